This design comes from an exercise in tuning for small area and a short achievable clock period on the open sky130 flow, not from production work.
Where RTL was checked, it was by simulation tests only, not by an equivalence proof against the original.
The runs stand in the order in which they began. Some may have run side by side, so a run need not build on the results above it, and the first need not be the original design.
The series may have gaps, and a smaller design here may also do less where the tests do not look.
Function not checked in runs 5 to 10, 19 to 27, 41 to 48, 53, 54, 56 to 58 and 61: the RTL went through the layout flow alone.
No activity file was given, so power comes from the tool's default toggle rates.

[run.sh]
#!/bin/bash
# synth_recipe.tcl (not shown) runs the flow's synth.tcl, then flattens the netlist and writes it again
# the make line also repeats each setting of config.mk as NAME=value (left out here)
make -C /OpenROAD-flow-scripts/flow DESIGN_CONFIG=/design/flow/config.mk WORK_HOME=/design/flow/orfs CLKGATE_MAP_FILE= SYNTH_SCRIPT=/design/flow/synth_recipe.tcl finish
[config.mk]
export PLATFORM = sky130hd
export DESIGN_NAME = fpu16_top
export DESIGN_NICKNAME = fpu16_top
export VERILOG_FILES = /design/flow/design.v
export SDC_FILE = /design/flow/constraint.sdc
export NUM_CORES = 4
export LEC_CHECK = 0
export CAP_MARGIN = 20
export CORE_MARGIN = 2
export CORE_UTILIZATION = 40
export SLEW_MARGIN = 20
[constraint.sdc]
create_clock -name core_clock -period 8.0 [get_ports {aclk}]
set_input_delay 1.6000 -clock core_clock [delete_from_list [all_inputs] [get_ports {aclk}]]
set_output_delay 1.6000 -clock core_clock [all_outputs]
set_load 0.01 [all_outputs]
[design.v]
module fpu_add_pipe(
    input aclk,
    input [15:0] s_axis_a_tdata,                
    input [15:0] s_axis_b_tdata,                
    input s_axis_a_tvalid,
    input s_axis_b_tvalid,
    output reg [15:0] m_axis_result_tdata,               
    output  m_axis_result_tvalid
    );
    reg [1:0] error_num;
    reg is_ready_out;
    reg [14:0] sum_raw_1;
    reg sum_raw_zero_1;
    reg [4:0] l_e_1;
    reg [4:0] l_e_0_1;
    reg [10:0] l_m_1; 
    reg l_s_1;
    reg is_valid_ain_1, is_valid_bin_1;
    reg [15:0] opa_1, opb_1;
    reg s_zero_1;
    reg [1:0] ls_zero_1;
    reg pos_add_neg_inf_1;
    reg guard_2;
    reg round_bit_2;
    reg sticky_2;
    reg [14:0] sum_raw_2;
    reg sum_raw_zero_2;
    reg [4:0] sum_e_0_2;
    reg [3:0] shift_m_2;
    reg e_subnormal_2;
    reg normalize_flag_2;
    reg [4:0] l_e_0_2;
    reg l_s_2;
    reg [4:0] l_e_2;
    reg [10:0] l_m_2; 
    reg is_valid_ain_2, is_valid_bin_2;
    reg [15:0] opa_2, opb_2;
    reg s_zero_2;
    reg [1:0] ls_zero_2;
    reg pos_add_neg_inf_2;
    reg guard_3;
    reg round_bit_3;
    reg sticky_3;
    reg [10:0] sum_normalize_3;
    reg [4:0] sum_e_3;
    reg l_s_3;
    reg [4:0] l_e_0_3;
    reg [10:0] l_m_3; 
    reg sum_raw_zero_3;
    reg is_valid_ain_3, is_valid_bin_3;
    reg [15:0] opa_3, opb_3;
    reg s_zero_3;
    reg [1:0] ls_zero_3;
    reg pos_add_neg_inf_3;
    wire opa_s;
    wire opb_s;
    wire [4:0] opa_e;
    wire [4:0] opb_e;
    wire [4:0] opa_e_s;
    wire [4:0] opb_e_s;
    wire [10:0] opa_m;
    wire [10:0] opb_m;
    wire subnormal_a;
    wire subnormal_b;
    wire is_valid_ain_0;
    wire is_valid_bin_0;
    wire [15:0] opa_0;
    wire [15:0] opb_0;
    assign opa_s = s_axis_a_tdata[15];
    assign opb_s = s_axis_b_tdata[15];
    assign subnormal_a = ~(|opa_e);
    assign subnormal_b = ~(|opb_e);
    assign opa_e = s_axis_a_tdata[14:10];
    assign opb_e = s_axis_b_tdata[14:10];
    assign opa_e_s = subnormal_a ? opa_e + 1 : opa_e;
    assign opb_e_s = subnormal_b ? opb_e + 1 : opb_e;
    assign opa_m = subnormal_a ? {1'b0, s_axis_a_tdata[9:0]} : {1'b1, s_axis_a_tdata[9:0]};
    assign opb_m = subnormal_b ? {1'b0, s_axis_b_tdata[9:0]} : {1'b1, s_axis_b_tdata[9:0]};
    assign is_valid_ain_0 = s_axis_a_tvalid;
    assign is_valid_bin_0 = s_axis_b_tvalid;
    assign opa_0 = s_axis_a_tdata;
    assign opb_0 = s_axis_b_tdata;
    wire opa_lt_opb = (opa_e > opb_e) ? 1 : ((opa_e == opb_e) && (s_axis_a_tdata[9:0] > s_axis_b_tdata[9:0])) ? 1 : 0;
    wire l_s = opa_lt_opb ? opa_s : opb_s;
    wire s_s = opa_lt_opb ? opb_s : opa_s;
    wire l_subnormal = opa_lt_opb ? subnormal_a : subnormal_b;
    wire s_subnormal = opa_lt_opb ? subnormal_b : subnormal_a;
    wire [4:0] l_e_0 = opa_lt_opb ? opa_e : opb_e;
    wire [4:0] s_e_0 = opa_lt_opb ? opb_e : opa_e;
    wire [4:0] l_e = opa_lt_opb ? opa_e_s : opb_e_s;
    wire [4:0] s_e = opa_lt_opb ? opb_e_s : opa_e_s;
    wire [10:0] l_m = opa_lt_opb ? opa_m : opb_m;
    wire [10:0] s_m = opa_lt_opb ? opb_m : opa_m;
    wire s_zero = s_subnormal && ~(|s_m[9:0]);
    wire [1:0] ls_zero = { l_s && s_s, (l_subnormal && ~(|l_m[9:0])) && s_zero };
    wire pos_add_neg_inf = (l_s ^ s_s) && (&s_e) && (~(|s_axis_a_tdata[9:0])&&~(|s_axis_b_tdata[9:0])); 
    wire [4:0] diff = l_e - s_e;
    wire [3:0] diff_e = diff > 4'd14 ? 4'd14 : diff;
    wire [13:0] s_m_shift_0 = {s_m, 3'b0};
    reg sticky;
    always@(*)begin
        case(diff_e)
        00: sticky = 1'b0;
        01: sticky = s_m_shift_0[0];
        02: sticky = |s_m_shift_0[01:0];
        03: sticky = |s_m_shift_0[02:0];
        04: sticky = |s_m_shift_0[03:0];
        05: sticky = |s_m_shift_0[04:0];
        06: sticky = |s_m_shift_0[05:0];
        07: sticky = |s_m_shift_0[06:0];
        08: sticky = |s_m_shift_0[07:0];
        09: sticky = |s_m_shift_0[08:0];
        10: sticky = |s_m_shift_0[09:0];
        11: sticky = |s_m_shift_0[10:0];
        12: sticky = |s_m_shift_0[11:0];
        13: sticky = |s_m_shift_0[12:0];
        default: sticky = |s_m_shift_0[13:0];
        endcase
    end
    wire [13:0] s_m_shift_1 = s_m_shift_0 >> diff_e;
    wire [13:0] s_m_shift = {s_m_shift_1[13:1], s_m_shift_1[0] | sticky};
    wire sub_add_flag = s_s ^ l_s;
    wire [13:0] l_m_longer = {l_m, 3'b0};
    wire [14:0] sum_raw = sub_add_flag ? l_m_longer - s_m_shift : l_m_longer + s_m_shift;
    wire sum_raw_zero = ~(|sum_raw);
    wire normalize_flag = sum_raw_1[14];
    wire [5:0] e_right_shift = l_e_1 + 1;   
    wire [4:0] sum_e_right = e_right_shift[5] ? 5'b11111 : e_right_shift[4:0];
    wire [4:0] sum_e_0 = normalize_flag ? sum_e_right : l_e_1; 
    wire [10:0] sum_for_normalize = normalize_flag ? sum_raw_1[13:4] : sum_raw_1[12:3];
    wire [3:0] shift_m_0;
    LZC_for_fadd_new U0_shift_module(sum_raw_1[13:3], shift_m_0);
    wire guard_0 = normalize_flag ? sum_raw_1[3] : sum_raw_1[2];
    wire round_bit_0 = normalize_flag ? sum_raw_1[2] : sum_raw_1[1];
    wire sticky_n_0 = normalize_flag ? (sum_raw_1[1] | sum_raw_1[0]) : sum_raw_1[0];
    wire e_subnormal = (sum_e_0 <= shift_m_0 && ~normalize_flag) || (sum_e_0==1 && l_e_0_1==0);
    wire [3:0] shift_m = (sum_e_0 == 1 || normalize_flag) ? 0 : 
                        e_subnormal ? l_e_1 - 1 : shift_m_0;
    wire guard;
    wire round_bit;
    Rounding_bit_gen U0_rounding_module(shift_m, guard_0, round_bit_0, guard, round_bit);
    wire [14:0] sum_normalize_00 = sum_raw_2 << shift_m_2;
    wire [10:0] sum_normalize_0 = normalize_flag_2 ? sum_raw_2[13:4] : sum_normalize_00[12:3];
    wire [4:0] sum_e = (e_subnormal_2 && ~sum_normalize_00[13])? sum_e_0_2 - shift_m_2 - 1 : sum_e_0_2 - shift_m_2;
    wire [10:0] sum_m = (guard_3 && (round_bit_3 | sticky_3 | sum_normalize_3[0])) ? sum_normalize_3 + 1 :
                                                                                sum_normalize_3;
    wire [4:0] sum_e_f = sum_m[10] ? sum_e_3 + 1 : sum_e_3;
    reg [15:0] sum_f;
    reg [15:0] sum_ff;
    reg [4:0] sum_e_ff;
    reg pos_add_neg_inf_ff;
    reg vld_ff;
    always@(posedge aclk)begin
        sum_f <= pos_add_neg_inf_3 ? 16'hfe00 :
            ls_zero_3[0] ? {ls_zero_3[1], 15'b0} : 16'hffff;
        sum_ff <= s_zero_3 | (&l_e_0_3) ? {l_s_3, l_e_0_3, l_m_3[9:0]} : 
            sum_raw_zero_3 ? 16'b0 :
            &sum_e_f ? {l_s_3, sum_e_f, 10'b0} : {l_s_3, sum_e_f, sum_m[9:0]};     
        sum_e_ff <= sum_e_f;   
        pos_add_neg_inf_ff <= pos_add_neg_inf_3;
        vld_ff <= is_valid_ain_3 & is_valid_bin_3;
    end
    reg [15:0] sum_fff;
    reg [15:0] sum_e_fff;
    reg pos_add_neg_inf_fff;
    reg vld_fff;
    always@(posedge aclk)begin
        sum_fff <= &sum_f ? sum_ff : sum_f;
        sum_e_fff <= sum_e_ff;
        pos_add_neg_inf_fff <= pos_add_neg_inf_ff;
        vld_fff <= vld_ff;
    end
    always@(posedge aclk)begin
        m_axis_result_tdata <= sum_fff;
        is_ready_out <= vld_fff;
        error_num <= (&(sum_fff[14:10]) && |(sum_fff[9:0])) | pos_add_neg_inf_fff ? 1:(&(sum_fff[14:10]) && ~(|sum_fff[9:0])) ? 2:0;
    end
    assign m_axis_result_tvalid = ~(|error_num) && is_ready_out;
    always@(posedge aclk)begin
        l_e_1 <= l_e;
        l_e_0_1 <= l_e_0;
        l_m_1 <= l_m;
        l_s_1 <= l_s;
        sum_raw_1 <= sum_raw;
        sum_raw_zero_1 <= sum_raw_zero;
        is_valid_ain_1 <= is_valid_ain_0;
        is_valid_bin_1 <= is_valid_bin_0;
        opa_1 <= opa_0;
        opb_1 <= opb_0;
        s_zero_1 <= s_zero;
        ls_zero_1 <= ls_zero;
        pos_add_neg_inf_1 <= pos_add_neg_inf;
    end
    always@(posedge aclk)begin
        sum_raw_2 <= sum_raw_1;
        sum_raw_zero_2 <= sum_raw_zero_1;
        sum_e_0_2 <= sum_e_0;
        guard_2 <= guard;
        round_bit_2 <= round_bit;
        sticky_2 <= sticky_n_0;
        shift_m_2 <= shift_m;
        e_subnormal_2 <= e_subnormal;
        normalize_flag_2 <= normalize_flag;
        l_e_0_2 <= l_e_0_1;
        l_s_2 <= l_s_1;
        l_e_2 <= l_e_1;
        l_m_2 <= l_m_1;
        is_valid_ain_2 <= is_valid_ain_1;
        is_valid_bin_2 <= is_valid_bin_1;
        opa_2 <= opa_1;
        opb_2 <= opb_1;
        s_zero_2 <= s_zero_1;
        ls_zero_2 <= ls_zero_1;
        pos_add_neg_inf_2 <= pos_add_neg_inf_1;             
    end
    always@(posedge aclk)begin
        guard_3 <= guard_2;
        round_bit_3 <= round_bit_2;
        sticky_3 <= sticky_2;
        sum_normalize_3 <= sum_normalize_0;
        sum_raw_zero_3 <= sum_raw_zero_2;
        sum_e_3 <= sum_e;
        l_s_3 <= l_s_2;
        l_e_0_3 <= l_e_0_2;
        l_m_3 <= l_m_2;
        is_valid_ain_3 <= is_valid_ain_2;
        is_valid_bin_3 <= is_valid_bin_2;
        opa_3 <= opa_2;
        opb_3 <= opb_2;
        s_zero_3 <= s_zero_2;
        ls_zero_3 <= ls_zero_2;
        pos_add_neg_inf_3 <= pos_add_neg_inf_2;        
    end
endmodule
module LZC_for_fadd_new(
    input wire [10:0] op,
    output wire [3:0] shift_cnt
    );
    assign shift_cnt =
    op[10] ? 0 :
    op[9] ? 1 :
    op[8] ? 2 :
    op[7] ? 3 :
    op[6] ? 4 :
    op[5] ? 5 :
    op[4] ? 6 :
    op[3] ? 7 :
    op[2] ? 8 :
    op[1] ? 9 :
    op[0] ? 10:
    11;
endmodule
module Rounding_bit_gen(
    input wire [3:0] shift_m,
    input wire guard_i,
    input wire round_bit_i,
    output wire guard_o,
    output wire round_bit_o
    );
    reg guard;
    reg round_bit;
    always@(*)begin
        case(shift_m)
        0: begin 
            guard = guard_i; 
            round_bit = round_bit_i;
        end
        1: begin
            guard = round_bit_i;
            round_bit = 0;
        end
        default: begin
            guard = 0;
            round_bit = 0;
        end
        endcase
    end
    assign guard_o = guard;
    assign round_bit_o = round_bit;
endmodule
module fpu_sub_pipe(
    input aclk,
    input [15:0] s_axis_a_tdata,                
    input [15:0] s_axis_b_tdata,                
    input s_axis_a_tvalid,
    input s_axis_b_tvalid,
    output reg [15:0] m_axis_result_tdata,               
    output  m_axis_result_tvalid
    );
    reg is_ready_out;
    reg [1:0] error_num;
    reg [14:0] sum_raw_1;
    reg sum_raw_zero_1;
    reg [4:0] l_e_1;
    reg [4:0] l_e_0_1;
    reg [10:0] l_m_1; 
    reg f_s_1;
    reg l_s_1;
    reg is_valid_ain_1, is_valid_bin_1;
    reg [15:0] opa_1, opb_1;
    reg s_zero_1;
    reg [1:0] ls_zero_1;
    reg pos_add_neg_inf_1;
    reg guard_2;
    reg round_bit_2;
    reg sticky_2;
    reg [14:0] sum_raw_2;
    reg sum_raw_zero_2;
    reg [4:0] sum_e_0_2;
    reg [3:0] shift_m_2;
    reg e_subnormal_2;
    reg normalize_flag_2;
    reg [4:0] l_e_0_2;
    reg f_s_2;
    reg l_s_2;
    reg [4:0] l_e_2;
    reg [10:0] l_m_2; 
    reg is_valid_ain_2, is_valid_bin_2;
    reg [15:0] opa_2, opb_2;
    reg s_zero_2;
    reg [1:0] ls_zero_2;
    reg pos_add_neg_inf_2;
    reg guard_3;
    reg round_bit_3;
    reg sticky_3;
    reg [10:0] sum_normalize_3;
    reg [4:0] sum_e_3;
    reg f_s_3;
    reg l_s_3;
    reg [4:0] l_e_0_3;
    reg [10:0] l_m_3; 
    reg sum_raw_zero_3;
    reg is_valid_ain_3, is_valid_bin_3;
    reg [15:0] opa_3, opb_3;
    reg s_zero_3;
    reg [1:0] ls_zero_3;
    reg pos_add_neg_inf_3;
    wire opa_s;
    wire opb_s;
    wire [4:0] opa_e;
    wire [4:0] opb_e;
    wire [4:0] opa_e_s;
    wire [4:0] opb_e_s;
    wire [10:0] opa_m;
    wire [10:0] opb_m;
    wire subnormal_a;
    wire subnormal_b;
    wire is_valid_ain_0;
    wire is_valid_bin_0;
    wire [15:0] opa_0;
    wire [15:0] opb_0;
    assign opa_s = s_axis_a_tdata[15];
    assign opb_s = s_axis_b_tdata[15];
    assign subnormal_a = ~(|opa_e);
    assign subnormal_b = ~(|opb_e);
    assign opa_e = s_axis_a_tdata[14:10];
    assign opb_e = s_axis_b_tdata[14:10];
    assign opa_e_s = subnormal_a ? opa_e + 1 : opa_e;
    assign opb_e_s = subnormal_b ? opb_e + 1 : opb_e;
    assign opa_m = subnormal_a ? {1'b0, s_axis_a_tdata[9:0]} : {1'b1, s_axis_a_tdata[9:0]};
    assign opb_m = subnormal_b ? {1'b0, s_axis_b_tdata[9:0]} : {1'b1, s_axis_b_tdata[9:0]};
    assign is_valid_ain_0 = s_axis_a_tvalid;
    assign is_valid_bin_0 = s_axis_b_tvalid;
    assign opa_0 = s_axis_a_tdata;
    assign opb_0 = s_axis_b_tdata;
    wire opa_lt_opb = (opa_e > opb_e) ? 1 : ((opa_e == opb_e) && (s_axis_a_tdata[9:0] > s_axis_b_tdata[9:0])) ? 1 : 0;
    wire f_s = ((opa_lt_opb && ~opa_s) || (~opa_lt_opb && opb_s)) ? 0 : 1; 
    wire l_s = opa_lt_opb ? opa_s : opb_s;
    wire s_s = opa_lt_opb ? opb_s : opa_s;
    wire l_subnormal = opa_lt_opb ? subnormal_a : subnormal_b;
    wire s_subnormal = opa_lt_opb ? subnormal_b : subnormal_a;
    wire [4:0] l_e_0 = opa_lt_opb ? opa_e : opb_e;
    wire [4:0] s_e_0 = opa_lt_opb ? opb_e : opa_e;
    wire [4:0] l_e = opa_lt_opb ? opa_e_s : opb_e_s;
    wire [4:0] s_e = opa_lt_opb ? opb_e_s : opa_e_s;
    wire [10:0] l_m = opa_lt_opb ? opa_m : opb_m;
    wire [10:0] s_m = opa_lt_opb ? opb_m : opa_m;
    wire s_zero = s_subnormal && ~(|s_m[9:0]);
    wire [1:0] ls_zero = { l_s && s_s, (l_subnormal && ~(|l_m[9:0])) && s_zero };
    wire pos_add_neg_inf = (l_s ^ s_s) && (&s_e) && (~(|s_axis_a_tdata[9:0])&&~(|s_axis_b_tdata[9:0])); 
    wire [4:0] diff = l_e - s_e;
    wire [3:0] diff_e = diff > 4'd14 ? 4'd14 : diff;
    wire [13:0] s_m_shift_0 = {s_m, 3'b0};
    reg sticky;
    always@(*)begin
        case(diff_e)
        00: sticky = 1'b0;
        01: sticky = s_m_shift_0[0];
        02: sticky = |s_m_shift_0[01:0];
        03: sticky = |s_m_shift_0[02:0];
        04: sticky = |s_m_shift_0[03:0];
        05: sticky = |s_m_shift_0[04:0];
        06: sticky = |s_m_shift_0[05:0];
        07: sticky = |s_m_shift_0[06:0];
        08: sticky = |s_m_shift_0[07:0];
        09: sticky = |s_m_shift_0[08:0];
        10: sticky = |s_m_shift_0[09:0];
        11: sticky = |s_m_shift_0[10:0];
        12: sticky = |s_m_shift_0[11:0];
        13: sticky = |s_m_shift_0[12:0];
        default: sticky = |s_m_shift_0[13:0];
        endcase
    end
    wire [13:0] s_m_shift_1 = s_m_shift_0 >> diff_e;
    wire [13:0] s_m_shift = {s_m_shift_1[13:1], s_m_shift_1[0] | sticky};
    wire sub_add_flag = s_s ^ l_s;
    wire [13:0] l_m_longer = {l_m, 3'b0};
    wire [14:0] sum_raw = sub_add_flag ? l_m_longer + s_m_shift : l_m_longer - s_m_shift;
    wire sum_raw_zero = ~(|sum_raw);
    wire normalize_flag = sum_raw_1[14];
    wire [5:0] e_right_shift = l_e_1 + 1;   
    wire [4:0] sum_e_right = e_right_shift[5] ? 5'b11111 : e_right_shift[4:0];
    wire [4:0] sum_e_0 = normalize_flag ? sum_e_right : l_e_1; 
    wire [10:0] sum_for_normalize = normalize_flag ? sum_raw_1[13:4] : sum_raw_1[12:3];
    wire [3:0] shift_m_0;
    LZC_for_fadd_new U0_shift_module(sum_raw_1[13:3], shift_m_0);
    wire guard_0 = normalize_flag ? sum_raw_1[3] : sum_raw_1[2];
    wire round_bit_0 = normalize_flag ? sum_raw_1[2] : sum_raw_1[1];
    wire sticky_n_0 = normalize_flag ? (sum_raw_1[1] | sum_raw_1[0]) : sum_raw_1[0];
    wire e_subnormal = (sum_e_0 <= shift_m_0 && ~normalize_flag) || (sum_e_0==1 && l_e_0_1==0);
    wire [3:0] shift_m = (sum_e_0 == 1 || normalize_flag) ? 0 : 
                        e_subnormal ? l_e_1 - 1 : shift_m_0;
    wire guard;
    wire round_bit;
    Rounding_bit_gen U0_rounding_module(shift_m, guard_0, round_bit_0, guard, round_bit);
    wire [14:0] sum_normalize_00 = sum_raw_2 << shift_m_2;
    wire [10:0] sum_normalize_0 = normalize_flag_2 ? sum_raw_2[13:4] : sum_normalize_00[12:3];
    wire [4:0] sum_e = (e_subnormal_2 && ~sum_normalize_00[13])? sum_e_0_2 - shift_m_2 - 1 : sum_e_0_2 - shift_m_2;
    wire [10:0] sum_m = (guard_3 && (round_bit_3 | sticky_3 | sum_normalize_3[0])) ? sum_normalize_3 + 1 :
                                                                                sum_normalize_3;
    wire [4:0] sum_e_f = sum_m[10] ? sum_e_3 + 1 : sum_e_3;
    reg [15:0] sum_f;
    reg [15:0] sum_ff;
    reg [4:0] sum_e_ff;
    reg pos_add_neg_inf_ff;
    reg vld_ff;
    always@(posedge aclk)begin
        sum_f <= pos_add_neg_inf_3 ? 16'hfe00 :
            ls_zero_3[0] ? {ls_zero_3[1], 15'b0} : 16'hffff;
        sum_ff <= s_zero_3 | (&l_e_0_3) ? {f_s_3, l_e_0_3, l_m_3[9:0]} : 
            sum_raw_zero_3 ? 16'b0 :
            &sum_e_f ? {f_s_3, sum_e_f, 10'b0} : {f_s_3, sum_e_f, sum_m[9:0]};     
        sum_e_ff <= sum_e_f;   
        pos_add_neg_inf_ff <= pos_add_neg_inf_3;
        vld_ff <= is_valid_ain_3 & is_valid_bin_3;
    end
    reg [15:0] sum_fff;
    reg [15:0] sum_e_fff;
    reg pos_add_neg_inf_fff;
    reg vld_fff;
    always@(posedge aclk)begin
        sum_fff <= &sum_f ? sum_ff : sum_f;
        sum_e_fff <= sum_e_ff;
        pos_add_neg_inf_fff <= pos_add_neg_inf_ff;
        vld_fff <= vld_ff;
    end
    always@(posedge aclk)begin
        m_axis_result_tdata <= sum_fff;
        is_ready_out <= vld_fff;
        error_num <= (&(sum_fff[14:10]) && |(sum_fff[9:0])) | pos_add_neg_inf_fff ? 1:(&(sum_fff[14:10]) && ~(|sum_fff[9:0])) ? 2:0;
    end
    assign m_axis_result_tvalid = ~(|error_num) && is_ready_out;
    always@(posedge aclk)begin
        l_e_1 <= l_e;
        l_e_0_1 <= l_e_0;
        l_m_1 <= l_m;
        l_s_1 <= l_s;
        f_s_1 <= f_s;
        sum_raw_1 <= sum_raw;
        sum_raw_zero_1 <= sum_raw_zero;
        is_valid_ain_1 <= is_valid_ain_0;
        is_valid_bin_1 <= is_valid_bin_0;
        opa_1 <= opa_0;
        opb_1 <= opb_0;
        s_zero_1 <= s_zero;
        ls_zero_1 <= ls_zero;
        pos_add_neg_inf_1 <= pos_add_neg_inf;
    end
    always@(posedge aclk)begin
        sum_raw_2 <= sum_raw_1;
        sum_raw_zero_2 <= sum_raw_zero_1;
        sum_e_0_2 <= sum_e_0;
        guard_2 <= guard;
        round_bit_2 <= round_bit;
        sticky_2 <= sticky_n_0;
        shift_m_2 <= shift_m;
        e_subnormal_2 <= e_subnormal;
        normalize_flag_2 <= normalize_flag;
        l_e_0_2 <= l_e_0_1;
        l_s_2 <= l_s_1;
        f_s_2 <= f_s_1;
        l_e_2 <= l_e_1;
        l_m_2 <= l_m_1;
        is_valid_ain_2 <= is_valid_ain_1;
        is_valid_bin_2 <= is_valid_bin_1;
        opa_2 <= opa_1;
        opb_2 <= opb_1;
        s_zero_2 <= s_zero_1;
        ls_zero_2 <= ls_zero_1;
        pos_add_neg_inf_2 <= pos_add_neg_inf_1;             
    end
    always@(posedge aclk)begin
        guard_3 <= guard_2;
        round_bit_3 <= round_bit_2;
        sticky_3 <= sticky_2;
        sum_normalize_3 <= sum_normalize_0;
        sum_raw_zero_3 <= sum_raw_zero_2;
        sum_e_3 <= sum_e;
        l_s_3 <= l_s_2;
        f_s_3 <= f_s_2;
        l_e_0_3 <= l_e_0_2;
        l_m_3 <= l_m_2;
        is_valid_ain_3 <= is_valid_ain_2;
        is_valid_bin_3 <= is_valid_bin_2;
        opa_3 <= opa_2;
        opb_3 <= opb_2;
        s_zero_3 <= s_zero_2;
        ls_zero_3 <= ls_zero_2;
        pos_add_neg_inf_3 <= pos_add_neg_inf_2;        
    end
endmodule
module fpu_mul_pipe(
    input aclk,
    input [15:0] s_axis_a_tdata,   
    input [15:0] s_axis_b_tdata,   
    input s_axis_a_tvalid,
    input s_axis_b_tvalid,
    output reg [15:0] m_axis_result_tdata,  
    output m_axis_result_tvalid
    );
    reg is_ready_out;
    reg [1:0] error_num;
    reg [6:0] opa_e_s_1, opb_e_s_1;
    reg [10:0] opa_m_s_1, opb_m_s_1;
    reg opa_s_1, opb_s_1;
    reg is_valid_ain_1, is_valid_bin_1;
    reg zero_mul_1;
    reg [1:0] nan_mul_1;
    reg [15:0] opa_1, opb_1;
    reg [6:0] mul_e_2;
    reg mul_s_2;
    reg [21:0] mul_m_raw_2;
    reg is_valid_ain_2, is_valid_bin_2;
    reg zero_mul_2;
    reg [1:0] nan_mul_2;    
    reg [15:0] opa_2, opb_2;
    reg [6:0] mul_e_test_3;
    reg [21:0] mul_m_raw_3;
    reg [21:0] mul_normalize_test_3;
    reg [6:0] mul_e_3;
    reg mul_s_3;
    reg is_valid_ain_3, is_valid_bin_3;
    reg zero_mul_3;
    reg [1:0] nan_mul_3;    
    reg [15:0] opa_3, opb_3;
    reg [11:0] mul_normalize_4;
    reg sticky_4;
    reg ovf_4;
    reg mul_s_4;
    reg round_up_or_not_4;
    reg [6:0] mul_e_test_f_4;
    reg is_valid_ain_4, is_valid_bin_4;
    reg zero_mul_4;
    reg [1:0] nan_mul_4;    
    reg [15:0] opa_4, opb_4;
    wire ovf;
    wire opa_s, opb_s;
    wire [4:0] opa_e, opb_e;
    wire [6:0] opa_e_n, opb_e_n;
    wire [6:0] opa_e_s, opb_e_s;
    wire [10:0] opa_m, opb_m;
    wire [10:0] opa_m_s, opb_m_s;
    wire subnormal_a, subnormal_b;
    wire nan_a, nan_b;
    wire is_valid_ain_0, is_valid_bin_0;
    wire [15:0] opa_0, opb_0;
    assign opa_s = s_axis_a_tdata[15];
    assign opb_s = s_axis_b_tdata[15];
    assign subnormal_a = ~(|opa_e);
    assign subnormal_b = ~(|opb_e);
    assign opa_e = s_axis_a_tdata[14:10];
    assign opb_e = s_axis_b_tdata[14:10];
    assign opa_e_n = opa_e - 7'd15;
    assign opb_e_n = opb_e - 7'd15;
    assign nan_a = &opa_e;
    assign nan_b = &opb_e;
    assign opa_m = subnormal_a ? {1'b0, s_axis_a_tdata[9:0]} : {1'b1, s_axis_a_tdata[9:0]};
    assign opb_m = subnormal_b ? {1'b0, s_axis_b_tdata[9:0]} : {1'b1, s_axis_b_tdata[9:0]};
    assign is_valid_ain_0 = s_axis_a_tvalid;
    assign is_valid_bin_0 = s_axis_b_tvalid;
    assign opa_0 = s_axis_a_tdata;
    assign opb_0 = s_axis_b_tdata;
    wire [3:0] shift_a;
    wire [3:0] shift_b;
    LZC_for_fmul_pipe U1_shift_module(opa_m, shift_a);
    LZC_for_fmul_pipe U2_shift_module(opb_m, shift_b);
    assign opa_m_s = subnormal_a ? opa_m << shift_a : opa_m;
    assign opb_m_s = subnormal_b ? opb_m << shift_b : opb_m;
    assign opa_e_s = subnormal_a ? opa_e_n + 1 - shift_a : opa_e_n;
    assign opb_e_s = subnormal_b ? opb_e_n + 1 - shift_b : opb_e_n;
    wire zero_mul = (~(|opa_e) && ~(|s_axis_a_tdata[9:0])) | (~(|opb_e) && ~(|s_axis_b_tdata[9:0]));
    wire [1:0] nan_mul = {nan_a, nan_b};
    wire [6:0] mul_e = opb_e_s + opa_e_s + 1;
    wire mul_s = opa_s ^ opb_s;
    wire [21:0] mul_m_raw = opa_m_s * opb_m_s;
    wire normalize_flag = mul_m_raw_2[21];
    wire [3:0] shift_m_0;
    LZC_for_fmul_pipe U0_shift_module(mul_m_raw_2[21:11], shift_m_0);
    wire [4:0] shift_m_test = normalize_flag ? 0 : shift_m_0;
    wire [21:0] mul_normalize_test = mul_m_raw_2 << shift_m_test;
    wire [6:0] mul_e_test = mul_e_2 - shift_m_test;
    wire right_normalize_flag = $signed(mul_e_test_3) < -14;
    wire [6:0] right_shift = right_normalize_flag ? -14 - mul_e_test_3 : 0;
    reg [6:0] right_sft_ff;
    reg [6:0] mul_e_test_33;
    reg [21:0] mul_normalize_test_33;
    reg [21:0] mul_m_raw_33;
    reg [6:0] mul_e_33;
    reg [1:0] nan_mul_33;
    reg mul_s_33;
    reg is_valid_ain_33, is_valid_bin_33;
    reg zero_mul_33;
    reg [15:0] opa_33, opb_33;
    always@(posedge aclk) begin
        right_sft_ff <= right_shift;
        mul_e_test_33 <= mul_e_test_3;
        mul_normalize_test_33 <= mul_normalize_test_3;
        mul_m_raw_33 <= mul_m_raw_3;
        mul_e_33 <= mul_e_3;
        nan_mul_33 <= nan_mul_3;
        mul_s_33 <= mul_s_3;
        is_valid_ain_33 <= is_valid_ain_3;
        is_valid_bin_33 <= is_valid_bin_3;
        zero_mul_33 <= zero_mul_3;
        opa_33 <= opa_3;
        opb_33 <= opb_3; 
    end
    wire [6:0] mul_e_test_f = mul_e_test_33 + right_sft_ff;
    wire [21:0] mul_normalize_test_right = mul_normalize_test_33 >> right_sft_ff;
    wire or_result;
    assign or_result = |mul_normalize_test_33[9:0];
    reg sticky;
    always@(*)begin
        case(right_sft_ff)
        7'd00: sticky = or_result;
        01: sticky = mul_normalize_test_33[10] | or_result;
        02: sticky = |mul_normalize_test_33[11:10] | or_result;
        03: sticky = |mul_normalize_test_33[12:10] | or_result;
        04: sticky = |mul_normalize_test_33[13:10] | or_result;
        05: sticky = |mul_normalize_test_33[14:10] | or_result;
        06: sticky = |mul_normalize_test_33[15:10] | or_result;
        07: sticky = |mul_normalize_test_33[16:10] | or_result;
        08: sticky = |mul_normalize_test_33[17:10] | or_result;
        09: sticky = |mul_normalize_test_33[18:10] | or_result;
        10: sticky = |mul_normalize_test_33[19:10] | or_result;
        11: sticky = |mul_normalize_test_33[20:10] | or_result;
        default: sticky = |mul_normalize_test_33[21:10] | or_result;
        endcase
    end
    reg [6:0] right_sft_fff;
    reg [6:0] mul_e_test_ff;
    reg [21:0]  mul_normalize_test_right_f;
    reg [21:0] mul_m_raw_333;
    reg [6:0] mul_e_333;
    reg [1:0] nan_mul_333;
    reg sticky_333;
    reg mul_s_333;
    reg is_valid_ain_333, is_valid_bin_333;
    reg zero_mul_333;
    reg [15:0] opa_333, opb_333;
    always@(posedge aclk)begin
        right_sft_fff <= right_sft_ff;
        mul_e_test_ff <= mul_e_test_f;
        mul_normalize_test_right_f <= mul_normalize_test_right;
        mul_m_raw_333 <= mul_m_raw_33;
        sticky_333 <= sticky;
        mul_e_333 <= mul_e_33;
        nan_mul_333 <= nan_mul_33;
        mul_s_333 <= mul_s_33;
        is_valid_ain_333 <= is_valid_ain_33;
        is_valid_bin_333 <= is_valid_bin_33;
        zero_mul_333 <= zero_mul_33;
        opa_333 <= opa_33;
        opb_333 <= opb_33; 
    end
    wire ovf_1 = (mul_m_raw_333[21] && (& (mul_e_333 + 15))) || (|nan_mul_333) ? 1 : 0;
    wire [10:0] round_bits = mul_normalize_test_right_f[10:0];
    wire last_mantissa = mul_normalize_test_right_f[11];
    wire [9:0] round_bits_nos = round_bits[9:0];
    reg round_up_or_not;
    always@(*)begin
        if(round_bits[10] == 1 && ((|round_bits_nos) | sticky_333))begin
            round_up_or_not = 1;
        end
        else if(round_bits[10] == 1 && (~(|round_bits_nos))) begin
            round_up_or_not = last_mantissa ? 1:0;
        end
        else begin
            round_up_or_not = 0;
        end        
    end
    wire [11:0] mul_normalize = ovf_1 ? 11'b0 :
                mul_normalize_test_right_f[21:11] + round_up_or_not; 
    always@(posedge aclk)begin
        ovf_4 <= ovf_1;
        mul_normalize_4 <= mul_normalize;
        mul_s_4 <= mul_s_333;
        mul_e_test_f_4 <= mul_e_test_ff;
        is_valid_ain_4 <= is_valid_ain_333;
        is_valid_bin_4 <= is_valid_bin_333;
        zero_mul_4 <= zero_mul_333;
        nan_mul_4 <= nan_mul_333;  
        opa_4 <= opa_333;
        opb_4 <= opb_333;     
    end
    wire [6:0] mul_e_f = mul_normalize_4[11] ? mul_e_test_f_4 + 1: mul_e_test_f_4;
    wire [6:0] mul_e_ff = mul_e_f + 15;
    wire ovf_f = $signed(mul_e_ff) > 30;
    wire [6:0] mul_e_fff = $signed(mul_e_ff[4:0]) == 1 && ~mul_normalize_4[10] ? 6'd0 :
                            mul_e_ff;
    wire [15:0] mul_r = {mul_s_4, mul_e_fff[4:0], mul_normalize_4[9:0]};
    reg [6:0] mul_e_fff1;
    reg ovf_f1;
    reg [15:0] mul_r_f;
    reg mul_s_5;
    reg is_valid_ain_5, is_valid_bin_5;
    reg zero_mul_5;
    reg [1:0] nan_mul_5;    
    reg [15:0] opa_5, opb_5;
    always@(posedge aclk)begin
        mul_e_fff1 <= mul_e_fff;
        ovf_f1 <= ovf_f | ovf_4;
        mul_r_f <= mul_r;
        is_valid_ain_5 <= is_valid_ain_4;
        is_valid_bin_5 <= is_valid_bin_4;
        zero_mul_5 <= zero_mul_4;
        nan_mul_5 <= nan_mul_4;  
        mul_s_5 <= mul_s_4;
        opa_5 <= opa_4;
        opb_5 <= opb_4;  
    end
    wire [15:0] mul_f;
    assign mul_f = nan_mul_5[1] ? {mul_s_5, opa_5[14:0]} :
                nan_mul_5[0] && ~nan_mul_5[1] ? {mul_s_5, opb_5[14:0]} : 
                zero_mul_5 ? {mul_s_5, 15'b0} : 
                ovf_f1 && ~(|nan_mul_5) ? {mul_s_5, 5'b11111, 10'b0} : 
                mul_r_f;
    always@(posedge aclk)begin
        m_axis_result_tdata <= mul_f;
        error_num <= (ovf_f1 && |(mul_f[9:0])) ? 1 : 
                    (ovf_f1 && ~(|mul_f[9:0])) ? 2 : 0;
        is_ready_out <= is_valid_ain_5 & is_valid_bin_5;
    end
    assign m_axis_result_tvalid = ~(|error_num) && is_ready_out;
    always@(posedge aclk)begin
        mul_e_2 <= mul_e;
        mul_s_2 <= mul_s;
        mul_m_raw_2 <= mul_m_raw;
        is_valid_ain_2 <= is_valid_ain_0;
        is_valid_bin_2 <= is_valid_bin_0;
        zero_mul_2 <= zero_mul;
        nan_mul_2 <= nan_mul;
        opa_2 <= opa_0;
        opb_2 <= opb_0;
    end
    always @(posedge aclk) begin
        mul_s_3 <= mul_s_2;
        mul_e_test_3 <= mul_e_test;
        mul_m_raw_3 <= mul_m_raw_2;
        mul_normalize_test_3 <= mul_normalize_test;
        mul_e_3 <= mul_e_2;
        is_valid_ain_3 <= is_valid_ain_2;
        is_valid_bin_3 <= is_valid_bin_2;
        zero_mul_3 <= zero_mul_2;
        nan_mul_3 <= nan_mul_2;  
        opa_3 <= opa_2;
        opb_3 <= opb_2;         
    end
endmodule
module LZC_for_fmul_pipe(
    input wire [10:0] op,
    output wire [3:0] shift_cnt
    );
    assign shift_cnt =
    op[10] ? 0 :
    op[9] ? 1 :
    op[8] ? 2 :
    op[7] ? 3 :
    op[6] ? 4 :
    op[5] ? 5 :
    op[4] ? 6 :
    op[3] ? 7 :
    op[2] ? 8 :
    op[1] ? 9 :
    op[0] ? 10:
    11;
endmodule
module fpu_comp_large(
    input aclk,
    input [15:0] s_axis_a_tdata,                
    input [15:0] s_axis_b_tdata,                
    input s_axis_a_tvalid,
    input s_axis_b_tvalid,
    output [7:0] m_axis_result_tdata,               
    output reg m_axis_result_tvalid
    );
    wire opa_s;
    wire opb_s;
    wire [4:0] opa_e;
    wire [4:0] opb_e;
    wire [4:0] opa_e_s;
    wire [4:0] opb_e_s;
    wire [10:0] opa_m;
    wire [10:0] opb_m;
    wire [15:0] opa_0;
    wire [15:0] opb_0;
    reg [15:0] opa_1;
    reg [15:0] opb_1;
    wire is_valid_ain_0, is_valid_bin_0;
    reg is_valid_ain_1, is_valid_bin_1;
    reg is_ready_out;
    reg [1:0] error_num;
    assign opa_s = s_axis_a_tdata[15];
    assign opb_s = s_axis_b_tdata[15];
    assign opa_e = s_axis_a_tdata[14:10];
    assign opb_e = s_axis_b_tdata[14:10];
    assign opa_m = s_axis_a_tdata[9:0];
    assign opb_m = s_axis_b_tdata[9:0];
    assign opa_0 = s_axis_a_tdata;
    assign opb_0 = s_axis_b_tdata;
    assign is_valid_ain_0 = s_axis_a_tvalid;
    assign is_valid_bin_0 = s_axis_b_tvalid;
    wire a_e_b = ~(| (s_axis_a_tdata ^ s_axis_b_tdata));
    wire s_a_g_b = (~opa_s) & opb_s;
    wire s_a_e_b = ~(opa_s ^ opb_s);
    wire e_a_g_b = (opa_e > opb_e);
    wire e_a_l_b = (opa_e < opb_e);
    wire e_a_e_b = (opa_e == opb_e);
    wire m_a_g_b = (opa_m > opb_m);
    wire m_a_l_b = (opa_m < opb_m);
    reg con1;
    reg con2;
    reg con3;
    reg con4;
    reg con5;
    reg con6;
    always@(posedge aclk)begin
        con1 <= a_e_b;
        con2 <= ~a_e_b & s_a_g_b;
        con3 <= ~a_e_b & s_a_e_b & (~opa_s) & e_a_g_b;
        con4 <= ~a_e_b & s_a_e_b & (~opa_s) & e_a_e_b & m_a_g_b;
        con5 <= ~a_e_b & s_a_e_b & opa_s & e_a_l_b;
        con6 <= ~a_e_b & s_a_e_b & opa_s & e_a_e_b & m_a_l_b;     
        opa_1 <= opa_0;
        opb_1 <= opb_0;   
        is_valid_ain_1 <= is_valid_ain_0;
        is_valid_bin_1 <= is_valid_bin_0;
    end
    assign m_axis_result_tdata = (con1 | con2 | con3 | con4 | con5 | con6) ? 8'b00000001 : 8'b00000000;
    always@(*)begin
        m_axis_result_tvalid = is_valid_ain_1 & is_valid_bin_1;
        is_ready_out = m_axis_result_tvalid;
    end
endmodule
module fpu16_top(
    input         aclk,
    input  [15:0] a,
    input  [15:0] b,
    input         a_valid,
    input         b_valid,
    output [15:0] add_result,
    output        add_valid,
    output [15:0] sub_result,
    output        sub_valid,
    output [15:0] mul_result,
    output        mul_valid,
    output [7:0]  cmp_result,
    output        cmp_valid
    );
    fpu_add_pipe u_add(
        .aclk(aclk),
        .s_axis_a_tdata(a), .s_axis_b_tdata(b),
        .s_axis_a_tvalid(a_valid), .s_axis_b_tvalid(b_valid),
        .m_axis_result_tdata(add_result), .m_axis_result_tvalid(add_valid));
    fpu_sub_pipe u_sub(
        .aclk(aclk),
        .s_axis_a_tdata(a), .s_axis_b_tdata(b),
        .s_axis_a_tvalid(a_valid), .s_axis_b_tvalid(b_valid),
        .m_axis_result_tdata(sub_result), .m_axis_result_tvalid(sub_valid));
    fpu_mul_pipe u_mul(
        .aclk(aclk),
        .s_axis_a_tdata(a), .s_axis_b_tdata(b),
        .s_axis_a_tvalid(a_valid), .s_axis_b_tvalid(b_valid),
        .m_axis_result_tdata(mul_result), .m_axis_result_tvalid(mul_valid));
    fpu_comp_large u_cmp(
        .aclk(aclk),
        .s_axis_a_tdata(a), .s_axis_b_tdata(b),
        .s_axis_a_tvalid(a_valid), .s_axis_b_tvalid(b_valid),
        .m_axis_result_tdata(cmp_result), .m_axis_result_tvalid(cmp_valid));
endmodule
==> metrics.cfg, run 1 <==
[run_status]
status = complete, no violations

[worst_hold_path]
holdCritStartpoint = u_mul.opb_33[7]
hold_class = flip-flop to flip-flop
min_to = u_mul.opb_333[7]
whs_path_depth = 0

[critical_path]
rr_startpoint = u_sub.l_e_1[0]
cp_slowest_cell = fa_1
r2r_slack_ns = 4.08
r2r_cells = 17
start_kind = primary input
cp_max_fo = 5
arrival_ns = 8.39
end_kind = flip-flop
r2r-end = u_add.round_bit_2
worstPathRequired_ns = 8.53
cpPeakStageDelay_ns = 0.49
cp_common_cell = fa_1
crit_type = primary input to flip-flop

[sta]
fin_crit_sh_pct = 98.2
final_max_slew_viol_count = 0
hold_viol_final = 0
worst_clock_skew_ns = 0.0294
setup_tns_ns = 0
setup_viol = 0
rsz0062_at_grt = yes
slew_headroom_pct = 25.0
timing.final.crit_period_ns = 7.86
setup_ws_ns = 0.144
fmax_mhz = 127
worst_pin_slew_ns = 1.11

[clocking]
clk_path_buf_depth = 3
cts_tree = yes
cts_max_level = 3
cts_hold_repair.buffers = 0
clock-sinks = 703
clock_latency_ns = 0.61
cts_buffers = 70
clockRootBuffer = clkbuf_16
clkTransAtPathRegs_ns = 0.06

[cells_and_area]
instances_no_fill = 4878
fill_cells = 7074
drive_gt1_share_pct = 23.3
syn2layout_area_growth_pct = 29.0
final_area_sq_mm = 0.0403
nets = 4080

[placement]
place_ws_ns = -1.05
port_buffers = 87
dp_hpwl_microns = 61800
gp_congestion = 0.923
place_area_sq_mm = 0.0365
placed_cells = 4691

[logic_synthesis]
ys.flop_type = dfxtp_1
syn-mean-instance-area_sq_um = 9.54
synth_edf_count = 0
syn_area_sq_mm = 0.0312
synth_cell_types = 97
synthArstFlopShare_pct = 0
ys_seq_elements = 703
synth.yosys.seq_area_share_pct = 45.1
netlist_instances = 3271
synth_warnings = 5

[die]
pin_count = 95
die_w_microns = 283
die_y_microns = 283
rows = 102
dieArea_sq_mm = 0.0803
core_area_sq_mm = 0.0773
start_util_pct = 40.4

[grt]
antenna_found_initial = 10
grtUsageTotal_pct = 19.4
grt_start_max_net_pins = 42
grt_pass1_wl_microns = 126000
grt_pass1_vias = 22800
grt_overflow_total = 0

[power_and_ir_drop]
vdd_drop_max_uv = 263
p_sw_share_pct = 36.1
clock_power_share_pct = 21.0
p_seq_share_pct = 33.0
internal-power_mw = 10.4
p_leak_nw = 17.8
powerDensity_mw_per_mm2 = 404
p_comb_share_pct = 45.9
power_switching_mw = 5.87

[detailed_routing]
vias = 24400
ant_nets = 0
vias_per_cell = 5.00
first_iter_violations = 1818
wirelength_microns = 80000
route.detailed.drc = 0
dr.pass1.iters = 5
wl_per_cell_microns = 16.4

[job]
maxCapViolations = 0

## critical path: cells and delay by family
kind / cells / cell delay, ns
multiplexers: 1 / 0.14
XOR/XNOR: 1 / 0.16
AND/OR/NAND/NOR: 5 / 0.56
buffers and inverters: 9 / 0.84
AO/OA/AOI/OAI: 11 / 2.36
adder cells (fa/ha/maj): 7 / 2.71
## layout make-up
cell class | instances | area (sq um) | area share (%)
clock inverter | 30 | 418 | 1.04
antenna | 3 | 7.51 | 0.0186
clock buffer | 97 | 2080 | 5.15
multi-input combinational | 2170 | 16700 | 41.5
timing repair buffer | 573 | 4700 | 11.7
inverter | 262 | 1010 | 2.50
sequential | 703 | 14100 | 34.9
tap | 1040 | 1300 | 3.23
## what timing repair did
item | 4_1_cts | 5_1_grt
resized for setup | 50 | 186
gates cloned | 0 | 1
pin swaps | 22 | 93
endpoints found under the setup margin | 11 | 13
setup buffers | 12 | 45
## worst max-delay path by stage
stage	startpoint	end	slack, ns	cells after the start
after floorplan	b[6]	u_sub.sum_raw_zero_1	-0.03	39
after global placement	b[11]	u_add.sum_raw_zero_1	-0.98	36
after detailed placement	a[10]	u_mul.mul_m_raw_2[21]	-1.05	35
after CTS	a[3]	u_mul.mul_m_raw_2[20]	0.005	34
after global routing	b[10]	u_mul.mul_m_raw_2[21]	-0.16	40
final	b[10]	u_mul.mul_m_raw_2[21]	0.14	34
## metrics by stage
stage | utilization [%] | power, mW | hold WS [ns]
2_1_floorplan | - | 9.83 | 0.310
3_3_place_gp | 47.2 | 12.5 | 0.310
3_5_place_dp | 47.2 | 12.6 | 0.312
4_1_cts | 50.8 | 16.2 | 0.300
5_1_grt | 52.1 | 17.5 | 0.305
6_report | 52.1 | 16.3 | 0.301
## routing by layer
layer / GRT usage [%] / routed length [microns] / vias to the layer above
li1: - / - / 12300
met1: 28.9 / 39700 / 11400
met2: 29.6 / 34400 / 626
met3: 2.59 / 4300 / 122
met4: 5.05 / 1600 / 10
met5: 0 / 52 / -
## layout by cell type, fill, tap and decap left out, types with 59 or more instances in the layout
master and n:
o21ai_0 140, mux2i_1 80, inv_1 237, nand2_1 278, nor2_1 287, buf_4 456, a21oi_1 152, dfxtp_1 702
xnor2_1 66, nor3_1 59, fa_1 86, ha_1 155, clkbuf_16 73
## flip-flops by register name, indices dropped and copies added, names as in the netlist, 22 cells and up
| name | flops |
|---|---|
| u_mul.mul_normalize_test_33 | 22 |
| u_mul.mul_normalize_test_3 | 22 |
| u_mul.mul_m_raw_2 | 22 |
| u_mul.mul_normalize_test_right_f | 22 |
## logic make-up (layout without fill, tap and decap cells)
kind of cell               count (synthesis)  after routing  synth area share [%]
AOI/OAI and AO/OA                        683            683                  14.6
xor gates and xnor gates                 118            118                  3.36
adders and majority gates                265            265                  12.8
buffers and inverters                    404            962                  4.98
DFF                                      703            703                  45.1
muxes                                    140            140                  4.95
other                                      1             10                0.0120
and+or+nand+nor                          957            957                  14.3
## cell usage after synthesis (11+ instances only)
library cell / n / area [sq um]
o21ai_0: 152 / 761
nor2b_1: 35 / 219
nand4_1: 16 / 100
nor3_1: 62 / 310
o22ai_1: 14 / 87.6
a22o_1: 13 / 114
a21o_1: 33 / 248
clkbuf_1: 117 / 439
and2_1: 34 / 213
o211ai_1: 19 / 143
fa_1: 89 / 1780
a31oi_1: 22 / 138
o21bai_1: 13 / 97.6
xnor2_1: 66 / 578
a31o_2: 23 / 201
or3_1: 21 / 131
and3_1: 26 / 163
nand2_1: 291 / 1090
a21oi_1: 173 / 866
or2_2: 11 / 68.8
dfxtp_1: 703 / 14100
o21a_1: 26 / 195
o31ai_1: 14 / 105
inv_1: 255 / 957
nor4_1: 35 / 219
buf_1: 13 / 48.8
a41oi_1: 13 / 114
ha_1: 176 / 2200
nand2b_1: 33 / 206
nor2_1: 296 / 1110
mux2i_1: 98 / 981
nand3_1: 50 / 250
xor2_1: 51 / 447
mux2_2: 33 / 372
a211oi_1: 43 / 323
## power by group through the flow
stage	registers, mW	logic [mW]	clock network (mW)
5_1_grt	5.51	8.33	3.64
3_3_place_gp	5.42	7.10	0
4_1_cts	5.36	7.29	3.50
2_1_floorplan	5.13	4.70	0
3_5_place_dp	5.43	7.14	0
6_report	5.38	7.48	3.43
==> run 2, diff against run 1 <==
==> design.v (replaced) <==
module fpu_addsub_core(
    input  [15:0] a,
    input  [15:0] b,
    output [15:0] add_res,
    output [15:0] sub_res
    );
    wire sa = a[15], sb = b[15];
    wire a_gt = a[14:0] > b[14:0];
    wire [14:0] l = a_gt ? a[14:0] : b[14:0];
    wire [14:0] s = a_gt ? b[14:0] : a[14:0];
    wire l_s = a_gt ? sa : sb;
    wire s_s = a_gt ? sb : sa;
    wire l_sub = ~(|l[14:10]);
    wire s_sub = ~(|s[14:10]);
    wire [4:0] l_e = {l[14:11], l[10] | l_sub};
    wire [4:0] s_e = {s[14:11], s[10] | s_sub};
    wire [10:0] l_m = {~l_sub, l[9:0]};
    wire [10:0] s_m = {~s_sub, s[9:0]};
    wire s_zero = s_sub & ~(|s[9:0]);
    wire l_zero = l_sub & ~(|l[9:0]);
    wire l_inf = &l[14:10];
    wire eff_sub = sa ^ sb;
    wire pani = eff_sub & (&s[14:10]) & ~(|a[9:0]) & ~(|b[9:0]);
    wire [4:0] diff = l_e - s_e;
    wire [3:0] d = diff > 5'd14 ? 4'd14 : diff[3:0];
    wire [13:0] s_ext = {s_m, 3'b0};
    wire [13:0] s_shr = s_ext >> d;
    wire [13:0] lost = s_ext & ~(14'h3fff << d);
    wire [13:0] s_al = {s_shr[13:1], s_shr[0] | (|lost)};
    wire [13:0] l_ext = {l_m, 3'b0};
    wire [14:0] ps = {1'b0, l_ext} + {1'b0, s_al};
    wire p_nf = ps[14];
    wire [9:0] p_fr = p_nf ? ps[13:4] : ps[12:3];
    wire p_g = p_nf ? ps[3] : ps[2];
    wire p_r = p_nf ? ps[2] : ps[1];
    wire p_st = p_nf ? (ps[1] | ps[0]) : ps[0];
    wire [4:0] p_e = p_nf ? l_e + 5'd1 : (ps[13] ? l_e : 5'd0);
    wire p_inc = p_g & (p_r | p_st | p_fr[0]);
    wire [10:0] p_m = {1'b0, p_fr} + p_inc;
    wire [4:0] p_ef = p_e + p_m[10];
    wire [14:0] p_res = (&p_ef) ? {5'b11111, 10'b0} : {p_ef, p_m[9:0]};
    wire p_zero = ~(|ps);
    wire [14:0] ms = {1'b0, l_ext} - {1'b0, s_al};
    wire [10:0] mt = ms[13:3];
    wire [3:0] lzc =
        mt[10] ? 4'd0 : mt[9] ? 4'd1 : mt[8] ? 4'd2 : mt[7] ? 4'd3 :
        mt[6] ? 4'd4 : mt[5] ? 4'd5 : mt[4] ? 4'd6 : mt[3] ? 4'd7 :
        mt[2] ? 4'd8 : mt[1] ? 4'd9 : mt[0] ? 4'd10 : 4'd11;
    wire [4:0] lem1 = l_e - 5'd1;
    wire m_esub = ({1'b0, lzc} >= l_e) | (l_e == 5'd1 && l[14:10] == 5'd0);
    wire [3:0] sh = (l_e == 5'd1) ? 4'd0 : ({1'b0, lzc} >= l_e) ? lem1[3:0] : lzc;
    wire [14:0] mn = ms << sh;
    wire [9:0] m_fr = mn[12:3];
    wire m_g = (sh == 4'd0) ? ms[2] : (sh == 4'd1) ? ms[1] : 1'b0;
    wire m_r = (sh == 4'd0) ? ms[1] : 1'b0;
    wire m_st = ms[0];
    wire [4:0] m_e = (m_esub & ~mn[13]) ? 5'd0 : l_e - {1'b0, sh};
    wire m_inc = m_g & (m_r | m_st | m_fr[0]);
    wire [10:0] m_m = {1'b0, m_fr} + m_inc;
    wire [4:0] m_ef = m_e + m_m[10];
    wire [14:0] m_res = (&m_ef) ? {5'b11111, 10'b0} : {m_ef, m_m[9:0]};
    wire m_zero = ~(|ms);
    wire f_s = a_gt ? sa : ~sb;
    wire both_zero = l_zero & s_zero;
    wire pass_l = s_zero | l_inf;
    wire [14:0] add_mag = eff_sub ? m_res : p_res;
    wire [14:0] sub_mag = eff_sub ? p_res : m_res;
    wire add_z = eff_sub ? m_zero : p_zero;
    wire sub_z = eff_sub ? p_zero : m_zero;
    assign add_res = pani ? 16'hfe00 : both_zero ? {l_s & s_s, 15'b0} :
                     pass_l ? {l_s, l} : add_z ? 16'b0 : {l_s, add_mag};
    assign sub_res = pani ? 16'hfe00 : both_zero ? {l_s & s_s, 15'b0} :
                     pass_l ? {f_s, l} : sub_z ? 16'b0 : {f_s, sub_mag};
endmodule
module fpu_mul_core(
    input  [15:0] a,
    input  [15:0] b,
    output [15:0] res,
    output        err
    );
    wire sa = a[15], sb = b[15];
    wire [4:0] ea = a[14:10], eb = b[14:10];
    wire sub_a = ~(|ea), sub_b = ~(|eb);
    wire nan_a = &ea, nan_b = &eb;
    wire [10:0] ma = {~sub_a, a[9:0]};
    wire [10:0] mb = {~sub_b, b[9:0]};
    wire [3:0] lza, lzb;
    lzc11 u_lza(ma, lza);
    lzc11 u_lzb(mb, lzb);
    wire [10:0] ma_s = sub_a ? ma << lza : ma;
    wire [10:0] mb_s = sub_b ? mb << lzb : mb;
    wire [6:0] ea_s = sub_a ? 7'd114 - {3'b0, lza} : {2'b0, ea} - 7'd15;
    wire [6:0] eb_s = sub_b ? 7'd114 - {3'b0, lzb} : {2'b0, eb} - 7'd15;
    wire zero = (sub_a & ~(|a[9:0])) | (sub_b & ~(|b[9:0]));
    wire s = sa ^ sb;
    wire [6:0] mul_e = ea_s + eb_s + 7'd1;
    wire [21:0] P = ma_s * mb_s;
    wire nf = P[21];
    wire [3:0] lzp;
    lzc11 u_lzp(P[21:11], lzp);
    wire [3:0] sht = nf ? 4'd0 : lzp;
    wire [21:0] norm = P << sht;
    wire [6:0] e_t = mul_e - {3'b0, sht};
    wire rnf = $signed(e_t) < -14;
    wire [6:0] rs = rnf ? 7'd114 - e_t : 7'd0;
    wire [6:0] e_tf = e_t + rs;
    wire [21:0] normr = norm >> rs;
    wire [7:0] rs10 = {1'b0, rs} + 8'd10;
    wire sticky = |(norm & ~({22{1'b1}} << rs10));
    wire ovf_1 = nan_a | nan_b;
    wire ru = normr[10] & ((|normr[9:0]) | sticky | normr[11]);
    wire [11:0] mant = ovf_1 ? 12'b0 : {1'b0, normr[21:11]} + ru;
    wire [6:0] e_f = mant[11] ? e_tf + 7'd1 : e_tf;
    wire [6:0] e_ff = e_f + 7'd15;
    wire ovf_f = $signed(e_ff) > 30;
    wire [4:0] e_fff = (e_ff[4:0] == 5'd1 && ~mant[10]) ? 5'd0 : e_ff[4:0];
    wire ovf = ovf_f | ovf_1;
    assign res = nan_a ? {s, a[14:0]} : nan_b ? {s, b[14:0]} : zero ? {s, 15'b0} :
                 ovf ? {s, 5'b11111, 10'b0} : {s, e_fff, mant[9:0]};
    assign err = ovf;
endmodule
module lzc11(
    input  [10:0] op,
    output [3:0]  cnt
    );
    assign cnt =
        op[10] ? 4'd0 : op[9] ? 4'd1 : op[8] ? 4'd2 : op[7] ? 4'd3 :
        op[6] ? 4'd4 : op[5] ? 4'd5 : op[4] ? 4'd6 : op[3] ? 4'd7 :
        op[2] ? 4'd8 : op[1] ? 4'd9 : op[0] ? 4'd10 : 4'd11;
endmodule
module fpu_cmp_core(
    input  [15:0] a,
    input  [15:0] b,
    output        ge
    );
    wire mag_ge = a[14:0] >= b[14:0];
    wire mag_le = a[14:0] <= b[14:0];
    assign ge = (a[15] ^ b[15]) ? ~a[15] : (a[15] ? mag_le : mag_ge);
endmodule
module fpu16_top(
    input         aclk,
    input  [15:0] a,
    input  [15:0] b,
    input         a_valid,
    input         b_valid,
    output [15:0] add_result,
    output        add_valid,
    output [15:0] sub_result,
    output        sub_valid,
    output [15:0] mul_result,
    output        mul_valid,
    output [7:0]  cmp_result,
    output        cmp_valid
    );
    reg [15:0] a0, a1, a2, a3, a4, a5;
    reg [15:0] b0, b1, b2, b3, b4, b5;
    reg v0, v1, v2, v3, v4, v5;
    always @(posedge aclk) begin
        a0 <= a;  b0 <= b;  v0 <= a_valid & b_valid;
        a1 <= a0; b1 <= b0; v1 <= v0;
        a2 <= a1; b2 <= b1; v2 <= v1;
        a3 <= a2; b3 <= b2; v3 <= v2;
        a4 <= a3; b4 <= b3; v4 <= v3;
        a5 <= a4; b5 <= b4; v5 <= v4;
    end
    wire ge;
    fpu_cmp_core u_cmp(.a(a0), .b(b0), .ge(ge));
    assign cmp_result = {7'b0, ge};
    assign cmp_valid = v0;
    wire [15:0] add_c, sub_c;
    fpu_addsub_core u_as(.a(a4), .b(b4), .add_res(add_c), .sub_res(sub_c));
    reg [15:0] add_q, sub_q;
    reg add_vq, sub_vq;
    always @(posedge aclk) begin
        add_q <= add_c;
        sub_q <= sub_c;
        add_vq <= v4 & ~(&add_c[14:10]);
        sub_vq <= v4 & ~(&sub_c[14:10]);
    end
    assign add_result = add_q;
    assign add_valid = add_vq;
    assign sub_result = sub_q;
    assign sub_valid = sub_vq;
    wire [15:0] mul_c;
    wire mul_err;
    fpu_mul_core u_mul(.a(a5), .b(b5), .res(mul_c), .err(mul_err));
    reg [15:0] mul_q;
    reg mul_vq;
    always @(posedge aclk) begin
        mul_q <= mul_c;
        mul_vq <= v5 & ~mul_err;
    end
    assign mul_result = mul_q;
    assign mul_valid = mul_vq;
endmodule
==> metrics.cfg, run 2 <==
[run_status]
status = complete, but fails checks
so.violations = setup timing

[detailed_routing]
route.detailed.drc = 0  ; unchanged
ant_nets = 0  ; unchanged
vias = 25900  ; +6.1%
first_iter_violations = 2037  ; +12%

[logic_synthesis]
synth_most_common_cell = nor2_1
synth_edf_count = 0  ; unchanged
synth-simple-area-share_pct = 21.3  ; +7.0 points
synth_compound_area_share_pct = 22.8  ; +8.2 points
synthTopCellsByArea = dfxtp_1, ha_1, fa_1
netlist_instances = 2774  ; -15%
synth_xor_area_share_pct = 4.44  ; +1.1 points
synth_top_family_by_area = compound AO/OA/AOI/OAI gates
synth.yosys.seq_area_share_pct = 22.8  ; -22 points
syn-mean-instance-area_sq_um = 7.88  ; -17%
ys_seq_elements = 249  ; -65%
yosysTopAreaCell = dfxtp_1
synth_top_area_share_pct = 22.8  ; -22 points
synthMuxAreaShare_pct = 4.56  ; -0.39 points
synth_warnings = 1  ; -4
synthArstFlopShare_pct = 0  ; unchanged
syn_area_sq_mm = 0.0219  ; -30%
synth_commonest_cells = nor2_1, nand2_1, inv_1

[cells_and_area]
syn2layout_area_growth_pct = 61.2
nets = 4184  ; +2.5%
layout_common_cells = buf_4, nand2_1, nor2_1
multi_input_area_sq_mm = 0.0178  ; +6.7%
ff_latch_area_sq_mm = 0.00501  ; -64%
final_area_sq_mm = 0.0352  ; -13%
instances_no_fill = 4616  ; -5.4%
drive_gt1_share_pct = 41.8  ; +19 points
layout_commonest_cell = buf_4
final_core_util_pct = 65.3  ; +13 points

[sta]
setup_viol = 50  ; +50
hold_viol_final = 0  ; unchanged
worst_clock_skew_ns = 0.0276  ; -0.00177 ns
rsz0062_at_grt = yes
final_max_slew_viol_count = 0  ; unchanged
setup_ws_ns = -5.58  ; -5.72 ns
fin_crit_sh_pct = 170  ; +72 points

[clocking]
clk_path_buf_depth = 3  ; unchanged
clock-sinks = 249  ; -65%
clock_latency_ns = 0.56  ; -0.05 ns
cts_hold_repair.buffers = 0  ; unchanged
clockRootBuffer = clkbuf_16
cts_max_level = 1  ; -2
clkTransAtPathRegs_ns = 0.07  ; about the same
cts_tree = yes

[critical_path]
cp_slowest_cell = fa_1
crit_type = flip-flop to flip-flop
cpPeakStageDelay_ns = 0.52  ; +0.03 ns
worstPathRequired_ns = 8.47  ; -0.06 ns
arrival_ns = 14.05  ; +5.66 ns
start_kind = flip-flop

[grt]
antenna_found_initial = 0  ; -10
grt_pass1_wl_microns = 138000  ; +9.6%
grt_overflow_total = 0  ; unchanged
grt_pass1_vias = 25800  ; +13%

[die]
pin_count = 95  ; unchanged
die_y_microns = 238  ; -16%
rows = 85  ; -17%
start_util_pct = 40.5  ; +0.17 points
core_area_sq_mm = 0.0539  ; -30%
dieArea_sq_mm = 0.0565  ; -30%

[placement]
place_area_sq_mm = 0.0313  ; -14%
dp_hpwl_microns = 71000  ; +15%
place_ws_ns = -5.91  ; -4.86 ns
placed_cells = 4415  ; -5.9%
port_buffers = 87  ; unchanged
gp_congestion = 1.01  ; +9.0%

-- run 2: changes by cell type after synthesis, sizes merged, moves of 21 or more --
cell	before	now
nor2	301	275
nand2	291	270
clkbuf	117	95
dfxtp	703	249
nand3	50	91
o21ai	162	136
-- run 2: cell families after synthesis --
kind of cell / after synthesis
flops: 249
mux: 95
buf+inv: 383
simple gates: 967
other cells: 1
compound gates: 720
fa+ha+maj: 249
xor+xnor: 110
-- run 2: routing by layer --
layer	up-vias	part of all wire, %	global-route usage (%)
met5	-	0	0
met4	0	5.4	14.5
met3	323	5.5	3.32
met2	1079	49	55.5
met1	12300	40	36.1
li1	12100	-	-
-- run 2: timing repair --
| action | CTS | global route |
|---|---|---|
| buffers inserted | 111 | 56 |
| setup endpoints to repair | 50 | 50 |
| pin swaps | 110 | 123 |
| gates resized for setup | 177 | 194 |
| gates cloned | 3 | 1 |
-- run 2: path summary, 6_finish.rpt --
kind,to,depth (start not counted),startpoint,slack (ns)
worst max-delay path,mul_q[8],64,a5[10],-5.58
worst min-delay path,b2[13],0,b1[13],0.32
worst max register to register,mul_q[8],64,a5[10],-5.58
worst min register to register,b2[13],0,b1[13],0.32
-- run 2: critical path: cells and delay by family, from the launching register on --
kind                     cells  cell delay (ns)
multiplexers                 2             0.52
flip-flops                   1             0.33
AO/OA/AOI/OAI               22             4.80
adder cells (fa/ha/maj)     10             3.64
XOR/XNOR                     2             0.33
AND/OR/NAND/NOR             12             2.10
buffers and inverters       16             1.76
-- run 2: cell type report --
class / instances / area share (%)
antenna: 1 / 0.00710
sequential: 249 / 14.2
multi-input combinational: 2150 / 50.6
inverter: 257 / 2.77
clock inverter: 12 / 0.515
clock buffer: 31 / 1.92
tap: 696 / 2.47
timing repair buffer: 1220 / 27.5
Power of run 2 is left out: the tool's default activity adds up to more than one toggle a clock period on the data nets, which glitch-free logic cannot reach.
==> run 3, diff against run 2 <==
==> design.v (replaced) <==
module fpu_as_s1(
    input  [15:0] a,
    input  [15:0] b,
    output [14:0] l,        
    output [13:0] s_al,     
    output        l_s,      
    output        eff_sub,  
    output        f_s,      
    output        pani,     
    output        both_zero,
    output        pass_l    
    );
    wire sa = a[15], sb = b[15];
    wire a_gt = a[14:0] > b[14:0];
    assign l = a_gt ? a[14:0] : b[14:0];
    wire [14:0] s = a_gt ? b[14:0] : a[14:0];
    assign l_s = a_gt ? sa : sb;
    assign f_s = a_gt ? sa : ~sb;
    assign eff_sub = sa ^ sb;
    wire l_sub = ~(|l[14:10]);
    wire s_sub = ~(|s[14:10]);
    wire [4:0] l_e = {l[14:11], l[10] | l_sub};
    wire [4:0] s_e = {s[14:11], s[10] | s_sub};
    wire [10:0] s_m = {~s_sub, s[9:0]};
    wire s_zero = s_sub & ~(|s[9:0]);
    wire l_zero = l_sub & ~(|l[9:0]);
    assign both_zero = l_zero & s_zero;
    assign pass_l = s_zero | (&l[14:10]);
    assign pani = eff_sub & (&s[14:10]) & ~(|a[9:0]) & ~(|b[9:0]);
    wire [4:0] diff = l_e - s_e;
    wire [3:0] d = diff > 5'd14 ? 4'd14 : diff[3:0];
    wire [13:0] s_ext = {s_m, 3'b0};
    wire [13:0] s_shr = s_ext >> d;
    wire [13:0] lost = s_ext & ~(14'h3fff << d);
    assign s_al = {s_shr[13:1], s_shr[0] | (|lost)};
endmodule
module fpu_as_s2(
    input  [14:0] l,
    input  [13:0] s_al,
    input         l_s,
    input         eff_sub,
    input         f_s,
    input         pani,
    input         both_zero,
    input         pass_l,
    output [15:0] add_res,
    output [15:0] sub_res
    );
    wire l_sub = ~(|l[14:10]);
    wire [4:0] l_e = {l[14:11], l[10] | l_sub};
    wire [13:0] l_ext = {~l_sub, l[9:0], 3'b0};
    wire [14:0] ps = {1'b0, l_ext} + {1'b0, s_al};
    wire p_nf = ps[14];
    wire [9:0] p_fr = p_nf ? ps[13:4] : ps[12:3];
    wire p_g = p_nf ? ps[3] : ps[2];
    wire p_r = p_nf ? ps[2] : ps[1];
    wire p_st = p_nf ? (ps[1] | ps[0]) : ps[0];
    wire [4:0] p_e = p_nf ? l_e + 5'd1 : (ps[13] ? l_e : 5'd0);
    wire p_inc = p_g & (p_r | p_st | p_fr[0]);
    wire [10:0] p_m = {1'b0, p_fr} + p_inc;
    wire [4:0] p_ef = p_e + p_m[10];
    wire [14:0] p_res = (&p_ef) ? {5'b11111, 10'b0} : {p_ef, p_m[9:0]};
    wire p_zero = ~(|ps);
    wire [14:0] ms = {1'b0, l_ext} - {1'b0, s_al};
    wire [10:0] mt = ms[13:3];
    wire [3:0] lzc =
        mt[10] ? 4'd0 : mt[9] ? 4'd1 : mt[8] ? 4'd2 : mt[7] ? 4'd3 :
        mt[6] ? 4'd4 : mt[5] ? 4'd5 : mt[4] ? 4'd6 : mt[3] ? 4'd7 :
        mt[2] ? 4'd8 : mt[1] ? 4'd9 : mt[0] ? 4'd10 : 4'd11;
    wire [4:0] lem1 = l_e - 5'd1;
    wire m_esub = ({1'b0, lzc} >= l_e) | (l_e == 5'd1 && l[14:10] == 5'd0);
    wire [3:0] sh = (l_e == 5'd1) ? 4'd0 : ({1'b0, lzc} >= l_e) ? lem1[3:0] : lzc;
    wire [14:0] mn = ms << sh;
    wire [9:0] m_fr = mn[12:3];
    wire m_g = (sh == 4'd0) ? ms[2] : (sh == 4'd1) ? ms[1] : 1'b0;
    wire m_r = (sh == 4'd0) ? ms[1] : 1'b0;
    wire m_st = ms[0];
    wire [4:0] m_e = (m_esub & ~mn[13]) ? 5'd0 : l_e - {1'b0, sh};
    wire m_inc = m_g & (m_r | m_st | m_fr[0]);
    wire [10:0] m_m = {1'b0, m_fr} + m_inc;
    wire [4:0] m_ef = m_e + m_m[10];
    wire [14:0] m_res = (&m_ef) ? {5'b11111, 10'b0} : {m_ef, m_m[9:0]};
    wire m_zero = ~(|ms);
    wire [14:0] add_mag = eff_sub ? m_res : p_res;
    wire [14:0] sub_mag = eff_sub ? p_res : m_res;
    wire add_z = eff_sub ? m_zero : p_zero;
    wire sub_z = eff_sub ? p_zero : m_zero;
    wire zs = both_zero & l_s & ~eff_sub;
    assign add_res = pani ? 16'hfe00 : both_zero ? {zs, 15'b0} :
                     pass_l ? {l_s, l} : add_z ? 16'b0 : {l_s, add_mag};
    assign sub_res = pani ? 16'hfe00 : both_zero ? {zs, 15'b0} :
                     pass_l ? {f_s, l} : sub_z ? 16'b0 : {f_s, sub_mag};
endmodule
module fpu_mul_s1(
    input  [15:0] a,
    input  [15:0] b,
    output [21:0] q,       
    output [6:0]  t,       
    output [4:0]  tz,      
    output        s,
    output        nan,
    output        zero
    );
    wire [4:0] ea = a[14:10], eb = b[14:10];
    wire sub_a = ~(|ea), sub_b = ~(|eb);
    wire nan_a = &ea, nan_b = &eb;
    wire [10:0] ma = {~sub_a, a[9:0]};
    wire [10:0] mb = {~sub_b, b[9:0]};
    wire one_a = nan_b & ~nan_a;
    wire [10:0] ma1 = {ma[10] | one_a, ma[9:0] & {10{~one_a}}};
    wire [10:0] mb1 = {mb[10] | nan_a, mb[9:0] & {10{~nan_a}}};
    assign q = ma1 * mb1;
    assign t = {2'b0, ea[4:1], ea[0] | sub_a} + {2'b0, eb[4:1], eb[0] | sub_b} - 7'd15;
    wire [3:0] tza, tzb;
    tzc11 u_tza(ma1, tza);
    tzc11 u_tzb(mb1, tzb);
    assign tz = tza + tzb;
    assign s = a[15] ^ b[15];
    assign nan = nan_a | nan_b;
    assign zero = (sub_a & ~(|a[9:0])) | (sub_b & ~(|b[9:0]));
endmodule
module fpu_mul_s2(
    input  [21:0] q,
    input  [6:0]  t,
    input  [4:0]  tz,
    input         s,
    input         nan,
    input         zero,
    output [15:0] res,
    output        err
    );
    wire [3:0] lq =
        q[21] ? 4'd0 : q[20] ? 4'd1 : q[19] ? 4'd2 : q[18] ? 4'd3 :
        q[17] ? 4'd4 : q[16] ? 4'd5 : q[15] ? 4'd6 : q[14] ? 4'd7 :
        q[13] ? 4'd8 : q[12] ? 4'd9 : q[11] ? 4'd10 : 4'd11;
    wire normal = ~t[6] & (t[5:0] >= {2'b0, lq});
    wire [6:0] l = normal ? {3'b0, lq} : t;
    wire [32:0] qp = {q, 11'b0};
    wire [6:0] sh = 7'd11 - l;
    wire [32:0] z = qp >> sh[4:0];
    wire [11:0] win = z[21:10];
    wire [6:0] tzl = {2'b0, tz} + l;
    wire sticky = $signed(tzl) <= 9;
    wire inc = win[0] & (sticky | win[1]);
    wire [11:0] m = {1'b0, win[11:1]} + inc;
    wire [6:0] e = t + 7'd1 - {3'b0, lq};
    wire [6:0] ef = e + m[11];
    wire ovf = normal & ($signed(ef) > 30);
    wire [4:0] field = normal ? ef[4:0] : {4'b0, m[10]};
    assign res = nan ? {s, 5'b11111, m[9:0]} : zero ? {s, 15'b0} :
                 ovf ? {s, 5'b11111, 10'b0} : {s, field, m[9:0]};
    assign err = nan | (ovf & ~zero);
endmodule
module tzc11(
    input  [10:0] op,
    output [3:0]  cnt
    );
    assign cnt =
        op[0] ? 4'd0 : op[1] ? 4'd1 : op[2] ? 4'd2 : op[3] ? 4'd3 :
        op[4] ? 4'd4 : op[5] ? 4'd5 : op[6] ? 4'd6 : op[7] ? 4'd7 :
        op[8] ? 4'd8 : op[9] ? 4'd9 : 4'd10;
endmodule
module fpu_cmp_core(
    input  [15:0] a,
    input  [15:0] b,
    output        ge
    );
    wire mag_ge = a[14:0] >= b[14:0];
    wire mag_le = a[14:0] <= b[14:0];
    assign ge = (a[15] ^ b[15]) ? ~a[15] : (a[15] ? mag_le : mag_ge);
endmodule
module fpu16_top(
    input         aclk,
    input  [15:0] a,
    input  [15:0] b,
    input         a_valid,
    input         b_valid,
    output [15:0] add_result,
    output        add_valid,
    output [15:0] sub_result,
    output        sub_valid,
    output [15:0] mul_result,
    output        mul_valid,
    output [7:0]  cmp_result,
    output        cmp_valid
    );
    reg [15:0] a0, a1, a2, a3, a4;
    reg [15:0] b0, b1, b2, b3, b4;
    reg v0, v1, v2, v3, v4, v5;
    always @(posedge aclk) begin
        a0 <= a;  b0 <= b;  v0 <= a_valid & b_valid;
        a1 <= a0; b1 <= b0; v1 <= v0;
        a2 <= a1; b2 <= b1; v2 <= v1;
        a3 <= a2; b3 <= b2; v3 <= v2;
        a4 <= a3; b4 <= b3; v4 <= v3;
        v5 <= v4;
    end
    wire ge;
    fpu_cmp_core u_cmp(.a(a), .b(b), .ge(ge));
    reg cmp_q;
    always @(posedge aclk) cmp_q <= ge;
    assign cmp_result = {7'b0, cmp_q};
    assign cmp_valid = v0;
    wire [14:0] as_l;
    wire [13:0] as_sal;
    wire as_ls, as_es, as_fs, as_pani, as_bz, as_pl;
    fpu_as_s1 u_as1(.a(a3), .b(b3), .l(as_l), .s_al(as_sal), .l_s(as_ls),
        .eff_sub(as_es), .f_s(as_fs), .pani(as_pani), .both_zero(as_bz), .pass_l(as_pl));
    reg [14:0] as_l4;
    reg [13:0] as_sal4;
    reg as_ls4, as_es4, as_fs4, as_pani4, as_bz4, as_pl4;
    always @(posedge aclk) begin
        as_l4 <= as_l; as_sal4 <= as_sal; as_ls4 <= as_ls; as_es4 <= as_es;
        as_fs4 <= as_fs; as_pani4 <= as_pani; as_bz4 <= as_bz; as_pl4 <= as_pl;
    end
    wire [15:0] add_c, sub_c;
    fpu_as_s2 u_as2(.l(as_l4), .s_al(as_sal4), .l_s(as_ls4), .eff_sub(as_es4),
        .f_s(as_fs4), .pani(as_pani4), .both_zero(as_bz4), .pass_l(as_pl4),
        .add_res(add_c), .sub_res(sub_c));
    reg [15:0] add_q, sub_q;
    reg add_vq, sub_vq;
    always @(posedge aclk) begin
        add_q <= add_c;
        sub_q <= sub_c;
        add_vq <= v4 & ~(&add_c[14:10]);
        sub_vq <= v4 & ~(&sub_c[14:10]);
    end
    assign add_result = add_q;
    assign add_valid = add_vq;
    assign sub_result = sub_q;
    assign sub_valid = sub_vq;
    wire [21:0] m_q;
    wire [6:0] m_t;
    wire [4:0] m_tz;
    wire m_s, m_nan, m_zero;
    fpu_mul_s1 u_mul1(.a(a4), .b(b4), .q(m_q), .t(m_t), .tz(m_tz), .s(m_s),
        .nan(m_nan), .zero(m_zero));
    reg [21:0] m_q5;
    reg [6:0] m_t5;
    reg [4:0] m_tz5;
    reg m_s5, m_nan5, m_zero5;
    always @(posedge aclk) begin
        m_q5 <= m_q; m_t5 <= m_t; m_tz5 <= m_tz;
        m_s5 <= m_s; m_nan5 <= m_nan; m_zero5 <= m_zero;
    end
    wire [15:0] mul_c;
    wire mul_err;
    fpu_mul_s2 u_mul2(.q(m_q5), .t(m_t5), .tz(m_tz5), .s(m_s5), .nan(m_nan5),
        .zero(m_zero5), .res(mul_c), .err(mul_err));
    reg [15:0] mul_q;
    reg mul_vq;
    always @(posedge aclk) begin
        mul_q <= mul_c;
        mul_vq <= v5 & ~mul_err;
    end
    assign mul_result = mul_q;
    assign mul_valid = mul_vq;
endmodule
--- a/config.mk
+++ b/config.mk
@@ -8,4 +8,5 @@
 export CAP_MARGIN = 20
 export CORE_MARGIN = 2
 export CORE_UTILIZATION = 40
+export SETUP_SLACK_MARGIN = 4.5
 export SLEW_MARGIN = 20
==> metrics.cfg, run 3 <==
[placement]
gp_congestion = 0.940  ; -6.5%
place_ws_ns = 0.257  ; +6.17 ns
port_buffers = 87  ; unchanged
dp_hpwl_microns = 47000  ; -34%

[critical_path]
start_kind = flip-flop
cpPeakStageDelay_ns = 0.45  ; -0.07 ns
worstPathRequired_ns = 8.44  ; -0.03 ns
rr_startpoint = as_l4[7]
crit_type = flip-flop to flip-flop
critical-path-top-delay-family = simple AND/OR/NAND/NOR gates
path_buf_inv = 4  ; -12
startpoint = as_l4[7]
cp_max_fo = 9
cp_slowest_cell = ha_2
r2r_slack_ns = 1.19  ; +6.77 ns
crit_cells = 30  ; -53%
arrival_ns = 7.25  ; -6.80 ns
r2r_cells = 30  ; -53%
end_kind = flip-flop
r2r-end = sub_q[9]

[die]
die_w_microns = 228
core_area_sq_mm = 0.0499  ; -7.5%
die_y_microns = 228  ; -4.1%
pin_count = 95  ; unchanged
dieArea_sq_mm = 0.0520  ; -8.1%
start_util_pct = 40.2  ; -0.30 points

[detailed_routing]
route.detailed.drc = 0  ; unchanged
ant_nets = 0  ; unchanged
wl_per_cell_microns = 20.3
first_iter_violations = 1503  ; -26%
vias = 19500  ; -25%

[clocking]
clockRootBuffer = clkbuf_16
clkTransAtPathRegs_ns = 0.07  ; about the same
cts_max_level = 2  ; +1
cts_buffers = 34
clock_latency_ns = 0.56  ; about the same
cts_tree = yes
cts_hold_repair.buffers = 0  ; unchanged

[sta]
setup_viol = 0  ; -100%
fin_crit_sh_pct = 85.1  ; -85 points
worst_clock_skew_ns = 0.0214  ; -0.00621 ns
setup_ws_ns = 1.19  ; +6.77 ns
hold_viol_final = 0  ; unchanged
rsz0062_at_grt = yes
final_max_slew_viol_count = 0  ; unchanged

[power_and_ir_drop]
p_seq_share_pct = 16.5

[logic_synthesis]
synth_top_area_share_pct = 28.9  ; +6.1 points
synth_commonest_cells = dfxtp_1, nand2_1, inv_1
synth.yosys.seq_area_share_pct = 28.9  ; +6.1 points
syn-mean-instance-area_sq_um = 8.59  ; +9.1%
yosysTopAreaCell = dfxtp_1
netlist_instances = 2335  ; -16%
synth_edf_count = 0  ; unchanged
syn_area_sq_mm = 0.0201  ; -8.2%
ys_seq_elements = 290  ; +16%
synth_most_common_cell = dfxtp_1
synthTopCellsByArea = dfxtp_1, ha_1, fa_1
synthArstFlopShare_pct = 0  ; unchanged
synth_warnings = 1  ; unchanged

[cells_and_area]
layout_commonest_cell = dfxtp_1
antenna_cells = 0  ; -1
nets = 2960  ; -29%
drive_gt1_share_pct = 34.5  ; -7.3 points
layout_common_cells = dfxtp_1, buf_4, nand2_1

[grt]
antenna_found_initial = 1  ; +1
grt_overflow_total = 0  ; unchanged
grt_pass1_wl_microns = 105000  ; -24%
grt_pass1_vias = 19100  ; -26%

[worst_hold_path]
whs_path_depth = 0  ; unchanged
min_to = a3[11]

[run_status]
status = complete, no violations

run 3: changes by cell type in the layout (fill, tap and decap cells not counted), moves of 19 or more:
cell	previous run	this run
a21oi_1	131	86
buf_4	1087	222
buf_6	31	66
dfxtp_4	0	19
inv_1	220	165
mux2i_1	58	21
nand2_1	254	176
nand3_1	77	96
nor2_1	244	159
nor3_1	67	28
xnor2_1	63	38
run 3: cell type report:
| class | instances | area [sq um] |
|---|---|---|
| multi-input cells | 1755 | 16100 |
| fillers | 4259 | 21400 |
| inverters | 204 | 816 |
| clock inverters | 21 | 267 |
| repair buffers | 387 | 3520 |
| well taps | 672 | 841 |
| clock buffers | 40 | 913 |
| repair inverters | 2 | 17.5 |
| flip-flops and latches | 290 | 5920 |
run 3: per-layer routing:
layer	global-route usage, %	up-vias	share of wire [%]
li1	-	8970	-
met5	0	-	0
met4	11.1	0	4.4
met2	40.7	887	46
met1	32.6	9394	42
met3	4.14	227	6.7
run 3: repair_timing:
item	4_1_cts	5_1_grt
gates cloned	12	2
buffers inserted	216	60
setup endpoints to repair	85	94
gates resized for setup	435	218
pin swaps	178	131
run 3: kinds of logic after synthesis:
family                     synth area share, %
AOI/OAI and AO/OA                         18.9
xor gates and xnor gates                  3.40
adders and majority gates                 18.9
buffers and inverters                     6.31
DFF                                       28.9
muxes                                     3.36
other                                   0.0187
and+or+nand+nor                           20.2
run 3: metrics by stage:
step | hold slack [ns] | instances | utilization (%) | power (mW)
2_1_floorplan | 0.310 | 2341 | - | 6.16
3_3_place_gp | 0.310 | 3020 | 44.4 | 7.67
3_5_place_dp | 0.312 | 3020 | 44.4 | 7.71
4_1_cts | 0.317 | 3309 | 54.1 | 10.9
5_1_grt | 0.324 | 3371 | 57.0 | 12.5
6_report | 0.314 | 3371 | 57.0 | 11.8
==> run 4, diff against run 3 <==
--- a/config.mk
+++ b/config.mk
@@ -8,5 +8,4 @@
 export CAP_MARGIN = 20
 export CORE_MARGIN = 2
 export CORE_UTILIZATION = 40
-export SETUP_SLACK_MARGIN = 4.5
 export SLEW_MARGIN = 20
==> metrics.cfg, run 4 <==
[critical_path]
worstPathRequired_ns = 8.48  ; +0.04 ns
end_kind = flip-flop
cp_common_cell = ha_1
cp_slowest_cell = or4_4
cpPeakStageDelay_ns = 0.44  ; about the same
arrival_ns = 7.96  ; +0.71 ns
crit_type = flip-flop to flip-flop
cp_max_fo = 22  ; +13
start_kind = flip-flop

[placement]
place_ws_ns = -0.00340  ; -0.260 ns
gp_congestion = 0.938  ; -0.19%
dp_hpwl_microns = 46300  ; -1.4%
port_buffers = 87  ; unchanged
placed_cells = 3038  ; +0.60%

[sta]
worst_clock_skew_ns = 0.0284  ; +0.00694 ns
hold_viol_final = 0  ; unchanged
rsz0062_at_grt = no
fmax_mhz = 134
fin_crit_sh_pct = 93.6  ; +8.5 points
final_max_slew_viol_count = 0  ; unchanged
slew_headroom_pct = 27.8
setup_ws_ns = 0.514  ; -0.676 ns

[die]
core_area_sq_mm = 0.0499  ; unchanged
die_w_microns = 228  ; unchanged
pin_count = 95  ; unchanged
dieArea_sq_mm = 0.0520  ; unchanged
start_util_pct = 40.2  ; unchanged
die_y_microns = 228  ; unchanged

[detailed_routing]
wl_per_cell_microns = 18.7  ; -7.7%
vias = 17500  ; -10%
wl_met1_microns = 26900  ; -7.5%
top_layer_used = met4
ant_nets = 0  ; unchanged
first_iter_violations = 1288  ; -14%
wl_met3_microns = 3450  ; -25%
route.detailed.drc = 0  ; unchanged
wl_met2_microns = 26300  ; -17%

[logic_synthesis]
synth.yosys.seq_area_share_pct = 28.9  ; unchanged
synthTopCellsByArea = dfxtp_1, ha_1, fa_1
yosysTopAreaCell = dfxtp_1
ys_seq_elements = 290  ; unchanged
syn_area_sq_mm = 0.0201  ; unchanged
synth_top_area_share_pct = 28.9  ; unchanged
synth_warnings = 1  ; unchanged
syn-mean-instance-area_sq_um = 8.59  ; unchanged
synth_edf_count = 0  ; unchanged
synthArstFlopShare_pct = 0  ; unchanged
synth_commonest_cells = dfxtp_1, nand2_1, inv_1

[cells_and_area]
nets = 2687  ; -9.2%
antenna_cells = 0  ; unchanged
layout_common_cells = dfxtp_1, nand2_1, inv_1
instances_no_fill = 3098  ; -8.1%
final_core_util_pct = 45.6  ; -11 points
drive_gt1_share_pct = 8.78  ; -26 points
layout_commonest_cell = dfxtp_1

[clocking]
cts_max_level = 1  ; -1
clockRootBuffer = clkbuf_16
clkTransAtPathRegs_ns = 0.07  ; about the same
cts_buffers = 31  ; -8.8%
clock_latency_ns = 0.59  ; +0.03 ns
cts_tree = yes

[run_status]
status = complete, no violations

[grt]
use_met2_pct = 35.8  ; -4.9 points
grt_pass1_wl_microns = 92800  ; -11%
grt_overflow_total = 0  ; unchanged
grt_util_met1_pct = 30.8  ; -1.8 points
antenna_found_initial = 1  ; unchanged
busiest_layer = met2
grt_pass1_vias = 16900  ; -11%
grtUsageMet3_pct = 2.61  ; -1.5 points

[power_and_ir_drop]
total_power_mw = 8.93  ; -24%

## run 4: cell counts after synthesis
Identical to the previous run, type by type.
## run 4: path summary, 6_finish.rpt
check                              start       end  slack [ns]  cells past startpoint
worst max-delay path            as_l4[3]  sub_q[9]        0.51                     30
worst min-delay path              a2[15]    a3[15]        0.31                      0
worst max register to register  as_l4[3]  sub_q[9]        0.51                     30
worst min register to register    a2[15]    a3[15]        0.31                      0
## run 4: worst max-delay path, delay by kind of cell, from the launching register on
kind	cells	cell delay [ns]
AO/OA/AOI/OAI	11	2.61
AND/OR/NAND/NOR	11	2.32
adder cells (fa/ha/maj)	3	0.87
multiplexers	3	0.78
flip-flops	1	0.38
XOR/XNOR	1	0.21
buffers and inverters	1	0.19
## run 4: logic make-up (layout without fill, tap and decap cells)
kind of cell             count (synthesis)  count (layout)  share of synthesized area, %
multiplexers                            61              61                          3.36
adder cells (fa/ha/maj)                251             251                          18.9
other                                    1               7                        0.0187
AND/OR/NAND/NOR                        805             805                          20.2
AO/OA/AOI/OAI                          545             545                          18.9
flip-flops                             290             290                          28.9
buffers and inverters                  305             390                          6.31
XOR/XNOR                                77              77                          3.40
## run 4: cell type report
cell class              count  area (sq um)  share of cell area [%]
well taps                 672           841                    3.70
clock buffers              42           907                    3.99
inverters                 204           773                    3.40
clock inverters            16           163                   0.715
repair buffers            128          1180                    5.18
flip-flops and latches    290          5810                    25.5
multi-input cells        1746         13100                    57.5
## run 4: report_power, final
part	internal (mW)	switching, mW	total (mW)
logic	2.26	3.30	5.56
clock network	0.841	0.614	1.46
registers	1.74	0.176	1.92
## run 4: what timing repair did
action | 4_1_cts | 5_1_grt
resized for setup | 1 | 15
setup endpoints to repair | 1 | 25
setup buffers | 0 | 2
pin swaps | 0 | 1
gates cloned | 0 | 0
hold buffers | 0 | 0
==> run 5, diff against run 4 <==
==> design.v (replaced) <==
module mul11_cs(
    input  [10:0] x,
    input  [10:0] y,
    output [21:0] r0,
    output [21:0] r1
    );
    wire w1 = x[0] & y[9] ^ x[1] & y[8];
    wire w2 = x[0] & y[9] & x[1] & y[8];
    wire w3 = x[0] & y[10] ^ x[1] & y[9] ^ x[2] & y[8];
    wire w4 = (x[0] & y[10] & x[1] & y[9]) | (x[0] & y[10] & x[2] & y[8]) | (x[1] & y[9] & x[2] & y[8]);
    wire w5 = x[3] & y[7] ^ x[4] & y[6];
    wire w6 = x[3] & y[7] & x[4] & y[6];
    wire w7 = x[1] & y[10] ^ x[2] & y[9] ^ x[3] & y[8];
    wire w8 = (x[1] & y[10] & x[2] & y[9]) | (x[1] & y[10] & x[3] & y[8]) | (x[2] & y[9] & x[3] & y[8]);
    wire w9 = x[4] & y[7] ^ x[5] & y[6];
    wire w10 = x[4] & y[7] & x[5] & y[6];
    wire w11 = x[2] & y[10] ^ x[3] & y[9] ^ x[4] & y[8];
    wire w12 = (x[2] & y[10] & x[3] & y[9]) | (x[2] & y[10] & x[4] & y[8]) | (x[3] & y[9] & x[4] & y[8]);
    wire w13 = x[0] & y[6] ^ x[1] & y[5];
    wire w14 = x[0] & y[6] & x[1] & y[5];
    wire w15 = x[0] & y[7] ^ x[1] & y[6] ^ x[2] & y[5];
    wire w16 = (x[0] & y[7] & x[1] & y[6]) | (x[0] & y[7] & x[2] & y[5]) | (x[1] & y[6] & x[2] & y[5]);
    wire w17 = x[3] & y[4] ^ x[4] & y[3];
    wire w18 = x[3] & y[4] & x[4] & y[3];
    wire w19 = x[0] & y[8] ^ x[1] & y[7] ^ x[2] & y[6];
    wire w20 = (x[0] & y[8] & x[1] & y[7]) | (x[0] & y[8] & x[2] & y[6]) | (x[1] & y[7] & x[2] & y[6]);
    wire w21 = x[3] & y[5] ^ x[4] & y[4] ^ x[5] & y[3];
    wire w22 = (x[3] & y[5] & x[4] & y[4]) | (x[3] & y[5] & x[5] & y[3]) | (x[4] & y[4] & x[5] & y[3]);
    wire w23 = x[6] & y[2] ^ x[7] & y[1];
    wire w24 = x[6] & y[2] & x[7] & y[1];
    wire w25 = w1 ^ x[2] & y[7] ^ x[3] & y[6];
    wire w26 = (w1 & x[2] & y[7]) | (w1 & x[3] & y[6]) | (x[2] & y[7] & x[3] & y[6]);
    wire w27 = x[4] & y[5] ^ x[5] & y[4] ^ x[6] & y[3];
    wire w28 = (x[4] & y[5] & x[5] & y[4]) | (x[4] & y[5] & x[6] & y[3]) | (x[5] & y[4] & x[6] & y[3]);
    wire w29 = x[7] & y[2] ^ x[8] & y[1] ^ x[9] & y[0];
    wire w30 = (x[7] & y[2] & x[8] & y[1]) | (x[7] & y[2] & x[9] & y[0]) | (x[8] & y[1] & x[9] & y[0]);
    wire w31 = w2 ^ w3 ^ w5;
    wire w32 = (w2 & w3) | (w2 & w5) | (w3 & w5);
    wire w33 = x[5] & y[5] ^ x[6] & y[4] ^ x[7] & y[3];
    wire w34 = (x[5] & y[5] & x[6] & y[4]) | (x[5] & y[5] & x[7] & y[3]) | (x[6] & y[4] & x[7] & y[3]);
    wire w35 = x[8] & y[2] ^ x[9] & y[1] ^ x[10] & y[0];
    wire w36 = (x[8] & y[2] & x[9] & y[1]) | (x[8] & y[2] & x[10] & y[0]) | (x[9] & y[1] & x[10] & y[0]);
    wire w37 = w4 ^ w6 ^ w7;
    wire w38 = (w4 & w6) | (w4 & w7) | (w6 & w7);
    wire w39 = w9 ^ x[6] & y[5] ^ x[7] & y[4];
    wire w40 = (w9 & x[6] & y[5]) | (w9 & x[7] & y[4]) | (x[6] & y[5] & x[7] & y[4]);
    wire w41 = x[8] & y[3] ^ x[9] & y[2] ^ x[10] & y[1];
    wire w42 = (x[8] & y[3] & x[9] & y[2]) | (x[8] & y[3] & x[10] & y[1]) | (x[9] & y[2] & x[10] & y[1]);
    wire w43 = w8 ^ w10 ^ w11;
    wire w44 = (w8 & w10) | (w8 & w11) | (w10 & w11);
    wire w45 = x[5] & y[7] ^ x[6] & y[6] ^ x[7] & y[5];
    wire w46 = (x[5] & y[7] & x[6] & y[6]) | (x[5] & y[7] & x[7] & y[5]) | (x[6] & y[6] & x[7] & y[5]);
    wire w47 = x[8] & y[4] ^ x[9] & y[3] ^ x[10] & y[2];
    wire w48 = (x[8] & y[4] & x[9] & y[3]) | (x[8] & y[4] & x[10] & y[2]) | (x[9] & y[3] & x[10] & y[2]);
    wire w49 = w12 ^ x[3] & y[10] ^ x[4] & y[9];
    wire w50 = (w12 & x[3] & y[10]) | (w12 & x[4] & y[9]) | (x[3] & y[10] & x[4] & y[9]);
    wire w51 = x[5] & y[8] ^ x[6] & y[7] ^ x[7] & y[6];
    wire w52 = (x[5] & y[8] & x[6] & y[7]) | (x[5] & y[8] & x[7] & y[6]) | (x[6] & y[7] & x[7] & y[6]);
    wire w53 = x[8] & y[5] ^ x[9] & y[4] ^ x[10] & y[3];
    wire w54 = (x[8] & y[5] & x[9] & y[4]) | (x[8] & y[5] & x[10] & y[3]) | (x[9] & y[4] & x[10] & y[3]);
    wire w55 = x[4] & y[10] ^ x[5] & y[9] ^ x[6] & y[8];
    wire w56 = (x[4] & y[10] & x[5] & y[9]) | (x[4] & y[10] & x[6] & y[8]) | (x[5] & y[9] & x[6] & y[8]);
    wire w57 = x[7] & y[7] ^ x[8] & y[6] ^ x[9] & y[5];
    wire w58 = (x[7] & y[7] & x[8] & y[6]) | (x[7] & y[7] & x[9] & y[5]) | (x[8] & y[6] & x[9] & y[5]);
    wire w59 = x[5] & y[10] ^ x[6] & y[9] ^ x[7] & y[8];
    wire w60 = (x[5] & y[10] & x[6] & y[9]) | (x[5] & y[10] & x[7] & y[8]) | (x[6] & y[9] & x[7] & y[8]);
    wire w61 = x[0] & y[4] ^ x[1] & y[3];
    wire w62 = x[0] & y[4] & x[1] & y[3];
    wire w63 = x[0] & y[5] ^ x[1] & y[4] ^ x[2] & y[3];
    wire w64 = (x[0] & y[5] & x[1] & y[4]) | (x[0] & y[5] & x[2] & y[3]) | (x[1] & y[4] & x[2] & y[3]);
    wire w65 = x[3] & y[2] ^ x[4] & y[1];
    wire w66 = x[3] & y[2] & x[4] & y[1];
    wire w67 = w13 ^ x[2] & y[4] ^ x[3] & y[3];
    wire w68 = (w13 & x[2] & y[4]) | (w13 & x[3] & y[3]) | (x[2] & y[4] & x[3] & y[3]);
    wire w69 = x[4] & y[2] ^ x[5] & y[1] ^ x[6] & y[0];
    wire w70 = (x[4] & y[2] & x[5] & y[1]) | (x[4] & y[2] & x[6] & y[0]) | (x[5] & y[1] & x[6] & y[0]);
    wire w71 = w14 ^ w15 ^ w17;
    wire w72 = (w14 & w15) | (w14 & w17) | (w15 & w17);
    wire w73 = x[5] & y[2] ^ x[6] & y[1] ^ x[7] & y[0];
    wire w74 = (x[5] & y[2] & x[6] & y[1]) | (x[5] & y[2] & x[7] & y[0]) | (x[6] & y[1] & x[7] & y[0]);
    wire w75 = w16 ^ w18 ^ w19;
    wire w76 = (w16 & w18) | (w16 & w19) | (w18 & w19);
    wire w77 = w21 ^ w23 ^ x[8] & y[0];
    wire w78 = (w21 & w23) | (w21 & x[8] & y[0]) | (w23 & x[8] & y[0]);
    wire w79 = w20 ^ w22 ^ w24;
    wire w80 = (w20 & w22) | (w20 & w24) | (w22 & w24);
    wire w81 = w25 ^ w27 ^ w29;
    wire w82 = (w25 & w27) | (w25 & w29) | (w27 & w29);
    wire w83 = w26 ^ w28 ^ w30;
    wire w84 = (w26 & w28) | (w26 & w30) | (w28 & w30);
    wire w85 = w31 ^ w33 ^ w35;
    wire w86 = (w31 & w33) | (w31 & w35) | (w33 & w35);
    wire w87 = w32 ^ w34 ^ w36;
    wire w88 = (w32 & w34) | (w32 & w36) | (w34 & w36);
    wire w89 = w37 ^ w39 ^ w41;
    wire w90 = (w37 & w39) | (w37 & w41) | (w39 & w41);
    wire w91 = w38 ^ w40 ^ w42;
    wire w92 = (w38 & w40) | (w38 & w42) | (w40 & w42);
    wire w93 = w43 ^ w45 ^ w47;
    wire w94 = (w43 & w45) | (w43 & w47) | (w45 & w47);
    wire w95 = w44 ^ w46 ^ w48;
    wire w96 = (w44 & w46) | (w44 & w48) | (w46 & w48);
    wire w97 = w49 ^ w51 ^ w53;
    wire w98 = (w49 & w51) | (w49 & w53) | (w51 & w53);
    wire w99 = w50 ^ w52 ^ w54;
    wire w100 = (w50 & w52) | (w50 & w54) | (w52 & w54);
    wire w101 = w55 ^ w57 ^ x[10] & y[4];
    wire w102 = (w55 & w57) | (w55 & x[10] & y[4]) | (w57 & x[10] & y[4]);
    wire w103 = w56 ^ w58 ^ w59;
    wire w104 = (w56 & w58) | (w56 & w59) | (w58 & w59);
    wire w105 = x[8] & y[7] ^ x[9] & y[6] ^ x[10] & y[5];
    wire w106 = (x[8] & y[7] & x[9] & y[6]) | (x[8] & y[7] & x[10] & y[5]) | (x[9] & y[6] & x[10] & y[5]);
    wire w107 = w60 ^ x[6] & y[10] ^ x[7] & y[9];
    wire w108 = (w60 & x[6] & y[10]) | (w60 & x[7] & y[9]) | (x[6] & y[10] & x[7] & y[9]);
    wire w109 = x[8] & y[8] ^ x[9] & y[7] ^ x[10] & y[6];
    wire w110 = (x[8] & y[8] & x[9] & y[7]) | (x[8] & y[8] & x[10] & y[6]) | (x[9] & y[7] & x[10] & y[6]);
    wire w111 = x[7] & y[10] ^ x[8] & y[9] ^ x[9] & y[8];
    wire w112 = (x[7] & y[10] & x[8] & y[9]) | (x[7] & y[10] & x[9] & y[8]) | (x[8] & y[9] & x[9] & y[8]);
    wire w113 = x[0] & y[3] ^ x[1] & y[2];
    wire w114 = x[0] & y[3] & x[1] & y[2];
    wire w115 = w61 ^ x[2] & y[2] ^ x[3] & y[1];
    wire w116 = (w61 & x[2] & y[2]) | (w61 & x[3] & y[1]) | (x[2] & y[2] & x[3] & y[1]);
    wire w117 = w62 ^ w63 ^ w65;
    wire w118 = (w62 & w63) | (w62 & w65) | (w63 & w65);
    wire w119 = w64 ^ w66 ^ w67;
    wire w120 = (w64 & w66) | (w64 & w67) | (w66 & w67);
    wire w121 = w68 ^ w70 ^ w71;
    wire w122 = (w68 & w70) | (w68 & w71) | (w70 & w71);
    wire w123 = w72 ^ w74 ^ w75;
    wire w124 = (w72 & w74) | (w72 & w75) | (w74 & w75);
    wire w125 = w76 ^ w78 ^ w79;
    wire w126 = (w76 & w78) | (w76 & w79) | (w78 & w79);
    wire w127 = w80 ^ w82 ^ w83;
    wire w128 = (w80 & w82) | (w80 & w83) | (w82 & w83);
    wire w129 = w84 ^ w86 ^ w87;
    wire w130 = (w84 & w86) | (w84 & w87) | (w86 & w87);
    wire w131 = w88 ^ w90 ^ w91;
    wire w132 = (w88 & w90) | (w88 & w91) | (w90 & w91);
    wire w133 = w92 ^ w94 ^ w95;
    wire w134 = (w92 & w94) | (w92 & w95) | (w94 & w95);
    wire w135 = w96 ^ w98 ^ w99;
    wire w136 = (w96 & w98) | (w96 & w99) | (w98 & w99);
    wire w137 = w100 ^ w102 ^ w103;
    wire w138 = (w100 & w102) | (w100 & w103) | (w102 & w103);
    wire w139 = w104 ^ w106 ^ w107;
    wire w140 = (w104 & w106) | (w104 & w107) | (w106 & w107);
    wire w141 = w108 ^ w110 ^ w111;
    wire w142 = (w108 & w110) | (w108 & w111) | (w110 & w111);
    wire w143 = w112 ^ x[8] & y[10] ^ x[9] & y[9];
    wire w144 = (w112 & x[8] & y[10]) | (w112 & x[9] & y[9]) | (x[8] & y[10] & x[9] & y[9]);
    wire w145 = x[0] & y[2] ^ x[1] & y[1];
    wire w146 = x[0] & y[2] & x[1] & y[1];
    wire w147 = w113 ^ x[2] & y[1] ^ x[3] & y[0];
    wire w148 = (w113 & x[2] & y[1]) | (w113 & x[3] & y[0]) | (x[2] & y[1] & x[3] & y[0]);
    wire w149 = w114 ^ w115 ^ x[4] & y[0];
    wire w150 = (w114 & w115) | (w114 & x[4] & y[0]) | (w115 & x[4] & y[0]);
    wire w151 = w116 ^ w117 ^ x[5] & y[0];
    wire w152 = (w116 & w117) | (w116 & x[5] & y[0]) | (w117 & x[5] & y[0]);
    wire w153 = w118 ^ w119 ^ w69;
    wire w154 = (w118 & w119) | (w118 & w69) | (w119 & w69);
    wire w155 = w120 ^ w121 ^ w73;
    wire w156 = (w120 & w121) | (w120 & w73) | (w121 & w73);
    wire w157 = w122 ^ w123 ^ w77;
    wire w158 = (w122 & w123) | (w122 & w77) | (w123 & w77);
    wire w159 = w124 ^ w125 ^ w81;
    wire w160 = (w124 & w125) | (w124 & w81) | (w125 & w81);
    wire w161 = w126 ^ w127 ^ w85;
    wire w162 = (w126 & w127) | (w126 & w85) | (w127 & w85);
    wire w163 = w128 ^ w129 ^ w89;
    wire w164 = (w128 & w129) | (w128 & w89) | (w129 & w89);
    wire w165 = w130 ^ w131 ^ w93;
    wire w166 = (w130 & w131) | (w130 & w93) | (w131 & w93);
    wire w167 = w132 ^ w133 ^ w97;
    wire w168 = (w132 & w133) | (w132 & w97) | (w133 & w97);
    wire w169 = w134 ^ w135 ^ w101;
    wire w170 = (w134 & w135) | (w134 & w101) | (w135 & w101);
    wire w171 = w136 ^ w137 ^ w105;
    wire w172 = (w136 & w137) | (w136 & w105) | (w137 & w105);
    wire w173 = w138 ^ w139 ^ w109;
    wire w174 = (w138 & w139) | (w138 & w109) | (w139 & w109);
    wire w175 = w140 ^ w141 ^ x[10] & y[7];
    wire w176 = (w140 & w141) | (w140 & x[10] & y[7]) | (w141 & x[10] & y[7]);
    wire w177 = w142 ^ w143 ^ x[10] & y[8];
    wire w178 = (w142 & w143) | (w142 & x[10] & y[8]) | (w143 & x[10] & y[8]);
    wire w179 = w144 ^ x[9] & y[10] ^ x[10] & y[9];
    wire w180 = (w144 & x[9] & y[10]) | (w144 & x[10] & y[9]) | (x[9] & y[10] & x[10] & y[9]);
    assign r0 = {1'b0, w180, w178, w176, w174, w172, w170, w168, w166, w164, w162, w160, w158, w156, w154, w152, w150, w148, w146, w145, x[0] & y[1], x[0] & y[0]};
    assign r1 = {1'b0, x[10] & y[10], w179, w177, w175, w173, w171, w169, w167, w165, w163, w161, w159, w157, w155, w153, w151, w149, w147, x[2] & y[0], x[1] & y[0], 1'b0};
endmodule
module lzc12(
    input  [11:0] op,
    output [3:0]  cnt
    );
    assign cnt =
        op[11] ? 4'd0 : op[10] ? 4'd1 : op[9] ? 4'd2 : op[8] ? 4'd3 :
        op[7] ? 4'd4 : op[6] ? 4'd5 : op[5] ? 4'd6 : op[4] ? 4'd7 :
        op[3] ? 4'd8 : op[2] ? 4'd9 : op[1] ? 4'd10 : op[0] ? 4'd11 : 4'd12;
endmodule
module tzc11(
    input  [10:0] op,
    output [3:0]  cnt
    );
    assign cnt =
        op[0] ? 4'd0 : op[1] ? 4'd1 : op[2] ? 4'd2 : op[3] ? 4'd3 :
        op[4] ? 4'd4 : op[5] ? 4'd5 : op[6] ? 4'd6 : op[7] ? 4'd7 :
        op[8] ? 4'd8 : op[9] ? 4'd9 : op[10] ? 4'd10 : 4'd11;
endmodule
module fpu_cmp_core(
    input  [15:0] a,
    input  [15:0] b,
    output        ge
    );
    wire mag_ge = a[14:0] >= b[14:0];
    wire mag_le = a[14:0] <= b[14:0];
    assign ge = (a[15] ^ b[15]) ? ~a[15] : (a[15] ? mag_le : mag_ge);
endmodule
module fpu16_top(
    input         aclk,
    input  [15:0] a,
    input  [15:0] b,
    input         a_valid,
    input         b_valid,
    output [15:0] add_result,
    output        add_valid,
    output [15:0] sub_result,
    output        sub_valid,
    output [15:0] mul_result,
    output        mul_valid,
    output [7:0]  cmp_result,
    output        cmp_valid
    );
    reg v0, v1, v2, v3, v4, v5;
    always @(posedge aclk) begin
        v0 <= a_valid & b_valid;
        v1 <= v0; v2 <= v1; v3 <= v2; v4 <= v3; v5 <= v4;
    end
    reg [15:0] a0, b0;
    reg cmp_q;
    wire ge;
    fpu_cmp_core u_cmp(.a(a), .b(b), .ge(ge));
    always @(posedge aclk) begin
        a0 <= a;
        b0 <= b;
        cmp_q <= ge;
    end
    assign cmp_result = {7'b0, cmp_q};
    assign cmp_valid = v0;
    wire a_gt = a0[14:0] > b0[14:0];
    wire h_a0 = |a0[14:10];
    wire h_b0 = |b0[14:10];
    wire [4:0] ea1 = {a0[14:11], a0[10] | ~h_a0};
    wire [4:0] eb1 = {b0[14:11], b0[10] | ~h_b0};
    wire [4:0] dab = ea1 - eb1;
    wire [4:0] dba = eb1 - ea1;
    wire [3:0] dab_c = (dab > 5'd14) ? 4'd14 : dab[3:0];
    wire [3:0] dba_c = (dba > 5'd14) ? 4'd14 : dba[3:0];
    reg [14:0] l1, s1;
    reg ls1, es1, fs1, hl1, hs1;
    reg [3:0] d1;
    always @(posedge aclk) begin
        l1  <= a_gt ? a0[14:0] : b0[14:0];
        s1  <= a_gt ? b0[14:0] : a0[14:0];
        ls1 <= a_gt ? a0[15] : b0[15];
        es1 <= a0[15] ^ b0[15];
        fs1 <= a_gt ? a0[15] : ~b0[15];
        hl1 <= a_gt ? h_a0 : h_b0;
        hs1 <= a_gt ? h_b0 : h_a0;
        d1  <= a_gt ? dab_c : dba_c;
    end
    wire [13:0] s_ext = {hs1, s1[9:0], 3'b0};
    wire [13:0] s_shr = s_ext >> d1;
    wire [13:0] s_lost = s_ext & ~(14'h3fff << d1);
    reg [14:0] l2;
    reg [13:0] sal2;
    reg ls2, es2, fs2, hl2, pani2, bz2;
    always @(posedge aclk) begin
        l2    <= l1;
        sal2  <= {s_shr[13:1], s_shr[0] | (|s_lost)};
        ls2   <= ls1;
        es2   <= es1;
        fs2   <= fs1;
        hl2   <= hl1;
        pani2 <= es1 & (&s1[14:10]) & ~(|l1[9:0]) & ~(|s1[9:0]);
        bz2   <= ~hl1 & ~(|l1[9:0]);
    end
    wire linf2 = &l2[14:10];
    wire [13:0] sal_e = linf2 ? 14'b0 : sal2;
    wire [13:0] l_ext = {hl2, l2[9:0], 3'b0};
    reg [14:0] ps3;
    reg [13:0] ms3;
    reg [4:0] le3;
    reg linf3, ls3, es3, fs3, pani3, bz3;
    always @(posedge aclk) begin
        ps3   <= {1'b0, l_ext} + {1'b0, sal_e};
        ms3   <= l_ext - sal_e;
        le3   <= {l2[14:11], l2[10] | ~hl2};
        linf3 <= linf2;
        ls3   <= ls2;
        es3   <= es2;
        fs3   <= fs2;
        pani3 <= pani2;
        bz3   <= bz2;
    end
    wire p_nf = ps3[14];
    wire [9:0] p_fr = p_nf ? ps3[13:4] : ps3[12:3];
    wire p_g  = p_nf ? ps3[3] : ps3[2];
    wire p_r  = p_nf ? ps3[2] : ps3[1];
    wire p_st = p_nf ? (ps3[1] | ps3[0]) : ps3[0];
    wire [4:0] p_e = p_nf ? le3 + 5'd1 : (ps3[13] ? le3 : 5'd0);
    wire p_inc = p_g & (p_r | p_st | p_fr[0]);
    wire [10:0] m_force = (le3 >= 5'd12) ? 11'b0 : (11'b1 << (5'd11 - le3));
    wire [10:0] m_top = ms3[13:3] | m_force;
    wire [3:0] m_sh =
        m_top[10] ? 4'd0 : m_top[9] ? 4'd1 : m_top[8] ? 4'd2 : m_top[7] ? 4'd3 :
        m_top[6] ? 4'd4 : m_top[5] ? 4'd5 : m_top[4] ? 4'd6 : m_top[3] ? 4'd7 :
        m_top[2] ? 4'd8 : m_top[1] ? 4'd9 : m_top[0] ? 4'd10 : 4'd11;
    wire [13:0] m_n = ms3 << m_sh;
    wire [4:0] m_e = m_n[13] ? le3 - {1'b0, m_sh} : 5'd0;
    wire m_inc = (m_sh == 4'd0) ? ms3[2] & (ms3[1] | ms3[0] | ms3[3]) :
                 (m_sh == 4'd1) ? ms3[1] & (ms3[0] | ms3[2]) : 1'b0;
    reg [14:0] pv4, mv4;
    reg pinc4, minc4, mz4, linf4, ls4, es4, fs4, pani4, bz4;
    always @(posedge aclk) begin
        pv4   <= {p_e, p_fr};
        pinc4 <= p_inc;
        mv4   <= {m_e, m_n[12:3]};
        minc4 <= m_inc;
        mz4   <= ~(|ms3);
        linf4 <= linf3;
        ls4   <= ls3;
        es4   <= es3;
        fs4   <= fs3;
        pani4 <= pani3;
        bz4   <= bz3;
    end
    wire [14:0] p_rnd = pv4 + pinc4;
    wire [14:0] m_rnd = mv4 + minc4;
    wire [14:0] p_res = ((&p_rnd[14:10]) & ~linf4) ? 15'h7c00 : p_rnd;
    wire [14:0] m_res = ((&m_rnd[14:10]) & ~linf4) ? 15'h7c00 : m_rnd;
    wire [14:0] add_mag = es4 ? m_res : p_res;
    wire [14:0] sub_mag = es4 ? p_res : m_res;
    wire zs = bz4 & ls4 & ~es4;
    wire [15:0] add_c = pani4 ? 16'hfe00 : bz4 ? {zs, 15'b0} :
                        (es4 & mz4) ? 16'b0 : {ls4, add_mag};
    wire [15:0] sub_c = pani4 ? 16'hfe00 : bz4 ? {zs, 15'b0} :
                        (~es4 & mz4) ? 16'b0 : {fs4, sub_mag};
    reg [15:0] add_q, sub_q;
    reg add_vq, sub_vq;
    always @(posedge aclk) begin
        add_q  <= add_c;
        sub_q  <= sub_c;
        add_vq <= v4 & ~(&add_c[14:10]);
        sub_vq <= v4 & ~(&sub_c[14:10]);
    end
    assign add_result = add_q;
    assign add_valid = add_vq;
    assign sub_result = sub_q;
    assign sub_valid = sub_vq;
    wire [10:0] m_x = {hl1, l1[9:0]};
    wire [10:0] m_y = {hs1, s1[9:0]};
    wire [21:0] cs0, cs1;
    mul11_cs u_mul(.x(m_x), .y(m_y), .r0(cs0), .r1(cs1));
    wire [3:0] tz_x, tz_y;
    tzc11 u_tzx(m_x, tz_x);
    tzc11 u_tzy(m_y, tz_y);
    reg [21:0] cs0_2, cs1_2;
    reg [6:0] t2;
    reg [4:0] tz2;
    reg msg2, nan2, psel2, zero2;
    always @(posedge aclk) begin
        cs0_2 <= cs0;
        cs1_2 <= cs1;
        t2    <= {2'b0, l1[14:11], l1[10] | ~hl1} + {2'b0, s1[14:11], s1[10] | ~hs1} - 7'd15;
        tz2   <= tz_x + tz_y;
        msg2  <= es1;
        nan2  <= &l1[14:10];
        psel2 <= (&s1[14:10]) & (ls1 ^ fs1);
        zero2 <= ~hs1 & ~(|s1[9:0]);
    end
    wire [21:0] q_sum = cs0_2 + cs1_2;
    wire [9:0] payload = psel2 ? sal2[12:3] : l2[9:0];
    reg [21:0] q3;
    reg [6:0] t3;
    reg [4:0] tz3;
    reg msg3, nan3, zero3;
    always @(posedge aclk) begin
        q3    <= nan2 ? {2'b01, payload, 10'b0} : q_sum;
        t3    <= t2;
        tz3   <= tz2;
        msg3  <= msg2;
        nan3  <= nan2;
        zero3 <= zero2;
    end
    wire [3:0] lq;
    lzc12 u_lq(q3[21:10], lq);
    wire normal = ~t3[6] & (t3[5:0] >= {2'b0, lq});
    wire [6:0] tzq = {2'b0, tz3} + {3'b0, lq};
    wire [6:0] tzt = {2'b0, tz3} + t3;
    reg [21:0] q4;
    reg [6:0] l4, e4;
    reg normal4, st4, msg4, nan4, zero4;
    always @(posedge aclk) begin
        q4      <= q3;
        l4      <= normal ? {3'b0, lq} : t3;
        e4      <= t3 + 7'd1 - {3'b0, lq};
        normal4 <= normal;
        st4     <= normal ? (tzq <= 7'd9) : ($signed(tzt) <= 9);
        msg4    <= msg3;
        nan4    <= nan3;
        zero4   <= zero3;
    end
    wire [32:0] q_pad = {q4, 11'b0};
    wire [6:0] q_sh = 7'd11 - l4;
    wire [32:0] q_z = q_pad >> q_sh[4:0];
    wire [11:0] win = q_z[21:10];
    reg [10:0] mant5;
    reg [6:0] e5;
    reg inc5, normal5, msg5, nan5, zero5;
    always @(posedge aclk) begin
        mant5   <= win[11:1];
        inc5    <= win[0] & (st4 | win[1]);
        e5      <= e4;
        normal5 <= normal4;
        msg5    <= msg4;
        nan5    <= nan4;
        zero5   <= zero4;
    end
    wire [11:0] mr = {1'b0, mant5} + inc5;
    wire [6:0] ef = e5 + mr[11];
    wire ovf = normal5 & ($signed(ef) > 30);
    wire [4:0] field = normal5 ? ef[4:0] : {4'b0, mr[10]};
    wire [15:0] mul_c = nan5 ? {msg5, 5'b11111, mr[9:0]} : zero5 ? {msg5, 15'b0} :
                        ovf ? {msg5, 5'b11111, 10'b0} : {msg5, field, mr[9:0]};
    wire mul_err = nan5 | (ovf & ~zero5);
    reg [15:0] mul_q;
    reg mul_vq;
    always @(posedge aclk) begin
        mul_q  <= mul_c;
        mul_vq <= v5 & ~mul_err;
    end
    assign mul_result = mul_q;
    assign mul_valid = mul_vq;
endmodule
==> metrics.cfg, run 5 <==
[detailed_routing]
route.detailed.drc = 0  ; unchanged
first_iter_violations = 788  ; -39%
vias = 15600  ; -11%
wl_per_cell_microns = 15.8  ; -15%
ant_nets = 0  ; unchanged

[clocking]
cts_post_setup_buffers_inserted = 0  ; unchanged
cts_tree = yes
clockRootBuffer = clkbuf_16
clock_latency_ns = 0.59  ; about the same
cts_buffers = 42  ; +35%
clkTransAtPathRegs_ns = 0.06  ; about the same
ctsResizeCount = 0  ; -1
cts_hold_repair.buffers = 0  ; unchanged

[die]
die_w_microns = 232  ; +1.6%
core_area_sq_mm = 0.0513  ; +2.9%
die_y_microns = 232  ; +1.6%
dieArea_sq_mm = 0.0537  ; +3.3%
pin_count = 95  ; unchanged
start_util_pct = 40.4  ; +0.17 points

[cells_and_area]
syn2layout_area_growth_pct = 13.6
antenna_cells = 0  ; unchanged
layout_common_cells = dfxtp_1, nand2_1, nor2_1
drive_gt1_share_pct = 7.17  ; -1.6 points
nets = 2552  ; -5.0%
layout_commonest_cell = dfxtp_1

[sta]
setup_ws_ns = 4.26  ; +3.74 ns
worst_clock_skew_ns = 0.0312  ; +0.00287 ns
hold_viol_final = 0  ; unchanged
fmax_mhz = 267  ; +100%
slew_headroom_pct = 32.2  ; +4.5 points
final_max_slew_viol_count = 0  ; unchanged
rsz0062_at_grt = no

[critical_path]
arrival_ns = 4.18  ; -3.78 ns
worstSetupEndpoint = cs1_2[12]
cp_common_cell = fa_1
crit_type = flip-flop to flip-flop
r2r_cells = 7  ; -77%
cp_max_fo = 24  ; +9.1%
end_kind = flip-flop
cp_slowest_cell = dfxtp_1
worstPathRequired_ns = 8.44  ; -0.04 ns
r2r-end = cs1_2[12]
start_kind = flip-flop
r2r_slack_ns = 4.26  ; +3.74 ns
cpPeakStageDelay_ns = 0.90  ; +0.46 ns
rr_startpoint = s1[8]

[grt]
busiest_layer = met2
grtUsageMet3_pct = 2.30  ; -0.31 points
grt_pass1_vias = 15100  ; -11%
grt_pass1_wl_microns = 78100  ; -16%
antenna_found_initial = 0  ; -1
grt_util_met1_pct = 24.1  ; -6.7 points
grt_overflow_total = 0  ; unchanged

[worst_hold_path]
min_to = tz3[2]
whs_path_depth = 0  ; unchanged
holdCritStartpoint = tz2[2]

[logic_synthesis]
synth_edf_count = 0  ; unchanged
synth_commonest_cells = dfxtp_1, nand2_1, nor2_1
yosysTopAreaCell = dfxtp_1
syn_area_sq_mm = 0.0207  ; +3.3%
synth.yosys.seq_area_share_pct = 38.1  ; +9.2 points
synth_top_area_share_pct = 38.1  ; +9.2 points
synthArstFlopShare_pct = 0  ; unchanged
ys_seq_elements = 395  ; +36%
syn-mean-instance-area_sq_um = 9.05  ; +5.3%
synth_warnings = 1  ; unchanged

[placement]
port_buffers = 87  ; unchanged
gp_congestion = 0.844  ; -10%
place_ws_ns = 3.79  ; +3.79 ns
dp_hpwl_microns = 36800  ; -21%

[run_status]
status = complete, no violations

## run 5: power breakdown
part | leakage [nW] | switching, mW | internal, mW
combinational | 6.09 | 2.11 | 1.86
sequential | 3.31 | 0.579 | 2.69
clock | 0.715 | 0.813 | 1.22
## run 5: area by class of cell
cell class                      count  area (sq um)
Timing Repair Buffer               95           931
Fill cell                        4957         27800
Inverter                          176           661
Sequential cell                   395          7910
Clock buffer                       57          1190
Multi-Input combinational cell   1616         11700
Tap cell                          680           851
Clock inverter                     19           292
## run 5: cell families after synthesis
kind of cell,Yosys count,synth area share (%)
AND/OR/NAND/NOR,679,15.3
buffers and inverters,286,5.51
flip-flops,395,38.1
adder cells (fa/ha/maj),198,13.7
multiplexers,108,6.14
XOR/XNOR,168,7.10
AO/OA/AOI/OAI,456,14.1
other,1,0.0181
## run 5: per-layer routing
| metal | vias to the layer above | wire, microns |
|---|---|---|
| met4 | 0 | 1440 |
| met5 | - | 0 |
| met2 | 372 | 21700 |
| met1 | 7236 | 22700 |
| met3 | 89 | 2180 |
| li1 | 7864 | - |
## run 5: worst max-delay path: cells and delay by family (launching register included)
kind / cells / cell delay (ns)
and+or+nand+nor: 1 / 0.30
DFF: 1 / 0.90
adders and majority gates: 5 / 2.37
buffers and inverters: 1 / 0.05
## run 5: through the flow
stage / power [mW] / util, % / cells / hold WS (ns)
finish: 9.28 / 45.9 / 3038 / 0.317
global placement: 7.19 / 43.0 / 2962 / 0.310
CTS: 9.35 / 45.9 / 3038 / 0.308
global route: 10.0 / 45.9 / 3038 / 0.329
floorplan: 6.10 / - / 2297 / 0.310
detailed placement: 7.29 / 43.0 / 2962 / 0.312
==> run 6, diff against run 5 <==
--- a/config.mk
+++ b/config.mk
@@ -5,6 +5,7 @@
 export SDC_FILE = /design/flow/constraint.sdc
 export NUM_CORES = 4
 export LEC_CHECK = 0
+export ABC_AREA = 1
 export CAP_MARGIN = 20
 export CORE_MARGIN = 2
 export CORE_UTILIZATION = 40
==> metrics.cfg, run 6 <==
[logic_synthesis]
synth_top_area_share_pct = 39.2  ; +1.1 points
netlist_instances = 2579
yosysTopAreaCell = dfxtp_1
synth_commonest_cells = nand2_1, dfxtp_1, inv_1
synth-adder-area-share_pct = 13.8  ; +0.049 points
ys_seq_elements = 395  ; unchanged
syn_area_sq_mm = 0.0202  ; -2.8%
synthMuxAreaShare_pct = 0.149  ; -6.0 points
synthArstFlopShare_pct = 0  ; unchanged
synth_edf_count = 0  ; unchanged
syn-mean-instance-area_sq_um = 7.81  ; -14%
synth_top_family_by_area = simple AND/OR/NAND/NOR gates

[grt]
grt_pass1_vias = 16100  ; +6.8%
grt_overflow_total = 0  ; unchanged
antenna_found_initial = 0  ; unchanged
grt_pass1_wl_microns = 84000  ; +7.6%

[clocking]
clock_latency_ns = 0.56  ; -0.03 ns
ctsResizeCount = 0  ; unchanged
clkTransAtPathRegs_ns = 0.06  ; about the same
cts_max_level = 2
cts_post_setup_buffers_inserted = 0  ; unchanged
cts_hold_repair.buffers = 0  ; unchanged
cts_tree = yes
clockRootBuffer = clkbuf_16
cts_buffers = 43  ; +2.4%

[cells_and_area]
syn2layout_area_growth_pct = 15.0
drive_gt1_share_pct = 5.15  ; -2.0 points
antenna_cells = 0  ; unchanged
fill_cells = 4945  ; -0.24%
layout_commonest_cell = nand2_1
nets = 2872  ; +13%
layout_common_cells = nand2_1, dfxtp_1, inv_1

[critical_path]
worstPathRequired_ns = 8.44  ; about the same
arrival_ns = 4.14  ; -0.04 ns
worstSetupEndpoint = cs1_2[12]
cp_max_fo = 16  ; -33%
crit_type = flip-flop to flip-flop
r2r-end = cs1_2[12]
start_kind = flip-flop
r2r_slack_ns = 4.30  ; +0.04 ns

[detailed_routing]
route.detailed.drc = 0  ; unchanged
wl_per_cell_microns = 15.6  ; -1.7%
vias = 16700  ; +7.0%
wirelength_microns = 52200
ant_nets = 0  ; unchanged
first_iter_violations = 1122  ; +42%

[sta]
rsz0062_at_grt = no
hold_ws_ns = 0.322  ; +0.00569 ns
worst_clock_skew_ns = 0.0226  ; -0.00862 ns
fmax_mhz = 270  ; +1.1%
hold_viol_final = 0  ; unchanged
slew_headroom_pct = 34.6  ; +2.4 points
setup_ws_ns = 4.30  ; +0.0407 ns
setup_viol = 0

[power_and_ir_drop]
p_comb_share_pct = 40.5  ; -2.3 points
internal-power_mw = 5.48  ; -5.1%
p_seq_share_pct = 35.3  ; about the same
power_switching_mw = 3.51  ; +0.18%
clock_power_share_pct = 24.2  ; +2.3 points
p_sw_share_pct = 39.1  ; +1.3 points

[die]
core_area_sq_mm = 0.0500  ; -2.6%
dieArea_sq_mm = 0.0522  ; -2.8%
start_util_pct = 40.3  ; -0.084 points
die_w_microns = 228  ; -1.4%
pin_count = 95  ; unchanged
die_y_microns = 228  ; -1.4%

[placement]
port_buffers = 87  ; unchanged
place_ws_ns = 4.29  ; +0.503 ns
placed_cells = 3273  ; +10%
gp_congestion = 0.918  ; +8.8%

[run_status]
status = complete, no violations

-- run 6: changes by cell type after synthesis, moves of 47 or more --
cell / change
xnor2_1: -76
inv_1: +168
nand2_1: +324
nand3_1: +65
o21ai_0: +125
mux2i_1: -47
-- run 6: layout make-up --
| class | instances | area (sq um) | share of cell area [%] |
|---|---|---|---|
| Tap cell | 672 | 841 | 3.63 |
| Sequential cell | 395 | 7910 | 34.1 |
| Clock buffer | 51 | 1190 | 5.13 |
| Multi-Input combinational cell | 1752 | 10600 | 45.6 |
| Inverter | 360 | 1350 | 5.83 |
| Timing Repair Buffer | 94 | 923 | 3.98 |
| Clock inverter | 28 | 403 | 1.74 |
-- run 6: worst max-delay path, cell delays in order (launching register included) --
cell and delay, ns:
dfxtp_1 0.72, inv_1 0.24, o21ai_0 0.28, o21ai_0 0.15, xnor2_1 0.23, fa_1 0.49, fa_1 0.46, fa_1 0.51
inv_1 0.05, fa_1 0.45
-- run 6: how the worst min path moves through the flow --
stage / start / to / slack [ns] / cells past startpoint
after floorplan: bz2 / bz3 / 0.31 / 0
after global placement: v2 / v3 / 0.31 / 0
after detailed placement: e4[1] / e5[1] / 0.31 / 0
after CTS: es2 / es3 / 0.33 / 0
after global routing: t2[3] / t3[3] / 0.33 / 0
final: es2 / es3 / 0.32 / 0
-- run 6: power by group through the flow --
stage	combinational, mW	clock (mW)	sequential, mW
3_3_place_gp	3.57	0	3.20
3_5_place_dp	3.63	0	3.21
5_1_grt	4.17	2.32	3.25
2_1_floorplan	2.68	0	3.01
4_1_cts	3.66	2.24	3.17
6_report	3.64	2.18	3.17
-- run 6: routing by layer --
metal / track usage, % / part of all wire [%]
met5: 0 / 0
met4: 7.37 / 3.6
met3: 2.73 / 4.3
met2: 34.5 / 48
met1: 25.3 / 45
==> run 7, diff against run 6 <==
--- a/config.mk
+++ b/config.mk
@@ -9,4 +9,5 @@
 export CAP_MARGIN = 20
 export CORE_MARGIN = 2
 export CORE_UTILIZATION = 40
+export SETUP_SLACK_MARGIN = 4.9
 export SLEW_MARGIN = 20
==> metrics.cfg, run 7 <==
[grt]
grt_pass1_vias = 16500  ; +2.7%
busiest_layer = met2
grt_util_met1_pct = 25.4  ; +0.11 points
grt_overflow_total = 0  ; unchanged
grt_pass1_wl_microns = 86100  ; +2.4%
use_met2_pct = 34.7  ; +0.21 points
grtUsageMet3_pct = 3.27  ; +0.54 points

[critical_path]
path_cells = clkdlybuf4s50_1
critical-path-top-delay-family = buffers and inverters
start_kind = flip-flop
path_buf_inv = 1  ; -1
cp_max_fo = 1  ; -15
r2r_slack_ns = 4.98  ; +0.68 ns
cp_slowest_cell = clkdlybuf4s50_1
arrival_ns = 1.42  ; -2.72 ns
worstPathRequired_ns = 6.40  ; -2.04 ns
r2r-end = cs1_2[11]
crit_type = flip-flop to primary output

[power_and_ir_drop]
p_seq_share_pct = 35.6  ; +0.3 points
clock_power_share_pct = 21.5  ; -2.7 points
p_sw_share_pct = 40.0  ; +0.94 points
p_comb_share_pct = 42.8  ; +2.3 points
internal-power_mw = 5.35  ; -2.3%

[cells_and_area]
antenna_cells = 0  ; unchanged
syn2layout_area_growth_pct = 17.2
nets = 2902  ; +1.0%
layout_commonest_cell = nand2_1
fill_cells = 4972  ; +0.55%
layout_common_cells = nand2_1, dfxtp_1, inv_1
multi_input_area_sq_mm = 0.0109  ; +3.4%
drive_gt1_share_pct = 8.62  ; +3.5 points

[placement]
port_buffers = 87  ; unchanged
placed_cells = 3272  ; -0.031%
gp_congestion = 0.944  ; +2.8%

[detailed_routing]
top_layer_used = met4
wl_met3_microns = 2400  ; +8.0%
vias = 16800  ; +0.71%
wl_met2_microns = 25100  ; +1.2%
wl_per_cell_microns = 16.0  ; +2.9%
wl_met1_microns = 23700  ; +1.8%

[clocking]
cts_tree = yes
cts_hold_repair.buffers = 0  ; unchanged
clock_latency_ns = 0.57  ; about the same
cts_max_level = 2  ; unchanged
cts_buffers = 42  ; -2.3%
cts_post_setup_buffers_inserted = 10  ; +10
ctsResizeCount = 44  ; +44
clockRootBuffer = clkbuf_16

[logic_synthesis]
ys_seq_elements = 395  ; unchanged
synth_top_area_share_pct = 39.2  ; unchanged
syn-mean-instance-area_sq_um = 7.81  ; unchanged
netlist_instances = 2579  ; unchanged
synth_commonest_cells = nand2_1, dfxtp_1, inv_1
synthArstFlopShare_pct = 0  ; unchanged
synth_edf_count = 0  ; unchanged
syn_area_sq_mm = 0.0202  ; unchanged

[die]
start_util_pct = 40.3  ; unchanged
die_w_microns = 228  ; unchanged
pin_count = 95  ; unchanged
die_y_microns = 228  ; unchanged
core_area_sq_mm = 0.0500  ; unchanged

[sta]
setup_viol = 0  ; unchanged
fmax_mhz = 331  ; +23%
rsz0062_at_grt = yes
worst_clock_skew_ns = 0.0237  ; +0.00104 ns
worst_pin_slew_ns = 1.08
hold_viol_final = 0  ; unchanged
slew_headroom_pct = 27.5  ; -7.2 points

[worst_hold_path]
holdCritStartpoint = bz3
min_to = bz4

[run_status]
status = complete, no violations

## run 7: worst max-delay path by stage
stage          slack, ns  cells after the start       from             end
2_1_floorplan       4.91                     11        hs1       cs1_2[11]
3_3_place_gp        4.28                     13       b[2]           cmp_q
3_5_place_dp        4.26                     13       b[2]           cmp_q
4_1_cts             4.83                     10        hs1       cs1_2[11]
5_1_grt             4.83                     18     l2[14]         ps3[13]
6_report            4.98                      1  add_q[14]  add_result[14]
## run 7: cell families after synthesis
group           after synthesis  share of synthesized area, %
compound gates              518                          14.2
xor+xnor                    112                          4.87
fa+ha+maj                   191                          13.8
buf+inv                     438                          8.43
flops                       395                          39.2
mux                           3                         0.149
other cells                   1                        0.0186
simple gates                921                          19.3
## run 7: stage by stage
step / setup slack (ns) / hold WS, ns / utilization (%) / cell area [sq um] / total power, mW
final: 4.98 / 0.310 / 47.3 / 23600 / 8.92
after global routing: 4.83 / 0.307 / 47.3 / 23600 / 9.69
after CTS: 4.83 / 0.308 / 46.3 / 23100 / 8.85
after detailed placement: 4.26 / 0.312 / 43.2 / 21600 / 6.85
after global placement: 4.28 / 0.311 / 43.2 / 21600 / 6.77
after floorplan: 4.91 / 0.310 / - / 20200 / 5.69
## run 7: cell type report
class                      count  share of cell area (%)
multi-input combinational   1754                    46.2
sequential                   395                    33.8
inverter                     360                    5.78
clock buffer                  60                    5.12
timing repair buffer         123                    4.88
tap                          672                    3.56
clock inverter                10                   0.657
## run 7: power groups by stage
stage	combinational [mW]	clock [mW]	sequential, mW
finish	3.82	1.92	3.18
global route	4.37	2.05	3.26
CTS	3.71	1.97	3.17
detailed placement	3.64	0	3.21
global placement	3.57	0	3.20
floorplan	2.68	0	3.01
==> run 8, diff against run 7 <==
--- a/config.mk
+++ b/config.mk
@@ -9,5 +9,5 @@
 export CAP_MARGIN = 20
 export CORE_MARGIN = 2
 export CORE_UTILIZATION = 40
-export SETUP_SLACK_MARGIN = 4.9
+export SETUP_SLACK_MARGIN = 4.6
 export SLEW_MARGIN = 20
==> metrics.cfg, run 8 <==
[critical_path]
cp_slowest_cell = dfxtp_1
critical-path-top-delay-family = adder cells
path_buf_inv = 2  ; +1
crit_type = flip-flop to flip-flop
start_kind = flip-flop
r2r_slack_ns = 4.70  ; -0.28 ns
arrival_ns = 3.74  ; +2.32 ns
r2r-end = cs1_2[12]
cp_max_fo = 12  ; +11
worstPathRequired_ns = 8.44  ; +2.04 ns

[clocking]
cts_max_level = 2  ; unchanged
cts_tree = yes
clock_latency_ns = 0.56  ; about the same
cts_hold_repair.buffers = 0  ; unchanged
cts_buffers = 43  ; +2.4%
clockRootBuffer = clkbuf_16

[die]
core_area_sq_mm = 0.0500  ; unchanged
die_w_microns = 228  ; unchanged
pin_count = 95  ; unchanged
start_util_pct = 40.3  ; unchanged
die_y_microns = 228  ; unchanged

[cells_and_area]
final_core_util_pct = 46.7  ; -0.57 points
drive_gt1_share_pct = 6.48  ; -2.1 points
syn2layout_area_growth_pct = 15.8
layout_commonest_cell = nand2_1
antenna_cells = 0  ; unchanged
layout_common_cells = nand2_1, dfxtp_1, inv_1
nets = 2877  ; -0.86%
fill_cells = 4940  ; -0.64%

[logic_synthesis]
synth_commonest_cells = nand2_1, dfxtp_1, inv_1
ys_seq_elements = 395  ; unchanged
synthArstFlopShare_pct = 0  ; unchanged
netlist_instances = 2579  ; unchanged
syn_area_sq_mm = 0.0202  ; unchanged
syn-mean-instance-area_sq_um = 7.81  ; unchanged
synth_top_area_share_pct = 39.2  ; unchanged
synth_edf_count = 0  ; unchanged

[detailed_routing]
wl_per_cell_microns = 15.6  ; -2.6%
wl_met2_microns = 25100  ; about the same
wl_met1_microns = 23400  ; -1.3%
wl_met3_microns = 2050  ; -15%
vias = 16700  ; -0.70%
top_layer_used = met4

[grt]
grt_start_max_net_pins = 46
grt_pass1_wl_microns = 84100  ; -2.3%
busiest_layer = met2
grtUsageMet3_pct = 2.73  ; -0.54 points
grt_overflow_total = 0  ; unchanged
use_met2_pct = 34.6  ; -0.14 points
grt_util_met1_pct = 25.3  ; -0.12 points

[power_and_ir_drop]
total_power_mw = 9.05  ; +1.4%
powerSeq_mw = 3.18  ; about the same
p_comb_share_pct = 40.8  ; -2.0 points
p_sw_share_pct = 39.2  ; -0.83 points
p_comb_mw = 3.69  ; -3%
p_seq_share_pct = 35.1  ; -0.5 points
p_clk_mw = 2.18  ; +14%
internal-power_mw = 5.50  ; +2.8%

[sta]
setup_viol = 0  ; unchanged
fmax_mhz = 303  ; -8.6%
slew_headroom_pct = 32.9  ; +5.5 points
worst_pin_slew_ns = 1.00  ; -0.0733 ns
hold_viol_final = 0  ; unchanged
hold_ws_ns = 0.322  ; +0.0124 ns
rsz0062_at_grt = no

[run_status]
status = complete, no violations

[worst_hold_path]
holdCritStartpoint = es2
min_to = es3

[placement]
port_buffers = 87  ; unchanged
gp_congestion = 0.918  ; -2.8%

[job]
maxCapViolations = 0

-- run 8: repair_timing --
item	CTS	global route
resized for setup	7	40
buffers inserted	0	3
gates cloned	0	2
pin swaps	0	3
endpoints found under the setup margin	18	38
-- run 8: how the worst max path moves through the flow --
stage	depth (start not counted)	end	from
after floorplan	11	cs1_2[11]	hs1
after global placement	13	cmp_q	b[2]
after detailed placement	13	cmp_q	b[2]
after CTS	9	cs1_2[12]	l1[2]
after global routing	23	mv4[14]	le3[1]
final	8	cs1_2[12]	s1[2]
-- run 8: cell type report --
class                   count  area (sq um)  share of cell area (%)
inverters                 360          1350                    5.79
multi-input cells        1754         10700                    45.7
well taps                 672           841                    3.60
clock inverters            28           403                    1.73
repair buffers             97           946                    4.05
clock buffers              51          1190                    5.09
flip-flops and latches    395          7950                    34.1
-- run 8: cells by family after synthesis --
family | Yosys count | share of synthesized area [%]
adders and majority gates | 191 | 13.8
and+or+nand+nor | 921 | 19.3
xor gates and xnor gates | 112 | 4.87
other | 1 | 0.0186
AOI/OAI and AO/OA | 518 | 14.2
DFF | 395 | 39.2
buffers and inverters | 438 | 8.43
muxes | 3 | 0.149
-- run 8: worst register-to-register path: cells and delay by family (launching register included) --
| family | cells | cell delay [ns] |
|---|---|---|
| xor+xnor | 1 | 0.17 |
| simple gates | 1 | 0.11 |
| fa+ha+maj | 3 | 1.35 |
| flops | 1 | 0.75 |
| compound gates | 1 | 0.39 |
| buf+inv | 2 | 0.41 |
-- run 8: per-stage QoR --
step           worst slack [ns]  std cells  area [sq um]
2_1_floorplan              4.75       2585         20200
4_1_cts                    4.58       3352         23200
5_1_grt                    4.60       3357         23300
3_3_place_gp               4.30       3273         21600
6_report                   4.70       3357         23300
3_5_place_dp               4.29       3273         21600
==> run 9, diff against run 8 <==
--- a/design.v
+++ b/design.v
@@ -210,9 +210,38 @@
     input  [15:0] b,
     output        ge
     );
-    wire mag_ge = a[14:0] >= b[14:0];
-    wire mag_le = a[14:0] <= b[14:0];
-    assign ge = (a[15] ^ b[15]) ? ~a[15] : (a[15] ? mag_le : mag_ge);
+    wire gt, eq;
+    mag_cmp15 u_mag(.x(a[14:0]), .y(b[14:0]), .gt(gt), .eq(eq));
+    assign ge = (a[15] ^ b[15]) ? ~a[15] : (a[15] ? ~gt : (gt | eq));
+endmodule
+module mag_cmp15(
+    input  [14:0] x,
+    input  [14:0] y,
+    output        gt,
+    output        eq
+    );
+    wire [15:0] g0 = {1'b0, x & ~y};
+    wire [15:0] e0 = {1'b1, ~(x ^ y)};
+    wire [7:0] g1, e1;
+    wire [3:0] g2, e2;
+    wire [1:0] g3, e3;
+    genvar i;
+    generate
+        for (i = 0; i < 8; i = i + 1) begin : l1
+            assign g1[i] = g0[2*i+1] | (e0[2*i+1] & g0[2*i]);
+            assign e1[i] = e0[2*i+1] & e0[2*i];
+        end
+        for (i = 0; i < 4; i = i + 1) begin : l2
+            assign g2[i] = g1[2*i+1] | (e1[2*i+1] & g1[2*i]);
+            assign e2[i] = e1[2*i+1] & e1[2*i];
+        end
+        for (i = 0; i < 2; i = i + 1) begin : l3
+            assign g3[i] = g2[2*i+1] | (e2[2*i+1] & g2[2*i]);
+            assign e3[i] = e2[2*i+1] & e2[2*i];
+        end
+    endgenerate
+    assign gt = g3[1] | (e3[1] & g3[0]);
+    assign eq = e3[1] & e3[0];
 endmodule
 module fpu16_top(
     input         aclk,
@@ -245,7 +274,8 @@
     end
     assign cmp_result = {7'b0, cmp_q};
     assign cmp_valid = v0;
-    wire a_gt = a0[14:0] > b0[14:0];
+    wire a_gt, a_eq;
+    mag_cmp15 u_agt(.x(a0[14:0]), .y(b0[14:0]), .gt(a_gt), .eq(a_eq));
     wire h_a0 = |a0[14:10];
     wire h_b0 = |b0[14:10];
     wire [4:0] ea1 = {a0[14:11], a0[10] | ~h_a0};
--- a/config.mk
+++ b/config.mk
@@ -9,5 +9,7 @@
 export CAP_MARGIN = 20
 export CORE_MARGIN = 2
 export CORE_UTILIZATION = 40
-export SETUP_SLACK_MARGIN = 4.6
+export CTS_CLUSTER_DIAMETER = 100
+export CTS_CLUSTER_SIZE = 30
+export SETUP_SLACK_MARGIN = 5.0
 export SLEW_MARGIN = 20
==> metrics.cfg, run 9 <==
[run_status]
status = complete, no violations

[clocking]
cts_buffers = 18  ; -58%
clock_latency_ns = 0.56  ; about the same
clkTransAtPathRegs_ns = 0.10
cts_hold_repair.buffers = 0  ; unchanged
clockRootBuffer = clkbuf_16

[logic_synthesis]
synth_edf_count = 0  ; unchanged
synth_commonest_cells = nand2_1, dfxtp_1, inv_1
synthArstFlopShare_pct = 0  ; unchanged
synth_compound_area_share_pct = 14.0  ; -0.17 points
ys_seq_elements = 395  ; unchanged
synth_top_area_share_pct = 39.0  ; -0.27 points
synth-adder-area-share_pct = 13.8  ; -0.034 points
synth_xor_area_share_pct = 4.92  ; +0.052 points
syn-mean-instance-area_sq_um = 7.82  ; +0.12%
synth-simple-area-share_pct = 19.3  ; about the same
synth_top_family_by_area = simple AND/OR/NAND/NOR gates
syn_area_sq_mm = 0.0203  ; +0.70%
synthMuxAreaShare_pct = 0.148  ; -0.0010 points
netlist_instances = 2594  ; +0.58%

[sta]
hold_ws_ns = 0.324  ; +0.00137 ns
worst_pin_slew_ns = 0.829  ; -0.176 ns
rsz0062_at_grt = yes
fmax_mhz = 326  ; +7.7%
setup_viol = 0  ; unchanged
setup_ws_ns = 4.93  ; +0.236 ns
slew_headroom_pct = 44.7  ; +12 points
hold_viol_final = 0  ; unchanged

[cells_and_area]
final_core_util_pct = 46.9  ; +0.16 points
syn2layout_area_growth_pct = 15.6
instances_no_fill = 3387  ; +0.89%
final_area_sq_mm = 0.0235  ; +0.56%
layout_commonest_cell = nand2_1
drive_gt1_share_pct = 10.6  ; +4.1 points
nets = 2935  ; +2.0%
antenna_cells = 0  ; unchanged

[die]
die_y_microns = 229  ; +0.34%
core_area_sq_mm = 0.0501  ; +0.21%
start_util_pct = 40.5  ; +0.20 points
pin_count = 95  ; unchanged
die_w_microns = 229  ; +0.34%

[detailed_routing]
wl_per_cell_microns = 15.6  ; about the same
vias = 16800  ; +0.65%

[critical_path]
r2r_slack_ns = 4.93  ; +0.24 ns
cp_max_fo = 2  ; -10
r2r-end = mul_q[3]
crit_type = flip-flop to flip-flop
worstPathRequired_ns = 8.44  ; about the same
cp_slowest_cell = dfxtp_2
arrival_ns = 3.51  ; -0.23 ns
start_kind = flip-flop

[power_and_ir_drop]
p_sw_share_pct = 42.5  ; +3.3 points
p_seq_share_pct = 38.7  ; +3.6 points
powerSeq_mw = 3.17  ; about the same
total_power_mw = 8.19  ; -9.5%
internal-power_mw = 4.71  ; -14%
clock_power_share_pct = 13.5
p_comb_share_pct = 47.8  ; +7.0 points
p_comb_mw = 3.92  ; +6.2%
p_clk_mw = 1.11  ; -49%

[placement]
gp_congestion = 0.910  ; -0.84%
port_buffers = 87  ; unchanged
place_ws_ns = 4.34  ; +0.0530 ns
place_area_sq_mm = 0.0216  ; +0.24%
placed_cells = 3273  ; unchanged

[job]
maxCapViolations = 0  ; unchanged

[worst_hold_path]
holdCritStartpoint = t2[3]
min_to = t3[3]

[grt]
grt_pass1_wl_microns = 83800  ; -0.25%
grt_start_max_net_pins = 48  ; +4.3%
grt_overflow_total = 0  ; unchanged

==> run 9: cell types whose count changed after synthesis, moves of 5 or more <==
cell | before | now
a22o_1 | 1 | 6
nand2_1 | 557 | 533
a21oi_1 | 162 | 149
nor2_1 | 151 | 165
o21ai_0 | 225 | 246
o22ai_1 | 20 | 13
inv_2 | 15 | 6
o21ai_1 | 21 | 8
inv_1 | 342 | 360
nand3_1 | 119 | 114
nand4_1 | 17 | 25
==> run 9: cell type report <==
class | count | area [sq um]
clock buffer | 21 | 472
clock inverter | 6 | 103
fill | 4991 | 26600
inverter | 370 | 1410
multi-input combinational | 1748 | 11100
sequential | 395 | 7990
tap | 672 | 841
timing repair buffer | 175 | 1520
==> run 9: layer usage <==
layer	vias up	wire (microns)	global-route usage, %
li1	8560	-	-
met2	429	25000	34.4
met5	-	0	0
met4	0	1650	5.56
met3	86	2620	2.37
met1	7691	23500	25.1
==> run 9: worst max-delay path by stage <==
stage	startpoint	endpoint	slack, ns
finish	mant5[0]	mul_q[3]	4.93
global route	mant5[0]	mul_q[7]	4.79
CTS	le3[1]	mv4[14]	4.92
detailed placement	l1[0]	cs1_2[11]	4.34
global placement	l1[0]	cs1_2[11]	4.41
floorplan	l1[1]	cs1_2[11]	4.99
==> run 9: repair_timing <==
action | in CTS | in global routing
cloned | 2 | 0
setup endpoints to repair | 97 | 53
pin swaps | 26 | 51
buffers inserted | 55 | 30
gates resized for setup | 143 | 101
endpoints found under the hold margin | 0 | 0
==> run 9: critical path, delay by kind of cell (launching register included) <==
kind | cells | cell delay (ns)
DFF | 1 | 0.36
buffers and inverters | 19 | 2.13
adders and majority gates | 1 | 0.16
and+or+nand+nor | 4 | 0.31
==> run 10, diff against run 9 <==
==> flow/run.sh (new file) <==
#!/bin/bash
# The standard layout, with stronger port buffers and a tighter setup repair target.
set -euo pipefail
bash standard.sh SETUP_SLACK_MARGIN=5.3 "BUFFER_PORTS_ARGS=-buffer_cell sky130_fd_sc_hd__buf_4" finish > standard.log 2>&1
==> standard.sh (new file) <==
#!/bin/bash
# synth_recipe.tcl (not shown) runs the flow's synth.tcl, then flattens the netlist and writes it again
# the make line also repeats each setting of config.mk as NAME=value (left out here)
make -C /OpenROAD-flow-scripts/flow DESIGN_CONFIG=/design/flow/config.mk WORK_HOME=/design/flow/orfs CLKGATE_MAP_FILE= SYNTH_SCRIPT=/design/flow/synth_recipe.tcl "${@:-finish}"
--- a/config.mk
+++ b/config.mk
@@ -9,7 +9,4 @@
 export CAP_MARGIN = 20
 export CORE_MARGIN = 2
 export CORE_UTILIZATION = 40
-export CTS_CLUSTER_DIAMETER = 100
-export CTS_CLUSTER_SIZE = 30
-export SETUP_SLACK_MARGIN = 5.0
 export SLEW_MARGIN = 20
removed: run.sh
==> metrics.cfg, run 10 <==
[critical_path]
arrival_ns = 3.48  ; -0.03 ns
worstPathRequired_ns = 8.52  ; +0.08 ns
crit_type = flip-flop to flip-flop
start_kind = flip-flop
cp_max_fo = 4  ; +2
path_buf_inv = 3  ; -16
cp_slowest_cell = fa_2
critical-path-top-delay-family = adder cells

[detailed_routing]
top_layer_used = met4
wl_met1_microns = 24000  ; +2.4%
ant_nets = 0
vias = 17400  ; +3.9%
wl_met3_microns = 2840  ; +8.3%
wl_met2_microns = 26600  ; +6.3%
wl_per_cell_microns = 15.8  ; +1.7%

[grt]
grt_overflow_total = 0  ; unchanged
grt_pass1_wl_microns = 87000  ; +3.7%
grt_start_max_net_pins = 47  ; -2.1%

[cells_and_area]
multi_input_area_sq_mm = 0.0118  ; +5.9%
fill_cells = 4711  ; -5.6%
final_area_sq_mm = 0.0255  ; +8.8%
ff_latch_area_sq_mm = 0.00801  ; +0.27%
nets = 3016  ; +2.8%
layout_commonest_cell = nand2_1
final_core_util_pct = 51.0  ; +4.1 points
instances_no_fill = 3497  ; +3.2%
drive_gt1_share_pct = 21.8  ; +11 points
syn2layout_area_growth_pct = 25.8

[run_status]
status = complete, no violations

[logic_synthesis]
synth_commonest_cells = nand2_1, dfxtp_1, inv_1
netlist_instances = 2594  ; unchanged
synth_edf_count = 0  ; unchanged
synthArstFlopShare_pct = 0  ; unchanged
ys_seq_elements = 395  ; unchanged
syn_area_sq_mm = 0.0203  ; unchanged
ys.flop_type = dfxtp_1
syn-mean-instance-area_sq_um = 7.82  ; unchanged
synth_top_area_share_pct = 39.0  ; unchanged

[die]
dieArea_sq_mm = 0.0525
die_w_microns = 229  ; unchanged
core_area_sq_mm = 0.0501  ; unchanged
die_y_microns = 229  ; unchanged
start_util_pct = 40.5  ; unchanged
pin_count = 95  ; unchanged

[clocking]
cts_tree = yes
clk_path_buf_depth = 3
ctsResizeCount = 167  ; +17%
cts_buffers = 44  ; +26
clock-sinks = 395
clock_latency_ns = 0.58  ; +0.02 ns
clkTransAtPathRegs_ns = 0.06  ; -0.04 ns
clockRootBuffer = clkbuf_16
cts_hold_repair.buffers = 0  ; unchanged
cts_post_setup_buffers_inserted = 83  ; +51%

[sta]
fmax_mhz = 338  ; +3.5%
final_max_slew_viol_count = 0
setup_ws_ns = 5.04  ; +0.104 ns
rsz0062_at_grt = yes
fin_crit_sh_pct = 37.0
slew_headroom_pct = 41.1  ; -3.6 points
hold_viol_final = 0  ; unchanged
worst_pin_slew_ns = 0.876  ; +0.0470 ns
setup_viol = 0  ; unchanged

[placement]
port_buffers = 87  ; unchanged
place_area_sq_mm = 0.0215  ; -0.54%
gp_congestion = 0.937  ; +3.0%
dp_hpwl_microns = 40500
place_ws_ns = 4.58  ; +0.240 ns
placed_cells = 3276  ; +0.092%

[job]
maxCapViolations = 0  ; unchanged

[power_and_ir_drop]
vdd_drop_max_uv = 148

[run 10: layer usage]
metal  vias to the layer above  GRT usage (%)
li1                       8756              -
met1                      8027           25.8
met2                       499           35.0
met3                       139           2.86
met4                         0           7.91
met5                         -              0
[run 10: final cells by class]
type                    instances  share of cell area (%)
diodes                          1                 0.00980
clock buffers                  55                    4.76
clock inverters                26                    1.40
inverters                     370                    5.74
multi-input cells            1749                    46.2
flip-flops and latches        395                    31.4
well taps                     672                    3.29
repair buffers                226                    7.16
repair inverters                3                  0.0833
[run 10: path summary, 6_finish.rpt]
kind,from,to,slack (ns),depth (start not counted)
worst max-delay path,hs1,cs1_2[13],5.04,11
worst min-delay path,tz2[0],tz3[0],0.32,0
worst max register to register,hs1,cs1_2[13],5.04,11
worst min register to register,tz2[0],tz3[0],0.32,0
[run 10: metrics by stage]
| stage | total power [mW] | hold slack [ns] |
|---|---|---|
| 4_1_cts | 9.31 | 0.324 |
| 5_1_grt | 10.5 | 0.327 |
| 6_report | 9.70 | 0.323 |
| 2_1_floorplan | 5.80 | 0.310 |
| 3_3_place_gp | 6.81 | 0.310 |
| 3_5_place_dp | 6.87 | 0.312 |
[run 10: cells by family (layout without fill, tap and decap cells)]
kind of cell	Yosys count	after routing	synth area share, %
other	1	8	0.0185
buffers and inverters	459	680	8.85
flip-flops	395	395	39.0
AND/OR/NAND/NOR	918	920	19.3
multiplexers	3	3	0.148
adder cells (fa/ha/maj)	192	192	13.8
XOR/XNOR	114	114	4.92
AO/OA/AOI/OAI	512	513	14.0
[run 10: power by group]
group | total, mW | switching, mW | internal [mW]
combinational | 4.36 | 2.55 | 1.81
clock | 2.14 | 0.846 | 1.29
sequential | 3.20 | 0.519 | 2.68
total | 9.70 | 3.92 | 5.78
==> run 11, diff against run 10 <==
--- a/design.v
+++ b/design.v
@@ -302,7 +302,7 @@
     wire [13:0] s_lost = s_ext & ~(14'h3fff << d1);
     reg [14:0] l2;
     reg [13:0] sal2;
-    reg ls2, es2, fs2, hl2, pani2, bz2;
+    reg ls2, es2, fs2, hl2, linf2, pani2, bz2;
     always @(posedge aclk) begin
         l2    <= l1;
         sal2  <= {s_shr[13:1], s_shr[0] | (|s_lost)};
@@ -310,10 +310,10 @@
         es2   <= es1;
         fs2   <= fs1;
         hl2   <= hl1;
+        linf2 <= &l1[14:10];
         pani2 <= es1 & (&s1[14:10]) & ~(|l1[9:0]) & ~(|s1[9:0]);
         bz2   <= ~hl1 & ~(|l1[9:0]);
     end
-    wire linf2 = &l2[14:10];
     wire [13:0] sal_e = linf2 ? 14'b0 : sal2;
     wire [13:0] l_ext = {hl2, l2[9:0], 3'b0};
     reg [14:0] ps3;
@@ -443,22 +443,25 @@
     wire [6:0] q_sh = 7'd11 - l4;
     wire [32:0] q_z = q_pad >> q_sh[4:0];
     wire [11:0] win = q_z[21:10];
+    wire [6:0] e4p1 = e4 + 7'd1;
     reg [10:0] mant5;
-    reg [6:0] e5;
-    reg inc5, normal5, msg5, nan5, zero5;
+    reg [4:0] e5;
+    reg inc5, ovn5, ovc5, normal5, msg5, nan5, zero5;
     always @(posedge aclk) begin
         mant5   <= win[11:1];
         inc5    <= win[0] & (st4 | win[1]);
-        e5      <= e4;
+        e5      <= e4[4:0];
+        ovn5    <= normal4 & ($signed(e4) > 30);
+        ovc5    <= normal4 & ($signed(e4p1) > 30);
         normal5 <= normal4;
         msg5    <= msg4;
         nan5    <= nan4;
         zero5   <= zero4;
     end
     wire [11:0] mr = {1'b0, mant5} + inc5;
-    wire [6:0] ef = e5 + mr[11];
-    wire ovf = normal5 & ($signed(ef) > 30);
-    wire [4:0] field = normal5 ? ef[4:0] : {4'b0, mr[10]};
+    wire carry = inc5 & (&mant5);
+    wire ovf = carry ? ovc5 : ovn5;
+    wire [4:0] field = ~normal5 ? {4'b0, mr[10]} : carry ? e5 + 5'd1 : e5;
     wire [15:0] mul_c = nan5 ? {msg5, 5'b11111, mr[9:0]} : zero5 ? {msg5, 15'b0} :
                         ovf ? {msg5, 5'b11111, 10'b0} : {msg5, field, mr[9:0]};
     wire mul_err = nan5 | (ovf & ~zero5);
==> run.sh (new file) <==
#!/bin/bash
# synth_recipe.tcl (not shown) runs the flow's synth.tcl, then flattens the netlist and writes it again
# the make line also repeats each setting of config.mk as NAME=value (left out here)
make -C /OpenROAD-flow-scripts/flow DESIGN_CONFIG=/design/flow/config.mk WORK_HOME=/design/flow/orfs CLKGATE_MAP_FILE= SYNTH_SCRIPT=/design/flow/synth_recipe.tcl finish
--- a/config.mk
+++ b/config.mk
@@ -9,4 +9,5 @@
 export CAP_MARGIN = 20
 export CORE_MARGIN = 2
 export CORE_UTILIZATION = 40
+export SETUP_SLACK_MARGIN = 4.9
 export SLEW_MARGIN = 20
removed: flow/run.sh
removed: standard.sh
==> metrics.cfg, run 11 <==
[cells_and_area]
drive_gt1_share_pct = 7.04  ; -15 points
nets = 2940  ; -2.5%
antenna_cells = 0  ; -1
final_core_util_pct = 47.1  ; -3.9 points
layout_commonest_cell = nand2_1

[power_and_ir_drop]
vdd_drop_max_uv = 138  ; -6.8%
p_comb_mw = 3.76  ; -14%
p_sw_share_pct = 39.8  ; -0.58 points
clock_power_share_pct = 21.7  ; -0.3 points
internal-power_mw = 5.32  ; -8.0%
p_seq_share_pct = 35.7  ; +2.7 points
power-top-group = combinational logic
powerSeq_mw = 3.16  ; -1%
power_switching_mw = 3.52  ; -10%
total_power_mw = 8.84  ; -8.9%

[die]
dieArea_sq_mm = 0.0527  ; +0.33%
start_util_pct = 40.6  ; +0.052 points

[sta]
worst_pin_slew_ns = 0.895  ; +0.0197 ns
rsz0062_at_grt = yes
fmax_mhz = 325  ; -3.7%
final_max_slew_viol_count = 0  ; unchanged
slew_headroom_pct = 39.8  ; -1.3 points
setup_viol = 0  ; unchanged

[detailed_routing]
ant_nets = 0  ; unchanged
top_layer_used = met4
wl_per_cell_microns = 14.7  ; -7.0%
vias = 16800  ; -3.8%
wl_met1_microns = 21900  ; -8.9%

[logic_synthesis]
synthArstFlopShare_pct = 0  ; unchanged
syn-mean-instance-area_sq_um = 7.73  ; -1.2%
synth_edf_count = 0  ; unchanged
syn_area_sq_mm = 0.0204  ; +0.33%
synthMuxAreaShare_pct = 0.197  ; +0.049 points
synth_top_area_share_pct = 38.6  ; -0.33 points
synth_compound_area_share_pct = 13.8  ; -0.20 points
synth_top_family_by_area = simple AND/OR/NAND/NOR gates
ys.flop_type = dfxtp_1
synth-adder-area-share_pct = 13.8  ; +0.016 points
synth-simple-area-share_pct = 20.2  ; +0.86 points
netlist_instances = 2634  ; +1.5%

[critical_path]
worstPathRequired_ns = 8.42  ; -0.10 ns
r2r_slack_ns = 4.93  ; -0.11 ns
start_kind = flip-flop
cp_slowest_cell = fa_1
path_buf_inv = 2  ; -1
r2r-end = cs1_2[13]
arrival_ns = 3.50  ; +0.02 ns
crit_type = flip-flop to flip-flop

[grt]
grt_overflow_total = 0  ; unchanged
grt_pass1_wl_microns = 81600  ; -6.2%
grt_util_met1_pct = 23.3  ; -2.5 points
grtUsageMet3_pct = 2.59  ; -0.27 points
use_met2_pct = 33.4  ; -1.7 points
grt_start_max_net_pins = 49  ; +4.3%

[clocking]
clk_path_buf_depth = 3  ; unchanged
cts_tree = yes
cts_buffers = 42  ; -4.5%
cts_hold_repair.buffers = 0  ; unchanged
ctsResizeCount = 37  ; -78%
clock_latency_ns = 0.57  ; about the same
cts_post_setup_buffers_inserted = 10  ; -88%
clkTransAtPathRegs_ns = 0.06  ; about the same
clock-sinks = 393  ; -0.51%
clockRootBuffer = clkbuf_16

[worst_hold_path]
min_to = tz3[1]
holdCritStartpoint = tz2[1]
whs_path_depth = 0  ; unchanged

[job]
maxCapViolations = 0  ; unchanged

[run_status]
status = complete, no violations

[placement]
port_buffers = 87  ; unchanged
dp_hpwl_microns = 38600  ; -4.6%

[run 11: changes by cell type after synthesis, moves of 5 or more]
cell / before / now
xor2_1: 86 / 76
o21bai_1: 10 / 15
a21oi_1: 149 / 144
nand3_1: 114 / 121
nand2_1: 533 / 602
clkbuf_1: 66 / 72
nor2_1: 165 / 154
o211ai_1: 9 / 14
o21ai_0: 246 / 215
[run 11: cell families (layout without fill, tap and decap cells)]
| family | Yosys count | in the layout |
|---|---|---|
| flip-flops | 393 | 393 |
| multiplexers | 4 | 4 |
| adder cells (fa/ha/maj) | 193 | 193 |
| buffers and inverters | 460 | 560 |
| XOR/XNOR | 108 | 108 |
| AND/OR/NAND/NOR | 978 | 979 |
| AO/OA/AOI/OAI | 497 | 497 |
| other | 1 | 7 |
[run 11: final cells by class]
cell class              instances  area, sq um
flip-flops and latches        393         7930
repair buffers                116         1140
well taps                     672          841
inverters                     371         1410
clock buffers                  57         1200
fillers                      4936        26600
multi-input cells            1788        10900
clock inverters                16          179
[run 11: worst max-delay path by stage]
stage	depth (start not counted)	endpoint	slack (ns)	startpoint
6_report	9	cs1_2[13]	4.93	l1[2]
5_1_grt	23	mv4[14]	4.75	le3[0]
4_1_cts	11	cmp_q	4.90	b[1]
3_5_place_dp	11	cmp_q	4.26	b[1]
3_3_place_gp	11	cmp_q	4.27	b[1]
2_1_floorplan	10	cs1_2[11]	4.91	s1[6]
[run 11: through the flow]
step                std cells  setup slack [ns]  hold slack, ns  area, sq um
floorplan                2640              4.91           0.310        20400
global placement         3315              4.27           0.310        21700
detailed placement       3315              4.26           0.312        21700
CTS                      3398              4.90           0.325        23300
global route             3413              4.75           0.328        23600
finish                   3413              4.93           0.324        23600
==> run 12, diff against run 11 <==
--- a/config.mk
+++ b/config.mk
@@ -9,5 +9,6 @@
 export CAP_MARGIN = 20
 export CORE_MARGIN = 2
 export CORE_UTILIZATION = 40
+export CTS_BUF_LIST = sky130_fd_sc_hd__clkbuf_8
 export SETUP_SLACK_MARGIN = 4.9
 export SLEW_MARGIN = 20
==> metrics.cfg, run 12 <==
[run_status]
status = complete, no violations

[power_and_ir_drop]
p_comb_mw = 3.69  ; -2%
p_sw_share_pct = 40.1  ; +0.35 points
power-top-group = combinational logic
p_seq_share_pct = 35.7  ; about the same
powerSeq_mw = 3.15  ; about the same
clock_power_share_pct = 22.4  ; +0.7 points
power_switching_mw = 3.54  ; +0.69%
internal-power_mw = 5.28  ; -0.78%

[critical_path]
crit_type = flip-flop to flip-flop
start_kind = flip-flop
startpoint = l1[2]
crit_cells = 10  ; +1
cpPeakStageDelay_ns = 0.50
worstPathRequired_ns = 8.51  ; +0.09 ns
r2r-end = cs1_2[13]
r2r_cells = 10
cp_slowest_cell = fa_1
arrival_ns = 3.58  ; +0.08 ns
cp_common_cell = fa_1
path_buf_inv = 3  ; +1
worstSetupEndpoint = cs1_2[13]
r2r_slack_ns = 4.94  ; about the same

[grt]
grt_start_max_net_pins = 49  ; unchanged
grtUsageMet3_pct = 3.01  ; +0.42 points
grt_util_met1_pct = 23.2  ; -0.049 points
grt_pass1_wl_microns = 82000  ; +0.47%
use_met2_pct = 33.3  ; -0.085 points
grt_overflow_total = 0  ; unchanged

[clocking]
clock_latency_ns = 0.64  ; +0.07 ns
cts_tree = yes
clk_path_buf_depth = 3  ; unchanged
clkTransAtPathRegs_ns = 0.06  ; about the same
clock-sinks = 393  ; unchanged
cts_max_level = 3
clockRootBuffer = clkbuf_8

[placement]
placed_cells = 3315  ; unchanged
port_buffers = 87  ; unchanged
place_ws_ns = 4.26  ; unchanged
dp_hpwl_microns = 38600  ; unchanged

[cells_and_area]
layout_commonest_cell = nand2_1
fill_cells = 4961  ; +0.51%
drive_gt1_share_pct = 8.10  ; +1.1 points
nets = 2960  ; +0.68%
instances_no_fill = 3452  ; +1.1%

[logic_synthesis]
syn_area_sq_mm = 0.0204  ; unchanged
ys.flop_type = dfxtp_1
netlist_instances = 2634  ; unchanged
synth_top_area_share_pct = 38.6  ; unchanged
synth_cell_types = 63
synth_edf_count = 0  ; unchanged
synthArstFlopShare_pct = 0  ; unchanged
syn-mean-instance-area_sq_um = 7.73  ; unchanged

[sta]
setup_viol = 0  ; unchanged
worst_pin_slew_ns = 0.881  ; -0.0147 ns
slew_headroom_pct = 41.2  ; +1.5 points
setup_ws_ns = 4.94  ; +0.00914 ns
rsz0062_at_grt = yes
final_max_slew_viol_count = 0  ; unchanged
fmax_mhz = 326  ; +0.30%
hold_ws_ns = 0.313  ; -0.0104 ns

[die]
rows = 82
dieArea_sq_mm = 0.0527  ; unchanged
start_util_pct = 40.6  ; unchanged

[detailed_routing]
ant_nets = 0  ; unchanged
wl_met1_microns = 21900  ; +0.25%
vias = 16900  ; +0.97%
top_layer_used = met4
wl_per_cell_microns = 14.6  ; -1.1%
first_iter_violations = 746

[job]
maxCapViolations = 0  ; unchanged

## run 12: cell counts after synthesis
No cell type changed its count.
## run 12: final cells by class
| cell class | instances | area [sq um] | share of cell area [%] |
|---|---|---|---|
| Antenna cell | 1 | 2.50 | 0.0106 |
| Clock buffer | 79 | 1090 | 4.61 |
| Clock inverter | 36 | 393 | 1.66 |
| Inverter | 371 | 1400 | 5.94 |
| Multi-Input combinational cell | 1788 | 10900 | 46.2 |
| Sequential cell | 393 | 7920 | 33.6 |
| Tap cell | 672 | 841 | 3.56 |
| Timing Repair Buffer | 112 | 1050 | 4.46 |
## run 12: worst min path at each step
stage,from,end,cells past startpoint
finish,q3[9],q4[9],0
global route,q3[9],q4[9],0
detailed placement,v1,v2,0
global placement,bz3,bz4,0
CTS,q3[9],q4[9],0
floorplan,bz2,bz3,0
## run 12: cell families (layout without fill, tap and decap cells)
group | after synthesis | in the layout | synth area share (%)
xor+xnor | 108 | 108 | 4.65
mux | 4 | 4 | 0.197
flops | 393 | 393 | 38.6
other cells | 1 | 8 | 0.0184
simple gates | 978 | 979 | 20.2
fa+ha+maj | 193 | 193 | 13.8
buf+inv | 460 | 598 | 8.73
compound gates | 497 | 497 | 13.8
## run 12: per-stage QoR
stage / power [mW] / instance area, sq um
after floorplan: 5.71 / 20400
after global placement: 6.76 / 21700
after detailed placement: 6.83 / 21700
after CTS: 8.84 / 23300
after global routing: 9.61 / 23600
final: 8.82 / 23600
## run 12: timing repair
action | CTS | global route
resized for setup | 63 | 54
hold buffers | 0 | 0
pin swaps | 1 | 9
gates cloned | 0 | 1
endpoints found under the setup margin | 61 | 50
buffers inserted | 11 | 9
hold endpoints to repair | 0 | 0
==> run 13, diff against run 12 <==
--- a/design.v
+++ b/design.v
@@ -196,15 +196,6 @@
         op[7] ? 4'd4 : op[6] ? 4'd5 : op[5] ? 4'd6 : op[4] ? 4'd7 :
         op[3] ? 4'd8 : op[2] ? 4'd9 : op[1] ? 4'd10 : op[0] ? 4'd11 : 4'd12;
 endmodule
-module tzc11(
-    input  [10:0] op,
-    output [3:0]  cnt
-    );
-    assign cnt =
-        op[0] ? 4'd0 : op[1] ? 4'd1 : op[2] ? 4'd2 : op[3] ? 4'd3 :
-        op[4] ? 4'd4 : op[5] ? 4'd5 : op[6] ? 4'd6 : op[7] ? 4'd7 :
-        op[8] ? 4'd8 : op[9] ? 4'd9 : op[10] ? 4'd10 : 4'd11;
-endmodule
 module fpu_cmp_core(
     input  [15:0] a,
     input  [15:0] b,
@@ -390,18 +381,13 @@
     wire [10:0] m_y = {hs1, s1[9:0]};
     wire [21:0] cs0, cs1;
     mul11_cs u_mul(.x(m_x), .y(m_y), .r0(cs0), .r1(cs1));
-    wire [3:0] tz_x, tz_y;
-    tzc11 u_tzx(m_x, tz_x);
-    tzc11 u_tzy(m_y, tz_y);
     reg [21:0] cs0_2, cs1_2;
     reg [6:0] t2;
-    reg [4:0] tz2;
     reg msg2, nan2, psel2, zero2;
     always @(posedge aclk) begin
         cs0_2 <= cs0;
         cs1_2 <= cs1;
         t2    <= {2'b0, l1[14:11], l1[10] | ~hl1} + {2'b0, s1[14:11], s1[10] | ~hs1} - 7'd15;
-        tz2   <= tz_x + tz_y;
         msg2  <= es1;
         nan2  <= &l1[14:10];
         psel2 <= (&s1[14:10]) & (ls1 ^ fs1);
@@ -411,12 +397,10 @@
     wire [9:0] payload = psel2 ? sal2[12:3] : l2[9:0];
     reg [21:0] q3;
     reg [6:0] t3;
-    reg [4:0] tz3;
     reg msg3, nan3, zero3;
     always @(posedge aclk) begin
         q3    <= nan2 ? {2'b01, payload, 10'b0} : q_sum;
         t3    <= t2;
-        tz3   <= tz2;
         msg3  <= msg2;
         nan3  <= nan2;
         zero3 <= zero2;
@@ -424,17 +408,14 @@
     wire [3:0] lq;
     lzc12 u_lq(q3[21:10], lq);
     wire normal = ~t3[6] & (t3[5:0] >= {2'b0, lq});
-    wire [6:0] tzq = {2'b0, tz3} + {3'b0, lq};
-    wire [6:0] tzt = {2'b0, tz3} + t3;
     reg [21:0] q4;
     reg [6:0] l4, e4;
-    reg normal4, st4, msg4, nan4, zero4;
+    reg normal4, msg4, nan4, zero4;
     always @(posedge aclk) begin
         q4      <= q3;
         l4      <= normal ? {3'b0, lq} : t3;
         e4      <= t3 + 7'd1 - {3'b0, lq};
         normal4 <= normal;
-        st4     <= normal ? (tzq <= 7'd9) : ($signed(tzt) <= 9);
         msg4    <= msg3;
         nan4    <= nan3;
         zero4   <= zero3;
@@ -443,6 +424,8 @@
     wire [6:0] q_sh = 7'd11 - l4;
     wire [32:0] q_z = q_pad >> q_sh[4:0];
     wire [11:0] win = q_z[21:10];
+    wire [22:0] below = ~({23{1'b1}} << q_sh[4:0]);
+    wire st4 = |(q4 & below[22:1]);
     wire [6:0] e4p1 = e4 + 7'd1;
     reg [10:0] mant5;
     reg [4:0] e5;
--- a/config.mk
+++ b/config.mk
@@ -9,6 +9,5 @@
 export CAP_MARGIN = 20
 export CORE_MARGIN = 2
 export CORE_UTILIZATION = 40
-export CTS_BUF_LIST = sky130_fd_sc_hd__clkbuf_8
 export SETUP_SLACK_MARGIN = 4.9
 export SLEW_MARGIN = 20
==> metrics.cfg, run 13 <==
[run_status]
status = complete, no violations

[detailed_routing]
ant_nets = 0  ; unchanged
first_iter_violations = 1173  ; +57%
top_layer_used = met4
vias = 16200  ; -4.5%
wl_met1_microns = 21500  ; -1.8%
wl_per_cell_microns = 14.5  ; -0.51%

[sta]
rsz0062_at_grt = yes
hold_ws_ns = 0.321  ; +0.00766 ns
fmax_mhz = 330  ; +1.2%
setup_ws_ns = 4.97  ; +0.0377 ns
setup_viol = 0  ; unchanged
final_max_slew_viol_count = 0  ; unchanged
fin_crit_sh_pct = 37.8

[placement]
place_area_sq_mm = 0.0210  ; -3.4%
dp_hpwl_microns = 36900  ; -4.6%
placed_cells = 3201  ; -3.4%
place_ws_ns = 4.49  ; +0.237 ns
port_buffers = 87  ; unchanged

[cells_and_area]
drive_gt1_share_pct = 7.02  ; -1.1 points
nets = 2816  ; -4.9%
fill_cells = 4717  ; -4.9%
layout_commonest_cell = nand2_1
final_area_sq_mm = 0.0230  ; -2.7%
antenna_cells = 0  ; -1

[critical_path]
crit_type = flip-flop to primary output
r2r_slack_ns = 4.98  ; +0.04 ns
r2r_cells = 8  ; -2
cp_slowest_cell = clkdlybuf4s50_1
start_kind = flip-flop
crit_cells = 1  ; -9
cpPeakStageDelay_ns = 0.54  ; +0.04 ns
path_buf_inv = 1  ; -2
worstPathRequired_ns = 6.40  ; -2.11 ns
arrival_ns = 1.43  ; -2.15 ns

[logic_synthesis]
synth_xor_area_share_pct = 4.55  ; -0.10 points
synth_compound_area_share_pct = 14.4  ; +0.59 points
synthMuxAreaShare_pct = 0.357  ; +0.16 points
synth_cell_types = 63  ; unchanged
synth_edf_count = 0  ; unchanged
synth_top_family_by_area = simple AND/OR/NAND/NOR gates
synth-simple-area-share_pct = 19.8  ; -0.34 points
synth_top_area_share_pct = 38.9  ; +0.27 points
syn-mean-instance-area_sq_um = 7.76  ; +0.38%
netlist_instances = 2533  ; -3.8%
synth-adder-area-share_pct = 13.2  ; -0.57 points
syn_area_sq_mm = 0.0197  ; -3.5%
synthArstFlopShare_pct = 0  ; unchanged

[die]
start_util_pct = 40.3  ; -0.26 points
rows = 81  ; -1.2%
dieArea_sq_mm = 0.0509  ; -3.4%
pin_count = 95

[grt]
grt_overflow_total = 0  ; unchanged
grt_pass1_wl_microns = 77900  ; -5.0%
grt_start_max_net_pins = 34  ; -31%

[power_and_ir_drop]
total_power_mw = 9.10  ; +3.2%
p_seq_share_pct = 34.2  ; -1.5 points
internal-power_mw = 5.53  ; +4.7%
p_sw_share_pct = 39.3  ; -0.87 points
power_switching_mw = 3.58  ; +0.95%

[worst_hold_path]
whs_path_depth = 0  ; unchanged
min_to = t3[1]
holdCritStartpoint = t2[1]

[clocking]
cts_max_level = 2  ; -1
clk_path_buf_depth = 3  ; unchanged
cts_tree = yes
cts_hold_repair.buffers = 0  ; unchanged
clock-sinks = 382  ; -2.8%
clock_latency_ns = 0.56  ; -0.08 ns
clockRootBuffer = clkbuf_16

[job]
maxCapViolations = 0  ; unchanged

-- run 13: cell types whose count changed in the layout (fill, tap and decap cells not counted), sizes merged, moves of 9 or more --
cell	delta
clkinv	-9
nand2	-34
dfxtp	-11
inv	-32
clkdlybuf4s50	+34
a21oi	-17
ha	-12
clkbuf	-17
nor3	-11
nand3	+10
dlygate4sd2	-27
a211oi	+11
-- run 13: power groups by stage --
stage | Clock [mW] | Sequential (mW) | Combinational (mW)
3_3_place_gp | 0 | 3.15 | 3.67
4_1_cts | 2.24 | 3.12 | 3.75
5_1_grt | 2.31 | 3.19 | 4.38
2_1_floorplan | 0 | 2.96 | 2.72
3_5_place_dp | 0 | 3.16 | 3.71
6_report | 2.18 | 3.12 | 3.81
-- run 13: layer usage --
layer	GRT usage, %	vias up
met2	32.8	408
li1	-	8335
met4	7.39	0
met1	23.5	7333
met5	0	-
met3	2.81	85
-- run 13: repair_timing --
item / 4_1_cts / 5_1_grt
pin swaps: 3 / 1
setup endpoints to repair: 17 / 29
setup buffers: 3 / 16
gates resized for setup: 33 / 44
cloned: 0 / 2
-- run 13: final cells by class --
cell class | count | area [sq um] | share of cell area (%)
timing repair buffer | 110 | 1040 | 4.54
timing repair inverter | 1 | 5.00 | 0.0218
inverter | 349 | 1330 | 5.78
tap | 664 | 831 | 3.62
sequential | 382 | 7710 | 33.6
clock buffer | 61 | 1280 | 5.55
multi-input combinational | 1716 | 10500 | 45.5
clock inverter | 18 | 330 | 1.44
-- run 13: worst max-delay path by stage --
stage,from,end,slack [ns]
final,cmp_q,cmp_result[0],4.97
after global routing,le3[1],mv4[14],4.78
after CTS,s1[9],cs1_2[11],4.87
after detailed placement,b[1],cmp_q,4.49
after global placement,b[1],cmp_q,4.49
after floorplan,hs1,cs1_2[11],4.90
==> run 14, diff against run 13 <==
--- a/config.mk
+++ b/config.mk
@@ -9,5 +9,5 @@
 export CAP_MARGIN = 20
 export CORE_MARGIN = 2
 export CORE_UTILIZATION = 40
-export SETUP_SLACK_MARGIN = 4.9
+export SETUP_SLACK_MARGIN = 5.0
 export SLEW_MARGIN = 20
==> metrics.cfg, run 14 <==
[sta]
setup_viol = 0  ; unchanged
timing.final.crit_period_ns = 2.92
final_max_slew_viol_count = 0  ; unchanged
fmax_mhz = 342  ; +3.6%
rsz0062_at_grt = yes
fin_crit_sh_pct = 36.5  ; -1.3 points

[cells_and_area]
layout_commonest_cell = nand2_1
fill_cells = 4788  ; +1.5%
largest_class = multi-input gates
signal_buffers = 121  ; +10%
layout.nonclk_buf_share_pct = 4.64  ; +0.099 points
seq_cells = 382  ; unchanged
seq_share_pct = 33.4  ; -0.13 points
antenna_cells = 0  ; unchanged
multi_input_area_share_pct = 45.9  ; +0.37 points
nets = 2826  ; +0.36%
n_clock_buffer = 56  ; -8.2%
clock_area_share_pct = 6.70  ; -0.29 points
n_all_inverters = 350  ; unchanged
nMultiInputCombCells = 1716  ; unchanged
ff_latch_area_sq_mm = 0.00772  ; +0.18%
drive_gt1_share_pct = 8.55  ; +1.5 points
multi_input_area_sq_mm = 0.0106  ; +1.4%

[detailed_routing]
vias_per_cell = 4.95
ant_nets = 0  ; unchanged
top_layer_used = met4
first_iter_violations = 971  ; -17%
wl_met1_microns = 21400  ; -0.66%
wl_per_cell_microns = 14.6  ; +0.98%

[clocking]
clock-sinks = 382  ; unchanged
clk_path_buf_depth = 3  ; unchanged
cts_buffers = 42
cts_hold_repair.buffers = 0  ; unchanged
cts_max_level = 2  ; unchanged
clockRootBuffer = clkbuf_16
cts_tree = yes

[die]
start_util_pct = 40.3  ; unchanged
die_y_microns = 226
rows = 81  ; unchanged
dieArea_sq_mm = 0.0509  ; unchanged
n_tap_cell = 664  ; unchanged
pin_count = 95  ; unchanged

[critical_path]
arrival_ns = 3.40  ; +1.97 ns
crit_type = primary input to flip-flop
path_buf_inv = 3  ; +2
cp_slowest_cell = clkdlybuf4s50_1
start_kind = primary input
cpPeakStageDelay_ns = 0.47  ; -0.07 ns
worstPathRequired_ns = 8.48  ; +2.08 ns

[placement]
placed_cells = 3199  ; -0.062%
place_area_sq_mm = 0.0210  ; about the same
dp_hpwl_microns = 37200  ; +0.96%
port_buffers = 87  ; unchanged

[logic_synthesis]
synth_cell_types = 63  ; unchanged
synth_edf_count = 0  ; unchanged
ys_seq_elements = 382
syn-mean-instance-area_sq_um = 7.76  ; unchanged
synth_top_area_share_pct = 38.9  ; unchanged
syn_area_sq_mm = 0.0197  ; unchanged
synth_most_common_cell = nand2_1
synthArstFlopShare_pct = 0  ; unchanged
netlist_instances = 2533  ; unchanged

[power_and_ir_drop]
power_switching_mw = 3.60  ; +0.71%
p_seq_share_pct = 34.9  ; +0.7 points
internal-power_mw = 5.44  ; -1.6%
p_sw_share_pct = 39.8  ; +0.55 points
total_power_mw = 9.04  ; -0.67%

[grt]
grt_start_max_net_pins = 34  ; unchanged
grt_overflow_total = 0  ; unchanged
grt_pass1_wl_microns = 78600  ; +0.91%

[run_status]
status = complete, no violations

## run 14: cell counts after synthesis
No cell type changed its count.
## run 14: worst paths after layout
kind / depth (start not counted) / endpoint / slack (ns) / from
min reg2reg: 0 / es4 / 0.32 / es3
max reg2reg: 9 / cs1_2[15] / 5.11 / l1[4]
max: 11 / cmp_q / 5.08 / b[2]
min: 0 / es4 / 0.32 / es3
## run 14: power groups by stage
stage | Combinational (mW) | Clock, mW | Sequential (mW)
floorplan | 2.73 | 0 | 2.96
global placement | 3.64 | 0 | 3.19
detailed placement | 3.68 | 0 | 3.21
CTS | 3.67 | 2.18 | 3.15
global route | 4.33 | 2.25 | 3.23
finish | 3.76 | 2.13 | 3.16
## run 14: per-layer routing
layer	global-route usage [%]	vias to the layer above
met3	2.67	116
met5	0	-
li1	-	8357
met1	23.5	7454
met4	7.56	0
met2	33.5	444
## run 14: logic make-up after synthesis
logic type | share of synthesized area, %
buffers and inverters | 8.73
xor gates and xnor gates | 4.55
and+or+nand+nor | 19.8
other | 0.0191
muxes | 0.357
DFF | 38.9
adders and majority gates | 13.2
AOI/OAI and AO/OA | 14.4
## run 14: per-stage QoR
stage	utilization, %	hold WS, ns
final	47.4	0.323
after global routing	47.4	0.327
after CTS	46.5	0.316
after detailed placement	43.1	0.312
after global placement	43.1	0.310
after floorplan	-	0.310
## run 14: timing repair
| action | CTS | global route |
|---|---|---|
| setup endpoints to repair | 78 | 61 |
| setup buffers | 13 | 19 |
| resized for setup | 92 | 77 |
| cloned | 0 | 2 |
| pin swaps | 2 | 21 |
==> run 15, diff against run 14 <==
--- a/config.mk
+++ b/config.mk
@@ -9,5 +9,6 @@
 export CAP_MARGIN = 20
 export CORE_MARGIN = 2
 export CORE_UTILIZATION = 40
+export CTS_BUF_LIST = sky130_fd_sc_hd__clkbuf_4
 export SETUP_SLACK_MARGIN = 5.0
 export SLEW_MARGIN = 20
==> metrics.cfg, run 15 <==
[grt]
busiest_layer = met2
grt_util_met1_pct = 23.2  ; -0.29 points
grtUsageMet3_pct = 3.81  ; +1.1 points
grt_start_max_net_pins = 34  ; unchanged
use_met2_pct = 33.3  ; -0.17 points
grt_pass1_wl_microns = 79600  ; +1.3%
grt_overflow_total = 0  ; unchanged

[sta]
worst_clock_skew_ns = 0.0493
final_max_slew_viol_count = 0  ; unchanged
rsz0062_at_grt = yes
fmax_mhz = 346  ; +1.1%
setup_tns_ns = 0
hold_ws_ns = 0.311  ; -0.0116 ns
timing.final.crit_period_ns = 2.89  ; -0.0308 ns
worst_pin_slew_ns = 0.823
setup_viol = 0  ; unchanged
hold_viol_final = 0
fin_crit_sh_pct = 36.1  ; -0.39 points

[detailed_routing]
first_iter_violations = 976  ; +0.51%
wl_per_cell_microns = 14.2  ; -2.9%
ant_nets = 0  ; unchanged
top_layer_used = met4
wl_met1_microns = 21100  ; -1.3%
vias_per_cell = 4.90  ; -1.0%

[placement]
place_area_sq_mm = 0.0210  ; unchanged
port_buffers = 87  ; unchanged
placed_cells = 3199  ; unchanged
dp_hpwl_microns = 37200  ; unchanged

[logic_synthesis]
yosysTopAreaCell = dfxtp_1
synth_cell_types = 63  ; unchanged
synth_top_area_share_pct = 38.9  ; unchanged
ys.flop_type = dfxtp_1
syn-mean-instance-area_sq_um = 7.76  ; unchanged
netlist_instances = 2533  ; unchanged
synth_most_common_cell = nand2_1
synth_edf_count = 0  ; unchanged
ys_seq_elements = 382  ; unchanged
syn_area_sq_mm = 0.0197  ; unchanged
synthArstFlopShare_pct = 0  ; unchanged

[die]
start_util_pct = 40.3  ; unchanged
pin_count = 95  ; unchanged
dieArea_sq_mm = 0.0509  ; unchanged
rows = 81  ; unchanged
die_y_microns = 226  ; unchanged
core_area_sq_mm = 0.0487

[critical_path]
arrival_ns = 3.54  ; +0.14 ns
crit_type = flip-flop to flip-flop
start_kind = flip-flop
startpoint = s1[9]
cp_common_cell = fa_1
worstPathRequired_ns = 8.65  ; +0.17 ns
cpPeakStageDelay_ns = 0.50  ; +0.03 ns
cp_slowest_cell = fa_1
rr_startpoint = s1[9]

[cells_and_area]
nets = 2885  ; +2.1%
layout_common_cells = nand2_1, dfxtp_1, inv_1
layout_commonest_cell = nand2_1
drive_gt1_share_pct = 12.8  ; +4.3 points
final_core_util_pct = 46.2  ; -1.2 points

[clocking]
clockRootBuffer = clkbuf_4
cts_hold_repair.buffers = 0  ; unchanged
cts_tree = yes
cts_max_level = 3  ; +1
cts_buffers = 98  ; +130%
clock_latency_ns = 0.81
clock-sinks = 382  ; unchanged
clk_path_buf_depth = 3  ; unchanged

[power_and_ir_drop]
total_power_mw = 8.44  ; -6.7%
p_leak_nw = 10.9

[run_status]
status = complete, no violations

[worst_hold_path]
holdCritStartpoint = t2[1]

## run 15: cell counts after synthesis
No cell type changed its count.
## run 15: report_power, final
group / internal [mW] / switching (mW) / leakage, nW
sequential: 2.61 / 0.542 / 3.21
combinational: 1.45 / 2.28 / 6.93
clock: 0.802 / 0.754 / 0.715
## run 15: worst paths after layout
kind | to | slack (ns) | depth (start not counted)
worst max-delay path | cs1_2[13] | 5.11 | 9
worst min register to register | t3[1] | 0.31 | 0
worst max register to register | cs1_2[13] | 5.11 | 9
worst min-delay path | t3[1] | 0.31 | 0
## run 15: timing repair
action / CTS / global route
pin swaps: 2 / 15
endpoints found under the setup margin: 82 / 71
buffers inserted: 11 / 24
resized for setup: 235 / 74
cloned: 0 / 2
## run 15: logic make-up (layout without fill, tap and decap cells)
group,after synthesis,after routing,share of synthesized area (%)
xor gates and xnor gates,102,102,4.55
and+or+nand+nor,930,931,19.8
buffers and inverters,442,647,8.73
AOI/OAI and AO/OA,491,491,14.4
adders and majority gates,178,178,13.2
DFF,382,382,38.9
muxes,7,7,0.357
other,1,8,0.0191
## run 15: area by class of cell
| type | count | area (sq um) |
|---|---|---|
| fillers | 4930 | 26200 |
| multi-input cells | 1716 | 10500 |
| repair buffers | 124 | 912 |
| flip-flops and latches | 382 | 7730 |
| clock inverters | 34 | 153 |
| diodes | 1 | 2.50 |
| inverters | 349 | 1330 |
| well taps | 664 | 831 |
| repair inverters | 1 | 5.00 |
| clock buffers | 139 | 1040 |
## run 15: worst max-delay path, delay by kind of cell (launching register included)
kind                       cells  cell delay [ns]
xor gates and xnor gates       1             0.15
adders and majority gates      4             1.82
buffers and inverters          2             0.21
DFF                            1             0.39
and+or+nand+nor                2             0.18
==> run 16, diff against run 15 <==
--- a/config.mk
+++ b/config.mk
@@ -10,5 +10,6 @@
 export CORE_MARGIN = 2
 export CORE_UTILIZATION = 40
 export CTS_BUF_LIST = sky130_fd_sc_hd__clkbuf_4
+export CTS_CLUSTER_SIZE = 20
 export SETUP_SLACK_MARGIN = 5.0
 export SLEW_MARGIN = 20
==> metrics.cfg, run 16 <==
[logic_synthesis]
yosysTopAreaCell = dfxtp_1
synth_top_area_share_pct = 38.9  ; unchanged
ys_seq_elements = 382  ; unchanged
ys.flop_type = dfxtp_1
synth_compound_area_share_pct = 14.4  ; unchanged
syn-mean-instance-area_sq_um = 7.76  ; unchanged
syn_area_sq_mm = 0.0197  ; unchanged
netlist_instances = 2533  ; unchanged
synth_cell_types = 63  ; unchanged
synth-adder-area-share_pct = 13.2  ; unchanged
synth_edf_count = 0  ; unchanged
synth_top_family_by_area = simple AND/OR/NAND/NOR gates
synth_xor_area_share_pct = 4.55  ; unchanged
synthMuxAreaShare_pct = 0.357  ; unchanged
synth_most_common_cell = nand2_1
synth-simple-area-share_pct = 19.8  ; unchanged
synthArstFlopShare_pct = 0  ; unchanged

[clocking]
clk_path_buf_depth = 3  ; unchanged
cts_tree = yes
cts_max_level = 3  ; unchanged
clockRootBuffer = clkbuf_4
clock-sinks = 382  ; unchanged
cts_buffers = 98  ; unchanged
clock_latency_ns = 0.81  ; about the same

[power_and_ir_drop]
p_leak_nw = 10.9  ; unchanged

[sta]
hold_viol_final = 0  ; unchanged
fin_crit_sh_pct = 36.1  ; unchanged
rsz0062_at_grt = yes
final_max_slew_viol_count = 0  ; unchanged
slew_headroom_pct = 45.0
setup_viol = 0  ; unchanged
setup_tns_ns = 0  ; unchanged
timing.final.crit_period_ns = 2.89  ; unchanged
worst_pin_slew_ns = 0.823  ; unchanged
worst_clock_skew_ns = 0.0493  ; unchanged
fmax_mhz = 346  ; unchanged
hold_ws_ns = 0.311  ; unchanged

[critical_path]
worstPathRequired_ns = 8.65  ; about the same
crit_type = flip-flop to flip-flop
cp_slowest_cell = fa_1
start_kind = flip-flop
cpPeakStageDelay_ns = 0.50  ; about the same
path_buf_inv = 2  ; unchanged
arrival_ns = 3.54  ; about the same
cp_common_cell = fa_1

[cells_and_area]
multi_input_area_sq_mm = 0.0105  ; unchanged
layout_common_cells = nand2_1, dfxtp_1, inv_1
ff_latch_area_sq_mm = 0.00773  ; unchanged
syn2layout_area_growth_pct = 14.7
fill_cells = 4930  ; unchanged
final_core_util_pct = 46.2  ; unchanged
nets = 2885  ; unchanged
drive_gt1_share_pct = 12.8  ; unchanged
layout_commonest_cell = nand2_1

[die]
rows = 81  ; unchanged
die_y_microns = 226  ; unchanged
dieArea_sq_mm = 0.0509  ; unchanged
core_area_sq_mm = 0.0487  ; unchanged
start_util_pct = 40.3  ; unchanged
pin_count = 95  ; unchanged

[grt]
grt_pass1_wl_microns = 79600  ; unchanged
grt_overflow_total = 0  ; unchanged
grt_start_max_net_pins = 34  ; unchanged

[detailed_routing]
vias_per_cell = 4.90  ; unchanged
first_iter_violations = 976  ; unchanged
dr.pass1.iters = 5
ant_nets = 0  ; unchanged
wl_per_cell_microns = 14.2  ; unchanged

[placement]
port_buffers = 87  ; unchanged
dp_hpwl_microns = 37200  ; unchanged

[run_status]
status = complete, no violations

run 16: cell counts after synthesis:
No cell type changed its count.
run 16: layer usage:
| layer | up-vias | wire, microns | global-route usage (%) |
|---|---|---|---|
| met3 | 128 | 2470 | 3.81 |
| met4 | 0 | 1760 | 8.67 |
| li1 | 8543 | - | - |
| met2 | 470 | 23100 | 33.3 |
| met1 | 7564 | 21100 | 23.2 |
| met5 | - | 0 | 0 |
run 16: worst paths after layout:
kind              startpoint   endpoint  slack [ns]  cells after the start
setup reg to reg       s1[9]  cs1_2[13]        5.11                      9
hold reg to reg        t2[1]      t3[1]        0.31                      0
hold / removal         t2[1]      t3[1]        0.31                      0
setup / recovery       s1[9]  cs1_2[13]        5.11                      9
run 16: per-stage QoR:
stage	instances	total power, mW	cell area, sq um	setup WS [ns]
after global placement	3199	6.83	21000	4.50
after CTS	3383	8.44	22200	4.90
final	3410	8.44	22500	5.11
after floorplan	2539	5.69	19700	5.02
after detailed placement	3199	6.88	21000	4.41
after global routing	3410	9.26	22500	4.82
run 16: area by class of cell:
cell class / count / area share, %
inverters: 349 / 5.89
multi-input cells: 1716 / 46.8
repair buffers: 124 / 4.05
well taps: 664 / 3.69
clock inverters: 34 / 0.677
flip-flops and latches: 382 / 34.3
diodes: 1 / 0.0111
clock buffers: 139 / 4.63
repair inverters: 1 / 0.0222
run 16: power breakdown:
group          switching [mW]  leakage [nW]  total (mW)  internal, mW
Sequential              0.542          3.21        3.15          2.61
Combinational            2.28          6.93        3.73          1.45
Clock                   0.754         0.715        1.56         0.802
Total                    3.58          10.9        8.44          4.86
run 16: repair_timing:
action	4_1_cts	5_1_grt
endpoints found under the setup margin	82	71
setup buffers	11	24
gates cloned	0	2
resized for setup	235	74
endpoints found under the hold margin	0	0
pin swaps	2	15
hold buffers	0	0
==> run 17, diff against run 16 <==
--- a/config.mk
+++ b/config.mk
@@ -9,7 +9,6 @@
 export CAP_MARGIN = 20
 export CORE_MARGIN = 2
 export CORE_UTILIZATION = 40
-export CTS_BUF_LIST = sky130_fd_sc_hd__clkbuf_4
-export CTS_CLUSTER_SIZE = 20
+export CTS_BUF_LIST = sky130_fd_sc_hd__clkbuf_2 sky130_fd_sc_hd__clkbuf_4
 export SETUP_SLACK_MARGIN = 5.0
 export SLEW_MARGIN = 20
==> metrics.cfg, run 17 <==
[clocking]
clock_latency_ns = 0.81  ; about the same
cts_tree = yes
cts_buffers = 98  ; unchanged
clk_path_buf_depth = 3  ; unchanged
ctsResizeCount = 235  ; unchanged
clockRootBuffer = clkbuf_4
cts_post_setup_buffers_inserted = 11  ; unchanged
cts_hold_repair.buffers = 0  ; unchanged
clock-sinks = 382  ; unchanged

[cells_and_area]
nMultiInputCombCells = 1716  ; unchanged
antenna_cells = 1  ; unchanged
n_clock_buffer = 139  ; unchanged
drive_gt1_share_pct = 12.8  ; unchanged
signal_buffers = 124  ; unchanged
ff_latch_area_sq_mm = 0.00773  ; unchanged
multi_input_area_sq_mm = 0.0105  ; unchanged
seq_share_pct = 34.3  ; unchanged
layout.nonclk_buf_share_pct = 4.05  ; unchanged
n_all_inverters = 350  ; unchanged
nets = 2885  ; unchanged
layout_common_cells = nand2_1, dfxtp_1, inv_1
seq_cells = 382  ; unchanged
largest_class = multi-input gates
final_area_sq_mm = 0.0225  ; unchanged
clock_area_share_pct = 5.31  ; unchanged
fill_cells = 4930  ; unchanged
layout_commonest_cell = nand2_1
syn2layout_area_growth_pct = 14.7  ; unchanged
multi_input_area_share_pct = 46.8  ; unchanged

[logic_synthesis]
syn-mean-instance-area_sq_um = 7.76  ; unchanged
netlist_instances = 2533  ; unchanged
yosysTopAreaCell = dfxtp_1
synth_top_area_share_pct = 38.9  ; unchanged
synthArstFlopShare_pct = 0  ; unchanged
synth_most_common_cell = nand2_1
ys.flop_type = dfxtp_1
synth_commonest_cells = nand2_1, dfxtp_1, inv_1
synth_cell_types = 63  ; unchanged

[detailed_routing]
wl_per_cell_microns = 14.2  ; unchanged
dr.pass1.iters = 5  ; unchanged
ant_nets = 0  ; unchanged
first_iter_violations = 976  ; unchanged
vias_per_cell = 4.90  ; unchanged

[placement]
port_buffers = 87  ; unchanged
place_area_sq_mm = 0.0210  ; unchanged
place_ws_ns = 4.41  ; unchanged

[sta]
setup_viol = 0  ; unchanged
fmax_mhz = 346  ; unchanged
setup_tns_ns = 0  ; unchanged
setup_ws_ns = 5.11  ; unchanged
worst_clock_skew_ns = 0.0493  ; unchanged
timing.final.crit_period_ns = 2.89  ; unchanged
hold_viol_final = 0  ; unchanged
worst_pin_slew_ns = 0.823  ; unchanged
final_max_slew_viol_count = 0  ; unchanged
fin_crit_sh_pct = 36.1  ; unchanged

[grt]
grt_pass1_wl_microns = 79600  ; unchanged
grt_overflow_total = 0  ; unchanged
grt_start_max_net_pins = 34  ; unchanged

[critical_path]
crit_type = flip-flop to flip-flop
worstPathRequired_ns = 8.65  ; about the same
end_kind = flip-flop
arrival_ns = 3.54  ; about the same
start_kind = flip-flop

[die]
pin_count = 95  ; unchanged
core_area_sq_mm = 0.0487  ; unchanged
start_util_pct = 40.3  ; unchanged
dieArea_sq_mm = 0.0509  ; unchanged
die_y_microns = 226  ; unchanged

[power_and_ir_drop]
p_leak_nw = 10.9  ; unchanged

[run_status]
status = complete, no violations

-- run 17: cell counts after synthesis --
Identical to the previous run, type by type.
-- run 17: metal layers --
| metal | part of all wire (%) | global-route usage, % |
|---|---|---|
| met4 | 3.6 | 8.67 |
| met5 | 0 | 0 |
| met3 | 5.1 | 3.81 |
| met2 | 48 | 33.3 |
| met1 | 44 | 23.2 |
-- run 17: stage by stage --
step	util [%]	total power [mW]	hold WS, ns
3_5_place_dp	43.1	6.88	0.312
6_report	46.2	8.44	0.311
5_1_grt	46.2	9.26	0.310
4_1_cts	45.5	8.44	0.299
3_3_place_gp	43.1	6.83	0.310
2_1_floorplan	-	5.69	0.310
-- run 17: report_power, final --
part / total (mW) / internal [mW] / switching, mW
registers: 3.15 / 2.61 / 0.542
logic: 3.73 / 1.45 / 2.28
clock network: 1.56 / 0.802 / 0.754
total: 8.44 / 4.86 / 3.58
-- run 17: cell families after synthesis --
family	share of synthesized area, %
other cells	0.0191
mux	0.357
fa+ha+maj	13.2
compound gates	14.4
xor+xnor	4.55
simple gates	19.8
buf+inv	8.73
flops	38.9
-- run 17: worst paths after layout --
check        start         to  slack, ns  cells past startpoint
max          s1[9]  cs1_2[13]       5.11                      9
min          t2[1]      t3[1]       0.31                      0
max reg2reg  s1[9]  cs1_2[13]       5.11                      9
min reg2reg  t2[1]      t3[1]       0.31                      0
-- run 17: critical path: stages, from the launching register on --
cell	delay, ns
dfxtp_4	0.39
buf_4	0.16
nand3_1	0.09
nand2_1	0.09
xnor2_2	0.15
fa_1	0.50
fa_2	0.39
fa_1	0.50
inv_1	0.05
fa_1	0.43
==> run 18: too many edits to list; what changed since run 17 <==
design.v: 459 -> 481 lines; modules unchanged: 4
  mul11_cs: edited, 189 -> 211 lines, shown in part
==> module mul11_cs as of run 18, first 41 of 211 lines <==
module mul11_cs(
    input  [10:0] x,
    input  [10:0] y,
    output [21:0] r0,
    output [21:0] r1
    );
    wire neg0 = y[1];
    wire one0 = y[0] ^ 1'b0;
    wire two0 = (y[1] & ~y[0] & ~1'b0) | (~y[1] & y[0] & 1'b0);
    wire neg1 = y[3];
    wire one1 = y[2] ^ y[1];
    wire two1 = (y[3] & ~y[2] & ~y[1]) | (~y[3] & y[2] & y[1]);
    wire neg2 = y[5];
    wire one2 = y[4] ^ y[3];
    wire two2 = (y[5] & ~y[4] & ~y[3]) | (~y[5] & y[4] & y[3]);
    wire neg3 = y[7];
    wire one3 = y[6] ^ y[5];
    wire two3 = (y[7] & ~y[6] & ~y[5]) | (~y[7] & y[6] & y[5]);
    wire neg4 = y[9];
    wire one4 = y[8] ^ y[7];
    wire two4 = (y[9] & ~y[8] & ~y[7]) | (~y[9] & y[8] & y[7]);
    wire neg5 = 1'b0;
    wire one5 = y[10] ^ y[9];
    wire two5 = (1'b0 & ~y[10] & ~y[9]) | (~1'b0 & y[10] & y[9]);
    wire pp0_0 = ((one0 & x[0]) | (two0 & 1'b0)) ^ neg0;
    wire pp0_1 = ((one0 & x[1]) | (two0 & x[0])) ^ neg0;
    wire pp0_2 = ((one0 & x[2]) | (two0 & x[1])) ^ neg0;
    wire pp0_3 = ((one0 & x[3]) | (two0 & x[2])) ^ neg0;
    wire pp0_4 = ((one0 & x[4]) | (two0 & x[3])) ^ neg0;
    wire pp0_5 = ((one0 & x[5]) | (two0 & x[4])) ^ neg0;
    wire pp0_6 = ((one0 & x[6]) | (two0 & x[5])) ^ neg0;
    wire pp0_7 = ((one0 & x[7]) | (two0 & x[6])) ^ neg0;
    wire pp0_8 = ((one0 & x[8]) | (two0 & x[7])) ^ neg0;
    wire pp0_9 = ((one0 & x[9]) | (two0 & x[8])) ^ neg0;
    wire pp0_10 = ((one0 & x[10]) | (two0 & x[9])) ^ neg0;
    wire pp0_11 = ((one0 & 1'b0) | (two0 & x[10])) ^ neg0;
    wire pp1_0 = ((one1 & x[0]) | (two1 & 1'b0)) ^ neg1;
    wire pp1_1 = ((one1 & x[1]) | (two1 & x[0])) ^ neg1;
    wire pp1_2 = ((one1 & x[2]) | (two1 & x[1])) ^ neg1;
    wire pp1_3 = ((one1 & x[3]) | (two1 & x[2])) ^ neg1;
    wire pp1_4 = ((one1 & x[4]) | (two1 & x[3])) ^ neg1;
--- a/config.mk
+++ b/config.mk
@@ -9,6 +9,6 @@
 export CAP_MARGIN = 20
 export CORE_MARGIN = 2
 export CORE_UTILIZATION = 40
-export CTS_BUF_LIST = sky130_fd_sc_hd__clkbuf_2 sky130_fd_sc_hd__clkbuf_4
+export CTS_BUF_LIST = sky130_fd_sc_hd__clkbuf_4
 export SETUP_SLACK_MARGIN = 5.0
 export SLEW_MARGIN = 20
==> metrics.cfg, run 18 <==
[cells_and_area]
final_core_util_pct = 46.8  ; +0.54 points
final_area_sq_mm = 0.0223  ; -0.92%
syn2layout_area_growth_pct = 15.2
drive_gt1_share_pct = 14.0  ; +1.2 points
layout_commonest_cell = nand2_1

[sta]
worst_clock_skew_ns = 0.0544  ; +0.00509 ns
setup_ws_ns = 5.04  ; -0.0685 ns
final_max_slew_viol_count = 0  ; unchanged
timing.final.crit_period_ns = 2.96  ; +0.0685 ns
setup_tns_ns = 0  ; unchanged
fmax_mhz = 338  ; -2.3%
hold_viol_final = 0  ; unchanged
setup_viol = 0  ; unchanged
hold_ws_ns = 0.278  ; -0.0329 ns
fin_crit_sh_pct = 37.0  ; +0.86 points

[clocking]
clock_latency_ns = 0.84  ; +0.03 ns
cts_tree = yes
clock-sinks = 384  ; +0.52%
cts_max_level = 3
cts_hold_repair.buffers = 0  ; unchanged
clk_path_buf_depth = 3  ; unchanged
cts_buffers = 99  ; +1.0%
clockRootBuffer = clkbuf_4

[critical_path]
cpPeakStageDelay_ns = 0.52  ; +0.02 ns
crit_type = flip-flop to flip-flop
arrival_ns = 3.62  ; +0.08 ns
cp_common_cell = fa_1
r2r_slack_ns = 5.04  ; -0.07 ns
rr_startpoint = s1[9]
crit_cells = 8  ; -1
end_kind = flip-flop
critical-path-top-delay-family = adder cells
r2r-end = cs1_2[12]
path_buf_inv = 3  ; +1
cp_slowest_cell = fa_1
path_cells = ha_1, clkinv_1, o22ai_1, inv_1, fa_1, fa_1, inv_1, fa_1
worstSetupEndpoint = cs1_2[12]
start_kind = flip-flop
r2r_cells = 8  ; -1

[placement]
place_ws_ns = 3.97  ; -0.433 ns
port_buffers = 87  ; unchanged

[grt]
grt_pass1_wl_microns = 80900  ; +1.6%
grt_overflow_total = 0  ; unchanged

[power_and_ir_drop]
p_comb_mw = 4.22  ; +13%
power-top-group = combinational logic
p_comb_share_pct = 46.9  ; +2.7 points
p_leak_nw = 10.6  ; -2.7%
p_seq_share_pct = 34.3  ; -3.0 points
powerSeq_mw = 3.08  ; -2%
power_switching_mw = 3.85  ; +7.5%
p_sw_share_pct = 42.7  ; +0.30 points
total_power_mw = 9.00  ; +6.7%

[detailed_routing]
vias_per_cell = 4.98  ; +1.6%
wl_per_cell_microns = 15.5  ; +9.2%
ant_nets = 0  ; unchanged
dr.pass1.iters = 6  ; +1

[logic_synthesis]
synth_top_area_share_pct = 39.7  ; +0.75 points
synth_commonest_cells = nand2_1, dfxtp_1, inv_1
ys.flop_type = dfxtp_1
syn-mean-instance-area_sq_um = 8.14  ; +4.9%
yosysTopAreaCell = dfxtp_1
netlist_instances = 2382  ; -6.0%
synthTopCellsByArea = dfxtp_1, ha_1, nand2_1
synth_most_common_cell = nand2_1
synthArstFlopShare_pct = 0  ; unchanged
synth_cell_types = 70  ; +11%

[die]
core_area_sq_mm = 0.0477  ; -2.1%
dieArea_sq_mm = 0.0502  ; -1.4%
start_util_pct = 40.6  ; +0.28 points
die_y_microns = 224  ; -0.68%

[run_status]
status = complete, no violations

==> run 18: how the worst min path moves through the flow <==
stage,startpoint,endpoint,slack (ns),cells past startpoint
6_report,l2[14],le3[4],0.28,0
5_1_grt,l2[14],le3[4],0.28,0
2_1_floorplan,bz2,bz3,0.31,0
3_5_place_dp,fs2,fs3,0.31,0
4_1_cts,l2[14],le3[4],0.28,0
3_3_place_gp,msg5,mul_q[15],0.31,0
==> run 18: layer usage <==
metal	track usage, %	wire length [microns]	up-vias
li1	-	-	8170
met1	24.7	21800	7375
met2	34.0	24200	418
met3	3.92	2400	113
met4	8.43	1730	0
met5	0	0	-
==> run 18: what timing repair did <==
action                                  CTS  global route
endpoints found under the setup margin   92            39
cloned                                    1             0
setup buffers                            15            24
gates resized for setup                 259            32
pin swaps                                 3             7
==> run 18: cell type report <==
class | count | area (sq um) | area share (%)
clock inverters | 43 | 267 | 1.19
multi-input cells | 1570 | 10200 | 45.7
clock buffers | 136 | 1020 | 4.57
inverters | 351 | 1390 | 6.23
diodes | 1 | 2.50 | 0.0112
well taps | 615 | 769 | 3.45
flip-flops and latches | 384 | 7730 | 34.6
repair buffers | 130 | 938 | 4.20
==> run 18: logic make-up (layout without fill, tap and decap cells) <==
family,count (synthesis),count (layout),synth area share [%]
AND/OR/NAND/NOR,744,745,17.0
AO/OA/AOI/OAI,510,510,15.2
buffers and inverters,435,660,8.77
flip-flops,384,384,39.7
adder cells (fa/ha/maj),186,186,13.9
XOR/XNOR,117,117,5.29
multiplexers,5,5,0.258
other,1,8,0.0193
==> run 19, diff against run 18 <==
--- a/design.v
+++ b/design.v
@@ -291,15 +291,8 @@
     mag_cmp15 u_agt(.x(a0[14:0]), .y(b0[14:0]), .gt(a_gt), .eq(a_eq));
     wire h_a0 = |a0[14:10];
     wire h_b0 = |b0[14:10];
-    wire [4:0] ea1 = {a0[14:11], a0[10] | ~h_a0};
-    wire [4:0] eb1 = {b0[14:11], b0[10] | ~h_b0};
-    wire [4:0] dab = ea1 - eb1;
-    wire [4:0] dba = eb1 - ea1;
-    wire [3:0] dab_c = (dab > 5'd14) ? 4'd14 : dab[3:0];
-    wire [3:0] dba_c = (dba > 5'd14) ? 4'd14 : dba[3:0];
     reg [14:0] l1, s1;
     reg ls1, es1, fs1, hl1, hs1;
-    reg [3:0] d1;
     always @(posedge aclk) begin
         l1  <= a_gt ? a0[14:0] : b0[14:0];
         s1  <= a_gt ? b0[14:0] : a0[14:0];
@@ -308,8 +301,11 @@
         fs1 <= a_gt ? a0[15] : ~b0[15];
         hl1 <= a_gt ? h_a0 : h_b0;
         hs1 <= a_gt ? h_b0 : h_a0;
-        d1  <= a_gt ? dab_c : dba_c;
     end
+    wire [4:0] le1 = {l1[14:11], l1[10] | ~hl1};
+    wire [4:0] se1 = {s1[14:11], s1[10] | ~hs1};
+    wire [4:0] diff1 = le1 - se1;
+    wire [3:0] d1 = (diff1 > 5'd14) ? 4'd14 : diff1[3:0];
     wire [13:0] s_ext = {hs1, s1[9:0], 3'b0};
     wire [13:0] s_shr = s_ext >> d1;
     wire [13:0] s_lost = s_ext & ~(14'h3fff << d1);
@@ -409,7 +405,7 @@
     always @(posedge aclk) begin
         cs0_2 <= cs0;
         cs1_2 <= cs1;
-        t2    <= {2'b0, l1[14:11], l1[10] | ~hl1} + {2'b0, s1[14:11], s1[10] | ~hs1} - 7'd15;
+        t2    <= {2'b0, le1} + {2'b0, se1} - 7'd15;
         msg2  <= es1;
         nan2  <= &l1[14:10];
         psel2 <= (&s1[14:10]) & (ls1 ^ fs1);
==> metrics.cfg, run 19 <==
[run_status]
status = complete, no violations

[critical_path]
crit_type = flip-flop to flip-flop
cp_common_cell = fa_1
critical-path-top-delay-family = adder cells
path_cells = buf_12, nor2_4, nor2_4, inv_4, o22ai_2, xor2_1, fa_1, inv_1, fa_1, inv_1, fa_1
cp_slowest_cell = fa_1
crit_cells = 11  ; +3
rr_startpoint = s1[1]
start_kind = flip-flop
r2r_slack_ns = 5.09  ; +0.05 ns
path_buf_inv = 4  ; +1
r2r-end = cs1_2[11]
cpPeakStageDelay_ns = 0.52  ; about the same
arrival_ns = 3.60  ; -0.02 ns
r2r_cells = 11  ; +3
worstSetupEndpoint = cs1_2[11]

[sta]
final_max_slew_viol_count = 0  ; unchanged
hold_ws_ns = 0.324  ; +0.0459 ns
timing.final.crit_period_ns = 2.91  ; -0.0512 ns
setup_tns_ns = 0  ; unchanged
setup_viol = 0  ; unchanged
fmax_mhz = 344  ; +1.8%
worst_clock_skew_ns = 0.0439  ; -0.0105 ns
fin_crit_sh_pct = 36.3  ; -0.64 points
setup_ws_ns = 5.09  ; +0.0512 ns
hold_viol_final = 0  ; unchanged

[clocking]
cts_max_level = 3  ; unchanged
clk_path_buf_depth = 3  ; unchanged
clockRootBuffer = clkbuf_4
clock_latency_ns = 0.84  ; about the same
cts_hold_repair.buffers = 0  ; unchanged
cts_tree = yes
ctsResizeCount = 271  ; +4.6%
cts_buffers = 102  ; +3.0%
clock-sinks = 380  ; -1.0%

[logic_synthesis]
ys.flop_type = dfxtp_1
syn-mean-instance-area_sq_um = 8.10  ; -0.51%
synth_top_area_share_pct = 39.9  ; +0.22 points
synth_cell_types = 62  ; -11%
synthArstFlopShare_pct = 0  ; unchanged
synth_commonest_cells = nand2_1, dfxtp_1, inv_1
synthTopCellsByArea = dfxtp_1, ha_1, nand2_1
netlist_instances = 2356  ; -1.1%
yosysTopAreaCell = dfxtp_1
synth_most_common_cell = nand2_1

[die]
dieArea_sq_mm = 0.0494  ; -1.6%
die_y_microns = 222  ; -0.79%
die_w_microns = 222

[worst_hold_path]
min_to = le3[1]
whs_path_depth = 0  ; unchanged
holdCritStartpoint = l2[11]

[cells_and_area]
final_core_util_pct = 47.5  ; +0.74 points
drive_gt1_share_pct = 15.8  ; +1.8 points
syn2layout_area_growth_pct = 18.2
instances_no_fill = 3232
layout_commonest_cell = nand2_1

[grt]
grt_pass1_wl_microns = 78400  ; -3.1%
grt_overflow_total = 0  ; unchanged

[placement]
place_ws_ns = 4.02  ; +0.0416 ns
gp_congestion = 0.921
port_buffers = 87  ; unchanged

[power_and_ir_drop]
p_comb_share_pct = 47.9  ; +1.0 points
p_seq_share_pct = 32.5  ; -1.8 points
power_switching_mw = 4.14  ; +7.6%
clock_power_share_pct = 19.6
p_sw_share_pct = 43.2  ; +0.49 points
p_leak_nw = 10.6  ; +0.24%

[detailed_routing]
wl_per_cell_microns = 15.2  ; -2.1%
ant_nets = 0  ; unchanged
dr.pass1.iters = 5  ; -1
vias_per_cell = 4.95  ; -0.51%

run 19: worst register-to-register path, stage by stage, from the launching register on:
cell,delay [ns]
dfxtp_4,0.37
buf_12,0.16
nor2_4,0.25
nor2_4,0.09
inv_4,0.10
o22ai_2,0.08
xor2_1,0.19
fa_1,0.52
inv_1,0.05
fa_1,0.47
inv_1,0.05
fa_1,0.45
run 19: power groups by stage:
| stage | logic, mW | clock network [mW] | registers (mW) |
|---|---|---|---|
| global route | 5.22 | 2.04 | 3.19 |
| finish | 4.59 | 1.87 | 3.11 |
| CTS | 4.35 | 1.94 | 3.11 |
| detailed placement | 4.35 | 0 | 3.17 |
| global placement | 4.29 | 0 | 3.16 |
| floorplan | 3.14 | 0 | 3.00 |
run 19: metal layers:
metal	part of all wire [%]	vias to the layer above	track usage (%)
met4	3.1	0	7.69
met2	47	497	32.9
met3	5.6	121	4.19
met5	0	-	0
met1	44	7242	24.7
li1	-	8144	-
run 19: cell type report:
type / instances / area, sq um
Clock inverter: 39 / 353
Timing Repair Buffer: 141 / 1070
Fill cell: 4779 / 24900
Tap cell: 615 / 769
Multi-Input combinational cell: 1575 / 10300
Inverter: 334 / 1320
Antenna cell: 3 / 7.51
Clock buffer: 145 / 1090
Sequential cell: 380 / 7660
run 19: logic make-up (layout without fill, tap and decap cells):
group | Yosys count | after routing | share of synthesized area, %
adder cells (fa/ha/maj) | 183 | 183 | 13.9
buffers and inverters | 411 | 659 | 8.50
AO/OA/AOI/OAI | 511 | 512 | 15.1
multiplexers | 8 | 8 | 0.420
flip-flops | 380 | 380 | 39.9
other | 1 | 10 | 0.0197
XOR/XNOR | 117 | 117 | 5.37
AND/OR/NAND/NOR | 745 | 748 | 16.9
==> run 20, diff against run 19 <==
==> flow/run.sh (new file) <==
#!/bin/bash
# The standard layout, with buf_2 cells as the port buffers and a tighter setup repair target.
set -euo pipefail
bash standard.sh SETUP_SLACK_MARGIN=5.25 "BUFFER_PORTS_ARGS=-buffer_cell sky130_fd_sc_hd__buf_2" finish > standard.log 2>&1
==> standard.sh (new file) <==
#!/bin/bash
# synth_recipe.tcl (not shown) runs the flow's synth.tcl, then flattens the netlist and writes it again
# the make line also repeats each setting of config.mk as NAME=value (left out here)
make -C /OpenROAD-flow-scripts/flow DESIGN_CONFIG=/design/flow/config.mk WORK_HOME=/design/flow/orfs CLKGATE_MAP_FILE= SYNTH_SCRIPT=/design/flow/synth_recipe.tcl "${@:-finish}"
removed: run.sh
==> metrics.cfg, run 20 <==
[cells_and_area]
syn2layout_area_growth_pct = 25.8
signal_buffers = 217  ; +54%
layout.nonclk_buf_share_pct = 7.28  ; +2.5 points
ff_latch_area_sq_mm = 0.00769  ; +0.44%
n_clock_buffer = 136  ; -6.2%
fill_cells = 4553  ; -4.7%
layout_commonest_cell = nand2_1
reg.largest.list = cs0_2: 22 flops, q3: 22 flops, q4: 22 flops
nMultiInputCombCells = 1575  ; unchanged
drive_gt1_share_pct = 24.9  ; +9.1 points
seq_share_pct = 32.1  ; -1.9 points
multi_input_area_share_pct = 46.1  ; +0.51 points
largest_class = multi-input gates
clock_area_share_pct = 5.61  ; -0.79 points
seq_cells = 380  ; unchanged
n_all_inverters = 336  ; +0.60%
multi_input_area_sq_mm = 0.0111  ; +7.7%

[die]
die_y_microns = 222  ; unchanged
pin_count = 95
die_w_microns = 222  ; unchanged
n_tap_cell = 615  ; unchanged
dieArea_sq_mm = 0.0494  ; unchanged

[sta]
setup_viol = 0  ; unchanged
timing.final.crit_period_ns = 2.92  ; +0.00883 ns
worst_clock_skew_ns = 0.0834  ; +0.0395 ns
hold_viol_final = 0  ; unchanged
fin_crit_sh_pct = 36.5  ; +0.11 points
setup_tns_ns = 0  ; unchanged
setup_ws_ns = 5.08  ; -0.00883 ns
final_max_slew_viol_count = 0  ; unchanged
fmax_mhz = 343  ; -0.30%

[detailed_routing]
vias_per_cell = 4.98  ; +0.66%
ant_nets = 0  ; unchanged
wl_per_cell_microns = 15.2  ; -0.21%
dr.pass1.iters = 5  ; unchanged

[clocking]
clock-sinks = 380  ; unchanged
cts_buffers = 99  ; -2.9%
clk_path_buf_depth = 3  ; unchanged
cts_tree = yes
cts_max_level = 3  ; unchanged

[power_and_ir_drop]
p_seq_share_pct = 31.2  ; -1.3 points
p_clk_mw = 1.72  ; -8%
p_leak_nw = 11.1  ; +5.0%
clock_power_share_pct = 17.3  ; -2.3 points
power_switching_mw = 4.30  ; +3.8%
p_sw_share_pct = 43.0  ; -0.18 points
power-top-group = combinational logic
p_comb_share_pct = 51.6  ; +3.7 points

[placement]
place_ws_ns = 4.36  ; +0.340 ns
gp_congestion = 0.905  ; -1.7%
port_buffers = 87  ; unchanged

[critical_path]
crit_type = flip-flop to flip-flop
arrival_ns = 3.58  ; -0.02 ns
r2r_cells = 9  ; -2
start_kind = flip-flop
r2r_slack_ns = 5.08  ; about the same
rr_startpoint = s1[0]

[logic_synthesis]
yosysTopAreaCell = dfxtp_1
netlist_instances = 2356  ; unchanged
ys_seq_elements = 380
synthArstFlopShare_pct = 0  ; unchanged
synth_cell_types = 62  ; unchanged
synth_most_common_cell = nand2_1
ys.flop_type = dfxtp_1
syn-mean-instance-area_sq_um = 8.10  ; unchanged

[worst_hold_path]
holdCritStartpoint = normal4
whs_path_depth = 0  ; unchanged

[run_status]
status = complete, no violations

[grt]
grt_overflow_total = 0  ; unchanged
grt_pass1_wl_microns = 79500  ; +1.4%

[job]
maxCapViolations = 0

run 20: cell types whose count changed in the layout (fill, tap and decap cells not counted), moves of 21 or more:
cell             delta
dfxtp_1            -21
o22ai_1            -21
clkdlybuf4s50_1    -34
buf_6              +33
buf_4              +53
run 20: worst max path at each step:
stage,depth (start not counted),slack [ns],end
6_report,9,5.08,cs1_2[11]
5_1_grt,13,5.01,cs1_2[11]
4_1_cts,1,5.01,mul_result[14]
3_5_place_dp,9,4.36,cs1_2[16]
3_3_place_gp,9,4.38,cs1_2[13]
2_1_floorplan,12,5.22,cs1_2[12]
run 20: layer usage:
layer / up-vias / wire, microns / track usage, %
met5: - / 9 / 0
met4: 2 / 1750 / 9.42
met3: 139 / 2560 / 4.46
met2: 498 / 23600 / 33.4
met1: 7550 / 22300 / 24.1
li1: 8309 / - / -
run 20: cell families (layout without fill, tap and decap cells):
group | after synthesis | in the layout | synth area share, %
AND/OR/NAND/NOR | 745 | 748 | 16.9
AO/OA/AOI/OAI | 511 | 512 | 15.1
buffers and inverters | 411 | 737 | 8.50
flip-flops | 380 | 380 | 39.9
adder cells (fa/ha/maj) | 183 | 183 | 13.9
XOR/XNOR | 117 | 117 | 5.37
multiplexers | 8 | 8 | 0.420
other | 1 | 10 | 0.0197
run 20: critical path, stage by stage (launching register included):
cell,delay [ns]
dfxtp_4,0.41
clkinvlp_4,0.18
buf_4,0.23
buf_4,0.17
a21oi_1,0.34
fa_1,0.46
inv_1,0.08
fa_1,0.43
inv_2,0.07
fa_1,0.40
run 20: per-stage QoR:
step	hold WS (ns)	instances	cell area, sq um
2_1_floorplan	0.310	2362	19300
3_3_place_gp	0.311	2992	20100
3_5_place_dp	0.312	2992	20100
4_1_cts	0.308	3247	22700
5_1_grt	0.331	3309	24000
6_report	0.309	3310	24000
==> run 21, diff against run 20 <==
==> flow/run.sh (replaced) <==
#!/bin/bash
# The standard layout, with buf_2 cells as the port buffers.
set -euo pipefail
bash standard.sh "BUFFER_PORTS_ARGS=-buffer_cell sky130_fd_sc_hd__buf_2" finish > standard.log 2>&1
==> metrics.cfg, run 21 <==
[critical_path]
cpPeakStageDelay_ns = 0.32  ; -0.14 ns
crit_type = flip-flop to primary output
cp_slowest_cell = dfxtp_1
r2r_slack_ns = 5.12  ; +0.03 ns
critical-path-top-delay-family = flip-flops
path_buf_inv = 1  ; -4
rr_startpoint = s1[1]
start_kind = flip-flop
crit_cells = 1  ; -8
r2r_cells = 10  ; +1
path_cells = buf_2
worstSetupEndpoint = add_result[5]

[sta]
hold_viol_final = 0  ; unchanged
fmax_mhz = 347  ; +1.2%
final_max_slew_viol_count = 0  ; unchanged
timing.final.crit_period_ns = 2.88  ; -0.0336 ns
fin_crit_sh_pct = 36.0  ; -0.42 points
worst_clock_skew_ns = 0.0760  ; -0.00740 ns

[cells_and_area]
syn2layout_area_growth_pct = 16.5
largest_class = multi-input gates
reg.largest.list = cs0_2: 22 flops, q3: 22 flops, q4: 22 flops
n_clock_buffer = 136  ; unchanged
multi_input_area_share_pct = 46.1  ; about the same
seq_share_pct = 34.5  ; +2.4 points
clock_area_share_pct = 5.56  ; -0.046 points
ff_latch_area_sq_mm = 0.00765  ; -0.52%
multi_input_area_sq_mm = 0.0102  ; -7.3%
instances_no_fill = 3232  ; -2.4%
seq_cells = 380  ; unchanged
n_all_inverters = 335  ; -0.30%
drive_gt1_share_pct = 16.6  ; -8.3 points
layout_commonest_cell = nand2_1
nMultiInputCombCells = 1572  ; -0.19%
fill_cells = 4766  ; +4.7%
signal_buffers = 149  ; -31%
layout.nonclk_buf_share_pct = 4.28  ; -3.0 points

[logic_synthesis]
ys_seq_elements = 380  ; unchanged
synth-adder-area-share_pct = 13.9  ; unchanged
synth_cell_types = 62  ; unchanged
netlist_instances = 2356  ; unchanged
synth_commonest_cells = nand2_1, dfxtp_1, inv_1
synthArstFlopShare_pct = 0  ; unchanged
ys.flop_type = dfxtp_1
syn-mean-instance-area_sq_um = 8.10  ; unchanged
synthMuxAreaShare_pct = 0.420  ; unchanged
synth_compound_area_share_pct = 15.1  ; unchanged
yosysTopAreaCell = dfxtp_1
synth_most_common_cell = nand2_1
synth-simple-area-share_pct = 16.9  ; unchanged

[detailed_routing]
ant_nets = 0  ; unchanged
vias = 16000
dr.pass1.iters = 5  ; unchanged
vias_per_cell = 4.94  ; -0.83%
wl_per_cell_microns = 15.2  ; +0.27%

[grt]
grt_overflow_total = 0  ; unchanged
grt_pass1_wl_microns = 78900  ; -0.74%
grt_pass1_vias = 15600

[run_status]
status = complete, no violations

[die]
n_tap_cell = 615  ; unchanged
dieArea_sq_mm = 0.0494  ; unchanged
die_y_microns = 222  ; unchanged
die_w_microns = 222  ; unchanged

[clocking]
cts_buffers = 101  ; +2.0%
cts_tree = yes
clock-sinks = 380  ; unchanged
cts_max_level = 3  ; unchanged

[job]
maxCapViolations = 0  ; unchanged

[placement]
placed_cells = 2993  ; +0.033%
gp_congestion = 0.942  ; +4.1%

[worst_hold_path]
holdCritStartpoint = t2[1]

[power_and_ir_drop]
p_leak_nw = 10.5  ; -5.3%

## run 21: cell families (layout without fill, tap and decap cells)
group           count (synthesis)  count (layout)
buf+inv                       411             658
flops                         380             380
xor+xnor                      117             117
simple gates                  745             746
other cells                     1              14
compound gates                511             511
fa+ha+maj                     183             183
mux                             8               8
## run 21: metal layers
metal | wire [microns] | up-vias | GRT usage [%]
met1 | 21900 | 7260 | 25.0
met5 | 0 | - | 0
met4 | 1520 | 0 | 8.16
li1 | - | 8141 | -
met2 | 23200 | 459 | 33.0
met3 | 2600 | 116 | 4.28
## run 21: worst min path at each step
stage | cells after the start | slack, ns | endpoint
after floorplan | 0 | 0.31 | bz3
after global placement | 0 | 0.31 | mul_q[15]
after detailed placement | 0 | 0.31 | v4
after CTS | 0 | 0.31 | t3[1]
after global routing | 0 | 0.31 | t3[1]
final | 0 | 0.30 | t3[1]
## run 21: power by group
part	switching, mW	total, mW	internal, mW
logic	2.84	4.58	1.74
clock network	0.777	1.63	0.852
registers	0.457	3.09	2.64
total	4.08	9.30	5.23
## run 21: metrics by stage
step | instance area, sq um | util [%] | hold WS [ns] | worst slack (ns) | power, mW
after floorplan | 19100 | - | 0.310 | 4.98 | 6.13
after global placement | 20000 | 42.1 | 0.311 | 4.05 | 7.33
after detailed placement | 20000 | 42.1 | 0.312 | 4.00 | 7.39
after CTS | 21600 | 45.4 | 0.307 | 5.00 | 9.16
after global routing | 22200 | 46.8 | 0.315 | 4.89 | 10.2
final | 22200 | 46.8 | 0.302 | 5.12 | 9.30
## run 21: repair_timing
| action | 4_1_cts | 5_1_grt |
|---|---|---|
| setup buffers | 19 | 36 |
| resized for setup | 59 | 90 |
| cloned | 0 | 3 |
| pin swaps | 4 | 19 |
| endpoints found under the setup margin | 61 | 57 |
==> run 22, diff against run 21 <==
--- a/design.v
+++ b/design.v
@@ -1,27 +1,29 @@
 module mul11_cs(
     input  [10:0] x,
-    input  [10:0] y,
+    input  [5:0] neg,
+    input  [5:0] one,
+    input  [5:0] two,
     output [21:0] r0,
     output [21:0] r1
     );
-    wire neg0 = y[1];
-    wire one0 = y[0] ^ 1'b0;
-    wire two0 = (y[1] & ~y[0] & ~1'b0) | (~y[1] & y[0] & 1'b0);
-    wire neg1 = y[3];
-    wire one1 = y[2] ^ y[1];
-    wire two1 = (y[3] & ~y[2] & ~y[1]) | (~y[3] & y[2] & y[1]);
-    wire neg2 = y[5];
-    wire one2 = y[4] ^ y[3];
-    wire two2 = (y[5] & ~y[4] & ~y[3]) | (~y[5] & y[4] & y[3]);
-    wire neg3 = y[7];
-    wire one3 = y[6] ^ y[5];
-    wire two3 = (y[7] & ~y[6] & ~y[5]) | (~y[7] & y[6] & y[5]);
-    wire neg4 = y[9];
-    wire one4 = y[8] ^ y[7];
-    wire two4 = (y[9] & ~y[8] & ~y[7]) | (~y[9] & y[8] & y[7]);
-    wire neg5 = 1'b0;
-    wire one5 = y[10] ^ y[9];
-    wire two5 = (1'b0 & ~y[10] & ~y[9]) | (~1'b0 & y[10] & y[9]);
+    wire neg0 = neg[0];
+    wire one0 = one[0];
+    wire two0 = two[0];
+    wire neg1 = neg[1];
+    wire one1 = one[1];
+    wire two1 = two[1];
+    wire neg2 = neg[2];
+    wire one2 = one[2];
+    wire two2 = two[2];
+    wire neg3 = neg[3];
+    wire one3 = one[3];
+    wire two3 = two[3];
+    wire neg4 = neg[4];
+    wire one4 = one[4];
+    wire two4 = two[4];
+    wire neg5 = neg[5];
+    wire one5 = one[5];
+    wire two5 = two[5];
     wire pp0_0 = ((one0 & x[0]) | (two0 & 1'b0)) ^ neg0;
     wire pp0_1 = ((one0 & x[1]) | (two0 & x[0])) ^ neg0;
     wire pp0_2 = ((one0 & x[2]) | (two0 & x[1])) ^ neg0;
@@ -209,6 +211,31 @@
     assign r0 = {w110, w108, w106, w104, w102, w100, w98, w96, w94, w92, w90, w88, w86, w84, w82, w80, w78, w76, w74, w73, pp0_1, pp0_0};
     assign r1 = {w111, w109, w107, w105, w103, w101, w99, w97, w95, w93, w91, w89, w87, w85, w83, w81, w79, w77, w75, neg1, 1'b0, neg0};
 endmodule
+module booth_enc11(
+    input  [10:0] y,
+    output [5:0] neg,
+    output [5:0] one,
+    output [5:0] two
+    );
+    assign neg[0] = y[1];
+    assign one[0] = y[0] ^ 1'b0;
+    assign two[0] = (y[1] & ~y[0] & ~1'b0) | (~y[1] & y[0] & 1'b0);
+    assign neg[1] = y[3];
+    assign one[1] = y[2] ^ y[1];
+    assign two[1] = (y[3] & ~y[2] & ~y[1]) | (~y[3] & y[2] & y[1]);
+    assign neg[2] = y[5];
+    assign one[2] = y[4] ^ y[3];
+    assign two[2] = (y[5] & ~y[4] & ~y[3]) | (~y[5] & y[4] & y[3]);
+    assign neg[3] = y[7];
+    assign one[3] = y[6] ^ y[5];
+    assign two[3] = (y[7] & ~y[6] & ~y[5]) | (~y[7] & y[6] & y[5]);
+    assign neg[4] = y[9];
+    assign one[4] = y[8] ^ y[7];
+    assign two[4] = (y[9] & ~y[8] & ~y[7]) | (~y[9] & y[8] & y[7]);
+    assign neg[5] = 1'b0;
+    assign one[5] = y[10] ^ y[9];
+    assign two[5] = (1'b0 & ~y[10] & ~y[9]) | (~1'b0 & y[10] & y[9]);
+endmodule
 module lzc12(
     input  [11:0] op,
     output [3:0]  cnt
@@ -291,8 +318,12 @@
     mag_cmp15 u_agt(.x(a0[14:0]), .y(b0[14:0]), .gt(a_gt), .eq(a_eq));
     wire h_a0 = |a0[14:10];
     wire h_b0 = |b0[14:10];
+    wire [5:0] bn_a, bo_a, bt_a, bn_b, bo_b, bt_b;
+    booth_enc11 u_bea(.y({h_a0, a0[9:0]}), .neg(bn_a), .one(bo_a), .two(bt_a));
+    booth_enc11 u_beb(.y({h_b0, b0[9:0]}), .neg(bn_b), .one(bo_b), .two(bt_b));
     reg [14:0] l1, s1;
     reg ls1, es1, fs1, hl1, hs1;
+    reg [5:0] bo1, bt1;
     always @(posedge aclk) begin
         l1  <= a_gt ? a0[14:0] : b0[14:0];
         s1  <= a_gt ? b0[14:0] : a0[14:0];
@@ -301,14 +332,15 @@
         fs1 <= a_gt ? a0[15] : ~b0[15];
         hl1 <= a_gt ? h_a0 : h_b0;
         hs1 <= a_gt ? h_b0 : h_a0;
+        bo1 <= a_gt ? bo_b : bo_a;
+        bt1 <= a_gt ? bt_b : bt_a;
     end
     wire [4:0] le1 = {l1[14:11], l1[10] | ~hl1};
     wire [4:0] se1 = {s1[14:11], s1[10] | ~hs1};
     wire [4:0] diff1 = le1 - se1;
-    wire [3:0] d1 = (diff1 > 5'd14) ? 4'd14 : diff1[3:0];
     wire [13:0] s_ext = {hs1, s1[9:0], 3'b0};
-    wire [13:0] s_shr = s_ext >> d1;
-    wire [13:0] s_lost = s_ext & ~(14'h3fff << d1);
+    wire [13:0] s_shr = diff1[4] ? 14'b0 : s_ext >> diff1[3:0];
+    wire [13:0] s_lost = diff1[4] ? s_ext : s_ext & ~(14'h3fff << diff1[3:0]);
     reg [14:0] l2;
     reg [13:0] sal2;
     reg ls2, es2, fs2, hl2, linf2, pani2, bz2;
@@ -354,7 +386,13 @@
         m_top[6] ? 4'd4 : m_top[5] ? 4'd5 : m_top[4] ? 4'd6 : m_top[3] ? 4'd7 :
         m_top[2] ? 4'd8 : m_top[1] ? 4'd9 : m_top[0] ? 4'd10 : 4'd11;
     wire [13:0] m_n = ms3 << m_sh;
-    wire [4:0] m_e = m_n[13] ? le3 - {1'b0, m_sh} : 5'd0;
+    wire [10:0] m_t = ms3[13:3];
+    wire [3:0] m_lz =
+        m_t[10] ? 4'd0 : m_t[9] ? 4'd1 : m_t[8] ? 4'd2 : m_t[7] ? 4'd3 :
+        m_t[6] ? 4'd4 : m_t[5] ? 4'd5 : m_t[4] ? 4'd6 : m_t[3] ? 4'd7 :
+        m_t[2] ? 4'd8 : m_t[1] ? 4'd9 : m_t[0] ? 4'd10 : 4'd11;
+    wire [5:0] m_ed = {1'b0, le3} - {2'b0, m_lz};
+    wire [4:0] m_e = (m_ed[5] | (m_ed == 6'd0)) ? 5'd0 : m_ed[4:0];
     wire m_inc = (m_sh == 4'd0) ? ms3[2] & (ms3[1] | ms3[0] | ms3[3]) :
                  (m_sh == 4'd1) ? ms3[1] & (ms3[0] | ms3[2]) : 1'b0;
     reg [14:0] pv4, mv4;
@@ -398,7 +436,8 @@
     wire [10:0] m_x = {hl1, l1[9:0]};
     wire [10:0] m_y = {hs1, s1[9:0]};
     wire [21:0] cs0, cs1;
-    mul11_cs u_mul(.x(m_x), .y(m_y), .r0(cs0), .r1(cs1));
+    wire [5:0] bn1 = {1'b0, m_y[9], m_y[7], m_y[5], m_y[3], m_y[1]};
+    mul11_cs u_mul(.x(m_x), .neg(bn1), .one(bo1), .two(bt1), .r0(cs0), .r1(cs1));
     reg [21:0] cs0_2, cs1_2;
     reg [6:0] t2;
     reg msg2, nan2, psel2, zero2;
==> flow/run.sh (replaced) <==
#!/bin/bash
# The standard layout, with buf_2 cells as the port buffers.
set -euo pipefail
bash standard.sh SETUP_SLACK_MARGIN=5.15 "BUFFER_PORTS_ARGS=-buffer_cell sky130_fd_sc_hd__buf_2" finish > standard.log 2>&1
==> metrics.cfg, run 22 <==
[run_status]
status = complete, no violations

[die]
die_y_microns = 226  ; +1.6%
die_w_microns = 226  ; +1.6%
dieArea_sq_mm = 0.0511  ; +3.3%
pin_count = 95

[detailed_routing]
vias = 16500  ; +3.4%
route.detailed.drc = 0
dr.pass1.iters = 5  ; unchanged
ant_nets = 0  ; unchanged
vias_per_cell = 4.88  ; -1.2%
wl_per_cell_microns = 14.7  ; -3.4%

[clocking]
cts_buffers = 104  ; +3.0%
cts_tree = yes
cts_max_level = 3  ; unchanged
clk_path_buf_depth = 3
clock-sinks = 391  ; +2.9%

[logic_synthesis]
synthMuxAreaShare_pct = 0.482  ; +0.062 points
ys.flop_type = dfxtp_1
ys_seq_elements = 391  ; +2.9%
synth_cell_types = 65  ; +4.8%
netlist_instances = 2457  ; +4.3%
synth-simple-area-share_pct = 18.1  ; +1.3 points
yosysTopAreaCell = dfxtp_1
syn_area_sq_mm = 0.0197
synthArstFlopShare_pct = 0  ; unchanged
synth_most_common_cell = nand2_1
synthTopCellsByArea = dfxtp_1, ha_1, nand2_1
synth_commonest_cells = nand2_1, dfxtp_1, inv_1
synth_compound_area_share_pct = 14.3  ; -0.74 points

[worst_hold_path]
min_to = le3[1]
holdCritStartpoint = l2[11]
whs_path_depth = 0  ; unchanged

[grt]
grt_overflow_total = 0  ; unchanged
grt_pass1_vias = 15800  ; +1.7%
grt_pass1_wl_microns = 78800  ; -0.17%

[power_and_ir_drop]
total_power_mw = 9.35  ; +0.54%
p_sw_share_pct = 43.0  ; -0.83 points
internal-power_mw = 5.33  ; +2.0%
p_seq_share_pct = 34.4  ; +1.2 points
p_comb_share_pct = 47.8  ; -1.4 points
p_leak_nw = 10.8  ; +2.8%
clock_power_share_pct = 17.8  ; +0.3 points
power_switching_mw = 4.02  ; -1.4%

[sta]
final_max_slew_viol_count = 0  ; unchanged
setup_ws_ns = 5.13  ; +0.0137 ns
timing.final.crit_period_ns = 2.87  ; -0.0137 ns
hold_ws_ns = 0.280  ; -0.0220 ns
worst_clock_skew_ns = 0.0502  ; -0.0258 ns
fmax_mhz = 348  ; +0.48%
hold_viol_final = 0  ; unchanged
fin_crit_sh_pct = 35.9  ; -0.17 points

[critical_path]
cp_slowest_cell = dfxtp_2
path_cells = buf_6
crit_type = flip-flop to primary output
path_buf_inv = 1  ; unchanged
start_kind = flip-flop
end_kind = primary output
cpPeakStageDelay_ns = 0.33  ; about the same
r2r_cells = 9  ; -1
rr_startpoint = l1[6]
r2r_slack_ns = 5.18  ; +0.06 ns

[cells_and_area]
layout_commonest_cell = nand2_1
reg.largest.list = cs0_2: 22 flops, q3: 22 flops, q4: 22 flops
syn2layout_area_growth_pct = 15.7
instances_no_fill = 3382  ; +4.6%

[placement]
place_area_sq_mm = 0.0207  ; +3.5%
placed_cells = 3139  ; +4.9%
gp_congestion = 0.907  ; -3.8%
place_ws_ns = 4.40  ; +0.409 ns
dp_hpwl_microns = 37300

[job]
maxCapViolations = 0  ; unchanged

-- run 22: layout make-up --
class                           count  area, sq um
Antenna cell                        3         7.51
Clock buffer                      140         1050
Clock inverter                     36          215
Fill cell                        4953        26000
Inverter                          341         1370
Multi-Input combinational cell   1654        10400
Sequential cell                   391         7880
Tap cell                          664          831
Timing Repair Buffer              151         1010
Timing Repair inverter              2         10.0
-- run 22: power by group through the flow --
stage | combinational, mW | clock [mW] | sequential [mW]
2_1_floorplan | 3.19 | 0 | 3.08
3_3_place_gp | 4.20 | 0 | 3.23
3_5_place_dp | 4.24 | 0 | 3.23
4_1_cts | 4.31 | 1.74 | 3.20
5_1_grt | 5.13 | 1.85 | 3.30
6_report | 4.48 | 1.66 | 3.21
-- run 22: per-layer routing --
metal	track usage (%)	share of wire, %	vias to the layer above
met5	0	0	-
met4	7.13	2.5	0
met3	3.72	4.4	103
met2	33.5	49	450
met1	23.5	44	7507
li1	-	-	8456
-- run 22: worst max path at each step --
stage               from              to  cells past startpoint
2_1_floorplan       b[3]           cmp_q                      9
3_3_place_gp         hl1         sal2[0]                     14
3_5_place_dp         hl1         sal2[0]                     14
4_1_cts              hl1         sal2[0]                     15
5_1_grt        sub_q[15]  sub_result[15]                      1
6_report       add_q[12]  add_result[12]                      1
-- run 22: repair_timing --
| action | 4_1_cts | 5_1_grt |
|---|---|---|
| cloned | 0 | 5 |
| buffers inserted | 8 | 51 |
| setup endpoints to repair | 151 | 142 |
| endpoints found under the hold margin | 0 | 0 |
| pin swaps | 2 | 12 |
| resized for setup | 37 | 86 |
==> run 23, diff against run 22 <==
==> flow/run.sh (replaced) <==
#!/bin/bash
# The standard layout, with buf_2 cells as the port buffers.
set -euo pipefail
bash standard.sh "BUFFER_PORTS_ARGS=-buffer_cell sky130_fd_sc_hd__buf_2" finish > standard.log 2>&1
==> metrics.cfg, run 23 <==
[run_status]
status = complete, no violations

[cells_and_area]
drive_gt1_share_pct = 12.5
instances_no_fill = 3340  ; -1.2%
nets = 2813
layout_commonest_cell = nand2_1
fill_cells = 4956  ; +0.061%
layout_common_cells = nand2_1, dfxtp_1, inv_1
reg.largest.list = cs0_2: 22 flops, q3: 22 flops, q4: 22 flops
syn2layout_area_growth_pct = 12.8
final_area_sq_mm = 0.0222

[detailed_routing]
vias = 16400  ; -0.92%
wl_met2_microns = 23800  ; -2.7%
wl_per_cell_microns = 14.7  ; about the same
route.detailed.drc = 0  ; unchanged
wl_met1_microns = 21700  ; -0.38%
top_layer_used = met4
dr.pass1.iters = 5  ; unchanged
first_iter_violations = 840
ant_nets = 0  ; unchanged
vias_per_cell = 4.90  ; +0.33%
wl_met3_microns = 2370  ; +8.0%

[die]
die_w_microns = 226  ; unchanged
pin_count = 95  ; unchanged
dieArea_sq_mm = 0.0511  ; unchanged
die_y_microns = 226  ; unchanged

[logic_synthesis]
netlist_instances = 2457  ; unchanged
synth_edf_count = 0
synth_cell_types = 65  ; unchanged
synth.yosys.seq_area_share_pct = 39.7
syn_area_sq_mm = 0.0197  ; unchanged
synth_commonest_cells = nand2_1, dfxtp_1, inv_1
yosysTopAreaCell = dfxtp_1
ys_seq_elements = 391  ; unchanged
synthArstFlopShare_pct = 0  ; unchanged
synth_most_common_cell = nand2_1
ys.flop_type = dfxtp_1
synthTopCellsByArea = dfxtp_1, ha_1, nand2_1

[job]
maxCapViolations = 0  ; unchanged

[critical_path]
crit_type = flip-flop to flip-flop
end_kind = flip-flop
start_kind = flip-flop
arrival_ns = 3.60

[sta]
fin_crit_sh_pct = 36.4  ; +0.53 points
setup_ws_ns = 5.09  ; -0.0428 ns
hold_viol_final = 0  ; unchanged
fmax_mhz = 343  ; -1.5%
rsz0062_at_grt = yes
worst_clock_skew_ns = 0.0379  ; -0.0123 ns
timing.final.crit_period_ns = 2.91  ; +0.0428 ns
final_max_slew_viol_count = 0  ; unchanged
hold_ws_ns = 0.319  ; +0.0392 ns

[clocking]
cts_post_setup_buffers_inserted = 0  ; -8
cts_tree = yes
clock-sinks = 391  ; unchanged
clk_path_buf_depth = 3  ; unchanged
ctsResizeCount = 14  ; -62%
cts_max_level = 3  ; unchanged
cts_buffers = 101  ; -2.9%

[power_and_ir_drop]
p_leak_nw = 10.6  ; -1.8%
total_power_mw = 9.31  ; -0.50%

[grt]
grt_pass1_vias = 15900  ; +0.26%
grt_start_max_net_pins = 82
grt_overflow_total = 0  ; unchanged
grt_pass1_wl_microns = 79300  ; +0.61%
antenna_found_initial = 2

[placement]
gp_congestion = 0.903  ; -0.38%
dp_hpwl_microns = 37800  ; +1.2%
place_ws_ns = 4.47  ; +0.0603 ns
placed_cells = 3138  ; -0.032%
place_area_sq_mm = 0.0207  ; -0.14%

[worst_hold_path]
hold_class = flip-flop to flip-flop

## run 23: cell counts after synthesis
Identical to the previous run, type by type.
## run 23: worst max-delay path: stages (launching register included)
cell	delay, ns
dfxtp_4	0.40
clkinvlp_4	0.14
nor2_1	0.18
ha_1	0.17
inv_1	0.06
fa_2	0.34
nand2_1	0.08
nand2_1	0.05
a21oi_1	0.15
xor2_1	0.25
inv_1	0.15
nor2_4	0.17
inv_1	0.16
o21ai_0	0.19
o311a_1	0.19
o2111ai_1	0.09
## run 23: report_power, final
part / total (mW) / internal [mW] / switching [mW]
sequential: 3.21 / 2.70 / 0.507
combinational: 4.34 / 1.66 / 2.68
clock: 1.76 / 0.965 / 0.795
total: 9.31 / 5.32 / 3.98
## run 23: layout make-up
type                    instances  area [sq um]  area share, %
clock buffers                 139          1040           4.69
inverters                     341          1310           5.89
flip-flops and latches        391          7840           35.2
clock inverters                41           295           1.33
repair inverters                1          5.00         0.0225
repair buffers                107           586           2.63
multi-input cells            1651         10300           46.4
well taps                     664           831           3.73
diodes                          5          12.5         0.0562
## run 23: cell families after synthesis
kind of cell               Yosys count  synth area share (%)
AOI/OAI and AO/OA                  500                  14.3
adders and majority gates          184                  13.5
xor gates and xnor gates           122                  5.42
muxes                                9                 0.482
buffers and inverters              421                  8.45
DFF                                391                  39.7
other                                1                0.0190
and+or+nand+nor                    829                  18.1
## run 23: final timing paths
check | from | to | slack, ns | cells after the start
worst max-delay path | hl1 | sal2[0] | 5.09 | 15
worst min-delay path | t2[2] | t3[2] | 0.32 | 0
worst max register to register | hl1 | sal2[0] | 5.09 | 15
worst min register to register | t2[2] | t3[2] | 0.32 | 0
## run 23: routing by layer
metal	vias up	global-route usage, %
li1	8375	-
met1	7404	23.4
met2	465	33.3
met3	120	3.99
met4	0	7.81
met5	-	0
==> run 24, diff against run 23 <==
==> flow/run.sh (replaced) <==
#!/bin/bash
# The standard layout, with buf_2 cells as the port buffers.
set -euo pipefail
bash standard.sh SETUP_SLACK_MARGIN=5.2 "BUFFER_PORTS_ARGS=-buffer_cell sky130_fd_sc_hd__buf_2" finish > standard.log 2>&1
--- a/config.mk
+++ b/config.mk
@@ -9,6 +9,5 @@
 export CAP_MARGIN = 20
 export CORE_MARGIN = 2
 export CORE_UTILIZATION = 40
-export CTS_BUF_LIST = sky130_fd_sc_hd__clkbuf_4
 export SETUP_SLACK_MARGIN = 5.0
 export SLEW_MARGIN = 20
==> metrics.cfg, run 24 <==
[power_and_ir_drop]
p_comb_share_pct = 47.6  ; +1.0 points
p_comb_mw = 4.58  ; +5.5%
clock_power_share_pct = 19.1  ; +0.2 points
p_clk_mw = 1.83  ; +4%
internal-power_mw = 5.55  ; +4.3%
p_seq_share_pct = 33.3  ; -1.2 points
vdd_drop_max_uv = 165
powerSeq_mw = 3.20  ; about the same
power-top-group = combinational logic
p_sw_share_pct = 42.2  ; -0.55 points
p_leak_nw = 10.9  ; +2.4%

[grt]
grt_pass1_vias = 15400  ; -3.2%
grt_pass1_wl_microns = 78800  ; -0.57%
grt_start_max_net_pins = 54  ; -34%
grt_overflow_total = 0  ; unchanged
antenna_found_initial = 0  ; -2

[critical_path]
crit_type = flip-flop to flip-flop
start_kind = flip-flop
arrival_ns = 3.21  ; -0.39 ns

[sta]
final_max_slew_viol_count = 0  ; unchanged
fmax_mhz = 359  ; +4.6%
worst_clock_skew_ns = 0.0147  ; -0.0232 ns
rsz0062_at_grt = yes
hold_viol_final = 0  ; unchanged
setup_ws_ns = 5.22  ; +0.128 ns
timing.final.crit_period_ns = 2.78  ; -0.128 ns

[worst_hold_path]
hold_class = flip-flop to flip-flop

[cells_and_area]
reg.largest.list = cs0_2: 22 flops, q3: 22 flops, q4: 22 flops
syn2layout_area_growth_pct = 17.8
nets = 2836  ; +0.82%
instances_no_fill = 3311  ; -0.87%
ff_latch_area_sq_mm = 0.00788  ; +0.41%
layout_common_cells = nand2_1, dfxtp_1, inv_1
fill_cells = 4794  ; -3.3%
multi_input_area_sq_mm = 0.0106  ; +2.8%
drive_gt1_share_pct = 15.3  ; +2.8 points
layout_commonest_cell = nand2_1
antenna_cells = 0  ; -5

[placement]
place_ws_ns = 4.63  ; +0.161 ns
dp_hpwl_microns = 37900  ; +0.49%
gp_congestion = 0.908  ; +0.50%
placed_cells = 3140  ; +0.064%

[clocking]
cts_tree = yes
clock_latency_ns = 0.56
cts_buffers = 43  ; -57%
clk_path_buf_depth = 3  ; unchanged
cts_post_setup_buffers_inserted = 5  ; +5
cts_max_level = 2  ; -1
ctsResizeCount = 24  ; +10

[logic_synthesis]
netlist_instances = 2457  ; unchanged
synth_commonest_cells = nand2_1, dfxtp_1, inv_1
synth.yosys.seq_area_share_pct = 39.7  ; unchanged
synth_edf_count = 0  ; unchanged
syn_area_sq_mm = 0.0197  ; unchanged
ys_seq_elements = 391  ; unchanged
synthTopCellsByArea = dfxtp_1, ha_1, nand2_1
yosysTopAreaCell = dfxtp_1
synthArstFlopShare_pct = 0  ; unchanged
ys.flop_type = dfxtp_1

[die]
dieArea_sq_mm = 0.0511  ; unchanged
pin_count = 95  ; unchanged
die_w_microns = 226  ; unchanged

[detailed_routing]
first_iter_violations = 996  ; +19%
wl_per_cell_microns = 15.3  ; +4.0%
dr.pass1.iters = 5  ; unchanged
vias_per_cell = 4.96  ; +1.2%
ant_nets = 0  ; unchanged
vias = 16400  ; +0.29%
route.detailed.drc = 0  ; unchanged

[job]
maxCapViolations = 0  ; unchanged

[run_status]
status = complete, no violations

run 24: kinds of logic (layout without fill, tap and decap cells):
family	after synthesis	count (layout)	share of synthesized area, %
buffers and inverters	421	601	8.45
AOI/OAI and AO/OA	500	500	14.3
other	1	7	0.0190
xor gates and xnor gates	122	122	5.42
adders and majority gates	184	184	13.5
DFF	391	391	39.7
muxes	9	9	0.482
and+or+nand+nor	829	833	18.1
run 24: worst paths after layout:
path / startpoint / to / slack (ns) / cells past startpoint
setup reg to reg: l1[7] / cs1_2[12] / 5.22 / 9
hold reg to reg: t2[6] / t3[6] / 0.32 / 0
setup / recovery: l1[7] / cs1_2[12] / 5.22 / 9
hold / removal: t2[6] / t3[6] / 0.32 / 0
run 24: worst max-delay path, cell delays in order (launching register included):
cell and delay (ns):
dfxtp_4 0.37, clkinvlp_4 0.18, buf_4 0.19, o22ai_1 0.21, xor2_1 0.24, fa_1 0.46
inv_1 0.09, fa_1 0.40, inv_1 0.09, fa_1 0.42
run 24: area by class of cell:
class	instances	share of cell area (%)
inverters	341	5.97
clock inverters	14	0.372
multi-input cells	1655	45.7
flip-flops and latches	391	33.9
well taps	664	3.58
clock buffers	61	5.27
repair buffers	185	5.19
run 24: layer usage:
metal / track usage, % / vias to the layer above / wire length [microns]
li1: - / 8348 / -
met1: 24.0 / 7494 / 22200
met2: 33.8 / 458 / 24600
met3: 2.58 / 112 / 2390
met4: 6.66 / 0 / 1470
met5: 0 / - / 0
run 24: through the flow:
step / instance area (sq um) / hold slack (ns) / power, mW
after global placement: 20700 / 0.313 / 7.43
final: 23200 / 0.323 / 9.61
after detailed placement: 20700 / 0.312 / 7.47
after global routing: 23200 / 0.330 / 10.5
after floorplan: 19800 / 0.310 / 6.27
after CTS: 22100 / 0.316 / 9.37
==> run 25, diff against run 24 <==
==> flow/run.sh (replaced) <==
#!/bin/bash
# The standard layout, with buf_2 cells as the port buffers.
set -euo pipefail
bash standard.sh SETUP_SLACK_MARGIN=5.35 "BUFFER_PORTS_ARGS=-buffer_cell sky130_fd_sc_hd__buf_2" finish > standard.log 2>&1
==> metrics.cfg, run 25 <==
[run_status]
status = complete, no violations

[clocking]
cts_tree = yes
clock_latency_ns = 0.56  ; about the same
cts_buffers = 43  ; unchanged
clk_path_buf_depth = 3  ; unchanged
cts_max_level = 2  ; unchanged

[worst_hold_path]
hold_class = flip-flop to flip-flop

[cells_and_area]
fill_cells = 4759  ; -0.73%
layout_common_cells = nand2_1, dfxtp_1, inv_1
reg.largest.list = cs0_2: 22 flops, q3: 22 flops, q4: 22 flops
antenna_cells = 0  ; unchanged
drive_gt1_share_pct = 17.8  ; +2.5 points
layout_commonest_cell = nand2_1
syn2layout_area_growth_pct = 20.3
nets = 2825  ; -0.39%

[power_and_ir_drop]
p_comb_share_pct = 47.9  ; +0.3 points
vdd_drop_max_uv = 166  ; +0.26%
power_switching_mw = 4.16
p_comb_mw = 4.75  ; +4%
p_seq_share_pct = 32.6  ; -0.7 points
power-top-group = combinational logic
p_leak_nw = 10.9  ; +0.32%
p_clk_mw = 1.92  ; +5%
clock_power_share_pct = 19.4  ; +0.3 points
p_sw_share_pct = 42.0  ; -0.29 points
total_power_mw = 9.91  ; +3.0%
internal-power_mw = 5.75  ; +3.5%

[detailed_routing]
wl_met2_microns = 25100  ; +2.2%
wl_per_cell_microns = 15.5  ; +1.3%
first_iter_violations = 967  ; -2.9%
top_layer_used = met4
route.detailed.drc = 0  ; unchanged
wl_met3_microns = 2070  ; -14%
ant_nets = 0  ; unchanged
dr.pass1.iters = 5  ; unchanged
vias_per_cell = 4.96  ; +0.11%
wirelength_microns = 51000
vias = 16400  ; -0.25%

[grt]
grt_util_met1_pct = 24.3  ; +0.28 points
grtUsageMet3_pct = 2.38  ; -0.20 points
grt_pass1_vias = 15600  ; +1.6%
antenna_found_initial = 0  ; unchanged
grt_start_max_net_pins = 42  ; -22%
busiest_layer = met2
use_met2_pct = 34.9  ; +1.1 points
grt_overflow_total = 0  ; unchanged

[sta]
final_max_slew_viol_count = 0  ; unchanged
rsz0062_at_grt = yes
hold_viol_final = 0  ; unchanged
fmax_mhz = 374  ; +4.0%

[critical_path]
start_kind = flip-flop
arrival_ns = 3.11  ; -0.10 ns
crit_type = flip-flop to flip-flop
worstPathRequired_ns = 8.43

[logic_synthesis]
ys_seq_elements = 391  ; unchanged
syn_area_sq_mm = 0.0197  ; unchanged
synth_edf_count = 0  ; unchanged
synthTopCellsByArea = dfxtp_1, ha_1, nand2_1
netlist_instances = 2457  ; unchanged
yosysTopAreaCell = dfxtp_1
synth.yosys.seq_area_share_pct = 39.7  ; unchanged
synthArstFlopShare_pct = 0  ; unchanged
synth_commonest_cells = nand2_1, dfxtp_1, inv_1
ys.flop_type = dfxtp_1

[placement]
dp_hpwl_microns = 37700  ; -0.73%
gp_congestion = 0.912  ; +0.44%

[die]
core_area_sq_mm = 0.0488
pin_count = 95  ; unchanged
die_w_microns = 226  ; unchanged
dieArea_sq_mm = 0.0511  ; unchanged

[job]
maxCapViolations = 0  ; unchanged

## run 25: repair_timing
item	in CTS	in global routing
cloned	3	4
buffers inserted	36	43
gates resized for setup	89	176
setup endpoints to repair	124	112
hold endpoints to repair	0	0
hold buffers	0	0
pin swaps	13	70
## run 25: cell families after synthesis
group,Yosys count,synth area share (%)
AND/OR/NAND/NOR,829,18.1
AO/OA/AOI/OAI,500,14.3
buffers and inverters,421,8.45
flip-flops,391,39.7
adder cells (fa/ha/maj),184,13.5
XOR/XNOR,122,5.42
multiplexers,9,0.482
other,1,0.0190
## run 25: layout make-up
| class | instances | area [sq um] | area share, % |
|---|---|---|---|
| clock buffers | 56 | 1160 | 4.91 |
| clock inverters | 18 | 210 | 0.886 |
| inverters | 341 | 1380 | 5.83 |
| multi-input cells | 1655 | 11100 | 46.8 |
| flip-flops and latches | 391 | 7910 | 33.3 |
| well taps | 664 | 831 | 3.50 |
| repair buffers | 171 | 1110 | 4.70 |
| repair inverters | 3 | 17.5 | 0.0739 |
## run 25: worst paths after layout
check	endpoint	from	slack, ns	cells after the start
max	cs1_2[14]	l1[9]	5.32	8
max reg2reg	cs1_2[14]	l1[9]	5.32	8
min reg2reg	q4[0]	q3[0]	0.32	0
min	q4[0]	q3[0]	0.32	0
## run 25: critical path, cell delays in order (launching register included)
cell and delay (ns):
dfxtp_4 0.37, clkinvlp_4 0.09, buf_4 0.16, o22ai_1 0.19, xor2_1 0.24, fa_1 0.48, fa_2 0.53, inv_1 0.05
fa_1 0.43
## run 25: stage by stage
stage	worst slack [ns]	hold WS, ns	instance area [sq um]	instances
after global placement	4.72	0.313	20700	3139
after detailed placement	4.58	0.313	20700	3139
after floorplan	5.18	0.310	19800	2463
final	5.32	0.319	23700	3299
after global routing	5.21	0.319	23700	3299
after CTS	5.30	0.312	22700	3252
==> run 26, diff against run 25 <==
==> flow/run.sh (replaced) <==
#!/bin/bash
# The standard layout, with buf_2 cells as the port buffers.
set -euo pipefail
bash standard.sh SETUP_SLACK_MARGIN=5.45 "BUFFER_PORTS_ARGS=-buffer_cell sky130_fd_sc_hd__buf_2" finish > standard.log 2>&1
==> metrics.cfg, run 26 <==
[logic_synthesis]
synth-simple-area-share_pct = 18.1  ; unchanged
synth.yosys.seq_area_share_pct = 39.7  ; unchanged
synth_commonest_cells = nand2_1, dfxtp_1, inv_1
ys.flop_type = dfxtp_1
synthMuxAreaShare_pct = 0.482  ; unchanged
synth_edf_count = 0  ; unchanged
synth-adder-area-share_pct = 13.5  ; unchanged
synthTopCellsByArea = dfxtp_1, ha_1, nand2_1
ys_seq_elements = 391  ; unchanged
synth_top_family_by_area = simple AND/OR/NAND/NOR gates
yosysTopAreaCell = dfxtp_1
netlist_instances = 2457  ; unchanged
synthArstFlopShare_pct = 0  ; unchanged
syn_area_sq_mm = 0.0197  ; unchanged
synth_xor_area_share_pct = 5.42  ; unchanged

[placement]
gp_congestion = 0.894  ; -1.9%
place_area_sq_mm = 0.0207  ; unchanged
dp_hpwl_microns = 37200  ; -1.3%
place_ws_ns = 4.51  ; -0.0692 ns
placed_cells = 3138  ; -0.032%

[critical_path]
worstPathRequired_ns = 8.45  ; +0.02 ns
path_cells = clkinvlp_4, buf_8, buf_8, o22ai_2, xor2_1, fa_1, inv_2, fa_1, fa_1, inv_1
critical-path-top-delay-family = adder cells
r2r_cells = 10  ; +2
arrival_ns = 3.10  ; about the same
start_kind = flip-flop
crit_type = flip-flop to flip-flop
crit_cells = 10  ; +2
path_buf_inv = 5  ; +2
cp_max_fo = 6
cp_common_cell = fa_1
cp_slowest_cell = fa_1
cpPeakStageDelay_ns = 0.49  ; -0.04 ns

[die]
pin_count = 95  ; unchanged
die_w_microns = 226  ; unchanged
core_area_sq_mm = 0.0488  ; unchanged
dieArea_sq_mm = 0.0511  ; unchanged

[grt]
grt_overflow_total = 0  ; unchanged
grt_pass1_vias = 16000  ; +2.2%
grt_start_max_net_pins = 42  ; unchanged
antenna_found_initial = 1  ; +1

[power_and_ir_drop]
vdd_drop_max_uv = 177  ; +6.7%
p_leak_nw = 11.3  ; +3.8%
powerDensity_mw_per_mm2 = 416
total_power_mw = 10.3  ; +3.9%

[cells_and_area]
reg.largest.list = cs0_2: 22 flops, q3: 22 flops, q4: 22 flops
drive_gt1_share_pct = 22.3  ; +4.6 points
instances_no_fill = 3342  ; +1.3%
layout_commonest_cell = nand2_1
layout_common_cells = nand2_1, dfxtp_1, inv_1
antenna_cells = 0  ; unchanged
final_area_sq_mm = 0.0247  ; +4.3%
nets = 2868  ; +1.5%

[sta]
final_max_slew_viol_count = 0  ; unchanged
rsz0062_at_grt = yes
setup_ws_ns = 5.35  ; +0.0264 ns
hold_viol_final = 0  ; unchanged
hold_ws_ns = 0.318  ; -0.00148 ns
fmax_mhz = 377  ; +1.0%

[detailed_routing]
dr.pass1.iters = 5  ; unchanged
route.detailed.drc = 0  ; unchanged
wirelength_microns = 52200  ; +2.2%
vias = 16800  ; +2.4%
wl_per_cell_microns = 15.6  ; +0.92%

[worst_hold_path]
whs_path_depth = 0  ; unchanged

[clocking]
cts_max_level = 2  ; unchanged
cts_buffers = 42  ; -2.3%
cts_tree = yes
cts_hold_repair.buffers = 0  ; unchanged
clock_latency_ns = 0.57  ; about the same

[run_status]
status = complete, no violations

[run 26: repair_timing]
item / 4_1_cts / 5_1_grt
gates resized for setup: 201 / 217
endpoints found under the setup margin: 197 / 177
cloned: 4 / 5
setup buffers: 77 / 45
pin swaps: 58 / 99
[run 26: layer usage]
metal | share of wire (%) | global-route usage [%] | vias to the layer above
met5 | 0 | 0 | -
met1 | 43 | 24.1 | 7756
met4 | 3.2 | 6.58 | 0
met3 | 4.6 | 3.10 | 116
met2 | 50 | 35.3 | 475
li1 | - | - | 8413
[run 26: cell families after synthesis]
kind of cell / after synthesis
AND/OR/NAND/NOR: 829
AO/OA/AOI/OAI: 500
buffers and inverters: 421
flip-flops: 391
adder cells (fa/ha/maj): 184
XOR/XNOR: 122
multiplexers: 9
other: 1
[run 26: layout make-up]
cell class                      instances  area (sq um)
Fill cell                            4650         24100
Multi-Input combinational cell       1656         11400
Sequential cell                       391          7950
Timing Repair Buffer                  214          1640
Inverter                              341          1420
Clock buffer                           58          1220
Tap cell                              664           831
Clock inverter                         15           240
Timing Repair inverter                  3          17.5
[run 26: where the power goes]
| group | leakage, nW | total (mW) | internal [mW] | switching [mW] |
|---|---|---|---|---|
| Clock | 0.712 | 2.03 | 1.26 | 0.776 |
| Combinational | 7.33 | 4.99 | 2.05 | 2.94 |
| Sequential | 3.29 | 3.27 | 2.72 | 0.545 |
[run 26: path summary, 6_finish.rpt]
path              startpoint        end  slack (ns)
setup / recovery       l1[8]  cs1_2[16]        5.35
hold / removal         q3[2]      q4[2]        0.32
setup reg to reg       l1[8]  cs1_2[16]        5.35
hold reg to reg        q3[2]      q4[2]        0.32
==> run 27, diff against run 26 <==
==> flow/run.sh (replaced) <==
#!/bin/bash
# The standard layout, with buf_2 cells as the port buffers.
set -euo pipefail
bash standard.sh SETUP_SLACK_MARGIN=5.35 "BUFFER_PORTS_ARGS=-buffer_cell sky130_fd_sc_hd__buf_2" finish > standard.log 2>&1
--- a/config.mk
+++ b/config.mk
@@ -8,6 +8,6 @@
 export ABC_AREA = 1
 export CAP_MARGIN = 20
 export CORE_MARGIN = 2
-export CORE_UTILIZATION = 40
+export CORE_UTILIZATION = 55
 export SETUP_SLACK_MARGIN = 5.0
 export SLEW_MARGIN = 20
==> metrics.cfg, run 27 <==
[power_and_ir_drop]
powerDensity_mw_per_mm2 = 419  ; +0.61%
p_leak_nw = 10.8  ; -4.4%
total_power_mw = 9.70  ; -5.7%
vdd_drop_max_uv = 237  ; +34%

[cells_and_area]
layout_commonest_cell = nand2_1
drive_gt1_share_pct = 16.8  ; -5.6 points
nets = 2803  ; -2.3%
final_area_sq_mm = 0.0232  ; -6.3%
instances_no_fill = 3073  ; -8.0%
layout_common_cells = nand2_1, dfxtp_1, inv_1
reg.largest.list = cs0_2: 22 flops, q3: 22 flops, q4: 22 flops

[critical_path]
crit_type = flip-flop to flip-flop
cp_common_cell = fa_1
cp_max_fo = 6  ; unchanged
cp_slowest_cell = fa_1
path_buf_inv = 2  ; -3
cpPeakStageDelay_ns = 0.54  ; +0.05 ns
critical-path-top-delay-family = adder cells
arrival_ns = 3.12  ; +0.02 ns
worstPathRequired_ns = 8.43  ; -0.02 ns
end_kind = flip-flop

[detailed_routing]
dr.pass1.iters = 8  ; +3
route.detailed.drc = 0  ; unchanged
wirelength_microns = 47800  ; -8.4%
vias = 16300  ; -2.5%
ant_nets = 0
wl_per_cell_microns = 15.5  ; -0.42%
wl_met3_microns = 2350  ; -1.4%
top_layer_used = met4
vias_per_cell = 5.32
first_iter_violations = 880

[logic_synthesis]
synth.yosys.seq_area_share_pct = 39.7  ; unchanged
synth_commonest_cells = nand2_1, dfxtp_1, inv_1
synthTopCellsByArea = dfxtp_1, ha_1, nand2_1
ys_seq_elements = 391  ; unchanged
syn_area_sq_mm = 0.0197  ; unchanged
ys.flop_type = dfxtp_1
syn-mean-instance-area_sq_um = 8.03
synth_most_common_cell = nand2_1
netlist_instances = 2457  ; unchanged
synthArstFlopShare_pct = 0  ; unchanged
yosysTopAreaCell = dfxtp_1
synth_edf_count = 0  ; unchanged

[grt]
grt_util_met1_pct = 30.8  ; +6.7 points
grt_pass1_vias = 15200  ; -4.8%
grt_overflow_total = 0  ; unchanged
grt_start_max_net_pins = 82  ; +95%
grtUsageTotal_pct = 24.3
grtUsageMet3_pct = 4.04  ; +0.95 points
antenna_found_initial = 1  ; unchanged
use_met2_pct = 41.3  ; +6.0 points
busiest_layer = met2

[job]
maxCapViolations = 0

[clocking]
clock_latency_ns = 0.56  ; about the same
cts_buffers = 40  ; -4.8%
cts_max_level = 2  ; unchanged
cts_hold_repair.buffers = 0  ; unchanged
cts_tree = yes

[die]
die_w_microns = 193  ; -14%
pin_count = 95  ; unchanged
dieArea_sq_mm = 0.0374  ; -27%
core_area_sq_mm = 0.0354  ; -28%

[placement]
dp_hpwl_microns = 35300  ; -4.9%
place_area_sq_mm = 0.0205  ; -1.3%
placed_cells = 2935  ; -6.5%
gp_congestion = 0.919  ; +2.7%

[sta]
worst_pin_slew_ns = 0.874
rsz0062_at_grt = yes
fmax_mhz = 372  ; -1.3%
final_max_slew_viol_count = 0  ; unchanged

[run_status]
status = complete, no violations

==> run 27: metrics by stage <==
step	hold WS, ns	worst slack, ns	util [%]
2_1_floorplan	0.310	5.18	-
3_3_place_gp	0.311	4.48	57.8
3_5_place_dp	0.312	4.45	57.8
4_1_cts	0.325	5.29	62.9
5_1_grt	0.324	5.26	65.5
6_report	0.324	5.31	65.5
==> run 27: cells by family after synthesis <==
logic type | count (synthesis) | synth area share, %
buffers and inverters | 421 | 8.45
and+or+nand+nor | 829 | 18.1
muxes | 9 | 0.482
DFF | 391 | 39.7
xor gates and xnor gates | 122 | 5.42
AOI/OAI and AO/OA | 500 | 14.3
other | 1 | 0.0190
adders and majority gates | 184 | 13.5
==> run 27: cell type report <==
type                       count  area [sq um]
clock buffer                  56          1160
clock inverter                14           164
fill                        3133         12200
inverter                     341          1380
multi-input combinational   1654         11000
sequential                   391          7910
tap                          461           577
timing repair buffer         152           978
timing repair inverter         4          27.5
==> run 27: power breakdown <==
part | total (mW) | switching (mW) | internal (mW) | leakage (nW)
combinational | 4.59 | 2.77 | 1.82 | 6.90
clock | 1.86 | 0.752 | 1.11 | 0.659
sequential | 3.24 | 0.533 | 2.71 | 3.29
==> run 27: repair_timing <==
action / 4_1_cts / 5_1_grt
endpoints found under the setup margin: 82 / 88
pin swaps: 13 / 60
gates resized for setup: 81 / 167
hold endpoints to repair: 0 / 0
setup buffers: 34 / 27
gates cloned: 2 / 5
==> run 27: final timing paths <==
kind              startpoint  slack (ns)  cells after the start   endpoint
setup / recovery       l1[7]        5.31                      7  cs1_2[10]
hold / removal        l2[11]        0.32                      0     le3[1]
setup reg to reg       l1[7]        5.31                      7  cs1_2[10]
hold reg to reg       l2[11]        0.32                      0     le3[1]
==> run 28, diff against run 27 <==
--- a/design.v
+++ b/design.v
@@ -318,12 +318,17 @@
     mag_cmp15 u_agt(.x(a0[14:0]), .y(b0[14:0]), .gt(a_gt), .eq(a_eq));
     wire h_a0 = |a0[14:10];
     wire h_b0 = |b0[14:10];
+    wire [4:0] ea0 = {a0[14:11], a0[10] | ~h_a0};
+    wire [4:0] eb0 = {b0[14:11], b0[10] | ~h_b0};
+    wire [4:0] dab = ea0 - eb0;
+    wire [4:0] dba = eb0 - ea0;
     wire [5:0] bn_a, bo_a, bt_a, bn_b, bo_b, bt_b;
     booth_enc11 u_bea(.y({h_a0, a0[9:0]}), .neg(bn_a), .one(bo_a), .two(bt_a));
     booth_enc11 u_beb(.y({h_b0, b0[9:0]}), .neg(bn_b), .one(bo_b), .two(bt_b));
     reg [14:0] l1, s1;
     reg ls1, es1, fs1, hl1, hs1;
     reg [5:0] bo1, bt1;
+    reg [4:0] d1;
     always @(posedge aclk) begin
         l1  <= a_gt ? a0[14:0] : b0[14:0];
         s1  <= a_gt ? b0[14:0] : a0[14:0];
@@ -334,13 +339,13 @@
         hs1 <= a_gt ? h_b0 : h_a0;
         bo1 <= a_gt ? bo_b : bo_a;
         bt1 <= a_gt ? bt_b : bt_a;
+        d1  <= a_gt ? dab : dba;
     end
     wire [4:0] le1 = {l1[14:11], l1[10] | ~hl1};
     wire [4:0] se1 = {s1[14:11], s1[10] | ~hs1};
-    wire [4:0] diff1 = le1 - se1;
     wire [13:0] s_ext = {hs1, s1[9:0], 3'b0};
-    wire [13:0] s_shr = diff1[4] ? 14'b0 : s_ext >> diff1[3:0];
-    wire [13:0] s_lost = diff1[4] ? s_ext : s_ext & ~(14'h3fff << diff1[3:0]);
+    wire [13:0] s_shr = d1[4] ? 14'b0 : s_ext >> d1[3:0];
+    wire [13:0] s_lost = d1[4] ? s_ext : s_ext & ~(14'h3fff << d1[3:0]);
     reg [14:0] l2;
     reg [13:0] sal2;
     reg ls2, es2, fs2, hl2, linf2, pani2, bz2;
--- a/config.mk
+++ b/config.mk
@@ -8,6 +8,6 @@
 export ABC_AREA = 1
 export CAP_MARGIN = 20
 export CORE_MARGIN = 2
-export CORE_UTILIZATION = 55
+export CORE_UTILIZATION = 65
 export SETUP_SLACK_MARGIN = 5.0
 export SLEW_MARGIN = 20
==> metrics.cfg, run 28 <==
[grt]
grt_overflow_total = 0  ; unchanged
grt_pass1_vias = 16000  ; +5.5%
antenna_found_initial = 0  ; -1
busiest_layer = met2
grtUsageTotal_pct = 29.6  ; +5.3 points
grt_util_met1_pct = 36.9  ; +6.0 points
use_met2_pct = 51.5  ; +10 points

[power_and_ir_drop]
total_power_mw = 9.60  ; -1.0%
vdd_drop_max_uv = 339  ; +43%
p_seq_share_pct = 33.7  ; +0.3 points
internal-power_mw = 5.65  ; +0.12%
power_switching_mw = 3.95  ; -2.6%
p_sw_share_pct = 41.2  ; -0.67 points

[critical_path]
r2r_slack_ns = 5.25  ; -0.06 ns
arrival_ns = 3.15  ; +0.03 ns
rr_startpoint = l1[8]
r2r-end = cs1_2[14]
startpoint = l1[8]
end_kind = flip-flop
worstSetupEndpoint = cs1_2[14]
cp_max_fo = 5  ; -1
r2r_cells = 8  ; +1
crit_type = flip-flop to flip-flop

[cells_and_area]
layout.nonclk_buf_share_pct = 4.03  ; -0.19 points
clock_area_share_pct = 6.27  ; +0.55 points
layout_common_cells = nand2_1, dfxtp_1, inv_1
signal_buffers = 144  ; -5.3%
largest_class = multi-input gates
seq_cells = 396  ; +1.3%
nets = 2811  ; +0.29%
instances_no_fill = 3007  ; -2.1%
drive_gt1_share_pct = 14.9  ; -1.9 points
ff_latch_area_sq_mm = 0.00800  ; +1.1%
n_all_inverters = 357  ; +3.5%

[job]
maxCapViolations = 0  ; unchanged

[detailed_routing]
wl_met3_microns = 3270  ; +39%
top_layer_used = met4
route.detailed.drc = 0  ; unchanged
first_iter_violations = 1372  ; +56%
dr.pass1.iters = 7  ; -1
vias = 17000  ; +4.3%
wirelength_microns = 49700  ; +4.1%
wl_per_cell_microns = 16.5  ; +6.4%
ant_nets = 0  ; unchanged

[sta]
setup_ws_ns = 5.25  ; -0.0644 ns
rsz0062_at_grt = yes
worst_pin_slew_ns = 0.822  ; -0.0514 ns
fmax_mhz = 364  ; -2.3%
hold_ws_ns = 0.326  ; +0.00151 ns
final_max_slew_viol_count = 0  ; unchanged

[placement]
dp_hpwl_microns = 34700  ; -1.9%
placed_cells = 2878  ; -1.9%
gp_congestion = 0.978  ; +6.5%

[die]
pin_count = 95  ; unchanged
n_tap_cell = 390  ; -15%
core_area_sq_mm = 0.0299  ; -16%

[logic_synthesis]
yosysTopAreaCell = dfxtp_1
syn_area_sq_mm = 0.0198  ; +0.67%
synthArstFlopShare_pct = 0  ; unchanged
synth_most_common_cell = nand2_1
ys.flop_type = dfxtp_1
synth_edf_count = 0  ; unchanged
synth.yosys.seq_area_share_pct = 39.9  ; +0.24 points
netlist_instances = 2466  ; +0.37%
ys_seq_elements = 396  ; +1.3%
synthTopCellsByArea = dfxtp_1, ha_1, nand2_1

[clocking]
clock_latency_ns = 0.52  ; -0.04 ns
ctsResizeCount = 61  ; -25%
cts_max_level = 2  ; unchanged
cts_tree = yes

[run_status]
status = complete, no violations

## run 28: cell types whose count changed after synthesis, moves of 5 or more
cell,before,now
xor2_1,108,103
nor2_1,185,170
nand2_2,8,3
nand2_1,421,411
buf_2,6,11
a31oi_1,21,11
a21boi_0,5,0
a21oi_1,150,167
clkbuf_1,53,47
o21ai_0,189,201
dfxtp_1,391,396
inv_1,320,335
## run 28: logic make-up after synthesis
kind of cell	share of synthesized area, %
flip-flops	39.9
adder cells (fa/ha/maj)	13.6
buffers and inverters	8.47
multiplexers	0.630
AO/OA/AOI/OAI	14.6
AND/OR/NAND/NOR	17.4
XOR/XNOR	5.34
other	0.0189
## run 28: worst min path at each step
stage                     startpoint  endpoint  slack, ns
after floorplan                  bz2       bz3       0.31
after global placement           fs3       fs4       0.31
after detailed placement       t2[6]     t3[6]       0.31
after CTS                      q3[4]     q4[4]       0.33
after global routing           zero4     zero5       0.33
final                          q3[8]     q4[8]       0.33
## run 28: per-stage QoR
stage | util (%) | area (sq um)
6_report | 77.2 | 23100
3_3_place_gp | 68.5 | 20500
4_1_cts | 74.4 | 22200
2_1_floorplan | - | 19900
3_5_place_dp | 68.5 | 20500
5_1_grt | 77.2 | 23100
## run 28: power groups by stage
stage                     Combinational (mW)  Clock [mW]  Sequential (mW)
after floorplan                         2.96           0             3.09
after global placement                  3.79           0             3.21
after detailed placement                3.89           0             3.23
after CTS                               4.00        2.05             3.20
after global routing                    4.90        2.13             3.30
final                                   4.34        2.03             3.23
## run 28: worst max-delay path, stage by stage (launching register included)
cell and delay (ns):
dfxtp_4 0.38, clkinvlp_4 0.13, buf_12 0.17, o22ai_1 0.23, xor2_1 0.24, fa_1 0.44, fa_2 0.53, inv_1 0.05
fa_1 0.44
==> run 29, diff against run 28 <==
--- a/config.mk
+++ b/config.mk
@@ -8,6 +8,6 @@
 export ABC_AREA = 1
 export CAP_MARGIN = 20
 export CORE_MARGIN = 2
-export CORE_UTILIZATION = 65
+export CORE_UTILIZATION = 55
 export SETUP_SLACK_MARGIN = 5.0
 export SLEW_MARGIN = 20
==> metrics.cfg, run 29 <==
[sta]
fmax_mhz = 373  ; +2.6%
hold_viol_final = 0
timing.final.crit_period_ns = 2.68
worst_pin_slew_ns = 0.647  ; -0.175 ns
rsz0062_at_grt = yes
final_max_slew_viol_count = 0  ; unchanged
slew_headroom_pct = 56.8
hold_ws_ns = 0.318  ; -0.00800 ns
setup_ws_ns = 5.32  ; +0.0696 ns

[grt]
grt_overflow_total = 0  ; unchanged
grt_pass1_wl_microns = 78300
grt_pass1_vias = 15800  ; -1.4%
antenna_found_initial = 0  ; unchanged
grtUsageTotal_pct = 25.4  ; -4.2 points

[power_and_ir_drop]
vdd_drop_max_uv = 270  ; -20%
total_power_mw = 9.51  ; -0.98%

[critical_path]
cp_common_cell = fa_1
path_buf_inv = 3  ; unchanged
cp_slowest_cell = fa_1
cpPeakStageDelay_ns = 0.46  ; -0.07 ns
arrival_ns = 3.12  ; -0.03 ns
end_kind = flip-flop
crit_type = flip-flop to flip-flop
critical-path-top-delay-family = adder cells
path_cells = clkinvlp_4, o22ai_1, xor2_1, fa_1, inv_1, fa_1, inv_1, fa_1
start_kind = flip-flop
cp_max_fo = 6  ; +1

[placement]
port_buffers = 87
gp_congestion = 0.945  ; -3.4%
dp_hpwl_microns = 36600  ; +5.7%
place_area_sq_mm = 0.0206  ; +0.51%
placed_cells = 2951  ; +2.5%

[logic_synthesis]
netlist_instances = 2466  ; unchanged
ys_seq_elements = 396  ; unchanged
synthArstFlopShare_pct = 0  ; unchanged
yosysTopAreaCell = dfxtp_1
synth_most_common_cell = nand2_1
synth_edf_count = 0  ; unchanged
synth.yosys.seq_area_share_pct = 39.9  ; unchanged
syn_area_sq_mm = 0.0198  ; unchanged
synth_cell_types = 65
ys.flop_type = dfxtp_1
synthTopCellsByArea = dfxtp_1, ha_1, nand2_1

[die]
die_y_microns = 194
core_area_sq_mm = 0.0356  ; +19%
pin_count = 95  ; unchanged
dieArea_sq_mm = 0.0376
die_w_microns = 194

[clocking]
cts_buffers = 42
cts_hold_repair.buffers = 0
clock_latency_ns = 0.57  ; +0.05 ns
cts_max_level = 2  ; unchanged
clock-sinks = 396
clkTransAtPathRegs_ns = 0.06
cts_tree = yes

[detailed_routing]
route.detailed.drc = 0  ; unchanged
ant_nets = 0  ; unchanged
dr.pass1.iters = 5  ; -2
vias = 16500  ; -3.3%
wl_per_cell_microns = 16.0  ; -3.5%
wirelength_microns = 49000  ; -1.4%
first_iter_violations = 1049  ; -24%

[cells_and_area]
nets = 2806  ; -0.18%
drive_gt1_share_pct = 14.6  ; -0.32 points
syn2layout_area_growth_pct = 15.8
final_core_util_pct = 64.6  ; -13 points
instances_no_fill = 3074  ; +2.2%
final_area_sq_mm = 0.0230  ; -0.33%
layout_common_cells = nand2_1, dfxtp_1, inv_1

[job]
maxCapViolations = 0  ; unchanged

[run_status]
status = complete, no violations

run 29: cell counts after synthesis:
Identical to the previous run, type by type.
run 29: logic make-up (layout without fill, tap and decap cells):
group                    after synthesis  count (layout)  share of synthesized area [%]
adder cells (fa/ha/maj)              187             187                           13.6
AO/OA/AOI/OAI                        518             518                           14.6
buffers and inverters                429             568                           8.47
flip-flops                           396             396                           39.9
multiplexers                          12              12                          0.630
other                                  1               7                         0.0189
AND/OR/NAND/NOR                      802             804                           17.4
XOR/XNOR                             121             121                           5.34
run 29: routing by layer:
metal  track usage [%]  vias up  share of wire (%)
li1                  -     8315                  -
met1              32.4     7517                 44
met2              42.7      503                 47
met3              4.23      138                5.0
met4              11.0        0                4.3
met5                 0        -                  0
run 29: worst paths after layout:
path | slack (ns) | cells past startpoint | end | start
max reg2reg | 5.32 | 8 | cs1_2[11] | l1[9]
max | 5.32 | 8 | cs1_2[11] | l1[9]
min reg2reg | 0.32 | 0 | le3[2] | l2[12]
min | 0.32 | 0 | le3[2] | l2[12]
run 29: where the power goes:
group	total [mW]	switching (mW)	internal [mW]	leakage [nW]
logic	4.26	2.62	1.64	6.77
registers	3.21	0.497	2.72	3.33
clock network	2.03	0.781	1.25	0.712
run 29: what timing repair did:
| item | 4_1_cts | 5_1_grt |
|---|---|---|
| gates cloned | 1 | 3 |
| resized for setup | 68 | 112 |
| pin swaps | 3 | 22 |
| setup buffers | 25 | 21 |
| endpoints found under the hold margin | 0 | 0 |
| endpoints found under the setup margin | 91 | 84 |
run 29: layout make-up:
cell class,instances,area (sq um),area share [%]
multi-input cells,1649,10700,46.4
flip-flops and latches,396,7990,34.8
inverters,354,1410,6.14
clock buffers,62,1300,5.66
repair buffers,139,857,3.73
well taps,461,577,2.51
clock inverters,11,175,0.762
repair inverters,2,12.5,0.0544
==> run 30, diff against run 29 <==
==> flow/run.sh (replaced) <==
#!/bin/bash
# The standard layout, with buf_2 cells as the port buffers and setup repair
# aimed at a 2.65 ns period (slack margin 5.35 ns at the 8 ns clock).
set -euo pipefail
bash standard.sh SETUP_SLACK_MARGIN=5.35 "BUFFER_PORTS_ARGS=-buffer_cell sky130_fd_sc_hd__buf_2" finish > standard.log 2>&1
==> metrics.cfg, run 30 <==
[cells_and_area]
seq_cells = 396  ; unchanged
ff_latch_area_sq_mm = 0.00799  ; unchanged
layout_common_cells = nand2_1, dfxtp_1, inv_1
signal_buffers = 139  ; unchanged
syn2layout_area_growth_pct = 15.8  ; unchanged
n_all_inverters = 356  ; unchanged
seq_share_pct = 34.8  ; unchanged
instances_no_fill = 3074  ; unchanged
largest_class = multi-input gates
multi_input_area_share_pct = 46.4  ; unchanged
clock_area_share_pct = 6.42  ; unchanged
multi_input_area_sq_mm = 0.0107  ; unchanged
drive_gt1_share_pct = 14.6  ; unchanged

[worst_hold_path]
whs_path_depth = 0  ; unchanged
min_to = le3[2]
holdCritStartpoint = l2[12]

[run_status]
status = complete, no violations

[job]
maxCapViolations = 0  ; unchanged

[detailed_routing]
route.detailed.drc = 0  ; unchanged
dr.pass1.iters = 5  ; unchanged
vias = 16500  ; unchanged
ant_nets = 0  ; unchanged
wirelength_microns = 49000  ; unchanged
wl_per_cell_microns = 16.0  ; unchanged

[grt]
grtUsageTotal_pct = 25.4  ; unchanged
grt_pass1_vias = 15800  ; unchanged
grt_overflow_total = 0  ; unchanged
antenna_found_initial = 0  ; unchanged

[die]
die_w_microns = 194  ; unchanged
pin_count = 95  ; unchanged
core_area_sq_mm = 0.0356  ; unchanged
die_y_microns = 194  ; unchanged
n_tap_cell = 461  ; unchanged
dieArea_sq_mm = 0.0376  ; unchanged

[clocking]
cts_buffers = 42  ; unchanged
clock_latency_ns = 0.57  ; about the same
cts_tree = yes
clock-sinks = 396  ; unchanged
cts_hold_repair.buffers = 0  ; unchanged
cts_max_level = 2  ; unchanged

[logic_synthesis]
netlist_instances = 2466  ; unchanged
synth_compound_area_share_pct = 14.6  ; unchanged
synth_most_common_cell = nand2_1
synth_top_family_by_area = simple AND/OR/NAND/NOR gates
yosysTopAreaCell = dfxtp_1
synthMuxAreaShare_pct = 0.630  ; unchanged
ys.flop_type = dfxtp_1
synth-adder-area-share_pct = 13.6  ; unchanged
synth-simple-area-share_pct = 17.4  ; unchanged
ys_seq_elements = 396  ; unchanged
syn_area_sq_mm = 0.0198  ; unchanged
synthArstFlopShare_pct = 0  ; unchanged
synth_xor_area_share_pct = 5.34  ; unchanged
synth_edf_count = 0  ; unchanged

[power_and_ir_drop]
vdd_drop_max_uv = 270  ; unchanged

[sta]
hold_ws_ns = 0.318  ; unchanged
slew_headroom_pct = 56.8  ; unchanged
worst_pin_slew_ns = 0.647  ; unchanged
fmax_mhz = 373  ; unchanged
final_max_slew_viol_count = 0  ; unchanged
hold_viol_final = 0  ; unchanged

[critical_path]
start_kind = flip-flop
cp_max_fo = 6  ; unchanged
arrival_ns = 3.12  ; about the same
r2r-end = cs1_2[11]
r2r_slack_ns = 5.32  ; about the same
startpoint = l1[9]
rr_startpoint = l1[9]

[placement]
gp_congestion = 0.945  ; unchanged
dp_hpwl_microns = 36600  ; unchanged
port_buffers = 87  ; unchanged

run 30: critical path: stages (launching register included):
cell	delay [ns]
dfxtp_4	0.40
clkinvlp_4	0.20
o22ai_1	0.24
xor2_1	0.24
fa_1	0.46
inv_1	0.09
fa_1	0.42
inv_1	0.09
fa_1	0.42
run 30: worst max path at each step:
stage	to	cells past startpoint	slack, ns
after global placement	inc5	12	4.75
final	cs1_2[11]	8	5.32
after detailed placement	inc5	12	4.64
after floorplan	cmp_q	9	5.30
after CTS	ms3[13]	15	5.30
after global routing	cs1_2[15]	7	5.26
run 30: routing by layer:
layer / up-vias / global-route usage [%] / share of wire, %
li1: 8315 / - / -
met1: 7517 / 32.4 / 44
met2: 503 / 42.7 / 47
met3: 138 / 4.23 / 5.0
met4: 0 / 11.0 / 4.3
met5: - / 0 / 0
run 30: stage by stage:
stage / setup WS, ns / area [sq um] / util [%] / total power, mW
3_3_place_gp: 4.75 / 20600 / 57.9 / 7.11
3_5_place_dp: 4.64 / 20600 / 57.9 / 7.18
6_report: 5.32 / 23000 / 64.6 / 9.51
2_1_floorplan: 5.30 / 19900 / - / 6.05
4_1_cts: 5.30 / 22400 / 63.0 / 9.35
5_1_grt: 5.26 / 23000 / 64.6 / 10.3
run 30: where the power goes:
group          internal (mW)  leakage, nW  switching (mW)
sequential              2.72         3.33           0.497
clock                   1.25        0.712           0.781
combinational           1.64         6.77            2.62
run 30: what timing repair did:
item                       in CTS  in global routing
setup endpoints to repair      91                 84
pin swaps                       3                 22
cloned                          1                  3
setup buffers                  25                 21
gates resized for setup        68                112
run 30: logic make-up after synthesis:
family,count (synthesis)
xor+xnor,121
compound gates,518
other cells,1
fa+ha+maj,187
buf+inv,429
mux,12
simple gates,802
flops,396
==> run 31, diff against run 30 <==
==> flow/run.sh (replaced) <==
#!/bin/bash
set -euo pipefail
bash standard.sh SETUP_SLACK_MARGIN=5.35 "BUFFER_PORTS_ARGS=-buffer_cell sky130_fd_sc_hd__buf_2" "CTS_ARGS=-sink_clustering_enable -repair_clock_nets -root_buf sky130_fd_sc_hd__clkbuf_16 -buf_list sky130_fd_sc_hd__clkbuf_8" finish > standard.log 2>&1
==> metrics.cfg, run 31 <==
[run_status]
status = complete, no violations

[placement]
place_area_sq_mm = 0.0206  ; unchanged
place_ws_ns = 4.64  ; unchanged
gp_congestion = 0.945  ; unchanged
dp_hpwl_microns = 36600  ; unchanged

[critical_path]
r2r-end = cs1_2[13]
cp_slowest_cell = fa_1
cp_max_fo = 6  ; unchanged
rr_startpoint = l1[9]
r2r_slack_ns = 5.33  ; about the same
path_cells = clkinvlp_4, o22ai_4, xor2_2, fa_1, inv_1, fa_1, inv_2, fa_2
cp_common_cell = fa_1
arrival_ns = 3.16  ; +0.04 ns
r2r_cells = 8
cpPeakStageDelay_ns = 0.54  ; +0.08 ns

[power_and_ir_drop]
total_power_mw = 9.47  ; -0.43%
powerSeq_mw = 3.21  ; about the same
vdd_drop_max_uv = 270  ; +0.11%
power_switching_mw = 3.93  ; +1.0%
p_seq_share_pct = 33.9  ; about the same
p_sw_share_pct = 41.6  ; +0.59 points
p_clk_mw = 2.00  ; about the same
internal-power_mw = 5.53  ; -1.4%
clock_power_share_pct = 21.1  ; -0.3 points
powerDensity_mw_per_mm2 = 410

[detailed_routing]
route.detailed.drc = 0  ; unchanged
wirelength_microns = 49100  ; +0.20%
ant_nets = 0  ; unchanged
wl_per_cell_microns = 15.7  ; -1.5%
dr.pass1.iters = 6  ; +1

[sta]
final_max_slew_viol_count = 0  ; unchanged
fmax_mhz = 374  ; +0.32%
hold_viol_final = 0  ; unchanged
hold_ws_ns = 0.319  ; +0.00184 ns
slew_headroom_pct = 55.7  ; -1.0 points
worst_pin_slew_ns = 0.663  ; +0.0155 ns
setup_ws_ns = 5.33  ; +0.00857 ns

[cells_and_area]
drive_gt1_share_pct = 15.9  ; +1.3 points
instances_no_fill = 3126  ; +1.7%
final_area_sq_mm = 0.0231  ; +0.49%
syn2layout_area_growth_pct = 16.3
nets = 2834
layout_common_cells = nand2_1, dfxtp_1, inv_1
final_core_util_pct = 64.9  ; +0.32 points

[die]
dieArea_sq_mm = 0.0376  ; unchanged
pin_count = 95  ; unchanged
die_y_microns = 194  ; unchanged
core_area_sq_mm = 0.0356  ; unchanged
die_w_microns = 194  ; unchanged

[worst_hold_path]
whs_path_depth = 0  ; unchanged
holdCritStartpoint = q3[4]
min_to = q4[4]

[clocking]
cts_hold_repair.buffers = 0  ; unchanged
clock-sinks = 396  ; unchanged
cts_post_setup_buffers_inserted = 24  ; -4.0%
clock_latency_ns = 0.55  ; -0.02 ns
cts_max_level = 3  ; +1
ctsResizeCount = 62  ; -8.8%
cts_buffers = 69  ; +64%
cts_tree = yes

[grt]
grt_pass1_vias = 16100  ; +1.8%
antenna_found_initial = 0  ; unchanged
grt_overflow_total = 0  ; unchanged
grtUsageTotal_pct = 25.6  ; +0.14 points

[logic_synthesis]
yosysTopAreaCell = dfxtp_1
synthArstFlopShare_pct = 0  ; unchanged
ys_seq_elements = 396  ; unchanged
netlist_instances = 2466  ; unchanged
syn_area_sq_mm = 0.0198  ; unchanged
ys.flop_type = dfxtp_1

[job]
maxCapViolations = 0  ; unchanged

==> run 31: how the worst max path moves through the flow <==
stage                      from        end  slack (ns)  depth (start not counted)
after floorplan            b[1]      cmp_q        5.30                          9
after global placement    l4[2]       inc5        4.75                         12
after detailed placement  l4[2]       inc5        4.64                         12
after CTS                 linf2    ms3[13]        5.30                         15
after global routing      linf2    ms3[12]        5.25                         14
final                     l1[9]  cs1_2[13]        5.33                          8
==> run 31: critical path: cells and delay by family (launching register included) <==
family | cells | cell delay, ns
adder cells (fa/ha/maj) | 3 | 1.55
flip-flops | 1 | 0.39
buffers and inverters | 3 | 0.34
AO/OA/AOI/OAI | 1 | 0.23
XOR/XNOR | 1 | 0.11
==> run 31: logic make-up (layout without fill, tap and decap cells) <==
kind of cell	after synthesis	count (layout)	synth area share (%)
other	1	7	0.0189
AO/OA/AOI/OAI	518	518	14.6
XOR/XNOR	121	121	5.34
multiplexers	12	12	0.630
buffers and inverters	429	620	8.47
flip-flops	396	396	39.9
AND/OR/NAND/NOR	802	804	17.4
adder cells (fa/ha/maj)	187	187	13.6
==> run 31: metal layers <==
layer | global-route usage [%] | routed length [microns] | vias up
li1 | - | - | 8383
met4 | 11.7 | 2050 | 0
met3 | 4.49 | 2630 | 152
met2 | 42.7 | 23000 | 573
met1 | 32.3 | 21400 | 7546
met5 | 0 | 0 | -
==> run 31: final cells by class <==
type / count / area (sq um)
Timing Repair inverter: 2 / 12.5
Clock buffer: 82 / 1230
Tap cell: 461 / 577
Fill cell: 3116 / 12500
Inverter: 354 / 1410
Sequential cell: 396 / 8000
Clock inverter: 42 / 313
Timing Repair Buffer: 140 / 890
Multi-Input combinational cell: 1649 / 10700
==> run 32, diff against run 31 <==
==> flow/run.sh (replaced) <==
#!/bin/bash
# The standard layout, with buf_2 cells as the port buffers and setup repair
# aimed at a 2.65 ns period (slack margin 5.35 ns at the 8 ns clock).
set -euo pipefail
bash standard.sh SETUP_SLACK_MARGIN=5.35 "BUFFER_PORTS_ARGS=-buffer_cell sky130_fd_sc_hd__buf_1" finish > standard.log 2>&1
==> metrics.cfg, run 32 <==
[cells_and_area]
n_clock_buffer = 57  ; -30%
layout_common_cells = nand2_1, dfxtp_1, inv_1
largest_class = multi-input gates
multi_input_area_share_pct = 46.7  ; +0.50 points
syn2layout_area_growth_pct = 16.3  ; about the same
layout.nonclk_buf_share_pct = 3.68  ; -0.17 points
instances_no_fill = 3084  ; -1.3%
seq_cells = 396  ; unchanged
clock_area_share_pct = 6.20  ; -0.48 points
signal_buffers = 145  ; +3.6%
nMultiInputCombCells = 1649  ; unchanged
drive_gt1_share_pct = 12.7  ; -3.2 points
nets = 2813  ; -0.74%
n_all_inverters = 357  ; +0.28%
final_core_util_pct = 64.9  ; about the same
seq_share_pct = 34.7  ; +0.058 points
fill_cells = 3096  ; -0.64%
ff_latch_area_sq_mm = 0.00801  ; +0.16%

[detailed_routing]
dr.pass1.iters = 6  ; unchanged
wl_per_cell_microns = 15.9  ; +1.1%
route.detailed.drc = 0  ; unchanged
ant_nets = 0  ; unchanged
wirelength_microns = 49000  ; -0.25%

[critical_path]
cp_slowest_cell = fa_1
crit_cells = 6  ; -2
cp_max_fo = 6  ; unchanged
path_buf_inv = 1  ; -2
arrival_ns = 3.13  ; -0.03 ns
cpPeakStageDelay_ns = 0.54  ; about the same
worstSetupEndpoint = cs1_2[10]
path_cells = clkinvlp_4, o22ai_1, xor2_1, fa_1, fa_1, fa_1
startpoint = l1[7]
rr_startpoint = l1[7]
cp_common_cell = fa_1
r2r-end = cs1_2[10]
r2r_slack_ns = 5.32  ; about the same

[placement]
gp_congestion = 0.929  ; -1.7%

[power_and_ir_drop]
clock_power_share_pct = 21.1  ; about the same
powerDensity_mw_per_mm2 = 409  ; -0.12%
vdd_drop_max_uv = 294  ; +8.7%
internal-power_mw = 5.55  ; +0.27%
powerSeq_mw = 3.24  ; about the same
p_seq_share_pct = 34.3  ; +0.4 points

[logic_synthesis]
synth-adder-area-share_pct = 13.6  ; unchanged
synth-simple-area-share_pct = 17.4  ; unchanged
syn_area_sq_mm = 0.0198  ; unchanged
synthMuxAreaShare_pct = 0.630  ; unchanged
ys.flop_type = dfxtp_1
synth_compound_area_share_pct = 14.6  ; unchanged
netlist_instances = 2466  ; unchanged
synth_top_family_by_area = simple AND/OR/NAND/NOR gates

[clocking]
cts_buffers = 42  ; -39%
clock_latency_ns = 0.58  ; +0.03 ns
cts_max_level = 2  ; -1
clock-sinks = 396  ; unchanged

[die]
die_y_microns = 194  ; unchanged
dieArea_sq_mm = 0.0376  ; unchanged
pin_count = 95  ; unchanged
core_area_sq_mm = 0.0356  ; unchanged

[grt]
grt_pass1_vias = 15700  ; -2.4%
grt_overflow_total = 0  ; unchanged
grtUsageMet3_pct = 4.14  ; -0.35 points
busiest_layer = met2
antenna_found_initial = 0  ; unchanged
use_met2_pct = 43.1  ; +0.34 points

[sta]
final_max_slew_viol_count = 0  ; unchanged
worst_pin_slew_ns = 0.836  ; +0.173 ns
hold_viol_final = 0  ; unchanged
slew_headroom_pct = 44.2  ; -12 points

[run_status]
status = complete, no violations

[job]
maxCapViolations = 0  ; unchanged

## run 32: cell counts after synthesis
No cell type changed its count.
## run 32: through the flow
| stage | instance area, sq um | power, mW | worst slack, ns | hold WS, ns |
|---|---|---|---|---|
| floorplan | 19900 | 6.05 | 5.30 | 0.310 |
| detailed placement | 20500 | 7.15 | 4.62 | 0.312 |
| finish | 23100 | 9.45 | 5.32 | 0.316 |
| global route | 23100 | 10.2 | 5.27 | 0.331 |
| global placement | 20500 | 7.05 | 4.79 | 0.310 |
| CTS | 22300 | 9.25 | 5.31 | 0.320 |
## run 32: worst min path at each step
| stage | from | endpoint | slack, ns | cells past startpoint |
|---|---|---|---|---|
| 6_report | q3[7] | q4[7] | 0.32 | 0 |
| 5_1_grt | q3[5] | q4[5] | 0.33 | 0 |
| 4_1_cts | q3[7] | q4[7] | 0.32 | 0 |
| 3_5_place_dp | l2[14] | le3[4] | 0.31 | 0 |
| 3_3_place_gp | zero3 | zero4 | 0.31 | 0 |
| 2_1_floorplan | bz2 | bz3 | 0.31 | 0 |
## run 32: routing by layer
| layer | part of all wire [%] | routed length (microns) |
|---|---|---|
| met4 | 3.6 | 1760 |
| met1 | 44 | 21700 |
| met3 | 5.3 | 2580 |
| met5 | 0 | 0 |
| met2 | 47 | 23000 |
## run 32: timing repair
action / 4_1_cts / 5_1_grt
pin swaps: 3 / 38
resized for setup: 79 / 151
setup buffers: 24 / 30
cloned: 3 / 2
setup endpoints to repair: 100 / 91
## run 32: cells by family (layout without fill, tap and decap cells)
family          Yosys count  in the layout
fa+ha+maj               187            187
buf+inv                 429            578
simple gates            802            804
xor+xnor                121            121
compound gates          518            518
other cells               1              7
flops                   396            396
mux                      12             12
==> run 33, diff against run 32 <==
==> flow/run.sh (replaced) <==
#!/bin/bash
# The standard layout, with buf_2 cells as the port buffers and setup repair
# aimed at a 2.65 ns period (slack margin 5.35 ns at the 8 ns clock).
set -euo pipefail
bash standard.sh SETUP_SLACK_MARGIN=5.28 "BUFFER_PORTS_ARGS=-buffer_cell sky130_fd_sc_hd__buf_2" finish > standard.log 2>&1
==> metrics.cfg, run 33 <==
[run_status]
status = complete, no violations

[cells_and_area]
nMultiInputCombCells = 1648  ; -0.061%
drive_gt1_share_pct = 12.9  ; +0.21 points
nets = 2800  ; -0.46%
instances_no_fill = 3072  ; -0.39%
clock_area_share_pct = 6.26  ; +0.061 points
multi_input_area_share_pct = 46.3  ; -0.39 points
n_all_inverters = 358  ; +0.28%
signal_buffers = 132  ; -9.0%
seq_cells = 396  ; unchanged
fill_cells = 3107  ; +0.36%
seq_share_pct = 35.1  ; +0.45 points
syn2layout_area_growth_pct = 14.5
ff_latch_area_sq_mm = 0.00798  ; -0.31%
largest_class = multi-input gates
layout.nonclk_buf_share_pct = 3.46  ; -0.22 points
n_clock_buffer = 61  ; +7.0%
layout_common_cells = nand2_1, dfxtp_1, inv_1

[grt]
grt_pass1_vias = 15500  ; -1.7%
antenna_found_initial = 0  ; unchanged
grt_overflow_total = 0  ; unchanged

[die]
dieArea_sq_mm = 0.0376  ; unchanged
die_y_microns = 194  ; unchanged
pin_count = 95  ; unchanged
core_area_sq_mm = 0.0356  ; unchanged

[critical_path]
rr_startpoint = l1[7]
path_cells = clkinvlp_4, o22ai_1, xor2_1, fa_1, inv_1, fa_1, inv_1, fa_1
cpPeakStageDelay_ns = 0.46  ; -0.08 ns
arrival_ns = 3.12  ; about the same
cp_max_fo = 6  ; unchanged
startpoint = l1[7]
cp_slowest_cell = fa_1
cp_common_cell = fa_1

[clocking]
clock-sinks = 396  ; unchanged
cts_tree = yes
cts_buffers = 42  ; unchanged
ctsResizeCount = 41  ; -48%
cts_hold_repair.buffers = 0
cts_post_setup_buffers_inserted = 16  ; -33%
clock_latency_ns = 0.56  ; -0.02 ns
cts_max_level = 2  ; unchanged

[sta]
worst_clock_skew_ns = 0.0180
final_max_slew_viol_count = 0  ; unchanged
slew_headroom_pct = 54.1  ; +9.9 points
setup_ws_ns = 5.32  ; -0.00309 ns
hold_viol_final = 0  ; unchanged
worst_pin_slew_ns = 0.687  ; -0.149 ns
setup_viol = 0

[power_and_ir_drop]
internal-power_mw = 5.51  ; -0.71%
powerDensity_mw_per_mm2 = 412  ; +0.60%
clock_power_share_pct = 21.0  ; about the same
vdd_drop_max_uv = 285  ; -3.1%
p_seq_share_pct = 34.4  ; about the same

[detailed_routing]
wirelength_microns = 49200  ; +0.30%
dr.pass1.iters = 5  ; -1
wl_per_cell_microns = 16.0  ; +0.69%
ant_nets = 0  ; unchanged

[placement]
gp_congestion = 0.987  ; +6.3%
place_ws_ns = 4.53  ; -0.0897 ns

[logic_synthesis]
synth_compound_area_share_pct = 14.6  ; unchanged
synth_top_family_by_area = simple AND/OR/NAND/NOR gates
synth_top_area_share_pct = 39.9
synth_warnings = 1
synthArstFlopShare_pct = 0
netlist_instances = 2466  ; unchanged
synthMuxAreaShare_pct = 0.630  ; unchanged
ys.flop_type = dfxtp_1
synth-simple-area-share_pct = 17.4  ; unchanged
syn_area_sq_mm = 0.0198  ; unchanged

[worst_hold_path]
holdCritStartpoint = t2[6]

[job]
maxCapViolations = 0  ; unchanged

-- run 33: stage by stage --
stage / area [sq um] / power, mW / util, % / hold WS (ns)
finish: 22700 / 9.36 / 63.9 / 0.320
global route: 22700 / 10.1 / 63.9 / 0.327
CTS: 22200 / 9.25 / 62.5 / 0.321
detailed placement: 20600 / 7.20 / 57.8 / 0.312
global placement: 20600 / 7.10 / 57.8 / 0.310
floorplan: 19900 / 6.05 / - / 0.310
-- run 33: path summary, 6_finish.rpt --
| kind | end | slack, ns | cells after the start |
|---|---|---|---|
| setup / recovery | cs1_2[12] | 5.32 | 8 |
| hold / removal | t3[6] | 0.32 | 0 |
| hold reg to reg | t3[6] | 0.32 | 0 |
| setup reg to reg | cs1_2[12] | 5.32 | 8 |
-- run 33: worst max-delay path: cells and delay by family (launching register included) --
kind | cells | cell delay, ns
adder cells (fa/ha/maj) | 3 | 1.27
buffers and inverters | 3 | 0.42
flip-flops | 1 | 0.40
AO/OA/AOI/OAI | 1 | 0.26
XOR/XNOR | 1 | 0.22
-- run 33: per-layer routing --
| metal | wire (microns) | part of all wire [%] | track usage, % | up-vias |
|---|---|---|---|---|
| li1 | - | - | - | 8300 |
| met1 | 21100 | 43 | 31.8 | 7499 |
| met5 | 0 | 0 | 0 | - |
| met2 | 23200 | 47 | 42.4 | 568 |
| met4 | 2060 | 4.2 | 10.8 | 0 |
| met3 | 2830 | 5.7 | 3.98 | 126 |
-- run 33: power groups by stage --
stage	Clock, mW	Combinational [mW]	Sequential, mW
finish	1.97	4.17	3.22
global route	2.09	4.75	3.29
CTS	2.01	4.04	3.21
detailed placement	0	3.96	3.24
global placement	0	3.87	3.23
floorplan	0	2.96	3.09
==> run 34, diff against run 33 <==
==> flow/run.sh (replaced) <==
#!/bin/bash
# The standard layout, with buf_2 cells as the port buffers and setup repair
# aimed at a 2.65 ns period (slack margin 5.35 ns at the 8 ns clock).
set -euo pipefail
bash standard.sh SETUP_SLACK_MARGIN=5.24 "BUFFER_PORTS_ARGS=-buffer_cell sky130_fd_sc_hd__buf_2" finish > standard.log 2>&1
==> metrics.cfg, run 34 <==
[cells_and_area]
fill_cells = 3152  ; +1.4%
n_clock_buffer = 61  ; unchanged
syn2layout_area_growth_pct = 13.7
seq_share_pct = 35.4  ; +0.24 points
nMultiInputCombCells = 1647  ; -0.061%
layout.nonclk_buf_share_pct = 3.35  ; -0.12 points
largest_class = multi-input gates
signal_buffers = 128  ; -3.0%
multi_input_area_share_pct = 46.1  ; -0.26 points
layout_common_cells = nand2_1, dfxtp_1, inv_1
instances_no_fill = 3068  ; -0.13%
drive_gt1_share_pct = 12.0  ; -0.94 points
nets = 2796  ; -0.14%
final_area_sq_mm = 0.0226  ; -0.67%
clock_area_share_pct = 6.30  ; +0.042 points
ff_latch_area_sq_mm = 0.00798  ; unchanged
n_all_inverters = 359  ; +0.28%

[critical_path]
worstSetupEndpoint = cs1_2[13]
rr_startpoint = bo1[2]
arrival_ns = 3.15  ; +0.03 ns
cp_max_fo = 10  ; +4
r2r_cells = 8  ; unchanged
startpoint = bo1[2]
r2r_slack_ns = 5.29  ; -0.03 ns
r2r-end = cs1_2[13]

[sta]
slew_headroom_pct = 50.1  ; -4.0 points
worst_clock_skew_ns = 0.0197  ; +0.00162 ns
final_max_slew_viol_count = 0  ; unchanged
worst_pin_slew_ns = 0.741  ; +0.0536 ns
hold_viol_final = 0  ; unchanged
setup_viol = 0  ; unchanged

[grt]
grt_pass1_vias = 15300  ; -0.88%
grt_overflow_total = 0  ; unchanged
antenna_found_initial = 0  ; unchanged

[clocking]
ctsResizeCount = 30  ; -27%
cts_hold_repair.buffers = 0  ; unchanged
clkTransAtPathRegs_ns = 0.06
cts_max_level = 2  ; unchanged
cts_tree = yes
cts_buffers = 42  ; unchanged
clock-sinks = 396  ; unchanged
clock_latency_ns = 0.57  ; about the same
cts_post_setup_buffers_inserted = 5  ; -11

[die]
n_tap_cell = 461
die_y_microns = 194  ; unchanged
core_area_sq_mm = 0.0356  ; unchanged
start_util_pct = 55.8
pin_count = 95  ; unchanged
dieArea_sq_mm = 0.0376  ; unchanged

[logic_synthesis]
synth.yosys.seq_area_share_pct = 39.9
syn_area_sq_mm = 0.0198  ; unchanged
ys.flop_type = dfxtp_1
netlist_instances = 2466  ; unchanged
yosysTopAreaCell = dfxtp_1
synth_warnings = 1  ; unchanged
synthArstFlopShare_pct = 0  ; unchanged
synth_top_area_share_pct = 39.9  ; unchanged

[placement]
place_area_sq_mm = 0.0206  ; unchanged
gp_congestion = 0.987  ; unchanged

[worst_hold_path]
holdCritStartpoint = fs3
whs_path_depth = 0  ; unchanged
min_to = fs4

[power_and_ir_drop]
internal-power_mw = 5.49  ; -0.31%
vdd_drop_max_uv = 285  ; about the same
p_seq_share_pct = 34.5  ; about the same
powerDensity_mw_per_mm2 = 414  ; +0.41%

[job]
maxCapViolations = 0  ; unchanged

[detailed_routing]
ant_nets = 0  ; unchanged
wirelength_microns = 49200  ; about the same
dr.pass1.iters = 7  ; +2

[run_status]
status = complete, no violations

==> run 34: cell counts after synthesis <==
No cell type changed its count.
==> run 34: power groups by stage <==
stage               sequential [mW]  combinational [mW]  clock (mW)
floorplan                      3.09                2.96           0
global placement               3.23                3.87           0
detailed placement             3.24                3.96           0
CTS                            3.20                4.02        2.01
global route                   3.29                4.71        2.09
finish                         3.22                4.15        1.97
==> run 34: cell families (layout without fill, tap and decap cells) <==
family	Yosys count	count (layout)	synth area share, %
simple gates	802	802	17.4
compound gates	518	518	14.6
buf+inv	429	564	8.47
flops	396	396	39.9
fa+ha+maj	187	187	13.6
xor+xnor	121	121	5.34
mux	12	12	0.630
other cells	1	7	0.0189
==> run 34: layer usage <==
metal | wire, microns | vias to the layer above | track usage (%)
li1 | - | 8294 | -
met1 | 21300 | 7536 | 31.6
met2 | 22900 | 615 | 42.1
met3 | 2710 | 150 | 3.64
met4 | 2200 | 0 | 10.2
met5 | 0 | - | 0
==> run 34: per-stage QoR <==
stage | util (%) | hold slack, ns | total power, mW | setup slack [ns]
2_1_floorplan | - | 0.310 | 6.05 | 5.30
5_1_grt | 63.5 | 0.327 | 10.1 | 5.17
3_5_place_dp | 57.8 | 0.312 | 7.20 | 4.53
6_report | 63.5 | 0.320 | 9.33 | 5.29
3_3_place_gp | 57.8 | 0.310 | 7.10 | 4.79
4_1_cts | 62.2 | 0.321 | 9.24 | 5.24
==> run 34: worst max-delay path: stages (launching register included) <==
cell and delay (ns):
dfxtp_1 0.43, clkinv_2 0.24, o22ai_1 0.24, xor2_1 0.22, fa_1 0.45, inv_1 0.08, fa_1 0.40, inv_1 0.10
fa_1 0.42
==> run 35, diff against run 34 <==
==> flow/run.sh (replaced) <==
#!/bin/bash
# The standard layout, with buf_2 cells as the port buffers and setup repair
# aimed at a 2.65 ns period (slack margin 5.35 ns at the 8 ns clock).
set -euo pipefail
bash standard.sh SETUP_SLACK_MARGIN=5.28 "BUFFER_PORTS_ARGS=-buffer_cell sky130_fd_sc_hd__buf_2" finish > standard.log 2>&1
--- a/config.mk
+++ b/config.mk
@@ -9,5 +9,7 @@
 export CAP_MARGIN = 20
 export CORE_MARGIN = 2
 export CORE_UTILIZATION = 55
+export CTS_CLUSTER_DIAMETER = 100
+export CTS_CLUSTER_SIZE = 30
 export SETUP_SLACK_MARGIN = 5.0
 export SLEW_MARGIN = 20
==> metrics.cfg, run 35 <==
[cells_and_area]
multi_input_area_share_pct = 47.8  ; +1.8 points
largest_class = multi-input gates
clock_area_share_pct = 2.55  ; -3.8 points
final_core_util_pct = 61.5  ; -1.9 points
fill_cells = 3180  ; +0.89%
n_clock_buffer = 20  ; -67%
signal_buffers = 137  ; +7.0%
syn2layout_area_growth_pct = 10.2
layout_common_cells = nand2_1, dfxtp_1, inv_1
ff_latch_area_sq_mm = 0.00799  ; +0.13%
seq_share_pct = 36.5  ; +1.2 points
n_all_inverters = 360  ; +0.28%
drive_gt1_share_pct = 11.4  ; -0.54 points
final_area_sq_mm = 0.0219  ; -3.1%
instances_no_fill = 3024  ; -1.4%
nMultiInputCombCells = 1647  ; unchanged
nets = 2782  ; -0.50%

[logic_synthesis]
syn_area_sq_mm = 0.0198  ; unchanged
synthTopCellsByArea = dfxtp_1, ha_1, nand2_1
yosysTopAreaCell = dfxtp_1
synthArstFlopShare_pct = 0  ; unchanged
synth_top_area_share_pct = 39.9  ; unchanged
ys.flop_type = dfxtp_1
synth_warnings = 1  ; unchanged
netlist_instances = 2466  ; unchanged

[power_and_ir_drop]
total_power_mw = 8.46  ; -9.4%
vdd_drop_max_uv = 273  ; -4.0%
powerDensity_mw_per_mm2 = 387  ; -6.5%

[sta]
setup_viol = 0  ; unchanged
hold_viol_final = 0  ; unchanged
final_max_slew_viol_count = 0  ; unchanged
hold_ws_ns = 0.331  ; +0.0103 ns
setup_ws_ns = 5.34  ; +0.0554 ns
worst_pin_slew_ns = 0.673  ; -0.0673 ns
slew_headroom_pct = 55.1  ; +5.0 points
worst_clock_skew_ns = 0.0281  ; +0.00848 ns
timing.final.crit_period_ns = 2.66

[detailed_routing]
wirelength_microns = 48100  ; -2.2%
ant_nets = 0  ; unchanged
dr.pass1.iters = 7  ; unchanged

[critical_path]
path_cells = clkinvlp_4, buf_4, o22ai_1, xor2_1, fa_1, fa_1, inv_1, fa_1
path_buf_inv = 3  ; unchanged
rr_startpoint = l1[3]
cp_common_cell = fa_1
startpoint = l1[3]
cp_max_fo = 8  ; -2
start_kind = flip-flop
arrival_ns = 3.10  ; -0.05 ns
critical-path-top-delay-family = adder cells
cp_slowest_cell = fa_1
cpPeakStageDelay_ns = 0.51  ; +0.06 ns

[die]
start_util_pct = 55.8  ; unchanged
die_y_microns = 194  ; unchanged
n_tap_cell = 461  ; unchanged
core_area_sq_mm = 0.0356  ; unchanged
dieArea_sq_mm = 0.0376  ; unchanged

[clocking]
clkTransAtPathRegs_ns = 0.11  ; +0.05 ns
clock_latency_ns = 0.56  ; about the same
cts_tree = yes
cts_buffers = 18  ; -57%
cts_max_level = 1  ; -1
clock-sinks = 396  ; unchanged
cts_hold_repair.buffers = 0  ; unchanged

[placement]
place_area_sq_mm = 0.0206  ; unchanged
gp_congestion = 0.987  ; unchanged

[grt]
grt_overflow_total = 0  ; unchanged
grt_pass1_wl_microns = 75800
antenna_found_initial = 1  ; +1

[worst_hold_path]
holdCritStartpoint = l2[12]

[job]
maxCapViolations = 0  ; unchanged

[run_status]
status = complete, no violations

run 35: cell types whose count changed in the layout (fill, tap and decap cells not counted), moves of 4 or more:
cell | previous run | this run
clkbuf_1 | 9 | 0
buf_4 | 35 | 42
clkinv_2 | 16 | 4
clkbuf_16 | 45 | 19
inv_4 | 1 | 5
clkbuf_8 | 7 | 1
ha_1 | 137 | 133
run 35: where the power goes:
part | internal [mW] | switching, mW | total (mW)
Clock | 0.456 | 0.630 | 1.09
Sequential | 2.71 | 0.499 | 3.21
Combinational | 1.60 | 2.56 | 4.17
Total | 4.77 | 3.69 | 8.46
run 35: timing repair:
item / in CTS / in global routing
resized for setup: 46 / 85
pin swaps: 1 / 10
setup buffers: 17 / 28
gates cloned: 2 / 4
setup endpoints to repair: 81 / 67
run 35: final timing paths:
check,endpoint,slack [ns],depth (start not counted)
setup reg to reg,cs1_2[12],5.34,8
setup / recovery,cs1_2[12],5.34,8
hold / removal,le3[2],0.33,0
hold reg to reg,le3[2],0.33,0
run 35: routing by layer:
| layer | routed length [microns] | global-route usage (%) |
|---|---|---|
| met1 | 21000 | 31.3 |
| met4 | 2160 | 11.0 |
| met5 | 8 | 0 |
| met2 | 22300 | 41.1 |
| met3 | 2620 | 3.22 |
run 35: logic make-up after synthesis:
| group | Yosys count | synth area share (%) |
|---|---|---|
| simple gates | 802 | 17.4 |
| buf+inv | 429 | 8.47 |
| flops | 396 | 39.9 |
| mux | 12 | 0.630 |
| compound gates | 518 | 14.6 |
| xor+xnor | 121 | 5.34 |
| other cells | 1 | 0.0189 |
| fa+ha+maj | 187 | 13.6 |
==> run 36, diff against run 35 <==
--- a/config.mk
+++ b/config.mk
@@ -9,7 +9,7 @@
 export CAP_MARGIN = 20
 export CORE_MARGIN = 2
 export CORE_UTILIZATION = 55
-export CTS_CLUSTER_DIAMETER = 100
-export CTS_CLUSTER_SIZE = 30
+export CTS_CLUSTER_DIAMETER = 80
+export CTS_CLUSTER_SIZE = 25
 export SETUP_SLACK_MARGIN = 5.0
 export SLEW_MARGIN = 20
==> metrics.cfg, run 36 <==
[grt]
grt_pass1_wl_microns = 76800  ; +1.4%
antenna_found_initial = 0  ; -1
busiest_layer = met2
grt_util_met1_pct = 32.1  ; +0.79 points
grtUsageMet3_pct = 2.92  ; -0.30 points

[detailed_routing]
wl_met3_microns = 2530  ; -3.3%
ant_nets = 0  ; unchanged
wl_met1_microns = 21200  ; +1.2%
wl_met2_microns = 23000  ; +2.8%
dr.pass1.iters = 5  ; -2

[sta]
worst_clock_skew_ns = 0.0261  ; -0.00207 ns
slew_headroom_pct = 55.4  ; +0.33 points
timing.final.crit_period_ns = 2.73  ; +0.0751 ns
hold_viol_final = 0  ; unchanged
setup_viol = 0  ; unchanged
worst_pin_slew_ns = 0.668  ; -0.00492 ns
final_max_slew_viol_count = 0  ; unchanged

[cells_and_area]
nMultiInputCombCells = 1647  ; unchanged
multi_input_area_share_pct = 47.3  ; -0.52 points
fill_cells = 3130  ; -1.6%
drive_gt1_share_pct = 12.2  ; +0.74 points
seq_share_pct = 36.0  ; -0.56 points
nets = 2789  ; +0.25%
ff_latch_area_sq_mm = 0.00799  ; about the same
n_clock_buffer = 26  ; +30%
clock_area_share_pct = 3.74  ; +1.2 points
final_area_sq_mm = 0.0222  ; +1.6%
layout_common_cells = nand2_1, dfxtp_1, inv_1
instances_no_fill = 3041  ; +0.56%
largest_class = multi-input gates
signal_buffers = 139  ; +1.5%
syn2layout_area_growth_pct = 12.0

[logic_synthesis]
yosysTopAreaCell = dfxtp_1
syn_area_sq_mm = 0.0198  ; unchanged
synth_xor_area_share_pct = 5.34  ; unchanged
synthMuxAreaShare_pct = 0.630  ; unchanged
synth-simple-area-share_pct = 17.4  ; unchanged
synth_warnings = 1  ; unchanged
synthTopCellsByArea = dfxtp_1, ha_1, nand2_1
ys.flop_type = dfxtp_1
synth-adder-area-share_pct = 13.6  ; unchanged

[critical_path]
startpoint = l1[6]
rr_startpoint = l1[6]
r2r_cells = 8  ; unchanged
worstSetupEndpoint = cs1_2[15]
path_buf_inv = 3  ; unchanged
cpPeakStageDelay_ns = 0.49  ; -0.02 ns
r2r-end = cs1_2[15]
arrival_ns = 3.21  ; +0.11 ns
crit_cells = 8  ; unchanged
critical-path-top-delay-family = adder cells
cp_max_fo = 6  ; -2
cp_slowest_cell = fa_1
path_cells = clkinvlp_4, buf_2, o22ai_2, xor2_1, fa_1, fa_1, fa_1, inv_1
start_kind = flip-flop

[power_and_ir_drop]
clock_power_share_pct = 15.5  ; +2.7 points
vdd_drop_max_uv = 271  ; -1.0%
powerDensity_mw_per_mm2 = 394  ; +1.8%
p_seq_share_pct = 36.7  ; -1.2 points
p_comb_share_pct = 47.8  ; -1.4 points

[worst_hold_path]
holdCritStartpoint = t2[6]

[clocking]
clock_latency_ns = 0.57  ; about the same
cts_max_level = 1  ; unchanged
clock-sinks = 396  ; unchanged
cts_hold_repair.buffers = 0  ; unchanged

[die]
die_y_microns = 194  ; unchanged
core_area_sq_mm = 0.0356  ; unchanged
start_util_pct = 55.8  ; unchanged

[placement]
gp_congestion = 0.987  ; unchanged

[job]
maxCapViolations = 0  ; unchanged

[run_status]
status = complete, no violations

[run 36: power groups by stage]
stage / Sequential (mW) / Clock [mW] / Combinational [mW]
after floorplan: 3.09 / 0 / 2.96
after global placement: 3.23 / 0 / 3.87
after detailed placement: 3.24 / 0 / 3.96
after CTS: 3.20 / 1.40 / 4.03
after global routing: 3.29 / 1.47 / 4.76
final: 3.21 / 1.36 / 4.18
[run 36: worst register-to-register path, cell delays in order (launching register included)]
cell and delay (ns):
dfxtp_4 0.41, clkinvlp_4 0.12, buf_2 0.19, o22ai_2 0.15
xor2_1 0.28, fa_1 0.49, fa_1 0.46, fa_1 0.49
inv_1 0.04
[run 36: logic make-up (layout without fill, tap and decap cells)]
family / after synthesis / in the layout
xor+xnor: 121 / 121
buf+inv: 429 / 537
flops: 396 / 396
compound gates: 518 / 518
fa+ha+maj: 187 / 187
mux: 12 / 12
other cells: 1 / 7
simple gates: 802 / 802
[run 36: how the worst min path moves through the flow]
stage               endpoint  slack [ns]  cells past startpoint
floorplan                bz3        0.31                      0
global placement       zero4        0.31                      0
detailed placement       ls4        0.31                      0
CTS                    t3[6]        0.33                      0
global route           t3[6]        0.33                      0
finish                 t3[6]        0.32                      0
[run 36: what timing repair did]
| item | 4_1_cts | 5_1_grt |
|---|---|---|
| buffers inserted | 22 | 25 |
| endpoints found under the hold margin | 0 | 0 |
| gates cloned | 2 | 2 |
| pin swaps | 1 | 15 |
| resized for setup | 47 | 86 |
| setup endpoints to repair | 75 | 73 |
[run 36: through the flow]
stage / setup WS (ns) / hold slack (ns)
after floorplan: 5.30 / 0.310
after global placement: 4.79 / 0.310
after detailed placement: 4.53 / 0.312
after CTS: 5.22 / 0.328
after global routing: 5.19 / 0.327
final: 5.27 / 0.325
==> run 37, diff against run 36 <==
==> flow/run.sh (replaced) <==
#!/bin/bash
# The standard layout, with buf_2 cells as the port buffers and setup repair
# aimed at a 2.72 ns period (slack margin 5.28 ns at the 8 ns clock).
set -euo pipefail
bash standard.sh SETUP_SLACK_MARGIN=5.28 "BUFFER_PORTS_ARGS=-buffer_cell sky130_fd_sc_hd__buf_2" finish > standard.log 2>&1
--- a/config.mk
+++ b/config.mk
@@ -9,7 +9,7 @@
 export CAP_MARGIN = 20
 export CORE_MARGIN = 2
 export CORE_UTILIZATION = 55
-export CTS_CLUSTER_DIAMETER = 80
-export CTS_CLUSTER_SIZE = 25
+export CTS_CLUSTER_DIAMETER = 100
+export CTS_CLUSTER_SIZE = 30
 export SETUP_SLACK_MARGIN = 5.0
 export SLEW_MARGIN = 20
==> metrics.cfg, run 37 <==
[job]
maxCapViolations = 0  ; unchanged

[cells_and_area]
fill_cells = 3180  ; +1.6%
final_area_sq_mm = 0.0219  ; -1.5%
instances_no_fill = 3024  ; -0.56%
syn2layout_area_growth_pct = 10.2
reg.largest.list = cs0_2: 22 flops, q3: 22 flops, q4: 22 flops
ff_latch_area_sq_mm = 0.00799  ; about the same
multi_input_area_sq_mm = 0.0105
drive_gt1_share_pct = 11.4  ; -0.74 points
layout_common_cells = nand2_1, dfxtp_1, inv_1
nets = 2782  ; -0.25%

[sta]
hold_ws_ns = 0.331  ; +0.00596 ns
slew_headroom_pct = 55.1  ; -0.33 points
timing.final.crit_period_ns = 2.66  ; -0.0751 ns
hold_viol_final = 0  ; unchanged
setup_viol = 0  ; unchanged
worst_clock_skew_ns = 0.0281  ; +0.00207 ns
final_max_slew_viol_count = 0  ; unchanged
worst_pin_slew_ns = 0.673  ; +0.00492 ns
setup_tns_ns = 0

[clocking]
cts_hold_repair.buffers = 0  ; unchanged
clkTransAtPathRegs_ns = 0.11
clock_latency_ns = 0.56  ; about the same
clock-sinks = 396  ; unchanged
cts_max_level = 1  ; unchanged
clockRootBuffer = clkbuf_16

[logic_synthesis]
synth_warnings = 1  ; unchanged
ys.flop_type = dfxtp_1
synthArstFlopShare_pct = 0
syn_area_sq_mm = 0.0198  ; unchanged
yosysTopAreaCell = dfxtp_1
synth_edf_count = 0
syn-mean-instance-area_sq_um = 8.05
synthTopCellsByArea = dfxtp_1, ha_1, nand2_1

[critical_path]
cp_slowest_cell = fa_1
path_cells = clkinvlp_4, buf_4, o22ai_1, xor2_1, fa_1, fa_1, inv_1, fa_1
worstPathRequired_ns = 8.44
arrival_ns = 3.10  ; -0.11 ns
cp_max_fo = 8  ; +2
start_kind = flip-flop
crit_type = flip-flop to flip-flop
r2r_cells = 8  ; unchanged
cpPeakStageDelay_ns = 0.51  ; +0.02 ns

[grt]
busiest_layer = met2
grt_util_met1_pct = 31.3  ; -0.79 points
grt_pass1_vias = 15200
grtUsageMet3_pct = 3.22  ; +0.30 points
grt_pass1_wl_microns = 75800  ; -1.4%
grt_start_max_net_pins = 87
antenna_found_initial = 1  ; +1

[detailed_routing]
wl_met2_microns = 22300  ; -2.8%
wl_met3_microns = 2620  ; +3.4%
route.detailed.drc = 0
wl_met1_microns = 21000  ; -1.2%
ant_nets = 0  ; unchanged
wl_per_cell_microns = 15.9
dr.pass1.iters = 7  ; +2
wirelength_microns = 48100

[die]
rows = 69
core_area_sq_mm = 0.0356  ; unchanged
pin_count = 95
die_w_microns = 194
start_util_pct = 55.8  ; unchanged
die_y_microns = 194  ; unchanged

[placement]
gp_congestion = 0.987  ; unchanged
port_buffers = 87

[worst_hold_path]
hold_class = flip-flop to flip-flop
whs_path_depth = 0  ; unchanged

[power_and_ir_drop]
vdd_drop_max_uv = 273  ; +1.0%
powerDensity_mw_per_mm2 = 387  ; -1.8%

[run_status]
status = complete, no violations

-- run 37: cell counts after synthesis --
No cell type changed its count.
-- run 37: path summary, 6_finish.rpt --
kind / from / end / slack (ns)
max: l1[3] / cs1_2[12] / 5.34
min: l2[12] / le3[2] / 0.33
max reg2reg: l1[3] / cs1_2[12] / 5.34
min reg2reg: l2[12] / le3[2] / 0.33
-- run 37: layout make-up --
cell class	count	area share, %
timing repair inverter	6	0.172
multi-input combinational	1647	47.8
inverter	354	6.43
clock buffer	20	2.24
sequential	396	36.5
tap	461	2.64
clock inverter	3	0.315
timing repair buffer	137	3.84
-- run 37: what timing repair did --
item                       in CTS  in global routing
setup buffers                  17                 28
setup endpoints to repair      81                 67
gates resized for setup        46                 85
gates cloned                    2                  4
pin swaps                       1                 10
-- run 37: metrics by stage --
stage                     power (mW)  utilization [%]  worst slack [ns]
after floorplan                 6.05                -              5.30
after global placement          7.10             57.8              4.79
after detailed placement        7.20             57.8              4.53
after CTS                       8.34             60.1              5.22
after global routing            9.21             61.5              5.22
final                           8.46             61.5              5.34
-- run 37: report_power, final --
part | internal [mW] | total [mW] | leakage [nW] | switching (mW)
Sequential | 2.71 | 3.21 | 3.33 | 0.499
Clock | 0.456 | 1.09 | 0.268 | 0.630
Combinational | 1.60 | 4.17 | 6.71 | 2.56
-- run 37: kinds of logic after synthesis --
family	share of synthesized area (%)
muxes	0.630
buffers and inverters	8.47
other	0.0189
DFF	39.9
adders and majority gates	13.6
xor gates and xnor gates	5.34
and+or+nand+nor	17.4
AOI/OAI and AO/OA	14.6
-- run 37: critical path, delay by kind of cell (launching register included) --
family          cells  cell delay, ns
compound gates      1            0.21
xor+xnor            1            0.12
fa+ha+maj           3            1.36
buf+inv             3            0.45
flops               1            0.40
==> run 38, diff against run 37 <==
--- a/config.mk
+++ b/config.mk
@@ -5,7 +5,7 @@
 export SDC_FILE = /design/flow/constraint.sdc
 export NUM_CORES = 4
 export LEC_CHECK = 0
-export ABC_AREA = 1
+export ABC_AREA = 0
 export CAP_MARGIN = 20
 export CORE_MARGIN = 2
 export CORE_UTILIZATION = 55
==> metrics.cfg, run 38 <==
[grt]
grt_start_max_net_pins = 77  ; -11%
grt_pass1_vias = 13700  ; -9.6%
grt_pass1_wl_microns = 70200  ; -7.4%
antenna_found_initial = 1  ; unchanged

[logic_synthesis]
yosysTopAreaCell = dfxtp_1
synth_warnings = 1  ; unchanged
syn_area_sq_mm = 0.0199  ; +0.23%
syn-mean-instance-area_sq_um = 9.39  ; +17%
synth_edf_count = 0  ; unchanged
ys.flop_type = dfxtp_1
synthTopCellsByArea = dfxtp_1, ha_1, xnor2_1

[critical_path]
crit_type = flip-flop to flip-flop
arrival_ns = 3.18  ; +0.08 ns
r2r_cells = 13  ; +5
rr_startpoint = le3[1]
cp_max_fo = 7  ; -1
worstPathRequired_ns = 8.40  ; -0.04 ns
r2r-end = mv4[9]
worstSetupEndpoint = mv4[9]
start_kind = flip-flop
r2r_slack_ns = 5.22  ; -0.12 ns

[die]
pin_count = 95  ; unchanged
n_tap_cell = 461  ; unchanged
start_util_pct = 55.9  ; +0.13 points
die_y_microns = 194  ; +0.11%
rows = 69  ; unchanged
die_w_microns = 194  ; +0.11%

[sta]
hold_viol_final = 0  ; unchanged
final_max_slew_viol_count = 0  ; unchanged
slew_headroom_pct = 46.2  ; -8.8 points
setup_tns_ns = 0  ; unchanged
hold_ws_ns = 0.331  ; +0.000178 ns
setup_ws_ns = 5.22  ; -0.121 ns
worst_pin_slew_ns = 0.806  ; +0.132 ns
worst_clock_skew_ns = 0.0165  ; -0.0116 ns
timing.final.crit_period_ns = 2.78  ; +0.121 ns

[cells_and_area]
largest_class = multi-input gates
n_all_inverters = 177  ; -51%
seq_cells = 396  ; unchanged
multi_input_area_sq_mm = 0.0113  ; +7.9%
nMultiInputCombCells = 1448  ; -12%
final_core_util_pct = 61.7  ; +0.23 points
ff_latch_area_sq_mm = 0.00800  ; +0.11%
layout_common_cells = dfxtp_1, inv_1, nor2_1
drive_gt1_share_pct = 15.2  ; +3.8 points
layout.nonclk_buf_share_pct = 4.15  ; +0.32 points
clock_area_share_pct = 2.20  ; -0.35 points
fill_cells = 3001  ; -5.6%
final_area_sq_mm = 0.0220  ; +0.37%
reg.largest.list = cs0_2: 22 flops, q3: 22 flops, q4: 22 flops
n_clock_buffer = 17  ; -15%
signal_buffers = 132  ; -3.6%
instances_no_fill = 2634  ; -13%

[worst_hold_path]
whs_path_depth = 0  ; unchanged
min_to = le3[2]
holdCritStartpoint = l2[12]
hold_class = flip-flop to flip-flop

[detailed_routing]
wirelength_microns = 43100  ; -10%
route.detailed.drc = 0  ; unchanged
dr.pass1.iters = 5  ; -2

[placement]
place_ws_ns = 4.34  ; -0.188 ns
port_buffers = 87  ; unchanged
gp_congestion = 0.900  ; -8.9%

[power_and_ir_drop]
vdd_drop_max_uv = 282  ; +3.2%
total_power_mw = 8.82  ; +4.3%

[clocking]
cts_max_level = 1  ; unchanged
clock_latency_ns = 0.52  ; -0.04 ns
cts_hold_repair.buffers = 0  ; unchanged
clock-sinks = 396  ; unchanged

[job]
maxCapViolations = 0  ; unchanged

[run_status]
status = complete, no violations

## run 38: cell count changes after synthesis, sizes merged, moves of 54 or more
cell / delta
xnor2: +95
nand2: -266
inv: -167
o22ai: -54
xor2: -58
o21ai: -115
nand3: -90
## run 38: critical path, stage by stage, from the launching register on
cell      delay [ns]
dfxtp_4         0.37
inv_4           0.04
ha_4            0.17
buf_6           0.12
a211oi_4        0.26
and3_4          0.25
a21o_1          0.17
a211oi_2        0.07
a31oi_4         0.27
buf_12          0.14
buf_16          0.12
mux2i_2         0.22
mux2i_1         0.13
a221o_1         0.34
## run 38: repair_timing
action,4_1_cts,5_1_grt
pin swaps,14,30
cloned,3,2
buffers inserted,17,21
endpoints found under the setup margin,120,77
resized for setup,71,59
## run 38: cells by family (layout without fill, tap and decap cells)
kind of cell | Yosys count | count (layout) | synth area share (%)
AO/OA/AOI/OAI | 458 | 459 | 15.1
XOR/XNOR | 158 | 158 | 6.96
adder cells (fa/ha/maj) | 188 | 188 | 13.6
buffers and inverters | 281 | 329 | 5.55
flip-flops | 396 | 396 | 39.8
multiplexers | 113 | 113 | 6.62
other | 1 | 7 | 0.0188
AND/OR/NAND/NOR | 523 | 523 | 12.2
## run 38: layer usage
layer | share of wire, % | wire length (microns) | up-vias | GRT usage, %
met2 | 48 | 20600 | 320 | 38.8
met5 | 0 | 0 | - | 0
met4 | 2.7 | 1170 | 0 | 6.29
met1 | 46 | 19800 | 6745 | 29.6
li1 | - | - | 7362 | -
met3 | 3.6 | 1570 | 57 | 1.97
## run 38: where the power goes
group | switching (mW) | internal (mW)
Sequential | 0.651 | 2.72
Clock | 0.576 | 0.426
Combinational | 2.33 | 2.11
Total | 3.56 | 5.26
==> run 39, diff against run 38 <==
--- a/config.mk
+++ b/config.mk
@@ -5,10 +5,10 @@
 export SDC_FILE = /design/flow/constraint.sdc
 export NUM_CORES = 4
 export LEC_CHECK = 0
-export ABC_AREA = 0
+export ABC_AREA = 1
 export CAP_MARGIN = 20
 export CORE_MARGIN = 2
-export CORE_UTILIZATION = 55
+export CORE_UTILIZATION = 50
 export CTS_CLUSTER_DIAMETER = 100
 export CTS_CLUSTER_SIZE = 30
 export SETUP_SLACK_MARGIN = 5.0
==> metrics.cfg, run 39 <==
[worst_hold_path]
hold_class = flip-flop to flip-flop

[sta]
setup_tns_ns = 0  ; unchanged
worst_pin_slew_ns = 0.619  ; -0.187 ns
fin_crit_sh_pct = 33.3
timing.final.crit_period_ns = 2.66  ; -0.115 ns
hold_ws_ns = 0.326  ; -0.00453 ns
slew_headroom_pct = 58.7  ; +12 points
fmax_mhz = 376
worst_clock_skew_ns = 0.0196  ; +0.00308 ns
final_max_slew_viol_count = 0  ; unchanged
hold_viol_final = 0  ; unchanged
setup_ws_ns = 5.34  ; +0.115 ns

[detailed_routing]
dr.pass1.iters = 6  ; +1
route.detailed.drc = 0  ; unchanged
wirelength_microns = 48400  ; +12%

[clocking]
cts_max_level = 1  ; unchanged
clock-sinks = 396  ; unchanged
clock_latency_ns = 0.54  ; +0.02 ns
cts_tree = yes
cts_hold_repair.buffers = 0  ; unchanged

[logic_synthesis]
synth-adder-area-share_pct = 13.6  ; -0.019 points
synth_warnings = 1  ; unchanged
syn_area_sq_mm = 0.0198  ; -0.23%
netlist_instances = 2466
syn-mean-instance-area_sq_um = 8.05  ; -14%
synth_edf_count = 0  ; unchanged
synthTopCellsByArea = dfxtp_1, ha_1, nand2_1
synth-simple-area-share_pct = 17.4  ; +5.2 points
synth_top_family_by_area = simple AND/OR/NAND/NOR gates
ys.flop_type = dfxtp_1
synthMuxAreaShare_pct = 0.630  ; -6.0 points
yosysTopAreaCell = dfxtp_1
synth_compound_area_share_pct = 14.6  ; -0.59 points
synth_xor_area_share_pct = 5.34  ; -1.6 points

[placement]
gp_congestion = 0.890  ; -1.1%
port_buffers = 87  ; unchanged
place_ws_ns = 4.73  ; +0.390 ns

[cells_and_area]
multi_input_area_sq_mm = 0.0105  ; -7.1%
final_area_sq_mm = 0.0220  ; +0.22%
instances_no_fill = 3089  ; +17%
layout_common_cells = nand2_1, dfxtp_1, inv_1
fill_cells = 3671  ; +22%
final_core_util_pct = 56.6  ; -5.2 points
ff_latch_area_sq_mm = 0.00799  ; -0.11%
drive_gt1_share_pct = 11.7  ; -3.4 points
reg.largest.list = cs0_2: 22 flops, q3: 22 flops, q4: 22 flops

[run_status]
status = complete, no violations

[die]
pin_count = 95  ; unchanged
start_util_pct = 51.0  ; -4.9 points
rows = 72  ; +4.3%
die_w_microns = 203  ; +4.7%
die_y_microns = 203  ; +4.7%

[grt]
grt_start_max_net_pins = 58  ; -25%
antenna_found_initial = 1  ; unchanged
grt_pass1_wl_microns = 76900  ; +9.6%
grt_pass1_vias = 15200  ; +11%

[critical_path]
critical-path-top-delay-family = adder cells
worstPathRequired_ns = 8.42  ; +0.02 ns
path_cells = clkinvlp_4, buf_2, o22ai_1, xor2_1, fa_1, inv_1, fa_1, inv_1, fa_1
r2r_slack_ns = 5.34  ; +0.12 ns
crit_type = flip-flop to flip-flop
cpPeakStageDelay_ns = 0.44  ; +0.07 ns
cp_common_cell = fa_1
cp_slowest_cell = fa_1
start_kind = flip-flop
arrival_ns = 3.09  ; -0.09 ns
path_buf_inv = 4  ; unchanged
cp_max_fo = 5  ; -2

[job]
maxCapViolations = 0  ; unchanged

[power_and_ir_drop]
total_power_mw = 8.45  ; -4.2%
vdd_drop_max_uv = 189  ; -33%

[run 39: cell types whose count changed after synthesis, sizes merged, moves of 53 or more]
cell   before  now
nand3      41  131
xor2       45  103
o22ai      13   67
xnor2     113   18
a22oi      53    0
inv       173  340
nand2     150  416
o21ai      92  207
[run 39: cell families after synthesis]
logic type,Yosys count
fa+ha+maj,187
other cells,1
flops,396
compound gates,518
mux,12
buf+inv,429
xor+xnor,121
simple gates,802
[run 39: per-layer routing]
metal / vias to the layer above / GRT usage [%] / share of wire (%)
met4: 0 / 8.50 / 3.3
met5: - / 0 / 0
met3: 95 / 2.25 / 5.1
met1: 7332 / 30.5 / 45
li1: 8252 / - / -
met2: 511 / 38.2 / 47
[run 39: where the power goes]
part | internal, mW | leakage [nW] | switching (mW)
logic | 1.61 | 6.75 | 2.55
registers | 2.71 | 3.33 | 0.506
clock network | 0.448 | 0.263 | 0.626
total | 4.77 | 10.3 | 3.68
[run 39: repair_timing]
| item | 4_1_cts | 5_1_grt |
|---|---|---|
| gates resized for setup | 42 | 82 |
| pin swaps | 2 | 7 |
| setup endpoints to repair | 87 | 75 |
| endpoints found under the hold margin | 0 | 0 |
| setup buffers | 19 | 35 |
| gates cloned | 2 | 5 |
[run 39: area by class of cell]
| class | instances | share of cell area [%] |
|---|---|---|
| timing repair buffer | 144 | 4.06 |
| multi-input combinational | 1649 | 47.7 |
| clock buffer | 19 | 2.16 |
| timing repair inverter | 5 | 0.125 |
| tap | 518 | 2.94 |
| inverter | 354 | 6.41 |
| sequential | 396 | 36.3 |
| clock inverter | 4 | 0.301 |
[run 39: final timing paths]
check / depth (start not counted) / end / from
setup reg to reg: 9 / cs1_2[11] / l1[7]
hold reg to reg: 0 / v3 / v2
setup / recovery: 9 / cs1_2[11] / l1[7]
hold / removal: 0 / v3 / v2
==> run 40, diff against run 39 <==
--- a/config.mk
+++ b/config.mk
@@ -8,7 +8,7 @@
 export ABC_AREA = 1
 export CAP_MARGIN = 20
 export CORE_MARGIN = 2
-export CORE_UTILIZATION = 50
+export CORE_UTILIZATION = 60
 export CTS_CLUSTER_DIAMETER = 100
 export CTS_CLUSTER_SIZE = 30
 export SETUP_SLACK_MARGIN = 5.0
==> metrics.cfg, run 40 <==
[die]
rows = 66  ; -8.3%
pin_count = 95  ; unchanged
start_util_pct = 61.0  ; +10 points
die_y_microns = 186  ; -8.5%
die_w_microns = 186  ; -8.5%

[critical_path]
arrival_ns = 3.11  ; +0.02 ns
worstPathRequired_ns = 8.43  ; about the same
start_kind = flip-flop
worstSetupEndpoint = cs1_2[8]
r2r_cells = 8  ; -1
path_buf_inv = 3  ; -1
r2r_slack_ns = 5.32  ; -0.02 ns
cp_common_cell = fa_1
cp_slowest_cell = fa_1
crit_cells = 8  ; -1
startpoint = l1[3]
rr_startpoint = l1[3]
crit_type = flip-flop to flip-flop
critical-path-top-delay-family = adder cells
path_cells = clkinvlp_4, o22ai_1, xor2_1, fa_1, inv_1, fa_1, inv_1, fa_1
r2r-end = cs1_2[8]
cpPeakStageDelay_ns = 0.50  ; +0.06 ns

[cells_and_area]
reg.largest.list = cs0_2: 22 flops, q3: 22 flops, q4: 22 flops
drive_gt1_share_pct = 11.8  ; +0.066 points
antenna_cells = 0
layout_common_cells = nand2_1, dfxtp_1, inv_1

[logic_synthesis]
synthTopCellsByArea = dfxtp_1, ha_1, nand2_1
yosysTopAreaCell = dfxtp_1
syn_area_sq_mm = 0.0198  ; unchanged
ys.flop_type = dfxtp_1
syn-mean-instance-area_sq_um = 8.05  ; unchanged
synth_edf_count = 0  ; unchanged
synth_warnings = 1  ; unchanged
netlist_instances = 2466  ; unchanged

[grt]
grt_pass1_wl_microns = 74200  ; -3.5%
antenna_found_initial = 0  ; -1
grt_start_max_net_pins = 87  ; +50%
grt_pass1_vias = 15000  ; -1.8%

[sta]
fmax_mhz = 372  ; -0.83%
worst_clock_skew_ns = 0.0280  ; +0.00843 ns
hold_viol_final = 0  ; unchanged
worst_pin_slew_ns = 0.653  ; +0.0340 ns
setup_tns_ns = 0  ; unchanged
timing.final.crit_period_ns = 2.68  ; +0.0222 ns
fin_crit_sh_pct = 33.6  ; +0.28 points

[clocking]
cts_hold_repair.buffers = 0  ; unchanged
cts_post_setup_buffers_inserted = 23  ; +4
clkTransAtPathRegs_ns = 0.11
clock-sinks = 396  ; unchanged
cts_max_level = 1  ; unchanged
ctsResizeCount = 45  ; +7.1%
clock_latency_ns = 0.54  ; about the same
cts_tree = yes

[power_and_ir_drop]
p_sw_share_pct = 43.4  ; -0.16 points
p_clk_mw = 1.01  ; -6%
power_switching_mw = 3.64  ; -1.1%
vdd_drop_max_uv = 234  ; +24%
internal-power_mw = 4.75  ; -0.44%
p_comb_mw = 4.15  ; about the same
p_seq_share_pct = 38.5  ; +0.4 points
power-top-group = combinational logic
p_comb_share_pct = 49.5  ; +0.3 points

[run_status]
status = complete, no violations

[placement]
port_buffers = 87  ; unchanged
gp_congestion = 0.935  ; +5.0%

[worst_hold_path]
holdCritStartpoint = l2[12]

[detailed_routing]
dr.pass1.iters = 6  ; unchanged
ant_nets = 0
wirelength_microns = 47100  ; -2.5%
route.detailed.drc = 0  ; unchanged

[job]
maxCapViolations = 0  ; unchanged

-- run 40: cell counts after synthesis --
Identical to the previous run, type by type.
-- run 40: per-stage QoR --
step / power (mW) / setup WS [ns] / cell area [sq um] / util [%] / cells
final: 8.39 / 5.32 / 21800 / 67.2 / 3007
after floorplan: 6.05 / 5.30 / 19900 / - / 2472
after detailed placement: 7.16 / 4.67 / 20500 / 63.1 / 2928
after CTS: 8.24 / 5.10 / 21300 / 65.5 / 2976
after global routing: 9.17 / 5.20 / 21800 / 67.2 / 3007
after global placement: 7.04 / 4.81 / 20500 / 63.1 / 2928
-- run 40: final cells by class --
cell class | instances | area (sq um)
clock buffer | 20 | 457
clock inverter | 2 | 28.8
fill | 2808 | 10700
inverter | 354 | 1400
multi-input combinational | 1647 | 10500
sequential | 396 | 7990
tap | 442 | 553
timing repair buffer | 141 | 900
timing repair inverter | 5 | 30.0
-- run 40: worst min path at each step --
| stage | to | depth (start not counted) | slack [ns] |
|---|---|---|---|
| detailed placement | t3[3] | 0 | 0.31 |
| global route | le3[2] | 0 | 0.33 |
| finish | le3[2] | 0 | 0.33 |
| floorplan | bz3 | 0 | 0.31 |
| global placement | mul_q[15] | 0 | 0.31 |
| CTS | le3[2] | 0 | 0.33 |
-- run 40: metal layers --
layer	vias to the layer above	track usage, %	share of wire (%)
met5	-	0	0
met4	0	10.4	4.4
met3	119	2.27	5.0
met2	571	45.5	47
met1	7401	34.9	44
li1	8238	-	-
-- run 40: cell families after synthesis --
| family | synth area share, % |
|---|---|
| simple gates | 17.4 |
| buf+inv | 8.47 |
| mux | 0.630 |
| xor+xnor | 5.34 |
| flops | 39.9 |
| fa+ha+maj | 13.6 |
| compound gates | 14.6 |
| other cells | 0.0189 |
==> run 41, diff against run 40 <==
--- a/design.v
+++ b/design.v
@@ -484,7 +484,11 @@
     end
     wire [32:0] q_pad = {q4, 11'b0};
     wire [6:0] q_sh = 7'd11 - l4;
-    wire [32:0] q_z = q_pad >> q_sh[4:0];
+    wire [32:0] q_z16 = q_sh[4] ? q_pad >> 16 : q_pad;
+    wire [32:0] q_z8  = q_sh[3] ? q_z16 >> 8 : q_z16;
+    wire [32:0] q_z4  = q_sh[2] ? q_z8 >> 4 : q_z8;
+    wire [32:0] q_z2  = q_sh[1] ? q_z4 >> 2 : q_z4;
+    wire [32:0] q_z   = q_sh[0] ? q_z2 >> 1 : q_z2;
     wire [11:0] win = q_z[21:10];
     wire [22:0] below = ~({23{1'b1}} << q_sh[4:0]);
     wire st4 = |(q4 & below[22:1]);
--- a/config.mk
+++ b/config.mk
@@ -8,7 +8,7 @@
 export ABC_AREA = 1
 export CAP_MARGIN = 20
 export CORE_MARGIN = 2
-export CORE_UTILIZATION = 60
+export CORE_UTILIZATION = 55
 export CTS_CLUSTER_DIAMETER = 100
 export CTS_CLUSTER_SIZE = 30
 export SETUP_SLACK_MARGIN = 5.0
==> metrics.cfg, run 41 <==
[critical_path]
cp_common_cell = fa_1
path_cells = clkinvlp_4, buf_4, o22ai_2, xor2_1, fa_1, fa_1, inv_1, fa_1
path_buf_inv = 3  ; unchanged
cpPeakStageDelay_ns = 0.50  ; about the same
crit_type = flip-flop to flip-flop
cp_slowest_cell = fa_1
start_kind = flip-flop
critical-path-top-delay-family = adder cells
arrival_ns = 3.17  ; +0.06 ns
end_kind = flip-flop
worstPathRequired_ns = 8.40  ; -0.03 ns

[detailed_routing]
wirelength_microns = 46800  ; -0.76%
dr.pass1.iters = 6  ; unchanged
vias = 16100
route.detailed.drc = 0  ; unchanged
ant_nets = 0  ; unchanged

[placement]
gp_congestion = 0.911  ; -2.5%
place_area_sq_mm = 0.0205  ; -0.32%
placed_cells = 2929  ; +0.034%
place_ws_ns = 4.55  ; -0.123 ns
port_buffers = 87  ; unchanged

[cells_and_area]
final_area_sq_mm = 0.0219  ; +0.18%
final_core_util_pct = 61.7  ; -5.5 points
layout_commonest_cell = nand2_1
layout_common_cells = nand2_1, dfxtp_1, inv_1
reg.largest.list = cs0_2: 22 flops, q3: 22 flops, q4: 22 flops
multi_input_area_sq_mm = 0.0106  ; +0.75%
drive_gt1_share_pct = 12.9  ; +1.1 points
instances_no_fill = 3001  ; -0.20%
ff_latch_area_sq_mm = 0.00799  ; about the same
antenna_cells = 0  ; unchanged

[run_status]
status = complete, no violations

[sta]
fin_crit_sh_pct = 34.6  ; +1.0 points
worst_pin_slew_ns = 0.866  ; +0.213 ns
fmax_mhz = 362  ; -2.9%
worst_clock_skew_ns = 0.0175  ; -0.0106 ns
timing.final.crit_period_ns = 2.77  ; +0.0814 ns

[logic_synthesis]
ys.flop_type = dfxtp_1
synth_edf_count = 0  ; unchanged
synth_warnings = 1  ; unchanged
synth_compound_area_share_pct = 14.4  ; -0.20 points
synth.yosys.seq_area_share_pct = 40.2
synth_xor_area_share_pct = 5.32  ; -0.015 points
synthTopCellsByArea = dfxtp_1, ha_1, nand2_1
yosysTopAreaCell = dfxtp_1
netlist_instances = 2445  ; -0.85%
syn-mean-instance-area_sq_um = 8.07  ; +0.31%
synth_top_family_by_area = simple AND/OR/NAND/NOR gates
syn_area_sq_mm = 0.0197  ; -0.55%
synth-adder-area-share_pct = 13.7  ; +0.075 points
synth-simple-area-share_pct = 17.4  ; -0.037 points
synthMuxAreaShare_pct = 0.488  ; -0.14 points

[worst_hold_path]
hold_class = flip-flop to flip-flop

[die]
pin_count = 95  ; unchanged
start_util_pct = 55.6  ; -5.4 points
die_w_microns = 193  ; +4.1%
rows = 69  ; +4.5%
die_y_microns = 193  ; +4.1%

[clocking]
clkTransAtPathRegs_ns = 0.10  ; about the same
clock-sinks = 396  ; unchanged
clock_latency_ns = 0.52  ; -0.02 ns
cts_hold_repair.buffers = 0  ; unchanged
cts_tree = yes
cts_max_level = 1  ; unchanged

[grt]
grt_start_max_net_pins = 87  ; unchanged
grt_overflow_total = 0
grt_pass1_vias = 15100  ; +1.3%
grt_pass1_wl_microns = 74900  ; +0.92%

[power_and_ir_drop]
total_power_mw = 8.35  ; -0.49%
vdd_drop_max_uv = 256  ; +9.4%

[job]
maxCapViolations = 0  ; unchanged

run 41: worst reg2reg max path, delay by kind of cell (launching register included):
kind | cells | cell delay, ns
adder cells (fa/ha/maj) | 3 | 1.41
flip-flops | 1 | 0.40
buffers and inverters | 3 | 0.48
AO/OA/AOI/OAI | 1 | 0.15
XOR/XNOR | 1 | 0.22
run 41: path summary, 6_finish.rpt:
path         slack (ns)  cells after the start   endpoint  startpoint
max                5.23                      8  cs1_2[14]       l1[8]
min                0.34                      0     le3[1]      l2[11]
max reg2reg        5.23                      8  cs1_2[14]       l1[8]
min reg2reg        0.34                      0     le3[1]      l2[11]
run 41: layout make-up:
| cell class | count | area share, % |
|---|---|---|
| sequential | 396 | 36.5 |
| clock inverter | 3 | 0.149 |
| inverter | 360 | 6.46 |
| tap | 461 | 2.64 |
| clock buffer | 17 | 1.94 |
| multi-input combinational | 1623 | 48.3 |
| timing repair inverter | 2 | 0.0572 |
| timing repair buffer | 139 | 3.94 |
run 41: cells by family after synthesis:
logic type | count (synthesis)
other | 1
DFF | 396
and+or+nand+nor | 798
AOI/OAI and AO/OA | 501
buffers and inverters | 433
adders and majority gates | 187
muxes | 9
xor gates and xnor gates | 120
run 41: per-layer routing:
layer / share of wire [%] / vias up / track usage (%)
met5: 0 / - / 0
met4: 3.5 / 0 / 8.11
met3: 4.9 / 116 / 2.13
met2: 47 / 541 / 41.9
met1: 44 / 7281 / 31.1
li1: - / 8145 / -
run 41: timing repair:
item,in CTS,in global routing
resized for setup,51,123
pin swaps,1,29
gates cloned,2,1
setup buffers,17,32
setup endpoints to repair,59,95
run 41: where the power goes:
group	internal, mW	switching, mW
Combinational	1.63	2.54
Clock	0.395	0.585
Sequential	2.71	0.492
Total	4.73	3.61
==> run 42, diff against run 41 <==
==> flow/run.sh (replaced) <==
#!/bin/bash
# The standard layout, with buf_2 cells as the port buffers and setup repair
# aimed at a 2.72 ns period (slack margin 5.28 ns at the 8 ns clock).
set -euo pipefail
bash standard.sh SETUP_SLACK_MARGIN=5.33 "BUFFER_PORTS_ARGS=-buffer_cell sky130_fd_sc_hd__buf_2" finish > standard.log 2>&1
==> metrics.cfg, run 42 <==
[critical_path]
crit_type = flip-flop to flip-flop
end_kind = flip-flop
start_kind = flip-flop
cpPeakStageDelay_ns = 0.55  ; +0.05 ns
cp_slowest_cell = fa_1
critical-path-top-delay-family = adder cells
cp_common_cell = fa_1
worstPathRequired_ns = 8.42  ; +0.02 ns
arrival_ns = 3.11  ; -0.06 ns
path_cells = clkinvlp_4, o22ai_2, xor2_1, fa_1, inv_1, fa_1, inv_1, fa_1
path_buf_inv = 3  ; unchanged

[cells_and_area]
final_area_sq_mm = 0.0222  ; +1.5%
layout_commonest_cell = nand2_1
multi_input_area_sq_mm = 0.0107  ; +1.0%
layout_common_cells = nand2_1, dfxtp_1, inv_1
reg.largest.list = cs0_2: 22 flops, q3: 22 flops, q4: 22 flops
drive_gt1_share_pct = 14.6  ; +1.7 points
ff_latch_area_sq_mm = 0.00801  ; +0.23%
nets = 2779
antenna_cells = 0  ; unchanged

[logic_synthesis]
syn-mean-instance-area_sq_um = 8.07  ; unchanged
synth_warnings = 1  ; unchanged
ys.flop_type = dfxtp_1
synth_edf_count = 0  ; unchanged
synthTopCellsByArea = dfxtp_1, ha_1, nand2_1
syn_area_sq_mm = 0.0197  ; unchanged
synth_cell_types = 60
netlist_instances = 2445  ; unchanged
synth_most_common_cell = nand2_1
synth.yosys.seq_area_share_pct = 40.2  ; unchanged
yosysTopAreaCell = dfxtp_1

[die]
rows = 69  ; unchanged
start_util_pct = 55.6  ; unchanged
die_y_microns = 193  ; unchanged
pin_count = 95  ; unchanged
dieArea_sq_mm = 0.0374
die_w_microns = 193  ; unchanged

[clocking]
clock_latency_ns = 0.52  ; about the same
clock-sinks = 396  ; unchanged
cts_max_level = 1  ; unchanged
cts_hold_repair.buffers = 0  ; unchanged
clkTransAtPathRegs_ns = 0.11  ; about the same
cts_tree = yes

[grt]
grt_start_max_net_pins = 87  ; unchanged
grt_overflow_total = 0  ; unchanged
grtUsageMet3_pct = 2.30  ; +0.17 points
use_met2_pct = 41.3  ; -0.60 points
grt_pass1_vias = 15200  ; +0.57%
grt_pass1_wl_microns = 75700  ; +1.1%
grt_util_met1_pct = 31.3  ; +0.17 points
busiest_layer = met2

[placement]
port_buffers = 87  ; unchanged
gp_congestion = 0.917  ; +0.65%
place_area_sq_mm = 0.0205  ; unchanged

[sta]
timing.final.crit_period_ns = 2.69  ; -0.0744 ns
worst_pin_slew_ns = 0.900  ; +0.0341 ns
fin_crit_sh_pct = 33.6  ; -0.93 points
fmax_mhz = 372  ; +2.8%
setup_tns_ns = 0
rsz0062_at_grt = yes
worst_clock_skew_ns = 0.0157  ; -0.00171 ns

[power_and_ir_drop]
vdd_drop_max_uv = 275  ; +7.4%

[run_status]
status = complete, no violations

[detailed_routing]
vias = 16200  ; +0.89%
wirelength_microns = 47600  ; +1.8%
dr.pass1.iters = 6  ; unchanged
ant_nets = 0  ; unchanged
route.detailed.drc = 0  ; unchanged
first_iter_violations = 977

[worst_hold_path]
hold_class = flip-flop to flip-flop

[job]
maxCapViolations = 0  ; unchanged

## run 42: cell counts after synthesis
Identical to the previous run, type by type.
## run 42: kinds of logic (layout without fill, tap and decap cells)
family,Yosys count,after routing,share of synthesized area [%]
xor+xnor,120,120,5.32
fa+ha+maj,187,187,13.7
simple gates,798,800,17.4
other cells,1,7,0.0190
compound gates,501,501,14.4
mux,9,9,0.488
flops,396,396,40.2
buf+inv,433,539,8.56
## run 42: power by group
group	internal (mW)	switching (mW)
sequential	2.72	0.503
clock	0.404	0.592
combinational	1.69	2.56
total	4.81	3.65
## run 42: what timing repair did
item                                    4_1_cts  5_1_grt
gates cloned                                  3        3
buffers inserted                             22       42
pin swaps                                     7       45
gates resized for setup                      68      151
endpoints found under the setup margin       67      125
## run 42: worst paths after layout
check               from        to  slack [ns]  depth (start not counted)
setup / recovery  bo1[0]  cs1_2[8]        5.31                          8
hold / removal    l2[12]    le3[2]        0.33                          0
setup reg to reg  bo1[0]  cs1_2[8]        5.31                          8
hold reg to reg   l2[12]    le3[2]        0.33                          0
## run 42: layout make-up
class	instances	area share, %
clock buffers	18	1.98
inverters	360	6.44
repair buffers	155	4.61
flip-flops and latches	396	36.1
clock inverters	3	0.124
multi-input cells	1624	48.1
well taps	461	2.60
repair inverters	3	0.0901
## run 42: routing by layer
layer  up-vias  routed length [microns]
li1       8197                        -
met1      7348                    20600
met2       537                    22300
met3       144                     2310
met4         0                     2390
met5         -                        0
## run 42: metrics by stage
stage               std cells  util [%]  total power, mW  hold slack, ns  worst slack, ns
floorplan                2451         -             6.01           0.310             5.30
global placement         2929      57.7             7.02           0.310             4.64
detailed placement       2929      57.7             7.10           0.312             4.54
CTS                      2975      60.1             8.19           0.333             5.22
global route             3020      62.6             9.24           0.337             5.21
finish                   3020      62.6             8.46           0.330             5.31
==> run 43, diff against run 42 <==
==> flow/run.sh (replaced) <==
#!/bin/bash
# The standard layout, with buf_2 cells as the port buffers and setup repair
# aimed at a 2.72 ns period (slack margin 5.28 ns at the 8 ns clock).
set -euo pipefail
bash standard.sh SETUP_SLACK_MARGIN=5.28 "BUFFER_PORTS_ARGS=-buffer_cell sky130_fd_sc_hd__buf_2" finish > standard.log 2>&1
--- a/config.mk
+++ b/config.mk
@@ -8,7 +8,7 @@
 export ABC_AREA = 1
 export CAP_MARGIN = 20
 export CORE_MARGIN = 2
-export CORE_UTILIZATION = 55
+export CORE_UTILIZATION = 50
 export CTS_CLUSTER_DIAMETER = 100
 export CTS_CLUSTER_SIZE = 30
 export SETUP_SLACK_MARGIN = 5.0
==> metrics.cfg, run 43 <==
[run_status]
status = complete, no violations

[critical_path]
cpPeakStageDelay_ns = 0.73  ; +0.18 ns
worstPathRequired_ns = 8.41  ; about the same
path_buf_inv = 1  ; -2
cp_slowest_cell = dfxtp_1
path_cells = inv_1, o21ai_0, nand2_1, a22o_1, nor4_1, nand3_1, o221a_2
end_kind = flip-flop
arrival_ns = 3.12  ; about the same
crit_type = flip-flop to flip-flop

[placement]
port_buffers = 87  ; unchanged
place_ws_ns = 4.42  ; -0.129 ns
placed_cells = 2987  ; +2.0%
gp_congestion = 0.904  ; -1.4%

[detailed_routing]
route.detailed.drc = 0  ; unchanged
wl_met2_microns = 22000  ; -1.7%
wirelength_microns = 47500  ; -0.20%
top_layer_used = met5
dr.pass1.iters = 5  ; -1
wl_met3_microns = 2270  ; -1.7%
wl_met1_microns = 21400  ; +4.0%
first_iter_violations = 1033  ; +5.7%
ant_nets = 0  ; unchanged
vias = 15900  ; -2.3%

[die]
rows = 72  ; +4.3%
dieArea_sq_mm = 0.0411  ; +9.8%
die_y_microns = 203  ; +4.8%
die_w_microns = 203  ; +4.8%
pin_count = 95  ; unchanged
start_util_pct = 50.8  ; -4.8 points

[logic_synthesis]
synth_cell_types = 60  ; unchanged
synth_edf_count = 0  ; unchanged
synth-simple-area-share_pct = 17.4  ; unchanged
syn-mean-instance-area_sq_um = 8.07  ; unchanged
synth.yosys.seq_area_share_pct = 40.2  ; unchanged
synthMuxAreaShare_pct = 0.488  ; unchanged
ys.flop_type = dfxtp_1
synthTopCellsByArea = dfxtp_1, ha_1, nand2_1
synth_top_family_by_area = simple AND/OR/NAND/NOR gates
syn_area_sq_mm = 0.0197  ; unchanged
synth_compound_area_share_pct = 14.4  ; unchanged
netlist_instances = 2445  ; unchanged
yosysTopAreaCell = dfxtp_1
synth-adder-area-share_pct = 13.7  ; unchanged
synth_most_common_cell = nand2_1
synth_warnings = 1  ; unchanged
synth_xor_area_share_pct = 5.32  ; unchanged

[clocking]
cts_tree = yes
clock-sinks = 396  ; unchanged
clock_latency_ns = 0.53  ; about the same
cts_max_level = 1  ; unchanged
cts_hold_repair.buffers = 0  ; unchanged
clkTransAtPathRegs_ns = 0.10  ; about the same

[sta]
setup_tns_ns = 0  ; unchanged
timing.final.crit_period_ns = 2.72  ; +0.0248 ns
fin_crit_sh_pct = 34.0  ; +0.31 points
setup_ws_ns = 5.28  ; -0.0248 ns
fmax_mhz = 368  ; -0.91%
worst_clock_skew_ns = 0.0179  ; +0.00217 ns
rsz0062_at_grt = yes

[cells_and_area]
antenna_cells = 0  ; unchanged
reg.largest.list = cs0_2: 22 flops, q3: 22 flops, q4: 22 flops
final_core_util_pct = 56.3  ; -6.3 points
layout_commonest_cell = nand2_1
drive_gt1_share_pct = 12.3  ; -2.3 points
layout_common_cells = nand2_1, dfxtp_1, inv_1

[grt]
grt_overflow_total = 0  ; unchanged
grt_pass1_vias = 14900  ; -2.4%
grt_start_max_net_pins = 87  ; unchanged

[power_and_ir_drop]
vdd_drop_max_uv = 165  ; -40%

[worst_hold_path]
hold_class = flip-flop to flip-flop

[job]
maxCapViolations = 0  ; unchanged

==> run 43: cell counts after synthesis <==
Identical to the previous run, type by type.
==> run 43: final timing paths <==
path           from  endpoint  slack (ns)  depth (start not counted)
max reg2reg   l4[0]      inc5        5.28                          7
min reg2reg  l2[13]    le3[3]        0.33                          0
min          l2[13]    le3[3]        0.33                          0
max           l4[0]      inc5        5.28                          7
==> run 43: cell type report <==
cell class	instances	area, sq um
sequential	396	8000
tap	518	648
clock buffer	19	443
multi-input combinational	1622	10500
timing repair buffer	134	815
clock inverter	2	25.0
fill	3639	17000
inverter	360	1420
timing repair inverter	2	12.5
==> run 43: cells by family after synthesis <==
kind of cell / count (synthesis)
other: 1
flip-flops: 396
adder cells (fa/ha/maj): 187
XOR/XNOR: 120
AO/OA/AOI/OAI: 501
AND/OR/NAND/NOR: 798
multiplexers: 9
buffers and inverters: 433
==> run 43: repair_timing <==
item | 4_1_cts | 5_1_grt
buffers inserted | 16 | 27
gates cloned | 2 | 0
resized for setup | 48 | 109
endpoints found under the setup margin | 61 | 111
pin swaps | 1 | 16
==> run 43: metrics by stage <==
step | power, mW | instance area [sq um] | hold WS [ns]
detailed placement | 7.13 | 20500 | 0.312
CTS | 8.20 | 21300 | 0.334
floorplan | 6.01 | 19800 | 0.310
global route | 9.17 | 21900 | 0.336
finish | 8.33 | 21900 | 0.330
global placement | 7.06 | 20500 | 0.310
==> run 43: where the power goes <==
part           leakage [nW]  switching, mW  internal [mW]  total (mW)
Sequential             3.33          0.485           2.71        3.20
Combinational          6.72           2.51           1.63        4.14
Clock                 0.229          0.587          0.405       0.992
==> run 43: metal layers <==
metal	vias to the layer above	track usage [%]
met5	-	0
met4	2	8.86
met3	106	2.30
met2	417	37.9
met1	7182	30.3
li1	8146	-
==> run 44, diff against run 43 <==
--- a/config.mk
+++ b/config.mk
@@ -8,7 +8,7 @@
 export ABC_AREA = 1
 export CAP_MARGIN = 20
 export CORE_MARGIN = 2
-export CORE_UTILIZATION = 50
+export CORE_UTILIZATION = 60
 export CTS_CLUSTER_DIAMETER = 100
 export CTS_CLUSTER_SIZE = 30
 export SETUP_SLACK_MARGIN = 5.0
==> metrics.cfg, run 44 <==
[run_status]
status = complete, no violations

[die]
dieArea_sq_mm = 0.0344  ; -16%
die_y_microns = 185  ; -8.5%
die_w_microns = 185  ; -8.5%
rows = 66  ; -8.3%
pin_count = 95  ; unchanged

[critical_path]
path_cells = clkinvlp_4, o22ai_1, xor2_1, fa_1, inv_1, fa_1, inv_1, fa_1
cp_slowest_cell = fa_1
crit_type = flip-flop to flip-flop
worstPathRequired_ns = 8.41  ; about the same
arrival_ns = 3.09  ; -0.03 ns
cpPeakStageDelay_ns = 0.50  ; -0.23 ns
end_kind = flip-flop
path_buf_inv = 3  ; +2

[logic_synthesis]
synth_warnings = 1  ; unchanged
yosysTopAreaCell = dfxtp_1
synth.yosys.seq_area_share_pct = 40.2  ; unchanged
synth_cell_types = 60  ; unchanged
syn-mean-instance-area_sq_um = 8.07  ; unchanged
ys_seq_elements = 396
ys.flop_type = dfxtp_1
netlist_instances = 2445  ; unchanged
synth_most_common_cell = nand2_1
synthTopCellsByArea = dfxtp_1, ha_1, nand2_1

[power_and_ir_drop]
internal-power_mw = 4.77  ; +0.55%
powerSeq_mw = 3.21  ; about the same
p_comb_share_pct = 50.0  ; +0.3 points
clock_power_share_pct = 11.8  ; about the same
p_clk_mw = 0.984  ; -0.8%
p_sw_share_pct = 43.0  ; about the same
p_comb_mw = 4.19  ; +1%
power-top-group = combinational logic
total_power_mw = 8.38  ; +0.53%
power_switching_mw = 3.60  ; +0.50%
p_seq_share_pct = 38.3  ; about the same

[worst_hold_path]
hold_class = flip-flop to flip-flop

[sta]
setup_tns_ns = 0  ; unchanged
fmax_mhz = 374  ; +1.5%
timing.final.crit_period_ns = 2.68  ; -0.0403 ns
fin_crit_sh_pct = 33.5  ; -0.50 points
worst_clock_skew_ns = 0.0240  ; +0.00611 ns
rsz0062_at_grt = yes
setup_ws_ns = 5.32  ; +0.0403 ns

[cells_and_area]
final_area_sq_mm = 0.0218  ; -0.26%
fill_cells = 2754  ; -24%
reg.largest.list = cs0_2: 22 flops, q3: 22 flops, q4: 22 flops
antenna_cells = 0  ; unchanged
syn2layout_area_growth_pct = 10.4
drive_gt1_share_pct = 12.4  ; +0.089 points
layout_common_cells = nand2_1, dfxtp_1, inv_1
layout_commonest_cell = nand2_1

[clocking]
clk_path_buf_depth = 3
clock_latency_ns = 0.53  ; about the same
cts_tree = yes
clock-sinks = 396  ; unchanged
cts_max_level = 1  ; unchanged
cts_hold_repair.buffers = 0  ; unchanged

[grt]
grt_pass1_vias = 15000  ; +0.91%
grt_start_max_net_pins = 87  ; unchanged
grt_overflow_total = 0  ; unchanged

[detailed_routing]
first_iter_violations = 1152  ; +12%
ant_nets = 0  ; unchanged
wirelength_microns = 46200  ; -2.7%
vias = 16100  ; +1.6%
route.detailed.drc = 0  ; unchanged

[job]
maxCapViolations = 0  ; unchanged

[placement]
place_area_sq_mm = 0.0205  ; -0.43%
port_buffers = 87  ; unchanged
placed_cells = 2912  ; -2.5%
place_ws_ns = 4.36  ; -0.0524 ns
gp_congestion = 0.934  ; +3.3%

-- run 44: changes by cell type in the layout (fill, tap and decap cells not counted), moves of 3 or more --
cell        delta
a31oi_1        -3
a31oi_2        +3
nor2_4         -4
buf_4          +6
dfxtp_4        -4
dfxtp_2        +5
clkinvlp_4     +7
inv_4          -5
nor2_1         +4
-- run 44: routing by layer --
metal / routed length, microns / vias to the layer above / GRT usage (%) / part of all wire (%)
met1: 19900 / 7304 / 34.0 / 43
li1: - / 8154 / - / -
met3: 2530 / 105 / 2.79 / 5.5
met4: 1560 / 0 / 8.95 / 3.4
met5: 0 / - / 0 / 0
met2: 22300 / 536 / 46.3 / 48
-- run 44: cells by family (layout without fill, tap and decap cells) --
group	after synthesis	after routing	synth area share, %
buf+inv	433	523	8.56
mux	9	9	0.488
simple gates	798	798	17.4
other cells	1	7	0.0190
xor+xnor	120	120	5.32
fa+ha+maj	187	187	13.7
flops	396	396	40.2
compound gates	501	501	14.4
-- run 44: layout make-up --
cell class / instances / area, sq um / area share (%)
Timing Repair Buffer: 139 / 863 / 3.96
Multi-Input combinational cell: 1622 / 10500 / 48.1
Tap cell: 442 / 553 / 2.54
Sequential cell: 396 / 7990 / 36.6
Inverter: 360 / 1420 / 6.52
Timing Repair inverter: 3 / 22.5 / 0.103
Clock buffer: 19 / 443 / 2.03
Clock inverter: 2 / 23.8 / 0.109
-- run 44: what timing repair did --
item	4_1_cts	5_1_grt
endpoints found under the setup margin	61	115
pin swaps	3	19
cloned	1	2
setup buffers	16	31
resized for setup	46	104
-- run 44: worst paths after layout --
check,from,end,slack (ns),cells after the start
max,l1[4],cs1_2[8],5.32,8
min,ls2,ls3,0.33,0
max reg2reg,l1[4],cs1_2[8],5.32,8
min reg2reg,ls2,ls3,0.33,0
==> run 45, diff against run 44 <==
--- a/config.mk
+++ b/config.mk
@@ -11,5 +11,6 @@
 export CORE_UTILIZATION = 60
 export CTS_CLUSTER_DIAMETER = 100
 export CTS_CLUSTER_SIZE = 30
+export GPL_ROUTABILITY_DRIVEN = 0
 export SETUP_SLACK_MARGIN = 5.0
 export SLEW_MARGIN = 20
==> metrics.cfg, run 45 <==
[cells_and_area]
layout_commonest_cell = nand2_1
syn2layout_area_growth_pct = 9.41
reg.largest.list = cs0_2: 22 flops, q3: 22 flops, q4: 22 flops
nets = 2746
instances_no_fill = 2968
final_core_util_pct = 66.5
antenna_cells = 0  ; unchanged
drive_gt1_share_pct = 11.3  ; -1.1 points
layout_common_cells = nand2_1, dfxtp_1, inv_1
final_area_sq_mm = 0.0216  ; -0.92%

[sta]
slew_headroom_pct = 54.2
worst_clock_skew_ns = 0.0261  ; +0.00208 ns
worst_pin_slew_ns = 0.686
final_max_slew_viol_count = 0
rsz0062_at_grt = yes
setup_tns_ns = 0  ; unchanged
hold_viol_final = 0
fmax_mhz = 369  ; -1.1%
setup_ws_ns = 5.29  ; -0.0309 ns
setup_viol = 0
timing.final.crit_period_ns = 2.71  ; +0.0309 ns
hold_ws_ns = 0.332
fin_crit_sh_pct = 33.8  ; +0.39 points

[grt]
antenna_found_initial = 0
grt_pass1_vias = 14800  ; -1.5%
grt_start_max_net_pins = 87  ; unchanged
grtUsageTotal_pct = 25.8
grt_pass1_wl_microns = 72000
grt_overflow_total = 0  ; unchanged

[detailed_routing]
wirelength_microns = 45300  ; -2.0%
route.detailed.drc = 0  ; unchanged
wl_per_cell_microns = 15.3
first_iter_violations = 1240  ; +7.6%
dr.pass1.iters = 7
vias = 16100  ; -0.087%
ant_nets = 0  ; unchanged
vias_per_cell = 5.42

[die]
rows = 66  ; unchanged
dieArea_sq_mm = 0.0344  ; unchanged
core_area_sq_mm = 0.0325
pin_count = 95  ; unchanged
die_y_microns = 185  ; unchanged
start_util_pct = 60.8
die_w_microns = 185  ; unchanged

[placement]
placed_cells = 2911  ; -0.034%
place_area_sq_mm = 0.0204  ; about the same
port_buffers = 87  ; unchanged
place_ws_ns = 4.64  ; +0.281 ns
dp_hpwl_microns = 34600

[logic_synthesis]
yosysTopAreaCell = dfxtp_1
syn_area_sq_mm = 0.0197
synthTopCellsByArea = dfxtp_1, ha_1, nand2_1
synth_most_common_cell = nand2_1
ys.flop_type = dfxtp_1
syn-mean-instance-area_sq_um = 8.07  ; unchanged
synth_edf_count = 0
synthArstFlopShare_pct = 0
synth_commonest_cells = nand2_1, dfxtp_1, inv_1
synth_top_area_share_pct = 40.2
synth.yosys.seq_area_share_pct = 40.2  ; unchanged
netlist_instances = 2445  ; unchanged
ys_seq_elements = 396  ; unchanged
synth_warnings = 1  ; unchanged
synth_cell_types = 60  ; unchanged

[power_and_ir_drop]
p_leak_nw = 10.2
powerDensity_mw_per_mm2 = 385
total_power_mw = 8.31  ; -0.83%
vdd_drop_max_uv = 290

[clocking]
cts_max_level = 1  ; unchanged
clock-sinks = 396  ; unchanged
clock_latency_ns = 0.53  ; about the same
clockRootBuffer = clkbuf_16
clkTransAtPathRegs_ns = 0.11
cts_tree = yes
cts_buffers = 17
cts_hold_repair.buffers = 0  ; unchanged
clk_path_buf_depth = 3  ; unchanged

[critical_path]
cp_max_fo = 6
start_kind = flip-flop
end_kind = flip-flop
arrival_ns = 3.11  ; +0.02 ns
r2r_slack_ns = 5.29  ; -0.03 ns
crit_type = flip-flop to flip-flop
worstPathRequired_ns = 8.40  ; about the same
r2r_cells = 6  ; -2

[run_status]
status = complete, no violations

[worst_hold_path]
whs_path_depth = 0  ; unchanged
hold_class = flip-flop to flip-flop

[job]
maxCapViolations = 0  ; unchanged

-- run 45: cell types whose count changed in the layout (fill, tap and decap cells not counted), sizes merged --
cell / previous run / this run
buf: 138 / 120
clkbuf: 20 / 23
clkinv: 8 / 9
clkinvlp: 20 / 18
inv: 337 / 338
-- run 45: path summary, 6_finish.rpt --
check                             from   endpoint
worst max-delay path             l1[7]  cs1_2[10]
worst min-delay path            l2[12]     le3[2]
worst max register to register   l1[7]  cs1_2[10]
worst min register to register  l2[12]     le3[2]
-- run 45: kinds of logic after synthesis --
logic type,synth area share (%)
AND/OR/NAND/NOR,17.4
buffers and inverters,8.56
XOR/XNOR,5.32
other,0.0190
adder cells (fa/ha/maj),13.7
flip-flops,40.2
AO/OA/AOI/OAI,14.4
multiplexers,0.488
-- run 45: per-layer routing --
metal  wire [microns]  track usage [%]  up-vias
met2            21300             45.1      596
met4             2070             9.68        0
met1            19500             33.1     7233
met3             2420             2.22      142
li1                 -                -     8114
met5                0                0        -
-- run 45: critical path: stages (launching register included) --
cell        delay [ns]
dfxtp_4           0.42
clkinvlp_4        0.25
o22ai_2           0.25
xor2_1            0.20
fa_1              0.48
fa_1              0.53
fa_1              0.45
-- run 45: timing repair --
action,CTS,global route
setup buffers,10,22
gates cloned,3,1
pin swaps,1,22
endpoints found under the setup margin,65,79
resized for setup,43,90
endpoints found under the hold margin,0,0
-- run 45: power by group --
part	internal, mW	switching, mW
Sequential	2.71	0.475
Clock	0.415	0.592
Combinational	1.60	2.51
Total	4.73	3.58
-- run 45: final cells by class --
class                      instances  area (sq um)
multi-input combinational       1622         10400
sequential                       396          7990
clock inverter                     1          20.0
timing repair inverter             4          27.5
timing repair buffer             123           726
inverter                         360          1420
tap                              442           553
clock buffer                      20           457
fill                            2791         10900
==> run 46, diff against run 45 <==
==> flow/run.sh (replaced) <==
#!/bin/bash
# The standard layout, with buf_2 cells as the port buffers and setup repair
# aimed at a 2.72 ns period (slack margin 5.28 ns at the 8 ns clock).
set -euo pipefail
bash standard.sh SETUP_SLACK_MARGIN=5.31 "BUFFER_PORTS_ARGS=-buffer_cell sky130_fd_sc_hd__buf_2" finish > standard.log 2>&1
--- a/config.mk
+++ b/config.mk
@@ -11,6 +11,5 @@
 export CORE_UTILIZATION = 60
 export CTS_CLUSTER_DIAMETER = 100
 export CTS_CLUSTER_SIZE = 30
-export GPL_ROUTABILITY_DRIVEN = 0
 export SETUP_SLACK_MARGIN = 5.0
 export SLEW_MARGIN = 20
==> metrics.cfg, run 46 <==
[grt]
use_met2_pct = 46.0  ; +0.87 points
grtUsageTotal_pct = 26.6  ; +0.78 points
grt_util_met1_pct = 33.7  ; +0.57 points
grt_pass1_wl_microns = 73700  ; +2.4%
grt_start_max_net_pins = 87  ; unchanged
grt_overflow_total = 0  ; unchanged
grt_pass1_vias = 15100  ; +2.3%
grtUsageMet3_pct = 3.32  ; +1.1 points
antenna_found_initial = 1  ; +1

[cells_and_area]
antenna_cells = 0  ; unchanged
instances_no_fill = 3001  ; +1.1%
drive_gt1_share_pct = 14.8  ; +3.5 points
layout_common_cells = nand2_1, dfxtp_1, inv_1
nets = 2778  ; +1.2%
fill_cells = 2766  ; -0.90%
syn2layout_area_growth_pct = 12.7

[sta]
setup_tns_ns = 0  ; unchanged
fin_crit_sh_pct = 34.5  ; +0.65 points
fmax_mhz = 362  ; -1.9%
setup_viol = 0  ; unchanged
worst_clock_skew_ns = 0.0321  ; +0.00598 ns
rsz0062_at_grt = yes
worst_pin_slew_ns = 0.693  ; +0.00712 ns
hold_viol_final = 0  ; unchanged

[power_and_ir_drop]
vdd_drop_max_uv = 263  ; -9.4%

[detailed_routing]
wl_met3_microns = 2530  ; +4.2%
route.detailed.drc = 0  ; unchanged
top_layer_used = met4
wirelength_microns = 47500  ; +4.8%
wl_per_cell_microns = 15.8  ; +3.6%
vias = 16300  ; +1.4%
wl_met2_microns = 22500  ; +5.6%
ant_nets = 0  ; unchanged
dr.pass1.iters = 8  ; +1

[logic_synthesis]
netlist_instances = 2445  ; unchanged
ys.flop_type = dfxtp_1
synth_most_common_cell = nand2_1
synth_cell_types = 60  ; unchanged
syn_area_sq_mm = 0.0197  ; unchanged
synth_edf_count = 0  ; unchanged
synth.yosys.seq_area_share_pct = 40.2  ; unchanged
syn-mean-instance-area_sq_um = 8.07  ; unchanged
synth_warnings = 1  ; unchanged
yosysTopAreaCell = dfxtp_1
synthTopCellsByArea = dfxtp_1, ha_1, nand2_1

[die]
pin_count = 95  ; unchanged
die_y_microns = 185  ; unchanged
rows = 66  ; unchanged
core_area_sq_mm = 0.0325  ; unchanged
dieArea_sq_mm = 0.0344  ; unchanged
start_util_pct = 60.8  ; unchanged

[clocking]
cts_tree = yes
clkTransAtPathRegs_ns = 0.11  ; about the same
clock_latency_ns = 0.54  ; about the same
cts_buffers = 17  ; unchanged
cts_max_level = 1  ; unchanged
clock-sinks = 396  ; unchanged

[critical_path]
critical-path-top-delay-family = adder cells
end_kind = flip-flop
cpPeakStageDelay_ns = 0.52  ; about the same
arrival_ns = 3.18  ; +0.07 ns
cp_common_cell = fa_1
crit_type = flip-flop to flip-flop
start_kind = flip-flop
cp_slowest_cell = fa_1

[placement]
placed_cells = 2911  ; unchanged
dp_hpwl_microns = 35400  ; +2.5%
place_ws_ns = 4.40  ; -0.249 ns
port_buffers = 87  ; unchanged

[run_status]
status = complete, no violations

[worst_hold_path]
hold_class = flip-flop to flip-flop

==> run 46: repair_timing <==
item	4_1_cts	5_1_grt
pin swaps	1	50
buffers inserted	18	43
hold buffers	0	0
gates cloned	4	3
endpoints found under the setup margin	63	96
gates resized for setup	58	171
==> run 46: logic make-up after synthesis <==
| kind of cell | after synthesis | synth area share, % |
|---|---|---|
| adders and majority gates | 187 | 13.7 |
| muxes | 9 | 0.488 |
| and+or+nand+nor | 798 | 17.4 |
| AOI/OAI and AO/OA | 501 | 14.4 |
| buffers and inverters | 433 | 8.56 |
| xor gates and xnor gates | 120 | 5.32 |
| DFF | 396 | 40.2 |
| other | 1 | 0.0190 |
==> run 46: report_power, final <==
part	total (mW)	internal, mW	switching (mW)
clock	0.997	0.408	0.589
sequential	3.22	2.72	0.505
combinational	4.29	1.71	2.58
total	8.51	4.84	3.67
==> run 46: area by class of cell <==
type | instances | area, sq um | area share (%)
timing repair buffer | 154 | 993 | 4.46
timing repair inverter | 5 | 32.5 | 0.146
sequential | 396 | 8010 | 36.0
clock buffer | 19 | 443 | 1.99
clock inverter | 3 | 33.8 | 0.152
tap | 442 | 553 | 2.49
multi-input combinational | 1622 | 10800 | 48.3
inverter | 360 | 1430 | 6.44
==> run 46: final timing paths <==
check,start,end,slack [ns],depth (start not counted)
worst max-delay path,l1[6],cs1_2[12],5.24,9
worst max register to register,l1[6],cs1_2[12],5.24,9
worst min-delay path,l2[11],le3[1],0.33,0
worst min register to register,l2[11],le3[1],0.33,0
==> run 46: through the flow <==
stage | power, mW | instance area [sq um]
2_1_floorplan | 6.01 | 19800
3_3_place_gp | 6.98 | 20400
6_report | 8.51 | 22300
5_1_grt | 9.30 | 22300
4_1_cts | 8.16 | 21200
3_5_place_dp | 7.08 | 20400
==> run 47, diff against run 46 <==
--- a/design.v
+++ b/design.v
@@ -248,11 +248,13 @@
 module fpu_cmp_core(
     input  [15:0] a,
     input  [15:0] b,
-    output        ge
+    output        ge,
+    output        mag_gt
     );
     wire gt, eq;
     mag_cmp15 u_mag(.x(a[14:0]), .y(b[14:0]), .gt(gt), .eq(eq));
     assign ge = (a[15] ^ b[15]) ? ~a[15] : (a[15] ? ~gt : (gt | eq));
+    assign mag_gt = gt;
 endmodule
 module mag_cmp15(
     input  [14:0] x,
@@ -304,42 +306,39 @@
         v1 <= v0; v2 <= v1; v3 <= v2; v4 <= v3; v5 <= v4;
     end
     reg [15:0] a0, b0;
-    reg cmp_q;
-    wire ge;
-    fpu_cmp_core u_cmp(.a(a), .b(b), .ge(ge));
+    reg cmp_q, a_gt;
+    wire ge, mag_gt;
+    fpu_cmp_core u_cmp(.a(a), .b(b), .ge(ge), .mag_gt(mag_gt));
     always @(posedge aclk) begin
         a0 <= a;
         b0 <= b;
         cmp_q <= ge;
+        a_gt <= mag_gt;
     end
     assign cmp_result = {7'b0, cmp_q};
     assign cmp_valid = v0;
-    wire a_gt, a_eq;
-    mag_cmp15 u_agt(.x(a0[14:0]), .y(b0[14:0]), .gt(a_gt), .eq(a_eq));
-    wire h_a0 = |a0[14:10];
-    wire h_b0 = |b0[14:10];
-    wire [4:0] ea0 = {a0[14:11], a0[10] | ~h_a0};
-    wire [4:0] eb0 = {b0[14:11], b0[10] | ~h_b0};
-    wire [4:0] dab = ea0 - eb0;
-    wire [4:0] dba = eb0 - ea0;
-    wire [5:0] bn_a, bo_a, bt_a, bn_b, bo_b, bt_b;
-    booth_enc11 u_bea(.y({h_a0, a0[9:0]}), .neg(bn_a), .one(bo_a), .two(bt_a));
-    booth_enc11 u_beb(.y({h_b0, b0[9:0]}), .neg(bn_b), .one(bo_b), .two(bt_b));
+    wire [14:0] l0 = a_gt ? a0[14:0] : b0[14:0];
+    wire [14:0] s0 = a_gt ? b0[14:0] : a0[14:0];
+    wire hl0 = |l0[14:10];
+    wire hs0 = |s0[14:10];
+    wire [4:0] d0 = {l0[14:11], l0[10] | ~hl0} - {s0[14:11], s0[10] | ~hs0};
+    wire [5:0] bn0, bo0, bt0;
+    booth_enc11 u_be(.y({hs0, s0[9:0]}), .neg(bn0), .one(bo0), .two(bt0));
     reg [14:0] l1, s1;
     reg ls1, es1, fs1, hl1, hs1;
     reg [5:0] bo1, bt1;
     reg [4:0] d1;
     always @(posedge aclk) begin
-        l1  <= a_gt ? a0[14:0] : b0[14:0];
-        s1  <= a_gt ? b0[14:0] : a0[14:0];
+        l1  <= l0;
+        s1  <= s0;
         ls1 <= a_gt ? a0[15] : b0[15];
         es1 <= a0[15] ^ b0[15];
         fs1 <= a_gt ? a0[15] : ~b0[15];
-        hl1 <= a_gt ? h_a0 : h_b0;
-        hs1 <= a_gt ? h_b0 : h_a0;
-        bo1 <= a_gt ? bo_b : bo_a;
-        bt1 <= a_gt ? bt_b : bt_a;
-        d1  <= a_gt ? dab : dba;
+        hl1 <= hl0;
+        hs1 <= hs0;
+        bo1 <= bo0;
+        bt1 <= bt0;
+        d1  <= d0;
     end
     wire [4:0] le1 = {l1[14:11], l1[10] | ~hl1};
     wire [4:0] se1 = {s1[14:11], s1[10] | ~hs1};
==> flow/run.sh (replaced) <==
#!/bin/bash
# The standard layout, with buf_2 cells as the port buffers and setup repair
# aimed at a 2.72 ns period (slack margin 5.28 ns at the 8 ns clock).
set -euo pipefail
bash standard.sh SETUP_SLACK_MARGIN=5.28 "BUFFER_PORTS_ARGS=-buffer_cell sky130_fd_sc_hd__buf_2" finish > standard.log 2>&1
--- a/config.mk
+++ b/config.mk
@@ -11,5 +11,6 @@
 export CORE_UTILIZATION = 60
 export CTS_CLUSTER_DIAMETER = 100
 export CTS_CLUSTER_SIZE = 30
+export GPL_ROUTABILITY_DRIVEN = 0
 export SETUP_SLACK_MARGIN = 5.0
 export SLEW_MARGIN = 20
==> metrics.cfg, run 47 <==
[run_status]
status = complete, no violations

[sta]
setup_tns_ns = 0  ; unchanged
hold_viol_final = 0  ; unchanged
setup_viol = 0  ; unchanged
fin_crit_sh_pct = 34.3  ; -0.19 points
worst_pin_slew_ns = 0.703  ; +0.0101 ns
worst_clock_skew_ns = 0.0143  ; -0.0178 ns
rsz0062_at_grt = yes

[detailed_routing]
wl_per_cell_microns = 15.3  ; -3.4%
dr.pass1.iters = 6  ; -2
vias = 15600  ; -4.5%
wirelength_microns = 43900  ; -7.5%
route.detailed.drc = 0  ; unchanged
ant_nets = 0  ; unchanged

[critical_path]
end_kind = flip-flop
critical-path-top-delay-family = adder cells
crit_type = flip-flop to flip-flop
cp_common_cell = fa_1
worstPathRequired_ns = 8.40
arrival_ns = 3.15  ; -0.03 ns
start_kind = flip-flop
cp_slowest_cell = fa_1

[die]
dieArea_sq_mm = 0.0335  ; -2.5%
pin_count = 95  ; unchanged
die_y_microns = 183  ; -1.2%
core_area_sq_mm = 0.0316  ; -2.8%
rows = 65  ; -1.5%
start_util_pct = 61.0  ; +0.16 points

[placement]
place_area_sq_mm = 0.0199  ; -2.6%
dp_hpwl_microns = 33000  ; -6.8%
port_buffers = 87  ; unchanged

[clocking]
clkTransAtPathRegs_ns = 0.11  ; about the same
cts_buffers = 17  ; unchanged
cts_max_level = 1  ; unchanged
clock-sinks = 397  ; +0.25%
clock_latency_ns = 0.52  ; -0.02 ns

[cells_and_area]
antenna_cells = 0  ; unchanged
fill_cells = 2610  ; -5.6%
final_area_sq_mm = 0.0214  ; -3.9%
ff_latch_area_sq_mm = 0.00801  ; about the same
drive_gt1_share_pct = 13.1  ; -1.7 points
layout_common_cells = nand2_1, dfxtp_1, inv_1
multi_input_area_sq_mm = 0.00989  ; -8.0%
instances_no_fill = 2875  ; -4.2%

[logic_synthesis]
synthTopCellsByArea = dfxtp_1, nand2_1, ha_1
yosysTopAreaCell = dfxtp_1
ys.flop_type = dfxtp_1
synth_edf_count = 0  ; unchanged
syn_area_sq_mm = 0.0192  ; -2.5%
synth.yosys.seq_area_share_pct = 41.3  ; +1.1 points
synth_cell_types = 62  ; +3.3%
syn-mean-instance-area_sq_um = 8.18  ; +1.3%
synth_most_common_cell = nand2_1

[power_and_ir_drop]
internal-power_mw = 4.96  ; +2.6%
powerSeq_mw = 3.26  ; +1%
p_clk_mw = 0.991  ; -0.6%
clock_power_share_pct = 11.3  ; -0.4 points
vdd_drop_max_uv = 263  ; -0.23%
p_comb_mw = 4.53  ; +5.6%
power_switching_mw = 3.82  ; +3.9%
p_sw_share_pct = 43.5  ; +0.32 points
power-top-group = combinational logic
p_comb_share_pct = 51.6  ; +1.2 points
p_seq_share_pct = 37.1  ; -0.7 points

[grt]
grt_start_max_net_pins = 64  ; -26%
grt_pass1_wl_microns = 68500  ; -7.0%
grt_overflow_total = 0  ; unchanged
grtUsageTotal_pct = 24.9  ; -1.7 points
grt_pass1_vias = 14200  ; -5.8%
antenna_found_initial = 0  ; -1

[worst_hold_path]
hold_class = flip-flop to flip-flop

==> run 47: cell count changes in the layout (fill, tap and decap cells not counted), sizes merged, moves of 10 or more <==
| cell | delta |
|---|---|
| xor2 | +11 |
| a21oi | -21 |
| nand3 | +10 |
| nor2 | -36 |
| ha | -18 |
| o21ai | -11 |
==> run 47: cells by family after synthesis <==
logic type | Yosys count | share of synthesized area, %
simple gates | 764 | 17.5
compound gates | 457 | 13.6
buf+inv | 437 | 8.88
flops | 397 | 41.3
fa+ha+maj | 168 | 12.8
xor+xnor | 123 | 5.64
mux | 7 | 0.364
other cells | 1 | 0.0195
==> run 47: routing by layer <==
layer  GRT usage (%)  vias up  wire (microns)
li1                -     7854               -
met1            32.4     6959           18600
met2            43.0      608           20600
met3            2.62      150            2800
met4            8.93        0            1900
met5               0        -               0
==> run 47: cell type report <==
class	instances	area share (%)
Clock inverter	2	0.117
Timing Repair Buffer	157	4.79
Multi-Input combinational cell	1527	46.2
Inverter	367	6.81
Sequential cell	397	37.4
Tap cell	402	2.35
Clock buffer	19	2.12
Timing Repair inverter	4	0.129
==> run 47: worst paths after layout <==
path	from	endpoint	slack [ns]	cells after the start
max	l1[8]	cs1_2[10]	5.26	7
min	bz3	bz4	0.33	0
max reg2reg	l1[8]	cs1_2[10]	5.26	7
min reg2reg	bz3	bz4	0.33	0
==> run 47: through the flow <==
stage	power [mW]	hold slack (ns)	setup slack, ns
after floorplan	6.36	0.310	5.25
after global placement	7.38	0.310	4.87
after detailed placement	7.48	0.312	4.76
after CTS	8.50	0.334	5.25
after global routing	9.63	0.340	5.19
final	8.78	0.328	5.26
==> run 47: what timing repair did <==
action	4_1_cts	5_1_grt
hold buffers	0	0
pin swaps	0	27
gates resized for setup	23	112
setup endpoints to repair	44	78
setup buffers	8	57
cloned	1	4
==> run 48, diff against run 47 <==
--- a/config.mk
+++ b/config.mk
@@ -11,6 +11,5 @@
 export CORE_UTILIZATION = 60
 export CTS_CLUSTER_DIAMETER = 100
 export CTS_CLUSTER_SIZE = 30
-export GPL_ROUTABILITY_DRIVEN = 0
 export SETUP_SLACK_MARGIN = 5.0
 export SLEW_MARGIN = 20
==> metrics.cfg, run 48 <==
[die]
die_y_microns = 183  ; unchanged
pin_count = 95  ; unchanged
start_util_pct = 61.0  ; unchanged
dieArea_sq_mm = 0.0335  ; unchanged
rows = 65  ; unchanged
core_area_sq_mm = 0.0316  ; unchanged

[clocking]
cts_max_level = 1  ; unchanged
clkTransAtPathRegs_ns = 0.10  ; about the same
cts_hold_repair.buffers = 0  ; unchanged
cts_buffers = 17  ; unchanged
clock_latency_ns = 0.53  ; about the same
clock-sinks = 397  ; unchanged

[cells_and_area]
drive_gt1_share_pct = 13.4  ; +0.31 points
multi_input_area_sq_mm = 0.00990  ; about the same
ff_latch_area_sq_mm = 0.00801  ; about the same
antenna_cells = 0  ; unchanged
fill_cells = 2683  ; +2.8%
layout_common_cells = nand2_1, dfxtp_1, inv_1

[power_and_ir_drop]
internal-power_mw = 4.98  ; +0.38%
p_comb_mw = 4.61  ; +2%
vdd_drop_max_uv = 278  ; +6.0%
power_switching_mw = 3.88  ; +1.7%
p_clk_mw = 0.989  ; about the same
powerSeq_mw = 3.27  ; about the same
power-top-group = combinational logic
total_power_mw = 8.86  ; +0.95%
p_seq_share_pct = 36.9  ; -0.2 points
p_comb_share_pct = 52.0  ; +0.4 points
p_sw_share_pct = 43.8  ; +0.32 points
clock_power_share_pct = 11.2  ; about the same

[logic_synthesis]
syn-mean-instance-area_sq_um = 8.18  ; unchanged
yosysTopAreaCell = dfxtp_1
synthTopCellsByArea = dfxtp_1, nand2_1, ha_1
syn_area_sq_mm = 0.0192  ; unchanged
ys.flop_type = dfxtp_1
synth_cell_types = 62  ; unchanged
synth_commonest_cells = nand2_1, dfxtp_1, inv_1
ys_seq_elements = 397
synth_most_common_cell = nand2_1
synth.yosys.seq_area_share_pct = 41.3  ; unchanged
synth_edf_count = 0  ; unchanged

[critical_path]
end_kind = flip-flop
arrival_ns = 3.12  ; -0.03 ns
start_kind = flip-flop
worstPathRequired_ns = 8.41  ; about the same

[detailed_routing]
ant_nets = 0  ; unchanged
route.detailed.drc = 0  ; unchanged
dr.pass1.iters = 6  ; unchanged
wl_per_cell_microns = 15.6  ; +1.9%
wirelength_microns = 44800  ; +2.0%

[grt]
grtUsageTotal_pct = 25.5  ; +0.65 points
grt_overflow_total = 0  ; unchanged
antenna_found_initial = 0  ; unchanged
grt_pass1_vias = 14400  ; +1.5%
grt_pass1_wl_microns = 70200  ; +2.4%
grt_start_max_net_pins = 64  ; unchanged

[placement]
gp_congestion = 0.973
place_ws_ns = 4.51  ; -0.251 ns
port_buffers = 87  ; unchanged
dp_hpwl_microns = 33600  ; +1.7%

[sta]
setup_viol = 0  ; unchanged
hold_viol_final = 0  ; unchanged
hold_ws_ns = 0.336  ; +0.00836 ns
rsz0062_at_grt = yes
worst_pin_slew_ns = 0.928  ; +0.225 ns
fin_crit_sh_pct = 33.8  ; -0.47 points
timing.final.crit_period_ns = 2.71
setup_tns_ns = 0  ; unchanged
setup_ws_ns = 5.29  ; +0.0378 ns

[worst_hold_path]
hold_class = flip-flop to flip-flop

[run_status]
status = complete, no violations

## run 48: final cells by class
| cell class | instances | area share [%] |
|---|---|---|
| well taps | 402 | 2.35 |
| clock inverters | 3 | 0.170 |
| flip-flops and latches | 397 | 37.4 |
| inverters | 367 | 6.83 |
| clock buffers | 18 | 2.01 |
| repair buffers | 161 | 4.87 |
| multi-input cells | 1527 | 46.3 |
| repair inverters | 3 | 0.0936 |
## run 48: logic make-up after synthesis
kind of cell | share of synthesized area [%]
simple gates | 17.5
compound gates | 13.6
fa+ha+maj | 12.8
other cells | 0.0195
buf+inv | 8.88
mux | 0.364
flops | 41.3
xor+xnor | 5.64
## run 48: worst max-delay path, stage by stage, from the launching register on
cell and delay [ns]:
dfxtp_4 0.39, clkinvlp_4 0.11, buf_2 0.18, o22ai_1 0.23, xor2_1 0.24, fa_1 0.45, fa_1 0.52, fa_1 0.45
## run 48: what timing repair did
| action | 4_1_cts | 5_1_grt |
|---|---|---|
| cloned | 1 | 3 |
| pin swaps | 0 | 27 |
| setup endpoints to repair | 46 | 72 |
| gates resized for setup | 30 | 106 |
| setup buffers | 8 | 62 |
## run 48: through the flow
stage | instances | cell area [sq um]
CTS | 2813 | 20500
detailed placement | 2783 | 19900
global route | 2878 | 21400
global placement | 2783 | 19900
floorplan | 2360 | 19300
finish | 2878 | 21400
## run 48: final timing paths
check	start	to	slack, ns	depth (start not counted)
max	l1[8]	cs1_2[9]	5.29	7
max reg2reg	l1[8]	cs1_2[9]	5.29	7
min reg2reg	fs3	fs4	0.34	0
min	fs3	fs4	0.34	0
## run 48: per-layer routing
layer  global-route usage, %  wire [microns]  vias to the layer above
met5                       0               0                        -
met4                    8.99            1700                        0
met3                    2.64            2530                      126
met2                    44.3           21200                      554
met1                    33.2           19300                     7091
li1                        -               -                     7866
==> run 49, diff against run 48 <==
--- a/design.v
+++ b/design.v
@@ -4,7 +4,8 @@
     input  [5:0] one,
     input  [5:0] two,
     output [21:0] r0,
-    output [21:0] r1
+    output [21:0] r1,
+    output [21:0] r2
     );
     wire neg0 = neg[0];
     wire one0 = one[0];
@@ -168,48 +169,9 @@
     wire w70 = (w40 & pp4_10) | (w40 & pp5_8) | (pp4_10 & pp5_8);
     wire w71 = pp4_11 ^ pp5_9;
     wire w72 = pp4_11 & pp5_9;
-    wire w73 = pp0_2 ^ pp1_0;
-    wire w74 = pp0_2 & pp1_0;
-    wire w75 = pp0_3 ^ pp1_1;
-    wire w76 = pp0_3 & pp1_1;
-    wire w77 = w41 ^ pp2_0 ^ neg2;
-    wire w78 = (w41 & pp2_0) | (w41 & neg2) | (pp2_0 & neg2);
-    wire w79 = w42 ^ w43 ^ pp2_1;
-    wire w80 = (w42 & w43) | (w42 & pp2_1) | (w43 & pp2_1);
-    wire w81 = w44 ^ w45 ^ neg3;
-    wire w82 = (w44 & w45) | (w44 & neg3) | (w45 & neg3);
-    wire w83 = w46 ^ w47 ^ pp3_1;
-    wire w84 = (w46 & w47) | (w46 & pp3_1) | (w47 & pp3_1);
-    wire w85 = w48 ^ w49 ^ neg4;
-    wire w86 = (w48 & w49) | (w48 & neg4) | (w49 & neg4);
-    wire w87 = w50 ^ w51 ^ w11;
-    wire w88 = (w50 & w51) | (w50 & w11) | (w51 & w11);
-    wire w89 = w52 ^ w53 ^ w15;
-    wire w90 = (w52 & w53) | (w52 & w15) | (w53 & w15);
-    wire w91 = w54 ^ w55 ^ w19;
-    wire w92 = (w54 & w55) | (w54 & w19) | (w55 & w19);
-    wire w93 = w56 ^ w57 ^ w23;
-    wire w94 = (w56 & w57) | (w56 & w23) | (w57 & w23);
-    wire w95 = w58 ^ w59 ^ w27;
-    wire w96 = (w58 & w59) | (w58 & w27) | (w59 & w27);
-    wire w97 = w60 ^ w61 ^ w31;
-    wire w98 = (w60 & w61) | (w60 & w31) | (w61 & w31);
-    wire w99 = w62 ^ w63 ^ w35;
-    wire w100 = (w62 & w63) | (w62 & w35) | (w63 & w35);
-    wire w101 = w64 ^ w65 ^ ~neg2;
-    wire w102 = (w64 & w65) | (w64 & ~neg2) | (w65 & ~neg2);
-    wire w103 = w66 ^ w67 ^ 1'b1;
-    wire w104 = (w66 & w67) | (w66 & 1'b1) | (w67 & 1'b1);
-    wire w105 = w68 ^ w69 ^ ~neg3;
-    wire w106 = (w68 & w69) | (w68 & ~neg3) | (w69 & ~neg3);
-    wire w107 = w70 ^ w71 ^ 1'b1;
-    wire w108 = (w70 & w71) | (w70 & 1'b1) | (w71 & 1'b1);
-    wire w109 = w72 ^ pp5_10 ^ ~neg4;
-    wire w110 = (w72 & pp5_10) | (w72 & ~neg4) | (pp5_10 & ~neg4);
-    wire w111 = pp5_11 ^ 1'b1;
-    wire w112 = pp5_11 & 1'b1;
-    assign r0 = {w110, w108, w106, w104, w102, w100, w98, w96, w94, w92, w90, w88, w86, w84, w82, w80, w78, w76, w74, w73, pp0_1, pp0_0};
-    assign r1 = {w111, w109, w107, w105, w103, w101, w99, w97, w95, w93, w91, w89, w87, w85, w83, w81, w79, w77, w75, neg1, 1'b0, neg0};
+    assign r0 = {pp5_11, w72, w70, w68, w66, w64, w62, w60, w58, w56, w54, w52, w50, w48, w46, w44, w42, w41, pp0_3, pp0_2, pp0_1, pp0_0};
+    assign r1 = {1'b1, pp5_10, w71, w69, w67, w65, w63, w61, w59, w57, w55, w53, w51, w49, w47, w45, w43, pp2_0, pp1_1, pp1_0, 1'b0, neg0};
+    assign r2 = {1'b0, ~neg4, 1'b1, ~neg3, 1'b1, ~neg2, w35, w31, w27, w23, w19, w15, w11, neg4, pp3_1, neg3, pp2_1, neg2, 1'b0, neg1, 1'b0, 1'b0};
 endmodule
 module booth_enc11(
     input  [10:0] y,
@@ -439,28 +401,32 @@
     assign sub_valid = sub_vq;
     wire [10:0] m_x = {hl1, l1[9:0]};
     wire [10:0] m_y = {hs1, s1[9:0]};
-    wire [21:0] cs0, cs1;
+    wire [21:0] cs0, cs1, cs2;
     wire [5:0] bn1 = {1'b0, m_y[9], m_y[7], m_y[5], m_y[3], m_y[1]};
-    mul11_cs u_mul(.x(m_x), .neg(bn1), .one(bo1), .two(bt1), .r0(cs0), .r1(cs1));
-    reg [21:0] cs0_2, cs1_2;
+    mul11_cs u_mul(.x(m_x), .neg(bn1), .one(bo1), .two(bt1), .r0(cs0), .r1(cs1), .r2(cs2));
+    wire nan1 = &l1[14:10];
+    wire psel1 = (&s1[14:10]) & (ls1 ^ fs1);
+    wire [9:0] payload = psel1 ? s1[9:0] : l1[9:0];
+    reg [21:0] cs0_2, cs1_2, cs2_2;
     reg [6:0] t2;
-    reg msg2, nan2, psel2, zero2;
+    reg msg2, nan2, zero2;
     always @(posedge aclk) begin
-        cs0_2 <= cs0;
-        cs1_2 <= cs1;
+        cs0_2 <= nan1 ? {2'b01, payload, 10'b0} : cs0;
+        cs1_2 <= nan1 ? 22'b0 : cs1;
+        cs2_2 <= nan1 ? 22'b0 : cs2;
         t2    <= {2'b0, le1} + {2'b0, se1} - 7'd15;
         msg2  <= es1;
-        nan2  <= &l1[14:10];
-        psel2 <= (&s1[14:10]) & (ls1 ^ fs1);
+        nan2  <= nan1;
         zero2 <= ~hs1 & ~(|s1[9:0]);
     end
-    wire [21:0] q_sum = cs0_2 + cs1_2;
-    wire [9:0] payload = psel2 ? sal2[12:3] : l2[9:0];
+    wire [21:0] q_s = cs0_2 ^ cs1_2 ^ cs2_2;
+    wire [21:0] q_c = (cs0_2 & cs1_2) | (cs0_2 & cs2_2) | (cs1_2 & cs2_2);
+    wire [21:0] q_sum = q_s + {q_c[20:0], 1'b0};
     reg [21:0] q3;
     reg [6:0] t3;
     reg msg3, nan3, zero3;
     always @(posedge aclk) begin
-        q3    <= nan2 ? {2'b01, payload, 10'b0} : q_sum;
+        q3    <= q_sum;
         t3    <= t2;
         msg3  <= msg2;
         nan3  <= nan2;
==> metrics.cfg, run 49 <==
[grt]
grt_pass1_wl_microns = 72700  ; +3.6%
grt_overflow_total = 0  ; unchanged
grtUsageTotal_pct = 26.4  ; +0.90 points
antenna_found_initial = 0  ; unchanged
grt_start_max_net_pins = 59  ; -7.8%

[critical_path]
cp_slowest_cell = dfxtp_1
cpPeakStageDelay_ns = 0.72  ; +0.20 ns
arrival_ns = 3.21  ; +0.09 ns
end_kind = flip-flop
path_cells = clkinvlp_4, buf_4, xor2_1, fa_1, inv_1, fa_1, inv_1, nor2_1
start_kind = flip-flop
path_buf_inv = 4  ; +2
r2r_slack_ns = 5.27  ; -0.02 ns
r2r_cells = 8  ; +1
critical-path-top-delay-family = adder cells
worstPathRequired_ns = 8.48  ; +0.07 ns

[logic_synthesis]
synth_commonest_cells = nand2_1, dfxtp_1, inv_1
synth_xor_area_share_pct = 5.82  ; +0.19 points
synth-adder-area-share_pct = 12.8  ; +0.017 points
ys_seq_elements = 412  ; +3.8%
synth_edf_count = 0  ; unchanged
synth_compound_area_share_pct = 12.5  ; -1.1 points
synth_top_family_by_area = simple AND/OR/NAND/NOR gates
yosysTopAreaCell = dfxtp_1
synth-simple-area-share_pct = 17.9  ; +0.45 points
syn_area_sq_mm = 0.0196  ; +1.6%
syn-mean-instance-area_sq_um = 8.20  ; +0.28%
synthTopCellsByArea = dfxtp_1, nand2_1, ha_1
synth_cell_types = 64  ; +3.2%
synth.yosys.seq_area_share_pct = 42.2  ; +0.89 points
ys.flop_type = dfxtp_1

[placement]
gp_congestion = 0.919  ; -5.6%
place_area_sq_mm = 0.0203  ; +2.0%
port_buffers = 87  ; unchanged
placed_cells = 2844  ; +2.2%
dp_hpwl_microns = 34500  ; +2.8%

[worst_hold_path]
min_to = le3[1]
hold_class = flip-flop to flip-flop

[run_status]
status = complete, no violations

[sta]
worst_pin_slew_ns = 0.858  ; -0.0701 ns
setup_viol = 0  ; unchanged
timing.final.crit_period_ns = 2.73  ; +0.0219 ns
setup_tns_ns = 0  ; unchanged
setup_ws_ns = 5.27  ; -0.0219 ns
rsz0062_at_grt = yes
hold_viol_final = 0  ; unchanged
hold_ws_ns = 0.324  ; -0.0122 ns

[cells_and_area]
antenna_cells = 0  ; unchanged
drive_gt1_share_pct = 11.6  ; -1.8 points
layout_common_cells = nand2_1, dfxtp_1, inv_1
final_area_sq_mm = 0.0215  ; +0.66%
multi_input_area_sq_mm = 0.0101  ; +2.4%
instances_no_fill = 2900  ; +0.76%
fill_cells = 2774  ; +3.4%
ff_latch_area_sq_mm = 0.00828  ; +3.4%

[die]
core_area_sq_mm = 0.0323  ; +2.3%
die_y_microns = 185  ; +0.78%
start_util_pct = 60.6  ; -0.43 points
die_w_microns = 185
rows = 66  ; +1.5%
pin_count = 95  ; unchanged
dieArea_sq_mm = 0.0340  ; +1.6%

[clocking]
clock_latency_ns = 0.54  ; about the same
cts_max_level = 1  ; unchanged
clock-sinks = 412  ; +3.8%
cts_buffers = 18  ; +1
clkTransAtPathRegs_ns = 0.11  ; about the same

[detailed_routing]
ant_nets = 0  ; unchanged
dr.pass1.iters = 5  ; -1
wirelength_microns = 45300  ; +1.1%
route.detailed.drc = 0  ; unchanged

-- run 49: changes by cell type after synthesis, moves of 5 or more --
cell and change:
a21oi_1 -5, inv_1 -21, nand3_2 -6, o21ai_0 -26, xnor2_1 +12, clkbuf_1 +10, or2_2 +7, dfxtp_1 +15
nor2_1 +32, nand2_1 +33
-- run 49: timing repair --
item,in CTS,in global routing
endpoints found under the setup margin,41,72
pin swaps,2,23
cloned,1,2
buffers inserted,6,25
gates resized for setup,25,97
hold buffers,0,0
-- run 49: final cells by class --
class	instances	area share, %
repair inverters	1	0.0349
multi-input cells	1557	47.1
clock inverters	4	0.296
clock buffers	18	2.09
flip-flops and latches	412	38.4
well taps	442	2.57
repair buffers	121	3.28
inverters	345	6.23
-- run 49: per-layer routing --
| layer | GRT usage, % | routed length (microns) | share of wire, % |
|---|---|---|---|
| met5 | 0 | 0 | 0 |
| met4 | 8.48 | 1500 | 3.3 |
| met3 | 2.65 | 2190 | 4.8 |
| met2 | 45.5 | 21700 | 48 |
| met1 | 34.9 | 20000 | 44 |
-- run 49: worst max path at each step --
stage / from / end / slack, ns / cells past startpoint
final: s1[5] / cs1_2[8] / 5.27 / 8
after global routing: linf2 / ps3[14] / 5.17 / 16
after CTS: l4[2] / inc5 / 5.26 / 12
after detailed placement: l4[2] / inc5 / 4.54 / 12
after global placement: l4[2] / inc5 / 4.54 / 12
after floorplan: b[1] / cmp_q / 5.18 / 10
-- run 49: kinds of logic after synthesis --
kind of cell,Yosys count
xor gates and xnor gates,130
other,1
muxes,7
and+or+nand+nor,816
DFF,412
buffers and inverters,424
adders and majority gates,169
AOI/OAI and AO/OA,426
Power of run 49 is not shown: the default activity estimate is doubtful for this run.
==> run 50, diff against run 49 <==
--- a/config.mk
+++ b/config.mk
@@ -8,7 +8,7 @@
 export ABC_AREA = 1
 export CAP_MARGIN = 20
 export CORE_MARGIN = 2
-export CORE_UTILIZATION = 60
+export CORE_UTILIZATION = 55
 export CTS_CLUSTER_DIAMETER = 100
 export CTS_CLUSTER_SIZE = 30
 export SETUP_SLACK_MARGIN = 5.0
==> metrics.cfg, run 50 <==
[cells_and_area]
final_area_sq_mm = 0.0215  ; -0.27%
layout_common_cells = nand2_1, dfxtp_1, inv_1
drive_gt1_share_pct = 11.2  ; -0.41 points
antenna_cells = 0  ; unchanged
instances_no_fill = 2920  ; +0.69%
fill_cells = 3193  ; +15%

[logic_synthesis]
ys_seq_elements = 412  ; unchanged
synth_cell_types = 64  ; unchanged
yosysTopAreaCell = dfxtp_1
synth_edf_count = 0  ; unchanged
synth_commonest_cells = nand2_1, dfxtp_1, inv_1
ys.flop_type = dfxtp_1
synthTopCellsByArea = dfxtp_1, nand2_1, ha_1
syn_area_sq_mm = 0.0196  ; unchanged
synth.yosys.seq_area_share_pct = 42.2  ; unchanged
syn-mean-instance-area_sq_um = 8.20  ; unchanged

[die]
die_w_microns = 193  ; +4.3%
die_y_microns = 193  ; +4.3%
start_util_pct = 55.4  ; -5.2 points
pin_count = 95  ; unchanged
dieArea_sq_mm = 0.0371  ; +8.9%
rows = 69  ; +4.5%
core_area_sq_mm = 0.0353  ; +9.4%

[detailed_routing]
route.detailed.drc = 0  ; unchanged
ant_nets = 0  ; unchanged
wl_per_cell_microns = 15.5
dr.pass1.iters = 5  ; unchanged
wirelength_microns = 45400  ; +0.18%
vias = 15500

[worst_hold_path]
hold_class = flip-flop to flip-flop
min_to = t3[3]

[grt]
grtUsageTotal_pct = 24.4  ; -2.1 points
antenna_found_initial = 0  ; unchanged
grt_overflow_total = 0  ; unchanged
grt_pass1_wl_microns = 71900  ; -1.2%
grt_start_max_net_pins = 64  ; +8.5%

[sta]
setup_ws_ns = 5.29  ; +0.0228 ns
timing.final.crit_period_ns = 2.71  ; -0.0228 ns
hold_ws_ns = 0.328  ; +0.00367 ns
setup_tns_ns = 0  ; unchanged
hold_viol_final = 0  ; unchanged
rsz0062_at_grt = yes
setup_viol = 0  ; unchanged
worst_pin_slew_ns = 0.856  ; -0.00248 ns

[placement]
dp_hpwl_microns = 34900  ; +1.1%
port_buffers = 87  ; unchanged
placed_cells = 2864  ; +0.70%
place_ws_ns = 4.60
gp_congestion = 0.893  ; -2.8%
place_area_sq_mm = 0.0203  ; +0.15%

[critical_path]
start_kind = flip-flop
end_kind = flip-flop
cp_slowest_cell = dfxtp_4
arrival_ns = 3.13  ; -0.08 ns
r2r_slack_ns = 5.29  ; +0.02 ns
r2r_cells = 12  ; +4
r2r-end = inc5
rr_startpoint = l4[2]
worstPathRequired_ns = 8.43  ; -0.05 ns
path_buf_inv = 2  ; -2
path_cells = clkinvlp_4, ha_4, nor2_4, inv_1, a21oi_1, o221ai_1, a211oi_1, nand2_1, nor2_1, o211ai_1, o22ai_1, nor2_1
critical-path-top-delay-family = compound AO/OA/AOI/OAI gates
cpPeakStageDelay_ns = 0.48  ; -0.24 ns

[run_status]
status = complete, no violations

[clocking]
clock-sinks = 412  ; unchanged
cts_max_level = 1  ; unchanged
clock_latency_ns = 0.55  ; about the same
clkTransAtPathRegs_ns = 0.11  ; about the same
cts_hold_repair.buffers = 0  ; unchanged
cts_buffers = 18  ; unchanged
clk_path_buf_depth = 3

[run 50: repair_timing]
action,4_1_cts,5_1_grt
gates cloned,1,2
endpoints found under the setup margin,41,75
gates resized for setup,20,84
pin swaps,1,24
setup buffers,4,26
[run 50: metal layers]
layer / up-vias / track usage, % / part of all wire, %
met4: 0 / 7.93 / 3.3
met2: 484 / 41.5 / 47
met1: 7084 / 32.2 / 45
li1: 7808 / - / -
met5: - / 0 / 0
met3: 88 / 2.86 / 5.3
[run 50: worst max-delay path by stage]
| stage | start | end | slack, ns | cells past startpoint |
|---|---|---|---|---|
| finish | l4[2] | inc5 | 5.29 | 12 |
| global route | l4[2] | inc5 | 5.21 | 12 |
| CTS | l4[2] | inc5 | 5.19 | 12 |
| detailed placement | l4[2] | inc5 | 4.60 | 12 |
| global placement | l4[2] | inc5 | 4.57 | 12 |
| floorplan | b[1] | cmp_q | 5.18 | 10 |
[run 50: kinds of logic (layout without fill, tap and decap cells)]
logic type      count (synthesis)  after routing  synth area share (%)
xor+xnor                      130            130                  5.82
simple gates                  816            818                  17.9
other cells                     1              7                0.0192
compound gates                426            426                  12.5
flops                         412            412                  42.2
fa+ha+maj                     169            169                  12.8
mux                             7              7                 0.358
buf+inv                       424            490                  8.40
[run 50: final cells by class]
| type | count | area [sq um] | area share (%) |
|---|---|---|---|
| multi-input cells | 1557 | 10000 | 46.8 |
| flip-flops and latches | 412 | 8270 | 38.5 |
| inverters | 345 | 1330 | 6.21 |
| repair buffers | 121 | 694 | 3.23 |
| well taps | 461 | 577 | 2.69 |
| clock buffers | 19 | 475 | 2.21 |
| clock inverters | 4 | 73.8 | 0.344 |
| repair inverters | 1 | 7.51 | 0.0350 |
Power of run 50 is not shown: the default activity estimate is doubtful for this run.
==> run 51, diff against run 50 <==
==> flow/run.sh (replaced) <==
#!/bin/bash
# The standard layout, with buf_2 cells as the port buffers and setup repair
# aimed at a 2.72 ns period (slack margin 5.28 ns at the 8 ns clock).
set -euo pipefail
bash standard.sh SETUP_SLACK_MARGIN=5.42 "BUFFER_PORTS_ARGS=-buffer_cell sky130_fd_sc_hd__buf_2" finish > standard.log 2>&1
--- a/config.mk
+++ b/config.mk
@@ -8,7 +8,7 @@
 export ABC_AREA = 1
 export CAP_MARGIN = 20
 export CORE_MARGIN = 2
-export CORE_UTILIZATION = 55
+export CORE_UTILIZATION = 60
 export CTS_CLUSTER_DIAMETER = 100
 export CTS_CLUSTER_SIZE = 30
 export SETUP_SLACK_MARGIN = 5.0
==> metrics.cfg, run 51 <==
[cells_and_area]
nets = 2668
antenna_cells = 0  ; unchanged
instances_no_fill = 2906  ; -0.48%
final_area_sq_mm = 0.0221  ; +3.0%
layout_common_cells = nand2_1, dfxtp_1, inv_1
drive_gt1_share_pct = 15.3  ; +4.1 points

[grt]
grtUsageMet3_pct = 2.77  ; -0.089 points
antenna_found_initial = 0  ; unchanged
grt_pass1_wl_microns = 73200  ; +1.8%
grt_overflow_total = 0  ; unchanged
grtUsageTotal_pct = 26.6  ; +2.2 points
busiest_layer = met2
grt_util_met1_pct = 34.4  ; +2.2 points
grt_start_max_net_pins = 59  ; -7.8%
use_met2_pct = 46.5  ; +4.9 points

[logic_synthesis]
synth_edf_count = 0  ; unchanged
synth_commonest_cells = nand2_1, dfxtp_1, inv_1
yosysTopAreaCell = dfxtp_1
synthTopCellsByArea = dfxtp_1, nand2_1, ha_1
ys.flop_type = dfxtp_1
synth.yosys.seq_area_share_pct = 42.2  ; unchanged
synth_cell_types = 64  ; unchanged
syn_area_sq_mm = 0.0196  ; unchanged
ys_seq_elements = 412  ; unchanged
syn-mean-instance-area_sq_um = 8.20  ; unchanged

[detailed_routing]
ant_nets = 0  ; unchanged
route.detailed.drc = 0  ; unchanged
dr.pass1.iters = 6  ; +1
wl_per_cell_microns = 16.1  ; +3.9%
wirelength_microns = 46900  ; +3.4%
vias = 15800  ; +2.1%

[sta]
worst_pin_slew_ns = 0.950  ; +0.0938 ns
hold_viol_final = 0  ; unchanged
worst_clock_skew_ns = 0.0143
setup_ws_ns = 5.40  ; +0.106 ns
setup_viol = 0  ; unchanged
timing.final.crit_period_ns = 2.60  ; -0.106 ns
hold_ws_ns = 0.327  ; -0.000286 ns
rsz0062_at_grt = yes
setup_tns_ns = 0  ; unchanged

[worst_hold_path]
hold_class = flip-flop to flip-flop

[critical_path]
start_kind = flip-flop
end_kind = flip-flop
crit_type = flip-flop to flip-flop
cpPeakStageDelay_ns = 0.53  ; +0.05 ns
critical-path-top-delay-family = compound AO/OA/AOI/OAI gates
cp_max_fo = 5
path_buf_inv = 1  ; -1
cp_slowest_cell = fa_1
arrival_ns = 3.04  ; -0.09 ns
path_cells = fa_1, ha_4, inv_4, o21bai_4, nand3_2, nand2_2, nand2_1, o211ai_1, a31oi_1, o21ai_1, a21oi_2, o21ai_1, xor2_1

[clocking]
cts_hold_repair.buffers = 0  ; unchanged
clock-sinks = 412  ; unchanged
clk_path_buf_depth = 3  ; unchanged
cts_buffers = 17  ; -1
cts_max_level = 1  ; unchanged
clkTransAtPathRegs_ns = 0.11  ; about the same
clock_latency_ns = 0.52  ; -0.03 ns

[placement]
place_area_sq_mm = 0.0203  ; -0.14%
place_ws_ns = 4.70  ; +0.103 ns
port_buffers = 87  ; unchanged
gp_congestion = 0.925  ; +3.6%
placed_cells = 2844  ; -0.70%
dp_hpwl_microns = 35000  ; +0.13%

[die]
rows = 66  ; -4.3%
dieArea_sq_mm = 0.0340  ; -8.2%
die_y_microns = 185  ; -4.2%
die_w_microns = 185  ; -4.2%
pin_count = 95  ; unchanged
core_area_sq_mm = 0.0323  ; -8.6%

[run_status]
status = complete, no violations

[run 51: cell counts after synthesis]
Identical to the previous run, type by type.
[run 51: worst paths after layout]
check / start / to / slack (ns) / cells past startpoint
setup / recovery: cs2_2[4] / q3[17] / 5.40 / 13
setup reg to reg: cs2_2[4] / q3[17] / 5.40 / 13
hold / removal: l2[11] / le3[1] / 0.33 / 0
hold reg to reg: l2[11] / le3[1] / 0.33 / 0
[run 51: cells by family (layout without fill, tap and decap cells)]
group | Yosys count | in the layout | synth area share [%]
AND/OR/NAND/NOR | 816 | 820 | 17.9
other | 1 | 7 | 0.0192
XOR/XNOR | 130 | 130 | 5.82
multiplexers | 7 | 7 | 0.358
adder cells (fa/ha/maj) | 169 | 169 | 12.8
flip-flops | 412 | 412 | 42.2
buffers and inverters | 424 | 493 | 8.40
AO/OA/AOI/OAI | 426 | 426 | 12.5
[run 51: routing by layer]
metal / routed length, microns / share of wire (%) / up-vias
met1: 20400 / 44 / 7327
li1: - / - / 7826
met5: 0 / 0 / -
met3: 2310 / 4.9 / 113
met4: 1680 / 3.6 / 0
met2: 22500 / 48 / 516
[run 51: repair_timing]
item | 4_1_cts | 5_1_grt
buffers inserted | 18 | 20
gates resized for setup | 65 | 203
pin swaps | 6 | 53
endpoints found under the setup margin | 77 | 143
cloned | 2 | 3
[run 51: final cells by class]
cell class                      count  area (sq um)  share of cell area [%]
Multi-Input combinational cell   1559         10500                    47.6
Sequential cell                   412          8320                    37.6
Inverter                          345          1360                    6.13
Timing Repair Buffer              128           920                    4.16
Tap cell                          442           553                    2.50
Clock buffer                       17           425                    1.92
Clock inverter                      2          12.5                  0.0566
Timing Repair inverter              1          7.51                  0.0339
Power of run 51 is not shown: the default activity estimate is doubtful for this run.
==> run 52, diff against run 51 <==
==> flow/run.sh (replaced) <==
#!/bin/bash
# The standard layout, with buf_2 cells as the port buffers and setup repair
# aimed at a 2.72 ns period (slack margin 5.28 ns at the 8 ns clock).
set -euo pipefail
bash standard.sh SETUP_SLACK_MARGIN=5.36 "BUFFER_PORTS_ARGS=-buffer_cell sky130_fd_sc_hd__buf_2" finish > standard.log 2>&1
==> metrics.cfg, run 52 <==
[run_status]
status = complete, no violations

[sta]
setup_viol = 0  ; unchanged
worst_clock_skew_ns = 0.0257  ; +0.0114 ns
worst_pin_slew_ns = 0.921  ; -0.0286 ns
final_max_slew_viol_count = 0
fmax_mhz = 384
setup_tns_ns = 0  ; unchanged
slew_headroom_pct = 38.0
rsz0062_at_grt = yes
setup_ws_ns = 5.40  ; -0.00384 ns
hold_ws_ns = 0.336  ; +0.00825 ns
timing.final.crit_period_ns = 2.60  ; +0.00384 ns
hold_viol_final = 0  ; unchanged
fin_crit_sh_pct = 32.5

[die]
core_area_sq_mm = 0.0323  ; unchanged
die_y_microns = 185  ; unchanged
start_util_pct = 60.6
dieArea_sq_mm = 0.0340  ; unchanged
die_w_microns = 185  ; unchanged
rows = 66  ; unchanged
pin_count = 95  ; unchanged

[detailed_routing]
wl_met3_microns = 2150  ; -6.8%
vias_per_cell = 5.36
route.detailed.drc = 0  ; unchanged
dr.pass1.iters = 8  ; +2
wl_met2_microns = 21900  ; -2.7%
top_layer_used = met4
ant_nets = 0  ; unchanged
vias = 15600  ; -1.4%
wl_met1_microns = 20000  ; -1.9%
wirelength_microns = 45700  ; -2.5%
first_iter_violations = 1081
wl_per_cell_microns = 15.7  ; -2.5%

[worst_hold_path]
hold_class = flip-flop to flip-flop
holdCritStartpoint = q3[6]
whs_path_depth = 0  ; unchanged
min_to = q4[6]

[grt]
use_met2_pct = 45.7  ; -0.81 points
grt_util_met1_pct = 34.6  ; +0.19 points
grtUsageMet3_pct = 2.73  ; -0.040 points
grt_pass1_wl_microns = 73100  ; -0.19%
grt_start_max_net_pins = 57  ; -3.4%
grt_overflow_total = 0  ; unchanged
busiest_layer = met2
grt_pass1_vias = 14700
antenna_found_initial = 0  ; unchanged
grtUsageTotal_pct = 26.4  ; -0.15 points

[placement]
place_ws_ns = 4.64  ; -0.0572 ns
dp_hpwl_microns = 34600  ; -0.97%
gp_congestion = 0.934  ; +0.96%
port_buffers = 87  ; unchanged

[clocking]
cts_buffers = 17  ; unchanged
cts_max_level = 1  ; unchanged
clk_path_buf_depth = 3  ; unchanged
clkTransAtPathRegs_ns = 0.11  ; about the same
cts_tree = yes
clock-sinks = 412  ; unchanged
cts_hold_repair.buffers = 0  ; unchanged
clock_latency_ns = 0.54  ; +0.02 ns
clockRootBuffer = clkbuf_16

[cells_and_area]
syn2layout_area_growth_pct = 11.0
layout_common_cells = nand2_1, dfxtp_1, inv_1
drive_gt1_share_pct = 12.8  ; -2.5 points
nets = 2666  ; -0.075%
antenna_cells = 0  ; unchanged
reg.largest.list = cs0_2: 22 flops, q3: 22 flops, q4: 22 flops
layout_commonest_cell = nand2_1

[critical_path]
worstPathRequired_ns = 6.40
path_buf_inv = 1  ; unchanged
cp_slowest_cell = dfxtp_1
r2r-end = q3[17]
start_kind = flip-flop
critical-path-top-delay-family = flip-flops
end_kind = primary output
arrival_ns = 1.00  ; -2.04 ns
cp_max_fo = 1  ; -4
r2r_cells = 13  ; unchanged
crit_type = flip-flop to primary output
r2r_slack_ns = 5.43  ; +0.03 ns
path_cells = buf_2
rr_startpoint = cs1_2[4]
cpPeakStageDelay_ns = 0.34  ; -0.19 ns

[logic_synthesis]
ys_seq_elements = 412  ; unchanged
synth.yosys.seq_area_share_pct = 42.2  ; unchanged
synth_most_common_cell = nand2_1
synth_cell_types = 64  ; unchanged
netlist_instances = 2385
syn-mean-instance-area_sq_um = 8.20  ; unchanged
yosysTopAreaCell = dfxtp_1
synth_edf_count = 0  ; unchanged
synth_top_area_share_pct = 42.2
synthTopCellsByArea = dfxtp_1, nand2_1, ha_1
synthArstFlopShare_pct = 0
syn_area_sq_mm = 0.0196  ; unchanged
synth_commonest_cells = nand2_1, dfxtp_1, inv_1
synth_warnings = 1
ys.flop_type = dfxtp_1

[job]
maxCapViolations = 0

==> run 52: cell counts after synthesis <==
No cell type changed its count.
==> run 52: cell families after synthesis <==
kind of cell               synth area share [%]
other                                    0.0192
and+or+nand+nor                            17.9
DFF                                        42.2
buffers and inverters                      8.40
adders and majority gates                  12.8
muxes                                     0.358
xor gates and xnor gates                   5.82
AOI/OAI and AO/OA                          12.5
==> run 52: final cells by class <==
cell class	count	area, sq um
clock inverter	2	17.5
tap	442	553
inverter	345	1340
sequential	412	8280
fill	2700	10600
multi-input combinational	1557	10300
timing repair buffer	128	758
clock buffer	18	439
timing repair inverter	1	7.51
==> run 52: per-stage QoR <==
step	instance area (sq um)	instances	utilization, %
2_1_floorplan	19600	2391	-
3_3_place_gp	20300	2844	62.9
3_5_place_dp	20300	2844	62.9
4_1_cts	21000	2882	65.1
5_1_grt	21700	2905	67.2
6_report	21700	2905	67.2
==> run 52: how the worst max path moves through the flow <==
| stage | startpoint | to | cells past startpoint |
|---|---|---|---|
| after CTS | l4[2] | inc5 | 12 |
| final | cmp_q | cmp_result[0] | 1 |
| after floorplan | b[1] | cmp_q | 10 |
| after global routing | l4[2] | inc5 | 12 |
| after detailed placement | l4[2] | inc5 | 12 |
| after global placement | l4[2] | inc5 | 12 |
==> run 52: what timing repair did <==
item                       CTS  global route
pin swaps                    4            37
gates resized for setup     35           129
setup endpoints to repair   55            88
gates cloned                 1             2
setup buffers               17            21
Power of run 52 is not shown: the default activity estimate is doubtful for this run.
==> run 53, diff against run 52 <==
--- a/design.v
+++ b/design.v
@@ -436,11 +436,12 @@
     lzc12 u_lq(q3[21:10], lq);
     wire normal = ~t3[6] & (t3[5:0] >= {2'b0, lq});
     reg [21:0] q4;
-    reg [6:0] l4, e4;
+    reg [6:0] e4;
+    reg [4:0] q_sh;
     reg normal4, msg4, nan4, zero4;
     always @(posedge aclk) begin
         q4      <= q3;
-        l4      <= normal ? {3'b0, lq} : t3;
+        q_sh    <= normal ? 5'd11 - {1'b0, lq} : 5'd11 - t3[4:0];
         e4      <= t3 + 7'd1 - {3'b0, lq};
         normal4 <= normal;
         msg4    <= msg3;
@@ -448,7 +449,6 @@
         zero4   <= zero3;
     end
     wire [32:0] q_pad = {q4, 11'b0};
-    wire [6:0] q_sh = 7'd11 - l4;
     wire [32:0] q_z16 = q_sh[4] ? q_pad >> 16 : q_pad;
     wire [32:0] q_z8  = q_sh[3] ? q_z16 >> 8 : q_z16;
     wire [32:0] q_z4  = q_sh[2] ? q_z8 >> 4 : q_z8;
==> flow/run.sh (replaced) <==
#!/bin/bash
# The standard layout, with buf_2 cells as the port buffers and setup repair
# aimed at a 2.64 ns period (slack margin 5.36 ns at the 8 ns clock).
set -euo pipefail
bash standard.sh SETUP_SLACK_MARGIN=5.36 "BUFFER_PORTS_ARGS=-buffer_cell sky130_fd_sc_hd__buf_2" finish > standard.log 2>&1
==> metrics.cfg, run 53 <==
[die]
pin_count = 95  ; unchanged
die_y_microns = 185  ; about the same
dieArea_sq_mm = 0.0341  ; about the same
rows = 66  ; unchanged
core_area_sq_mm = 0.0323  ; unchanged
start_util_pct = 60.6  ; about the same

[grt]
grt_start_max_net_pins = 64  ; +12%
antenna_found_initial = 1  ; +1
grt_pass1_vias = 14800  ; +1.2%
grt_overflow_total = 0  ; unchanged
grtUsageTotal_pct = 26.9  ; +0.50 points

[placement]
gp_congestion = 0.960  ; +2.8%
dp_hpwl_microns = 35000  ; +0.99%
port_buffers = 87  ; unchanged

[critical_path]
worstPathRequired_ns = 8.40  ; +2.00 ns
cp_slowest_cell = dfxtp_2
path_buf_inv = 1  ; unchanged
cpPeakStageDelay_ns = 0.36  ; +0.02 ns
end_kind = flip-flop
arrival_ns = 2.99  ; +1.99 ns
crit_type = flip-flop to flip-flop

[clocking]
clock-sinks = 412  ; unchanged
clk_path_buf_depth = 3  ; unchanged
clkTransAtPathRegs_ns = 0.11  ; about the same
clock_latency_ns = 0.52  ; -0.02 ns
clockRootBuffer = clkbuf_16
cts_post_setup_buffers_inserted = 9  ; -8
cts_max_level = 1  ; unchanged
cts_tree = yes
cts_hold_repair.buffers = 0  ; unchanged
cts_buffers = 17  ; unchanged

[logic_synthesis]
synth_top_area_share_pct = 42.1  ; about the same
synth_warnings = 1  ; unchanged
synth_most_common_cell = nand2_1
synth_cell_types = 62  ; -3.1%
synthMuxAreaShare_pct = 0.256  ; -0.10 points
synth-simple-area-share_pct = 18.2  ; +0.25 points
synth-adder-area-share_pct = 12.6  ; -0.14 points
synth_xor_area_share_pct = 6.04  ; +0.21 points
synth_edf_count = 0  ; unchanged
synth.yosys.seq_area_share_pct = 42.1  ; about the same
synthArstFlopShare_pct = 0  ; unchanged
syn-mean-instance-area_sq_um = 8.18  ; -0.25%
synth_top_family_by_area = simple AND/OR/NAND/NOR gates
yosysTopAreaCell = dfxtp_1
synthTopCellsByArea = dfxtp_1, nand2_1, ha_1

[cells_and_area]
drive_gt1_share_pct = 13.8  ; +1.0 points
reg.largest.list = cs0_2: 22 flops, q3: 22 flops, q4: 22 flops
nets = 2670  ; +0.15%
fill_cells = 2682  ; -0.67%
syn2layout_area_growth_pct = 11.4
layout_common_cells = nand2_1, dfxtp_1, inv_1
layout_commonest_cell = nand2_1

[sta]
worst_clock_skew_ns = 0.0175  ; -0.00820 ns
hold_viol_final = 0  ; unchanged
worst_pin_slew_ns = 0.908  ; -0.0129 ns
final_max_slew_viol_count = 0  ; unchanged
setup_viol = 0  ; unchanged
slew_headroom_pct = 38.8  ; +0.87 points
fmax_mhz = 386  ; +0.36%
setup_tns_ns = 0  ; unchanged

[detailed_routing]
wirelength_microns = 46300  ; +1.3%
first_iter_violations = 1247  ; +15%
vias_per_cell = 5.40  ; +0.90%
wl_per_cell_microns = 15.9  ; +1.1%
route.detailed.drc = 0  ; unchanged
ant_nets = 0  ; unchanged
dr.pass1.iters = 6  ; -2

[job]
maxCapViolations = 0  ; unchanged

[worst_hold_path]
hold_class = flip-flop to flip-flop

[run_status]
status = complete, no violations

## run 53: cell types whose count changed in the layout (fill, tap and decap cells not counted), moves of 9 or more
cell,before,now
a21oi_1,119,99
a21oi_2,8,18
nand2_1,433,416
nand2_2,10,24
nand3_1,114,123
nor2_1,155,167
o21ai_0,134,146
## run 53: area by class of cell
class	count	area [sq um]	area share, %
antenna	1	2.50	0.0115
clock buffer	18	439	2.01
clock inverter	2	10.0	0.0459
inverter	345	1340	6.13
multi-input combinational	1567	10400	47.8
sequential	412	8280	38.0
tap	442	553	2.54
timing repair buffer	124	738	3.39
timing repair inverter	1	5.00	0.0230
## run 53: stage by stage
stage / util (%) / cells / hold slack [ns] / cell area, sq um / setup slack, ns
2_1_floorplan: - / 2399 / 0.310 / 19600 / 5.24
3_3_place_gp: 62.7 / 2853 / 0.310 / 20300 / 4.81
3_5_place_dp: 62.7 / 2853 / 0.312 / 20300 / 4.72
4_1_cts: 64.7 / 2882 / 0.336 / 20900 / 5.36
5_1_grt: 67.5 / 2911 / 0.344 / 21800 / 5.26
6_report: 67.5 / 2912 / 0.336 / 21800 / 5.41
## run 53: final timing paths
path | startpoint | slack (ns) | endpoint | cells past startpoint
min | zero2 | 0.34 | zero3 | 0
min reg2reg | zero2 | 0.34 | zero3 | 0
max reg2reg | minc4 | 5.41 | add_q[4] | 17
max | minc4 | 5.41 | add_q[4] | 17
## run 53: logic make-up after synthesis
group	after synthesis
fa+ha+maj	167
flops	412
buf+inv	422
other cells	1
compound gates	420
mux	5
xor+xnor	134
simple gates	832
## run 53: routing by layer
metal  track usage, %  up-vias  part of all wire, %
met4             11.4        0                  4.8
met1             34.3     7163                   42
met3             3.58      138                  5.8
met2             46.1      594                   47
met5                0        -                    0
li1                 -     7844                    -
Power of run 53 is not shown: the default activity estimate is doubtful for this run.
==> run 54, diff against run 53 <==
==> flow/run.sh (replaced) <==
#!/bin/bash
# The standard layout, with buf_2 cells as the port buffers and setup repair
# aimed at a 2.64 ns period (slack margin 5.36 ns at the 8 ns clock).
set -euo pipefail
bash standard.sh SETUP_SLACK_MARGIN=5.39 "BUFFER_PORTS_ARGS=-buffer_cell sky130_fd_sc_hd__buf_2" finish > standard.log 2>&1
==> metrics.cfg, run 54 <==
[run_status]
status = complete, no violations

[detailed_routing]
wl_met2_microns = 22300  ; +2.4%
top_layer_used = met4
wl_per_cell_microns = 16.0  ; +0.72%
route.detailed.drc = 0  ; unchanged
first_iter_violations = 1249  ; +0.16%
wl_met3_microns = 2690  ; about the same
wirelength_microns = 46800  ; +1.0%
ant_nets = 0  ; unchanged
vias_per_cell = 5.40  ; -0.15%

[cells_and_area]
final_core_util_pct = 68.5  ; +0.97 points
fill_cells = 2637  ; -1.7%
multi_input_area_sq_mm = 0.0106  ; +1.3%
reg.largest.list = cs0_2: 22 flops, q3: 22 flops, q4: 22 flops
syn2layout_area_growth_pct = 13.0
drive_gt1_share_pct = 15.3  ; +1.4 points
nets = 2679  ; +0.34%
ff_latch_area_sq_mm = 0.00831  ; +0.29%
layout_commonest_cell = nand2_1
layout_common_cells = nand2_1, dfxtp_1, inv_1

[clocking]
clk_path_buf_depth = 3  ; unchanged
cts_max_level = 1  ; unchanged
clockRootBuffer = clkbuf_16
clkTransAtPathRegs_ns = 0.11  ; about the same
clock_latency_ns = 0.52  ; about the same
cts_tree = yes
clock-sinks = 412  ; unchanged

[grt]
grt_pass1_vias = 14900  ; +0.53%
grt_util_met1_pct = 34.3  ; +0.080 points
use_met2_pct = 46.4  ; +0.35 points
antenna_found_initial = 1  ; unchanged
grt_start_max_net_pins = 64  ; unchanged
busiest_layer = met2
grtUsageMet3_pct = 3.58  ; unchanged

[placement]
place_ws_ns = 4.72  ; unchanged
gp_congestion = 0.960  ; unchanged
dp_hpwl_microns = 35000  ; unchanged
port_buffers = 87  ; unchanged
placed_cells = 2853  ; unchanged

[logic_synthesis]
synth_cell_types = 62  ; unchanged
syn-mean-instance-area_sq_um = 8.18  ; unchanged
synth_warnings = 1  ; unchanged
synth.yosys.seq_area_share_pct = 42.1  ; unchanged
synthMuxAreaShare_pct = 0.256  ; unchanged
synth-adder-area-share_pct = 12.6  ; unchanged
synth-simple-area-share_pct = 18.2  ; unchanged
synth_most_common_cell = nand2_1
synth_top_family_by_area = simple AND/OR/NAND/NOR gates
synthTopCellsByArea = dfxtp_1, nand2_1, ha_1
synth_edf_count = 0  ; unchanged
synthArstFlopShare_pct = 0  ; unchanged

[die]
rows = 66  ; unchanged
core_area_sq_mm = 0.0323  ; unchanged
start_util_pct = 60.6  ; unchanged
dieArea_sq_mm = 0.0341  ; unchanged
die_y_microns = 185  ; unchanged
pin_count = 95  ; unchanged

[sta]
fmax_mhz = 385  ; -0.27%
setup_ws_ns = 5.40  ; -0.00694 ns
hold_viol_final = 0  ; unchanged
worst_clock_skew_ns = 0.0178  ; +0.000311 ns
slew_headroom_pct = 38.8  ; about the same
worst_pin_slew_ns = 0.908  ; -0.000407 ns
setup_viol = 0  ; unchanged
final_max_slew_viol_count = 0  ; unchanged

[critical_path]
arrival_ns = 3.00  ; about the same
end_kind = flip-flop
worstPathRequired_ns = 8.40  ; about the same
crit_type = flip-flop to flip-flop

[job]
maxCapViolations = 0  ; unchanged

[worst_hold_path]
hold_class = flip-flop to flip-flop

run 54: timing repair:
action | CTS | global route
setup endpoints to repair | 75 | 99
hold buffers | 0 | 0
cloned | 1 | 2
gates resized for setup | 52 | 206
buffers inserted | 11 | 33
endpoints found under the hold margin | 0 | 0
pin swaps | 7 | 64
run 54: layout make-up:
type | instances | share of cell area [%]
flip-flops and latches | 412 | 37.6
inverters | 345 | 6.07
multi-input cells | 1567 | 47.8
diodes | 1 | 0.0113
clock buffers | 18 | 1.99
repair inverters | 1 | 0.0226
well taps | 442 | 2.50
repair buffers | 133 | 4.01
clock inverters | 2 | 0.0453
run 54: critical path, stage by stage (launching register included):
cell	delay, ns
dfxtp_2	0.36
ha_4	0.15
ha_4	0.14
nand2_4	0.06
nor2_4	0.09
nand2_2	0.08
nor2_4	0.10
nand2_2	0.08
nor2_4	0.19
nand3_4	0.10
nor3_4	0.26
xor2_4	0.23
buf_12	0.14
nand4_4	0.15
nand3_2	0.14
nand2_1	0.07
nand2_1	0.09
a21oi_1	0.05
run 54: path summary, 6_finish.rpt:
check	to	startpoint	slack (ns)	cells after the start
worst min register to register	zero3	zero2	0.34	0
worst max-delay path	add_q[4]	minc4	5.40	17
worst min-delay path	zero3	zero2	0.34	0
worst max register to register	add_q[4]	minc4	5.40	17
run 54: per-stage QoR:
step	hold slack [ns]	instance area, sq um
2_1_floorplan	0.310	19600
3_3_place_gp	0.310	20300
3_5_place_dp	0.312	20300
4_1_cts	0.336	21000
5_1_grt	0.344	22100
6_report	0.337	22100
Power of run 54 is not shown: the default activity estimate is doubtful for this run.
==> run 55, diff against run 54 <==
--- a/design.v
+++ b/design.v
@@ -436,12 +436,11 @@
     lzc12 u_lq(q3[21:10], lq);
     wire normal = ~t3[6] & (t3[5:0] >= {2'b0, lq});
     reg [21:0] q4;
-    reg [6:0] e4;
-    reg [4:0] q_sh;
+    reg [6:0] l4, e4;
     reg normal4, msg4, nan4, zero4;
     always @(posedge aclk) begin
         q4      <= q3;
-        q_sh    <= normal ? 5'd11 - {1'b0, lq} : 5'd11 - t3[4:0];
+        l4      <= normal ? {3'b0, lq} : t3;
         e4      <= t3 + 7'd1 - {3'b0, lq};
         normal4 <= normal;
         msg4    <= msg3;
@@ -449,6 +448,7 @@
         zero4   <= zero3;
     end
     wire [32:0] q_pad = {q4, 11'b0};
+    wire [6:0] q_sh = 7'd11 - l4;
     wire [32:0] q_z16 = q_sh[4] ? q_pad >> 16 : q_pad;
     wire [32:0] q_z8  = q_sh[3] ? q_z16 >> 8 : q_z16;
     wire [32:0] q_z4  = q_sh[2] ? q_z8 >> 4 : q_z8;
==> flow/run.sh (replaced) <==
#!/bin/bash
# The standard layout, with buf_2 cells as the port buffers and setup repair
# aimed at a 2.64 ns period (slack margin 5.36 ns at the 8 ns clock).
set -euo pipefail
bash standard.sh SETUP_SLACK_MARGIN=5.36 "BUFFER_PORTS_ARGS=-buffer_cell sky130_fd_sc_hd__buf_2" finish > standard.log 2>&1
==> metrics.cfg, run 55 <==
[logic_synthesis]
synth_cell_types = 64  ; +3.2%
ys_seq_elements = 412
synth_most_common_cell = nand2_1
synth.yosys.seq_area_share_pct = 42.2  ; about the same
syn_area_sq_mm = 0.0196
synthArstFlopShare_pct = 0  ; unchanged
synthTopCellsByArea = dfxtp_1, nand2_1, ha_1
synth_top_area_share_pct = 42.2
synth_warnings = 1  ; unchanged
ys.flop_type = dfxtp_1
synth_edf_count = 0  ; unchanged
syn-mean-instance-area_sq_um = 8.20  ; +0.25%
synth_commonest_cells = nand2_1, dfxtp_1, inv_1
netlist_instances = 2385
yosysTopAreaCell = dfxtp_1

[die]
pin_count = 95  ; unchanged
die_y_microns = 185  ; about the same
dieArea_sq_mm = 0.0340  ; about the same
start_util_pct = 60.6  ; about the same
core_area_sq_mm = 0.0323  ; unchanged
rows = 66  ; unchanged
die_w_microns = 185

[cells_and_area]
final_area_sq_mm = 0.0217  ; -1.8%
layout_commonest_cell = nand2_1
instances_no_fill = 2905
antenna_cells = 0  ; -1
reg.largest.list = cs0_2: 22 flops, q3: 22 flops, q4: 22 flops
drive_gt1_share_pct = 12.8  ; -2.5 points
final_core_util_pct = 67.2  ; -1.2 points
syn2layout_area_growth_pct = 11.0
ff_latch_area_sq_mm = 0.00828  ; -0.35%
multi_input_area_sq_mm = 0.0103  ; -2.4%
layout_common_cells = nand2_1, dfxtp_1, inv_1
fill_cells = 2700  ; +2.4%
nets = 2666  ; -0.49%

[sta]
worst_clock_skew_ns = 0.0257  ; +0.00789 ns
hold_ws_ns = 0.336  ; -0.00157 ns
worst_pin_slew_ns = 0.921  ; +0.0133 ns
setup_ws_ns = 5.40  ; -0.00244 ns
timing.final.crit_period_ns = 2.60
fin_crit_sh_pct = 32.5
hold_viol_final = 0  ; unchanged
setup_viol = 0  ; unchanged
rsz0062_at_grt = yes
setup_tns_ns = 0
fmax_mhz = 384  ; about the same
final_max_slew_viol_count = 0  ; unchanged
slew_headroom_pct = 38.0  ; -0.89 points

[critical_path]
crit_type = flip-flop to primary output
end_kind = primary output
r2r_slack_ns = 5.43  ; +0.03 ns
cpPeakStageDelay_ns = 0.34  ; -0.02 ns
arrival_ns = 1.00  ; -2.00 ns
cp_slowest_cell = dfxtp_1
start_kind = flip-flop
critical-path-top-delay-family = flip-flops
worstPathRequired_ns = 6.40  ; -2.00 ns
path_cells = buf_2
cp_max_fo = 1
path_buf_inv = 1  ; unchanged

[clocking]
clockRootBuffer = clkbuf_16
cts_hold_repair.buffers = 0  ; unchanged
clk_path_buf_depth = 3  ; unchanged
cts_tree = yes
cts_max_level = 1  ; unchanged
clkTransAtPathRegs_ns = 0.11  ; about the same
clock-sinks = 412  ; unchanged
cts_buffers = 17
clock_latency_ns = 0.54  ; +0.02 ns

[worst_hold_path]
hold_class = flip-flop to flip-flop

[placement]
place_ws_ns = 4.64  ; -0.0796 ns
gp_congestion = 0.934  ; -2.7%
place_area_sq_mm = 0.0203  ; +0.24%
port_buffers = 87  ; unchanged
placed_cells = 2844  ; -0.32%
dp_hpwl_microns = 34600  ; -0.98%

[detailed_routing]
vias = 15600
first_iter_violations = 1081  ; -13%
ant_nets = 0  ; unchanged
dr.pass1.iters = 8
wirelength_microns = 45700  ; -2.3%
vias_per_cell = 5.36  ; -0.74%
route.detailed.drc = 0  ; unchanged
wl_per_cell_microns = 15.7  ; -1.8%

[job]
maxCapViolations = 0  ; unchanged

[grt]
grt_start_max_net_pins = 57  ; -11%
grt_pass1_vias = 14700  ; -1.7%
antenna_found_initial = 0  ; -1
grt_overflow_total = 0
grt_pass1_wl_microns = 73100
grtUsageTotal_pct = 26.4

[run_status]
status = complete, no violations

==> run 55: changes by cell type after synthesis, sizes merged, moves of 3 or more <==
cell / change
nand3: -12
nand4: -3
xor2: -3
and2: -3
nor2: -6
a21oi: +9
nor3: +3
o21ai: -10
==> run 55: kinds of logic (layout without fill, tap and decap cells) <==
logic type,after synthesis,after routing,synth area share [%]
compound gates,426,426,12.5
xor+xnor,130,130,5.82
fa+ha+maj,169,169,12.8
buf+inv,424,494,8.40
flops,412,412,42.2
mux,7,7,0.358
other cells,1,7,0.0192
simple gates,816,818,17.9
==> run 55: routing by layer <==
metal  track usage (%)  up-vias  part of all wire, %
met3              2.73      109                  4.7
met5                 0        -                    0
li1                  -     7811                    -
met1              34.6     7143                   44
met2              45.7      498                   48
met4              8.99        0                  3.7
==> run 55: timing repair <==
action	in CTS	in global routing
pin swaps	4	37
cloned	1	2
gates resized for setup	35	129
setup buffers	17	21
setup endpoints to repair	55	88
==> run 55: cell type report <==
| cell class | instances | share of cell area, % |
|---|---|---|
| inverters | 345 | 6.18 |
| multi-input cells | 1557 | 47.5 |
| clock inverters | 2 | 0.0807 |
| clock buffers | 18 | 2.02 |
| repair buffers | 128 | 3.49 |
| repair inverters | 1 | 0.0346 |
| well taps | 442 | 2.55 |
| flip-flops and latches | 412 | 38.1 |
==> run 55: final timing paths <==
kind / from / end / depth (start not counted)
setup / recovery: cmp_q / cmp_result[0] / 1
hold / removal: q3[6] / q4[6] / 0
setup reg to reg: cs1_2[4] / q3[17] / 13
hold reg to reg: q3[6] / q4[6] / 0
Power of run 55 is not shown: the default activity estimate is doubtful for this run.
==> run 56, diff against run 55 <==
--- a/design.v
+++ b/design.v
@@ -436,11 +436,12 @@
     lzc12 u_lq(q3[21:10], lq);
     wire normal = ~t3[6] & (t3[5:0] >= {2'b0, lq});
     reg [21:0] q4;
-    reg [6:0] l4, e4;
+    reg [6:0] e4;
+    reg [4:0] q_sh;
     reg normal4, msg4, nan4, zero4;
     always @(posedge aclk) begin
         q4      <= q3;
-        l4      <= normal ? {3'b0, lq} : t3;
+        q_sh    <= normal ? 5'd11 - {1'b0, lq} : 5'd11 - t3[4:0];
         e4      <= t3 + 7'd1 - {3'b0, lq};
         normal4 <= normal;
         msg4    <= msg3;
@@ -448,7 +449,6 @@
         zero4   <= zero3;
     end
     wire [32:0] q_pad = {q4, 11'b0};
-    wire [6:0] q_sh = 7'd11 - l4;
     wire [32:0] q_z16 = q_sh[4] ? q_pad >> 16 : q_pad;
     wire [32:0] q_z8  = q_sh[3] ? q_z16 >> 8 : q_z16;
     wire [32:0] q_z4  = q_sh[2] ? q_z8 >> 4 : q_z8;
==> flow/run.sh (replaced) <==
#!/bin/bash
# The standard layout, with buf_2 cells as the port buffers and setup repair
# aimed at a 2.64 ns period (slack margin 5.36 ns at the 8 ns clock).
set -euo pipefail
bash standard.sh SETUP_SLACK_MARGIN=5.33 "BUFFER_PORTS_ARGS=-buffer_cell sky130_fd_sc_hd__buf_2" finish > standard.log 2>&1
==> metrics.cfg, run 56 <==
[cells_and_area]
nets = 2670  ; +0.15%
final_area_sq_mm = 0.0216  ; -0.34%
layout_commonest_cell = nand2_1
fill_cells = 2712  ; +0.44%
layout_common_cells = nand2_1, dfxtp_1, inv_1
syn2layout_area_growth_pct = 10.6
final_core_util_pct = 67.0  ; -0.23 points

[grt]
grt_overflow_total = 0  ; unchanged
antenna_found_initial = 1  ; +1
grtUsageTotal_pct = 26.9  ; +0.48 points
grt_pass1_wl_microns = 73600  ; +0.66%

[logic_synthesis]
ys.flop_type = dfxtp_1
synth_edf_count = 0  ; unchanged
synth_most_common_cell = nand2_1
synth_commonest_cells = nand2_1, dfxtp_1, inv_1
netlist_instances = 2393  ; +0.34%
syn_area_sq_mm = 0.0196  ; about the same
synthArstFlopShare_pct = 0  ; unchanged
synth_warnings = 1  ; unchanged
synth_top_area_share_pct = 42.1  ; about the same
ys_seq_elements = 412  ; unchanged
synthTopCellsByArea = dfxtp_1, nand2_1, ha_1
yosysTopAreaCell = dfxtp_1

[sta]
setup_tns_ns = 0  ; unchanged
hold_viol_final = 0  ; unchanged
hold_ws_ns = 0.336  ; +0.000719 ns
rsz0062_at_grt = yes
slew_headroom_pct = 38.4  ; +0.42 points
worst_clock_skew_ns = 0.0197  ; -0.00595 ns
final_max_slew_viol_count = 0  ; unchanged
timing.final.crit_period_ns = 2.63  ; +0.0281 ns
worst_pin_slew_ns = 0.915  ; -0.00622 ns
fin_crit_sh_pct = 32.9  ; +0.35 points

[critical_path]
cp_max_fo = 7  ; +6
path_cells = o21bai_1, a21oi_1, o21ai_1, nand2_1, nand2_1, nand2_1, a21oi_4, ha_1, inv_1, a21oi_1, o211ai_1, nand2_1, nand2_1, nand2_1, nand2_4, nand2_1, o21ai_1, ha_2, inv_1
startpoint = q3[12]
rr_startpoint = q3[12]
crit_cells = 19  ; +18
r2r_cells = 19  ; +6
r2r_slack_ns = 5.37  ; -0.06 ns
crit_type = flip-flop to flip-flop
r2r-end = q_sh[3]
cp_slowest_cell = dfxtp_1
cpPeakStageDelay_ns = 0.39  ; +0.05 ns
start_kind = flip-flop
worstSetupEndpoint = q_sh[3]

[detailed_routing]
route.detailed.drc = 0  ; unchanged
vias_per_cell = 5.40  ; +0.74%
dr.pass1.iters = 6  ; -2
wirelength_microns = 46200  ; +1.0%
vias = 15700  ; +0.98%
first_iter_violations = 1265  ; +17%
wl_per_cell_microns = 15.9  ; +0.80%

[job]
maxCapViolations = 0  ; unchanged

[placement]
dp_hpwl_microns = 35000  ; +0.99%
place_area_sq_mm = 0.0203  ; -0.24%

[die]
rows = 66  ; unchanged
dieArea_sq_mm = 0.0341  ; about the same
pin_count = 95  ; unchanged
start_util_pct = 60.6  ; about the same
die_w_microns = 185  ; about the same
die_y_microns = 185  ; about the same

[clocking]
cts_hold_repair.buffers = 0  ; unchanged
clock_latency_ns = 0.52  ; -0.02 ns
cts_tree = yes
clk_path_buf_depth = 3  ; unchanged
clock-sinks = 412  ; unchanged
clkTransAtPathRegs_ns = 0.10  ; about the same

[worst_hold_path]
hold_class = flip-flop to flip-flop
holdCritStartpoint = zero2

[run_status]
status = complete, no violations

## run 56: cell count changes in the layout (fill, tap and decap cells not counted), sizes merged, moves of 4 or more
cell	before	now
a21oi	128	119
buf	128	124
inv	325	321
nand3	123	135
nand4	14	18
nor2	182	188
o21ai	152	162
## run 56: cell type report
cell class / instances / area (sq um) / share of cell area [%]
tap: 442 / 553 / 2.56
antenna: 1 / 2.50 / 0.0116
timing repair inverter: 1 / 5.00 / 0.0231
clock inverter: 2 / 10.0 / 0.0463
inverter: 345 / 1330 / 6.16
multi-input combinational: 1567 / 10300 / 47.5
sequential: 412 / 8280 / 38.3
clock buffer: 18 / 439 / 2.03
timing repair buffer: 124 / 738 / 3.41
## run 56: per-stage QoR
step | std cells | setup slack, ns
after global routing | 2911 | 5.20
after floorplan | 2399 | 5.24
after global placement | 2853 | 4.81
after detailed placement | 2853 | 4.72
final | 2912 | 5.37
after CTS | 2879 | 5.35
## run 56: cell families (layout without fill, tap and decap cells)
kind of cell	Yosys count	count (layout)	synth area share, %
muxes	5	5	0.256
other	1	8	0.0192
adders and majority gates	167	167	12.6
buffers and inverters	422	490	8.46
DFF	412	412	42.1
and+or+nand+nor	832	834	18.2
AOI/OAI and AO/OA	420	420	12.3
xor gates and xnor gates	134	134	6.04
## run 56: routing by layer
metal / up-vias / track usage, % / wire, microns
met5: - / 0 / 0
met4: 0 / 11.6 / 2030
met3: 117 / 3.58 / 2830
met2: 589 / 46.0 / 22000
met1: 7165 / 34.2 / 19400
li1: 7843 / - / -
## run 56: timing repair
action	4_1_cts	5_1_grt
pin swaps	5	34
resized for setup	32	131
cloned	0	3
endpoints found under the setup margin	53	69
setup buffers	6	29
Power of run 56 is not shown: the default activity estimate is doubtful for this run.
==> run 57, diff against run 56 <==
--- a/design.v
+++ b/design.v
@@ -284,11 +284,14 @@
     wire hl0 = |l0[14:10];
     wire hs0 = |s0[14:10];
     wire [4:0] d0 = {l0[14:11], l0[10] | ~hl0} - {s0[14:11], s0[10] | ~hs0};
+    wire nan0 = &l0[14:10];
+    wire psel0 = (&s0[14:10]) & ~a_gt;
     wire [5:0] bn0, bo0, bt0;
     booth_enc11 u_be(.y({hs0, s0[9:0]}), .neg(bn0), .one(bo0), .two(bt0));
     reg [14:0] l1, s1;
     reg ls1, es1, fs1, hl1, hs1;
-    reg [5:0] bo1, bt1;
+    reg [10:0] mx1;
+    reg [5:0] bn1, bo1, bt1;
     reg [4:0] d1;
     always @(posedge aclk) begin
         l1  <= l0;
@@ -298,8 +301,10 @@
         fs1 <= a_gt ? a0[15] : ~b0[15];
         hl1 <= hl0;
         hs1 <= hs0;
-        bo1 <= bo0;
-        bt1 <= bt0;
+        mx1 <= psel0 ? {hs0, s0[9:0]} : {hl0, l0[9:0]};
+        bn1 <= nan0 ? 6'b000000 : bn0;
+        bo1 <= nan0 ? 6'b100000 : bo0;
+        bt1 <= nan0 ? 6'b000000 : bt0;
         d1  <= d0;
     end
     wire [4:0] le1 = {l1[14:11], l1[10] | ~hl1};
@@ -399,24 +404,18 @@
     assign add_valid = add_vq;
     assign sub_result = sub_q;
     assign sub_valid = sub_vq;
-    wire [10:0] m_x = {hl1, l1[9:0]};
-    wire [10:0] m_y = {hs1, s1[9:0]};
     wire [21:0] cs0, cs1, cs2;
-    wire [5:0] bn1 = {1'b0, m_y[9], m_y[7], m_y[5], m_y[3], m_y[1]};
-    mul11_cs u_mul(.x(m_x), .neg(bn1), .one(bo1), .two(bt1), .r0(cs0), .r1(cs1), .r2(cs2));
-    wire nan1 = &l1[14:10];
-    wire psel1 = (&s1[14:10]) & (ls1 ^ fs1);
-    wire [9:0] payload = psel1 ? s1[9:0] : l1[9:0];
+    mul11_cs u_mul(.x(mx1), .neg(bn1), .one(bo1), .two(bt1), .r0(cs0), .r1(cs1), .r2(cs2));
     reg [21:0] cs0_2, cs1_2, cs2_2;
     reg [6:0] t2;
     reg msg2, nan2, zero2;
     always @(posedge aclk) begin
-        cs0_2 <= nan1 ? {2'b01, payload, 10'b0} : cs0;
-        cs1_2 <= nan1 ? 22'b0 : cs1;
-        cs2_2 <= nan1 ? 22'b0 : cs2;
+        cs0_2 <= cs0;
+        cs1_2 <= cs1;
+        cs2_2 <= cs2;
         t2    <= {2'b0, le1} + {2'b0, se1} - 7'd15;
         msg2  <= es1;
-        nan2  <= nan1;
+        nan2  <= &l1[14:10];
         zero2 <= ~hs1 & ~(|s1[9:0]);
     end
     wire [21:0] q_s = cs0_2 ^ cs1_2 ^ cs2_2;
==> flow/run.sh (replaced) <==
#!/bin/bash
# The standard layout, with buf_2 cells as the port buffers and setup repair
# aimed at a 2.64 ns period (slack margin 5.36 ns at the 8 ns clock).
set -euo pipefail
bash standard.sh SETUP_SLACK_MARGIN=5.36 "BUFFER_PORTS_ARGS=-buffer_cell sky130_fd_sc_hd__buf_2" finish > standard.log 2>&1
==> metrics.cfg, run 57 <==
[cells_and_area]
syn2layout_area_growth_pct = 12.9
final_core_util_pct = 69.3  ; +2.2 points
reg.largest.list = cs0_2: 22 flops, q3: 22 flops, q4: 22 flops
layout_commonest_cell = dfxtp_1
drive_gt1_share_pct = 14.8
antenna_cells = 0  ; -1
instances_no_fill = 2825  ; -3.0%
final_area_sq_mm = 0.0220  ; +1.5%
layout_common_cells = dfxtp_1, nand2_1, inv_1
nets = 2624  ; -1.7%
fill_cells = 2580  ; -4.9%

[die]
core_area_sq_mm = 0.0317
pin_count = 95  ; unchanged
dieArea_sq_mm = 0.0339  ; -0.55%
die_w_microns = 184  ; -0.28%
rows = 65  ; -1.5%
die_y_microns = 184  ; -0.28%
start_util_pct = 61.3  ; +0.74 points

[sta]
worst_clock_skew_ns = 0.0332  ; +0.0135 ns
worst_pin_slew_ns = 0.798  ; -0.117 ns
setup_viol = 0
setup_ws_ns = 5.35  ; -0.0149 ns
timing.final.crit_period_ns = 2.65  ; +0.0149 ns
hold_viol_final = 0  ; unchanged
rsz0062_at_grt = yes
slew_headroom_pct = 46.7  ; +8.4 points
setup_tns_ns = 0  ; unchanged
fmax_mhz = 378
fin_crit_sh_pct = 33.1  ; +0.19 points
final_max_slew_viol_count = 0  ; unchanged
hold_ws_ns = 0.329  ; -0.00749 ns

[detailed_routing]
ant_nets = 0
wl_per_cell_microns = 16.0  ; +1.1%
dr.pass1.iters = 6  ; unchanged
first_iter_violations = 1044  ; -17%
vias_per_cell = 5.39  ; -0.11%
route.detailed.drc = 0  ; unchanged
vias = 15200  ; -3.1%
wirelength_microns = 45300  ; -1.9%

[logic_synthesis]
netlist_instances = 2311  ; -3.4%
synthTopCellsByArea = dfxtp_1, nand2_1, ha_1
synth_top_area_share_pct = 44.0  ; +1.9 points
ys.flop_type = dfxtp_1
syn_area_sq_mm = 0.0195  ; -0.56%
yosysTopAreaCell = dfxtp_1
synth_edf_count = 0  ; unchanged
synthArstFlopShare_pct = 0  ; unchanged
syn-mean-instance-area_sq_um = 8.42
synth.yosys.seq_area_share_pct = 44.0
ys_seq_elements = 428  ; +3.9%
synth_commonest_cells = dfxtp_1, nand2_1, inv_1
synth_cell_types = 56
synth_warnings = 1  ; unchanged
synth_most_common_cell = dfxtp_1

[placement]
dp_hpwl_microns = 34300  ; -1.8%
place_area_sq_mm = 0.0203  ; about the same
place_ws_ns = 4.77  ; +0.0424 ns
gp_congestion = 0.939
placed_cells = 2745  ; -3.8%
port_buffers = 87

[clocking]
clockRootBuffer = clkbuf_16
cts_buffers = 18
clkTransAtPathRegs_ns = 0.11  ; about the same
clock_latency_ns = 0.54  ; +0.02 ns
cts_tree = yes
cts_hold_repair.buffers = 0  ; unchanged
clock-sinks = 428  ; +3.9%
cts_max_level = 1
cts_post_setup_buffers_inserted = 17  ; +11
clk_path_buf_depth = 3  ; unchanged
ctsResizeCount = 51  ; +59%

[grt]
grt_pass1_vias = 14200
antenna_found_initial = 0  ; -1
grt_overflow_total = 0  ; unchanged
grt_start_max_net_pins = 35
grt_pass1_wl_microns = 71400  ; -3.0%
grtUsageTotal_pct = 26.1  ; -0.87 points

[critical_path]
start_kind = flip-flop
worstPathRequired_ns = 8.44
crit_type = flip-flop to flip-flop
arrival_ns = 3.08
cp_max_fo = 3  ; -4
end_kind = flip-flop

[run_status]
status = complete, no violations

[worst_hold_path]
hold_class = flip-flop to flip-flop

[job]
maxCapViolations = 0  ; unchanged

==> run 57: changes by cell type in the layout (fill, tap and decap cells not counted), sizes merged, moves of 5 or more <==
cell	delta
nand2	-30
nor2	-30
nand3	-22
buf	+20
dfxtp	+16
a21oi	-10
inv	-9
xnor2	-7
nor3	+6
o21a	+5
o221ai	-5
==> run 57: cell families (layout without fill, tap and decap cells) <==
group	count (synthesis)	in the layout	synth area share (%)
buffers and inverters	395	500	7.87
other	1	7	0.0193
adders and majority gates	167	167	12.6
DFF	428	428	44.0
AOI/OAI and AO/OA	423	423	12.5
xor gates and xnor gates	130	130	5.89
and+or+nand+nor	759	760	16.7
muxes	8	8	0.412
==> run 57: area by class of cell <==
cell class	instances	area [sq um]	share of cell area, %
Timing Repair inverter	2	12.5	0.0570
Clock inverter	1	20.0	0.0911
Clock buffer	20	489	2.23
Multi-Input combinational cell	1495	10100	45.9
Tap cell	402	503	2.29
Inverter	330	1280	5.81
Sequential cell	428	8610	39.2
Timing Repair Buffer	147	957	4.36
==> run 57: routing by layer <==
metal / track usage, % / share of wire (%)
met1: 33.7 / 43
met2: 46.4 / 49
met3: 2.08 / 4.1
met4: 7.97 / 3.5
met5: 0 / 0
==> run 57: worst max-delay path, cell delays in order, from the launching register on <==
cell and delay [ns]:
dfxtp_1 0.36, or2_2 0.35, nor3_2 0.15, o21ai_2 0.10, ha_1 0.22, inv_1 0.08
fa_1 0.46, nor2_1 0.17, nor2_2 0.06, o21ai_1 0.20, a21oi_1 0.12, xor2_1 0.28
==> run 57: path summary, 6_finish.rpt <==
path,start,to,slack [ns],depth (start not counted)
max,q3[21],e4[6],5.35,11
min,es3,es4,0.33,0
min reg2reg,es3,es4,0.33,0
max reg2reg,q3[21],e4[6],5.35,11
Power of run 57 is not shown: the default activity estimate is doubtful for this run.
==> run 58, diff against run 57 <==
--- a/config.mk
+++ b/config.mk
@@ -8,7 +8,7 @@
 export ABC_AREA = 1
 export CAP_MARGIN = 20
 export CORE_MARGIN = 2
-export CORE_UTILIZATION = 60
+export CORE_UTILIZATION = 55
 export CTS_CLUSTER_DIAMETER = 100
 export CTS_CLUSTER_SIZE = 30
 export SETUP_SLACK_MARGIN = 5.0
==> metrics.cfg, run 58 <==
[logic_synthesis]
ys_seq_elements = 428  ; unchanged
synth_most_common_cell = dfxtp_1
synth.yosys.seq_area_share_pct = 44.0  ; unchanged
synth_warnings = 1  ; unchanged
synthTopCellsByArea = dfxtp_1, nand2_1, ha_1
synth_edf_count = 0  ; unchanged
synth_cell_types = 56  ; unchanged
yosysTopAreaCell = dfxtp_1
syn-mean-instance-area_sq_um = 8.42  ; unchanged
syn_area_sq_mm = 0.0195  ; unchanged
netlist_instances = 2311  ; unchanged
ys.flop_type = dfxtp_1
synth_top_area_share_pct = 44.0  ; unchanged

[die]
die_w_microns = 192  ; +4.4%
rows = 68  ; +4.6%
start_util_pct = 56.1  ; -5.3 points
dieArea_sq_mm = 0.0369  ; +8.9%
die_y_microns = 192  ; +4.4%

[critical_path]
r2r-end = sub_q[2]
arrival_ns = 1.00  ; -2.08 ns
cp_max_fo = 1  ; -2
r2r_cells = 19  ; +8
crit_type = flip-flop to primary output
path_buf_inv = 1  ; unchanged
path_cells = buf_2
start_kind = flip-flop
end_kind = primary output
r2r_slack_ns = 5.40  ; +0.04 ns

[clocking]
cts_max_level = 1  ; unchanged
cts_tree = yes
cts_buffers = 18  ; unchanged
clock-sinks = 428  ; unchanged

[grt]
grtUsageTotal_pct = 24.0  ; -2.1 points
use_met2_pct = 43.7  ; -2.7 points
grt_util_met1_pct = 30.5  ; -3.2 points
antenna_found_initial = 1  ; +1
grt_pass1_vias = 14200  ; -0.098%
grt_overflow_total = 0  ; unchanged
grt_start_max_net_pins = 35  ; unchanged

[job]
maxCapViolations = 0  ; unchanged

[detailed_routing]
first_iter_violations = 749  ; -28%
ant_nets = 0  ; unchanged
wl_per_cell_microns = 15.9  ; -1.2%
wl_met2_microns = 22700  ; +2.2%
vias = 15200  ; -0.28%
wl_met1_microns = 19800  ; +0.71%
dr.pass1.iters = 5  ; -1
wl_met3_microns = 1840  ; -1.2%
route.detailed.drc = 0  ; unchanged
vias_per_cell = 5.28  ; -2.1%

[placement]
port_buffers = 87  ; unchanged
gp_congestion = 0.969  ; +3.1%
place_ws_ns = 4.75  ; -0.0113 ns

[sta]
timing.final.crit_period_ns = 2.60  ; -0.0429 ns
slew_headroom_pct = 39.7  ; -7.0 points
worst_pin_slew_ns = 0.903  ; +0.105 ns
setup_tns_ns = 0  ; unchanged
setup_ws_ns = 5.40  ; +0.0429 ns
hold_viol_final = 0  ; unchanged
fin_crit_sh_pct = 32.5  ; -0.54 points
final_max_slew_viol_count = 0  ; unchanged
worst_clock_skew_ns = 0.0264  ; -0.00686 ns
fmax_mhz = 384  ; +1.6%
setup_viol = 0  ; unchanged

[cells_and_area]
ff_latch_area_sq_mm = 0.00862  ; about the same
layout_common_cells = dfxtp_1, nand2_1, inv_1
instances_no_fill = 2878  ; +1.9%
syn2layout_area_growth_pct = 13.4

[worst_hold_path]
hold_class = flip-flop to flip-flop
holdCritStartpoint = l2[12]

[run_status]
status = complete, no violations

run 58: changes by cell type in the layout (fill, tap and decap cells not counted), moves of 3 or more:
cell      change
nand2_2       +6
a211oi_1      -3
dfxtp_1       -3
nand2_1       -6
a211oi_2      +3
a21oi_2       -4
buf_2         -3
dfxtp_2       +4
inv_2         -5
inv_1         +6
buf_4         -3
run 58: logic make-up (layout without fill, tap and decap cells):
kind of cell | Yosys count | count (layout) | synth area share, %
compound gates | 423 | 423 | 12.5
xor+xnor | 130 | 130 | 5.89
fa+ha+maj | 167 | 167 | 12.6
buf+inv | 395 | 498 | 7.87
flops | 428 | 428 | 44.0
mux | 8 | 8 | 0.412
other cells | 1 | 8 | 0.0193
simple gates | 759 | 761 | 16.7
run 58: worst max-delay path by stage:
stage                     startpoint        endpoint  slack, ns  cells past startpoint
final                      mul_q[14]  mul_result[14]       5.40                      1
after global routing        cs0_2[4]          q3[21]       5.23                     14
after CTS                  mul_q[11]  mul_result[11]       5.36                      1
after detailed placement      le3[1]          mv4[7]       4.75                     16
after global placement          a_gt           d1[4]       4.82                     13
after floorplan                 b[1]           cmp_q       5.25                     10
run 58: timing repair:
item / in CTS / in global routing
gates cloned: 2 / 3
resized for setup: 51 / 145
endpoints found under the setup margin: 37 / 57
hold buffers: 0 / 0
endpoints found under the hold margin: 0 / 0
buffers inserted: 10 / 39
pin swaps: 10 / 47
run 58: final cells by class:
class / instances / share of cell area [%]
diodes: 1 / 0.0113
clock buffers: 21 / 2.23
clock inverters: 2 / 0.0964
inverters: 330 / 5.76
multi-input cells: 1496 / 45.8
flip-flops and latches: 428 / 39.1
well taps: 455 / 2.58
repair buffers: 144 / 4.40
repair inverters: 1 / 0.0340
Power of run 58 is not shown: the default activity estimate is doubtful for this run.
==> run 59, diff against run 58 <==
==> design.v: back to that of run 49 <==
--- a/config.mk
+++ b/config.mk
@@ -8,8 +8,9 @@
 export ABC_AREA = 1
 export CAP_MARGIN = 20
 export CORE_MARGIN = 2
-export CORE_UTILIZATION = 55
+export CORE_UTILIZATION = 60
 export CTS_CLUSTER_DIAMETER = 100
 export CTS_CLUSTER_SIZE = 30
+export PLACE_DENSITY = 0.75
 export SETUP_SLACK_MARGIN = 5.0
 export SLEW_MARGIN = 20
==> metrics.cfg, run 59 <==
[sta]
setup_ws_ns = 5.40  ; +0.00464 ns
final_max_slew_viol_count = 0  ; unchanged
timing.final.crit_period_ns = 2.60  ; -0.00464 ns
worst_pin_slew_ns = 0.919  ; +0.0157 ns
fmax_mhz = 385  ; +0.18%
fin_crit_sh_pct = 32.5  ; -0.058 points
setup_tns_ns = 0  ; unchanged
slew_headroom_pct = 38.1  ; -1.6 points
hold_viol_final = 0  ; unchanged
worst_clock_skew_ns = 0.0148  ; -0.0116 ns
setup_viol = 0  ; unchanged

[critical_path]
crit_type = flip-flop to primary output
path_cells = buf_2
cpPeakStageDelay_ns = 0.34
arrival_ns = 1.00  ; about the same
end_kind = primary output
start_kind = flip-flop
startpoint = add_q[10]
path_buf_inv = 1  ; unchanged
cp_max_fo = 1  ; unchanged

[logic_synthesis]
synth-simple-area-share_pct = 17.9  ; +1.2 points
syn-mean-instance-area_sq_um = 8.20  ; -2.6%
syn_area_sq_mm = 0.0196  ; +0.48%
synthMuxAreaShare_pct = 0.358  ; -0.053 points
synth-adder-area-share_pct = 12.8  ; +0.14 points
yosysTopAreaCell = dfxtp_1
synth_compound_area_share_pct = 12.5  ; +0.062 points
synth.yosys.seq_area_share_pct = 42.2  ; -1.8 points
ys_seq_elements = 412  ; -3.7%
synth_most_common_cell = nand2_1
synthTopCellsByArea = dfxtp_1, nand2_1, ha_1
synth_warnings = 1  ; unchanged
ys.flop_type = dfxtp_1
synthArstFlopShare_pct = 0
synth_xor_area_share_pct = 5.82  ; -0.067 points
synth_edf_count = 0  ; unchanged
synth_top_family_by_area = simple AND/OR/NAND/NOR gates
synth_top_area_share_pct = 42.2  ; -1.8 points
synth_cell_types = 64  ; +14%
netlist_instances = 2385  ; +3.2%

[grt]
grt_overflow_total = 0  ; unchanged
antenna_found_initial = 0  ; -1
grt_start_max_net_pins = 64  ; +83%
grtUsageTotal_pct = 26.9  ; +2.9 points
grt_pass1_vias = 14800  ; +4.3%

[detailed_routing]
dr.pass1.iters = 6  ; +1
first_iter_violations = 1150  ; +54%
route.detailed.drc = 0  ; unchanged
vias_per_cell = 5.40  ; +2.3%
vias = 15600  ; +3.0%
ant_nets = 0  ; unchanged
wl_per_cell_microns = 16.0  ; +0.84%

[die]
start_util_pct = 60.6  ; +4.5 points
die_y_microns = 185  ; -3.9%
die_w_microns = 185  ; -3.9%
rows = 66  ; -2.9%
dieArea_sq_mm = 0.0340  ; -7.7%

[placement]
port_buffers = 87  ; unchanged
gp_congestion = 0.990  ; +2.2%
place_ws_ns = 4.55  ; -0.206 ns

[job]
maxCapViolations = 0  ; unchanged

[cells_and_area]
syn2layout_area_growth_pct = 10.7
reg.largest.list = cs0_2: 22 flops, q3: 22 flops, q4: 22 flops
layout_common_cells = nand2_1, dfxtp_1, inv_1
antenna_cells = 0  ; -1

[clocking]
cts_buffers = 17  ; -1
cts_tree = yes
clock-sinks = 412  ; -3.7%

[run_status]
status = complete, no violations

[worst_hold_path]
hold_class = flip-flop to flip-flop
holdCritStartpoint = l2[11]

==> run 59: cell count changes after synthesis, moves of 8 or more <==
cell,delta
a21oi_1,+19
clkbuf_1,+13
dfxtp_1,-16
inv_1,+13
nand2_1,+27
nand3_1,+8
nor2_1,+21
o21ai_1,-8
==> run 59: repair_timing <==
action / CTS / global route
setup endpoints to repair: 54 / 90
gates cloned: 1 / 3
pin swaps: 2 / 34
hold endpoints to repair: 0 / 0
gates resized for setup: 31 / 135
hold buffers: 0 / 0
setup buffers: 12 / 20
==> run 59: layout make-up <==
type	count	area, sq um	area share [%]
Tap cell	442	553	2.56
Clock buffer	18	439	2.03
Timing Repair Buffer	122	706	3.26
Multi-Input combinational cell	1558	10300	47.6
Clock inverter	1	8.76	0.0405
Timing Repair inverter	1	7.51	0.0347
Sequential cell	412	8290	38.3
Inverter	345	1340	6.18
==> run 59: worst reg2reg max path: cells and delay by family, from the launching register on <==
| family | cells | cell delay (ns) |
|---|---|---|
| adder cells (fa/ha/maj) | 2 | 0.86 |
| AO/OA/AOI/OAI | 6 | 0.83 |
| flip-flops | 1 | 0.33 |
| AND/OR/NAND/NOR | 2 | 0.28 |
| XOR/XNOR | 1 | 0.18 |
==> run 59: routing by layer <==
metal  part of all wire (%)  GRT usage [%]  vias to the layer above  wire, microns
met4                    3.9           11.4                        0           1830
met3                    5.1           3.10                       97           2350
li1                       -              -                     7814              -
met5                      0              0                        -              0
met1                     43           33.5                     7251          19700
met2                     48           47.0                      485          22500
==> run 59: final timing paths <==
check | endpoint | slack (ns) | depth (start not counted)
hold reg to reg | le3[1] | 0.34 | 0
hold / removal | le3[1] | 0.34 | 0
setup reg to reg | q3[20] | 5.44 | 11
setup / recovery | add_result[10] | 5.40 | 1
Power of run 59 is not shown: the default activity estimate is doubtful for this run.
==> run 60, diff against run 59 <==
--- a/config.mk
+++ b/config.mk
@@ -11,6 +11,6 @@
 export CORE_UTILIZATION = 60
 export CTS_CLUSTER_DIAMETER = 100
 export CTS_CLUSTER_SIZE = 30
-export PLACE_DENSITY = 0.75
+export PLACE_DENSITY = 0.5
 export SETUP_SLACK_MARGIN = 5.0
 export SLEW_MARGIN = 20
==> metrics.cfg, run 60 <==
[run_status]
status = complete, no violations

[critical_path]
cp_slowest_cell = dfxtp_1
r2r_cells = 13  ; +2
end_kind = primary output
start_kind = flip-flop
r2r-end = q3[17]
crit_type = flip-flop to primary output
cpPeakStageDelay_ns = 0.34  ; about the same
path_cells = buf_2
cp_max_fo = 1  ; unchanged
arrival_ns = 1.00  ; about the same
path_buf_inv = 1  ; unchanged
r2r_slack_ns = 5.43  ; about the same

[clocking]
clock-sinks = 412  ; unchanged
cts_hold_repair.buffers = 0  ; unchanged
cts_buffers = 17  ; unchanged
cts_tree = yes

[cells_and_area]
nets = 2666
reg.largest.list = cs0_2: 22 flops, q3: 22 flops, q4: 22 flops
syn2layout_area_growth_pct = 11.0
antenna_cells = 0  ; unchanged

[sta]
slew_headroom_pct = 38.0  ; -0.14 points
hold_viol_final = 0  ; unchanged
setup_ws_ns = 5.40  ; -0.00461 ns
worst_pin_slew_ns = 0.921  ; +0.00214 ns
final_max_slew_viol_count = 0  ; unchanged
fmax_mhz = 384  ; -0.18%
setup_tns_ns = 0  ; unchanged
setup_viol = 0  ; unchanged
hold_ws_ns = 0.336
timing.final.crit_period_ns = 2.60  ; +0.00461 ns
worst_clock_skew_ns = 0.0257  ; +0.0109 ns
fin_crit_sh_pct = 32.5  ; +0.058 points

[worst_hold_path]
holdCritStartpoint = q3[6]
min_to = q4[6]
whs_path_depth = 0  ; unchanged
hold_class = flip-flop to flip-flop

[logic_synthesis]
synthArstFlopShare_pct = 0  ; unchanged
yosysTopAreaCell = dfxtp_1
synth_edf_count = 0  ; unchanged
syn-mean-instance-area_sq_um = 8.20  ; unchanged
synth.yosys.seq_area_share_pct = 42.2  ; unchanged
ys_seq_elements = 412  ; unchanged
syn_area_sq_mm = 0.0196  ; unchanged
synth_most_common_cell = nand2_1
netlist_instances = 2385  ; unchanged
synth_cell_types = 64  ; unchanged
synth_top_area_share_pct = 42.2  ; unchanged
synth_warnings = 1  ; unchanged

[grt]
antenna_found_initial = 0  ; unchanged
grt_start_max_net_pins = 57  ; -11%
grt_pass1_vias = 14700  ; -1.1%
grt_overflow_total = 0  ; unchanged
grtUsageTotal_pct = 26.4  ; -0.43 points

[detailed_routing]
vias_per_cell = 5.36  ; -0.76%
wl_per_cell_microns = 15.7  ; -1.5%
dr.pass1.iters = 8  ; +2
vias = 15600  ; -0.55%
route.detailed.drc = 0  ; unchanged
ant_nets = 0  ; unchanged
first_iter_violations = 1081  ; -6.0%

[placement]
gp_congestion = 0.934  ; -5.7%
port_buffers = 87  ; unchanged
place_ws_ns = 4.64  ; +0.0955 ns

[die]
start_util_pct = 60.6  ; unchanged
die_y_microns = 185  ; unchanged
dieArea_sq_mm = 0.0340  ; unchanged
core_area_sq_mm = 0.0323
rows = 66  ; unchanged
die_w_microns = 185  ; unchanged

[job]
maxCapViolations = 0  ; unchanged

run 60: cells by family after synthesis:
group | Yosys count | synth area share (%)
and+or+nand+nor | 816 | 17.9
AOI/OAI and AO/OA | 426 | 12.5
buffers and inverters | 424 | 8.40
DFF | 412 | 42.2
adders and majority gates | 169 | 12.8
xor gates and xnor gates | 130 | 5.82
muxes | 7 | 0.358
other | 1 | 0.0192
run 60: routing by layer:
layer / GRT usage (%) / up-vias / part of all wire (%)
met4: 8.99 / 0 / 3.7
met5: 0 / - / 0
met1: 34.6 / 7143 / 44
li1: - / 7811 / -
met3: 2.73 / 109 / 4.7
met2: 45.7 / 498 / 48
run 60: worst max-delay path by stage:
stage               startpoint       endpoint  slack [ns]  cells past startpoint
floorplan                 b[1]          cmp_q        5.18                     10
global placement         l4[2]           inc5        4.63                     12
detailed placement       l4[2]           inc5        4.64                     12
CTS                      l4[2]           inc5        5.28                     12
global route             l4[2]           inc5        5.22                     12
finish                   cmp_q  cmp_result[0]        5.40                      1
run 60: repair_timing:
| item | 4_1_cts | 5_1_grt |
|---|---|---|
| cloned | 1 | 2 |
| buffers inserted | 17 | 21 |
| resized for setup | 35 | 129 |
| setup endpoints to repair | 55 | 88 |
| pin swaps | 4 | 37 |
run 60: cell type report:
| type | count | area [sq um] | share of cell area [%] |
|---|---|---|---|
| Clock buffer | 18 | 439 | 2.02 |
| Clock inverter | 2 | 17.5 | 0.0807 |
| Inverter | 345 | 1340 | 6.18 |
| Multi-Input combinational cell | 1557 | 10300 | 47.5 |
| Sequential cell | 412 | 8280 | 38.1 |
| Tap cell | 442 | 553 | 2.55 |
| Timing Repair Buffer | 128 | 758 | 3.49 |
| Timing Repair inverter | 1 | 7.51 | 0.0346 |
Power of run 60 is not shown: the default activity estimate is doubtful for this run.
==> run 61, diff against run 60 <==
--- a/design.v
+++ b/design.v
@@ -409,46 +409,44 @@
     wire [9:0] payload = psel1 ? s1[9:0] : l1[9:0];
     reg [21:0] cs0_2, cs1_2, cs2_2;
     reg [6:0] t2;
-    reg msg2, nan2, zero2;
+    reg msg2, nan2;
     always @(posedge aclk) begin
         cs0_2 <= nan1 ? {2'b01, payload, 10'b0} : cs0;
         cs1_2 <= nan1 ? 22'b0 : cs1;
         cs2_2 <= nan1 ? 22'b0 : cs2;
-        t2    <= {2'b0, le1} + {2'b0, se1} - 7'd15;
+        t2    <= ((~hs1 & ~(|s1[9:0])) & ~nan1) ? 7'b1110000 :
+                 {2'b0, le1} + {2'b0, se1} - 7'd15;
         msg2  <= es1;
         nan2  <= nan1;
-        zero2 <= ~hs1 & ~(|s1[9:0]);
     end
     wire [21:0] q_s = cs0_2 ^ cs1_2 ^ cs2_2;
     wire [21:0] q_c = (cs0_2 & cs1_2) | (cs0_2 & cs2_2) | (cs1_2 & cs2_2);
     wire [21:0] q_sum = q_s + {q_c[20:0], 1'b0};
     reg [21:0] q3;
     reg [6:0] t3;
-    reg msg3, nan3, zero3;
+    reg msg3, nan3;
     always @(posedge aclk) begin
         q3    <= q_sum;
         t3    <= t2;
         msg3  <= msg2;
         nan3  <= nan2;
-        zero3 <= zero2;
     end
     wire [3:0] lq;
     lzc12 u_lq(q3[21:10], lq);
     wire normal = ~t3[6] & (t3[5:0] >= {2'b0, lq});
     reg [21:0] q4;
-    reg [6:0] l4, e4;
-    reg normal4, msg4, nan4, zero4;
+    reg [6:0] e4;
+    reg [4:0] q_sh;
+    reg normal4, msg4, nan4;
     always @(posedge aclk) begin
         q4      <= q3;
-        l4      <= normal ? {3'b0, lq} : t3;
+        q_sh    <= normal ? 5'd11 - {1'b0, lq} : 5'd11 - t3[4:0];
         e4      <= t3 + 7'd1 - {3'b0, lq};
         normal4 <= normal;
         msg4    <= msg3;
         nan4    <= nan3;
-        zero4   <= zero3;
     end
     wire [32:0] q_pad = {q4, 11'b0};
-    wire [6:0] q_sh = 7'd11 - l4;
     wire [32:0] q_z16 = q_sh[4] ? q_pad >> 16 : q_pad;
     wire [32:0] q_z8  = q_sh[3] ? q_z16 >> 8 : q_z16;
     wire [32:0] q_z4  = q_sh[2] ? q_z8 >> 4 : q_z8;
@@ -460,7 +458,7 @@
     wire [6:0] e4p1 = e4 + 7'd1;
     reg [10:0] mant5;
     reg [4:0] e5;
-    reg inc5, ovn5, ovc5, normal5, msg5, nan5, zero5;
+    reg inc5, ovn5, ovc5, normal5, msg5, nan5;
     always @(posedge aclk) begin
         mant5   <= win[11:1];
         inc5    <= win[0] & (st4 | win[1]);
@@ -470,15 +468,14 @@
         normal5 <= normal4;
         msg5    <= msg4;
         nan5    <= nan4;
-        zero5   <= zero4;
     end
     wire [11:0] mr = {1'b0, mant5} + inc5;
     wire carry = inc5 & (&mant5);
     wire ovf = carry ? ovc5 : ovn5;
     wire [4:0] field = ~normal5 ? {4'b0, mr[10]} : carry ? e5 + 5'd1 : e5;
-    wire [15:0] mul_c = nan5 ? {msg5, 5'b11111, mr[9:0]} : zero5 ? {msg5, 15'b0} :
+    wire [15:0] mul_c = nan5 ? {msg5, 5'b11111, mr[9:0]} :
                         ovf ? {msg5, 5'b11111, 10'b0} : {msg5, field, mr[9:0]};
-    wire mul_err = nan5 | (ovf & ~zero5);
+    wire mul_err = nan5 | ovf;
     reg [15:0] mul_q;
     reg mul_vq;
     always @(posedge aclk) begin
--- a/config.mk
+++ b/config.mk
@@ -11,6 +11,5 @@
 export CORE_UTILIZATION = 60
 export CTS_CLUSTER_DIAMETER = 100
 export CTS_CLUSTER_SIZE = 30
-export PLACE_DENSITY = 0.5
 export SETUP_SLACK_MARGIN = 5.0
 export SLEW_MARGIN = 20
==> metrics.cfg, run 61 <==
[placement]
port_buffers = 87  ; unchanged
dp_hpwl_microns = 32900
gp_congestion = 0.979  ; +4.9%

[sta]
fin_crit_sh_pct = 32.4  ; -0.17 points
worst_pin_slew_ns = 0.945  ; +0.0245 ns
worst_clock_skew_ns = 0.0204  ; -0.00528 ns
hold_viol_final = 0  ; unchanged
setup_tns_ns = 0  ; unchanged
fmax_mhz = 386  ; +0.53%
setup_viol = 0  ; unchanged
slew_headroom_pct = 36.9  ; -1.1 points
final_max_slew_viol_count = 0  ; unchanged
timing.final.crit_period_ns = 2.59  ; -0.0137 ns

[grt]
grtUsageTotal_pct = 25.2  ; -1.3 points
grt_start_max_net_pins = 49  ; -14%
grt_util_met1_pct = 32.4  ; -2.2 points
busiest_layer = met2
grt_pass1_vias = 14400  ; -1.5%
use_met2_pct = 44.4  ; -1.3 points
grtUsageMet3_pct = 3.01  ; +0.28 points
grt_overflow_total = 0  ; unchanged
antenna_found_initial = 0  ; unchanged

[clocking]
cts_tree = yes
clock-sinks = 408  ; -0.97%
cts_buffers = 18  ; +1
cts_hold_repair.buffers = 0  ; unchanged
cts_post_setup_buffers_inserted = 11  ; -6
ctsResizeCount = 30  ; -14%

[critical_path]
end_kind = primary output
cp_max_fo = 1  ; unchanged
arrival_ns = 0.99  ; about the same
crit_type = flip-flop to primary output
cp_slowest_cell = dfxtp_1
cpPeakStageDelay_ns = 0.33  ; about the same
path_cells = buf_2

[logic_synthesis]
syn_area_sq_mm = 0.0196  ; +0.49%
synth_most_common_cell = nand2_1
synth_edf_count = 0  ; unchanged
synth.yosys.seq_area_share_pct = 41.6  ; -0.61 points
syn-mean-instance-area_sq_um = 8.21  ; +0.11%
yosysTopAreaCell = dfxtp_1
netlist_instances = 2394  ; +0.38%
synth_warnings = 1  ; unchanged
synth_cell_types = 65  ; +1.6%
ys_seq_elements = 408  ; -0.97%
synthArstFlopShare_pct = 0  ; unchanged

[die]
rows = 66  ; unchanged
die_w_microns = 185  ; +0.24%
die_y_microns = 185  ; +0.24%
start_util_pct = 60.7  ; +0.14 points
dieArea_sq_mm = 0.0342  ; +0.48%
core_area_sq_mm = 0.0324  ; +0.26%
pin_count = 95

[run_status]
status = complete, no violations

[cells_and_area]
antenna_cells = 0  ; unchanged
reg.largest.list = cs0_2: 22 flops, q3: 22 flops, q4: 22 flops
nets = 2681  ; +0.56%
syn2layout_area_growth_pct = 11.5

[detailed_routing]
wl_per_cell_microns = 15.3  ; -2.7%
dr.pass1.iters = 5  ; -3
wl_met2_microns = 21400  ; -2.1%
vias_per_cell = 5.29  ; -1.3%
wl_met3_microns = 2230  ; +3.4%
first_iter_violations = 885  ; -18%
wl_met1_microns = 19700  ; -1.6%
ant_nets = 0  ; unchanged
top_layer_used = met4
vias = 15500  ; -0.67%
route.detailed.drc = 0  ; unchanged

[job]
maxCapViolations = 0  ; unchanged

[worst_hold_path]
hold_class = flip-flop to flip-flop

run 61: cell count changes in the layout (fill, tap and decap cells not counted), sizes merged, moves of 4 or more:
| cell | delta |
|---|---|
| nand3 | +32 |
| inv | +14 |
| buf | +7 |
| o21ai | +5 |
| nor2 | -28 |
| xnor2 | -6 |
| dfxtp | -4 |
run 61: cells by family (layout without fill, tap and decap cells):
| group | Yosys count | after routing | share of synthesized area, % |
|---|---|---|---|
| adders and majority gates | 168 | 168 | 12.6 |
| and+or+nand+nor | 825 | 828 | 18.6 |
| buffers and inverters | 437 | 515 | 8.78 |
| other | 1 | 7 | 0.0191 |
| xor gates and xnor gates | 126 | 126 | 5.62 |
| muxes | 9 | 9 | 0.465 |
| DFF | 408 | 408 | 41.6 |
| AOI/OAI and AO/OA | 420 | 420 | 12.3 |
run 61: metrics by stage:
stage	instance area [sq um]	util, %	hold slack (ns)	std cells	worst slack, ns
after global routing	21900	67.7	0.340	2923	5.17
after detailed placement	20400	62.9	0.312	2852	4.85
final	21900	67.7	0.331	2923	5.41
after global placement	20400	62.9	0.310	2852	4.87
after CTS	21100	65.2	0.334	2886	5.36
after floorplan	19700	-	0.310	2400	5.18
run 61: cell type report:
cell class,count,area [sq um],share of cell area [%]
clock buffer,19,475,2.17
clock inverter,4,73.8,0.337
inverter,357,1380,6.30
multi-input combinational,1558,10400,47.5
sequential,408,8200,37.5
tap,442,553,2.52
timing repair buffer,135,815,3.72
run 61: worst paths after layout:
check / start / end / slack, ns / depth (start not counted)
worst max-delay path: cmp_q / cmp_result[0] / 5.41 / 1
worst min-delay path: v1 / v2 / 0.33 / 0
worst max register to register: q3[10] / q_sh[3] / 5.41 / 20
worst min register to register: v1 / v2 / 0.33 / 0
Power of run 61 is not shown: the default activity estimate is doubtful for this run.
==> run 62, diff against run 61 <==
--- a/design.v
+++ b/design.v
@@ -435,18 +435,18 @@
     lzc12 u_lq(q3[21:10], lq);
     wire normal = ~t3[6] & (t3[5:0] >= {2'b0, lq});
     reg [21:0] q4;
-    reg [6:0] e4;
-    reg [4:0] q_sh;
+    reg [6:0] l4, e4;
     reg normal4, msg4, nan4;
     always @(posedge aclk) begin
         q4      <= q3;
-        q_sh    <= normal ? 5'd11 - {1'b0, lq} : 5'd11 - t3[4:0];
+        l4      <= normal ? {3'b0, lq} : t3;
         e4      <= t3 + 7'd1 - {3'b0, lq};
         normal4 <= normal;
         msg4    <= msg3;
         nan4    <= nan3;
     end
     wire [32:0] q_pad = {q4, 11'b0};
+    wire [6:0] q_sh = 7'd11 - l4;
     wire [32:0] q_z16 = q_sh[4] ? q_pad >> 16 : q_pad;
     wire [32:0] q_z8  = q_sh[3] ? q_z16 >> 8 : q_z16;
     wire [32:0] q_z4  = q_sh[2] ? q_z8 >> 4 : q_z8;
==> metrics.cfg, run 62 <==
[grt]
grt_overflow_total = 0  ; unchanged
antenna_found_initial = 0  ; unchanged
grt_pass1_wl_microns = 72100
grt_pass1_vias = 14900  ; +3.3%
grt_start_max_net_pins = 46  ; -6.1%
grtUsageTotal_pct = 25.8  ; +0.63 points

[critical_path]
r2r_cells = 11  ; -45%
cp_slowest_cell = dfxtp_1
end_kind = primary output
path_buf_inv = 1
start_kind = flip-flop
crit_cells = 1  ; unchanged
arrival_ns = 0.99  ; about the same
cp_max_fo = 1  ; unchanged
rr_startpoint = cs0_2[6]
startpoint = cmp_q
crit_type = flip-flop to primary output
cpPeakStageDelay_ns = 0.33  ; about the same
path_cells = buf_2
r2r-end = q3[18]
worstPathRequired_ns = 6.40
critical-path-top-delay-family = flip-flops
r2r_slack_ns = 5.45  ; +0.04 ns
worstSetupEndpoint = cmp_result[0]

[logic_synthesis]
syn_area_sq_mm = 0.0196  ; about the same
yosysTopAreaCell = dfxtp_1
synth_cell_types = 68  ; +4.6%
netlist_instances = 2422  ; +1.2%
synth_edf_count = 0  ; unchanged
ys.flop_type = dfxtp_1
synth_most_common_cell = nand2_1
synthTopCellsByArea = dfxtp_1, nand2_1, ha_1
syn-mean-instance-area_sq_um = 8.11  ; -1.2%
synth_warnings = 1  ; unchanged
synthArstFlopShare_pct = 0  ; unchanged
synth.yosys.seq_area_share_pct = 41.6  ; about the same
synth_commonest_cells = nand2_1, dfxtp_1, inv_1
synth_top_area_share_pct = 41.6
ys_seq_elements = 408  ; unchanged

[cells_and_area]
layout_common_cells = nand2_1, dfxtp_1, inv_1
instances_no_fill = 2946  ; +0.79%
drive_gt1_share_pct = 13.6
final_core_util_pct = 67.4  ; -0.22 points
final_area_sq_mm = 0.0218  ; -0.33%
syn2layout_area_growth_pct = 11.2
antenna_cells = 0  ; unchanged
nets = 2706  ; +0.93%
layout_commonest_cell = nand2_1
reg.largest.list = cs0_2: 22 flops, q3: 22 flops, q4: 22 flops

[sta]
setup_viol = 0  ; unchanged
worst_pin_slew_ns = 0.880  ; -0.0651 ns
fmax_mhz = 386  ; about the same
slew_headroom_pct = 40.7  ; +3.8 points
timing.final.crit_period_ns = 2.59  ; -0.00129 ns
rsz0062_at_grt = yes
hold_viol_final = 0  ; unchanged
fin_crit_sh_pct = 32.3  ; about the same
final_max_slew_viol_count = 0  ; unchanged
setup_tns_ns = 0  ; unchanged
worst_clock_skew_ns = 0.0276  ; +0.00721 ns

[clocking]
clockRootBuffer = clkbuf_16
clock_latency_ns = 0.53
clock-sinks = 408  ; unchanged
cts_max_level = 1
clkTransAtPathRegs_ns = 0.10
clk_path_buf_depth = 3
cts_buffers = 17  ; -1
cts_tree = yes

[die]
dieArea_sq_mm = 0.0342  ; about the same
core_area_sq_mm = 0.0324  ; unchanged
pin_count = 95  ; unchanged
die_w_microns = 185  ; about the same
die_y_microns = 185  ; about the same
rows = 66  ; unchanged
start_util_pct = 60.6  ; about the same

[detailed_routing]
route.detailed.drc = 0  ; unchanged
dr.pass1.iters = 6  ; +1
vias = 15700  ; +1.6%
ant_nets = 0  ; unchanged
wl_per_cell_microns = 15.3  ; -0.32%
vias_per_cell = 5.33  ; +0.85%
wirelength_microns = 45000
first_iter_violations = 941  ; +6.3%

[placement]
placed_cells = 2882  ; +1.1%
gp_congestion = 0.940  ; -4.0%
port_buffers = 87  ; unchanged
place_area_sq_mm = 0.0204  ; +0.12%
dp_hpwl_microns = 34100  ; +3.6%

[job]
maxCapViolations = 0  ; unchanged

[run_status]
status = complete, no violations

[worst_hold_path]
hold_class = flip-flop to flip-flop

## run 62: worst min path at each step
stage | start | endpoint | cells past startpoint
final | fs2 | fs3 | 0
after floorplan | bz2 | bz3 | 0
after detailed placement | ls2 | ls3 | 0
after global routing | l2[12] | le3[2] | 0
after CTS | fs2 | fs3 | 0
after global placement | msg5 | mul_q[15] | 0
## run 62: what timing repair did
item,in CTS,in global routing
pin swaps,2,40
hold buffers,0,0
gates cloned,0,4
gates resized for setup,35,143
endpoints found under the setup margin,65,83
buffers inserted,18,21
## run 62: area by class of cell
type / instances / area (sq um)
clock inverters: 3 / 40.0
fillers: 2773 / 10500
well taps: 442 / 553
clock buffers: 18 / 439
multi-input cells: 1580 / 10400
flip-flops and latches: 408 / 8210
repair buffers: 128 / 749
repair inverters: 1 / 5.00
inverters: 366 / 1430
## run 62: kinds of logic after synthesis
family | count (synthesis) | share of synthesized area (%)
AO/OA/AOI/OAI | 421 | 12.2
XOR/XNOR | 127 | 5.67
adder cells (fa/ha/maj) | 169 | 12.7
buffers and inverters | 443 | 8.70
flip-flops | 408 | 41.6
multiplexers | 6 | 0.312
other | 1 | 0.0191
AND/OR/NAND/NOR | 847 | 18.8
## run 62: metrics by stage
| stage | setup slack [ns] | hold WS (ns) |
|---|---|---|
| after floorplan | 5.18 | 0.310 |
| after global routing | 5.26 | 0.337 |
| after detailed placement | 4.71 | 0.312 |
| final | 5.41 | 0.331 |
| after global placement | 4.75 | 0.312 |
| after CTS | 5.26 | 0.331 |
## run 62: layer usage
layer	vias up	routed length, microns	GRT usage (%)
met4	0	1450	8.54
met1	7199	19500	33.3
li1	7940	-	-
met5	-	0	0
met3	83	2190	2.32
met2	489	21800	45.5
Power of run 62 is not shown: the default activity estimate is doubtful for this run.
==> run 63, diff against run 62 <==
--- a/config.mk
+++ b/config.mk
@@ -11,5 +11,6 @@
 export CORE_UTILIZATION = 60
 export CTS_CLUSTER_DIAMETER = 100
 export CTS_CLUSTER_SIZE = 30
+export PLACE_DENSITY = 0.75
 export SETUP_SLACK_MARGIN = 5.0
 export SLEW_MARGIN = 20
==> metrics.cfg, run 63 <==
[cells_and_area]
layout_common_cells = nand2_1, dfxtp_1, inv_1
antenna_cells = 0  ; unchanged
fill_cells = 2720  ; -1.9%
syn2layout_area_growth_pct = 10.8
final_area_sq_mm = 0.0218  ; -0.36%
multi_input_area_sq_mm = 0.0102  ; -1.7%
layout_commonest_cell = nand2_1
reg.largest.list = cs0_2: 22 flops, q3: 22 flops, q4: 22 flops
drive_gt1_share_pct = 12.5  ; -1.1 points

[grt]
grt_pass1_wl_microns = 71700  ; -0.62%
grt_pass1_vias = 14800  ; -0.48%
antenna_found_initial = 0  ; unchanged

[logic_synthesis]
synth_compound_area_share_pct = 12.2  ; unchanged
synthArstFlopShare_pct = 0  ; unchanged
synth_warnings = 1  ; unchanged
synth_xor_area_share_pct = 5.67  ; unchanged
synth_top_family_by_area = simple AND/OR/NAND/NOR gates
synthMuxAreaShare_pct = 0.312  ; unchanged
synth_edf_count = 0  ; unchanged
syn_area_sq_mm = 0.0196  ; unchanged
synth_cell_types = 68  ; unchanged
synth-simple-area-share_pct = 18.8  ; unchanged
synth.yosys.seq_area_share_pct = 41.6  ; unchanged
synth_commonest_cells = nand2_1, dfxtp_1, inv_1
ys_seq_elements = 408  ; unchanged
netlist_instances = 2422  ; unchanged
syn-mean-instance-area_sq_um = 8.11  ; unchanged
synth_top_area_share_pct = 41.6  ; unchanged
synthTopCellsByArea = dfxtp_1, nand2_1, ha_1

[run_status]
status = complete, no violations

[placement]
dp_hpwl_microns = 33700  ; -1.2%
place_area_sq_mm = 0.0204  ; unchanged
gp_congestion = 0.960  ; +2.1%
port_buffers = 87  ; unchanged

[worst_hold_path]
whs_path_depth = 0  ; unchanged
min_to = le3[2]
holdCritStartpoint = l2[12]
hold_class = flip-flop to flip-flop

[sta]
worst_pin_slew_ns = 0.850  ; -0.0303 ns
slew_headroom_pct = 42.7  ; +2.0 points
worst_clock_skew_ns = 0.0248  ; -0.00284 ns
timing.final.crit_period_ns = 2.59  ; +0.00709 ns
fin_crit_sh_pct = 32.4  ; +0.089 points
rsz0062_at_grt = yes
setup_viol = 0  ; unchanged
setup_tns_ns = 0  ; unchanged
fmax_mhz = 385  ; -0.27%
final_max_slew_viol_count = 0  ; unchanged

[detailed_routing]
wl_per_cell_microns = 15.2  ; -0.62%
wirelength_microns = 44700  ; -0.62%
dr.pass1.iters = 6  ; unchanged
ant_nets = 0  ; unchanged
vias_per_cell = 5.38  ; +0.92%
route.detailed.drc = 0  ; unchanged

[clocking]
clock-sinks = 408  ; unchanged
cts_hold_repair.buffers = 0  ; unchanged
clock_latency_ns = 0.54  ; about the same
cts_max_level = 1  ; unchanged
cts_buffers = 18  ; +1

[critical_path]
r2r-end = mv4[4]
arrival_ns = 0.99  ; about the same
path_buf_inv = 1  ; unchanged
path_cells = buf_2
worstPathRequired_ns = 6.40  ; about the same
r2r_cells = 16  ; +5
rr_startpoint = le3[1]

[die]
pin_count = 95  ; unchanged
die_y_microns = 185  ; unchanged
rows = 66  ; unchanged
dieArea_sq_mm = 0.0342  ; unchanged
core_area_sq_mm = 0.0324  ; unchanged

==> run 63: worst max path at each step <==
| stage | from | slack (ns) | end | depth (start not counted) |
|---|---|---|---|---|
| finish | add_q[15] | 5.41 | add_result[15] | 1 |
| global route | l4[2] | 5.23 | inc5 | 12 |
| CTS | l4[2] | 5.28 | inc5 | 12 |
| detailed placement | l4[2] | 4.62 | inc5 | 12 |
| global placement | l4[2] | 4.64 | inc5 | 12 |
| floorplan | b[1] | 5.18 | cmp_q | 10 |
==> run 63: per-layer routing <==
metal	track usage [%]	vias to the layer above	wire length (microns)	share of wire [%]
li1	-	7930	-	-
met1	32.5	7248	19100	43
met2	44.9	561	21200	47
met3	2.73	117	2530	5.7
met4	9.94	0	1870	4.2
met5	0	-	0	0
==> run 63: final cells by class <==
type | count | area share, %
tap | 442 | 2.54
timing repair inverter | 1 | 0.0230
clock inverter | 5 | 0.362
sequential | 408 | 37.8
timing repair buffer | 128 | 3.52
multi-input combinational | 1577 | 47.0
inverter | 366 | 6.57
clock buffer | 19 | 2.19
==> run 63: per-stage QoR <==
step                hold WS, ns  instances  setup slack [ns]  utilization [%]
floorplan                 0.310       2428              5.18                -
finish                    0.333       2946              5.41             67.2
detailed placement        0.312       2882              4.62             63.0
global placement          0.313       2882              4.64             63.0
global route              0.336       2946              5.23             67.2
CTS                       0.338       2926              5.28             65.4
==> run 63: timing repair <==
| action | CTS | global route |
|---|---|---|
| endpoints found under the setup margin | 65 | 89 |
| buffers inserted | 20 | 19 |
| gates resized for setup | 35 | 111 |
| cloned | 0 | 1 |
| pin swaps | 4 | 33 |
Power of run 63 is not shown: the default activity estimate is doubtful for this run.

==> re-timing with driven ports <==
Ports are ideal in the flow. The routed layouts listed here were re-timed in OpenROAD.
Step 1, drivers: a clkbuf_16 drives aclk and a buf_2 each remaining input, both assumed.
Step 2 adds t to the input delays and takes it off the output delays; t is the mean of the earliest and latest rising clock arrival at the registers after step 1. Input paths then give back, and output paths get back, about the clock's delay inside the block.
Three values: ideal, step 1, step 2; two values: the first two.
| run | t, ns | setup WS [ns] | worst setup path after step 2 | worst register clock-pin slew, ns | cell pins on the clock port's net |
|---|---|---|---|---|---|
| run 1 | 0.653 | 0.144 / 0.135 / -0.519 | input to register | 0.07 / 0.07 | 1 |
| run 2 | 0.605 | -5.576 / -5.576 / -5.576 | register to register | 0.08 / 0.08 | 1 |
| run 3 | 0.606 | 1.190 / 1.190 / 1.190 | register to register | 0.07 / 0.07 | 1 |
| run 4 | 0.633 | 0.514 / 0.514 / 0.514 | register to register | 0.07 / 0.07 | 1 |
| run 5 | 0.626 | 4.257 / 4.257 / 3.739 | input to register | 0.06 / 0.06 | 1 |
| run 6 | 0.610 | 4.298 / 4.298 / 4.298 | register to register | 0.06 / 0.06 | 1 |
| run 7 | 0.611 | 4.983 / 4.928 / 4.496 | input to register | 0.07 / 0.07 | 1 |
| run 8 | 0.610 | 4.699 / 4.699 / 4.309 | input to register | 0.06 / 0.06 | 1 |
| run 9 | 0.603 | 4.935 / 4.935 / 4.611 | input to register | 0.11 / 0.11 | 1 |
| run 10 | 0.627 | 5.039 / 5.039 / 4.985 | input to register | 0.06 / 0.06 | 1 |
| run 11 | 0.610 | 4.926 / 4.926 / 4.442 | input to register | 0.07 / 0.07 | 1 |
| run 12 | 0.671 | 4.935 / 4.912 / 4.383 | input to register | 0.07 / 0.07 | 1 |
| run 13 | 0.605 | 4.973 / 4.919 / 4.477 | input to register | 0.06 / 0.06 | 1 |
| run 14 | 0.615 | 5.079 / 5.107 / 4.493 | input to register | 0.06 / 0.06 | 1 |
| run 15 | 0.834 | 5.109 / 5.068 / 4.453 | input to register | 0.07 / 0.07 | 1 |
| run 16 | 0.834 | 5.109 / 5.068 / 4.453 | input to register | 0.07 / 0.07 | 1 |
| run 17 | 0.834 | 5.109 / 5.068 / 4.453 | input to register | 0.07 / 0.07 | 1 |
| run 18 | 0.865 | 5.041 / 5.041 / 4.481 | input to register | 0.08 / 0.08 | 1 |
| run 19 | 0.871 | 5.092 / 5.049 / 4.372 | input to register | 0.08 / 0.08 | 1 |
| run 20 | 0.867 | 5.083 / 5.054 / 4.812 | input to register | 0.07 / 0.07 | 1 |
| run 21 | 0.859 | 5.117 / 5.064 / 4.743 | input to register | 0.08 / 0.08 | 1 |
| run 22 | 0.873 | 5.130 / 5.076 / 4.778 | input to register | 0.09 / 0.09 | 1 |
| run 23 | 0.867 | 5.088 / 5.064 / 4.646 | input to register | 0.09 / 0.09 | 1 |
| run 24 | 0.606 | 5.216 / 5.216 / 4.777 | input to register | 0.06 / 0.06 | 1 |
| run 25 | 0.617 | 5.324 / 5.324 / 4.885 | input to register | 0.06 / 0.06 | 1 |
| run 26 | 0.616 | 5.350 / 5.343 / 4.967 | input to register | 0.06 / 0.06 | 1 |
| run 27 | 0.608 | 5.315 / 5.315 / 4.903 | input to register | 0.06 / 0.06 | 1 |
| run 28 | 0.568 | 5.250 / 5.250 / 4.981 | input to register | 0.06 / 0.06 | 1 |
| run 29 | 0.615 | 5.320 / 5.320 / 4.965 | input to register | 0.06 / 0.06 | 1 |
| run 30 | 0.615 | 5.320 / 5.320 / 4.965 | input to register | 0.06 / 0.06 | 1 |
| run 31 | 0.591 | 5.329 / 5.329 / 4.974 | input to register | 0.07 / 0.07 | 1 |
| run 32 | 0.617 | 5.319 / 5.319 / 4.991 | input to register | 0.06 / 0.06 | 1 |
| run 33 | 0.608 | 5.316 / 5.316 / 4.999 | input to register | 0.06 / 0.06 | 1 |
| run 34 | 0.607 | 5.288 / 5.288 / 4.999 | input to register | 0.06 / 0.06 | 1 |
| run 35 | 0.601 | 5.343 / 5.322 / 5.013 | input to register | 0.11 / 0.11 | 1 |
| run 36 | 0.617 | 5.268 / 5.268 / 5.008 | input to register | 0.10 / 0.10 | 1 |
| run 37 | 0.601 | 5.343 / 5.322 / 5.013 | input to register | 0.11 / 0.11 | 1 |
| run 38 | 0.565 | 5.222 / 5.222 / 4.728 | input to register | 0.11 / 0.11 | 1 |
| run 39 | 0.588 | 5.337 / 5.337 / 4.958 | input to register | 0.11 / 0.11 | 1 |
| run 40 | 0.574 | 5.315 / 5.315 / 4.992 | input to register | 0.11 / 0.11 | 1 |
| run 41 | 0.567 | 5.234 / 5.234 / 4.905 | input to register | 0.11 / 0.11 | 1 |
| run 42 | 0.571 | 5.308 / 5.308 / 4.996 | input to register | 0.11 / 0.11 | 1 |
| run 43 | 0.574 | 5.283 / 5.283 / 4.954 | input to register | 0.11 / 0.11 | 1 |
| run 44 | 0.570 | 5.324 / 5.324 / 4.936 | input to register | 0.11 / 0.11 | 1 |
| run 45 | 0.575 | 5.293 / 5.293 / 5.013 | input to register | 0.11 / 0.11 | 1 |
| run 46 | 0.580 | 5.240 / 5.240 / 4.919 | input to register | 0.11 / 0.11 | 1 |
| run 47 | 0.561 | 5.256 / 5.256 / 4.930 | input to register | 0.11 / 0.11 | 1 |
| run 48 | 0.578 | 5.294 / 5.294 / 4.907 | input to register | 0.12 / 0.12 | 1 |
| run 49 | 0.585 | 5.272 / 5.272 / 4.806 | input to register | 0.11 / 0.11 | 1 |
| run 50 | 0.599 | 5.295 / 5.295 / 4.854 | input to register | 0.11 / 0.11 | 1 |
| run 51 | 0.565 | 5.401 / 5.383 / 4.982 | input to register | 0.11 / 0.11 | 1 |
| run 52 | 0.579 | 5.397 / 5.348 / 4.894 | input to register | 0.12 / 0.12 | 1 |
| run 53 | 0.567 | 5.407 / 5.362 / 4.899 | input to register | 0.11 / 0.11 | 1 |
| run 54 | 0.568 | 5.400 / 5.373 / 4.925 | input to register | 0.11 / 0.11 | 1 |
| run 55 | 0.579 | 5.397 / 5.348 / 4.894 | input to register | 0.12 / 0.12 | 1 |
| run 56 | 0.566 | 5.369 / 5.339 / 4.949 | input to register | 0.11 / 0.11 | 1 |
| run 57 | 0.579 | 5.354 / 5.354 / 4.942 | input to register | 0.11 / 0.11 | 1 |
| run 58 | 0.583 | 5.397 / 5.342 / 4.941 | input to register | 0.11 / 0.11 | 1 |
| run 59 | 0.576 | 5.402 / 5.350 / 4.851 | input to register | 0.11 / 0.11 | 1 |
| run 60 | 0.579 | 5.397 / 5.348 / 4.894 | input to register | 0.12 / 0.12 | 1 |
| run 61 | 0.581 | 5.411 / 5.358 / 4.937 | input to register | 0.11 / 0.11 | 1 |
| run 62 | 0.568 | 5.412 / 5.362 / 4.951 | input to register | 0.11 / 0.11 | 1 |
| run 63 | 0.575 | 5.405 / 5.354 / 4.871 | input to register | 0.11 / 0.11 | 1 |
Met with ideal ports but missed after step 2: setup timing in run 1. For run 19, which loses most, drivers alone change the setup slack by -0.043 ns; drivers and shift together by -0.720 ns.
